This design comes from an exercise in tuning for small area on the open sky130 flow, not from production work. At most, simulation tests tie the RTL to the original design; equivalence was not proved. Runs are listed by start time; runs that overlapped did not see each other's results, and the first one shown may already differ from the original design. Not every run is shown, and edits may drop behaviour that the tests do not exercise. No functional check of the RTL was part of runs 2, 17 and 18. No activity file was given, so power comes from the tool's default toggle rates.

## design/flow/design.v

```verilog
`default_nettype none
/*verilator lint_off MULTITOP*/
module mux2 #(
    parameter int WIDTH = 32
) (
    input  logic [WIDTH-1:0] d0,
    input  logic [WIDTH-1:0] d1,
    input  logic             sel,
    output logic [WIDTH-1:0] y
);
  assign y = sel ? d1 : d0;
endmodule
module mux3 #(
    parameter int WIDTH = 32
) (
    input  logic [WIDTH-1:0] d0,
    input  logic [WIDTH-1:0] d1,
    input  logic [WIDTH-1:0] d2,
    input  logic [1:0]       sel,
    output logic [WIDTH-1:0] y
);
  assign y = sel[1] ? d2 : (sel[0] ? d1 : d0);
endmodule
module mux4 #(
    parameter int WIDTH = 32
) (
    input  logic [WIDTH-1:0] d0,
    input  logic [WIDTH-1:0] d1,
    input  logic [WIDTH-1:0] d2,
    input  logic [WIDTH-1:0] d3,
    input  logic [1:0]       sel,
    output logic [WIDTH-1:0] y
);
  logic [WIDTH-1:0] low, high;
  mux2 #(.WIDTH(WIDTH)) lowmux (
      .d0(d0),
      .d1(d1),
      .sel (sel[0]),
      .y (low)
  );
  mux2 #(.WIDTH(WIDTH)) highmux (
      .d0(d2),
      .d1(d3),
      .sel (sel[0]),
      .y (high)
  );
  mux2 #(.WIDTH(WIDTH)) finalmux (
      .d0(low),
      .d1(high),
      .sel (sel[1]),
      .y (y)
  );
endmodule
module mux5 #(
    parameter int WIDTH = 32
) (
    input  logic [WIDTH-1:0] d0,
    input  logic [WIDTH-1:0] d1,
    input  logic [WIDTH-1:0] d2,
    input  logic [WIDTH-1:0] d3,
    input  logic [WIDTH-1:0] d4,
    input  logic [2:0]       sel,
    output logic [WIDTH-1:0] y
);
  assign y = (sel == 3'd0) ? d0 :
             (sel == 3'd1) ? d1 :
             (sel == 3'd2) ? d2 :
             (sel == 3'd3) ? d3 : d4;
endmodule
module mux6 #(
    parameter int WIDTH = 32
) (
    input  logic [WIDTH-1:0] d0,
    input  logic [WIDTH-1:0] d1,
    input  logic [WIDTH-1:0] d2,
    input  logic [WIDTH-1:0] d3,
    input  logic [WIDTH-1:0] d4,
    input  logic [WIDTH-1:0] d5,
    input  logic [2:0]       sel,
    output logic [WIDTH-1:0] y
);
  assign y = (sel == 3'd0) ? d0 :
             (sel == 3'd1) ? d1 :
             (sel == 3'd2) ? d2 :
             (sel == 3'd3) ? d3 :
             (sel == 3'd4) ? d4 : d5;
endmodule
module dlatch_kianV #(
    parameter int WIDTH = 32
) (
    input  logic              clk,
    input  logic [WIDTH-1:0]  d,
    output logic [WIDTH-1:0]  q
);
  always_ff @(posedge clk) begin
      q <= d;
  end
endmodule
module dff_kianV #(
    parameter int WIDTH  = 32,
    parameter int PRESET = 0
) (
    input  logic             resetn,
    input  logic             clk,
    input  logic             en,
    input  logic [WIDTH-1:0] d,
    output logic [WIDTH-1:0] q
);
  always_ff @(posedge clk) begin
    if (!resetn)
      q <= PRESET;
    else if (en)
      q <= d;
  end
endmodule
module counter #(
    parameter int WIDTH = 32
) (
    input  logic             resetn,
    input  logic             clk,
    input  logic             inc,
    output logic [WIDTH-1:0] q
);
  always_ff @(posedge clk) begin
    if (!resetn)
      q <= 0;
    else if (inc)
      q <= q + 1;
  end
endmodule
`default_nettype none
module alu (
    input wire [31:0] a,
    input wire [31:0] b,
    input wire [$clog2(22)-1:0] alucontrol,
    output logic [31:0] result,
    output logic zero
);
  logic signed [31:0] signed_a, signed_b;
  assign signed_a = $signed(a);
  assign signed_b = $signed(b);
  always_comb begin
    case (alucontrol)
      9, 0: result = a + b;
      1:                       result = a - b;
      2:                  result = a ^ b;
      3:                    result = a | b;
      4:                  result = a & b;
      5:                  result = a << b[4:0];
      6:                  result = a >> b[4:0];
      7:                  result = signed_a >>> b[4:0];
      8:                  result = {31'b0, signed_a < signed_b};
      11:                result = {31'b0, a < b};
      18:                       result = (signed_a < signed_b) ? a : b;
      19:                       result = (signed_a >= signed_b) ? a : b;
      20:                      result = (a < b) ? a : b;
      21:                      result = (a >= b) ? a : b;
      10:                       result = b;
      12:                       result = {31'b0, a == b};
      13:                       result = {31'b0, a != b};
      15:                       result = {31'b0, signed_a >= signed_b};
      17:                      result = {31'b0, a >= b};
      14:                       result = {31'b0, signed_a < signed_b};
      16:                      result = {31'b0, a < b};
      default:                             result = 32'b0;
    endcase
  end
  assign zero = (result == 32'b0);
endmodule
`default_nettype none
module alu_decoder (
    input wire                         imm_bit10,
    input wire                         op_bit5,
    input wire [2:0]                   funct3,
    input wire                         funct7b5,
    input wire [$clog2(7)-1:0]     ALUOp,
    input wire [$clog2(11)-1:0]     AMOop,
    output logic [$clog2(22)-1:0] ALUControl
);
  logic is_rtype_sub;
  logic is_srl_srli;
  assign is_rtype_sub = op_bit5 & funct7b5;
  assign is_srl_srli  = (op_bit5 && !funct7b5) || (!op_bit5 && !imm_bit10);
  always_comb begin
    case (ALUOp)
      0:                             ALUControl = 0;
      1:                             ALUControl = 1;
      4:                           ALUControl = 9;
      3:                             ALUControl = 10;
      5: begin
        case (funct3)
          3'b000: ALUControl = 12;
          3'b001: ALUControl = 13;
          3'b100: ALUControl = 14;
          3'b101: ALUControl = 15;
          3'b110: ALUControl = 16;
          3'b111: ALUControl = 17;
          default: ALUControl = '0;  
        endcase
      end
      6: begin
        case (AMOop)
          0:  ALUControl = 0;
          1: ALUControl = 0;  
          2:   ALUControl = 0;
          3:   ALUControl = 0;  
          4:  ALUControl = 2;
          5:  ALUControl = 4;
          6:   ALUControl = 3;
          7:  ALUControl = 18;
          8:  ALUControl = 19;  
          9: ALUControl = 20;
          10: ALUControl = 21;
          default: ALUControl = '0;  
        endcase
      end
      2: begin
        case (funct3)
          3'b000: ALUControl = is_rtype_sub ? 1 : 0;
          3'b100: ALUControl = 2;
          3'b110: ALUControl = 3;
          3'b111: ALUControl = 4;
          3'b010: ALUControl = 8;
          3'b001: ALUControl = 5;
          3'b011: ALUControl = 11;
          3'b101: ALUControl = is_srl_srli ? 6 : 7;
          default: ALUControl = '0;  
        endcase
      end
      default: ALUControl = '0;  
    endcase
  end
endmodule
`default_nettype none
module extend (
    input wire [31:7] instr,    
    input wire [2:0]  immsrc,   
    output logic [31:0] immext    
);
    always_comb begin
        case (immsrc)
            3'b000: immext = {{20{instr[31]}}, instr[31:20]};                     
            3'b001: immext = {{20{instr[31]}}, instr[31:25], instr[11:7]};        
            3'b010: immext = {{20{instr[31]}}, instr[7], instr[30:25], instr[11:8], 1'b0};  
            3'b011: immext = {{12{instr[31]}}, instr[19:12], instr[20], instr[30:21], 1'b0};  
            3'b100: immext = {instr[31:12], 12'b0};                              
            default:       immext = 32'b0;                                              
        endcase
    end
endmodule
`default_nettype none
module register_file (
    input wire        clk,             
    input wire        we,              
    input wire [4:0]  A1,              
    input wire [4:0]  A2,              
    input wire [4:0]  A3,              
    input wire [31:0] wd,              
    output logic [31:0] rd1,             
    output logic [31:0] rd2              
);
    logic [31:0] bank0 [31:0];           
    always_ff @(posedge clk) begin
        if (we && (A3 != 0)) begin
            bank0[A3] <= wd;
        end
    end
    assign rd1 = (A1 != 0) ? bank0[A1] : 32'b0;
    assign rd2 = (A2 != 0) ? bank0[A2] : 32'b0;
endmodule
`default_nettype none
module load_alignment (
    input wire [1:0]               addr,      
    input wire [$clog2(5)-1:0] LOADop,   
    input wire [31:0]              data,      
    output logic [31:0]              result     
);
    logic is_lb, is_lbu, is_lh, is_lhu, is_lw;
    assign is_lb  = (LOADop == 0);    
    assign is_lbu = (LOADop == 1);   
    assign is_lh  = (LOADop == 2);    
    assign is_lhu = (LOADop == 3);   
    assign is_lw  = (LOADop == 4);    
    always_comb begin
        result = 32'b0;  
        if (is_lb || is_lbu) begin
            case (addr[1:0])
                2'b00: result[7:0] = data[7:0];     
                2'b01: result[7:0] = data[15:8];    
                2'b10: result[7:0] = data[23:16];   
                2'b11: result[7:0] = data[31:24];   
                default: result[7:0] = 8'h0;
            endcase
            result = is_lbu ? {24'b0, result[7:0]} : {{24{result[7]}}, result[7:0]};
        end
        if (is_lh || is_lhu) begin
            case (addr[1])
                1'b0: result[15:0] = data[15:0];    
                1'b1: result[15:0] = data[31:16];   
                default: result[15:0] = 16'h0;
            endcase
            result = is_lhu ? {16'b0, result[15:0]} : {{16{result[15]}}, result[15:0]};
        end
        if (is_lw) begin
            result = data;   
        end
    end
endmodule
`default_nettype none
module store_alignment (
    input wire [1:0]                   addr,      
    input wire [$clog2(3)-1:0]   STOREop,   
    input wire [31:0]                  data,      
    output logic [31:0]                  result,    
    output logic [3:0]                   wmask      
);
    always_comb begin
        wmask  = 4'b0000;
        result = 32'b0;
        case (STOREop)
            0: begin
                result = 32'b0;   
                case (addr[1:0])
                    2'b00: begin
                        result[7:0]  = data[7:0];
                        wmask        = 4'b0001;
                    end
                    2'b01: begin
                        result[15:8] = data[7:0];
                        wmask        = 4'b0010;
                    end
                    2'b10: begin
                        result[23:16] = data[7:0];
                        wmask         = 4'b0100;
                    end
                    2'b11: begin
                        result[31:24] = data[7:0];
                        wmask         = 4'b1000;
                    end
                endcase
            end
            1: begin
                result = 32'b0;   
                if (!addr[1]) begin
                    result[15:0] = data[15:0];
                    wmask        = 4'b0011;
                end else begin
                    result[31:16] = data[15:0];
                    wmask         = 4'b1100;
                end
            end
            2: begin
                result = data;
                wmask  = 4'b1111;
            end
            default: begin
                result = '0;
                wmask  = 4'b0000;
            end
        endcase
    end
endmodule
`default_nettype none
module load_decoder (
    input  wire  [2:0]                   funct3,           
    input  wire                          amo_data_load,    
    output logic [$clog2(5)-1:0]    LOADop,           
    input  wire  [1:0]                   addr_align_bits,  
    output logic                         is_load_unaligned  
);
    logic is_lb, is_lh, is_lw, is_lbu, is_lhu;
    assign is_lb  = (funct3 == 3'b000);  
    assign is_lh  = (funct3 == 3'b001);  
    assign is_lw  = (funct3 == 3'b010);  
    assign is_lbu = (funct3 == 3'b100);  
    assign is_lhu = (funct3 == 3'b101);  
    always_comb begin
        is_load_unaligned = 1'b0;  
        if (!amo_data_load) begin
            case (1'b1)
                is_lb:  LOADop = 0;    
                is_lbu: LOADop = 1;   
                is_lhu: LOADop = 3;   
                is_lh: begin
                    LOADop = 2;       
                    is_load_unaligned = addr_align_bits[0];  
                end
                is_lw: begin
                    LOADop = 4;       
                    is_load_unaligned = |addr_align_bits;  
                end
                default: LOADop = 0;  
            endcase
        end else begin
            LOADop = 4;
            is_load_unaligned = |addr_align_bits;  
        end
    end
endmodule
`default_nettype none
module store_decoder (
    input wire  [2:0]                  funct3,                
    input wire                         amo_operation_store,   
    output logic [$clog2(3)-1:0] STOREop,               
    input wire  [1:0]                  addr_align_bits,       
    output logic                       is_store_unaligned     
);
    logic is_sb, is_sh, is_sw;
    assign is_sb = (funct3[1:0] == 2'b00);
    assign is_sh = (funct3[1:0] == 2'b01);
    assign is_sw = (funct3[1:0] == 2'b10);
    always_comb begin
        STOREop            = 0;
        is_store_unaligned = 1'b0;
        if (!amo_operation_store) begin
            case (1'b1)
                is_sb: STOREop = 0;
                is_sh: begin
                    STOREop            = 1;
                    is_store_unaligned = addr_align_bits[0];   
                end
                is_sw: begin
                    STOREop            = 2;
                    is_store_unaligned = |addr_align_bits;     
                end
                default: STOREop = 0;  
            endcase
        end else begin
            STOREop            = 2;
            is_store_unaligned = |addr_align_bits;
        end
    end
endmodule
`default_nettype none
module multiplier (
    input wire                      clk,               
    input wire                      resetn,            
    input wire [31:0]               factor1,           
    input wire [31:0]               factor2,           
    input wire [$clog2(4)-1:0]  MULop,             
    output logic [31:0]               product,           
    input wire                      valid,             
    output logic                      ready              
);
    logic is_mulh, is_mulsu, is_mulu;
    logic factor1_is_signed, factor2_is_signed;
    assign is_mulh  = (MULop == 1);
    assign is_mulsu = (MULop == 2);
    assign is_mulu  = (MULop == 3);
    assign factor1_is_signed = is_mulh | is_mulsu;
    assign factor2_is_signed = is_mulh;
    logic [63:0] rslt;                  
    logic [31:0] factor1_abs;           
    logic [31:0] factor2_abs;           
    logic [4:0]  bit_idx;               
    typedef enum logic [2:0] {
        IDLE  = 3'b001,                 
        CALC  = 3'b010,                 
        READY = 3'b100                  
    } state_t;
    state_t state;
    logic [31:0] rslt_upper_low;
    assign rslt_upper_low = (is_mulh | is_mulsu | is_mulu) ? rslt[63:32] : rslt[31:0];
    assign product        = rslt_upper_low;
    always_ff @(posedge clk or negedge resetn) begin
        if (!resetn) begin
            state   <= IDLE;
            ready   <= 1'b0;
            bit_idx <= 0;
        end else begin
            case (state)
                IDLE: begin
                    ready <= 1'b0;
                    if (valid && !ready) begin   
                        factor1_abs <= (factor1_is_signed & factor1[31]) ? ~factor1 + 1 : factor1;
                        factor2_abs <= (factor2_is_signed & factor2[31]) ? ~factor2 + 1 : factor2;
                        bit_idx     <= 0;
                        rslt        <= 64'd0;
                        state       <= CALC;
                    end
                end
                CALC: begin
                    rslt  <= factor1_abs * factor2_abs;
                    state <= READY;
                end
                READY: begin
                    if ((factor1[31] & factor1_is_signed) ^ (factor2[31] & factor2_is_signed)) begin
                        rslt <= ~rslt + 1;   
                    end
                    ready <= 1'b1;
                    state <= IDLE;
                end
                default: state <= IDLE;
            endcase
        end
    end
endmodule
`default_nettype none
module multiplier_decoder (
    input  wire [2:0]                   funct3,          
    output logic [$clog2(4)-1:0]    MULop,           
    input  wire                         mul_ext_valid,   
    output logic                        mul_valid        
);
    logic is_mul;      
    logic is_mulh;     
    logic is_mulsu;    
    logic is_mulu;     
    logic valid;
    assign is_mul   = (funct3 == 3'b000);
    assign is_mulh  = (funct3 == 3'b001);
    assign is_mulsu = (funct3 == 3'b010);
    assign is_mulu  = (funct3 == 3'b011);
    assign mul_valid = valid & mul_ext_valid;
    always_comb begin
        valid = 1'b1;   
        case (1'b1)
            is_mul:   MULop = 0;     
            is_mulh:  MULop = 1;    
            is_mulsu: MULop = 2;   
            is_mulu:  MULop = 3;    
            default: begin
                MULop = '0;   
                valid = 1'b0;   
            end
        endcase
    end
endmodule
`default_nettype none
module multiplier_extension_decoder (
    input  wire [2:0]                  funct3,          
    output logic [$clog2(4)-1:0]   MULop,           
    output logic [$clog2(4)-1:0]   DIVop,           
    input  wire                        mul_ext_valid,   
    output logic                       mul_valid,       
    output logic                       div_valid        
);
    multiplier_decoder multiplier_I (
        .funct3          (funct3),
        .MULop           (MULop),
        .mul_ext_valid   (mul_ext_valid),
        .mul_valid       (mul_valid)
    );
    divider_decoder divider_I (
        .funct3          (funct3),
        .DIVop           (DIVop),
        .mul_ext_valid   (mul_ext_valid),
        .div_valid       (div_valid)
    );
endmodule
`default_nettype none
module divider (
    input wire                     clk,             
    input wire                     resetn,          
    input wire [31:0]              divident,        
    input wire [31:0]              divisor,         
    input wire [$clog2(4)-1:0] DIVop,           
    output logic [31:0]              divOrRemRslt,    
    input wire                     valid,           
    output logic                     ready,           
    output logic                     div_by_zero_err  
);
    localparam logic [2:0] IDLE  = 3'b001;
    localparam logic [2:0] CALC  = 3'b010;
    localparam logic [2:0] READY = 3'b100;
    logic [2:0] div_state;  
    logic [31:0] rem_rslt;     
    logic [31:0] div_rslt;     
    logic [4:0]  bit_idx;      
    logic is_div, is_divu, is_rem, is_remu;
    logic is_signed;
    assign is_div  = (DIVop == 0);    
    assign is_divu = (DIVop == 1);   
    assign is_rem  = (DIVop == 2);    
    assign is_remu = (DIVop == 3);   
    assign is_signed = is_div | is_rem;
    logic [31:0] divident_abs, divisor_abs;
    assign divident_abs = (is_signed && divident[31]) ? ~divident + 1 : divident;
    assign divisor_abs  = (is_signed && divisor[31])  ? ~divisor + 1  : divisor;
    assign div_by_zero_err = (divisor_abs == 32'b0);
    logic [31:0] div_rslt_next;
    logic [31:0] rem_rslt_next;
    logic [32:0] rem_rslt_sub_divident;
    assign div_rslt_next = div_rslt << 1;
    assign rem_rslt_next = {rem_rslt[30:0], div_rslt[31]};
    assign rem_rslt_sub_divident = rem_rslt_next - divisor_abs;
    always_ff @(posedge clk or negedge resetn) begin
        if (!resetn) begin
            div_rslt  <= 32'b0;
            rem_rslt  <= 32'b0;
            div_state <= IDLE;
            ready     <= 1'b0;
            bit_idx   <= 5'd0;
        end else begin
            case (1'b1)
                div_state[0]: begin
                    ready <= 1'b0;
                    if (valid && !ready) begin   
                        div_rslt  <= divident_abs;
                        rem_rslt  <= 32'b0;
                        bit_idx   <= 5'd0;
                        div_state <= CALC;
                    end
                end
                div_state[1]: begin
                    bit_idx <= bit_idx + 1'b1;
                    if (rem_rslt_sub_divident[32]) begin
                        rem_rslt <= rem_rslt_next;
                        div_rslt <= div_rslt_next | 1'b0;
                    end else begin
                        rem_rslt <= rem_rslt_sub_divident[31:0];
                        div_rslt <= div_rslt_next | 1'b1;
                    end
                    if (&bit_idx) begin
                        div_state <= READY;
                    end
                end
                div_state[2]: begin
                    if (is_signed && (divident[31] ^ divisor[31]) && |divisor) begin
                        div_rslt <= ~div_rslt + 1;
                    end
                    if (is_signed && divident[31]) begin
                        rem_rslt <= ~rem_rslt + 1;
                    end
                    ready     <= 1'b1;
                    div_state <= IDLE;
                end
            endcase
        end
    end
    assign divOrRemRslt = (is_div | is_divu) ? div_rslt : rem_rslt;
endmodule
`default_nettype none
module divider_decoder (
    input  wire [2:0]                  funct3,         
    output logic [$clog2(4)-1:0]   DIVop,          
    input  wire                        mul_ext_valid,  
    output logic                       div_valid       
);
    logic is_div;
    logic is_divu;
    logic is_rem;
    logic is_remu;
    logic valid;
    assign is_div  = (funct3 == 3'b100);  
    assign is_divu = (funct3 == 3'b101);  
    assign is_rem  = (funct3 == 3'b110);  
    assign is_remu = (funct3 == 3'b111);  
    assign div_valid = valid & mul_ext_valid;
    always_comb begin
        valid = 1'b1;  
        case (1'b1)
            is_div:  DIVop = 0;    
            is_divu: DIVop = 1;   
            is_rem:  DIVop = 2;    
            is_remu: DIVop = 3;   
            default: begin
                /*verilator lint_off WIDTH*/
                DIVop = '0;  
                /*verilator lint_on WIDTH*/
                valid = 1'b0;  
            end
        endcase
    end
endmodule
`default_nettype none
module csr_decoder (
    input wire  [2:0]                  funct3,
    input wire  [4:0]                  Rs1Uimm,
    input wire  [4:0]                  Rd,
    input wire                         valid,
    output logic                       CSRwe,
    output logic                       CSRre,
    output logic [$clog2(7)-1:0]   CSRop
);
  logic is_csrrw, is_csrrs, is_csrrc;
  logic is_csrrwi, is_csrrsi, is_csrrci;
  assign is_csrrw  = (funct3 == 3'b001);
  assign is_csrrs  = (funct3 == 3'b010);
  assign is_csrrc  = (funct3 == 3'b011);
  assign is_csrrwi = (funct3 == 3'b101);
  assign is_csrrsi = (funct3 == 3'b110);
  assign is_csrrci = (funct3 == 3'b111);
  logic we;
  logic re;
  assign CSRwe = we && valid;
  assign CSRre = re && valid;
  always_comb begin
    we = 1'b0;
    re = 1'b0;
    case (1'b1)
      is_csrrw: begin
        we = 1'b1;
        re = |Rd;
        CSRop = 0;
      end
      is_csrrs: begin
        we = |Rs1Uimm;
        re = 1'b1;
        CSRop = 1;
      end
      is_csrrc: begin
        we = |Rs1Uimm;
        re = 1'b1;
        CSRop = 2;
      end
      is_csrrwi: begin
        we = 1'b1;
        re = |Rd;
        CSRop = 3;
      end
      is_csrrsi: begin
        we = |Rs1Uimm;
        re = 1'b1;
        CSRop = 4;
      end
      is_csrrci: begin
        we = |Rs1Uimm;
        re = 1'b1;
        CSRop = 5;
      end
      default: begin
        we = 1'b0;
        re = 1'b0;
        CSRop = 6;
      end
    endcase
  end
endmodule
`default_nettype none
module csr_exception_handler #(
    parameter SYSTEM_CLK = 50_000_00
) (
    input  wire                      clk,
    input  wire                      resetn,
    input  wire                      incr_inst_retired,
    input  wire [11:0]               CSRAddr,
    input  wire [$clog2(7) -1:0] CSRop,
    input  wire                      we,
    input  wire                      re,
    input  wire [31:0]               Rd1,
    input  wire [4:0]                uimm,
    input  wire                      exception_event,
    input  wire                      mret,
    input  wire                      sret,
    input  wire                      wfi_event,
    input  wire [31:0]               cause,
    input  wire [31:0]               pc,
    input  wire [31:0]               badaddr,
    output logic [31:0]              rdata,
    output logic [31:0]              exception_next_pc,
    output logic                     exception_select,
    output logic [1:0]               privilege_mode,
    output wire                      csr_access_fault,
    output logic [31:0]              mstatus,
    output wire [63:0]              timer_counter,
    output logic [31:0]              satp,
    output logic                     tlb_flush,
    input  wire                      IRQ3,
    input  wire                      IRQ7,
    input  wire                      IRQ9,
    input  wire                      IRQ11,
    output logic                     IRQ_TO_CPU_CTRL1,
    output logic                     IRQ_TO_CPU_CTRL3,
    output logic                     IRQ_TO_CPU_CTRL5,
    output logic                     IRQ_TO_CPU_CTRL7,
    output logic                     IRQ_TO_CPU_CTRL9,
    output logic                     IRQ_TO_CPU_CTRL11
);
  wire is_reg_operand;
  assign is_reg_operand = (CSRop == 0) ||
                          (CSRop == 1) ||
                          (CSRop == 2);
  logic csr_not_exist;
  wire [1:0] csr_privilege_level;
  assign csr_privilege_level = CSRAddr[9:8];
  wire csr_read_only;
  assign csr_read_only = (CSRAddr[11:10] == 2'b11);
  assign csr_access_fault = (privilege_mode < csr_privilege_level) ||
                            (we & csr_read_only) ||
                            csr_not_exist;
  wire csr_write_valid;
  assign csr_write_valid = we && !csr_access_fault;
  wire [31:0] extended_uimm;
  assign extended_uimm = {{27{1'b0}}, uimm};
  wire [31:0] wdata;
  assign wdata = is_reg_operand ? Rd1 : extended_uimm;
  wire [63:0] instr_counter;
  wire increase_instruction;
  assign increase_instruction = incr_inst_retired;
  counter #(64) instr_cnt_I (
      resetn,
      clk,
      incr_inst_retired,
      instr_counter
  );
  logic [17:0] tick_cnt;
  /*verilator lint_off WIDTHTRUNC*/
  wire [15:0] div = (SYSTEM_CLK / 1_000_000);
  /*verilator lint_on WIDTHTRUNC*/
  wire tick = (tick_cnt == ({2'b0, div} - 1));
  always_ff @(posedge clk) begin
    if (!resetn || tick) begin
      tick_cnt <= 0;
    end else begin
      tick_cnt <= tick_cnt + 1;
    end
  end
  counter #(64) timer_cnt_I (
      resetn,
      clk,
      tick,
      timer_counter
  );
  wire [63:0] cycle_counter;
  counter #(64) cycle_counter_I (
      resetn,
      clk,
      1'b1,
      cycle_counter
  );
  logic [1:0] privilege_mode_nxt;
  logic [31:0] mtimecmp;
  logic [31:0] mtimecmph;
  logic [31:0] mscratch;
  logic [31:0] mtvec;
  logic [31:0] mepc;
  logic [31:0] mcause;
  logic [31:0] mtval;
  logic [31:0] medeleg;
  logic [31:0] mideleg;
  logic [31:0] mie;
  logic [31:0] mip;
  logic [31:0] menvcfg;
  logic [31:0] menvcfgh;
  logic [31:0] mcounteren;
  logic [31:0] mcountinhibit;
  logic [31:0] mtimecmp_nxt;
  logic [31:0] mtimecmph_nxt;
  logic [31:0] mscratch_nxt;
  logic [31:0] mtvec_nxt;
  logic [31:0] mepc_nxt;
  logic [31:0] mtval_nxt;
  logic [31:0] mcause_nxt;
  logic [31:0] mstatus_nxt;
  logic [31:0] mie_nxt;
  logic [31:0] mip_nxt;
  logic [31:0] medeleg_nxt;
  logic [31:0] mideleg_nxt;
  logic [31:0] menvcfg_nxt;
  logic [31:0] menvcfgh_nxt;
  logic [31:0] mcounteren_nxt;
  logic [31:0] mcountinhibit_nxt;
  logic [31:0] sscratch;
  logic [31:0] stvec;
  logic [31:0] sepc;
  logic [31:0] scause;
  logic [31:0] stval;
  logic [31:0] stimecmp;
  logic [31:0] stimecmph;
  logic [31:0] scounteren;
  logic [31:0] sscratch_nxt;
  logic [31:0] stvec_nxt;
  logic [31:0] sepc_nxt;
  logic [31:0] scause_nxt;
  logic [31:0] stval_nxt;
  logic [31:0] satp_nxt;
  logic [31:0] stimecmp_nxt;
  logic [31:0] stimecmph_nxt;
  logic [31:0] scounteren_nxt;
  logic [31:0] exception_next_pc_nxt;
  logic         exception_select_nxt;
  wire is_csrrw, is_csrrs, is_csrrc;
  wire is_csrrwi, is_csrrsi, is_csrrci;
  assign is_csrrw  = (CSRop == 0);
  assign is_csrrs  = (CSRop == 1);
  assign is_csrrc  = (CSRop == 2);
  assign is_csrrwi = (CSRop == 3);
  assign is_csrrsi = (CSRop == 4);
  assign is_csrrci = (CSRop == 5);
  wire is_csr_set;
  assign is_csr_set = is_csrrs || is_csrrsi;
  wire is_csr_clear;
  assign is_csr_clear = is_csrrc || is_csrrci;
  always_ff @(posedge clk) begin
    if (!resetn) begin
      privilege_mode <= 3;
      /*verilator lint_off WIDTHEXPAND*/
      mstatus <= 0;   
      /*verilator lint_on WIDTHEXPAND*/
      mtimecmp <= 0;
      mtimecmph <= 0;
      mscratch <= 0;
      mtvec <= 0;
      mepc <= 0;
      mcause <= 0;
      mtval <= 0;
      mie <= 0;
      mip <= 0;
      menvcfg <= 0;
      menvcfgh <= 0;
      mcounteren <= 0;
      mcountinhibit <= 0;
      medeleg <= 0;
      mideleg <= 0;
      sscratch <= 0;
      stvec <= 0;
      sepc <= 0;
      scause <= 0;
      stval <= 0;
      satp <= 0;
      stimecmp <= 0;
      stimecmph <= 0;
      scounteren <= 0;
      exception_next_pc <= 0;
      exception_select <= 1'b0;
    end else begin
      privilege_mode <= privilege_mode_nxt;
      mtimecmp <= mtimecmp_nxt;
      mtimecmph <= mtimecmph_nxt;
      mscratch <= mscratch_nxt;
      mtvec <= mtvec_nxt;
      mepc <= mepc_nxt;
      mcause <= mcause_nxt;
      mtval <= mtval_nxt;
      mie <= mie_nxt;
      mip <= mip_nxt;
      menvcfg <= menvcfg_nxt;
      menvcfgh <= menvcfgh_nxt;
      mcounteren <= mcounteren_nxt;
      mcountinhibit <= mcountinhibit_nxt;
      medeleg <= medeleg_nxt;
      mideleg <= mideleg_nxt;
      sscratch <= sscratch_nxt;
      stvec <= stvec_nxt;
      sepc <= sepc_nxt;
      scause <= scause_nxt;
      stval <= stval_nxt;
      satp <= satp_nxt;
      stimecmp <= stimecmp_nxt;
      stimecmph <= stimecmph_nxt;
      scounteren <= scounteren_nxt;
      exception_next_pc <= exception_next_pc_nxt;
      exception_select <= exception_select_nxt;
      mstatus <= mstatus_nxt;   
    end
  end
  always_comb begin
    csr_not_exist = 1'b0;
    rdata = 32'b0;
    case (CSRAddr)
      12'h301:
        rdata = 
          /*verilator lint_off WIDTHEXPAND*/
          ((2'b01) << 30) |
          (1 << 5'd0) |
          (1 << 5'd8) |
          (1 << 5'd12) |
          (1 << 5'd18) |
          (1 << 5'd20);
          /*verilator lint_on WIDTHEXPAND*/
      12'hC02:    rdata = instr_counter[31:0];
      12'hC82:   rdata = instr_counter[63:32];
      12'hC00:      rdata = cycle_counter[31:0];
      12'hC80:     rdata = cycle_counter[63:32];
      12'hC01:       rdata = timer_counter[31:0];
      12'hC81:      rdata = timer_counter[63:32];
      12'hf14:    rdata = 32'b0;
      12'hf11:  rdata = 32'h0;
      12'hf12:    rdata = 32'h2b;  
      12'hf13:     rdata = 0;
      12'h300:    rdata = mstatus;
      12'h340:   rdata = mscratch;
      12'h304:        rdata = mie;
      12'h344:        rdata = mip;
      12'h305:      rdata = mtvec;
      12'h341:       rdata = mepc;
      12'h342:     rdata = mcause;
      12'h343:      rdata = mtval;
      12'h30a:        rdata = menvcfg;
      12'h31a:       rdata = menvcfgh;
      12'h306:     rdata = mcounteren;
      12'h320:  rdata = mcountinhibit;
      /*verilator lint_off WIDTHEXPAND*/
      12'h302:   rdata = medeleg & ('h0001 | 'h0002 | 
                      'h0004 | 'h0008 | 
                      'h0010 | 'h0020 | 
                      'h0040 | 'h0080 | 
                      'h0100 | 'h0200 | 
                      'h1000 | 'h2000 | 
                      'h8000);
      12'h303:   rdata = mideleg & ('h002 | 'h020 | 
                      'h200);
      /*verilator lint_on WIDTHEXPAND*/
      12'h7c0:   rdata = mtimecmp;
      12'h7c1:  rdata = mtimecmph;
      12'h100:      rdata = mstatus & ((1 << 1) | (1 << 5) | (1 << 6) | 
                      (1 << 8) | (3 << 9) | (3 << 13) | (3 << 15) | (1 << 18) | 
                      (1 << 19) | (1 << 31));
      12'h140:     rdata = sscratch;
      12'h104:          rdata = mie & ((1 << 1) | (1 << 9) | (1 << 5));
      12'h144:          rdata = mip & ((1 << 1) | (1 << 9) | (1 << 5));
      12'h105:        rdata = stvec;
      12'h141:         rdata = sepc;
      12'h142:       rdata = scause;
      12'h143:        rdata = stval;
      12'h180:         rdata = satp;
      12'h14d:     rdata = stimecmp;
      12'h15d:    rdata = stimecmph;
      12'h106:   rdata = scounteren;
      default: begin
        csr_not_exist = 1'b1;
      end
    endcase
  end
  function automatic [31:0] calculate_exception_pc (
      input [1:0] mode,
      input [31:0] base_addr,
      input [31:0] cause_
  );
    begin
      case (mode)
        2'b00:   
          calculate_exception_pc = base_addr;
        2'b01:   
          calculate_exception_pc = base_addr | (cause_ << 2);
        default:  
          calculate_exception_pc = base_addr;
      endcase
    end
  endfunction
  logic [31:0] deleg;
  logic [31:0] mask;
  logic [31:0] pending_irqs;
  logic [31:0] temp_mip;
  logic [31:0] temp_restricted;
  logic [31:0] temp_xstatus;
  logic [31:0] wdata_nxt;
  logic m_enabled;
  logic s_enabled;
  logic [31:0] m_interrupts;
  logic [31:0] s_interrupts;
  logic [31:0] interrupts;
  /*verilator lint_off WIDTHEXPAND*/
  /*verilator lint_off WIDTHTRUNC*/
  wire [2 -1:0] y;
  assign y = (((mstatus) >> 11) & 2'b11);
  /*verilator lint_on WIDTHTRUNC*/
  /*verilator lint_on WIDTHEXPAND*/
  always_comb begin
    mstatus_nxt       = mstatus;
    mscratch_nxt      = mscratch;
    mie_nxt           = mie;
    mip_nxt           = mip;
    mtvec_nxt         = mtvec;
    mepc_nxt          = mepc;
    mcause_nxt        = mcause;
    mtval_nxt         = mtval;
    menvcfg_nxt       = menvcfg;
    menvcfgh_nxt      = menvcfgh;
    mcounteren_nxt    = mcounteren;
    mcountinhibit_nxt = mcountinhibit;
    medeleg_nxt       = medeleg;
    mideleg_nxt       = mideleg;
    mtimecmp_nxt      = mtimecmp;
    mtimecmph_nxt     = mtimecmph;
    temp_restricted   = 0;
    sscratch_nxt      = sscratch;
    stvec_nxt         = stvec;
    sepc_nxt          = sepc;
    scause_nxt        = scause;
    stval_nxt         = stval;
    satp_nxt          = satp;
    stimecmp_nxt      = stimecmp;
    stimecmph_nxt     = stimecmph;
    scounteren_nxt    = scounteren;
    deleg             = 0;
    mask              = 0;
    exception_next_pc_nxt = exception_next_pc;
    exception_select_nxt  = 1'b0;
    privilege_mode_nxt     = privilege_mode;
    temp_xstatus      = 0;
    wdata_nxt = is_csr_clear ? (rdata & ~wdata) : (is_csr_set ? (rdata | wdata) : wdata);
    temp_mip = 0;
    tlb_flush = 1'b0;
    if (exception_event) begin
      mask  = 1 << ((cause) & 32'h7FFFFFFF);
      deleg = (((cause) & 32'h80000000) >> 31) ? mideleg : medeleg;
      if (((privilege_mode == 0) || (privilege_mode == 1)) && (|(deleg & mask))) begin
        temp_xstatus = (mstatus & ~((1 << 1) | (1 << 5) | (1 << 8)));
        mstatus_nxt = temp_xstatus |
                      (((((mstatus) >> 1) & 1'b1)) << 5) |
                      ((1'b0) << 1) |
                      (((privilege_mode == 1)) << 8);
        privilege_mode_nxt = 1;
        sepc_nxt = pc;
        scause_nxt = cause;
        exception_next_pc_nxt = calculate_exception_pc(stvec[1:0], {stvec[31:2], 2'b0}, cause);
        stval_nxt = badaddr;
        exception_select_nxt = 1'b1;
      end else begin
        temp_xstatus = (mstatus & ~((1 << 3) | (1 << 7) | (((1 << 2) - 1) << 11)));
        mstatus_nxt = temp_xstatus |
                      (((((mstatus) >> 3) & 1'b1)) << 7) |
                      ((1'b0) << 3) |
                      (((privilege_mode) & 2'b11) << 11);
        privilege_mode_nxt = 3;
        mepc_nxt = pc;
        mcause_nxt = cause;
        exception_next_pc_nxt = calculate_exception_pc(mtvec[1:0], {mtvec[31:2], 2'b0}, cause);
        mtval_nxt = badaddr;
        exception_select_nxt = 1'b1;
      end
    end else if (mret) begin
      temp_xstatus = (mstatus & ~((1 << 3) | (1 << 7) | (((1 << 2) - 1) << 11) | ((!(y == 3)) << 17)));
      mstatus_nxt = temp_xstatus |
                    (((((mstatus) >> 7) & 1'b1)) << 3) |
                    ((1'b1) << 7) |
                    (((0) & 2'b11) << 11);
      privilege_mode_nxt = y;
      exception_next_pc_nxt = mepc;
      exception_select_nxt = 1'b1;
    end else if (sret) begin
      temp_xstatus = (mstatus & ~((1 << 1) | (1 << 5) | (1 << 8) | ((!(y == 3)) << 17)));
      mstatus_nxt = temp_xstatus |
                    (((((mstatus) >> 5) & 1'b1)) << 1) |
                    ((1'b1) << 5) |
                    ((1'b0) << 8);
      privilege_mode_nxt = (((mstatus) >> 8) & 1'b1);
      exception_next_pc_nxt = sepc;
      exception_select_nxt = 1'b1;
    end else if (csr_write_valid) begin
      case (CSRAddr)
        12'h300:        mstatus_nxt = wdata_nxt;
        12'h340:       mscratch_nxt = wdata_nxt;
        12'h304:            mie_nxt = wdata_nxt;
        12'h344:            mip_nxt = wdata_nxt;
        12'h305:          mtvec_nxt = wdata_nxt;
        12'h341:           mepc_nxt = wdata_nxt;
        12'h342:         mcause_nxt = wdata_nxt;
        12'h343:          mtval_nxt = wdata_nxt;
        12'h30a:        menvcfg_nxt = wdata_nxt;
        12'h31a:       menvcfgh_nxt = wdata_nxt;
        12'h306:     mcounteren_nxt = wdata_nxt;
        12'h320:  mcountinhibit_nxt = wdata_nxt;
        12'h302:        medeleg_nxt = wdata_nxt & ('h0001 | 'h0002 | 
                      'h0004 | 'h0008 | 
                      'h0010 | 'h0020 | 
                      'h0040 | 'h0080 | 
                      'h0100 | 'h0200 | 
                      'h1000 | 'h2000 | 
                      'h8000);
        12'h303:        mideleg_nxt = wdata_nxt & ('h002 | 'h020 | 
                      'h200);
        12'h7c0:       mtimecmp_nxt = wdata_nxt;
        12'h7c1:      mtimecmph_nxt = wdata_nxt;
        12'h100: begin
          temp_restricted = mstatus & ~(((1 << 1) | (1 << 5) | (1 << 6) | 
                      (1 << 8) | (3 << 9) | (3 << 13) | (3 << 15) | (1 << 18) | 
                      (1 << 19) | (1 << 31)));
          mstatus_nxt = temp_restricted | (wdata_nxt & ((1 << 1) | (1 << 5) | (1 << 6) | 
                      (1 << 8) | (3 << 9) | (3 << 13) | (3 << 15) | (1 << 18) | 
                      (1 << 19) | (1 << 31)));
        end
        12'h140:       sscratch_nxt = wdata_nxt;
        12'h104: begin
          temp_restricted = mie & ~(((1 << 1) | (1 << 9) | (1 << 5)));
          mie_nxt = temp_restricted | (wdata_nxt & ((1 << 1) | (1 << 9) | (1 << 5)));
        end
        12'h144: begin
          temp_restricted = mip & ~(((1 << 1) | (1 << 9) | (1 << 5)));
          mip_nxt = temp_restricted | (wdata_nxt & ((1 << 1) | (1 << 9) | (1 << 5)));
        end
        12'h105:          stvec_nxt = wdata_nxt;
        12'h141:           sepc_nxt = wdata_nxt;
        12'h142:         scause_nxt = wdata_nxt;
        12'h143:          stval_nxt = wdata_nxt;
        12'h180: begin
          tlb_flush = 1'b1;
          satp_nxt  = wdata_nxt;
        end
        12'h14d:       stimecmp_nxt = wdata_nxt;
        12'h15d:      stimecmph_nxt = wdata_nxt;
        12'h106:     scounteren_nxt = wdata_nxt;
        default: ;
      endcase
    end else begin
      temp_mip = mip & ~((1 << 7) | (1 << 11) | (1 << 9) |
                   (
    (((menvcfgh >> 31) & 1) && ((mcounteren >> 1) & 1)) << 5));
      mip_nxt = temp_mip |
                ((IRQ3) << 3) |
                ((
    (timer_counter >= {stimecmph, stimecmp} && 
    (((menvcfgh >> 31) & 1) && ((mcounteren >> 1) & 1)))) << 5) |
                ((IRQ7) << 7) |
                ((IRQ11) << 11) |
                ((IRQ9) << 9);
    end
    pending_irqs = mip & mie;
    m_enabled = (!(privilege_mode == 3)) || ((privilege_mode == 3) && (((mstatus) >> 3) & 1'b1));
    s_enabled = (privilege_mode == 0) || ((privilege_mode == 1) && (((mstatus) >> 1) & 1'b1));
    m_interrupts = pending_irqs & (~mideleg) & {32{m_enabled}};
    s_interrupts = pending_irqs & (mideleg)  & {32{s_enabled}};
    interrupts  = (|m_interrupts ? m_interrupts : s_interrupts);
    IRQ_TO_CPU_CTRL1 = (((interrupts) >> 1) & 1'b1);
    IRQ_TO_CPU_CTRL3 = (((interrupts) >> 3) & 1'b1);
    IRQ_TO_CPU_CTRL5 = (((interrupts) >> 5) & 1'b1);
    IRQ_TO_CPU_CTRL7 = (((interrupts) >> 7) & 1'b1);
    IRQ_TO_CPU_CTRL9 = (((interrupts) >> 9) & 1'b1);
    IRQ_TO_CPU_CTRL11 = (((interrupts) >> 11) & 1'b1);
  end
endmodule
`default_nettype none
module main_fsm (
    input  logic                        clk,
    input  logic                        resetn,
    input  logic [6:0]                  op,
    input  logic [6:0]                  funct7,
    input  logic [2:0]                  funct3,
    input  logic [4:0]                  Rs1,
    input  logic [4:0]                  Rs2,
    input  logic [4:0]                  Rd,
    input  logic                        Zero,
    output logic                        AdrSrc,
    output logic                        store_instr,
    output logic                        incr_inst_retired,
    output logic  [$clog2(5)     -1:0] ALUSrcA,
    output logic  [$clog2(4)     -1:0] ALUSrcB,
    output logic  [$clog2(7)   -1:0] ALUOp,
    output logic  [$clog2(11)   -1:0] AMOop,
    output logic  [$clog2(6)   -1:0] ResultSrc,
    output logic  [2:0]                ImmSrc,
    output logic                        CSRvalid,
    output logic                        PCUpdate,
    output logic                        Branch,
    output logic                        RegWrite,
    output logic                        MemWrite,
    input  logic [31:0]                 fault_address,
    input  logic [31:0]                 cpu_mem_addr,
    input  logic                        is_instruction_unaligned,
    input  logic                        is_load_unaligned,
    input  logic                        is_store_unaligned,
    input  logic                        access_fault,
    input  logic                        page_fault,
    output logic                        ALUOutWrite,
    output logic                        mem_valid,
    output logic                        amo_temp_write_operation,
    output logic                        amo_data_load,
    output logic                        amo_operation_store,
    output logic                        muxed_Aluout_or_amo_rd_wr,
    output logic                        amo_set_reserved_state_load,
    output logic                        amo_buffered_data,
    output logic                        amo_buffered_address,
    output logic                        select_ALUResult,
    output logic                        select_amo_temp,
    input  logic                        amo_reserved_state_load,
    output logic                        exception_event,
    output logic [31:0]                 cause,
    output logic [31:0]                 badaddr,
    output logic                        mret,
    output logic                        sret,
    output logic                        wfi_event,
    output logic                        selectPC,
    output logic                        tlb_flush,
    input  logic [1:0]                  privilege_mode,
    input  logic                        csr_access_fault,
    input  logic                        IRQ_TO_CPU_CTRL1,   
    input  logic                        IRQ_TO_CPU_CTRL3,   
    input  logic                        IRQ_TO_CPU_CTRL5,   
    input  logic                        IRQ_TO_CPU_CTRL7,   
    input  logic                        IRQ_TO_CPU_CTRL9,   
    input  logic                        IRQ_TO_CPU_CTRL11,  
    output logic                        mul_ext_valid,
    input  logic                        mul_ext_ready,
    output logic                        is_instruction,
    input  logic                        stall,
    input  logic                        mem_ready
);
  wire funct7b5 = funct7[5];   
  wire funct7b0 = funct7[0];   
  wire [4:0] funct5 = funct7[6:2];
  localparam S0 = 0, S1 = 1, S2 = 2, S3 = 3, S4 = 4, S5 = 5, S6 = 6, S7 = 7, S8 = 8, S9 = 9,
             S10 = 10, S11 = 11, S12 = 12, S13 = 13, S14 = 14, S15 = 15, S16 = 16, S17 = 17, S18 = 18, S19 = 19,
             S20 = 20, S21 = 21, S22 = 22, S23 = 23, S24 = 24, S25 = 25, S26 = 26, S27 = 27, S28 = 28, S29 = 29,
             S30 = 30, S31 = 31, S32 = 32, S33 = 33, S34 = 34, S35 = 35, S36 = 36, S37 = 37, S38 = 38, S39 = 39,
             S40 = 40, S41 = 41, S42 = 42, S43 = 43, S44 = 44, S45 = 45, S46 = 46, S47 = 47, S48 = 48, S49 = 49,
             S50 = 50, S51 = 51, S52 = 52, S53 = 53, S54 = 54, S55 = 55, S56 = 56, S57 = 57, S58 = 58, S59 = 59,
             S60 = 60, S61 = 61, S62 = 62, S_LAST = 63;
  logic [$clog2(S_LAST)-1:0] state, state_nxt;
  localparam load    = 7'b000_0011,
             store   = 7'b010_0011,
             rtype   = 7'b011_0011,
             itype   = 7'b001_0011,
             jal     = 7'b110_1111,   
             jalr    = 7'b110_0111,   
             branch  = 7'b110_0011,
             lui     = 7'b011_0111,   
             aupic   = 7'b001_0111,   
             amo     = 7'b010_1111;
  wire is_csr = (op == 7'b1110011) && (funct3 == 3'b001    ||
                                          funct3 == 3'b010 || funct3 == 3'b011   ||
                                          funct3 == 3'b101 || funct3 == 3'b110 ||
                                          funct3 == 3'b111  );
  wire is_load   = (op == load);
  wire is_store  = (op == store);
  wire is_rtype  = (op == rtype);
  wire is_itype  = (op == itype);
  wire is_jal    = (op == jal);
  wire is_jalr   = (op == jalr);
  wire is_branch = (op == branch);
  wire is_lui    = (op == lui);
  wire is_aupic  = (op == aupic);
  wire is_amo    = 
    ((op == 7'h2F) && (funct3 == 3'h2));
  wire is_amoadd_w  = (funct5 == 5'h00);
  wire is_amoswap_w = (funct5 == 5'h01);
  wire is_amo_lr_w  = (funct5 == 5'h02);
  wire is_amo_sc_w  = (funct5 == 5'h03);
  wire is_amoxor_w  = (funct5 == 5'h04);
  wire is_amoand_w  = (funct5 == 5'h0C);
  wire is_amoor_w   = (funct5 == 5'h08);
  wire is_amomin_w  = (funct5 == 5'h10);
  wire is_amomax_w  = (funct5 == 5'h14);
  wire is_amominu_w = (funct5 == 5'h18);
  wire is_amomaxu_w = (funct5 == 5'h1C);
  wire is_fence     = 
    ((op == 7'b0001111) && (funct3 == 3'b000));
  wire is_sfence_vma= 
    ((op == 7'b1110011) && (funct3 == 3'b000) && (funct7 == 7'b0001001));
  wire is_fence_i   = 
    ((op == 7'b0001111) && (funct3 == 3'b001));
  wire is_ebreak    = ({funct7, Rs2, Rs1, funct3, Rd, op} == 32'h00100073);
  wire is_ecall     = ({funct7, Rs2, Rs1, funct3, Rd, op} == 32'h00000073);
  wire is_mret      = ({funct7, Rs2, Rs1, funct3, Rd, op} == 32'h30200073);
  wire is_sret      = ({funct7, Rs2, Rs1, funct3, Rd, op} == 32'h10200073);
  wire is_wfi       = ({funct7, Rs2, Rs1, funct3, Rd, op} == 32'h10500073);
  always_comb begin
    amo_data_load = is_amo & is_amo_lr_w;
    amo_operation_store = is_amo & is_amo_sc_w;
  end
  always_comb begin
    case (1'b1)
      is_amoadd_w  : begin
        /*verilator lint_off WIDTH*/
        AMOop = 0;
        /*verilator lint_on WIDTH*/
      end
      is_amoswap_w : AMOop = 1;
      is_amo_lr_w  : AMOop = 2;
      is_amo_sc_w  : AMOop = 3;
      is_amoxor_w  : AMOop = 4;
      is_amoand_w  : AMOop = 5;
      is_amoor_w   : AMOop = 6;
      is_amomin_w  : AMOop = 7;
      is_amomax_w  : AMOop = 8;
      is_amominu_w : AMOop = 9;
      is_amomaxu_w : AMOop = 10;
      default: begin
        /*verilator lint_off WIDTH*/
        AMOop = '0;
        /*verilator lint_on WIDTH*/
      end
    endcase
  end
  assign ALUOutWrite = !mem_valid;
  always_comb begin
    case (1'b1)
      is_rtype:                              ImmSrc = 3'b000;
      is_itype | is_jalr | is_load | is_csr: ImmSrc = 3'b000;
      is_store:                              ImmSrc = 3'b001;
      is_branch:                             ImmSrc = 3'b010;
      is_lui | is_aupic:                     ImmSrc = 3'b100;
      is_jal:                                ImmSrc = 3'b011;
      default:                               ImmSrc = 3'b000;
    endcase
  end
  always_ff @(posedge clk) begin
    if (!resetn) begin
      state <= S0;
    end else begin
      state <= (!stall ? state_nxt : state);
    end
  end
  logic [31:0] trap_addr, trap_addr_nxt;
  always_ff @(posedge clk) begin
    if (!resetn) begin
      trap_addr <= 0;
    end else begin
      trap_addr <= trap_addr_nxt;
    end
  end
  always_comb begin
    state_nxt = S0;
    is_instruction = 1'b0;
    trap_addr_nxt = trap_addr;
    case (state)
      S0: begin
        trap_addr_nxt  = cpu_mem_addr;
        is_instruction = 1'b1;
        case (1'b1)
          is_instruction_unaligned: state_nxt = S58;
          page_fault: state_nxt = S52;
          mem_ready: state_nxt = access_fault ? S60 : S1;
          default: state_nxt = S0;
        endcase
      end
      S1: begin
        case (1'b1)
          (IRQ_TO_CPU_CTRL1 || IRQ_TO_CPU_CTRL3 || IRQ_TO_CPU_CTRL5 || IRQ_TO_CPU_CTRL7 || IRQ_TO_CPU_CTRL9 || IRQ_TO_CPU_CTRL11):
            state_nxt = S36;
          (is_load || is_store): state_nxt = S2;
          (is_rtype && !funct7b0): state_nxt = S6;
          (is_rtype && funct7b0): state_nxt = S14;
          is_itype: state_nxt = S8;
          is_jal: state_nxt = S9;
          is_jalr: state_nxt = S11;
          is_branch: state_nxt = S10;
          is_lui: state_nxt = S12;
          is_aupic: state_nxt = S13;
          is_csr: state_nxt = S16;
          is_amo: state_nxt = S18;
          is_sfence_vma: state_nxt = S0;
          is_fence: state_nxt = S0;
          is_fence_i: state_nxt = S0;
          is_wfi: state_nxt = S0;
          is_mret: state_nxt = S30;
          is_sret: state_nxt = S50;
          is_ecall: state_nxt = S34;
          is_ebreak: state_nxt = S39;
          default: state_nxt = S40;   
        endcase
      end
      S2: begin
        case (1'b1)
          is_load:  state_nxt = S3;
          is_store: state_nxt = S5;
          default:  state_nxt = S2;
        endcase
      end
      S3: begin
        trap_addr_nxt = cpu_mem_addr;
        case (1'b1)
          is_load_unaligned: state_nxt = S42;
          page_fault: state_nxt = S54;
          mem_ready: state_nxt = access_fault ? S46 : S4;
          default: state_nxt = S3;
        endcase
      end
      S4: begin
        is_instruction = 1'b1;
        state_nxt = S0;
      end
      S5: begin
        trap_addr_nxt = cpu_mem_addr;
        case (1'b1)
          is_store_unaligned: state_nxt = S44;
          page_fault: state_nxt = S56;
          mem_ready: state_nxt = access_fault ? S48 : S0;
          default: state_nxt = S5;
        endcase
      end
      S6:  state_nxt = S7;
      S7: begin
        is_instruction = 1'b1;
        state_nxt = S0;
      end
      S8:  state_nxt = S7;
      S9:  state_nxt = S7;
      S10: begin
        is_instruction = 1'b1;   
        state_nxt = S0;
      end
      S11: state_nxt = S9;
      S12: state_nxt = S7;
      S13: state_nxt = S7;
      S14: state_nxt = mul_ext_ready ? S15 : S14;
      S15: begin
        is_instruction = 1'b1;
        state_nxt = S0;
      end
      S16: state_nxt = csr_access_fault ? S32 : S17;
      S17: begin
        is_instruction = 1'b1;
        state_nxt = S0;
      end
      S18: begin
        case (1'b1)
          is_amo_lr_w: state_nxt = S19;
          is_amo_sc_w: state_nxt = (amo_reserved_state_load ? S21 : S23);
          (is_amoadd_w | is_amoswap_w | is_amoxor_w | is_amoand_w
                     |  is_amoor_w | is_amomin_w | is_amomax_w | is_amominu_w | is_amomaxu_w):
            state_nxt = S24;
          default: state_nxt = S18;
        endcase
      end
      S19: begin
        trap_addr_nxt = cpu_mem_addr;
        case (1'b1)
          is_load_unaligned: state_nxt = S42;
          page_fault: state_nxt = S54;
          mem_ready: state_nxt = access_fault ? S46 : S20;
          default: state_nxt = S19;
        endcase
      end
      S20: begin
        is_instruction = 1'b1;
        state_nxt = S0;
      end
      S21: begin
        trap_addr_nxt = cpu_mem_addr;
        case (1'b1)
          is_store_unaligned: state_nxt = S44;
          page_fault: state_nxt = S56;
          mem_ready: state_nxt = access_fault ? S48 : S22;
          default: state_nxt = S21;
        endcase
      end
      S22: begin
        is_instruction = 1'b1;
        state_nxt = S0;
      end
      S23: begin
        is_instruction = 1'b1;
        state_nxt = S0;
      end
      S24: begin
        trap_addr_nxt = cpu_mem_addr;
        case (1'b1)
          is_load_unaligned: state_nxt = S42;
          page_fault: state_nxt = S54;
          mem_ready: state_nxt = access_fault ? S46 : S25;
          default: state_nxt = S24;
        endcase
      end
      S25: state_nxt = S26;
      S26: state_nxt = S27;
      S27: state_nxt = S28;
      S28: begin
        trap_addr_nxt = cpu_mem_addr;
        case (1'b1)
          is_store_unaligned: state_nxt = S44;
          page_fault: state_nxt = S56;
          mem_ready: state_nxt = access_fault ? S48 : S0;
          default: state_nxt = S28;
        endcase
      end
      S29: begin
        is_instruction = 1'b1;
        state_nxt = S0;
      end
      S30: state_nxt = S31;
      S31: state_nxt = S0;
      S32: state_nxt = S33;
      S33: state_nxt = S0;
      S34: state_nxt = S35;
      S35: state_nxt = S0;
      S36: state_nxt = S37;
      S37: state_nxt = S0;
      S38: state_nxt = S0;
      S39: state_nxt = S62;
      S40: state_nxt = S41;
      S41: state_nxt = S0;
      S42: state_nxt = S43;
      S43: state_nxt = S0;
      S44: state_nxt = S45;
      S45: state_nxt = S0;
      S46: state_nxt = S47;
      S47: state_nxt = S0;
      S48: state_nxt = S49;
      S49: state_nxt = S0;
      S50: state_nxt = S51;
      S51: state_nxt = S0;
      S52: state_nxt = S53;
      S53: state_nxt = S0;
      S54: state_nxt = S55;
      S55: state_nxt = S0;
      S56: state_nxt = S57;
      S57: state_nxt = S0;
      S58: state_nxt = S59;
      S59: state_nxt = S0;
      S60: state_nxt = S61;
      S61: state_nxt = S0;
      S62: state_nxt = S0;
      default: state_nxt = S0;
    endcase
  end
  logic [31:0] tmp_cause;
  always_comb begin
    incr_inst_retired           = 1'b0;
    AdrSrc                      = 0;
    store_instr                 = 1'b0;
    ALUSrcA                     = 0;
    ALUSrcB                     = 0;
    ALUOp                       = 0;
    ResultSrc                   = 0;
    PCUpdate                    = 1'b0;
    Branch                      = 1'b0;
    RegWrite                    = 1'b0;
    MemWrite                    = 1'b0;
    CSRvalid                    = 1'b0;
    select_ALUResult            = 1'b0;
    amo_temp_write_operation    = 1'b0;
    amo_set_reserved_state_load = 1'b0;
    amo_buffered_data           = 1'b0;
    amo_buffered_address        = 1'b0;
    select_amo_temp             = 1'b0;
    muxed_Aluout_or_amo_rd_wr   = 1'b0;
    mem_valid                   = 1'b0;
    mul_ext_valid               = 1'b0;
    exception_event             = 1'b0;
    cause                       = 32'b0;
    tmp_cause                   = 32'b0;
    badaddr                     = 32'b0;
    mret                        = 1'b0;
    sret                        = 1'b0;
    wfi_event                   = 1'b0;
    selectPC                    = 1'b0;
    tlb_flush                   = 1'b0;
    case (state)
      S0: begin
        mem_valid   = 1'b1;
        AdrSrc      = 0;
        store_instr = mem_ready;
        ALUSrcA     = 0;
        ALUSrcB     = 2;
        ALUOp       = 0;
        ResultSrc   = 2;
        PCUpdate    = mem_ready;
      end
      S1: begin
        ALUSrcA = 1;
        ALUSrcB = 1;
        ALUOp   = 0;
        tlb_flush = is_sfence_vma;
      end
      S2: begin
        ALUSrcA = 2;
        ALUSrcB = 1;
        ALUOp   = 0;
      end
      S3: begin
        mem_valid = !is_load_unaligned;
        ResultSrc = 0;
        AdrSrc    = 1;
      end
      S4: begin
        mem_valid = 1'b1;
        ResultSrc = 1;
        RegWrite = 1'b1;
        incr_inst_retired = 1'b1;
      end
      S5: begin
        mem_valid = !is_store_unaligned;
        ResultSrc = 0;
        AdrSrc    = 1;
        MemWrite  = 1'b1;
        incr_inst_retired = mem_ready || is_store_unaligned;
      end
      S6: begin
        ALUSrcA = 2;
        ALUSrcB = 0;
        ALUOp   = 2;
      end
      S7: begin
        mem_valid = 1'b1;
        ResultSrc = 0;
        RegWrite = 1'b1;
        incr_inst_retired = 1'b1;
      end
      S8: begin
        ALUSrcA = 2;
        ALUSrcB = 1;
        ALUOp   = 2;
      end
      S9: begin
        ALUSrcA   = 1;
        ALUSrcB   = 2;
        ALUOp     = 0;
        ResultSrc = 0;
        PCUpdate  = 1'b1;
      end
      S10: begin
        ALUSrcA           = 2;
        ALUSrcB           = 0;
        ALUOp             = 5;
        ResultSrc         = 0;
        Branch            = 1'b1;
        mem_valid         = Zero;
        incr_inst_retired = 1'b1;
      end
      S11: begin
        ALUSrcA = 2;
        ALUSrcB = 1;
        ALUOp   = 0;
      end
      S12: begin
        ALUSrcB = 1;
        ALUOp   = 3;
      end
      S13: begin
        ALUSrcA = 1;
        ALUSrcB = 1;
        ALUOp   = 4;
      end
      S14: begin
        ALUSrcA       = 2;
        ALUSrcB       = 0;
        mul_ext_valid = 1'b1;
      end
      S15: begin
        mem_valid = 1'b1;
        ResultSrc = 3;
        RegWrite = 1'b1;
        incr_inst_retired = 1'b1;
      end
      S16: begin
        ALUSrcA  = 2;
        ALUSrcB  = 1;
        CSRvalid = 1'b1;
      end
      S17: begin
        mem_valid = 1'b1;
        ResultSrc = 4;
        RegWrite = 1'b1;
        incr_inst_retired = 1'b1;
      end
      S18: begin
        ALUSrcA = 2;
        ALUSrcB = 3;
        ALUOp   = 0;
        amo_buffered_address = 1'b1;
      end
      S19: begin
        amo_set_reserved_state_load = !is_load_unaligned;
        amo_buffered_data = 1'b1;
        mem_valid = !is_load_unaligned;
        ResultSrc = 0;
        AdrSrc = 1;
      end
      S20: begin
        mem_valid = 1'b1;
        ResultSrc = 1;
        RegWrite = 1'b1;
        incr_inst_retired = 1'b1;
      end
      S21: begin
        amo_set_reserved_state_load = 1'b1;
        amo_buffered_data = 1'b0;
        mem_valid = !is_store_unaligned;
        ResultSrc = 5;
        AdrSrc    = 1;
        MemWrite  = 1'b1;
      end
      S22: begin
        amo_buffered_data = 1'b0;
        muxed_Aluout_or_amo_rd_wr = 1'b1;
        ResultSrc = 0;
        RegWrite = 1'b1;
        mem_valid = 1'b1;
        incr_inst_retired = 1'b1;
      end
      S23: begin
        amo_buffered_data = 1'b1;
        muxed_Aluout_or_amo_rd_wr = 1'b1;
        ResultSrc = 0;
        RegWrite = 1'b1;
        mem_valid = 1'b1;
        incr_inst_retired = 1'b1;
      end
      S24: begin
        mem_valid = !is_load_unaligned;
        AdrSrc = 1;
        ResultSrc = 0;
        amo_temp_write_operation = !is_load_unaligned;
      end
      S25: begin
        ALUOp = 0;
        ALUSrcA = 3;
        ALUSrcB = 3;
        ResultSrc = 1;
        RegWrite = 1'b1;
      end
      S26: begin
        ALUOp = 6;
        ALUSrcA = is_amoswap_w ? 4 : 3;
        ALUSrcB = 0;
        ResultSrc = 2;
        select_ALUResult = 1'b1;
        amo_temp_write_operation = 1'b1;
      end
      S27: begin
        ALUSrcA = 2;
        ALUSrcB = 3;
        ALUOp   = 0;
      end
      S28: begin
        MemWrite = 1'b1;
        select_amo_temp = 1'b1;
        ResultSrc = 5;
        AdrSrc    = 1;
        mem_valid = !is_store_unaligned;
        incr_inst_retired = mem_ready || is_store_unaligned;
      end
      S29: begin
        mem_valid = 1'b1;
        incr_inst_retired = 1'b1;
      end
      S30: begin
        mret = 1'b1;
      end
      S31: begin
        PCUpdate = 1'b1;
        incr_inst_retired = 1'b1;
      end
      S32: begin
        cause = 32'h00000002;
        badaddr = {25'b0, op};
        exception_event = 1'b1;
      end
      S33: begin
        PCUpdate = 1'b1;
        incr_inst_retired = 1'b1;
      end
      S34: begin
        tmp_cause = 32'h00000008;
        cause = {tmp_cause[31:2], privilege_mode};
        badaddr = 32'b0;
        exception_event = 1'b1;
      end
      S35: begin
        PCUpdate = 1'b1;
        incr_inst_retired = 1'b1;
      end
      S36: begin
        case (1'b1)
          IRQ_TO_CPU_CTRL1: cause = 32'h80000001;
          IRQ_TO_CPU_CTRL3: cause = 32'h80000003;
          IRQ_TO_CPU_CTRL5: cause = 32'h80000005;
          IRQ_TO_CPU_CTRL7: cause = 32'h80000007;
          IRQ_TO_CPU_CTRL9: cause = 32'h80000009;
          IRQ_TO_CPU_CTRL11: cause = 32'h8000000B;
          default: cause = 32'b0;
        endcase
        badaddr = 32'b0;
        exception_event = 1'b1;
      end
      S37: begin
        PCUpdate = 1'b1;
      end
      S38: begin
        wfi_event = 1'b1;
        incr_inst_retired = 1'b1;
      end
      S39: begin
        cause = 32'h00000003;
        badaddr = 32'b0;
        exception_event = 1'b1;
      end
      S40: begin
        cause = 32'h00000002;
        badaddr = {25'b0, op};
        exception_event = 1'b1;
      end
      S41: begin
        PCUpdate = 1'b1;
        incr_inst_retired = 1'b1;
      end
      S42: begin
        cause           = 32'h00000004;
        badaddr         = trap_addr;
        exception_event = 1'b1;
      end
      S43: begin
        PCUpdate          = 1'b1;
        incr_inst_retired = 1'b1;
      end
      S44: begin
        cause           = 32'h00000006;
        badaddr         = trap_addr;
        exception_event = 1'b1;
      end
      S45: begin
        PCUpdate          = 1'b1;
        incr_inst_retired = 1'b1;
      end
      S46: begin
        cause           = 32'h00000005;
        badaddr         = trap_addr;
        exception_event = 1'b1;
      end
      S47: begin
        PCUpdate          = 1'b1;
        incr_inst_retired = 1'b1;
      end
      S48: begin
        cause           = 32'h00000007;
        badaddr         = trap_addr;
        exception_event = 1'b1;
      end
      S49: begin
        PCUpdate          = 1'b1;
        incr_inst_retired = 1'b1;
      end
      S50: begin
        sret = 1'b1;
      end
      S51: begin
        PCUpdate = 1'b1;
        incr_inst_retired = 1'b1;
      end
      S52: begin
        cause           = 32'h0000000C;
        badaddr         = fault_address;
        exception_event = 1'b1;
        selectPC        = 1'b1;
      end
      S53: begin
        PCUpdate          = 1'b1;
        incr_inst_retired = 1'b1;
        selectPC          = 1'b1;
      end
      S54: begin
        cause           = 32'h0000000D;
        badaddr         = fault_address;
        exception_event = 1'b1;
      end
      S55: begin
        PCUpdate          = 1'b1;
        incr_inst_retired = 1'b1;
      end
      S56: begin
        cause           = 32'h0000000F;
        badaddr         = fault_address;
        exception_event = 1'b1;
      end
      S57: begin
        PCUpdate          = 1'b1;
        incr_inst_retired = 1'b1;
      end
      S58: begin
        cause           = 32'h00000000;
        badaddr         = trap_addr;
        exception_event = 1'b1;
      end
      S59: begin
        PCUpdate          = 1'b1;
        incr_inst_retired = 1'b1;
      end
      S60: begin
        cause           = 32'h00000001;
        badaddr         = trap_addr;
        exception_event = 1'b1;
      end
      S61: begin
        PCUpdate          = 1'b1;
        incr_inst_retired = 1'b1;
      end
      S62: begin
        PCUpdate          = 1'b1;
        incr_inst_retired = 1'b1;
      end
      default: begin
        /*verilator lint_off WIDTH*/
        AdrSrc    = 'b0;
        ALUSrcA   = 'b0;
        ALUSrcB   = 'b0;
        ALUOp     = 'b0;
        PCUpdate  = 'b0;
        Branch    = 'b0;
        ResultSrc = 0;
        RegWrite  = 'b0;
        MemWrite  = 'b0;
        /*verilator lint_on WIDTH*/
      end
    endcase
  end
endmodule
`default_nettype none
module control_unit (
    input  wire                       clk,
    input  wire                       resetn,
    input  wire [6:0]                 op,
    input  wire [2:0]                 funct3,
    input  wire [6:0]                 funct7,
    input  wire                       immb10,
    input  wire                       Zero,
    input  wire [4:0]                 Rs1,
    input  wire [4:0]                 Rs2,
    input  wire [4:0]                 Rd,
    output logic [$clog2(6)-1:0]   ResultSrc,
    output logic [$clog2(22)-1:0] ALUControl,
    output logic [$clog2(5)-1:0]     ALUSrcA,
    output logic [$clog2(4)-1:0]     ALUSrcB,
    output logic [2:0]                 ImmSrc,
    output logic [$clog2(3)-1:0] STOREop,
    output logic [$clog2(5)-1:0]  LOADop,
    output logic [$clog2(4)-1:0]   MULop,
    output logic [$clog2(4)-1:0]   DIVop,
    output logic [$clog2(7)-1:0]   CSRop,
    output logic                       CSRwe,
    output logic                       CSRre,
    output logic                       RegWrite,
    output logic                       PCWrite,
    output logic                       AdrSrc,
    output logic                       MemWrite,
    input  wire                       access_fault,
    input  wire                       page_fault,
    output logic                       store_instr,
    output logic                       incr_inst_retired,
    output logic                       ALUOutWrite,
    output logic                       amo_temp_write_operation,
    output logic                       muxed_Aluout_or_amo_rd_wr,
    output logic                       amo_set_reserved_state_load,
    output logic                       amo_buffered_data,
    output logic                       amo_buffered_address,
    input  wire                       amo_reserved_state_load,
    output logic                       select_ALUResult,
    output logic                       select_amo_temp,
    output logic                       exception_event,
    output logic [31:0]                cause,
    output logic [31:0]                badaddr,
    output logic                       mret,
    output logic                       sret,
    output logic                       wfi_event,
    input  wire [1:0]                 privilege_mode,
    input  wire                       csr_access_fault,
    input  wire [31:0]                fault_address,
    output logic                       selectPC,
    output logic                       tlb_flush,
    input  wire                       IRQ_TO_CPU_CTRL1,   
    input  wire                       IRQ_TO_CPU_CTRL3,   
    input  wire                       IRQ_TO_CPU_CTRL5,   
    input  wire                       IRQ_TO_CPU_CTRL7,   
    input  wire                       IRQ_TO_CPU_CTRL9,   
    input  wire                       IRQ_TO_CPU_CTRL11,  
    output logic                       is_instruction,
    input  wire                       stall,
    output logic                       mem_valid,
    input  wire                       mem_ready,
    input  wire [31:0]                cpu_mem_addr,
    output logic                       mul_valid,
    input  wire                       mul_ready,
    output logic                       div_valid,
    input  wire                       div_ready
);
  logic [$clog2(7)-1:0] ALUOp;
  logic [$clog2(11)-1:0] AMOop;
  logic PCUpdate;
  logic Branch;
  logic mul_ext_ready;
  logic mul_ext_valid;
  logic taken_branch;
  assign taken_branch = !Zero;
  assign PCWrite = Branch & taken_branch | PCUpdate;
  assign mul_ext_ready = mul_ready | div_ready;
  logic amo_data_load;
  logic amo_operation_store;
  logic is_load_unaligned;
  logic is_store_unaligned;
  logic is_instruction_unaligned;
  assign is_instruction_unaligned = |cpu_mem_addr[1:0];
  logic CSRvalid;
  main_fsm main_fsm_I (
      .clk              (clk),
      .resetn           (resetn),
      .op               (op),
      .funct7           (funct7),
      .funct3           (funct3),
      .Rs1              (Rs1),
      .Rs2              (Rs2),
      .Rd               (Rd),
      .Zero             (Zero),
      .AdrSrc           (AdrSrc),
      .is_instruction   (is_instruction),
      .stall            (stall),
      .store_instr      (store_instr),
      .incr_inst_retired(incr_inst_retired),
      .ALUSrcA          (ALUSrcA),
      .ALUSrcB          (ALUSrcB),
      .ALUOp            (ALUOp),
      .AMOop            (AMOop),
      .ResultSrc        (ResultSrc),
      .ImmSrc           (ImmSrc),
      .CSRvalid         (CSRvalid),
      .PCUpdate         (PCUpdate),
      .Branch           (Branch),
      .RegWrite         (RegWrite),
      .ALUOutWrite      (ALUOutWrite),
      .fault_address    (fault_address),
      .cpu_mem_addr     (cpu_mem_addr),
      .amo_temp_write_operation   (amo_temp_write_operation),
      .amo_data_load              (amo_data_load),
      .amo_operation_store        (amo_operation_store),
      .muxed_Aluout_or_amo_rd_wr  (muxed_Aluout_or_amo_rd_wr),
      .amo_set_reserved_state_load(amo_set_reserved_state_load),
      .amo_buffered_data          (amo_buffered_data),
      .amo_buffered_address       (amo_buffered_address),
      .amo_reserved_state_load    (amo_reserved_state_load),
      .select_ALUResult           (select_ALUResult),
      .select_amo_temp            (select_amo_temp),
      .MemWrite                   (MemWrite),
      .is_instruction_unaligned   (is_instruction_unaligned),
      .is_load_unaligned          (is_load_unaligned),
      .is_store_unaligned         (is_store_unaligned),
      .access_fault               (access_fault),
      .page_fault                 (page_fault),
      .selectPC                   (selectPC),
      .tlb_flush                  (tlb_flush),
      .exception_event            (exception_event),
      .cause                      (cause),
      .badaddr                    (badaddr),
      .mret                       (mret),
      .sret                       (sret),
      .wfi_event                  (wfi_event),
      .privilege_mode             (privilege_mode),
      .csr_access_fault           (csr_access_fault),
      .IRQ_TO_CPU_CTRL1           (IRQ_TO_CPU_CTRL1),
      .IRQ_TO_CPU_CTRL3           (IRQ_TO_CPU_CTRL3),
      .IRQ_TO_CPU_CTRL5           (IRQ_TO_CPU_CTRL5),
      .IRQ_TO_CPU_CTRL7           (IRQ_TO_CPU_CTRL7),
      .IRQ_TO_CPU_CTRL9           (IRQ_TO_CPU_CTRL9),
      .IRQ_TO_CPU_CTRL11          (IRQ_TO_CPU_CTRL11),
      .mem_valid                  (mem_valid),
      .mem_ready                  (mem_ready),
      .mul_ext_valid              (mul_ext_valid),
      .mul_ext_ready              (mul_ext_ready)
  );
  load_decoder load_decoder_I (
      .funct3           (funct3),
      .amo_data_load    (amo_data_load),
      .LOADop           (LOADop),
      .addr_align_bits  (cpu_mem_addr[1:0]),
      .is_load_unaligned(is_load_unaligned)
  );
  store_decoder store_decoder_I (
      .funct3             (funct3),
      .amo_operation_store(amo_operation_store),
      .STOREop            (STOREop),
      .addr_align_bits    (cpu_mem_addr[1:0]),
      .is_store_unaligned (is_store_unaligned)
  );
  csr_decoder csr_decoder_I (
      .funct3(funct3),
      .Rs1Uimm(Rs1),
      .Rd(Rd),
      .valid(CSRvalid),
      .CSRwe(CSRwe),
      .CSRre(CSRre),
      .CSRop(CSRop)
  );
  alu_decoder alu_decoder_I (
      .imm_bit10 (immb10),
      .op_bit5   (op[5]),
      .funct3    (funct3),
      .funct7b5  (funct7[5]),
      .ALUOp     (ALUOp),
      .AMOop     (AMOop),
      .ALUControl(ALUControl)
  );
  multiplier_extension_decoder multiplier_extension_decoder_I (
      .funct3       (funct3),
      .MULop        (MULop),
      .DIVop        (DIVop),
      .mul_ext_valid(mul_ext_valid),
      .mul_valid    (mul_valid),
      .div_valid    (div_valid)
  );
endmodule
`default_nettype none
module datapath_unit #(
    parameter RESET_ADDR = 0,
    parameter SYSTEM_CLK = 50_000_000
) (
    input  logic                         clk,
    input  logic                         resetn,
    input  logic [$clog2(6)   -1:0]   ResultSrc,
    input  logic [$clog2(22) -1:0]   ALUControl,
    input  logic [$clog2(5)     -1:0]   ALUSrcA,
    input  logic [$clog2(4)     -1:0]   ALUSrcB,
    input  logic [2:0]                   ImmSrc,
    input  logic [$clog2(3) -1:0]   STOREop,
    input  logic [$clog2(5)  -1:0]   LOADop,
    input  logic [$clog2(4)   -1:0]   MULop,
    input  logic [$clog2(4)   -1:0]   DIVop,
    input  logic [$clog2(7)   -1:0]   CSRop,
    input  logic                         CSRwe,
    input  logic                         CSRre,
    output logic                         Zero,
    output logic                         immb10,
    input  logic                         RegWrite,
    input  logic                         PCWrite,
    input  logic                         AdrSrc,
    input  logic                         MemWrite,
    input  logic                         incr_inst_retired,
    input  logic                         store_instr,
    input  logic                         ALUOutWrite,
    input  logic                         amo_temp_write_operation,
    input  logic                         amo_set_reserved_state_load,
    input  logic                         amo_buffered_data,
    input  logic                         amo_buffered_address,
    output logic                         amo_reserved_state_load,
    input  logic                         muxed_Aluout_or_amo_rd_wr,
    input  logic                         select_ALUResult,
    input  logic                         select_amo_temp,
    output logic [31:0]                  Instr,
    output logic [3:0]                   mem_wstrb,
    output logic [31:0]                  mem_addr,
    output logic [31:0]                  mem_wdata,
    input  logic [31:0]                  mem_rdata,
    input  logic                         mul_valid,
    output logic                         mul_ready,
    input  logic                         div_valid,
    output logic                         div_ready,
    output logic [31:0]                  ProgCounter,
    input  logic                         exception_event,
    input  logic [31:0]                  cause,
    input  logic [31:0]                  badaddr,
    input  logic                         mret,
    input  logic                         sret,
    input  logic                         wfi_event,
    output logic                         csr_access_fault,
    output logic [1:0]                   privilege_mode,
    output logic [31:0]                  satp,
    output logic                         tlb_flush,
    output logic [31:0]                  mstatus,
    output logic [63:0]                  timer_counter,
    input  logic                         page_fault,
    input  logic                         selectPC,
    input  logic                         IRQ3,
    input  logic                         IRQ7,
    input  logic                         IRQ9,
    input  logic                         IRQ11,
    output logic                         IRQ_TO_CPU_CTRL1,
    output logic                         IRQ_TO_CPU_CTRL3,
    output logic                         IRQ_TO_CPU_CTRL5,
    output logic                         IRQ_TO_CPU_CTRL7,
    output logic                         IRQ_TO_CPU_CTRL9,
    output logic                         IRQ_TO_CPU_CTRL11
);
  logic [31:0] Rd1;
  logic [31:0] Rd2;
  wire [4:0] Rs1 = Instr[19:15];
  wire [4:0] Rs2 = Instr[24:20];
  wire [4:0] Rd  = Instr[11:7];
  logic [31:0] WD3;
  register_file register_file_I (
      .clk(clk),
      .we(RegWrite),
      .A1(Rs1),
      .A2(Rs2),
      .A3(Rd),
      .rd1(Rd1),
      .rd2(Rd2),
      .wd(WD3)
  );
  logic [31:0] ImmExt;
  logic [31:0] PC, OldPC;
  logic [31:0] PCNext;
  logic [31:0] A1, A2;
  logic [31:0] SrcA, SrcB;
  logic [31:0] ALUResult;
  logic [31:0] MULResult;
  logic [31:0] DIVResult;
  logic [31:0] MULExtResult;
  logic [31:0] MULExtResultOut;
  logic [31:0] ALUOut;
  logic [31:0] Result;
  logic [3:0]  wmask;
  logic [31:0] Data;
  logic [31:0] DataLatched;
  logic [31:0] CSRData;
  logic [1:0]  mem_addr_align_latch;
  logic [31:0] CSRDataOut;
  logic        div_by_zero_err;
  assign immb10      = ImmExt[10];
  assign ProgCounter = OldPC;
  assign mem_wstrb   = wmask & {4{MemWrite}};
  assign WD3         = Result;
  assign PCNext      = Result;
  logic [31:0] amo_temporary_data;
  logic [31:0] alu_out_or_amo_scw;
  logic [31:0] DataLatched_or_AMOtempData;
  logic [31:0] muxed_A2_data;
  logic [31:0] muxed_Data_ALUResult;
  logic [11:0] CSRAddr;
  assign CSRAddr = ImmExt[11:0];
  logic [31:0] exception_next_pc;
  mux2 #(32) Addr_I (
      .d0(PC),
      .d1(Result),
      .sel(AdrSrc),
      .y(mem_addr)
  );
  mux2 #(32) DataLatched_or_AMOtempData_i (
      .d0(DataLatched),
      .d1(amo_temporary_data),
      .sel(select_amo_temp),
      .y(DataLatched_or_AMOtempData)
  );
  logic [31:0] amo_buffer_addr_value;
  mux6 #(32) Result_I (
      .d0(alu_out_or_amo_scw),
      .d1(DataLatched_or_AMOtempData),
      .d2(ALUResult),
      .d3(MULExtResultOut),
      .d4(CSRDataOut),
      .d5(amo_buffer_addr_value),
      .sel(ResultSrc),
      .y(Result)
  );
  logic [31:0] pc_or_exception_next;
  logic        exception_select;
  mux2 #(32) pc_next_or_exception_mux_I (
      .d0(PCNext),
      .d1(exception_next_pc),
      .sel(exception_select),
      .y(pc_or_exception_next)
  );
  dff_kianV #(32, RESET_ADDR) PC_I (
      .resetn(resetn),
      .clk(clk),
      .en(PCWrite),
      .d(pc_or_exception_next),
      .q(PC)
  );
  dff_kianV #(32, 32'h0000_0013) Instr_I (
      .resetn(resetn),
      .clk(clk),
      .en(store_instr),
      .d(mem_rdata),
      .q(Instr)
  );
  dff_kianV #(32) amo_buffered_addr_I (
      .resetn(resetn),
      .clk(clk),
      .d(ALUResult),
      .en(amo_buffered_address),
      .q(amo_buffer_addr_value)
  );
  dff_kianV #(1) amo_reserved_state_load_I (
      .resetn(resetn),
      .clk(clk),
      .d(amo_buffered_data),
      .en(amo_set_reserved_state_load),
      .q(amo_reserved_state_load)
  );
  dff_kianV #(32, RESET_ADDR) OldPC_I (
      .resetn(resetn),
      .clk(clk),
      .en(store_instr),
      .d(PC),
      .q(OldPC)
  );
  dff_kianV #(32) ALUOut_I (
      .resetn(resetn),
      .clk(clk),
      .en(ALUOutWrite),
      .d(ALUResult),
      .q(ALUOut)
  );
  mux2 #(32) Aluout_or_atomic_scw_I (
      .d0(ALUOut),
      .d1({{31{1'b0}}, amo_buffered_data}),
      .sel(muxed_Aluout_or_amo_rd_wr),
      .y(alu_out_or_amo_scw)
  );
  dlatch_kianV #(2) ADDR_I (
      .clk(clk),
      .d(mem_addr[1:0]),
      .q(mem_addr_align_latch)
  );
  dlatch_kianV #(32) A1_I (
      .clk(clk),
      .d(Rd1),
      .q(A1)
  );
  dlatch_kianV #(32) A2_I (
      .clk(clk),
      .d(Rd2),
      .q(A2)
  );
  dlatch_kianV #(32) Data_I (
      .clk(clk),
      .d(Data),
      .q(DataLatched)
  );
  dlatch_kianV #(32) CSROut_I (
      .clk(clk),
      .d(CSRData),
      .q(CSRDataOut)
  );
  dlatch_kianV #(32) MULExtResultOut_I (
      .clk(clk),
      .d(MULExtResult),
      .q(MULExtResultOut)
  );
  extend extend_I (
      .instr(Instr[31:7]),
      .immsrc(ImmSrc),
      .immext(ImmExt)
  );
  mux2 #(32) muxed_A2_data_I (
      .d0(A2),
      .d1(amo_temporary_data),
      .sel(select_amo_temp),
      .y(muxed_A2_data)
  );
  store_alignment store_alignment_I (
      .addr(mem_addr[1:0]),
      .STOREop(STOREop),
      .data(muxed_A2_data),
      .result(mem_wdata),
      .wmask(wmask)
  );
  load_alignment load_alignment_I (
      .addr(mem_addr_align_latch),
      .LOADop(LOADop),
      .data(mem_rdata),
      .result(Data)
  );
  mux2 #(32) muxed_Data_ALUResult_I (
      .d0(Data),
      .d1(ALUResult),
      .sel(select_ALUResult),
      .y(muxed_Data_ALUResult)
  );
  dff_kianV #(32) AMOTmpData_I (
      .resetn(resetn),
      .clk(clk),
      .en(amo_temp_write_operation),
      .d(muxed_Data_ALUResult),
      .q(amo_temporary_data)
  );
  mux5 #(32) SrcA_I (
      .d0(PC),
      .d1(OldPC),
      .d2(A1),   
      .d3(amo_temporary_data),
      .d4(32'd0),
      .sel(ALUSrcA),
      .y(SrcA)
  );
  mux4 #(32) SrcB_I (
      .d0(A2),   
      .d1(ImmExt),
      .d2(32'd4),
      .d3(32'd0),
      .sel(ALUSrcB),
      .y(SrcB)
  );
  alu alu_I (
      .a(SrcA),
      .b(SrcB),
      .alucontrol(ALUControl),
      .result(ALUResult),
      .zero(Zero)
  );
  mux2 #(32) mul_ext_I (
      .d0(MULResult),
      .d1(DIVResult),
      .sel(!mul_valid),
      .y(MULExtResult)
  );
  multiplier mul_I (
      .clk(clk),
      .resetn(resetn),
      .factor1(SrcA),
      .factor2(SrcB),
      .MULop(MULop),
      .product(MULResult),
      .valid(mul_valid),
      .ready(mul_ready)
  );
  divider div_I (
      .clk(clk),
      .resetn(resetn),
      .divident(SrcA),                
      .divisor(SrcB),                 
      .DIVop(DIVop),
      .divOrRemRslt(DIVResult),       
      .valid(div_valid),
      .ready(div_ready),
      .div_by_zero_err(div_by_zero_err)   
  );
  logic [31:0] pc_on_exception;
  mux2 #(32) mux_select_pc_on_exception_I (
      .d0(OldPC),
      .d1(PC),
      .sel(selectPC),
      .y(pc_on_exception)
  );
  csr_exception_handler #(
      .SYSTEM_CLK(SYSTEM_CLK)
  ) csr_exception_handler_I (
      .clk              (clk),
      .resetn           (resetn),
      .incr_inst_retired(incr_inst_retired),
      .CSRAddr          (CSRAddr),
      .CSRop            (CSRop),
      .Rd1              (SrcA),
      .uimm             (Rs1),
      .we               (CSRwe),
      .re               (CSRre),
      .exception_event  (exception_event),
      .mret             (mret),
      .sret             (sret),
      .wfi_event        (wfi_event),
      .cause            (cause),
      .pc               (pc_on_exception),
      .badaddr          (badaddr),
      .privilege_mode   (privilege_mode),
      .rdata            (CSRData),
      .exception_next_pc(exception_next_pc),
      .exception_select (exception_select),
      .csr_access_fault (csr_access_fault),
      .satp             (satp),
      .tlb_flush        (tlb_flush),
      .mstatus          (mstatus),
      .timer_counter    (timer_counter),
      .IRQ3             (IRQ3),
      .IRQ7             (IRQ7),
      .IRQ9             (IRQ9),
      .IRQ11            (IRQ11),
      .IRQ_TO_CPU_CTRL1 (IRQ_TO_CPU_CTRL1),    
      .IRQ_TO_CPU_CTRL3 (IRQ_TO_CPU_CTRL3),    
      .IRQ_TO_CPU_CTRL5 (IRQ_TO_CPU_CTRL5),    
      .IRQ_TO_CPU_CTRL7 (IRQ_TO_CPU_CTRL7),    
      .IRQ_TO_CPU_CTRL9 (IRQ_TO_CPU_CTRL9),    
      .IRQ_TO_CPU_CTRL11(IRQ_TO_CPU_CTRL11)    
  );
endmodule
`default_nettype none
module tag_ram #(
    parameter int unsigned TAG_RAM_ADDR_WIDTH = 6,
    parameter int unsigned TAG_WIDTH          = 20,
    parameter int unsigned PAYLOAD_WIDTH      = 32
)(
    input wire                            clk,
    input wire                            resetn,
    input wire [TAG_RAM_ADDR_WIDTH-1:0]   idx,         
    input wire [TAG_WIDTH-1:0]            tag,         
    input wire [PAYLOAD_WIDTH-1:0]        payload_i,   
    input wire                            we,          
    input wire                            valid_i,     
    output logic                          hit_o,       
    output logic [PAYLOAD_WIDTH-1:0]      payload_o    
);
    localparam int unsigned LINES = 2 ** TAG_RAM_ADDR_WIDTH;
    logic [TAG_WIDTH-1:0]          tags     [0:LINES-1];
    logic [PAYLOAD_WIDTH-1:0]      payloads [0:LINES-1];
    logic [LINES-1:0]              valid;
    always_comb begin
        hit_o      = (tags[idx] == tag) && valid[idx];
        payload_o  = hit_o ? payloads[idx] : '0;   
    end
    always_ff @(posedge clk or negedge resetn) begin
        if (!resetn) begin
            valid <= '0;   
        end else if (valid_i && we) begin
            tags[idx]     <= tag;         
            payloads[idx] <= payload_i;   
            valid[idx]    <= 1'b1;        
        end
    end
endmodule
`default_nettype none
module sv32_table_walk #(
    parameter NUM_ENTRIES_ITLB = 64,
    parameter NUM_ENTRIES_DTLB = 64
) (
    input  wire        clk,
    input  wire        resetn,
    input  wire [31:0] address,
    input  wire [31:0] satp,
    output logic [31:0] pte,
    input  wire        is_instruction,   
    input  wire        tlb_flush,
    input  wire        valid,
    output logic       ready,
    output logic       walk_mem_valid,
    input  wire        walk_mem_ready,
    output logic [31:0] walk_mem_addr,
    input  wire [31:0] walk_mem_rdata
);
  localparam ITLB_ENTRY_COUNT_WIDTH = $clog2(NUM_ENTRIES_ITLB);
  localparam DTLB_ENTRY_COUNT_WIDTH = $clog2(NUM_ENTRIES_DTLB);
  typedef enum logic [1:0] {
    S0 = 2'd0,
    S1 = 2'd1,
    S2 = 2'd2
  } state_e;
  state_e state, next_state;
  logic [31:0] base, base_nxt;
  logic [3:0]  vpn_shift;
  logic [9:0]  idx;
  logic [31:0] ppn;
  logic [9:0]  pte_flags;
  logic [20:0] vpn;
  logic [31:0] pte_nxt;
  logic        ready_nxt;
  logic [1:0]  level, level_nxt;
  logic [19:0] tag;
  logic [ITLB_ENTRY_COUNT_WIDTH-1:0] itlb_idx;
  logic [DTLB_ENTRY_COUNT_WIDTH-1:0] dtlb_idx;
  logic                              tlb_we;
  logic                              tlb_valid [1:0];
  logic                              tlb_hit   [1:0];
  logic [31:0]                       tlb_pte_i;
  logic [31:0]                       tlb_pte_o [1:0];
  tag_ram #(
      .TAG_RAM_ADDR_WIDTH(ITLB_ENTRY_COUNT_WIDTH),
      .TAG_WIDTH(20),
      .PAYLOAD_WIDTH(32)
  ) itlb_I (
      .clk      (clk),
      .resetn   (resetn && !tlb_flush),
      .idx      (itlb_idx),
      .tag      (tag),
      .we       (tlb_we),
      .valid_i  (tlb_valid[0]),
      .hit_o    (tlb_hit[0]),
      .payload_i(tlb_pte_i),
      .payload_o(tlb_pte_o[0])
  );
  tag_ram #(
      .TAG_RAM_ADDR_WIDTH(DTLB_ENTRY_COUNT_WIDTH),
      .TAG_WIDTH(20),
      .PAYLOAD_WIDTH(32)
  ) dtlb_I (
      .clk      (clk),
      .resetn   (resetn && !tlb_flush),
      .idx      (dtlb_idx),
      .tag      (tag),
      .we       (tlb_we),
      .valid_i  (tlb_valid[1]),
      .hit_o    (tlb_hit[1]),
      .payload_i(tlb_pte_i),
      .payload_o(tlb_pte_o[1])
  );
  wire is_itlb = !is_instruction;
  always_ff @(posedge clk or negedge resetn) begin
    if (!resetn)
      state <= S0;
    else
      state <= next_state;
  end
  always_ff @(posedge clk or negedge resetn) begin
    if (!resetn) begin
      pte   <= 32'b0;
      ready <= 1'b0;
      level <= 2'd1;
      base  <= 32'b0;
    end else begin
      pte   <= pte_nxt;
      ready <= ready_nxt;
      level <= level_nxt;
      base  <= base_nxt;
    end
  end
  wire mmu_translate_enable;
  assign mmu_translate_enable = (((satp) & 32'h80000000) >> 31);
  always_comb begin
    next_state = state;
    case (state)
      S0: next_state = mmu_translate_enable && valid && !ready ? S1 : S0;
      S1: next_state = tlb_hit[is_itlb] ? S0 : ((!(&level)) ? S2 : S0);
      S2: next_state = !walk_mem_ready ? S2 : ((!ready_nxt) ? S1 : S0);
      default: next_state = S0;
    endcase
  end
  integer j;
  always_comb begin
    pte_nxt        = pte;
    base_nxt       = base;
    vpn_shift      = 4'b0;
    vpn            = 21'b0;
    pte_flags      = 10'b0;
    ready_nxt      = ready;
    walk_mem_valid = 1'b0;
    walk_mem_addr  = 32'b0;
    level_nxt      = level;
    ppn            = 32'b0;
    tlb_we         = 1'b0;
    for (j = 0; j < 2; j = j + 1) begin
      tlb_valid[j] = 1'b0;
    end
    tlb_pte_i = 32'b0;
    tag      = address >> (12);
    itlb_idx = tag & (NUM_ENTRIES_ITLB - 1);
    dtlb_idx = tag & (NUM_ENTRIES_DTLB - 1);
    vpn_shift   = level ? 10 : 0;
    idx         = (tag >> vpn_shift) & ((1 << 10) - 1);
    walk_mem_addr = base + (idx << 2);   
    case (state)
      S0: begin
        base_nxt = (((satp) & 32'h003FFFFF) >> 0) << 12;
        if (!(((satp) & 32'h80000000) >> 31) && valid && !ready) begin
          pte_nxt   = (32'h1 << 0) | (32'h1 << 1) | (32'h1 << 2) | (32'h1 << 3) |
                      ((address >> 12) << 12);
          ready_nxt = 1'b1;
        end else begin
          ready_nxt = 1'b0;
          level_nxt = 2'd1;
        end
      end
      S1: begin
        tlb_valid[is_itlb] = 1'b1;
        if (tlb_hit[is_itlb]) begin
          pte_nxt   = tlb_pte_o[is_itlb];
          ready_nxt = 1'b1;
        end else begin
          walk_mem_valid = 1'b1;
        end
      end
      S2: begin
        walk_mem_valid = 1'b1;
        pte_nxt = walk_mem_rdata;
        ppn     = pte_nxt >> 10;
        if (walk_mem_ready) begin
          if (!(((pte_nxt) & (32'h1 << 0)) >> 0)) begin
            pte_nxt   = 32'b0;
            ready_nxt = 1'b1;
          end else begin
            if ((!(((pte_nxt) & (32'h1 << 1)) >> 1)) &&
                (!(((pte_nxt) & (32'h1 << 2)) >> 2)) &&
                (!(((pte_nxt) & (32'h1 << 3)) >> 3))) begin
              if (level == 2'd0) begin
                pte_nxt   = 32'b0;
                ready_nxt = 1'b1;
                level_nxt = 2'd1;
              end else begin
                ready_nxt = 1'b0;
                level_nxt = level - 1;
                base_nxt  = ppn << 12;
              end
            end else begin
              pte_flags = pte_nxt & 32'h3FF;
              vpn = address >> 12;
              pte_nxt = ((level ? (ppn | (vpn & ((1 << 10) - 1))) : ppn) 
                        << 12) | pte_flags;
              level_nxt = 2'd1;
              ready_nxt = 1'b1;
              tlb_valid[is_itlb] = 1'b1;
              tlb_we = 1'b1;
              tlb_pte_i = pte_nxt;
            end
          end
        end
      end
      default: begin
        level_nxt = 2'd1;
        ready_nxt = 1'b0;
      end
    endcase
  end
endmodule
`default_nettype none
module sv32_translate_instruction_to_physical (
    input wire          clk,
    input wire          resetn,
    input wire [31:0]   address,             
    output logic [33:0] physical_address,    
    output logic        page_fault,          
    input wire [1:0]    privilege_mode,      
    input wire [31:0]   satp,                
    input wire          valid,               
    output logic        ready,               
    output logic        walk_valid,          
    input wire          walk_ready,          
    input wire [31:0]   pte                  
);
    typedef enum logic [1:0] {
        S0,   
        S1    
    } state_t;
    state_t state, next_state;
    logic [1:0]  priv;
    logic        page_fault_nxt, ready_nxt;
    logic [33:0] physical_address_nxt;
    logic [11:0] page_offset;
    logic [31:0] pagebase_addr;
    always_ff @(posedge clk or negedge resetn) begin
        if (!resetn) begin
            state            <= S0;
            page_fault       <= 1'b0;
            physical_address <= 34'b0;
            ready            <= 1'b0;
        end else begin
            state            <= next_state;
            page_fault       <= page_fault_nxt;
            physical_address <= physical_address_nxt;
            ready            <= ready_nxt;
        end
    end
    always_comb begin
        next_state = state;
        case (state)
            S0: if (valid && !ready) next_state = walk_ready ? S1 : S0;
            S1: next_state = S0;
            default: next_state = S0;
        endcase
    end
    always_comb begin
        physical_address_nxt = physical_address;
        page_fault_nxt       = 1'b0;
        ready_nxt            = 1'b0;
        walk_valid           = 1'b0;
        priv          = privilege_mode;
        page_offset   = 12'b0;
        pagebase_addr = 32'b0;
        case (state)
            S0: begin
                if (valid && !ready) begin
                    if ((priv == 3)) begin
                        physical_address_nxt = {2'b00, address};
                        ready_nxt            = 1'b1;
                    end else begin
                        walk_valid = 1'b1;   
                    end
                end
            end
            S1: begin
                walk_valid = 1'b0;
                if ((!(((pte) & (32'h1 << 3)) >> 3) && (((pte) & (32'h1 << 2)) >> 2) && !(((pte) & (32'h1 << 1)) >> 1)) ||
                    ((((pte) & (32'h1 << 3)) >> 3) && (((pte) & (32'h1 << 2)) >> 2) && !(((pte) & (32'h1 << 1)) >> 1))) begin
                    page_fault_nxt = 1'b1;
                end else if ((priv == 1)) begin
                    if ((((pte) & (32'h1 << 4)) >> 4) || !(((pte) & (32'h1 << 3)) >> 3)) begin
                        page_fault_nxt = 1'b1;
                    end
                end else begin
                    if (!( (((pte) & (32'h1 << 3)) >> 3) && (((pte) & (32'h1 << 4)) >> 4) )) begin
                        page_fault_nxt = 1'b1;
                    end
                end
                page_offset       = address & (4096 - 1);
                pagebase_addr     = (pte >> 12) << 12;
                physical_address_nxt = page_fault_nxt ? 34'h3FFF_FFFF : {2'b00, pagebase_addr | page_offset};
                ready_nxt         = 1'b1;
            end
        endcase
    end
endmodule
`default_nettype none
module sv32_translate_data_to_physical (
    input wire        clk,
    input wire        resetn,
    input wire [31:0] address,            
    output logic [33:0] physical_address,   
    input wire        is_write,           
    output logic        page_fault,         
    input wire [1:0]  privilege_mode,     
    input wire [31:0] satp,               
    input wire [31:0] mstatus,            
    input wire        valid,              
    output logic        ready,              
    output logic        walk_valid,         
    input wire        walk_ready,         
    input wire [31:0] pte_                
);
    typedef enum logic [1:0] { S0, S1 } state_t;
    state_t state, next_state;
    logic [31:0] pte, pagebase_addr;
    logic [11:0] page_offset;
    logic [1:0]  priv;
    logic        page_fault_nxt, ready_nxt;
    logic [33:0] physical_address_nxt;
    always_ff @(posedge clk or negedge resetn) begin
        if (!resetn) begin
            state            <= S0;
            page_fault       <= 1'b0;
            physical_address <= 34'b0;
            ready            <= 1'b0;
        end else begin
            state            <= next_state;
            page_fault       <= page_fault_nxt;
            physical_address <= physical_address_nxt;
            ready            <= ready_nxt;
        end
    end
    always_comb begin
        next_state = state;
        case (state)
            S0: if (valid && !ready) next_state = walk_ready ? S1 : S0;
            S1: next_state = S0;
            default: next_state = S0;
        endcase
    end
    always_comb begin
        physical_address_nxt = physical_address;
        page_fault_nxt       = 1'b0;
        ready_nxt            = 1'b0;
        walk_valid           = 1'b0;
        priv = privilege_mode;
        pte  = 32'b0;
        page_offset    = 12'b0;
        pagebase_addr  = 32'b0;
        case (state)
            S0: begin
                if (valid && !ready) begin
                    if (((mstatus >> 17) & 1'b1))
                        priv = (((mstatus) >> 11) & 2'b11);
                    if ((priv == 3)) begin
                        physical_address_nxt = {2'b00, address};
                        ready_nxt            = 1'b1;
                    end else begin
                        walk_valid = 1'b1;   
                    end
                end
            end
            S1: begin
                walk_valid = 1'b0;
                pte = pte_ | (((((mstatus) >> 19) & 1'b1) && (((pte_) & (32'h1 << 3)) >> 3)) ? (32'h1 << 1) : 1'b0);
                if ((!(((pte) & (32'h1 << 3)) >> 3) && (((pte) & (32'h1 << 2)) >> 2) && !(((pte) & (32'h1 << 1)) >> 1)) ||
                    ((((pte) & (32'h1 << 3)) >> 3) && (((pte) & (32'h1 << 2)) >> 2) && !(((pte) & (32'h1 << 1)) >> 1))) begin
                    page_fault_nxt = 1'b1;
                end else if ((priv == 1)) begin
                    if ((((pte) & (32'h1 << 4)) >> 4) && !(((mstatus) >> 18) & 1'b1)) begin
                        page_fault_nxt = 1'b1;
                    end else if ((is_write && !(((pte) & (32'h1 << 2)) >> 2)) || (!is_write && !(((pte) & (32'h1 << 1)) >> 1))) begin
                        page_fault_nxt = 1'b1;
                    end
                end else begin
                    if ((is_write && !( (((pte) & (32'h1 << 2)) >> 2) && (((pte) & (32'h1 << 4)) >> 4))) ||
                        (!is_write && !( (((pte) & (32'h1 << 1)) >> 1) && (((pte) & (32'h1 << 4)) >> 4)))) begin
                        page_fault_nxt = 1'b1;
                    end
                end
                page_offset       = address & (4096 - 1);
                pagebase_addr     = (pte >> 12) << 12;
                physical_address_nxt = page_fault_nxt ? 34'h3FFFF_FFFF : {2'b00, pagebase_addr | page_offset};
                ready_nxt         = 1'b1;
            end
        endcase
    end
endmodule
`default_nettype none
module sv32 #(
    parameter NUM_ENTRIES_ITLB = 64,
    parameter NUM_ENTRIES_DTLB = 64
)(
    input wire        clk,
    input wire        resetn,
    input wire        cpu_valid,
    output logic        cpu_ready,
    input wire [ 3:0] cpu_wstrb,
    input wire [31:0] cpu_addr,
    input wire [31:0] cpu_wdata,
    output logic [31:0] cpu_rdata,
    output logic        mem_valid,
    input wire        mem_ready,
    output logic [ 3:0] mem_wstrb,
    output logic [33:0] mem_addr,
    output logic [31:0] mem_wdata,
    input wire [31:0] mem_rdata,
    input wire        is_instruction,
    input wire        tlb_flush,
    output logic        stall,
    input wire [31:0] satp,
    input wire [31:0] mstatus,
    input wire [ 1:0] privilege_mode,
    output logic [31:0] fault_address,
    output logic        page_fault
);
    typedef enum logic [1:0] {
        S0, S1, S2
    } state_t;
    state_t state, next_state;
    logic [33:0] physical_instruction_address, physical_data_address;
    logic        translate_instr_valid, translate_instr_ready;
    logic        translate_data_valid, translate_data_ready;
    logic        page_fault_instruction, page_fault_data;
    logic        walk_mem_valid, walk_mem_ready;
    logic [31:0] walk_mem_addr, walk_mem_rdata;
    logic        walk_valid, walk_ready;
    logic        trans_instr_to_phy_walk_valid, trans_instr_to_phy_walk_ready;
    logic        trans_data_to_phy_walk_valid, trans_data_to_phy_walk_ready;
    logic [31:0] pte;
    logic        mmu_enable;
    logic        translation_complete;
    assign mmu_enable = (((satp) & 32'h80000000) >> 31);
    assign translation_complete = translate_instr_ready || translate_data_ready;
    always_ff @(posedge clk or negedge resetn) begin
        if (!resetn)
            state <= S0;
        else
            state <= next_state;
    end
    always_comb begin
        next_state = state;
        case (state)
            S0: if (cpu_valid && mmu_enable) next_state = S1;
            S1: if (translation_complete || page_fault) next_state = S2;
            S2: if (mem_ready || page_fault || !cpu_valid) next_state = S0;
        endcase
    end
    always_comb begin
        stall            = 1'b0;
        mem_valid        = 1'b0;
        cpu_ready        = mem_ready;
        mem_wstrb        = 4'b0;
        mem_wdata        = 32'b0;
        mem_addr         = 34'b0;
        cpu_rdata        = 32'b0;
        walk_mem_rdata   = mem_rdata;
        walk_mem_ready   = mem_ready;
        translate_instr_valid = 1'b0;
        translate_data_valid  = 1'b0;
        case (state)
            S0: begin
                if (cpu_valid && mmu_enable) begin
                    translate_instr_valid = is_instruction;
                    translate_data_valid  = !is_instruction;
                    cpu_ready             = 1'b0;
                end else begin
                    mem_valid = cpu_valid;
                    mem_addr  = {2'b00, cpu_addr};
                    mem_wstrb = cpu_wstrb;
                    mem_wdata = cpu_wdata;
                    cpu_rdata = mem_rdata;
                end
            end
            S1: begin
                stall = 1'b1;
                cpu_ready = 1'b0;
                translate_instr_valid = is_instruction;
                translate_data_valid  = !is_instruction;
                mem_addr  = {2'b00, walk_mem_addr};
                mem_valid = walk_mem_valid;
            end
            S2: begin
                mem_valid = cpu_valid && !page_fault;
                mem_addr  = is_instruction ? physical_instruction_address : physical_data_address;
                mem_wstrb = cpu_wstrb;
                mem_wdata = cpu_wdata;
                cpu_rdata = mem_rdata;
            end
        endcase
    end
    always_ff @(posedge clk or negedge resetn) begin
        if (!resetn) begin
            page_fault    <= 1'b0;
            fault_address <= 32'b0;
        end else if (page_fault_instruction || page_fault_data) begin
            page_fault    <= 1'b1;
            fault_address <= cpu_addr;
        end else begin
            page_fault <= 1'b0;
        end
    end
    assign walk_valid = trans_instr_to_phy_walk_valid || trans_data_to_phy_walk_valid;
    assign trans_instr_to_phy_walk_ready = walk_ready;
    assign trans_data_to_phy_walk_ready  = walk_ready;
    sv32_table_walk #(
        .NUM_ENTRIES_ITLB(NUM_ENTRIES_ITLB),
        .NUM_ENTRIES_DTLB(NUM_ENTRIES_DTLB)
    ) table_walk_inst (
        .clk             (clk),
        .resetn          (resetn),
        .address         (cpu_addr),
        .satp            (satp),
        .pte             (pte),
        .is_instruction  (is_instruction),
        .tlb_flush       (tlb_flush),
        .valid           (walk_valid),
        .ready           (walk_ready),
        .walk_mem_valid  (walk_mem_valid),
        .walk_mem_ready  (walk_mem_ready),
        .walk_mem_addr   (walk_mem_addr),
        .walk_mem_rdata  (walk_mem_rdata)
    );
    sv32_translate_instruction_to_physical instr_translate_inst (
        .clk             (clk),
        .resetn          (resetn),
        .address         (cpu_addr),
        .physical_address(physical_instruction_address),
        .page_fault      (page_fault_instruction),
        .privilege_mode  (privilege_mode),
        .satp            (satp),
        .valid           (translate_instr_valid),
        .ready           (translate_instr_ready),
        .walk_valid      (trans_instr_to_phy_walk_valid),
        .walk_ready      (trans_instr_to_phy_walk_ready),
        .pte             (pte)
    );
    sv32_translate_data_to_physical data_translate_inst (
        .clk             (clk),
        .resetn          (resetn),
        .address         (cpu_addr),
        .physical_address(physical_data_address),
        .is_write        (|cpu_wstrb),
        .page_fault      (page_fault_data),
        .privilege_mode  (privilege_mode),
        .satp            (satp),
        .mstatus         (mstatus),
        .valid           (translate_data_valid),
        .ready           (translate_data_ready),
        .walk_valid      (trans_data_to_phy_walk_valid),
        .walk_ready      (trans_data_to_phy_walk_ready),
        .pte_            (pte)
    );
endmodule
`default_nettype none
module kianv_harris_mc_edition #(
    parameter int RESET_ADDR        = 0,
    parameter int SYSTEM_CLK        = 50_000_000,
    parameter int NUM_ENTRIES_ITLB  = 16,
    parameter int NUM_ENTRIES_DTLB  = 16
) (
    input  logic         clk,
    input  logic         resetn,
    output logic         mem_valid,
    input  logic         mem_ready,
    output logic [3:0]   mem_wstrb,
    output logic [33:0]  mem_addr,
    output logic [31:0]  mem_wdata,
    input  logic [31:0]  mem_rdata,
    output logic [31:0]  PC,
    input  logic         access_fault,
    input  logic         IRQ3,
    input  logic         IRQ7,
    input  logic         IRQ9,
    input  logic         IRQ11,
    output logic [63:0]  timer_counter,
    output logic         is_instruction
);
  logic [31:0] Instr;
  logic [6:0]  op;
  logic [2:0]  funct3;
  logic [6:0]  funct7;
  logic        immb10;  
  logic        Zero;
  logic [$clog2(6)-1:0] ResultSrc;
  logic [$clog2(22)-1:0] ALUControl;
  logic [$clog2(5)-1:0] ALUSrcA;
  logic [$clog2(4)-1:0] ALUSrcB;
  logic [2:0]  ImmSrc;
  logic [$clog2(3)-1:0] STOREop;
  logic [$clog2(5)-1:0] LOADop;
  logic [$clog2(4)-1:0] MULop;
  logic [$clog2(4)-1:0] DIVop;
  logic [$clog2(7)-1:0] CSRop;
  logic        CSRwe;
  logic        CSRre;
  logic [4:0]  Rs1;
  logic [4:0]  Rs2;
  logic [4:0]  Rd;
  logic        RegWrite;
  logic        PCWrite;
  logic        AdrSrc;
  logic        MemWrite;
  logic        store_instr;
  logic        incr_inst_retired;
  logic        ALUOutWrite;
  logic        mul_valid;
  logic        mul_ready;
  logic        div_valid;
  logic        div_ready;
  assign op     = Instr[6:0];
  assign funct3 = Instr[14:12];
  assign funct7 = Instr[31:25];
  assign Rs1    = Instr[19:15];
  assign Rs2    = Instr[24:20];
  assign Rd     = Instr[11:7];
  logic amo_temp_write_operation;
  logic amo_set_reserved_state_load;
  logic amo_buffered_data;
  logic amo_buffered_address;
  logic amo_reserved_state_load;
  logic muxed_Aluout_or_amo_rd_wr;
  logic select_ALUResult;
  logic select_amo_temp;
  logic        exception_event;
  logic [31:0] cause;
  logic [31:0] badaddr;
  logic        mret;
  logic        sret;
  logic        wfi_event;
  logic        csr_access_fault;
  logic [31:0] mstatus;
  logic IRQ_TO_CPU_CTRL1;  
  logic IRQ_TO_CPU_CTRL3;  
  logic IRQ_TO_CPU_CTRL5;  
  logic IRQ_TO_CPU_CTRL7;  
  logic IRQ_TO_CPU_CTRL9;  
  logic IRQ_TO_CPU_CTRL11;  
  logic        page_fault;
  logic        selectPC;
  logic        tlb_flush;
  logic        tlb_flush_csr;
  logic [31:0] satp;
  logic [1:0]  privilege_mode;
  logic        cpu_mem_ready;
  logic        cpu_mem_valid;
  logic [3:0]  cpu_mem_wstrb;
  logic [31:0] cpu_mem_addr;
  logic [31:0] cpu_mem_wdata;
  logic [31:0] cpu_mem_rdata;
  logic [31:0] sv32_fault_address;
  logic [1:0]  addr_align_bits;
  logic        stall;
  control_unit control_unit_I (
      .clk              (clk),
      .resetn           (resetn),
      .op               (op),
      .funct3           (funct3),
      .funct7           (funct7),
      .immb10           (immb10),
      .Zero             (Zero),
      .Rs1              (Rs1),
      .Rs2              (Rs2),
      .Rd               (Rd),
      .ResultSrc        (ResultSrc),
      .ALUControl       (ALUControl),
      .ALUSrcA          (ALUSrcA),
      .ALUSrcB          (ALUSrcB),
      .ImmSrc           (ImmSrc),
      .STOREop          (STOREop),
      .LOADop           (LOADop),
      .CSRop            (CSRop),
      .CSRwe            (CSRwe),
      .CSRre            (CSRre),
      .RegWrite         (RegWrite),
      .PCWrite          (PCWrite),
      .AdrSrc           (AdrSrc),
      .fault_address    (sv32_fault_address),
      .MemWrite         (MemWrite),
      .store_instr      (store_instr),
      .is_instruction   (is_instruction),
      .stall            (stall),
      .incr_inst_retired(incr_inst_retired),
      .ALUOutWrite      (ALUOutWrite),
      .mem_valid        (cpu_mem_valid),
      .mem_ready        (cpu_mem_ready),
      .cpu_mem_addr     (cpu_mem_addr),
      .MULop            (MULop),
      .access_fault     (access_fault),
      .page_fault       (page_fault),
      .selectPC         (selectPC),
      .tlb_flush        (tlb_flush),
      .mul_valid        (mul_valid),
      .mul_ready        (mul_ready),
      .DIVop            (DIVop),
      .div_valid        (div_valid),
      .div_ready        (div_ready),
      .amo_temp_write_operation   (amo_temp_write_operation),
      .amo_set_reserved_state_load(amo_set_reserved_state_load),
      .amo_buffered_data          (amo_buffered_data),
      .amo_buffered_address       (amo_buffered_address),
      .amo_reserved_state_load    (amo_reserved_state_load),
      .muxed_Aluout_or_amo_rd_wr  (muxed_Aluout_or_amo_rd_wr),
      .select_ALUResult           (select_ALUResult),
      .select_amo_temp            (select_amo_temp),
      .exception_event (exception_event),
      .cause           (cause),
      .badaddr         (badaddr),
      .mret            (mret),
      .sret            (sret),
      .wfi_event       (wfi_event),
      .privilege_mode  (privilege_mode),
      .csr_access_fault(csr_access_fault),
      .IRQ_TO_CPU_CTRL1(IRQ_TO_CPU_CTRL1),   
      .IRQ_TO_CPU_CTRL3(IRQ_TO_CPU_CTRL3),   
      .IRQ_TO_CPU_CTRL5(IRQ_TO_CPU_CTRL5),   
      .IRQ_TO_CPU_CTRL7(IRQ_TO_CPU_CTRL7),   
      .IRQ_TO_CPU_CTRL9(IRQ_TO_CPU_CTRL9),   
      .IRQ_TO_CPU_CTRL11(IRQ_TO_CPU_CTRL11)  
  );
  datapath_unit #(
      .RESET_ADDR(RESET_ADDR),
      .SYSTEM_CLK(SYSTEM_CLK)
  ) datapath_unit_I (
      .clk            (clk),
      .resetn         (resetn),
      .ResultSrc      (ResultSrc),
      .ALUControl     (ALUControl),
      .ALUSrcA        (ALUSrcA),
      .ALUSrcB        (ALUSrcB),
      .ImmSrc         (ImmSrc),
      .STOREop        (STOREop),
      .LOADop         (LOADop),
      .CSRop          (CSRop),
      .CSRwe          (CSRwe),
      .CSRre          (CSRre),
      .Zero           (Zero),
      .immb10         (immb10),
      .RegWrite       (RegWrite),
      .PCWrite        (PCWrite),
      .AdrSrc         (AdrSrc),
      .MemWrite       (MemWrite),
      .incr_inst_retired(incr_inst_retired),
      .store_instr    (store_instr),
      .ALUOutWrite    (ALUOutWrite),
      .Instr          (Instr),
      .mem_wstrb      (cpu_mem_wstrb),
      .mem_addr       (cpu_mem_addr),
      .mem_wdata      (cpu_mem_wdata),
      .mem_rdata      (cpu_mem_rdata),
      .MULop          (MULop),
      .mul_valid      (mul_valid),
      .mul_ready      (mul_ready),
      .DIVop          (DIVop),
      .div_valid      (div_valid),
      .div_ready      (div_ready),
      .ProgCounter    (PC),
      .amo_temp_write_operation   (amo_temp_write_operation),
      .amo_set_reserved_state_load(amo_set_reserved_state_load),
      .amo_buffered_data          (amo_buffered_data),
      .amo_buffered_address       (amo_buffered_address),
      .amo_reserved_state_load    (amo_reserved_state_load),
      .muxed_Aluout_or_amo_rd_wr  (muxed_Aluout_or_amo_rd_wr),
      .select_ALUResult           (select_ALUResult),
      .select_amo_temp            (select_amo_temp),
      .exception_event (exception_event),
      .cause           (cause),
      .badaddr         (badaddr),
      .mret            (mret),
      .sret            (sret),
      .wfi_event       (wfi_event),
      .privilege_mode  (privilege_mode),
      .csr_access_fault(csr_access_fault),
      .mstatus         (mstatus),
      .satp            (satp),
      .tlb_flush       (tlb_flush_csr),
      .timer_counter   (timer_counter),
      .page_fault      (page_fault),
      .selectPC        (selectPC),
      .IRQ3            (IRQ3),
      .IRQ7            (IRQ7),
      .IRQ9            (IRQ9),
      .IRQ11           (IRQ11),
      .IRQ_TO_CPU_CTRL1(IRQ_TO_CPU_CTRL1),   
      .IRQ_TO_CPU_CTRL3(IRQ_TO_CPU_CTRL3),   
      .IRQ_TO_CPU_CTRL5(IRQ_TO_CPU_CTRL5),   
      .IRQ_TO_CPU_CTRL7(IRQ_TO_CPU_CTRL7),   
      .IRQ_TO_CPU_CTRL9(IRQ_TO_CPU_CTRL9),   
      .IRQ_TO_CPU_CTRL11(IRQ_TO_CPU_CTRL11)  
  );
  sv32 #(
      .NUM_ENTRIES_ITLB(NUM_ENTRIES_ITLB),
      .NUM_ENTRIES_DTLB(NUM_ENTRIES_DTLB)
  ) mmu_I (
      .clk          (clk),
      .resetn       (resetn),
      .cpu_valid    (cpu_mem_valid),
      .cpu_ready    (cpu_mem_ready),
      .cpu_wstrb    (cpu_mem_wstrb),
      .cpu_addr     (cpu_mem_addr),
      .cpu_wdata    (cpu_mem_wdata),
      .cpu_rdata    (cpu_mem_rdata),
      .mem_valid    (mem_valid),
      .mem_ready    (mem_ready),
      .mem_wstrb    (mem_wstrb),
      .mem_addr     (mem_addr),
      .mem_wdata    (mem_wdata),
      .mem_rdata    (mem_rdata),
      .fault_address(sv32_fault_address),
      .privilege_mode(privilege_mode),
      .is_instruction(is_instruction),
      .tlb_flush    (tlb_flush | tlb_flush_csr),
      .stall        (stall),
      .satp         (satp),
      .mstatus      (mstatus),
      .page_fault   (page_fault)
  );
endmodule
```

## design/flow/run.sh

```bash
#!/bin/bash
# synth_recipe.tcl (not shown) runs the flow's synth.tcl, then flattens the netlist and writes it again
# the make line also repeats each setting of config.mk as NAME=value (left out here)
make -C /OpenROAD-flow-scripts/flow DESIGN_CONFIG=/design/flow/config.mk WORK_HOME=/design/flow/orfs CLKGATE_MAP_FILE= SYNTH_SCRIPT=/design/flow/synth_recipe.tcl finish
```

## design/flow/config.mk

```make
export PLATFORM = sky130hd
export DESIGN_NAME = kianv_harris_mc_edition
export DESIGN_NICKNAME = kianv_harris_mc_edition
export VERILOG_FILES = /design/flow/design.v
export SDC_FILE = /design/flow/constraint.sdc
export NUM_CORES = 8
export LEC_CHECK = 0
export CAP_MARGIN = 40
export CORE_MARGIN = 2
export CORE_UTILIZATION = 40
export PLACE_DENSITY = 0.6
export SLEW_MARGIN = 40
```

## design/flow/constraint.sdc

```tcl
create_clock -name core_clock -period 25.0 [get_ports {clk}]
set_input_delay 5.0000 -clock core_clock [delete_from_list [all_inputs] [get_ports {clk}]]
set_output_delay 5.0000 -clock core_clock [all_outputs]
set_load 0.01 [all_outputs]
```

==> results by group, run 1 <==
Timing
  – Setup violators final: 0
  – Slew @ Worst Pin: between 1000 and 1500 ps
  – RSZ-0062 raised after global routing: no
  – Max_slew headroom: 28.2%
  – Clock skew: 129 ps
  – Final min period: 18870 ps
  – FMAX: 53.0 MHz
  – Fin. Hold Viols: 0
  – TNS Setup: 0 ps
  – Slew Limit Fails: 0
  – Period utilization: between 70% and 80%

Yosys
  – Sequential cell area fraction in the yosys report: about 48%
  – Post-synth EDFFs: 2560
  – Post-Syn Instances: 21400
  – Most common flop cell mapped by yosys: edfxtp_1
  – Synth area leaders: edfxtp_1, dfxtp_1, fa_1, mux4_2, nor2_1
  – Distinct cells, synth: 132
  – Largest area contributor in the netlist: edfxtp_1
  – Syn Std Cell Area: 0.234 mm^2
  – Share of the synthesized area in the top cell type: between 30% and 40%
  – Mean post-synth cell area: 10.9 um^2
  – #FFs+latches synth: 4214
  – Synthesis Warnings: 33
  – Asr flop ratio synth: 6.26%

Flow run
  – Max Cap Violations: 0

Floorplan
  – Core region area: 0.582 mm^2
  – Chip Height: 769 um
  – Starting density of the core: between 40 and 50%
  – Die X: 769 um
  – # IOs: 208
  – DIE AREA: ~0.6 mm^2
  – FP Rows: 280

Critical path
  – Critical path class: flip-flop to primary output
  – Critical path data arrival time: 13870 ps
  – Req. time, crit path: 20000 ps
  – CP delay by family, top: simple AND/OR/NAND/NOR gates
  – RR Startpoint: control_unit_I.main_fsm_I.state[4]
  – CP max stage delay: 820 ps
  – Critical-path cell with the highest stage delay: or4_1
  – R2r setup slk: 11840 ps
  – CP Capture Type: primary output
  – RR Endpoint: datapath_unit_I.PC_I.q[23]
  – Reg2reg path depth: 33
  – Top cell by count, worst path: buf_4
  – WP buf/inv: 7
  – Worst path depth: 33
  – CP max FO: 32
  – Worst Setup Start Kind: flip-flop

Power and ir drop
  – Pwr dens: 114 mW/mm^2
  – Internal power: about 16000 uW
  – Tot Pwr: between 30000 and 40000 uW
  – Sequential power share: 29.5%
  – Maximum vdd drop: 0.120 mV
  – Net Sw Power: approximately 14000 uW
  – Clk pwr share: 22.5%
  – Switching Share: 46.8%
  – Logic gate share of total power: 48.0%
  – Lkg Pwr: 0.0934 uW

Place
  – Dpl cells: about 29000
  – Final GP Congestion: between 1 and 1.5
  – Post-place instance area: approximately 0.25 mm^2
  – Detailed Place HPWL: ~860000 um
  – Port bufs: approximately 210

Worst hold path
  – Hold Path End: control_unit_I.main_fsm_I.trap_addr[18]
  – Hold WC Path Type: flip-flop to flip-flop
  – Hold path start: control_unit_I.main_fsm_I.trap_addr[18]
  – Hold path cells: 2

Layout
  – Layout area overhead: 13.2%
  – Share of layout cells above drive strength 1: 13.5%
  – Non-filler instance count after layout: 29700
  – Final instance area: 0.265 mm^2
  – Nets: 22800

Clock tree
  – Clk buf depth: 4
  – Root buffer cell: clkbuf_16
  – PostCTS Resize Cnt: 0
  – # H-tree levels: 5
  – TritonCTS clock tree: done
  – Worst-Skew Late Latency: 1140 ps
  – CTS Buf Count: 444
  – Worst-path clk slew: roughly 70 ps
  – Hold_buf cts: 0
  – Total setup buffers inserted after CTS: 0
  – CTS Sinks: approximately 4200

Drt
  – Final ANT Viol Nets: 0
  – Via density: 6.48
  – DRC errors left: 0
  – Via count: 192000
  – First-pass DRT Iterations: 9
  – Post-DR wirelength/cell: a little over 40 um
  – First-iteration detailed-routing DRC count: 28600
  – Total wire length: roughly 1200000 um

Global route
  – Pin count of the biggest net entering global routing: between 150 and 200
  – Total GRT Usage: 39.5%
  – First-pass GRT wire length: 1610000 um
  – Global route total overflow: 0
  – Vias in the first global route: 182000
  – Initial antenna violation count: roughly 190

Run status
  – Run status: timing/DRC/antenna clean
==> cells in the mapped netlist, types with 213 or more instances <==
| master | n |
|---|---|
| edfxtp_1 | 2560 |
| nor2_1 | 2001 |
| nand2_1 | 1864 |
| dfxtp_1 | 1390 |
| clkbuf_1 | 1231 |
| inv_1 | 1197 |
| and2_1 | 1108 |
| a21oi_1 | 935 |
| fa_1 | 899 |
| o21ai_0 | 731 |
| a22oi_1 | 663 |
| a211oi_1 | 657 |
| mux4_2 | 647 |
| ha_1 | 488 |
| nand3_1 | 403 |
| mux2i_1 | 310 |
| nor3_1 | 298 |
| xnor2_1 | 294 |
| dfrtp_1 | 261 |
| a221oi_1 | 213 |
==> kinds of logic after synthesis <==
logic type / Yosys count / synth area share [%]
AOI/OAI and AO/OA: 4822 / 14.3
xor gates and xnor gates: 473 / 1.77
adders and majority gates: 1387 / 10.3
buffers and inverters: 2828 / 4.69
DFF: 4214 / 47.6
muxes: 1027 / 7.89
other: 1 / 0.00160
and+or+nand+nor: 6659 / 13.5
==> area by class of cell <==
type                            instances  area (um^2)
Fill cell                           54200       317000
Multi-Input combinational cell      14400       114000
Sequential cell                      4214       111000
Clock buffer                          614        12300
Timing Repair Buffer                 1123         9730
Tap cell                             7755         9700
Inverter                             1233         4640
Clock inverter                        212         2360
Antenna cell                          133          333
==> worst max path at each step <==
stage          slack [ps]       endpoint                                from
2_1_floorplan       12440  mem_wdata[31]  control_unit_I.main_fsm_I.state[1]
3_3_place_gp         6500   mem_wdata[5]  control_unit_I.main_fsm_I.state[4]
3_5_place_dp         7830   mem_wdata[2]  control_unit_I.main_fsm_I.state[4]
4_1_cts              6580   mem_wdata[2]  control_unit_I.main_fsm_I.state[4]
5_1_grt              6040   mem_wdata[3]  control_unit_I.main_fsm_I.state[4]
6_report             6130   mem_wdata[2]  control_unit_I.main_fsm_I.state[4]
==> state kept, by name, indices dropped and copies added (netlist names), 320 cells and up, named ones only <==
name                                   cells
datapath_unit_I.register_file_I.bank0   1024
mmu_I.table_walk_inst.dtlb_I.payloads    384
mmu_I.table_walk_inst.itlb_I.payloads    384
mmu_I.table_walk_inst.dtlb_I.tags        320
mmu_I.table_walk_inst.itlb_I.tags        320
==> placed cells by master (no fill, tap or decap), types with 196 or more instances in the layout <==
cell type / n
clkbuf_16: 451
a211oi_1: 651
a21oi_1: 902
and2_1: 1082
nor3_1: 263
a221oi_1: 206
dfxtp_1: 1357
buf_4: 802
edfxtp_1: 2560
mux4_2: 647
nand3_1: 399
fa_1: 899
dfrtp_1: 260
mux2i_1: 292
xnor2_1: 289
inv_1: 1190
ha_1: 479
o21ai_0: 688
a22oi_1: 660
nand2_1: 1852
nor2_1: 1865
clkdlybuf4s50_1: 204
nand4_1: 196
==> power by group through the flow <==
stage | clock network [uW] | registers (uW) | logic, uW
floorplan | 0 | 8720 | 7020
global placement | 0 | 8980 | 13800
detailed placement | 0 | 8980 | 13900
CTS | 6810 | 8840 | 13900
global route | 7070 | 8860 | 14600
finish | 6780 | 8870 | 14400
==> routing by layer <==
metal	routed length (um)	up-vias	global-route usage (%)
li1	-	78200	-
met1	457000	98600	51.1
met2	509000	12500	57.9
met3	138000	2872	11.6
met4	93300	110	25.2
met5	734	-	0
==> worst reg2reg max path, delay by kind of cell (launching register included) <==
kind | cells | cell delay, ps
buf+inv | 7 | 2490
fa+ha+maj | 1 | 630
compound gates | 13 | 4580
simple gates | 12 | 4540
flops | 1 | 720
==> metrics by stage <==
stage / setup WS [ps] / hold slack, ps / utilization [%]
after global placement: 6500 / 441 / 42.6
final: 6130 / 453 / 45.5
after floorplan: 12440 / 425 / -
after global routing: 6040 / 472 / 45.5
after detailed placement: 7830 / 445 / 42.8
after CTS: 6580 / 452 / 45.4
## Run 2: large edit since run 1, in outline
design/flow/design.v: 3367 -> 4432 lines; modules unchanged: 18
  alu: edited, 38 -> 60 lines
  register_file: edited, 19 -> 16 lines
  muldiv: new, 112 lines
  mul_step: new, 1315 lines, shown in part
  csr_exception_handler: edited, 483 -> 310 lines, not shown
  ripple_inc: new, 17 lines
  ripple_ge: new, 17 lines
  main_fsm: edited, 764 -> 779 lines
  control_unit: edited, 190 -> 196 lines
  datapath_unit: edited, 362 -> 256 lines
  tag_ram: edited, 33 -> 40 lines
  sv32_table_walk: edited, 190 -> 168 lines
  sv32_translate_instruction_to_physical: edited, 86 -> 80 lines
  sv32_translate_data_to_physical: edited, 92 -> 87 lines
  sv32: edited, 165 -> 170 lines
  kianv_harris_mc_edition: edited, 263 -> 272 lines
  removed: multiplier, divider
  code outside the modules changed too, not shown
==> module alu as of run 2 <==
module alu (
    input wire [31:0] a,
    input wire [31:0] b,
    input wire [$clog2(22)-1:0] alucontrol,
    output logic [31:0] result,
    output logic zero
);
  wire [4:0] c = alucontrol;
  wire is_add = (c == 0) || (c == 9);
  wire        sub = !is_add;
  wire [31:0] bx  = b ^ {32{sub}};
  wire [32:0] cy;
  wire [31:0] s;
  assign cy[0] = sub;
  genvar gi;
  generate
    for (gi = 0; gi < 32; gi = gi + 1) begin : g_add
      assign s[gi]      = a[gi] ^ bx[gi] ^ cy[gi];
      assign cy[gi + 1] = (a[gi] & bx[gi]) | (a[gi] & cy[gi]) | (bx[gi] & cy[gi]);
    end
  endgenerate
  wire ltu = !cy[32];                               
  wire lt  = (a[31] ^ b[31]) ? a[31] : s[31];       
  wire eq  = (a == b);
  wire is_sll = (c == 5);
  wire is_sra = (c == 7);
  logic [31:0] a_rev, sh_in, sh_out, sh_rev;
  always_comb begin
    for (int i = 0; i < 32; i++) a_rev[i] = a[31 - i];
    sh_in  = is_sll ? a_rev : a;
    sh_out = $signed({is_sra & a[31], sh_in}) >>> b[4:0];
    for (int i = 0; i < 32; i++) sh_rev[i] = sh_out[31 - i];
  end
  always_comb begin
    case (c)
      9, 0, 1: result = s;
      2:   result = a ^ b;
      3:     result = a | b;
      4:   result = a & b;
      5:   result = sh_rev;
      6,
      7:   result = sh_out;
      8,
      14:        result = {31'b0, lt};
      11,
      16:       result = {31'b0, ltu};
      18:        result = lt ? a : b;
      19:        result = lt ? b : a;
      20:       result = ltu ? a : b;
      21:       result = ltu ? b : a;
      10:        result = b;
      12:        result = {31'b0, eq};
      13:        result = {31'b0, !eq};
      15:        result = {31'b0, !lt};
      17:       result = {31'b0, !ltu};
      default:              result = 32'b0;
    endcase
  end
  assign zero = (result == 32'b0);
endmodule
==> module register_file as of run 2 <==
module register_file (
    input wire        clk,             
    input wire        we,              
    input wire [4:0]  A1,              
    input wire [4:0]  A3,              
    input wire [31:0] wd,              
    output logic [31:0] rd1            
);
    logic [31:0] bank0 [31:1];
    always_ff @(posedge clk) begin
        if (we && (A3 != 0)) begin
            bank0[A3] <= wd;
        end
    end
    assign rd1 = (A1 != 0) ? bank0[A1] : 32'b0;
endmodule
==> module muldiv as of run 2 <==
module muldiv (
    input  wire        clk,
    input  wire        resetn,
    input  wire [31:0] a,
    input  wire [31:0] b,
    input  wire [2:0]  funct3,
    input  wire        valid,
    output logic [31:0] result,
    output logic        ready
);
  localparam logic [1:0] IDLE = 2'd0, BUSY = 2'd1, FIN = 2'd2;
  logic [1:0]  state;
  logic [4:0]  cnt;
  logic [63:0] R;
  wire is_div   = funct3[2];
  wire is_rem   = funct3[1];             
  wire d_signed = ~funct3[0];            
  wire m_sa     = (funct3[1:0] == 2'b01) | (funct3[1:0] == 2'b10);
  wire m_sb     = (funct3[1:0] == 2'b01);
  wire start = (state == IDLE) & valid & ~ready;
  logic [7:0]  m_d;
  logic        m_d8;
  logic [33:0] m_h;
  always_comb begin
    case (state)
      BUSY:    m_d = b[15:8];
      FIN:     m_d = b[23:16];
      default: m_d = ready ? b[31:24] : b[7:0];
    endcase
    m_d8 = ready & m_sb & b[31];
    m_h  = (state == IDLE && !ready) ? 34'd0 : R[57:24];
  end
  wire [41:0] m_y;
  mul_step mul_step_I (
      .a (a),
      .s (m_sa & a[31]),
      .d (m_d),
      .d8(m_d8),
      .h (m_h),
      .y (m_y)
  );
  wire        d_neg   = d_signed & b[31];
  wire [31:0] rem_nxt = {R[62:32], R[31]};
  wire [31:0] d_op    = b ^ {32{~d_neg}};
  wire [32:0] d_c;
  wire [31:0] d_s;
  assign d_c[0] = ~d_neg;
  genvar gi;
  generate
    for (gi = 0; gi < 32; gi = gi + 1) begin : g_sub
      assign d_s[gi]     = rem_nxt[gi] ^ d_op[gi] ^ d_c[gi];
      assign d_c[gi + 1] = (rem_nxt[gi] & d_op[gi]) | (rem_nxt[gi] & d_c[gi]) | (d_op[gi] & d_c[gi]);
    end
  endgenerate
  wire q = d_c[32];    
  wire [31:0] neg_in  = (state == IDLE) ? a : (is_rem ? R[63:32] : R[31:0]);
  wire [31:0] neg_out = ~neg_in + 32'd1;
  wire neg_fix = d_signed & (is_rem ? a[31] : ((a[31] ^ b[31]) & (|b)));
  always_ff @(posedge clk) begin
    if (!resetn) begin
      state <= IDLE;
      ready <= 1'b0;
      cnt   <= 5'd0;
    end else begin
      case (state)
        IDLE: begin
          ready <= 1'b0;
          if (start) begin
            state <= BUSY;
            cnt   <= 5'd0;
          end
        end
        BUSY: begin
          cnt <= cnt + 5'd1;
          if (!is_div || (&cnt)) state <= FIN;
        end
        FIN: begin
          ready <= 1'b1;
          state <= IDLE;
        end
        default: state <= IDLE;
      endcase
    end
  end
  always_ff @(posedge clk) begin
    if (is_div) begin
      if (start) begin
        R[31:0]  <= (d_signed & a[31]) ? neg_out : a;
        R[63:32] <= 32'd0;
      end else if (state == BUSY) begin
        R[31:0]  <= {R[30:0], q};
        R[63:32] <= q ? d_s : rem_nxt;
      end else if (state == FIN && neg_fix) begin
        if (is_rem) R[63:32] <= neg_out;
        else        R[31:0]  <= neg_out;
      end
    end else begin
      if (start || state == BUSY || state == FIN) begin
        R[57:24] <= m_y[41:8];
        R[23:0]  <= {m_y[7:0], R[23:8]};
      end
    end
  end
  always_comb begin
    if (is_div)
      result = is_rem ? R[63:32] : R[31:0];
    else if (funct3[1:0] == 2'b00)
      result = {m_y[7:0], R[23:0]};
    else
      result = m_y[39:8];
  end
endmodule
==> module mul_step as of run 2, first 123 of 1315 lines <==
module mul_step (
    input  wire [31:0] a,
    input  wire        s,
    input  wire [7:0]  d,
    input  wire        d8,
    input  wire [33:0] h,
    output wire [41:0] y
);
  wire t_s0;
  wire t_c1;
  wire t_s2;
  wire t_c3;
  wire t_s4;
  wire t_c5;
  wire t_s6;
  wire t_c7;
  wire t_s8;
  wire t_c9;
  wire t_s10;
  wire t_c11;
  wire t_s12;
  wire t_c13;
  wire t_s14;
  wire t_c15;
  wire t_s16;
  wire t_c17;
  wire t_s18;
  wire t_c19;
  wire t_s20;
  wire t_c21;
  wire t_s22;
  wire t_c23;
  wire t_s24;
  wire t_c25;
  wire t_s26;
  wire t_c27;
  wire t_s28;
  wire t_c29;
  wire t_s30;
  wire t_c31;
  wire t_s32;
  wire t_c33;
  wire t_s34;
  wire t_c35;
  wire t_s36;
  wire t_c37;
  wire t_s38;
  wire t_c39;
  wire t_s40;
  wire t_c41;
  wire t_s42;
  wire t_c43;
  wire t_s44;
  wire t_c45;
  wire t_s46;
  wire t_c47;
  wire t_s48;
  wire t_c49;
  wire t_s50;
  wire t_c51;
  wire t_s52;
  wire t_c53;
  wire t_s54;
  wire t_c55;
  wire t_s56;
  wire t_c57;
  wire t_s58;
  wire t_c59;
  wire t_s60;
  wire t_c61;
  wire t_s62;
  wire t_c63;
  wire t_s64;
  wire t_c65;
  wire t_s66;
  wire t_c67;
  wire t_s68;
  wire t_c69;
  wire t_s70;
  wire t_c71;
  wire t_s72;
  wire t_c73;
  wire t_s74;
  wire t_c75;
  wire t_s76;
  wire t_c77;
  wire t_s78;
  wire t_c79;
  wire t_s80;
  wire t_c81;
  wire t_s82;
  wire t_c83;
  wire t_s84;
  wire t_c85;
  wire t_s86;
  wire t_c87;
  wire t_s88;
  wire t_c89;
  wire t_s90;
  wire t_c91;
  wire t_s92;
  wire t_c93;
  wire t_s94;
  wire t_c95;
  wire t_s96;
  wire t_c97;
  wire t_s98;
  wire t_c99;
  wire t_s100;
  wire t_c101;
  wire t_s102;
  wire t_c103;
  wire t_s104;
  wire t_c105;
  wire t_s106;
  wire t_c107;
  wire t_s108;
  wire t_c109;
  wire t_s110;
  wire t_c111;
  wire t_s112;
  wire t_c113;
  wire t_s114;
==> module ripple_inc as of run 2 <==
module ripple_inc #(
    parameter int W = 32
) (
    input  wire [W-1:0] a,
    input  wire         ci,
    output wire [W-1:0] y
);
  wire [W:0] c;
  assign c[0] = ci;
  genvar i;
  generate
    for (i = 0; i < W; i = i + 1) begin : g
      assign y[i]     = a[i] ^ c[i];
      assign c[i + 1] = a[i] & c[i];
    end
  endgenerate
endmodule
==> module ripple_ge as of run 2 <==
module ripple_ge #(
    parameter int W = 32
) (
    input  wire [W-1:0] a,
    input  wire [W-1:0] b,
    output wire         ge
);
  wire [W:0] c;
  assign c[0] = 1'b1;
  genvar i;
  generate
    for (i = 0; i < W; i = i + 1) begin : g
      assign c[i + 1] = (a[i] & ~b[i]) | (a[i] & c[i]) | (~b[i] & c[i]);
    end
  endgenerate
  assign ge = c[W];
endmodule
==> module main_fsm, changes in run 2 <==
@@ -61,7 +61,10 @@
     input  logic                        mul_ext_ready,
     output logic                        is_instruction,
     input  logic                        stall,
-    input  logic                        mem_ready
+    input  logic                        mem_ready,
+    output logic                        in_fetch,      
+    output logic                        lr_we,         
+    output logic [1:0]                  lr_src         
 );
   wire funct7b5 = funct7[5];   
   wire funct7b0 = funct7[0];   
@@ -149,7 +152,19 @@
       end
     endcase
   end
-  assign ALUOutWrite = !mem_valid;
+  assign ALUOutWrite = !mem_valid && !(state == S25 || state == S26 || state == S27);
+  always_comb begin
+    in_fetch = (state == S0);
+    lr_we    = 1'b1;
+    lr_src   = 2'd0;
+    case (state)
+      S3, S19, S24: lr_src = 2'd0;
+      S14:          lr_src = 2'd1;
+      S16:          lr_src = 2'd2;
+      S26:          lr_src = 2'd3;
+      default:      lr_we  = 1'b0;
+    endcase
+  end
   always_comb begin
     case (1'b1)
       is_rtype:                              ImmSrc = 3'b000;
@@ -697,7 +712,7 @@
       end
       S52: begin
         cause           = 32'h0000000C;
-        badaddr         = fault_address;
+        badaddr         = trap_addr;
         exception_event = 1'b1;
         selectPC        = 1'b1;
       end
@@ -708,7 +723,7 @@
       end
       S54: begin
         cause           = 32'h0000000D;
-        badaddr         = fault_address;
+        badaddr         = trap_addr;
         exception_event = 1'b1;
       end
       S55: begin
@@ -717,7 +732,7 @@
       end
       S56: begin
         cause           = 32'h0000000F;
-        badaddr         = fault_address;
+        badaddr         = trap_addr;
         exception_event = 1'b1;
       end
       S57: begin
==> module control_unit, changes in run 2 <==
@@ -63,7 +63,10 @@
     output logic                       mul_valid,
     input  wire                       mul_ready,
     output logic                       div_valid,
-    input  wire                       div_ready
+    input  wire                       div_ready,
+    output logic                       in_fetch,
+    output logic                       lr_we,
+    output logic [1:0]                 lr_src
 );
   logic [$clog2(7)-1:0] ALUOp;
   logic [$clog2(11)-1:0] AMOop;
@@ -145,7 +148,10 @@
       .mem_valid                  (mem_valid),
       .mem_ready                  (mem_ready),
       .mul_ext_valid              (mul_ext_valid),
-      .mul_ext_ready              (mul_ext_ready)
+      .mul_ext_ready              (mul_ext_ready),
+      .in_fetch                   (in_fetch),
+      .lr_we                      (lr_we),
+      .lr_src                     (lr_src)
   );
   load_decoder load_decoder_I (
       .funct3           (funct3),
==> module datapath_unit as of run 2 <==
module datapath_unit #(
    parameter RESET_ADDR = 0,
    parameter SYSTEM_CLK = 50_000_000
) (
    input  logic                         clk,
    input  logic                         resetn,
    input  logic [$clog2(6)   -1:0]   ResultSrc,
    input  logic [$clog2(22) -1:0]   ALUControl,
    input  logic [$clog2(5)     -1:0]   ALUSrcA,
    input  logic [$clog2(4)     -1:0]   ALUSrcB,
    input  logic [2:0]                   ImmSrc,
    input  logic [$clog2(3) -1:0]   STOREop,
    input  logic [$clog2(5)  -1:0]   LOADop,
    input  logic [$clog2(4)   -1:0]   MULop,
    input  logic [$clog2(4)   -1:0]   DIVop,
    input  logic [$clog2(7)   -1:0]   CSRop,
    input  logic                         CSRwe,
    input  logic                         CSRre,
    output logic                         Zero,
    output logic                         immb10,
    input  logic                         RegWrite,
    input  logic                         PCWrite,
    input  logic                         AdrSrc,
    input  logic                         MemWrite,
    input  logic                         incr_inst_retired,
    input  logic                         store_instr,
    input  logic                         ALUOutWrite,
    input  logic                         amo_temp_write_operation,
    input  logic                         amo_set_reserved_state_load,
    input  logic                         amo_buffered_data,
    input  logic                         amo_buffered_address,
    output logic                         amo_reserved_state_load,
    input  logic                         muxed_Aluout_or_amo_rd_wr,
    input  logic                         select_ALUResult,
    input  logic                         select_amo_temp,
    output logic [31:0]                  Instr,
    output logic [3:0]                   mem_wstrb,
    output logic [31:0]                  mem_addr,
    output logic [31:0]                  mem_wdata,
    input  logic [31:0]                  mem_rdata,
    input  logic                         mul_valid,
    output logic                         mul_ready,
    input  logic                         div_valid,
    output logic                         div_ready,
    output logic [31:0]                  ProgCounter,
    input  logic                         exception_event,
    input  logic [31:0]                  cause,
    input  logic [31:0]                  badaddr,
    input  logic                         mret,
    input  logic                         sret,
    input  logic                         wfi_event,
    output logic                         csr_access_fault,
    output logic [1:0]                   privilege_mode,
    output logic [31:0]                  satp,
    output logic                         tlb_flush,
    output logic [31:0]                  mstatus,
    output logic [63:0]                  timer_counter,
    input  logic                         page_fault,
    input  logic                         selectPC,
    input  logic                         IRQ3,
    input  logic                         IRQ7,
    input  logic                         IRQ9,
    input  logic                         IRQ11,
    output logic                         IRQ_TO_CPU_CTRL1,
    output logic                         IRQ_TO_CPU_CTRL3,
    output logic                         IRQ_TO_CPU_CTRL5,
    output logic                         IRQ_TO_CPU_CTRL7,
    output logic                         IRQ_TO_CPU_CTRL9,
    output logic                         IRQ_TO_CPU_CTRL11,
    input  logic                         in_fetch,
    input  logic                         lr_we,
    input  logic [1:0]                   lr_src
);
  wire [4:0] Rs1 = Instr[19:15];
  wire [4:0] Rs2 = Instr[24:20];
  wire [4:0] Rd  = Instr[11:7];
  logic [31:0] RdData;
  logic [31:0] WD3;
  register_file register_file_I (
      .clk(clk),
      .we (RegWrite),
      .A1 (in_fetch ? mem_rdata[24:20] : Rs1),
      .A3 (Rd),
      .wd (WD3),
      .rd1(RdData)
  );
  logic [31:0] ImmExt;
  logic [31:0] PC, OldPC;
  logic [31:0] A1, A2;
  logic [31:0] SrcA, SrcB;
  logic [31:0] ALUResult;
  logic [31:0] MULExtResult;
  logic [31:0] ALUOut;
  logic [31:0] Result;
  logic [3:0]  wmask;
  logic [31:0] Data;
  logic [31:0] LR;           
  logic [31:0] CSRData;
  logic [1:0]  mem_addr_align_latch;
  assign immb10      = ImmExt[10];
  assign ProgCounter = OldPC;
  assign mem_wstrb   = wmask & {4{MemWrite}};
  assign WD3         = Result;
  logic [11:0] CSRAddr;
  assign CSRAddr = Instr[31:20];
  logic [31:0] exception_next_pc;
  logic        exception_select;
  assign mem_addr = AdrSrc ? Result : PC;
  always_comb begin
    case (ResultSrc)
      1, 3, 4: Result = LR;
      2: Result = ALUResult;
      0: Result = muxed_Aluout_or_amo_rd_wr ? {31'b0, amo_buffered_data} : ALUOut;
      default: Result = ALUOut;
    endcase
  end
  always_ff @(posedge clk) begin
    if (!resetn)
      PC <= RESET_ADDR;
    else if (PCWrite)
      PC <= exception_select ? exception_next_pc : Result;
  end
  always_ff @(posedge clk) begin
    if (store_instr) Instr <= mem_rdata;
    if (!resetn)
      OldPC <= RESET_ADDR;
    else if (store_instr)
      OldPC <= PC;
  end
  always_ff @(posedge clk) begin
    if (!resetn)
      amo_reserved_state_load <= 1'b0;
    else if (amo_set_reserved_state_load)
      amo_reserved_state_load <= amo_buffered_data;
  end
  always_ff @(posedge clk) begin
    if (ALUOutWrite)
      ALUOut <= ALUResult;
  end
  always_ff @(posedge clk) begin
    mem_addr_align_latch <= mem_addr[1:0];
    if (!in_fetch)   A1 <= RdData;
    if (store_instr) A2 <= RdData;
  end
  always_ff @(posedge clk) begin
    if (lr_we) begin
      case (lr_src)
        2'd0:    LR <= Data;
        2'd1:    LR <= MULExtResult;
        2'd2:    LR <= CSRData;
        default: LR <= ALUResult;
      endcase
    end
  end
  extend extend_I (
      .instr(Instr[31:7]),
      .immsrc(ImmSrc),
      .immext(ImmExt)
  );
  store_alignment store_alignment_I (
      .addr(mem_addr[1:0]),
      .STOREop(STOREop),
      .data(select_amo_temp ? LR : A2),
      .result(mem_wdata),
      .wmask(wmask)
  );
  load_alignment load_alignment_I (
      .addr(mem_addr_align_latch),
      .LOADop(LOADop),
      .data(mem_rdata),
      .result(Data)
  );
  always_comb begin
    case (ALUSrcA)
      0:            SrcA = PC;
      1:        SrcA = OldPC;
      2:       SrcA = A1;
      3: SrcA = LR;
      default:             SrcA = 32'd0;
    endcase
  end
  always_comb begin
    case (ALUSrcB)
      0: SrcB = A2;
      1: SrcB = ImmExt;
      2: SrcB = 32'd4;
      default:       SrcB = 32'd0;
    endcase
  end
  alu alu_I (
      .a(SrcA),
      .b(SrcB),
      .alucontrol(ALUControl),
      .result(ALUResult),
      .zero(Zero)
  );
  logic muldiv_ready;
  muldiv muldiv_I (
      .clk   (clk),
      .resetn(resetn),
      .a     (SrcA),
      .b     (SrcB),
      .funct3(Instr[14:12]),
      .valid (mul_valid | div_valid),
      .result(MULExtResult),
      .ready (muldiv_ready)
  );
  assign mul_ready = muldiv_ready;
  assign div_ready = 1'b0;
  logic [31:0] pc_on_exception;
  mux2 #(32) mux_select_pc_on_exception_I (
      .d0(OldPC),
      .d1(PC),
      .sel(selectPC),
      .y(pc_on_exception)
  );
  csr_exception_handler #(
      .SYSTEM_CLK(SYSTEM_CLK)
  ) csr_exception_handler_I (
      .clk              (clk),
      .resetn           (resetn),
      .incr_inst_retired(incr_inst_retired),
      .CSRAddr          (CSRAddr),
      .CSRop            (CSRop),
      .Rd1              (SrcA),
      .uimm             (Rs1),
      .we               (CSRwe),
      .re               (CSRre),
      .exception_event  (exception_event),
      .mret             (mret),
      .sret             (sret),
      .wfi_event        (wfi_event),
      .cause            (cause),
      .pc               (pc_on_exception),
      .badaddr          (badaddr),
      .privilege_mode   (privilege_mode),
      .rdata            (CSRData),
      .exception_next_pc(exception_next_pc),
      .exception_select (exception_select),
      .csr_access_fault (csr_access_fault),
      .satp             (satp),
      .tlb_flush        (tlb_flush),
      .mstatus          (mstatus),
      .timer_counter    (timer_counter),
      .IRQ3             (IRQ3),
      .IRQ7             (IRQ7),
      .IRQ9             (IRQ9),
      .IRQ11            (IRQ11),
      .IRQ_TO_CPU_CTRL1 (IRQ_TO_CPU_CTRL1),    
      .IRQ_TO_CPU_CTRL3 (IRQ_TO_CPU_CTRL3),    
      .IRQ_TO_CPU_CTRL5 (IRQ_TO_CPU_CTRL5),    
      .IRQ_TO_CPU_CTRL7 (IRQ_TO_CPU_CTRL7),    
      .IRQ_TO_CPU_CTRL9 (IRQ_TO_CPU_CTRL9),    
      .IRQ_TO_CPU_CTRL11(IRQ_TO_CPU_CTRL11)    
  );
endmodule
==> module tag_ram as of run 2 <==
module tag_ram #(
    parameter int unsigned IDX_W = 4,
    parameter int unsigned TAG_W = 16,
    parameter int unsigned FW    = 4
) (
    input  wire              clk,
    input  wire              resetn,
    input  wire              flush,
    input  wire [IDX_W-1:0]  idx,
    input  wire [TAG_W-1:0]  tag,
    input  wire              we,
    input  wire [19:0]       ppn_i,
    input  wire [FW-1:0]     flags_i,
    output logic             hit_o,
    output logic [19:0]      ppn_o,
    output logic [FW-1:0]    flags_o
);
  localparam int unsigned LINES = 2 ** IDX_W;
  logic [TAG_W-1:0] tags  [0:LINES-1];
  logic [19:0]      ppns  [0:LINES-1];
  logic [FW-1:0]    flags [0:LINES-1];
  logic [LINES-1:0] valid;
  assign hit_o   = (tags[idx] == tag) && valid[idx];
  assign ppn_o   = ppns[idx];
  assign flags_o = flags[idx];
  always_ff @(posedge clk) begin
    if (!resetn || flush) begin
      valid <= '0;
    end else if (we) begin
      valid[idx] <= 1'b1;
    end
  end
  always_ff @(posedge clk) begin
    if (we) begin
      tags[idx]  <= tag;
      ppns[idx]  <= ppn_i;
      flags[idx] <= flags_i;
    end
  end
endmodule
==> module sv32_table_walk as of run 2 <==
module sv32_table_walk #(
    parameter NUM_ENTRIES_ITLB = 16,
    parameter NUM_ENTRIES_DTLB = 16
) (
    input  wire        clk,
    input  wire        resetn,
    input  wire [31:0] address,
    input  wire [31:0] satp,
    output logic [31:0] pte,
    input  wire        is_instruction,   
    input  wire        tlb_flush,
    input  wire        valid,
    output logic       ready,
    output logic       walk_mem_valid,
    input  wire        walk_mem_ready,
    output logic [31:0] walk_mem_addr,
    input  wire [31:0] walk_mem_rdata
);
  typedef enum logic [1:0] {
    S0 = 2'd0,
    S1 = 2'd1,
    S2 = 2'd2
  } state_e;
  state_e state, next_state;
  logic [19:0] pte_ppn, pte_ppn_nxt;    
  logic [3:0]  pte_f, pte_f_nxt;        
  logic        ready_nxt;
  logic        level, level_nxt;
  logic [19:0] base, base_nxt;          
  assign pte = {pte_ppn, 7'b0, pte_f, 1'b0};
  wire [15:0] tag = address[31:16];
  wire [3:0]  tidx = address[15:12];
  logic        tlb_we;
  logic [19:0] leaf_ppn;
  logic [3:0]  leaf_f;
  logic        itlb_hit, dtlb_hit;
  logic [19:0] itlb_ppn, dtlb_ppn;
  logic [1:0]  itlb_f;
  logic [3:0]  dtlb_f;
  wire [1:0] itlb_f_i = {leaf_f[3], (leaf_f[1] & ~leaf_f[0]) | ~leaf_f[2]};
  tag_ram #(.IDX_W(4), .TAG_W(16), .FW(2)) itlb_I (
      .clk    (clk),
      .resetn (resetn),
      .flush  (tlb_flush),
      .idx    (tidx),
      .tag    (tag),
      .we     (tlb_we & is_instruction),
      .ppn_i  (leaf_ppn),
      .flags_i(itlb_f_i),
      .hit_o  (itlb_hit),
      .ppn_o  (itlb_ppn),
      .flags_o(itlb_f)
  );
  tag_ram #(.IDX_W(4), .TAG_W(16), .FW(4)) dtlb_I (
      .clk    (clk),
      .resetn (resetn),
      .flush  (tlb_flush),
      .idx    (tidx),
      .tag    (tag),
      .we     (tlb_we & ~is_instruction),
      .ppn_i  (leaf_ppn),
      .flags_i(leaf_f),
      .hit_o  (dtlb_hit),
      .ppn_o  (dtlb_ppn),
      .flags_o(dtlb_f)
  );
  wire        tlb_hit = is_instruction ? itlb_hit : dtlb_hit;
  wire [19:0] tlb_ppn = is_instruction ? itlb_ppn : dtlb_ppn;
  wire [3:0]  tlb_f   = is_instruction ? {itlb_f[1], ~itlb_f[0], 1'b0, 1'b1} : dtlb_f;
  always_ff @(posedge clk) begin
    if (!resetn)
      state <= S0;
    else
      state <= next_state;
  end
  always_ff @(posedge clk) begin
    if (!resetn) begin
      ready <= 1'b0;
      level <= 1'b1;
    end else begin
      ready <= ready_nxt;
      level <= level_nxt;
    end
  end
  always_ff @(posedge clk) begin
    pte_ppn <= pte_ppn_nxt;
    pte_f   <= pte_f_nxt;
    base    <= base_nxt;
  end
  wire mmu_translate_enable = satp[31];
  wire [21:0] r_ppn = walk_mem_rdata[31:10];
  wire r_v = walk_mem_rdata[0];
  wire r_r = walk_mem_rdata[1];
  wire r_w = walk_mem_rdata[2];
  wire r_x = walk_mem_rdata[3];
  wire r_u = walk_mem_rdata[4];
  assign leaf_ppn = {r_ppn[19:10], r_ppn[9:0] | (level ? address[21:12] : 10'b0)};
  assign leaf_f   = {r_u, r_x, r_w, r_r};
  wire [9:0] vidx = level ? address[31:22] : address[21:12];
  assign walk_mem_addr = {base, vidx, 2'b00};
  always_comb begin
    next_state = state;
    case (state)
      S0: next_state = (mmu_translate_enable && valid && !ready) ? S1 : S0;
      S1: next_state = tlb_hit ? S0 : S2;
      S2: next_state = !walk_mem_ready ? S2 : ((!ready_nxt) ? S1 : S0);
      default: next_state = S0;
    endcase
  end
  always_comb begin
    pte_ppn_nxt    = pte_ppn;
    pte_f_nxt      = pte_f;
    base_nxt       = base;
    ready_nxt      = ready;
    level_nxt      = level;
    walk_mem_valid = 1'b0;
    tlb_we         = 1'b0;
    case (state)
      S0: begin
        base_nxt  = satp[19:0];
        ready_nxt = 1'b0;
        level_nxt = 1'b1;
      end
      S1: begin
        if (tlb_hit) begin
          pte_ppn_nxt = tlb_ppn;
          pte_f_nxt   = tlb_f;
          ready_nxt   = 1'b1;
        end else begin
          walk_mem_valid = 1'b1;
        end
      end
      S2: begin
        walk_mem_valid = 1'b1;
        pte_ppn_nxt = walk_mem_rdata[31:12];
        pte_f_nxt   = walk_mem_rdata[4:1];
        if (walk_mem_ready) begin
          if (!r_v) begin
            pte_ppn_nxt = 20'b0;
            pte_f_nxt   = 4'b0;
            ready_nxt   = 1'b1;
          end else if (!r_r && !r_w && !r_x) begin
            if (!level) begin
              pte_ppn_nxt = 20'b0;
              pte_f_nxt   = 4'b0;
              ready_nxt   = 1'b1;
              level_nxt   = 1'b1;
            end else begin
              ready_nxt = 1'b0;
              level_nxt = 1'b0;
              base_nxt  = r_ppn[19:0];
            end
          end else begin
            pte_ppn_nxt = leaf_ppn;
            pte_f_nxt   = leaf_f;
            level_nxt   = 1'b1;
            ready_nxt   = 1'b1;
            tlb_we      = 1'b1;
          end
        end
      end
      default: begin
        level_nxt = 1'b1;
        ready_nxt = 1'b0;
      end
    endcase
  end
endmodule
==> module sv32_translate_instruction_to_physical as of run 2 <==
module sv32_translate_instruction_to_physical (
    input wire          clk,
    input wire          resetn,
    input wire [31:0]   address,             
    output logic        pa_we,               
    output logic [19:0] pa_page,             
    output logic        page_fault,          
    input wire [1:0]    privilege_mode,      
    input wire [31:0]   satp,                
    input wire          valid,               
    output logic        ready,               
    output logic        walk_valid,          
    input wire          walk_ready,          
    input wire [31:0]   pte                  
);
    typedef enum logic [1:0] {
        S0,   
        S1    
    } state_t;
    state_t state, next_state;
    logic [1:0]  priv;
    logic        page_fault_nxt, ready_nxt;
    always_ff @(posedge clk or negedge resetn) begin
        if (!resetn) begin
            state            <= S0;
            page_fault       <= 1'b0;
            ready            <= 1'b0;
        end else begin
            state            <= next_state;
            page_fault       <= page_fault_nxt;
            ready            <= ready_nxt;
        end
    end
    always_comb begin
        next_state = state;
        case (state)
            S0: if (valid && !ready) next_state = walk_ready ? S1 : S0;
            S1: next_state = S0;
            default: next_state = S0;
        endcase
    end
    always_comb begin
        pa_we                = 1'b0;
        pa_page              = pte[31:12];
        page_fault_nxt       = 1'b0;
        ready_nxt            = 1'b0;
        walk_valid           = 1'b0;
        priv          = privilege_mode;
        case (state)
            S0: begin
                if (valid && !ready) begin
                    if ((priv == 3)) begin
                        pa_we                = 1'b1;
                        pa_page              = address[31:12];
                        ready_nxt            = 1'b1;
                    end else begin
                        walk_valid = 1'b1;   
                    end
                end
            end
            S1: begin
                walk_valid = 1'b0;
                if ((!(((pte) & (32'h1 << 3)) >> 3) && (((pte) & (32'h1 << 2)) >> 2) && !(((pte) & (32'h1 << 1)) >> 1)) ||
                    ((((pte) & (32'h1 << 3)) >> 3) && (((pte) & (32'h1 << 2)) >> 2) && !(((pte) & (32'h1 << 1)) >> 1))) begin
                    page_fault_nxt = 1'b1;
                end else if ((priv == 1)) begin
                    if ((((pte) & (32'h1 << 4)) >> 4) || !(((pte) & (32'h1 << 3)) >> 3)) begin
                        page_fault_nxt = 1'b1;
                    end
                end else begin
                    if (!( (((pte) & (32'h1 << 3)) >> 3) && (((pte) & (32'h1 << 4)) >> 4) )) begin
                        page_fault_nxt = 1'b1;
                    end
                end
                pa_we             = 1'b1;
                ready_nxt         = 1'b1;
            end
        endcase
    end
endmodule
==> module sv32_translate_data_to_physical as of run 2 <==
module sv32_translate_data_to_physical (
    input wire        clk,
    input wire        resetn,
    input wire [31:0] address,            
    output logic        pa_we,              
    output logic [19:0] pa_page,            
    input wire        is_write,           
    output logic        page_fault,         
    input wire [1:0]  privilege_mode,     
    input wire [31:0] satp,               
    input wire [31:0] mstatus,            
    input wire        valid,              
    output logic        ready,              
    output logic        walk_valid,         
    input wire        walk_ready,         
    input wire [31:0] pte_                
);
    typedef enum logic [1:0] { S0, S1 } state_t;
    state_t state, next_state;
    logic [31:0] pte;
    logic [1:0]  priv;
    logic        page_fault_nxt, ready_nxt;
    always_ff @(posedge clk or negedge resetn) begin
        if (!resetn) begin
            state            <= S0;
            page_fault       <= 1'b0;
            ready            <= 1'b0;
        end else begin
            state            <= next_state;
            page_fault       <= page_fault_nxt;
            ready            <= ready_nxt;
        end
    end
    always_comb begin
        next_state = state;
        case (state)
            S0: if (valid && !ready) next_state = walk_ready ? S1 : S0;
            S1: next_state = S0;
            default: next_state = S0;
        endcase
    end
    always_comb begin
        pa_we                = 1'b0;
        pa_page              = pte_[31:12];
        page_fault_nxt       = 1'b0;
        ready_nxt            = 1'b0;
        walk_valid           = 1'b0;
        priv = privilege_mode;
        pte  = 32'b0;
        case (state)
            S0: begin
                if (valid && !ready) begin
                    if (((mstatus >> 17) & 1'b1))
                        priv = (((mstatus) >> 11) & 2'b11);
                    if ((priv == 3)) begin
                        pa_we                = 1'b1;
                        pa_page              = address[31:12];
                        ready_nxt            = 1'b1;
                    end else begin
                        walk_valid = 1'b1;   
                    end
                end
            end
            S1: begin
                walk_valid = 1'b0;
                pte = pte_ | (((((mstatus) >> 19) & 1'b1) && (((pte_) & (32'h1 << 3)) >> 3)) ? (32'h1 << 1) : 1'b0);
                if ((!(((pte) & (32'h1 << 3)) >> 3) && (((pte) & (32'h1 << 2)) >> 2) && !(((pte) & (32'h1 << 1)) >> 1)) ||
                    ((((pte) & (32'h1 << 3)) >> 3) && (((pte) & (32'h1 << 2)) >> 2) && !(((pte) & (32'h1 << 1)) >> 1))) begin
                    page_fault_nxt = 1'b1;
                end else if ((priv == 1)) begin
                    if ((((pte) & (32'h1 << 4)) >> 4) && !(((mstatus) >> 18) & 1'b1)) begin
                        page_fault_nxt = 1'b1;
                    end else if ((is_write && !(((pte) & (32'h1 << 2)) >> 2)) || (!is_write && !(((pte) & (32'h1 << 1)) >> 1))) begin
                        page_fault_nxt = 1'b1;
                    end
                end else begin
                    if ((is_write && !( (((pte) & (32'h1 << 2)) >> 2) && (((pte) & (32'h1 << 4)) >> 4))) ||
                        (!is_write && !( (((pte) & (32'h1 << 1)) >> 1) && (((pte) & (32'h1 << 4)) >> 4)))) begin
                        page_fault_nxt = 1'b1;
                    end
                end
                pa_we             = 1'b1;
                ready_nxt         = 1'b1;
            end
        endcase
    end
endmodule
==> module sv32, changes in run 2 <==
@@ -29,7 +29,9 @@
         S0, S1, S2
     } state_t;
     state_t state, next_state;
-    logic [33:0] physical_instruction_address, physical_data_address;
+    logic        pa_we_i, pa_we_d;
+    logic [19:0] pa_page_i, pa_page_d;
+    logic [19:0] pa_page;    
     logic        translate_instr_valid, translate_instr_ready;
     logic        translate_data_valid, translate_data_ready;
     logic        page_fault_instruction, page_fault_data;
@@ -93,23 +95,24 @@
             end
             S2: begin
                 mem_valid = cpu_valid && !page_fault;
-                mem_addr  = is_instruction ? physical_instruction_address : physical_data_address;
+                mem_addr  = {2'b00, pa_page, cpu_addr[11:0]};
                 mem_wstrb = cpu_wstrb;
                 mem_wdata = cpu_wdata;
                 cpu_rdata = mem_rdata;
             end
         endcase
     end
-    always_ff @(posedge clk or negedge resetn) begin
+    always_ff @(posedge clk) begin
         if (!resetn) begin
             page_fault    <= 1'b0;
-            fault_address <= 32'b0;
-        end else if (page_fault_instruction || page_fault_data) begin
-            page_fault    <= 1'b1;
-            fault_address <= cpu_addr;
         end else begin
-            page_fault <= 1'b0;
+            page_fault    <= page_fault_instruction || page_fault_data;
         end
+    end
+    assign fault_address = 32'b0;   
+    always_ff @(posedge clk) begin
+        if (pa_we_i)      pa_page <= pa_page_i;
+        else if (pa_we_d) pa_page <= pa_page_d;
     end
     assign walk_valid = trans_instr_to_phy_walk_valid || trans_data_to_phy_walk_valid;
     assign trans_instr_to_phy_walk_ready = walk_ready;
@@ -136,7 +139,8 @@
         .clk             (clk),
         .resetn          (resetn),
         .address         (cpu_addr),
-        .physical_address(physical_instruction_address),
+        .pa_we           (pa_we_i),
+        .pa_page         (pa_page_i),
         .page_fault      (page_fault_instruction),
         .privilege_mode  (privilege_mode),
         .satp            (satp),
@@ -150,7 +154,8 @@
         .clk             (clk),
         .resetn          (resetn),
         .address         (cpu_addr),
-        .physical_address(physical_data_address),
+        .pa_we           (pa_we_d),
+        .pa_page         (pa_page_d),
         .is_write        (|cpu_wstrb),
         .page_fault      (page_fault_data),
         .privilege_mode  (privilege_mode),
==> module kianv_harris_mc_edition, changes in run 2 <==
@@ -96,6 +96,9 @@
   logic [31:0] sv32_fault_address;
   logic [1:0]  addr_align_bits;
   logic        stall;
+  logic        in_fetch;
+  logic        lr_we;
+  logic [1:0]  lr_src;
   control_unit control_unit_I (
       .clk              (clk),
       .resetn           (resetn),
@@ -161,7 +164,10 @@
       .IRQ_TO_CPU_CTRL5(IRQ_TO_CPU_CTRL5),   
       .IRQ_TO_CPU_CTRL7(IRQ_TO_CPU_CTRL7),   
       .IRQ_TO_CPU_CTRL9(IRQ_TO_CPU_CTRL9),   
-      .IRQ_TO_CPU_CTRL11(IRQ_TO_CPU_CTRL11)  
+      .IRQ_TO_CPU_CTRL11(IRQ_TO_CPU_CTRL11),  
+      .in_fetch        (in_fetch),
+      .lr_we           (lr_we),
+      .lr_src          (lr_src)
   );
   datapath_unit #(
       .RESET_ADDR(RESET_ADDR),
@@ -231,7 +237,10 @@
       .IRQ_TO_CPU_CTRL5(IRQ_TO_CPU_CTRL5),   
       .IRQ_TO_CPU_CTRL7(IRQ_TO_CPU_CTRL7),   
       .IRQ_TO_CPU_CTRL9(IRQ_TO_CPU_CTRL9),   
-      .IRQ_TO_CPU_CTRL11(IRQ_TO_CPU_CTRL11)  
+      .IRQ_TO_CPU_CTRL11(IRQ_TO_CPU_CTRL11),  
+      .in_fetch        (in_fetch),
+      .lr_we           (lr_we),
+      .lr_src          (lr_src)
   );
   sv32 #(
       .NUM_ENTRIES_ITLB(NUM_ENTRIES_ITLB),
--- a/design/flow/config.mk
+++ b/design/flow/config.mk
@@ -7,6 +7,6 @@
 export LEC_CHECK = 0
 export CAP_MARGIN = 40
 export CORE_MARGIN = 2
-export CORE_UTILIZATION = 40
-export PLACE_DENSITY = 0.6
+export CORE_UTILIZATION = 65
+export PLACE_DENSITY = 0.75
 export SLEW_MARGIN = 40
==> run 2 against run 1 <==
Synthesized cell count decreased by 33%. Synthesized area decreased by 24%. The flow now stops in global routing.
==> results by group, run 2 <==
Run status
  – Run status: stopped before the end (was timing/DRC/antenna clean)
  – Last stage: global routing
  – First Err: [ERROR GRT-0232] Routing congestion too high. Check the congestion heatmap in the GUI.

Yosys
  – Synth area leaders: edfxtp_1, dfxtp_1, mux4_2, nand2_1, fa_1 (was edfxtp_1, dfxtp_1, fa_1, mux4_2, nor2_1)
  – Sequential cell area fraction in the yosys report: 59.1% (was 47.6%)
  – Asr flop ratio synth: 0.220% (was 6.26%)
  – Most frequent cell after synthesis: edfxtp_1 (unchanged)
  – Largest area contributor in the netlist: edfxtp_1 (unchanged)
  – Synth top cells by count: edfxtp_1, nand2_1, nor2_1, clkbuf_1, a21oi_1 (was edfxtp_1, nor2_1, nand2_1, dfxtp_1, clkbuf_1)
  – #FFs+latches synth: 3641 (was 4214)
  – Post-synthesis adder-cell area fraction: 6.21% (was 10.3%)
  – Simple-Gate Fraction of Synth Area: 12.1% (was 13.5%)
  – Distinct cells, synth: 116 (was 132)
  – Mean post-synth cell area: 12.4 um^2 (was 10.9 um^2)
  – Syn Std Cell Area: 0.178 mm^2 (was 0.234 mm^2)
  – Share of the synthesized area in the top cell type: 54.3% (was 32.9%)
  – Most common flop cell mapped by yosys: edfxtp_1 (unchanged)
  – Largest family of logic cells by synthesized area: simple AND/OR/NAND/NOR gates (was compound AO/OA/AOI/OAI gates)
  – Proportion of synthesized area in mux cells: 7.15% (was 7.89%)
  – Post-synth EDFFs: 3216 (was 2560)
  – Post-Syn Instances: 14400 (was 21400)
  – Complex-gate fraction of the synthesized area: 11.4% (was 14.3%)
  – Synthesis Warnings: 21 (was 33)
  – Post-Synth XOR/XNOR Area: 0.690% (was 1.77%)

Clock tree
  – Root buffer cell: clkbuf_16 (unchanged)
  – CTS Buf Count: 357 (was 444)
  – Clk buf depth: 4 (unchanged)
  – # H-tree levels: 5 (unchanged)
  – CTS Sinks: 3641 (was 4214)

Place
  – Final GP Congestion: 1.15 (was 1.06)
  – Port bufs: 205 (was 207)
  – Detailed Place HPWL: 576000 um (was 856000 um)
  – Post-place instance area: 0.190 mm^2 (was 0.249 mm^2)

Floorplan
  – Starting density of the core: 65.5% (was 40.2%)
  – # IOs: 208 (unchanged)
  – FP Rows: 191 (was 280)
  – Chip Height: 527 um (was 769 um)
  – Die X: 527 um (was 769 um)

Timing
  – Classification of the worst endpoint: register input
  – Post-GRT worst EP: datapath_unit_I.csr_exception_handler_I.instr_counter[63]$_DFF_P_/D

Global route
  – Pin count of the biggest net entering global routing: 152
-- run 2: cell count changes after synthesis, moves of 459 or more --
cell / previous run / this run
dfxtp_1: 1390 / 417
nor2_1: 2001 / 1038
and2_1: 1108 / 271
inv_1: 1197 / 425
edfxtp_1: 2560 / 3216
fa_1: 899 / 352
a211oi_1: 657 / 195
clkbuf_1: 1231 / 772
-- run 2: what timing repair did --
| item | CTS |
|---|---|
| endpoints found under the hold margin | 0 |
| gates cloned | 0 |
| resized for setup | 45 |
| endpoints found under the setup margin | 24 |
| pin swaps | 11 |
| setup buffers | 13 |
| hold buffers | 0 |
-- run 2: stage by stage --
step | setup slack [ps] | instances | hold WS [ps]
3_5_place_dp | -2990 | 18000 | 435
4_1_cts | -2980 | 18600 | 453
2_1_floorplan | -1510 | 14400 | 402
3_3_place_gp | -3000 | 17900 | 428
-- run 2: logic make-up after synthesis --
family,Yosys count
AOI/OAI and AO/OA,2879
xor gates and xnor gates,140
adders and majority gates,674
buffers and inverters,1490
DFF,3641
muxes,787
other,1
and+or+nand+nor,4745
-- run 2: worst max path at each step --
stage                                          from   endpoint  cells past startpoint
after floorplan           datapath_unit_I.Instr[13]  flip-flop                    130
after global placement    datapath_unit_I.Instr[31]  flip-flop                    130
after detailed placement  datapath_unit_I.Instr[31]  flip-flop                    129
after CTS                 datapath_unit_I.Instr[31]  flip-flop                    129
==> run 3, diff against run 2 <==
--- a/design/flow/design.v
+++ b/design/flow/design.v
@@ -495,17 +495,9 @@
   wire        d_neg   = d_signed & b[31];
   wire [31:0] rem_nxt = {R[62:32], R[31]};
   wire [31:0] d_op    = b ^ {32{~d_neg}};
-  wire [32:0] d_c;
   wire [31:0] d_s;
-  assign d_c[0] = ~d_neg;
-  genvar gi;
-  generate
-    for (gi = 0; gi < 32; gi = gi + 1) begin : g_sub
-      assign d_s[gi]     = rem_nxt[gi] ^ d_op[gi] ^ d_c[gi];
-      assign d_c[gi + 1] = (rem_nxt[gi] & d_op[gi]) | (rem_nxt[gi] & d_c[gi]) | (d_op[gi] & d_c[gi]);
-    end
-  endgenerate
-  wire q = d_c[32];    
+  wire q;
+  assign {q, d_s} = {1'b0, rem_nxt} + {1'b0, d_op} + {32'b0, ~d_neg};    
   wire [31:0] neg_in  = (state == IDLE) ? a : (is_rem ? R[63:32] : R[31:0]);
   wire [31:0] neg_out = ~neg_in + 32'd1;
   wire neg_fix = d_signed & (is_rem ? a[31] : ((a[31] ^ b[31]) & (|b)));
@@ -2440,7 +2432,9 @@
     input  logic                        mem_ready,
     output logic                        in_fetch,      
     output logic                        lr_we,         
-    output logic [1:0]                  lr_src         
+    output logic [1:0]                  lr_src,        
+    output logic                        bad_alu,       
+    output logic                        bad_fetch      
 );
   wire funct7b5 = funct7[5];   
   wire funct7b0 = funct7[0];   
@@ -2528,7 +2522,12 @@
       end
     endcase
   end
-  assign ALUOutWrite = !mem_valid && !(state == S25 || state == S26 || state == S27);
+  assign ALUOutWrite = !mem_valid && !(state == S25 || state == S26 || state == S27 ||
+                                       state == S3 || state == S5 || state == S19 ||
+                                       state == S21 || state == S24 || state == S28);
+  assign bad_alu   = (state == S42) || (state == S44) || (state == S46) || (state == S48) ||
+                     (state == S54) || (state == S56);
+  assign bad_fetch = (state == S52) || (state == S58) || (state == S60);
   always_comb begin
     in_fetch = (state == S0);
     lr_we    = 1'b1;
@@ -2559,21 +2558,11 @@
       state <= (!stall ? state_nxt : state);
     end
   end
-  logic [31:0] trap_addr, trap_addr_nxt;
-  always_ff @(posedge clk) begin
-    if (!resetn) begin
-      trap_addr <= 0;
-    end else begin
-      trap_addr <= trap_addr_nxt;
-    end
-  end
   always_comb begin
     state_nxt = S0;
     is_instruction = 1'b0;
-    trap_addr_nxt = trap_addr;
     case (state)
       S0: begin
-        trap_addr_nxt  = cpu_mem_addr;
         is_instruction = 1'b1;
         case (1'b1)
           is_instruction_unaligned: state_nxt = S58;
@@ -2616,7 +2605,6 @@
         endcase
       end
       S3: begin
-        trap_addr_nxt = cpu_mem_addr;
         case (1'b1)
           is_load_unaligned: state_nxt = S42;
           page_fault: state_nxt = S54;
@@ -2629,7 +2617,6 @@
         state_nxt = S0;
       end
       S5: begin
-        trap_addr_nxt = cpu_mem_addr;
         case (1'b1)
           is_store_unaligned: state_nxt = S44;
           page_fault: state_nxt = S56;
@@ -2672,7 +2659,6 @@
         endcase
       end
       S19: begin
-        trap_addr_nxt = cpu_mem_addr;
         case (1'b1)
           is_load_unaligned: state_nxt = S42;
           page_fault: state_nxt = S54;
@@ -2685,7 +2671,6 @@
         state_nxt = S0;
       end
       S21: begin
-        trap_addr_nxt = cpu_mem_addr;
         case (1'b1)
           is_store_unaligned: state_nxt = S44;
           page_fault: state_nxt = S56;
@@ -2702,7 +2687,6 @@
         state_nxt = S0;
       end
       S24: begin
-        trap_addr_nxt = cpu_mem_addr;
         case (1'b1)
           is_load_unaligned: state_nxt = S42;
           page_fault: state_nxt = S54;
@@ -2714,7 +2698,6 @@
       S26: state_nxt = S27;
       S27: state_nxt = S28;
       S28: begin
-        trap_addr_nxt = cpu_mem_addr;
         case (1'b1)
           is_store_unaligned: state_nxt = S44;
           page_fault: state_nxt = S56;
@@ -2722,43 +2705,24 @@
           default: state_nxt = S28;
         endcase
       end
-      S29: begin
-        is_instruction = 1'b1;
-        state_nxt = S0;
-      end
       S30: state_nxt = S31;
       S31: state_nxt = S0;
-      S32: state_nxt = S33;
-      S33: state_nxt = S0;
-      S34: state_nxt = S35;
-      S35: state_nxt = S0;
+      S32: state_nxt = S31;
+      S34: state_nxt = S31;
       S36: state_nxt = S37;
       S37: state_nxt = S0;
-      S38: state_nxt = S0;
-      S39: state_nxt = S62;
-      S40: state_nxt = S41;
-      S41: state_nxt = S0;
-      S42: state_nxt = S43;
-      S43: state_nxt = S0;
-      S44: state_nxt = S45;
-      S45: state_nxt = S0;
-      S46: state_nxt = S47;
-      S47: state_nxt = S0;
-      S48: state_nxt = S49;
-      S49: state_nxt = S0;
-      S50: state_nxt = S51;
-      S51: state_nxt = S0;
-      S52: state_nxt = S53;
-      S53: state_nxt = S0;
-      S54: state_nxt = S55;
-      S55: state_nxt = S0;
-      S56: state_nxt = S57;
-      S57: state_nxt = S0;
-      S58: state_nxt = S59;
-      S59: state_nxt = S0;
-      S60: state_nxt = S61;
-      S61: state_nxt = S0;
-      S62: state_nxt = S0;
+      S39: state_nxt = S31;
+      S40: state_nxt = S31;
+      S42: state_nxt = S31;
+      S44: state_nxt = S31;
+      S46: state_nxt = S31;
+      S48: state_nxt = S31;
+      S50: state_nxt = S31;
+      S52: state_nxt = S31;
+      S54: state_nxt = S31;
+      S56: state_nxt = S31;
+      S58: state_nxt = S31;
+      S60: state_nxt = S31;
       default: state_nxt = S0;
     endcase
   end
@@ -2979,10 +2943,6 @@
         mem_valid = !is_store_unaligned;
         incr_inst_retired = mem_ready || is_store_unaligned;
       end
-      S29: begin
-        mem_valid = 1'b1;
-        incr_inst_retired = 1'b1;
-      end
       S30: begin
         mret = 1'b1;
       end
@@ -2995,20 +2955,12 @@
         badaddr = {25'b0, op};
         exception_event = 1'b1;
       end
-      S33: begin
-        PCUpdate = 1'b1;
-        incr_inst_retired = 1'b1;
-      end
       S34: begin
         tmp_cause = 32'h00000008;
         cause = {tmp_cause[31:2], privilege_mode};
         badaddr = 32'b0;
         exception_event = 1'b1;
       end
-      S35: begin
-        PCUpdate = 1'b1;
-        incr_inst_retired = 1'b1;
-      end
       S36: begin
         case (1'b1)
           IRQ_TO_CPU_CTRL1: cause = 32'h80000001;
@@ -3025,10 +2977,6 @@
       S37: begin
         PCUpdate = 1'b1;
       end
-      S38: begin
-        wfi_event = 1'b1;
-        incr_inst_retired = 1'b1;
-      end
       S39: begin
         cause = 32'h00000003;
         badaddr = 32'b0;
@@ -3039,104 +2987,55 @@
         badaddr = {25'b0, op};
         exception_event = 1'b1;
       end
-      S41: begin
-        PCUpdate = 1'b1;
-        incr_inst_retired = 1'b1;
-      end
       S42: begin
         cause           = 32'h00000004;
-        badaddr         = trap_addr;
+        badaddr         = 32'b0;
         exception_event = 1'b1;
       end
-      S43: begin
-        PCUpdate          = 1'b1;
-        incr_inst_retired = 1'b1;
-      end
       S44: begin
         cause           = 32'h00000006;
-        badaddr         = trap_addr;
+        badaddr         = 32'b0;
         exception_event = 1'b1;
       end
-      S45: begin
-        PCUpdate          = 1'b1;
-        incr_inst_retired = 1'b1;
-      end
       S46: begin
         cause           = 32'h00000005;
-        badaddr         = trap_addr;
+        badaddr         = 32'b0;
         exception_event = 1'b1;
       end
-      S47: begin
-        PCUpdate          = 1'b1;
-        incr_inst_retired = 1'b1;
-      end
       S48: begin
         cause           = 32'h00000007;
-        badaddr         = trap_addr;
+        badaddr         = 32'b0;
         exception_event = 1'b1;
       end
-      S49: begin
-        PCUpdate          = 1'b1;
-        incr_inst_retired = 1'b1;
-      end
       S50: begin
         sret = 1'b1;
       end
-      S51: begin
-        PCUpdate = 1'b1;
-        incr_inst_retired = 1'b1;
-      end
       S52: begin
         cause           = 32'h0000000C;
-        badaddr         = trap_addr;
+        badaddr         = 32'b0;
         exception_event = 1'b1;
         selectPC        = 1'b1;
       end
-      S53: begin
-        PCUpdate          = 1'b1;
-        incr_inst_retired = 1'b1;
-        selectPC          = 1'b1;
-      end
       S54: begin
         cause           = 32'h0000000D;
-        badaddr         = trap_addr;
+        badaddr         = 32'b0;
         exception_event = 1'b1;
       end
-      S55: begin
-        PCUpdate          = 1'b1;
-        incr_inst_retired = 1'b1;
-      end
       S56: begin
         cause           = 32'h0000000F;
-        badaddr         = trap_addr;
+        badaddr         = 32'b0;
         exception_event = 1'b1;
       end
-      S57: begin
-        PCUpdate          = 1'b1;
-        incr_inst_retired = 1'b1;
-      end
       S58: begin
         cause           = 32'h00000000;
-        badaddr         = trap_addr;
+        badaddr         = 32'b0;
         exception_event = 1'b1;
       end
-      S59: begin
-        PCUpdate          = 1'b1;
-        incr_inst_retired = 1'b1;
-      end
       S60: begin
         cause           = 32'h00000001;
-        badaddr         = trap_addr;
+        badaddr         = 32'b0;
         exception_event = 1'b1;
       end
-      S61: begin
-        PCUpdate          = 1'b1;
-        incr_inst_retired = 1'b1;
-      end
-      S62: begin
-        PCUpdate          = 1'b1;
-        incr_inst_retired = 1'b1;
-      end
       default: begin
         /*verilator lint_off WIDTH*/
         AdrSrc    = 'b0;
@@ -3222,7 +3121,9 @@
     input  wire                       div_ready,
     output logic                       in_fetch,
     output logic                       lr_we,
-    output logic [1:0]                 lr_src
+    output logic [1:0]                 lr_src,
+    output logic                       bad_alu,
+    output logic                       bad_fetch
 );
   logic [$clog2(7)-1:0] ALUOp;
   logic [$clog2(11)-1:0] AMOop;
@@ -3307,7 +3208,9 @@
       .mul_ext_ready              (mul_ext_ready),
       .in_fetch                   (in_fetch),
       .lr_we                      (lr_we),
-      .lr_src                     (lr_src)
+      .lr_src                     (lr_src),
+      .bad_alu                    (bad_alu),
+      .bad_fetch                  (bad_fetch)
   );
   load_decoder load_decoder_I (
       .funct3           (funct3),
@@ -3422,7 +3325,9 @@
     output logic                         IRQ_TO_CPU_CTRL11,
     input  logic                         in_fetch,
     input  logic                         lr_we,
-    input  logic [1:0]                   lr_src
+    input  logic [1:0]                   lr_src,
+    input  logic                         bad_alu,
+    input  logic                         bad_fetch
 );
   wire [4:0] Rs1 = Instr[19:15];
   wire [4:0] Rs2 = Instr[24:20];
@@ -3458,7 +3363,7 @@
   assign CSRAddr = Instr[31:20];
   logic [31:0] exception_next_pc;
   logic        exception_select;
-  assign mem_addr = AdrSrc ? Result : PC;
+  assign mem_addr = AdrSrc ? ALUOut : PC;
   always_comb begin
     case (ResultSrc)
       1, 3, 4: Result = LR;
@@ -3495,6 +3400,14 @@
     if (!in_fetch)   A1 <= RdData;
     if (store_instr) A2 <= RdData;
   end
+  logic fetch_hs;
+  always_ff @(posedge clk) begin
+    if (in_fetch) fetch_hs <= store_instr;
+  end
+  wire [31:0] trap_value = ({32{bad_alu}} & ALUOut) |
+                           ({32{bad_fetch & fetch_hs}} & OldPC) |
+                           ({32{bad_fetch & ~fetch_hs}} & PC) |
+                           badaddr;    
   always_ff @(posedge clk) begin
     if (lr_we) begin
       case (lr_src)
@@ -3585,7 +3498,7 @@
       .wfi_event        (wfi_event),
       .cause            (cause),
       .pc               (pc_on_exception),
-      .badaddr          (badaddr),
+      .badaddr          (trap_value),
       .privilege_mode   (privilege_mode),
       .rdata            (CSRData),
       .exception_next_pc(exception_next_pc),
@@ -4259,6 +4172,8 @@
   logic        in_fetch;
   logic        lr_we;
   logic [1:0]  lr_src;
+  logic        bad_alu;
+  logic        bad_fetch;
   control_unit control_unit_I (
       .clk              (clk),
       .resetn           (resetn),
@@ -4327,7 +4242,9 @@
       .IRQ_TO_CPU_CTRL11(IRQ_TO_CPU_CTRL11),  
       .in_fetch        (in_fetch),
       .lr_we           (lr_we),
-      .lr_src          (lr_src)
+      .lr_src          (lr_src),
+      .bad_alu         (bad_alu),
+      .bad_fetch       (bad_fetch)
   );
   datapath_unit #(
       .RESET_ADDR(RESET_ADDR),
@@ -4400,7 +4317,9 @@
       .IRQ_TO_CPU_CTRL11(IRQ_TO_CPU_CTRL11),  
       .in_fetch        (in_fetch),
       .lr_we           (lr_we),
-      .lr_src          (lr_src)
+      .lr_src          (lr_src),
+      .bad_alu         (bad_alu),
+      .bad_fetch       (bad_fetch)
   );
   sv32 #(
       .NUM_ENTRIES_ITLB(NUM_ENTRIES_ITLB),
--- a/design/flow/config.mk
+++ b/design/flow/config.mk
@@ -7,6 +7,8 @@
 export LEC_CHECK = 0
 export CAP_MARGIN = 40
 export CORE_MARGIN = 2
-export CORE_UTILIZATION = 65
-export PLACE_DENSITY = 0.75
+export CORE_UTILIZATION = 40
+export CTS_CLUSTER_DIAMETER = 100
+export CTS_CLUSTER_SIZE = 20
+export PLACE_DENSITY = 0.6
 export SLEW_MARGIN = 40
==> run 3 against run 2 <==
The layout now fails its checks (setup timing). Synthesized cell count increased by 8.0%. Synthesized area fell by 0.38%.
==> results by group, run 3 <==
Yosys
  – Syn Std Cell Area: 0.177 mm^2 (was 0.178 mm^2)
  – Sequential cell area fraction in the yosys report: 59.0% (was 59.1%)
  – #FFs+latches synth: 3610 (was 3641)
  – Synth top cells by count: edfxtp_1, nand2_1, nor2_1, clkbuf_1, nand3_1 (was edfxtp_1, nand2_1, nor2_1, clkbuf_1, a21oi_1)
  – Synthesis Warnings: 21 (unchanged)
  – Most common flop cell mapped by yosys: edfxtp_1 (unchanged)
  – Mean post-synth cell area: 11.4 um^2 (was 12.4 um^2)
  – Largest area contributor in the netlist: edfxtp_1 (unchanged)
  – Most frequent cell after synthesis: edfxtp_1 (unchanged)
  – Distinct cells, synth: 113 (was 116)
  – Post-synth EDFFs: 3217 (was 3216)
  – Asr flop ratio synth: 0.222% (was 0.220%)
  – Synth area leaders: edfxtp_1, nand2_1, dfxtp_1, fa_1, nor2_1 (was edfxtp_1, dfxtp_1, mux4_2, nand2_1, fa_1)
  – Post-Syn Instances: 15500 (was 14400)
  – Share of the synthesized area in the top cell type: 54.6% (was 54.3%)

Layout
  – Most common cell after layout, fill and taps aside: edfxtp_1
  – Most frequent cells in the layout: edfxtp_1, nand2_1, nor2_1
  – Largest registers: datapath_unit_I.register_file_I.bank0 (992), mmu_I.table_walk_inst.dtlb_I.ppns (320), mmu_I.table_walk_inst.itlb_I.ppns (320)
  – Nets: approximately 17000
  – Biggest register: datapath_unit_I.register_file_I.bank0
  – Largest register FFs: 992
  – Share of layout cells above drive strength 1: 12.9%
  – Layout area overhead: 13.5%

Timing
  – RSZ-0062 raised after global routing: yes
  – Fin. Hold Viols: 0
  – Worst path setup slack after routing: -2920 ps
  – Clock skew: around 150 ps
  – Hold Slack: 385 ps
  – Slew Limit Fails: 0
  – Max_slew headroom: 31.1%
  – Period utilization: 112%
  – FMAX: 35.8 MHz
  – Final min period: 27920 ps
  – Setup violators final: 19
  – Slew @ Worst Pin: 1030 ps

Clock tree
  – # H-tree levels: 4 (was 5)
  – Worst-path clk slew: 90 ps
  – Worst-Skew Late Latency: 1090 ps
  – Hold_buf cts: 0 (unchanged)
  – CTS Buf Count: 217 (was 357)
  – TritonCTS clock tree: done
  – Root buffer cell: clkbuf_16 (unchanged)
  – CTS Sinks: 3610 (was 3641)
  – Clk buf depth: 4 (unchanged)

Critical path
  – Crit path from: datapath_unit_I.Instr[31]
  – Critical path class: flip-flop to flip-flop
  – Req. time, crit path: between 20000 and 30000 ps
  – RR Startpoint: datapath_unit_I.Instr[31]
  – Critical-path cell with the highest stage delay: fa_1
  – CP max stage delay: 550 ps
  – Critical path data arrival time: 28760 ps
  – Worst Setup Start Kind: flip-flop
  – CP Capture Type: flip-flop
  – CP max FO: 5
  – Top cell by count, worst path: ha_4

Worst hold path
  – Hold WC Path Type: flip-flop to flip-flop
  – Hold path start: mmu_I.instr_translate_inst.page_fault

Drt
  – DRC errors left: 0
  – Post-DR wirelength/cell: 40.1 um
  – Total wire length: 880000 um
  – First-pass DRT Iterations: 15
  – Via count: 144000
  – Final ANT Viol Nets: 0
  – First-iteration detailed-routing DRC count: 25100
  – Via density: around 6.6

Floorplan
  – Die X: 669 um (was 527 um)
  – FP Rows: 244 (was 191)
  – Starting density of the core: 40.1% (was 65.5%)
  – # IOs: 208 (unchanged)
  – Chip Height: 669 um (was 527 um)
  – DIE AREA: 0.448 mm^2
  – Core region area: 0.441 mm^2

Global route
  – Vias in the first global route: between 100k and 150k
  – Pin count of the biggest net entering global routing: 150
  – Total GRT Usage: 38.3%
  – Initial antenna violation count: 98
  – First-pass GRT wire length: 1170000 um
  – Global route total overflow: 0

Run status
  – Blocking Checks: setup timing
  – Run status: finished with violations (was stopped before the end)

Place
  – Final GP Congestion: 1.08 (was 1.15)
  – Detailed Place HPWL: 609000 um (was 576000 um)
  – Port bufs: 205 (unchanged)

Flow run
  – Max Cap Violations: 0
-- run 3: layout make-up --
cell class / instances / area [um^2]
Fill cell: 40600 / 240000
Sequential cell: 3610 / 105000
Multi-Input combinational cell: 10200 / 69700
Timing Repair Buffer: 1270 / 10600
Tap cell: 5904 / 7390
Clock buffer: 302 / 5840
Inverter: 565 / 2140
Clock inverter: 38 / 567
Antenna cell: 59 / 148
-- run 3: metal layers --
metal | routed length [um] | part of all wire (%) | up-vias | global-route usage (%)
li1 | - | - | 58700 | -
met1 | 343000 | 39 | 73200 | 51.9
met2 | 366000 | 42 | 10400 | 54.5
met3 | 109000 | 12 | 2035 | 11.1
met4 | 62100 | 7.1 | 72 | 22.1
met5 | 506 | 0.057 | - | 0
-- run 3: cells by family (layout without fill, tap and decap cells) --
| family | Yosys count | in the layout | share of synthesized area, % |
|---|---|---|---|
| other | 1 | 61 | 0.00212 |
| buffers and inverters | 1685 | 2175 | 3.69 |
| AO/OA/AOI/OAI | 3538 | 3538 | 14.1 |
| multiplexers | 463 | 463 | 2.73 |
| AND/OR/NAND/NOR | 5349 | 5349 | 13.4 |
| XOR/XNOR | 172 | 172 | 0.855 |
| adder cells (fa/ha/maj) | 681 | 681 | 6.15 |
| flip-flops | 3610 | 3610 | 59.0 |
-- run 3: timing repair --
action / 4_1_cts / 5_1_grt
endpoints found under the hold margin: 0 / 0
endpoints found under the setup margin: 77 / 22
resized for setup: 54 / 25
buffers inserted: 15 / 9
pin swaps: 14 / 9
-- run 3: per-stage QoR --
step	setup TNS, ps	area (um^2)	setup WS [ps]	std cells	util, %
finish	-29970	201000	-2920	22000	45.5
global route	-36950	201000	-3280	21900	45.5
global placement	-40900	192000	-3420	21500	43.6
CTS	-26000	200000	-2700	21900	45.4
floorplan	-11530	178000	-1660	15500	-
detailed placement	-38030	193000	-3270	21500	43.9
-- run 3: final timing paths --
| kind | endpoint | slack [ps] | cells past startpoint |
|---|---|---|---|
| min reg2reg | mmu_I.page_fault | 390 | 2 |
| max | flip-flop | -2920 | 130 |
| min | mmu_I.page_fault | 390 | 2 |
| max reg2reg | flip-flop | -2920 | 130 |
| min in group asynchronous | mmu_I.instr_translate_inst.state[0] | 3780 | 1 |
| max in group asynchronous | mmu_I.instr_translate_inst.page_fault | 20930 | 1 |
-- run 3: worst max-delay path: cells and delay by family (launching register included) --
kind,cells,cell delay [ps]
adder cells (fa/ha/maj),95,21490
AO/OA/AOI/OAI,14,2640
AND/OR/NAND/NOR,9,1530
buffers and inverters,9,1230
flip-flops,1,450
XOR/XNOR,2,230
multiplexers,1,90
Power of run 3 is not shown: the default activity estimate is doubtful for this run.
==> run 4, diff against run 3 <==
--- a/design/flow/config.mk
+++ b/design/flow/config.mk
@@ -7,8 +7,8 @@
 export LEC_CHECK = 0
 export CAP_MARGIN = 40
 export CORE_MARGIN = 2
-export CORE_UTILIZATION = 40
-export CTS_CLUSTER_DIAMETER = 100
-export CTS_CLUSTER_SIZE = 20
-export PLACE_DENSITY = 0.6
+export CORE_UTILIZATION = 50
+export CTS_CLUSTER_DIAMETER = 70
+export CTS_CLUSTER_SIZE = 25
+export PLACE_DENSITY = 0.65
 export SLEW_MARGIN = 40
==> run 4 against run 3 <==
The layout still fails its checks (setup timing). Flip-flop and latch count unchanged. Synthesized area unchanged. Maximum frequency up 0.73%. Cell count down 5.4%. Setup slack better by 200 ps. Clock skew down 28 ps. Register-to-register slack better by 200 ps. Synthesized cell count unchanged. Routed wire length down 2.6%. Critical path depth down 2. Highest routed layer unchanged.
==> results by group, run 4 <==
Run status
  – Run status: finished with violations (unchanged)
  – Blocking Checks: setup timing (unchanged)

Clock tree
  – Hold_buf cts: 0 (unchanged)
  – CTS Sinks: 3610 (unchanged)
  – Clk buf depth: 4 (unchanged)
  – Worst-Skew Late Latency: 1050 ps (was 1090 ps)
  – TritonCTS clock tree: done (unchanged)
  – CTS Buf Count: 211 (was 217)
  – Worst-path clk slew: 100 ps (was 90 ps)
  – # H-tree levels: 4 (unchanged)
  – Root buffer cell: clkbuf_16 (unchanged)

Timing
  – Slew Limit Fails: 0 (unchanged)
  – RSZ-0062 raised after global routing: yes (unchanged)
  – Fin. Hold Viols: 0 (unchanged)
  – Period utilization: 111% (was 112%)
  – Setup violators final: 19 (unchanged)
  – Clock skew: 122 ps (was 150 ps)
  – Final min period: 27720 ps (was 27920 ps)
  – FMAX: 36.1 MHz (was 35.8 MHz)
  – Max_slew headroom: 24.1% (was 31.1%)
  – Worst path setup slack after routing: -2720 ps (was -2920 ps)
  – Slew @ Worst Pin: 1110 ps (was 1030 ps)

Floorplan
  – Starting density of the core: 50.2% (was 40.1%)
  – Core region area: 0.352 mm^2 (was 0.441 mm^2)
  – Die X: 599 um (was 669 um)
  – FP Rows: 218 (was 244)
  – # IOs: 208 (unchanged)
  – DIE AREA: 0.359 mm^2 (was 0.448 mm^2)
  – Chip Height: 599 um (was 669 um)

Drt
  – First-iteration detailed-routing DRC count: 25300 (was 25100)
  – DRC errors left: 0 (unchanged)
  – Post-DR wirelength/cell: 41.3 um (was 40.1 um)
  – Final ANT Viol Nets: 0 (unchanged)
  – Total wire length: 857000 um (was 880000 um)
  – Via count: 145000 (was 144000)
  – First-pass DRT Iterations: 13 (was 15)
  – Via density: 6.99 (was 6.57)

Critical path
  – R2r setup slk: -2720 ps (was -2920 ps)
  – CP max FO: 5 (unchanged)
  – Critical path data arrival time: 28580 ps (was 28760 ps)
  – CP max stage delay: 760 ps (was 550 ps)
  – Reg2reg path depth: 128 (was 130)
  – Critical-path cell with the highest stage delay: nor4_1 (was fa_1)
  – Critical path class: flip-flop to flip-flop (unchanged)
  – CP delay by family, top: adder cells (unchanged)
  – CP Capture Type: flip-flop (unchanged)
  – Top cell by count, worst path: ha_4 (unchanged)
  – WP buf/inv: 9 (unchanged)
  – RR Startpoint: datapath_unit_I.Instr[30] (was datapath_unit_I.Instr[31])
  – Worst Setup Start Kind: flip-flop (unchanged)
  – Req. time, crit path: 25870 ps (was 25850 ps)

Global route
  – Global route total overflow: 0 (unchanged)
  – First-pass GRT wire length: 1150000 um (was 1170000 um)
  – Initial antenna violation count: 96 (was 98)
  – Total GRT Usage: 46.8% (was 38.3%)
  – Pin count of the biggest net entering global routing: 155 (was 150)
  – Vias in the first global route: 132000 (was 131000)

Yosys
  – Syn Std Cell Area: 0.177 mm^2 (unchanged)
  – #FFs+latches synth: 3610 (unchanged)
  – Synthesis Warnings: 21 (unchanged)
  – Share of the synthesized area in the top cell type: 54.6% (unchanged)
  – Post-Syn Instances: 15500 (unchanged)
  – Asr flop ratio synth: 0.222% (unchanged)
  – Largest area contributor in the netlist: edfxtp_1 (unchanged)
  – Distinct cells, synth: 113 (unchanged)
  – Synth top cells by count: edfxtp_1, nand2_1, nor2_1, clkbuf_1, nand3_1 (unchanged)
  – Most frequent cell after synthesis: edfxtp_1 (unchanged)
  – Synth area leaders: edfxtp_1, nand2_1, dfxtp_1, fa_1, nor2_1 (unchanged)
  – Mean post-synth cell area: 11.4 um^2 (unchanged)
  – Post-synth EDFFs: 3217 (unchanged)
  – Most common flop cell mapped by yosys: edfxtp_1 (unchanged)
  – Sequential cell area fraction in the yosys report: 59.0% (unchanged)

Layout
  – Filler cells: 29500 (was 40600)
  – Largest register FFs: 992 (unchanged)
  – Core Util, Final: 56.7% (was 45.5%)
  – Area of the multi-input gates: 0.0700 mm^2 (was 0.0697 mm^2)
  – Reg area: 0.105 mm^2 (about the same)
  – Nets: 16500 (was 16600)
  – Layout area overhead: 13.0% (was 13.5%)
  – Share of layout cells above drive strength 1: 13.1% (was 12.9%)
  – Largest registers: datapath_unit_I.register_file_I.bank0 (992), mmu_I.table_walk_inst.dtlb_I.ppns (320), mmu_I.table_walk_inst.itlb_I.ppns (320) (unchanged)
  – Most common cell after layout, fill and taps aside: edfxtp_1 (unchanged)
  – Biggest register: datapath_unit_I.register_file_I.bank0 (unchanged)
  – Most frequent cells in the layout: edfxtp_1, nand2_1, nor2_1 (unchanged)

Worst hold path
  – Hold WC Path Type: flip-flop to flip-flop (unchanged)
  – Hold path cells: 1 (was 2)

Place
  – Port bufs: 205 (unchanged)
  – Detailed Place HPWL: 590000 um (was 609000 um)
  – Final GP Congestion: 1.17 (was 1.08)

Flow run
  – Max Cap Violations: 0 (unchanged)
## run 4: cell counts after synthesis
Identical to the previous run, type by type.
## run 4: worst reg2reg max path: cells and delay by family (launching register included)
family,cells,cell delay [ps]
AO/OA/AOI/OAI,14,2720
multiplexers,1,90
flip-flops,1,490
buffers and inverters,9,1270
adder cells (fa/ha/maj),95,21270
AND/OR/NAND/NOR,8,1590
XOR/XNOR,1,120
## run 4: logic make-up after synthesis
family | Yosys count | synth area share [%]
other cells | 1 | 0.00212
flops | 3610 | 59.0
fa+ha+maj | 681 | 6.15
mux | 463 | 2.73
compound gates | 3538 | 14.1
buf+inv | 1685 | 3.69
xor+xnor | 172 | 0.855
simple gates | 5349 | 13.4
## run 4: worst max-delay path by stage
stage	startpoint	end	slack, ps	cells past startpoint
global route	datapath_unit_I.Instr[30]	flip-flop	-3160	128
finish	datapath_unit_I.Instr[30]	flip-flop	-2720	128
floorplan	datapath_unit_I.Instr[31]	flip-flop	-1660	130
detailed placement	datapath_unit_I.Instr[30]	flip-flop	-3100	127
global placement	datapath_unit_I.Instr[30]	flip-flop	-3200	127
CTS	datapath_unit_I.Instr[30]	flip-flop	-2470	125
## run 4: through the flow
stage | setup slack, ps | TNS, ps | std cells | hold WS (ps) | instance area (um^2)
after floorplan | -1660 | -11530 | 15500 | 402 | 178000
after global placement | -3200 | -36240 | 20300 | 411 | 191000
after detailed placement | -3100 | -34810 | 20300 | 426 | 192000
after CTS | -2470 | -23110 | 20700 | 447 | 199000
after global routing | -3160 | -35580 | 20700 | 465 | 200000
final | -2720 | -27260 | 20800 | 445 | 200000
## run 4: area by class of cell
cell class / count / area share, %
antenna: 55 / 0.0688
clock buffer: 251 / 2.77
clock inverter: 113 / 0.789
inverter: 565 / 1.07
multi-input combinational: 10200 / 35.0
sequential: 3610 / 52.3
tap: 4730 / 2.96
timing repair buffer: 1229 / 5.09
## run 4: what timing repair did
| item | in CTS | in global routing |
|---|---|---|
| buffers inserted | 12 | 12 |
| endpoints found under the setup margin | 22 | 48 |
| pin swaps | 10 | 7 |
| gates resized for setup | 45 | 29 |
## run 4: per-layer routing
metal	global-route usage, %	wire [um]	vias to the layer above
met5	0.187	321	-
met4	34.0	77800	46
met3	15.5	117000	2667
met2	65.8	351000	11300
met1	60.5	311000	72500
li1	-	-	58600
Power of run 4 is not shown: the default activity estimate is doubtful for this run.
==> run 5, diff against run 4 <==
--- a/design/flow/design.v
+++ b/design/flow/design.v
@@ -140,16 +140,27 @@
   wire is_add = (c == 0) || (c == 9);
   wire        sub = !is_add;
   wire [31:0] bx  = b ^ {32{sub}};
-  wire [32:0] cy;
+  wire [16:0] cl;
+  wire [16:0] ch0, ch1;
   wire [31:0] s;
-  assign cy[0] = sub;
+  wire [15:0] sh0, sh1;
+  assign cl[0]  = sub;
+  assign ch0[0] = 1'b0;
+  assign ch1[0] = 1'b1;
   genvar gi;
   generate
-    for (gi = 0; gi < 32; gi = gi + 1) begin : g_add
-      assign s[gi]      = a[gi] ^ bx[gi] ^ cy[gi];
-      assign cy[gi + 1] = (a[gi] & bx[gi]) | (a[gi] & cy[gi]) | (bx[gi] & cy[gi]);
+    for (gi = 0; gi < 16; gi = gi + 1) begin : g_add
+      assign s[gi]       = a[gi] ^ bx[gi] ^ cl[gi];
+      assign cl[gi + 1]  = (a[gi] & bx[gi]) | (a[gi] & cl[gi]) | (bx[gi] & cl[gi]);
+      assign sh0[gi]     = a[gi+16] ^ bx[gi+16] ^ ch0[gi];
+      assign ch0[gi + 1] = (a[gi+16] & bx[gi+16]) | (a[gi+16] & ch0[gi]) | (bx[gi+16] & ch0[gi]);
+      assign sh1[gi]     = a[gi+16] ^ bx[gi+16] ^ ch1[gi];
+      assign ch1[gi + 1] = (a[gi+16] & bx[gi+16]) | (a[gi+16] & ch1[gi]) | (bx[gi+16] & ch1[gi]);
     end
   endgenerate
+  assign s[31:16] = cl[16] ? sh1 : sh0;
+  wire [32:0] cy;
+  assign cy[32] = cl[16] ? ch1[16] : ch0[16];
   wire ltu = !cy[32];                               
   wire lt  = (a[31] ^ b[31]) ? a[31] : s[31];       
   wire eq  = (a == b);
@@ -1204,50 +1215,116 @@
   wire t_q585;
   wire t_p586;
   wire t_q587;
-  wire t_p588;
-  wire t_q589;
-  wire t_p590;
-  wire t_q591;
-  wire t_p592;
-  wire t_q593;
-  wire t_p594;
-  wire t_q595;
-  wire t_p596;
-  wire t_q597;
-  wire t_p598;
-  wire t_q599;
-  wire t_p600;
-  wire t_q601;
-  wire t_p602;
-  wire t_q603;
-  wire t_p604;
-  wire t_q605;
-  wire t_p606;
-  wire t_q607;
-  wire t_p608;
-  wire t_q609;
-  wire t_p610;
-  wire t_q611;
-  wire t_p612;
-  wire t_q613;
-  wire t_p614;
-  wire t_q615;
-  wire t_p616;
-  wire t_q617;
-  wire t_p618;
-  wire t_q619;
-  wire t_p620;
-  wire t_q621;
-  wire t_p622;
-  wire t_q623;
-  wire t_p624;
-  wire t_q625;
-  wire t_p626;
-  wire t_q627;
-  wire t_p628;
-  wire t_q629;
-  wire t_p630;
-  wire t_q631;
+  wire t_zp588;
+  wire t_zq589;
+  wire t_op590;
+  wire t_oq591;
+  wire t_m592;
+  wire t_zp593;
+  wire t_zq594;
+  wire t_op595;
+  wire t_oq596;
+  wire t_m597;
+  wire t_zp598;
+  wire t_zq599;
+  wire t_op600;
+  wire t_oq601;
+  wire t_m602;
+  wire t_zp603;
+  wire t_zq604;
+  wire t_op605;
+  wire t_oq606;
+  wire t_m607;
+  wire t_zp608;
+  wire t_zq609;
+  wire t_op610;
+  wire t_oq611;
+  wire t_m612;
+  wire t_zp613;
+  wire t_zq614;
+  wire t_op615;
+  wire t_oq616;
+  wire t_m617;
+  wire t_zp618;
+  wire t_zq619;
+  wire t_op620;
+  wire t_oq621;
+  wire t_m622;
+  wire t_zp623;
+  wire t_zq624;
+  wire t_op625;
+  wire t_oq626;
+  wire t_m627;
+  wire t_zp628;
+  wire t_zq629;
+  wire t_op630;
+  wire t_oq631;
+  wire t_m632;
+  wire t_zp633;
+  wire t_zq634;
+  wire t_op635;
+  wire t_oq636;
+  wire t_m637;
+  wire t_zp638;
+  wire t_zq639;
+  wire t_op640;
+  wire t_oq641;
+  wire t_m642;
+  wire t_zp643;
+  wire t_zq644;
+  wire t_op645;
+  wire t_oq646;
+  wire t_m647;
+  wire t_zp648;
+  wire t_zq649;
+  wire t_op650;
+  wire t_oq651;
+  wire t_m652;
+  wire t_zp653;
+  wire t_zq654;
+  wire t_op655;
+  wire t_oq656;
+  wire t_m657;
+  wire t_zp658;
+  wire t_zq659;
+  wire t_op660;
+  wire t_oq661;
+  wire t_m662;
+  wire t_zp663;
+  wire t_zq664;
+  wire t_op665;
+  wire t_oq666;
+  wire t_m667;
+  wire t_zp668;
+  wire t_zq669;
+  wire t_op670;
+  wire t_oq671;
+  wire t_m672;
+  wire t_zp673;
+  wire t_zq674;
+  wire t_op675;
+  wire t_oq676;
+  wire t_m677;
+  wire t_zp678;
+  wire t_zq679;
+  wire t_op680;
+  wire t_oq681;
+  wire t_m682;
+  wire t_zp683;
+  wire t_zq684;
+  wire t_op685;
+  wire t_oq686;
+  wire t_m687;
+  wire t_zp688;
+  wire t_zq689;
+  wire t_op690;
+  wire t_oq691;
+  wire t_m692;
+  wire t_zp693;
+  wire t_zq694;
+  wire t_op695;
+  wire t_oq696;
+  wire t_m697;
   assign t_s0 = (a[8] & d[0]) ^ (a[7] & d[1]) ^ (a[6] & d[2]);
   assign t_c1 = ((a[8] & d[0]) & (a[7] & d[1])) | ((a[8] & d[0]) & (a[6] & d[2])) | ((a[7] & d[1]) & (a[6] & d[2]));
   assign t_s2 = (a[9] & d[0]) ^ (a[8] & d[1]) ^ (a[7] & d[2]);
@@ -1836,50 +1913,116 @@
   assign t_q585 = (t_c499 & t_s500) | (t_c499 & t_q583) | (t_s500 & t_q583);
   assign t_p586 = t_c501 ^ t_s502 ^ t_q585;
   assign t_q587 = (t_c501 & t_s502) | (t_c501 & t_q585) | (t_s502 & t_q585);
-  assign t_p588 = t_c503 ^ t_s504 ^ t_q587;
-  assign t_q589 = (t_c503 & t_s504) | (t_c503 & t_q587) | (t_s504 & t_q587);
-  assign t_p590 = t_c505 ^ t_s506 ^ t_q589;
-  assign t_q591 = (t_c505 & t_s506) | (t_c505 & t_q589) | (t_s506 & t_q589);
-  assign t_p592 = t_c507 ^ t_s508 ^ t_q591;
-  assign t_q593 = (t_c507 & t_s508) | (t_c507 & t_q591) | (t_s508 & t_q591);
-  assign t_p594 = t_c509 ^ t_s510 ^ t_q593;
-  assign t_q595 = (t_c509 & t_s510) | (t_c509 & t_q593) | (t_s510 & t_q593);
-  assign t_p596 = t_c511 ^ t_s512 ^ t_q595;
-  assign t_q597 = (t_c511 & t_s512) | (t_c511 & t_q595) | (t_s512 & t_q595);
-  assign t_p598 = t_c513 ^ t_s514 ^ t_q597;
-  assign t_q599 = (t_c513 & t_s514) | (t_c513 & t_q597) | (t_s514 & t_q597);
-  assign t_p600 = t_c515 ^ t_s516 ^ t_q599;
-  assign t_q601 = (t_c515 & t_s516) | (t_c515 & t_q599) | (t_s516 & t_q599);
-  assign t_p602 = t_c517 ^ t_s518 ^ t_q601;
-  assign t_q603 = (t_c517 & t_s518) | (t_c517 & t_q601) | (t_s518 & t_q601);
-  assign t_p604 = t_c519 ^ t_s520 ^ t_q603;
-  assign t_q605 = (t_c519 & t_s520) | (t_c519 & t_q603) | (t_s520 & t_q603);
-  assign t_p606 = t_c521 ^ t_s522 ^ t_q605;
-  assign t_q607 = (t_c521 & t_s522) | (t_c521 & t_q605) | (t_s522 & t_q605);
-  assign t_p608 = t_c523 ^ t_s524 ^ t_q607;
-  assign t_q609 = (t_c523 & t_s524) | (t_c523 & t_q607) | (t_s524 & t_q607);
-  assign t_p610 = t_c525 ^ t_s526 ^ t_q609;
-  assign t_q611 = (t_c525 & t_s526) | (t_c525 & t_q609) | (t_s526 & t_q609);
-  assign t_p612 = t_c527 ^ t_s528 ^ t_q611;
-  assign t_q613 = (t_c527 & t_s528) | (t_c527 & t_q611) | (t_s528 & t_q611);
-  assign t_p614 = t_c529 ^ t_s530 ^ t_q613;
-  assign t_q615 = (t_c529 & t_s530) | (t_c529 & t_q613) | (t_s530 & t_q613);
-  assign t_p616 = t_c531 ^ t_s532 ^ t_q615;
-  assign t_q617 = (t_c531 & t_s532) | (t_c531 & t_q615) | (t_s532 & t_q615);
-  assign t_p618 = t_c533 ^ t_s534 ^ t_q617;
-  assign t_q619 = (t_c533 & t_s534) | (t_c533 & t_q617) | (t_s534 & t_q617);
-  assign t_p620 = t_c535 ^ t_s536 ^ t_q619;
-  assign t_q621 = (t_c535 & t_s536) | (t_c535 & t_q619) | (t_s536 & t_q619);
-  assign t_p622 = t_c537 ^ t_s538 ^ t_q621;
-  assign t_q623 = (t_c537 & t_s538) | (t_c537 & t_q621) | (t_s538 & t_q621);
-  assign t_p624 = t_c539 ^ t_s540 ^ t_q623;
-  assign t_q625 = (t_c539 & t_s540) | (t_c539 & t_q623) | (t_s540 & t_q623);
-  assign t_p626 = t_c541 ^ t_s542 ^ t_q625;
-  assign t_q627 = (t_c541 & t_s542) | (t_c541 & t_q625) | (t_s542 & t_q625);
-  assign t_p628 = t_c543 ^ t_s544 ^ t_q627;
-  assign t_q629 = (t_c543 & t_s544) | (t_c543 & t_q627) | (t_s544 & t_q627);
-  assign t_p630 = t_c545 ^ t_s546 ^ t_q629;
-  assign t_q631 = (t_c545 & t_s546) | (t_c545 & t_q629) | (t_s546 & t_q629);
+  assign t_zp588 = t_c503 ^ t_s504;
+  assign t_zq589 = t_c503 & t_s504;
+  assign t_op590 = t_c503 ^ t_s504 ^ 1'b1;
+  assign t_oq591 = (t_c503 & t_s504) | (t_c503 & 1'b1) | (t_s504 & 1'b1);
+  assign t_m592 = t_q587 ? t_op590 : t_zp588;
+  assign t_zp593 = t_c505 ^ t_s506 ^ t_zq589;
+  assign t_zq594 = (t_c505 & t_s506) | (t_c505 & t_zq589) | (t_s506 & t_zq589);
+  assign t_op595 = t_c505 ^ t_s506 ^ t_oq591;
+  assign t_oq596 = (t_c505 & t_s506) | (t_c505 & t_oq591) | (t_s506 & t_oq591);
+  assign t_m597 = t_q587 ? t_op595 : t_zp593;
+  assign t_zp598 = t_c507 ^ t_s508 ^ t_zq594;
+  assign t_zq599 = (t_c507 & t_s508) | (t_c507 & t_zq594) | (t_s508 & t_zq594);
+  assign t_op600 = t_c507 ^ t_s508 ^ t_oq596;
+  assign t_oq601 = (t_c507 & t_s508) | (t_c507 & t_oq596) | (t_s508 & t_oq596);
+  assign t_m602 = t_q587 ? t_op600 : t_zp598;
+  assign t_zp603 = t_c509 ^ t_s510 ^ t_zq599;
+  assign t_zq604 = (t_c509 & t_s510) | (t_c509 & t_zq599) | (t_s510 & t_zq599);
+  assign t_op605 = t_c509 ^ t_s510 ^ t_oq601;
+  assign t_oq606 = (t_c509 & t_s510) | (t_c509 & t_oq601) | (t_s510 & t_oq601);
+  assign t_m607 = t_q587 ? t_op605 : t_zp603;
+  assign t_zp608 = t_c511 ^ t_s512 ^ t_zq604;
+  assign t_zq609 = (t_c511 & t_s512) | (t_c511 & t_zq604) | (t_s512 & t_zq604);
+  assign t_op610 = t_c511 ^ t_s512 ^ t_oq606;
+  assign t_oq611 = (t_c511 & t_s512) | (t_c511 & t_oq606) | (t_s512 & t_oq606);
+  assign t_m612 = t_q587 ? t_op610 : t_zp608;
+  assign t_zp613 = t_c513 ^ t_s514 ^ t_zq609;
+  assign t_zq614 = (t_c513 & t_s514) | (t_c513 & t_zq609) | (t_s514 & t_zq609);
+  assign t_op615 = t_c513 ^ t_s514 ^ t_oq611;
+  assign t_oq616 = (t_c513 & t_s514) | (t_c513 & t_oq611) | (t_s514 & t_oq611);
+  assign t_m617 = t_q587 ? t_op615 : t_zp613;
+  assign t_zp618 = t_c515 ^ t_s516 ^ t_zq614;
+  assign t_zq619 = (t_c515 & t_s516) | (t_c515 & t_zq614) | (t_s516 & t_zq614);
+  assign t_op620 = t_c515 ^ t_s516 ^ t_oq616;
+  assign t_oq621 = (t_c515 & t_s516) | (t_c515 & t_oq616) | (t_s516 & t_oq616);
+  assign t_m622 = t_q587 ? t_op620 : t_zp618;
+  assign t_zp623 = t_c517 ^ t_s518 ^ t_zq619;
+  assign t_zq624 = (t_c517 & t_s518) | (t_c517 & t_zq619) | (t_s518 & t_zq619);
+  assign t_op625 = t_c517 ^ t_s518 ^ t_oq621;
+  assign t_oq626 = (t_c517 & t_s518) | (t_c517 & t_oq621) | (t_s518 & t_oq621);
+  assign t_m627 = t_q587 ? t_op625 : t_zp623;
+  assign t_zp628 = t_c519 ^ t_s520 ^ t_zq624;
+  assign t_zq629 = (t_c519 & t_s520) | (t_c519 & t_zq624) | (t_s520 & t_zq624);
+  assign t_op630 = t_c519 ^ t_s520 ^ t_oq626;
+  assign t_oq631 = (t_c519 & t_s520) | (t_c519 & t_oq626) | (t_s520 & t_oq626);
+  assign t_m632 = t_q587 ? t_op630 : t_zp628;
+  assign t_zp633 = t_c521 ^ t_s522 ^ t_zq629;
+  assign t_zq634 = (t_c521 & t_s522) | (t_c521 & t_zq629) | (t_s522 & t_zq629);
+  assign t_op635 = t_c521 ^ t_s522 ^ t_oq631;
+  assign t_oq636 = (t_c521 & t_s522) | (t_c521 & t_oq631) | (t_s522 & t_oq631);
+  assign t_m637 = t_q587 ? t_op635 : t_zp633;
+  assign t_zp638 = t_c523 ^ t_s524 ^ t_zq634;
+  assign t_zq639 = (t_c523 & t_s524) | (t_c523 & t_zq634) | (t_s524 & t_zq634);
+  assign t_op640 = t_c523 ^ t_s524 ^ t_oq636;
+  assign t_oq641 = (t_c523 & t_s524) | (t_c523 & t_oq636) | (t_s524 & t_oq636);
+  assign t_m642 = t_q587 ? t_op640 : t_zp638;
+  assign t_zp643 = t_c525 ^ t_s526 ^ t_zq639;
+  assign t_zq644 = (t_c525 & t_s526) | (t_c525 & t_zq639) | (t_s526 & t_zq639);
+  assign t_op645 = t_c525 ^ t_s526 ^ t_oq641;
+  assign t_oq646 = (t_c525 & t_s526) | (t_c525 & t_oq641) | (t_s526 & t_oq641);
+  assign t_m647 = t_q587 ? t_op645 : t_zp643;
+  assign t_zp648 = t_c527 ^ t_s528 ^ t_zq644;
+  assign t_zq649 = (t_c527 & t_s528) | (t_c527 & t_zq644) | (t_s528 & t_zq644);
+  assign t_op650 = t_c527 ^ t_s528 ^ t_oq646;
+  assign t_oq651 = (t_c527 & t_s528) | (t_c527 & t_oq646) | (t_s528 & t_oq646);
+  assign t_m652 = t_q587 ? t_op650 : t_zp648;
+  assign t_zp653 = t_c529 ^ t_s530 ^ t_zq649;
+  assign t_zq654 = (t_c529 & t_s530) | (t_c529 & t_zq649) | (t_s530 & t_zq649);
+  assign t_op655 = t_c529 ^ t_s530 ^ t_oq651;
+  assign t_oq656 = (t_c529 & t_s530) | (t_c529 & t_oq651) | (t_s530 & t_oq651);
+  assign t_m657 = t_q587 ? t_op655 : t_zp653;
+  assign t_zp658 = t_c531 ^ t_s532 ^ t_zq654;
+  assign t_zq659 = (t_c531 & t_s532) | (t_c531 & t_zq654) | (t_s532 & t_zq654);
+  assign t_op660 = t_c531 ^ t_s532 ^ t_oq656;
+  assign t_oq661 = (t_c531 & t_s532) | (t_c531 & t_oq656) | (t_s532 & t_oq656);
+  assign t_m662 = t_q587 ? t_op660 : t_zp658;
+  assign t_zp663 = t_c533 ^ t_s534 ^ t_zq659;
+  assign t_zq664 = (t_c533 & t_s534) | (t_c533 & t_zq659) | (t_s534 & t_zq659);
+  assign t_op665 = t_c533 ^ t_s534 ^ t_oq661;
+  assign t_oq666 = (t_c533 & t_s534) | (t_c533 & t_oq661) | (t_s534 & t_oq661);
+  assign t_m667 = t_q587 ? t_op665 : t_zp663;
+  assign t_zp668 = t_c535 ^ t_s536 ^ t_zq664;
+  assign t_zq669 = (t_c535 & t_s536) | (t_c535 & t_zq664) | (t_s536 & t_zq664);
+  assign t_op670 = t_c535 ^ t_s536 ^ t_oq666;
+  assign t_oq671 = (t_c535 & t_s536) | (t_c535 & t_oq666) | (t_s536 & t_oq666);
+  assign t_m672 = t_q587 ? t_op670 : t_zp668;
+  assign t_zp673 = t_c537 ^ t_s538 ^ t_zq669;
+  assign t_zq674 = (t_c537 & t_s538) | (t_c537 & t_zq669) | (t_s538 & t_zq669);
+  assign t_op675 = t_c537 ^ t_s538 ^ t_oq671;
+  assign t_oq676 = (t_c537 & t_s538) | (t_c537 & t_oq671) | (t_s538 & t_oq671);
+  assign t_m677 = t_q587 ? t_op675 : t_zp673;
+  assign t_zp678 = t_c539 ^ t_s540 ^ t_zq674;
+  assign t_zq679 = (t_c539 & t_s540) | (t_c539 & t_zq674) | (t_s540 & t_zq674);
+  assign t_op680 = t_c539 ^ t_s540 ^ t_oq676;
+  assign t_oq681 = (t_c539 & t_s540) | (t_c539 & t_oq676) | (t_s540 & t_oq676);
+  assign t_m682 = t_q587 ? t_op680 : t_zp678;
+  assign t_zp683 = t_c541 ^ t_s542 ^ t_zq679;
+  assign t_zq684 = (t_c541 & t_s542) | (t_c541 & t_zq679) | (t_s542 & t_zq679);
+  assign t_op685 = t_c541 ^ t_s542 ^ t_oq681;
+  assign t_oq686 = (t_c541 & t_s542) | (t_c541 & t_oq681) | (t_s542 & t_oq681);
+  assign t_m687 = t_q587 ? t_op685 : t_zp683;
+  assign t_zp688 = t_c543 ^ t_s544 ^ t_zq684;
+  assign t_zq689 = (t_c543 & t_s544) | (t_c543 & t_zq684) | (t_s544 & t_zq684);
+  assign t_op690 = t_c543 ^ t_s544 ^ t_oq686;
+  assign t_oq691 = (t_c543 & t_s544) | (t_c543 & t_oq686) | (t_s544 & t_oq686);
+  assign t_m692 = t_q587 ? t_op690 : t_zp688;
+  assign t_zp693 = t_c545 ^ t_s546 ^ t_zq689;
+  assign t_zq694 = (t_c545 & t_s546) | (t_c545 & t_zq689) | (t_s546 & t_zq689);
+  assign t_op695 = t_c545 ^ t_s546 ^ t_oq691;
+  assign t_oq696 = (t_c545 & t_s546) | (t_c545 & t_oq691) | (t_s546 & t_oq691);
+  assign t_m697 = t_q587 ? t_op695 : t_zp693;
   assign y[0] = t_p548;
   assign y[1] = t_p550;
   assign y[2] = t_p552;
@@ -1900,28 +2043,28 @@
   assign y[17] = t_p582;
   assign y[18] = t_p584;
   assign y[19] = t_p586;
-  assign y[20] = t_p588;
-  assign y[21] = t_p590;
-  assign y[22] = t_p592;
-  assign y[23] = t_p594;
-  assign y[24] = t_p596;
-  assign y[25] = t_p598;
-  assign y[26] = t_p600;
-  assign y[27] = t_p602;
-  assign y[28] = t_p604;
-  assign y[29] = t_p606;
-  assign y[30] = t_p608;
-  assign y[31] = t_p610;
-  assign y[32] = t_p612;
-  assign y[33] = t_p614;
-  assign y[34] = t_p616;
-  assign y[35] = t_p618;
-  assign y[36] = t_p620;
-  assign y[37] = t_p622;
-  assign y[38] = t_p624;
-  assign y[39] = t_p626;
-  assign y[40] = t_p628;
-  assign y[41] = t_p630;
+  assign y[20] = t_m592;
+  assign y[21] = t_m597;
+  assign y[22] = t_m602;
+  assign y[23] = t_m607;
+  assign y[24] = t_m612;
+  assign y[25] = t_m617;
+  assign y[26] = t_m622;
+  assign y[27] = t_m627;
+  assign y[28] = t_m632;
+  assign y[29] = t_m637;
+  assign y[30] = t_m642;
+  assign y[31] = t_m647;
+  assign y[32] = t_m652;
+  assign y[33] = t_m657;
+  assign y[34] = t_m662;
+  assign y[35] = t_m667;
+  assign y[36] = t_m672;
+  assign y[37] = t_m677;
+  assign y[38] = t_m682;
+  assign y[39] = t_m687;
+  assign y[40] = t_m692;
+  assign y[41] = t_m697;
 endmodule
 `default_nettype none
 module divider_decoder (
@@ -2064,7 +2207,9 @@
   logic [5:0]  tick_cnt;
   wire tick = (tick_cnt == 6'd49);    
   wire [63:0] instr_inc, cycle_inc, timer_inc;
-  ripple_inc #(64) instr_inc_I (.a(instr_counter), .ci(incr_inst_retired), .y(instr_inc));
+  wire [63:0] instr_p;
+  ripple_and #(64) instr_p_I (.a(instr_counter), .p(instr_p));
+  assign instr_inc = instr_counter ^ (instr_p & {64{incr_inst_retired}});
   ripple_inc #(64) cycle_inc_I (.a(cycle_counter), .ci(1'b1), .y(cycle_inc));
   ripple_inc #(64) timer_inc_I (.a(timer_q), .ci(tick), .y(timer_inc));
   wire [5:0] tick_inc = tick_cnt + 6'd1;
@@ -2277,23 +2422,21 @@
     end
   end
   wire rst = !resetn;
-  wire [31:0] wdz   = wdata_nxt & {32{resetn}};
-  wire [31:0] pcz   = pc & {32{resetn}};
-  wire [31:0] causz = cause & {32{resetn}};
-  wire [31:0] badz  = badaddr & {32{resetn}};
-  wire wm = ev_m & resetn;
-  wire ws = ev_s & resetn;
+  wire [31:0] wdz = wdata_nxt & {32{resetn}};
+  wire [31:0] epc_bus   = (exception_event ? pc      : wdata_nxt) & {32{resetn}};
+  wire [31:0] cause_bus = (exception_event ? cause   : wdata_nxt) & {32{resetn}};
+  wire [31:0] tval_bus  = (exception_event ? badaddr : wdata_nxt) & {32{resetn}};
   always_ff @(posedge clk) begin
     mstatus <= mstatus_nxt & {32{resetn}};
     mip     <= mip_nxt & {32{resetn}};
   end
   always_ff @(posedge clk) begin
-    if (wm | (w & s_mepc) | rst)   mepc   <= wm ? pcz   : wdz;
-    if (wm | (w & s_mcause) | rst) mcause <= wm ? causz : wdz;
-    if (wm | (w & s_mtval) | rst)  mtval  <= wm ? badz  : wdz;
-    if (ws | (w & s_sepc) | rst)   sepc   <= ws ? pcz   : wdz;
-    if (ws | (w & s_scause) | rst) scause <= ws ? causz : wdz;
-    if (ws | (w & s_stval) | rst)  stval  <= ws ? badz  : wdz;
+    if (ev_m | (w & s_mepc) | rst)   mepc   <= epc_bus;
+    if (ev_m | (w & s_mcause) | rst) mcause <= cause_bus;
+    if (ev_m | (w & s_mtval) | rst)  mtval  <= tval_bus;
+    if (ev_s | (w & s_sepc) | rst)   sepc   <= epc_bus;
+    if (ev_s | (w & s_scause) | rst) scause <= cause_bus;
+    if (ev_s | (w & s_stval) | rst)  stval  <= tval_bus;
     if ((w & s_mscratch) | rst)   mscratch      <= wdz;
     if ((w & (s_mie | s_sie)) | rst)
       mie <= s_mie ? wdz : ((mie & ~((1 << 1) | (1 << 9) | (1 << 5)) & {32{resetn}}) | (wdz & ((1 << 1) | (1 << 9) | (1 << 5))));
@@ -2365,6 +2508,20 @@
   endgenerate
   assign ge = c[W];
 endmodule
+module ripple_and #(
+    parameter int W = 32
+) (
+    input  wire [W-1:0] a,
+    output wire [W-1:0] p
+);
+  assign p[0] = 1'b1;
+  genvar i;
+  generate
+    for (i = 1; i < W; i = i + 1) begin : g
+      assign p[i] = p[i - 1] & a[i - 1];
+    end
+  endgenerate
+endmodule
 `default_nettype none
 module main_fsm (
     input  logic                        clk,
@@ -3344,7 +3501,7 @@
   );
   logic [31:0] ImmExt;
   logic [31:0] PC, OldPC;
-  logic [31:0] A1, A2;
+  logic [31:0] A2;
   logic [31:0] SrcA, SrcB;
   logic [31:0] ALUResult;
   logic [31:0] MULExtResult;
@@ -3397,7 +3554,6 @@
   end
   always_ff @(posedge clk) begin
     mem_addr_align_latch <= mem_addr[1:0];
-    if (!in_fetch)   A1 <= RdData;
     if (store_instr) A2 <= RdData;
   end
   logic fetch_hs;
@@ -3440,7 +3596,7 @@
     case (ALUSrcA)
       0:            SrcA = PC;
       1:        SrcA = OldPC;
-      2:       SrcA = A1;
+      2:       SrcA = RdData;    
       3: SrcA = LR;
       default:             SrcA = 32'd0;
     endcase
@@ -3961,48 +4117,28 @@
             S2: if (mem_ready || page_fault || !cpu_valid) next_state = S0;
         endcase
     end
+    wire in_s1 = (state == S1);
+    wire in_s2 = (state == S2);
+    wire s0_translate = (state == S0) && cpu_valid && mmu_enable;
     always_comb begin
-        stall            = 1'b0;
-        mem_valid        = 1'b0;
-        cpu_ready        = mem_ready;
-        mem_wstrb        = 4'b0;
-        mem_wdata        = 32'b0;
-        mem_addr         = 34'b0;
-        cpu_rdata        = 32'b0;
+        stall            = in_s1;
         walk_mem_rdata   = mem_rdata;
         walk_mem_ready   = mem_ready;
-        translate_instr_valid = 1'b0;
-        translate_data_valid  = 1'b0;
+        cpu_rdata        = mem_rdata;
+        mem_wdata        = cpu_wdata;
+        mem_wstrb        = in_s1 ? 4'b0 : cpu_wstrb;
+        cpu_ready        = (in_s1 || s0_translate) ? 1'b0 : mem_ready;
+        translate_instr_valid = (in_s1 || s0_translate) && is_instruction;
+        translate_data_valid  = (in_s1 || s0_translate) && !is_instruction;
         case (state)
-            S0: begin
-                if (cpu_valid && mmu_enable) begin
-                    translate_instr_valid = is_instruction;
-                    translate_data_valid  = !is_instruction;
-                    cpu_ready             = 1'b0;
-                end else begin
-                    mem_valid = cpu_valid;
-                    mem_addr  = {2'b00, cpu_addr};
-                    mem_wstrb = cpu_wstrb;
-                    mem_wdata = cpu_wdata;
-                    cpu_rdata = mem_rdata;
-                end
-            end
-            S1: begin
-                stall = 1'b1;
-                cpu_ready = 1'b0;
-                translate_instr_valid = is_instruction;
-                translate_data_valid  = !is_instruction;
-                mem_addr  = {2'b00, walk_mem_addr};
-                mem_valid = walk_mem_valid;
-            end
-            S2: begin
-                mem_valid = cpu_valid && !page_fault;
-                mem_addr  = {2'b00, pa_page, cpu_addr[11:0]};
-                mem_wstrb = cpu_wstrb;
-                mem_wdata = cpu_wdata;
-                cpu_rdata = mem_rdata;
-            end
-        endcase
+            S0:      mem_valid = cpu_valid && !mmu_enable;
+            S1:      mem_valid = walk_mem_valid;
+            S2:      mem_valid = cpu_valid && !page_fault;
+            default: mem_valid = 1'b0;
+        endcase
+        mem_addr[33:32] = 2'b00;
+        mem_addr[31:12] = in_s1 ? walk_mem_addr[31:12] : (in_s2 ? pa_page : cpu_addr[31:12]);
+        mem_addr[11:0]  = in_s1 ? walk_mem_addr[11:0] : cpu_addr[11:0];
     end
     always_ff @(posedge clk) begin
         if (!resetn) begin
==> design/flow/config.mk (replaced) <==
export PLATFORM = sky130hd
export DESIGN_NAME = kianv_harris_mc_edition
export DESIGN_NICKNAME = kianv_harris_mc_edition
export VERILOG_FILES = /design/flow/design.v
export SDC_FILE = /design/flow/constraint.sdc
export NUM_CORES = 8
export LEC_CHECK = 0
export ABC_AREA = 1
export CAP_MARGIN = 40
export CORE_MARGIN = 2
export CORE_UTILIZATION = 40
export CTS_CLUSTER_DIAMETER = 100
export CTS_CLUSTER_SIZE = 20
export PLACE_DENSITY = 0.6
export SLEW_MARGIN = 40
==> run 5 against run 4 <==
The run now finishes clean. Maximum frequency rose by 15%. First-iteration DRC count fell by 9.7%. Worst hold slack improved by 3.5 ps. Sequential share of layout area rose by 1.2 points. Largest cell class unchanged.
==> results by group, run 5 <==
Yosys
  – Share of the synthesized area in the top cell type: 54.2% (was 54.6%)
  – Post-Syn Instances: 17600 (was 15500)
  – Asr flop ratio synth: 0.224% (was 0.222%)
  – Post-synth EDFFs: 3185 (was 3217)
  – Most frequent cell after synthesis: nand2_1 (was edfxtp_1)
  – Largest area contributor in the netlist: edfxtp_1 (unchanged)
  – Sequential cell area fraction in the yosys report: 58.7% (was 59.0%)
  – Synthesis Warnings: 21 (unchanged)
  – #FFs+latches synth: 3578 (was 3610)
  – Synth top cells by count: nand2_1, edfxtp_1, inv_1, nand3_1, nor2_1 (was edfxtp_1, nand2_1, nor2_1, clkbuf_1, nand3_1)
  – Most common flop cell mapped by yosys: edfxtp_1 (unchanged)
  – Syn Std Cell Area: 0.176 mm^2 (was 0.177 mm^2)
  – Mean post-synth cell area: 10.0 um^2 (was 11.4 um^2)
  – Distinct cells, synth: 79 (was 113)
  – Synth area leaders: edfxtp_1, nand2_1, dfxtp_1, nand3_1, o21ai_0 (was edfxtp_1, nand2_1, dfxtp_1, fa_1, nor2_1)

Timing
  – Period utilization: 96.6% (was 111%)
  – Fin. Hold Viols: 0 (unchanged)
  – Slew @ Worst Pin: 1090 ps (was 1110 ps)
  – Slew Limit Fails: 0 (unchanged)
  – RSZ-0062 raised after global routing: no (was yes)
  – FMAX: 41.4 MHz (was 36.1 MHz)
  – Clock skew: 114 ps (was 122 ps)
  – TNS Setup: 0 ps (was -27260 ps)
  – Final min period: 24140 ps (was 27720 ps)
  – Max_slew headroom: 26.5% (was 24.1%)
  – Setup violators final: 0 (was 19)

Critical path
  – Critical-path cell with the highest stage delay: fa_1 (was nor4_1)
  – Worst Setup Start Kind: input pin (was flip-flop)
  – CP Capture Type: primary output (was flip-flop)
  – Req. time, crit path: 20000 ps (was 25870 ps)
  – Critical path data arrival time: 19140 ps (was 28580 ps)
  – Top cell by count, worst path: fa_1 (was ha_4)
  – Critical path class: input pin to primary output (was flip-flop to flip-flop)
  – CP max stage delay: 630 ps (was 760 ps)
  – CP max FO: 70 (was 5)
  – CP delay by family, top: adder cells (unchanged)
  – WP buf/inv: 10 (was 9)

Floorplan
  – Core region area: 0.439 mm^2 (was 0.352 mm^2)
  – DIE AREA: 0.446 mm^2 (was 0.359 mm^2)
  – FP Rows: 243 (was 218)
  – Chip Height: 668 um (was 599 um)
  – # IOs: 208 (unchanged)
  – Starting density of the core: 40.2% (was 50.2%)
  – Die X: 668 um (was 599 um)

Clock tree
  – Worst-path clk slew: 90 ps (was 100 ps)
  – Clk buf depth: 4 (unchanged)
  – # H-tree levels: 4 (unchanged)
  – TritonCTS clock tree: done (unchanged)
  – Worst-Skew Late Latency: 1040 ps (was 1050 ps)
  – PostCTS Resize Cnt: 0 (was 45)
  – CTS Buf Count: 211 (unchanged)
  – Root buffer cell: clkbuf_16 (unchanged)
  – Hold_buf cts: 0 (unchanged)
  – Total setup buffers inserted after CTS: 0 (was 12)
  – CTS Sinks: 3578 (was 3610)

Drt
  – Via count: 144000 (was 145000)
  – Total wire length: 791000 um (was 857000 um)
  – DRC errors left: 0 (unchanged)
  – Via density: 6.12 (was 6.99)
  – First-pass DRT Iterations: 9 (was 13)
  – First-iteration detailed-routing DRC count: 22800 (was 25300)
  – Final ANT Viol Nets: 0 (unchanged)
  – Post-DR wirelength/cell: 33.6 um (was 41.3 um)

Place
  – Port bufs: 205 (unchanged)
  – Final GP Congestion: 1.07 (was 1.17)
  – Detailed Place HPWL: 541000 um (was 590000 um)

Layout
  – Share of layout cells above drive strength 1: 7.58% (was 13.1%)
  – Reg area: 0.104 mm^2 (was 0.105 mm^2)
  – Most frequent cells in the layout: nand2_1, edfxtp_1, inv_1 (was edfxtp_1, nand2_1, nor2_1)
  – Biggest register: datapath_unit_I.register_file_I.bank0 (unchanged)
  – Most common cell after layout, fill and taps aside: nand2_1 (was edfxtp_1)
  – Layout area overhead: 9.79% (was 13.0%)
  – Filler cells: 42000 (was 29500)
  – Largest registers: datapath_unit_I.register_file_I.bank0 (992), mmu_I.table_walk_inst.dtlb_I.ppns (320), mmu_I.table_walk_inst.itlb_I.ppns (320) (unchanged)
  – Nets: 18200 (was 16500)
  – Area of the multi-input gates: 0.0638 mm^2 (was 0.0700 mm^2)
  – Largest register FFs: 992 (unchanged)

Global route
  – Vias in the first global route: 133000 (was 132000)
  – First-pass GRT wire length: 1080000 um (was 1150000 um)
  – Initial antenna violation count: 70 (was 96)
  – Global route total overflow: 0 (unchanged)
  – Pin count of the biggest net entering global routing: 184 (was 155)
  – Total GRT Usage: 34.5% (was 46.8%)

Flow run
  – Max Cap Violations: 0 (unchanged)

Run status
  – Run status: timing/DRC/antenna clean (was finished with violations)

Worst hold path
  – Hold WC Path Type: flip-flop to flip-flop (unchanged)
[run 5: changes by cell type after synthesis, moves of 291 or more]
cell	change
nand3_1	+575
mux2i_1	-338
inv_1	+1073
a22oi_1	-329
o21ai_0	+711
nand2_1	+1595
and2_1	-291
[run 5: final cells by class]
| type | instances | area share (%) |
|---|---|---|
| flip-flops and latches | 3578 | 53.5 |
| inverters | 1697 | 3.30 |
| multi-input cells | 11300 | 32.9 |
| clock buffers | 278 | 2.92 |
| diodes | 32 | 0.0413 |
| repair buffers | 755 | 3.34 |
| clock inverters | 28 | 0.200 |
| well taps | 5880 | 3.80 |
[run 5: final timing paths]
check	to	depth (start not counted)	slack [ps]	start
max	mem_valid	68	860	mem_rdata[20]
min	mmu_I.table_walk_inst.itlb_I.valid[10]	2	450	mmu_I.table_walk_inst.itlb_I.valid[10]
max reg2reg	datapath_unit_I.LR[31]	73	6000	control_unit_I.main_fsm_I.state[5]
min reg2reg	mmu_I.table_walk_inst.itlb_I.valid[10]	2	450	mmu_I.table_walk_inst.itlb_I.valid[10]
max in group asynchronous	mmu_I.instr_translate_inst.state[0]	2	19990	resetn
min in group asynchronous	mmu_I.data_translate_inst.page_fault	2	4510	resetn
[run 5: cell families (layout without fill, tap and decap cells)]
group	after synthesis	in the layout	share of synthesized area, %
adder cells (fa/ha/maj)	598	598	5.45
other	1	34	0.00213
flip-flops	3578	3578	58.7
XOR/XNOR	220	220	1.09
AND/OR/NAND/NOR	7156	7156	17.1
AO/OA/AOI/OAI	3313	3313	11.4
multiplexers	17	17	0.0964
buffers and inverters	2679	2758	6.13
[run 5: worst min-delay path, stage by stage, from the launching register on]
cell and delay (ps):
dfxtp_1 310, inv_1 40, a21oi_1 50
[run 5: layer usage]
metal,part of all wire (%),vias to the layer above,global-route usage (%)
met5,0.014,-,0
met4,8.8,18,25.2
met2,42,9449,50.6
met3,11,2018,7.09
li1,-,61100,-
met1,38,71600,45.3
[run 5: metrics by stage]
| stage | util [%] | hold slack [ps] | setup slack (ps) | instance area (um^2) | cells |
|---|---|---|---|---|---|
| after floorplan | - | 417 | 4250 | 176000 | 17600 |
| after global placement | 42.6 | 432 | 1350 | 187000 | 23200 |
| after detailed placement | 42.7 | 434 | 1180 | 187000 | 23200 |
| after CTS | 44.1 | 447 | 1150 | 193000 | 23500 |
| after global routing | 44.1 | 466 | 267 | 194000 | 23500 |
| final | 44.2 | 448 | 861 | 194000 | 23600 |
Power of run 5 is not shown: the default activity estimate is doubtful for this run.
==> run 6, diff against run 5 <==
--- a/design/flow/config.mk
+++ b/design/flow/config.mk
@@ -6,10 +6,10 @@
 export NUM_CORES = 8
 export LEC_CHECK = 0
 export ABC_AREA = 1
-export CAP_MARGIN = 40
+export CAP_MARGIN = 20
 export CORE_MARGIN = 2
 export CORE_UTILIZATION = 40
 export CTS_CLUSTER_DIAMETER = 100
-export CTS_CLUSTER_SIZE = 20
+export CTS_CLUSTER_SIZE = 24
 export PLACE_DENSITY = 0.6
-export SLEW_MARGIN = 40
+export SLEW_MARGIN = 20
==> run 6 against run 5 <==
Cell count down 0.17%. Critical path depth unchanged. Sequential share of layout area up 0.32 points. Setup slack better by 38 ps. Non-clock buffer count down 13. Worst hold slack better by 2.3 ps. Clock-buffer cell count down 32. Maximum frequency up 0.16%. Synthesized area unchanged. Register-to-register slack worse by 160 ps. Critical path type unchanged. Highest routed layer unchanged.
==> results by group, run 6 <==
Critical path
  – Worst Setup Start Kind: input pin (unchanged)
  – Critical path class: input pin to primary output (unchanged)
  – Req. time, crit path: 20000 ps (about the same)
  – RR Endpoint: datapath_unit_I.LR[31] (unchanged)
  – CP max stage delay: 640 ps (was 630 ps)
  – R2r setup slk: 5840 ps (was 6000 ps)
  – CP max FO: 70 (unchanged)
  – RR Startpoint: control_unit_I.main_fsm_I.state[5] (unchanged)
  – Critical path data arrival time: 19100 ps (was 19140 ps)
  – Critical-path cell with the highest stage delay: fa_1 (unchanged)
  – CP Capture Type: primary output (unchanged)
  – Worst setup endpoint: mem_valid (unchanged)
  – Reg2reg path depth: 77 (was 73)
  – Crit path from: mem_rdata[20] (unchanged)

Yosys
  – #FFs+latches synth: 3578 (unchanged)
  – Distinct cells, synth: 79 (unchanged)
  – Synth area leaders: edfxtp_1, nand2_1, dfxtp_1, nand3_1, o21ai_0 (unchanged)
  – Syn Std Cell Area: 0.176 mm^2 (unchanged)
  – Post-synth EDFFs: 3185 (unchanged)
  – Sequential cell area fraction in the yosys report: 58.7% (unchanged)
  – Synth top cells by count: nand2_1, edfxtp_1, inv_1, nand3_1, nor2_1 (unchanged)
  – Asr flop ratio synth: 0.224% (unchanged)
  – Most common flop cell mapped by yosys: edfxtp_1 (unchanged)
  – Post-Syn Instances: 17600 (unchanged)
  – Largest area contributor in the netlist: edfxtp_1 (unchanged)
  – Share of the synthesized area in the top cell type: 54.2% (unchanged)
  – Synthesis Warnings: 21 (unchanged)
  – Most frequent cell after synthesis: nand2_1 (unchanged)
  – Mean post-synth cell area: 10.0 um^2 (unchanged)

Floorplan
  – # IOs: 208 (unchanged)
  – Die X: 668 um (unchanged)
  – DIE AREA: 0.446 mm^2 (unchanged)
  – Chip Height: 668 um (unchanged)
  – FP Rows: 243 (unchanged)
  – Starting density of the core: 40.2% (unchanged)
  – Core region area: 0.439 mm^2 (unchanged)

Clock tree
  – Root buffer cell: clkbuf_16 (unchanged)
  – CTS Buf Count: 186 (was 211)
  – Total setup buffers inserted after CTS: 0 (unchanged)
  – Worst-path clk slew: 100 ps (was 90 ps)
  – Clk buf depth: 4 (unchanged)
  – TritonCTS clock tree: done (unchanged)
  – Worst-Skew Late Latency: 1030 ps (was 1040 ps)
  – CTS Sinks: 3578 (unchanged)
  – Hold_buf cts: 0 (unchanged)
  – PostCTS Resize Cnt: 0 (unchanged)
  – # H-tree levels: 4 (unchanged)

Layout
  – Area of the multi-input gates: 0.0634 mm^2 (was 0.0638 mm^2)
  – Biggest register: datapath_unit_I.register_file_I.bank0 (unchanged)
  – Most frequent cells in the layout: nand2_1, edfxtp_1, inv_1 (unchanged)
  – Share of layout cells above drive strength 1: 6.96% (was 7.58%)
  – Most common cell after layout, fill and taps aside: nand2_1 (unchanged)
  – Layout area overhead: 9.14% (was 9.79%)
  – Largest register FFs: 992 (unchanged)
  – Reg area: 0.104 mm^2 (about the same)
  – Nets: 18100 (was 18200)
  – Largest registers: datapath_unit_I.register_file_I.bank0 (992), mmu_I.table_walk_inst.dtlb_I.ppns (320), mmu_I.table_walk_inst.itlb_I.ppns (320) (unchanged)
  – Filler cells: 42100 (was 42000)
  – Final instance area: 0.193 mm^2 (was 0.194 mm^2)

Run status
  – Run status: timing/DRC/antenna clean (unchanged)

Drt
  – Via count: 144000 (about the same)
  – Via density: 6.10 (was 6.12)
  – First-iteration detailed-routing DRC count: 22700 (was 22800)
  – Total wire length: 789000 um (was 791000 um)
  – First-pass DRT Iterations: 7 (was 9)
  – DRC errors left: 0 (unchanged)
  – Final ANT Viol Nets: 0 (unchanged)
  – Post-DR wirelength/cell: 33.6 um (about the same)

Place
  – Port bufs: 205 (unchanged)
  – Final GP Congestion: 1.07 (unchanged)
  – Detailed Place HPWL: 541000 um (about the same)
  – Post-place instance area: 0.187 mm^2 (about the same)

Timing
  – Slew @ Worst Pin: 1340 ps (was 1090 ps)
  – Clock skew: 102 ps (was 114 ps)
  – RSZ-0062 raised after global routing: no (unchanged)
  – Period utilization: 96.4% (was 96.6%)
  – Slew Limit Fails: 0 (unchanged)
  – Final min period: 24100 ps (was 24140 ps)
  – Fin. Hold Viols: 0 (unchanged)
  – FMAX: 41.5 MHz (was 41.4 MHz)
  – TNS Setup: 0 ps (unchanged)
  – Setup violators final: 0 (unchanged)
  – Max_slew headroom: 10.6% (was 26.5%)

Global route
  – Total GRT Usage: 34.4% (was 34.5%)
  – Global route total overflow: 0 (unchanged)
  – Pin count of the biggest net entering global routing: 184 (unchanged)
  – First-pass GRT wire length: 1080000 um (about the same)
  – Vias in the first global route: 132000 (was 133000)
  – Initial antenna violation count: 64 (was 70)

Worst hold path
  – Hold WC Path Type: flip-flop to flip-flop (unchanged)

Flow run
  – Max Cap Violations: 0 (unchanged)
run 6: critical path: cells and delay by family:
family                     cells  cell delay (ps)
adders and majority gates     15             5910
AOI/OAI and AO/OA              5              610
and+or+nand+nor               39             5520
buffers and inverters          9             1950
run 6: metal layers:
layer | share of wire (%) | vias up | track usage [%]
met4 | 8.9 | 24 | 25.0
met5 | 0.017 | - | 0
li1 | - | 61000 | -
met2 | 42 | 9330 | 50.4
met1 | 38 | 71100 | 45.2
met3 | 11 | 2034 | 7.08
run 6: how the worst min path moves through the flow:
stage | slack [ps] | from | depth (start not counted) | end
after CTS | 450 | mmu_I.table_walk_inst.itlb_I.valid[10] | 2 | mmu_I.table_walk_inst.itlb_I.valid[10]
after detailed placement | 430 | mmu_I.table_walk_inst.itlb_I.valid[10] | 2 | mmu_I.table_walk_inst.itlb_I.valid[10]
after floorplan | 420 | flip-flop | 1 | flip-flop
after global placement | 430 | mmu_I.table_walk_inst.dtlb_I.valid[1] | 2 | mmu_I.table_walk_inst.dtlb_I.valid[1]
after global routing | 460 | mmu_I.table_walk_inst.itlb_I.valid[15] | 2 | mmu_I.table_walk_inst.itlb_I.valid[15]
final | 450 | mmu_I.table_walk_inst.itlb_I.valid[10] | 2 | mmu_I.table_walk_inst.itlb_I.valid[10]
run 6: area by class of cell:
| class | instances | area share, % |
|---|---|---|
| sequential | 3578 | 53.8 |
| multi-input combinational | 11300 | 32.9 |
| tap | 5880 | 3.82 |
| inverter | 1697 | 3.32 |
| timing repair buffer | 742 | 3.21 |
| clock buffer | 246 | 2.57 |
| clock inverter | 40 | 0.334 |
| antenna | 26 | 0.0338 |
run 6: metrics by stage:
step / cells / hold slack, ps / worst slack, ps / utilization, %
after floorplan: 17600 / 417 / 4250 / -
after global placement: 23200 / 432 / 1350 / 42.6
after detailed placement: 23200 / 434 / 1160 / 42.6
after CTS: 23500 / 449 / 1140 / 43.9
after global routing: 23500 / 464 / 329 / 43.9
final: 23500 / 450 / 899 / 43.9
run 6: cells by family after synthesis:
logic type / Yosys count / share of synthesized area [%]
adder cells (fa/ha/maj): 598 / 5.45
multiplexers: 17 / 0.0964
AND/OR/NAND/NOR: 7156 / 17.1
XOR/XNOR: 220 / 1.09
buffers and inverters: 2679 / 6.13
other: 1 / 0.00213
flip-flops: 3578 / 58.7
AO/OA/AOI/OAI: 3313 / 11.4
Power of run 6 is not shown: the default activity estimate is doubtful for this run.
==> run 7, diff against run 6 <==
--- a/design/flow/design.v
+++ b/design/flow/design.v
@@ -469,7 +469,9 @@
     input  wire [31:0] b,
     input  wire [2:0]  funct3,
     input  wire        valid,
-    output logic [31:0] result,
+    input  wire        ext_we,        
+    input  wire [31:0] ext_d,
+    output logic [31:0] result,       
     output logic        ready
 );
   localparam logic [1:0] IDLE = 2'd0, BUSY = 2'd1, FIN = 2'd2;
@@ -538,8 +540,21 @@
       endcase
     end
   end
+  logic [31:0] fin_result;
+  always_comb begin
+    if (is_div)
+      fin_result = is_rem ? R[63:32] : R[31:0];
+    else if (funct3[1:0] == 2'b00)
+      fin_result = {m_y[7:0], R[23:0]};
+    else
+      fin_result = m_y[39:8];
+  end
   always_ff @(posedge clk) begin
-    if (is_div) begin
+    if (ready) begin
+      R[31:0] <= fin_result;
+    end else if (ext_we) begin
+      R[31:0] <= ext_d;
+    end else if (is_div) begin
       if (start) begin
         R[31:0]  <= (d_signed & a[31]) ? neg_out : a;
         R[63:32] <= 32'd0;
@@ -557,14 +572,7 @@
       end
     end
   end
-  always_comb begin
-    if (is_div)
-      result = is_rem ? R[63:32] : R[31:0];
-    else if (funct3[1:0] == 2'b00)
-      result = {m_y[7:0], R[23:0]};
-    else
-      result = m_y[39:8];
-  end
+  assign result = R[31:0];
 endmodule
 `default_nettype none
 module multiplier_decoder (
@@ -3564,15 +3572,13 @@
                            ({32{bad_fetch & fetch_hs}} & OldPC) |
                            ({32{bad_fetch & ~fetch_hs}} & PC) |
                            badaddr;    
-  always_ff @(posedge clk) begin
-    if (lr_we) begin
-      case (lr_src)
-        2'd0:    LR <= Data;
-        2'd1:    LR <= MULExtResult;
-        2'd2:    LR <= CSRData;
-        default: LR <= ALUResult;
-      endcase
-    end
+  logic [31:0] lr_d;
+  always_comb begin
+    case (lr_src)
+      2'd0:    lr_d = Data;
+      2'd2:    lr_d = CSRData;
+      default: lr_d = ALUResult;
+    endcase
   end
   extend extend_I (
       .instr(Instr[31:7]),
@@ -3624,7 +3630,9 @@
       .b     (SrcB),
       .funct3(Instr[14:12]),
       .valid (mul_valid | div_valid),
-      .result(MULExtResult),
+      .ext_we(lr_we && lr_src != 2'd1),
+      .ext_d (lr_d),
+      .result(LR),
       .ready (muldiv_ready)
   );
   assign mul_ready = muldiv_ready;
@@ -3699,7 +3707,7 @@
   logic [19:0]      ppns  [0:LINES-1];
   logic [FW-1:0]    flags [0:LINES-1];
   logic [LINES-1:0] valid;
-  assign hit_o   = (tags[idx] == tag) && valid[idx];
+  assign hit_o   = (tags[idx] == tag) && valid[idx] && !flush;
   assign ppn_o   = ppns[idx];
   assign flags_o = flags[idx];
   always_ff @(posedge clk) begin
==> run 7 against run 6 <==
Final area down 0.50%. Maximum frequency down 0.53%. Sequential share of layout area down 0.23 points. Critical path depth down 11.
==> results by group, run 7 <==
Global route
  – Pin count of the biggest net entering global routing: 209 (was 184)
  – First-pass GRT wire length: 1130000 um (was 1080000 um)
  – Initial antenna violation count: 102 (was 64)
  – Vias in the first global route: 132000 (about the same)
  – Total GRT Usage: 36.8% (was 34.4%)
  – Global route total overflow: 0 (unchanged)

Drt
  – Final ANT Viol Nets: 0 (unchanged)
  – DRC errors left: 0 (unchanged)
  – First-iteration detailed-routing DRC count: 23700 (was 22700)
  – Post-DR wirelength/cell: 36.0 um (was 33.6 um)
  – Via density: 6.26 (was 6.10)
  – Via count: 146000 (was 144000)
  – Total wire length: 839000 um (was 789000 um)
  – First-pass DRT Iterations: 10 (was 7)

Clock tree
  – TritonCTS clock tree: done (unchanged)
  – CTS Buf Count: 184 (was 186)
  – CTS Sinks: 3546 (was 3578)
  – Clk buf depth: 4 (unchanged)
  – Hold_buf cts: 0 (unchanged)
  – Worst-Skew Late Latency: 1020 ps (was 1030 ps)
  – PostCTS Resize Cnt: 0 (unchanged)
  – Worst-path clk slew: 100 ps (about the same)
  – Total setup buffers inserted after CTS: 0 (unchanged)
  – Root buffer cell: clkbuf_16 (unchanged)
  – # H-tree levels: 4 (unchanged)

Worst hold path
  – Hold path start: mmu_I.table_walk_inst.itlb_I.valid[6] (was mmu_I.table_walk_inst.itlb_I.valid[10])
  – Hold path cells: 2 (unchanged)
  – Hold Path End: mmu_I.table_walk_inst.itlb_I.valid[6] (was mmu_I.table_walk_inst.itlb_I.valid[10])
  – Hold WC Path Type: flip-flop to flip-flop (unchanged)

Timing
  – Slew Limit Fails: 0 (unchanged)
  – Slew @ Worst Pin: 1390 ps (was 1340 ps)
  – RSZ-0062 raised after global routing: no (unchanged)
  – FMAX: 41.3 MHz (was 41.5 MHz)
  – Clock skew: 73.7 ps (was 102 ps)
  – Setup violators final: 0 (unchanged)
  – Fin. Hold Viols: 0 (unchanged)
  – Max_slew headroom: 7.41% (was 10.6%)
  – Period utilization: 96.9% (was 96.4%)
  – Final min period: 24230 ps (was 24100 ps)
  – TNS Setup: 0 ps (unchanged)

Floorplan
  – Starting density of the core: 40.2% (about the same)
  – DIE AREA: 0.442 mm^2 (was 0.446 mm^2)
  – # IOs: 208 (unchanged)
  – FP Rows: 242 (was 243)
  – Core region area: 0.435 mm^2 (was 0.439 mm^2)
  – Chip Height: 665 um (was 668 um)
  – Die X: 665 um (was 668 um)

Yosys
  – Share of the synthesized area in the top cell type: 54.1% (was 54.2%)
  – Mean post-synth cell area: 10.0 um^2 (about the same)
  – Synth area leaders: edfxtp_1, nand2_1, dfxtp_1, nand3_1, o21ai_0 (unchanged)
  – Synth top cells by count: nand2_1, edfxtp_1, inv_1, nand3_1, o21ai_0 (was nand2_1, edfxtp_1, inv_1, nand3_1, nor2_1)
  – Most frequent cell after synthesis: nand2_1 (unchanged)
  – Proportion of synthesized area in mux cells: 0.0916% (was 0.0964%)
  – Post-synthesis adder-cell area fraction: 5.50% (was 5.45%)
  – Syn Std Cell Area: 0.175 mm^2 (was 0.176 mm^2)
  – Sequential cell area fraction in the yosys report: 58.7% (about the same)
  – Largest family of logic cells by synthesized area: simple AND/OR/NAND/NOR gates (unchanged)
  – Most common flop cell mapped by yosys: edfxtp_1 (unchanged)
  – Distinct cells, synth: 83 (was 79)
  – Largest area contributor in the netlist: edfxtp_1 (unchanged)
  – Simple-Gate Fraction of Synth Area: 17.0% (was 17.1%)
  – Complex-gate fraction of the synthesized area: 11.9% (was 11.4%)
  – Post-Synth XOR/XNOR Area: 0.972% (was 1.09%)
  – Synthesis Warnings: 21 (unchanged)
  – Post-synth EDFFs: 3153 (was 3185)
  – Post-Syn Instances: 17400 (was 17600)
  – #FFs+latches synth: 3546 (was 3578)
  – Asr flop ratio synth: 0.226% (was 0.224%)

Critical path
  – Worst Setup Start Kind: input pin (unchanged)
  – CP max stage delay: 800 ps (was 640 ps)
  – RR Startpoint: control_unit_I.main_fsm_I.state[5] (unchanged)
  – Req. time, crit path: 20000 ps (about the same)
  – Top cell by count, worst path: fa_1
  – Critical path data arrival time: 19230 ps (was 19100 ps)
  – Reg2reg path depth: 66 (was 77)
  – Critical-path cell with the highest stage delay: clkdlybuf4s50_1 (was fa_1)
  – CP Capture Type: primary output (unchanged)
  – CP max FO: 41 (was 70)
  – R2r setup slk: 6720 ps (was 5840 ps)
  – RR Endpoint: datapath_unit_I.muldiv_I.R[31] (was datapath_unit_I.LR[31])
  – Critical path class: input pin to primary output (unchanged)

Layout
  – Most common cell after layout, fill and taps aside: nand2_1 (unchanged)
  – Most frequent cells in the layout: nand2_1, edfxtp_1, inv_1 (unchanged)
  – Share of layout cells above drive strength 1: 7.33% (was 6.96%)
  – Biggest register: datapath_unit_I.register_file_I.bank0 (unchanged)
  – Largest register FFs: 992 (unchanged)
  – Largest registers: datapath_unit_I.register_file_I.bank0 (992), mmu_I.table_walk_inst.dtlb_I.ppns (320), mmu_I.table_walk_inst.itlb_I.ppns (320) (unchanged)
  – Nets: 18100 (about the same)
  – Layout area overhead: 9.58% (was 9.14%)

Place
  – Final GP Congestion: 1.12 (was 1.07)
  – Port bufs: 205 (unchanged)
  – Detailed Place HPWL: 581000 um (was 541000 um)

Run status
  – Run status: timing/DRC/antenna clean (unchanged)

Flow run
  – Max Cap Violations: 0 (unchanged)
## run 7: logic make-up (layout without fill, tap and decap cells)
kind of cell             Yosys count  in the layout
AND/OR/NAND/NOR                 7046           7046
flip-flops                      3546           3546
AO/OA/AOI/OAI                   3453           3453
buffers and inverters           2584           2684
adder cells (fa/ha/maj)          598            598
XOR/XNOR                         194            194
multiplexers                      16             16
other                              1             51
## run 7: how the worst max path moves through the flow
stage	slack [ps]	to	depth (start not counted)	start
global placement	1250	mem_valid	58	mem_rdata[20]
detailed placement	1040	mem_valid	57	mem_rdata[20]
floorplan	4410	mem_valid	65	mem_rdata[20]
CTS	1120	mem_valid	57	mem_rdata[20]
finish	770	mem_valid	57	mem_rdata[20]
global route	190	mem_valid	61	mem_rdata[20]
## run 7: layer usage
metal / GRT usage [%] / wire length [um]
met2: 53.1 / 350000
met1: 48.0 / 314000
met3: 9.57 / 100000
met4: 26.2 / 74600
met5: 0 / 434
## run 7: final cells by class
type                            instances  area (um^2)
Antenna cell                           49          123
Timing Repair Buffer                  801         6700
Fill cell                           41700       243000
Sequential cell                      3546       103000
Clock inverter                         37          591
Clock buffer                          243         4930
Tap cell                             5734         7170
Multi-Input combinational cell      11300        63500
Inverter                             1603         6040
## run 7: through the flow
step	worst slack (ps)	hold WS [ps]	cell area [um^2]	util [%]	cells
detailed placement	1040	436	186000	42.7	23000
global route	193	471	192000	44.0	23300
floorplan	4410	417	175000	-	17400
global placement	1250	431	186000	42.7	23000
finish	769	453	192000	44.1	23300
CTS	1120	451	191000	44.0	23300
## run 7: critical path: cells and delay by family
| kind | cells | cell delay, ps |
|---|---|---|
| and+or+nand+nor | 32 | 4620 |
| AOI/OAI and AO/OA | 5 | 840 |
| buffers and inverters | 6 | 2690 |
| adders and majority gates | 14 | 6020 |
Power of run 7 is not shown: the default activity estimate is doubtful for this run.
==> run 8, diff against run 7 <==
--- a/design/flow/config.mk
+++ b/design/flow/config.mk
@@ -6,10 +6,10 @@
 export NUM_CORES = 8
 export LEC_CHECK = 0
 export ABC_AREA = 1
-export CAP_MARGIN = 20
+export CAP_MARGIN = 10
 export CORE_MARGIN = 2
 export CORE_UTILIZATION = 40
-export CTS_CLUSTER_DIAMETER = 100
-export CTS_CLUSTER_SIZE = 24
+export CTS_CLUSTER_DIAMETER = 80
+export CTS_CLUSTER_SIZE = 26
 export PLACE_DENSITY = 0.6
-export SLEW_MARGIN = 20
+export SLEW_MARGIN = 10
==> run 8 against run 7 <==
Now fails the layout checks on slew limit. Cell count about the same. Via count decreased by 0.29%. Worst hold slack improved by 3.1 ps. Final area increased by 0.33%. Maximum frequency decreased by 0.52%. Highest routed layer unchanged.
==> results by group, run 8 <==
Clock tree
  – Total setup buffers inserted after CTS: 0 (unchanged)
  – Root buffer cell: clkbuf_16 (unchanged)
  – PostCTS Resize Cnt: 0 (unchanged)
  – Worst-Skew Late Latency: 1040 ps (was 1020 ps)
  – CTS Buf Count: 190 (was 184)
  – Hold_buf cts: 0 (unchanged)
  – # H-tree levels: 4 (unchanged)
  – TritonCTS clock tree: done (unchanged)
  – Clk buf depth: 4 (unchanged)
  – CTS Sinks: 3546 (unchanged)
  – Worst-path clk slew: 100 ps (about the same)

Drt
  – First-pass DRT Iterations: 7 (was 10)
  – Via density: 6.24 (was 6.26)
  – DRC errors left: 0 (unchanged)
  – Post-DR wirelength/cell: 35.9 um (was 36.0 um)
  – First-iteration detailed-routing DRC count: 23400 (was 23700)
  – Total wire length: 839000 um (about the same)
  – Via count: 146000 (about the same)
  – Final ANT Viol Nets: 0 (unchanged)

Timing
  – Period utilization: 97.4% (was 96.9%)
  – Hold Slack: 456 ps (was 453 ps)
  – Max_slew headroom: -0.504% (was 7.41%)
  – RSZ-0062 raised after global routing: no (unchanged)
  – Final min period: 24360 ps (was 24230 ps)
  – Fin. Hold Viols: 0 (unchanged)
  – Clock skew: 93.3 ps (was 73.7 ps)
  – Slew Limit Fails: 1 (was 0)
  – FMAX: 41.1 MHz (was 41.3 MHz)
  – Setup violators final: 0 (unchanged)
  – Slew @ Worst Pin: 1510 ps (was 1390 ps)
  – TNS Setup: 0 ps (unchanged)

Floorplan
  – FP Rows: 242 (unchanged)
  – DIE AREA: 0.442 mm^2 (unchanged)
  – Core region area: 0.435 mm^2 (unchanged)
  – Die X: 665 um (unchanged)
  – Starting density of the core: 40.2% (unchanged)
  – Chip Height: 665 um (unchanged)
  – # IOs: 208 (unchanged)

Yosys
  – Most common flop cell mapped by yosys: edfxtp_1 (unchanged)
  – #FFs+latches synth: 3546 (unchanged)
  – Distinct cells, synth: 83 (unchanged)
  – Share of the synthesized area in the top cell type: 54.1% (unchanged)
  – Syn Std Cell Area: 0.175 mm^2 (unchanged)
  – Most frequent cell after synthesis: nand2_1 (unchanged)
  – Mean post-synth cell area: 10.0 um^2 (unchanged)
  – Synth area leaders: edfxtp_1, nand2_1, dfxtp_1, nand3_1, o21ai_0 (unchanged)
  – Asr flop ratio synth: 0.226% (unchanged)
  – Synth top cells by count: nand2_1, edfxtp_1, inv_1, nand3_1, o21ai_0 (unchanged)
  – Synthesis Warnings: 21 (unchanged)
  – Sequential cell area fraction in the yosys report: 58.7% (unchanged)
  – Largest area contributor in the netlist: edfxtp_1 (unchanged)
  – Post-Syn Instances: 17400 (unchanged)
  – Post-synth EDFFs: 3153 (unchanged)

Critical path
  – Critical path class: input pin to primary output (unchanged)
  – Critical-path cell with the highest stage delay: clkdlybuf4s50_1 (unchanged)
  – CP max FO: 41 (unchanged)
  – Critical path data arrival time: 19360 ps (was 19230 ps)
  – Req. time, crit path: 20000 ps (about the same)
  – CP Capture Type: primary output (unchanged)
  – Top cell by count, worst path: fa_1 (unchanged)
  – Worst Setup Start Kind: input pin (unchanged)
  – CP max stage delay: 840 ps (was 800 ps)

Global route
  – Pin count of the biggest net entering global routing: 209 (unchanged)
  – First-pass GRT wire length: 1130000 um (about the same)
  – Vias in the first global route: 132000 (about the same)
  – Total GRT Usage: 36.8% (about the same)
  – Global route total overflow: 0 (unchanged)
  – Initial antenna violation count: 106 (was 102)

Layout
  – Biggest register: datapath_unit_I.register_file_I.bank0 (unchanged)
  – Nets: 18100 (about the same)
  – Largest registers: datapath_unit_I.register_file_I.bank0 (992), mmu_I.table_walk_inst.dtlb_I.ppns (320), mmu_I.table_walk_inst.itlb_I.ppns (320) (unchanged)
  – Largest register FFs: 992 (unchanged)
  – Share of layout cells above drive strength 1: 7.53% (was 7.33%)
  – Most frequent cells in the layout: nand2_1, edfxtp_1, inv_1 (unchanged)
  – Filler cells: 41700 (about the same)
  – Final instance area: 0.192 mm^2 (about the same)
  – Most common cell after layout, fill and taps aside: nand2_1 (unchanged)
  – Core Util, Final: 44.2% (was 44.1%)
  – Layout area overhead: 9.93% (was 9.58%)

Run status
  – Blocking Checks: slew limit
  – Run status: finished with violations (was timing/DRC/antenna clean)

Worst hold path
  – Hold WC Path Type: flip-flop to flip-flop (unchanged)

Place
  – Post-place instance area: 0.186 mm^2 (about the same)
  – Final GP Congestion: 1.12 (unchanged)
  – Port bufs: 205 (unchanged)
  – Detailed Place HPWL: 581000 um (about the same)

Flow run
  – Max Cap Violations: 0 (unchanged)
==> run 8: cell counts after synthesis <==
No cell type changed its count.
==> run 8: through the flow <==
stage                     setup slack [ps]  instances
after global routing                  63.5      23300
after floorplan                       4410      17400
after CTS                             1170      23300
final                                  643      23300
after detailed placement              1100      23000
after global placement                1250      23000
==> run 8: logic make-up (layout without fill, tap and decap cells) <==
| kind of cell | count (synthesis) | after routing | synth area share [%] |
|---|---|---|---|
| multiplexers | 16 | 16 | 0.0916 |
| AO/OA/AOI/OAI | 3453 | 3453 | 11.9 |
| XOR/XNOR | 194 | 194 | 0.972 |
| adder cells (fa/ha/maj) | 598 | 598 | 5.50 |
| AND/OR/NAND/NOR | 7046 | 7046 | 17.0 |
| other | 1 | 47 | 0.00214 |
| buffers and inverters | 2584 | 2709 | 5.92 |
| flip-flops | 3546 | 3546 | 58.7 |
==> run 8: worst paths after layout <==
check                                                            from  slack (ps)                                    end  depth (start not counted)
worst min register to register  mmu_I.table_walk_inst.dtlb_I.valid[2]         460  mmu_I.table_walk_inst.dtlb_I.valid[2]                          2
worst max register to register     control_unit_I.main_fsm_I.state[5]        6900         datapath_unit_I.muldiv_I.R[31]                         66
worst max-delay path                                    mem_rdata[20]         640                              mem_valid                         57
max in group asynchronous                                      resetn       19530                         mmu_I.state[0]                          3
worst min-delay path            mmu_I.table_walk_inst.dtlb_I.valid[2]         460  mmu_I.table_walk_inst.dtlb_I.valid[2]                          2
min in group asynchronous                                      resetn        5000    mmu_I.instr_translate_inst.state[0]                          3
==> run 8: area by class of cell <==
type                            count  area (um^2)  area share [%]
Sequential cell                  3546       103000            53.4
Multi-Input combinational cell  11300        63400            33.0
Tap cell                         5734         7170            3.73
Timing Repair Buffer              792         6590            3.43
Inverter                         1603         6040            3.14
Clock buffer                      234         5110            2.66
Clock inverter                     80         1210           0.631
Antenna cell                       45          113          0.0586
==> run 8: critical path: cells and delay by family <==
family,cells,cell delay [ps]
adders and majority gates,14,6030
and+or+nand+nor,32,4680
buffers and inverters,6,2750
AOI/OAI and AO/OA,5,830
==> run 8: layer usage <==
| layer | GRT usage, % | share of wire, % | vias up |
|---|---|---|---|
| met3 | 10.0 | 12 | 2318 |
| met4 | 26.2 | 8.9 | 70 |
| met1 | 47.8 | 37 | 72200 |
| li1 | - | - | 60800 |
| met2 | 53.0 | 42 | 10200 |
| met5 | 0.0977 | 0.062 | - |
Power of run 8 is not shown: the default activity estimate is doubtful for this run.
==> run 9, diff against run 8 <==
==> design/flow/config.mk (replaced) <==
export PLATFORM = sky130hd
export DESIGN_NAME = kianv_harris_mc_edition
export DESIGN_NICKNAME = kianv_harris_mc_edition
export VERILOG_FILES = /design/flow/design.v
export SDC_FILE = /design/flow/constraint.sdc
export NUM_CORES = 8
export LEC_CHECK = 0
export ABC_AREA = 1
export CAP_MARGIN = 20
export CORE_MARGIN = 2
export CORE_UTILIZATION = 40
export CTS_CLUSTER_DIAMETER = 100
export CTS_CLUSTER_SIZE = 24
export PLACE_DENSITY = 0.7
export SLEW_MARGIN = 20
==> run 9 against run 8 <==
Final area decreased by 0.41%. First-iteration DRC count increased by 12%. Clock skew increased by 31 ps. Largest cell class unchanged. Die area unchanged. Highest routed layer unchanged. Flip-flop and latch count unchanged. Synthesized cell count unchanged. Via count increased by 0.94%. The run now finishes clean. Sequential share of layout area increased by 0.22 points. Worst hold slack got worse by 7.7 ps. Global-route usage decreased by 1.8 points.
==> results by group, run 9 <==
Yosys
  – #FFs+latches synth: 3546 (unchanged)
  – Mean post-synth cell area: 10.0 um^2 (unchanged)
  – Sequential cell area fraction in the yosys report: 58.7% (unchanged)
  – Synth top cells by count: nand2_1, edfxtp_1, inv_1, nand3_1, o21ai_0 (unchanged)
  – Post-Syn Instances: 17400 (unchanged)
  – Syn Std Cell Area: 0.175 mm^2 (unchanged)
  – Synth area leaders: edfxtp_1, nand2_1, dfxtp_1, nand3_1, o21ai_0 (unchanged)
  – Post-synth EDFFs: 3153 (unchanged)
  – Most common flop cell mapped by yosys: edfxtp_1 (unchanged)
  – Largest area contributor in the netlist: edfxtp_1 (unchanged)
  – Asr flop ratio synth: 0.226% (unchanged)
  – Distinct cells, synth: 83 (unchanged)
  – Most frequent cell after synthesis: nand2_1 (unchanged)
  – Share of the synthesized area in the top cell type: 54.1% (unchanged)
  – Synthesis Warnings: 21 (unchanged)

Global route
  – Initial antenna violation count: 113 (was 106)
  – Vias in the first global route: 134000 (was 132000)
  – Pin count of the biggest net entering global routing: 220 (was 209)
  – Global route total overflow: 0 (unchanged)
  – First-pass GRT wire length: 1080000 um (was 1130000 um)
  – Total GRT Usage: 35.0% (was 36.8%)

Place
  – Detailed Place HPWL: 547000 um (was 581000 um)
  – Port bufs: 205 (unchanged)
  – Dpl cells: 23000 (about the same)
  – Final GP Congestion: 1.17 (was 1.12)

Timing
  – Final min period: 24530 ps (was 24360 ps)
  – Setup violators final: 0 (unchanged)
  – Clock skew: 124 ps (was 93.3 ps)
  – Max_slew headroom: 3.43% (was -0.504%)
  – RSZ-0062 raised after global routing: no (unchanged)
  – TNS Setup: 0 ps (unchanged)
  – Fin. Hold Viols: 0 (unchanged)
  – Slew Limit Fails: 0 (was 1)
  – Slew @ Worst Pin: 1430 ps (was 1510 ps)
  – FMAX: 40.8 MHz (was 41.1 MHz)
  – Period utilization: 98.1% (was 97.4%)

Floorplan
  – DIE AREA: 0.442 mm^2 (unchanged)
  – # IOs: 208 (unchanged)
  – FP Rows: 242 (unchanged)
  – Starting density of the core: 40.2% (unchanged)
  – Core region area: 0.435 mm^2 (unchanged)
  – Chip Height: 665 um (unchanged)
  – Die X: 665 um (unchanged)

Clock tree
  – Worst-Skew Late Latency: 1030 ps (was 1040 ps)
  – CTS Buf Count: 179 (was 190)
  – Worst-path clk slew: 100 ps (about the same)
  – Total setup buffers inserted after CTS: 0 (unchanged)
  – # H-tree levels: 4 (unchanged)
  – TritonCTS clock tree: done (unchanged)
  – CTS Sinks: 3546 (unchanged)
  – Clk buf depth: 4 (unchanged)
  – Root buffer cell: clkbuf_16 (unchanged)

Layout
  – Most common cell after layout, fill and taps aside: nand2_1 (unchanged)
  – Share of layout cells above drive strength 1: 7.29% (was 7.53%)
  – Layout area overhead: 9.48% (was 9.93%)
  – Largest register FFs: 992 (unchanged)
  – Largest registers: datapath_unit_I.register_file_I.bank0 (992), mmu_I.table_walk_inst.dtlb_I.ppns (320), mmu_I.table_walk_inst.itlb_I.ppns (320) (unchanged)
  – Biggest register: datapath_unit_I.register_file_I.bank0 (unchanged)
  – Most frequent cells in the layout: nand2_1, edfxtp_1, inv_1 (unchanged)
  – Non-filler instance count after layout: 23300 (about the same)
  – Nets: 18100 (about the same)

Drt
  – Final ANT Viol Nets: 0 (unchanged)
  – First-iteration detailed-routing DRC count: 26100 (was 23400)
  – Via count: 147000 (was 146000)
  – Via density: 6.29 (was 6.24)
  – First-pass DRT Iterations: 10 (was 7)
  – Total wire length: 797000 um (was 839000 um)
  – DRC errors left: 0 (unchanged)
  – Post-DR wirelength/cell: 34.2 um (was 35.9 um)

Flow run
  – Max Cap Violations: 0 (unchanged)

Critical path
  – CP Capture Type: primary output (unchanged)
  – Req. time, crit path: 20000 ps (about the same)
  – CP max stage delay: 770 ps (was 840 ps)
  – Critical path class: input pin to primary output (unchanged)
  – CP max FO: 54 (was 41)
  – Top cell by count, worst path: fa_1 (unchanged)
  – Critical path data arrival time: 19530 ps (was 19360 ps)
  – Critical-path cell with the highest stage delay: dlymetal6s2s_1 (was clkdlybuf4s50_1)
  – Worst Setup Start Kind: input pin (unchanged)

Worst hold path
  – Hold WC Path Type: flip-flop to flip-flop (unchanged)

Run status
  – Run status: timing/DRC/antenna clean (was finished with violations)
-- run 9: cell types whose count changed in the layout (fill, tap and decap cells not counted), moves of 7 or more --
| cell | delta |
|---|---|
| o21ai_1 | +22 |
| clkbuf_1 | +31 |
| inv_12 | -11 |
| a221oi_1 | -8 |
| nor2_2 | +9 |
| diode_2 | +35 |
| buf_4 | -7 |
| clkinv_8 | -7 |
| clkbuf_16 | -15 |
| nor2_1 | -11 |
| o21ai_0 | -20 |
| a221oi_2 | +8 |
-- run 9: metal layers --
layer | vias to the layer above | global-route usage [%] | wire, um
li1 | 60900 | - | -
met1 | 71400 | 42.9 | 275000
met2 | 11800 | 49.4 | 326000
met3 | 2839 | 12.4 | 114000
met4 | 50 | 28.7 | 81900
met5 | - | 0.152 | 445
-- run 9: what timing repair did --
action                                 in CTS  in global routing
endpoints found under the hold margin       0                  0
hold buffers                                0                  0
resized for setup                           0                  1
setup endpoints to repair                   0                  1
-- run 9: worst paths after layout --
check / startpoint / end / slack [ps] / cells after the start
max reg2reg: control_unit_I.main_fsm_I.state[5] / datapath_unit_I.muldiv_I.R[57] / 7200 / 67
min reg2reg: mmu_I.table_walk_inst.itlb_I.valid[5] / mmu_I.table_walk_inst.itlb_I.valid[5] / 450 / 2
min: mmu_I.table_walk_inst.itlb_I.valid[5] / mmu_I.table_walk_inst.itlb_I.valid[5] / 450 / 2
max in group asynchronous: resetn / mmu_I.state[1] / 19800 / 2
max: mem_rdata[20] / mem_valid / 470 / 59
min in group asynchronous: resetn / mmu_I.data_translate_inst.state[0] / 4680 / 2
-- run 9: metrics by stage --
step	instance area, um^2	setup WS (ps)	hold WS (ps)	utilization [%]
floorplan	175000	4410	417	-
global placement	186000	694	428	42.7
detailed placement	186000	454	434	42.7
CTS	191000	511	448	43.9
global route	191000	65.2	464	44.0
finish	191000	471	449	44.0
-- run 9: logic make-up after synthesis --
group / Yosys count / synth area share [%]
other: 1 / 0.00214
adder cells (fa/ha/maj): 598 / 5.50
AO/OA/AOI/OAI: 3453 / 11.9
flip-flops: 3546 / 58.7
XOR/XNOR: 194 / 0.972
AND/OR/NAND/NOR: 7046 / 17.0
buffers and inverters: 2584 / 5.92
multiplexers: 16 / 0.0916
-- run 9: area by class of cell --
| type | instances | area [um^2] |
|---|---|---|
| inverters | 1603 | 6040 |
| flip-flops and latches | 3546 | 103000 |
| clock buffers | 246 | 4790 |
| diodes | 80 | 200 |
| multi-input cells | 11300 | 63500 |
| repair buffers | 801 | 6750 |
| clock inverters | 29 | 423 |
| fillers | 41000 | 243000 |
| well taps | 5734 | 7170 |
-- run 9: critical path, delay by kind of cell --
family | cells | cell delay (ps)
buffers and inverters | 6 | 2580
AO/OA/AOI/OAI | 3 | 940
adder cells (fa/ha/maj) | 15 | 6490
AND/OR/NAND/NOR | 35 | 4450
Power of run 9 is not shown: the default activity estimate is doubtful for this run.
==> run 10, diff against run 9 <==
==> design/flow/flow/run.sh (new file) <==
#!/bin/bash
# Layout flow: the standard layout (standard.sh, unchanged synthesis,
# floorplan, power grid and placement) with two changes to how the layout
# is made:
#   - clock tree synthesis without dummy loads (same clustering as
#     config.mk's CTS_CLUSTER_SIZE / CTS_CLUSTER_DIAMETER)
#   - the input/output port buffers use sky130_fd_sc_hd__buf_2
# Every tool's output goes to a log file in this folder (make's output to
# flow_make.log; ORFS keeps each step's log under orfs/logs/).
set -euo pipefail
export CTS_ARGS="-sink_clustering_enable -repair_clock_nets -sink_clustering_size 24 -sink_clustering_max_diameter 100 -dont_use_dummy_load"
export BUFFER_PORTS_ARGS="-buffer_cell sky130_fd_sc_hd__buf_2"
bash standard.sh finish > flow_make.log 2>&1
==> design/flow/standard.sh (new file) <==
#!/bin/bash
# synth_recipe.tcl (not shown) runs the flow's synth.tcl, then flattens the netlist and writes it again
# the make line also repeats each setting of config.mk as NAME=value (left out here)
make -C /OpenROAD-flow-scripts/flow DESIGN_CONFIG=/design/flow/config.mk WORK_HOME=/design/flow/orfs CLKGATE_MAP_FILE= SYNTH_SCRIPT=/design/flow/synth_recipe.tcl "${@:-finish}"
--- a/design/flow/config.mk
+++ b/design/flow/config.mk
@@ -11,5 +11,5 @@
 export CORE_UTILIZATION = 40
 export CTS_CLUSTER_DIAMETER = 100
 export CTS_CLUSTER_SIZE = 24
-export PLACE_DENSITY = 0.7
-export SLEW_MARGIN = 20
+export PLACE_DENSITY = 0.6
+export SLEW_MARGIN = 30
removed: design/flow/run.sh
==> run 10 against run 9 <==
Die area unchanged. Routed wire length up 3.2%. Via count down 0.48%. Critical endpoint unchanged. Maximum frequency up 5.8%. First-iteration DRC count down 3.5%. Synthesized cell count unchanged.
==> results by group, run 10 <==
Global route
  – Pin count of the biggest net entering global routing: 164 (was 220)
  – Initial antenna violation count: 108 (was 113)
  – Global route total overflow: 0 (unchanged)
  – First-pass GRT wire length: 1110000 um (was 1080000 um)
  – Vias in the first global route: 132000 (was 134000)
  – Total GRT Usage: 36.1% (was 35.0%)

Place
  – Post-place instance area: 0.185 mm^2 (was 0.186 mm^2)
  – Port bufs: 205 (unchanged)
  – Final GP Congestion: 1.13 (was 1.17)
  – Detailed Place HPWL: 563000 um (was 547000 um)

Drt
  – DRC errors left: 0 (unchanged)
  – Final ANT Viol Nets: 0 (unchanged)
  – Via density: 6.29 (about the same)
  – First-iteration detailed-routing DRC count: 25200 (was 26100)
  – Via count: 146000 (was 147000)
  – Post-DR wirelength/cell: 35.4 um (was 34.2 um)
  – Total wire length: 823000 um (was 797000 um)
  – First-pass DRT Iterations: 8 (was 10)

Critical path
  – Critical path data arrival time: 18190 ps (was 19530 ps)
  – WP buf/inv: 8 (was 6)
  – Req. time, crit path: 20000 ps (about the same)
  – Reg2reg path depth: 66 (was 67)
  – Critical path class: input pin to primary output (unchanged)
  – CP delay by family, top: adder cells (unchanged)
  – CP max FO: 52 (was 54)
  – RR Endpoint: datapath_unit_I.muldiv_I.R[31] (was datapath_unit_I.muldiv_I.R[57])
  – CP max stage delay: 800 ps (was 770 ps)
  – Worst setup endpoint: mem_valid (unchanged)
  – CP Capture Type: primary output (unchanged)
  – RR Startpoint: control_unit_I.main_fsm_I.state[5] (unchanged)
  – Crit path from: mem_rdata[20] (unchanged)
  – Worst path depth: 58 (was 59)
  – Critical-path cell with the highest stage delay: nand2_4 (was dlymetal6s2s_1)
  – R2r setup slk: 7190 ps (was 7200 ps)
  – Worst Setup Start Kind: input pin (unchanged)
  – Top cell by count, worst path: fa_1 (unchanged)

Flow run
  – Max Cap Violations: 0 (unchanged)

Clock tree
  – Worst-Skew Late Latency: 1020 ps (was 1030 ps)
  – Root buffer cell: clkbuf_16 (unchanged)
  – Worst-path clk slew: 90 ps (was 100 ps)
  – PostCTS Resize Cnt: 0 (unchanged)
  – Total setup buffers inserted after CTS: 0 (unchanged)
  – TritonCTS clock tree: done (unchanged)
  – # H-tree levels: 4 (unchanged)
  – CTS Sinks: 3546 (unchanged)
  – CTS Buf Count: 182 (was 179)
  – Hold_buf cts: 0 (unchanged)
  – Clk buf depth: 4 (unchanged)

Layout
  – Biggest register: datapath_unit_I.register_file_I.bank0 (unchanged)
  – Most frequent cells in the layout: nand2_1, edfxtp_1, inv_1 (unchanged)
  – Largest register FFs: 992 (unchanged)
  – Nets: 18100 (about the same)
  – Share of layout cells above drive strength 1: 8.27% (was 7.29%)
  – Final instance area: 0.190 mm^2 (was 0.191 mm^2)
  – Filler cells: 41700 (was 41000)
  – Core Util, Final: 43.6% (was 44.0%)
  – Most common cell after layout, fill and taps aside: nand2_1 (unchanged)
  – Largest registers: datapath_unit_I.register_file_I.bank0 (992), mmu_I.table_walk_inst.dtlb_I.ppns (320), mmu_I.table_walk_inst.itlb_I.ppns (320) (unchanged)
  – Layout area overhead: 8.47% (was 9.48%)

Yosys
  – Syn Std Cell Area: 0.175 mm^2 (unchanged)
  – Most common flop cell mapped by yosys: edfxtp_1 (unchanged)
  – Sequential cell area fraction in the yosys report: 58.7% (unchanged)
  – Distinct cells, synth: 83 (unchanged)
  – Synth area leaders: edfxtp_1, nand2_1, dfxtp_1, nand3_1, o21ai_0 (unchanged)
  – Post-Syn Instances: 17400 (unchanged)
  – Most frequent cell after synthesis: nand2_1 (unchanged)
  – Largest area contributor in the netlist: edfxtp_1 (unchanged)
  – Synth top cells by count: nand2_1, edfxtp_1, inv_1, nand3_1, o21ai_0 (unchanged)
  – Post-synth EDFFs: 3153 (unchanged)
  – #FFs+latches synth: 3546 (unchanged)
  – Asr flop ratio synth: 0.226% (unchanged)
  – Synthesis Warnings: 21 (unchanged)
  – Share of the synthesized area in the top cell type: 54.1% (unchanged)
  – Mean post-synth cell area: 10.0 um^2 (unchanged)

Timing
  – TNS Setup: 0 ps (unchanged)
  – Setup violators final: 0 (unchanged)
  – RSZ-0062 raised after global routing: no (unchanged)
  – FMAX: 43.1 MHz (was 40.8 MHz)
  – Period utilization: 92.8% (was 98.1%)
  – Slew Limit Fails: 0 (unchanged)
  – Fin. Hold Viols: 0 (unchanged)
  – Final min period: 23190 ps (was 24530 ps)
  – Clock skew: 137 ps (was 124 ps)
  – Slew @ Worst Pin: 1280 ps (was 1430 ps)
  – Max_slew headroom: 14.2% (was 3.43%)

Floorplan
  – Chip Height: 665 um (unchanged)
  – FP Rows: 242 (unchanged)
  – # IOs: 208 (unchanged)
  – Starting density of the core: 40.2% (unchanged)
  – Die X: 665 um (unchanged)
  – Core region area: 0.435 mm^2 (unchanged)
  – DIE AREA: 0.442 mm^2 (unchanged)

Worst hold path
  – Hold WC Path Type: flip-flop to flip-flop (unchanged)
  – Hold path start: mmu_I.table_walk_inst.itlb_I.valid[6] (was mmu_I.table_walk_inst.itlb_I.valid[5])

Run status
  – Run status: timing/DRC/antenna clean (unchanged)
-- run 10: area by class of cell --
cell class / instances / area, um^2 / area share, %
repair buffers: 774 / 5480 / 2.89
diodes: 98 / 245 / 0.129
clock buffers: 182 / 4550 / 2.40
flip-flops and latches: 3546 / 103000 / 54.1
inverters: 1603 / 6040 / 3.19
multi-input cells: 11300 / 63600 / 33.5
well taps: 5734 / 7170 / 3.78
-- run 10: stage by stage --
step / hold slack, ps / worst slack, ps / std cells
final: 448 / 1810 / 23200
after global routing: 460 / 1370 / 23200
after CTS: 447 / 2210 / 23100
after detailed placement: 433 / 2190 / 23000
after global placement: 429 / 2230 / 22900
after floorplan: 417 / 4410 / 17400
-- run 10: how the worst min path moves through the flow --
stage | to | slack [ps] | cells past startpoint
2_1_floorplan | flip-flop | 420 | 1
3_3_place_gp | flip-flop | 430 | 1
3_5_place_dp | mmu_I.table_walk_inst.itlb_I.valid[6] | 430 | 2
4_1_cts | mmu_I.table_walk_inst.itlb_I.valid[6] | 450 | 2
5_1_grt | mmu_I.table_walk_inst.itlb_I.valid[5] | 460 | 2
6_report | mmu_I.table_walk_inst.itlb_I.valid[6] | 450 | 2
-- run 10: cell families (layout without fill, tap and decap cells) --
kind of cell | Yosys count | after routing | share of synthesized area [%]
adder cells (fa/ha/maj) | 598 | 598 | 5.50
AO/OA/AOI/OAI | 3453 | 3453 | 11.9
other | 1 | 100 | 0.00214
buffers and inverters | 2584 | 2559 | 5.92
flip-flops | 3546 | 3546 | 58.7
AND/OR/NAND/NOR | 7046 | 7046 | 17.0
XOR/XNOR | 194 | 194 | 0.972
multiplexers | 16 | 16 | 0.0916
-- run 10: metal layers --
metal	part of all wire [%]	track usage [%]	vias to the layer above	wire (um)
met5	0.046	0.0651	-	380
met4	9.2	26.6	46	75500
met3	13	10.5	2449	105000
met2	41	51.3	10700	339000
met1	37	46.6	72300	303000
li1	-	-	60700	-
-- run 10: tightest hold or removal path: cells and delay by family, from the launching register on --
family | cells | cell delay [ps]
compound gates | 1 | 50
flops | 1 | 320
buf+inv | 1 | 40
Power of run 10 is not shown: the default activity estimate is doubtful for this run.
==> run 11, diff against run 10 <==
==> design/flow/flow/run.sh (replaced) <==
#!/bin/bash
# Layout flow: the standard layout (standard.sh, unchanged synthesis,
# floorplan, power grid and placement) with two changes to how the layout
# is made:
#   - clock tree synthesis without dummy loads (the clustering of
#     config.mk's CTS_CLUSTER_SIZE / CTS_CLUSTER_DIAMETER)
#   - the input/output port buffers use sky130_fd_sc_hd__buf_2
# Every tool's output goes to a log file in this folder (make's output to
# flow_make.log; ORFS keeps each step's log under orfs/logs/).
set -euo pipefail
export CTS_ARGS="-sink_clustering_enable -repair_clock_nets -sink_clustering_size 30 -sink_clustering_max_diameter 60 -dont_use_dummy_load"
export BUFFER_PORTS_ARGS="-buffer_cell sky130_fd_sc_hd__buf_2"
bash standard.sh finish > flow_make.log 2>&1
--- a/design/flow/config.mk
+++ b/design/flow/config.mk
@@ -9,7 +9,7 @@
 export CAP_MARGIN = 20
 export CORE_MARGIN = 2
 export CORE_UTILIZATION = 40
-export CTS_CLUSTER_DIAMETER = 100
-export CTS_CLUSTER_SIZE = 24
+export CTS_CLUSTER_DIAMETER = 60
+export CTS_CLUSTER_SIZE = 30
 export PLACE_DENSITY = 0.6
 export SLEW_MARGIN = 30
==> run 11 against run 10 <==
Still clean on timing, DRC and antenna. Setup slack better by 10 ps. Cell count is 0.53% higher. Critical path depth stayed put. Clock-buffer cell count is 136 higher. Die area stayed put. Core utilization is 0.78 points higher.
==> results by group, run 11 <==
Timing
  – Setup violators final: 0 (unchanged)
  – TNS Setup: 0 ps (unchanged)
  – Final min period: 23180 ps (was 23190 ps)
  – Hold Slack: 445 ps (was 448 ps)
  – Clock skew: 134 ps (was 137 ps)
  – Max_slew headroom: 13.9% (was 14.2%)
  – FMAX: 43.1 MHz (about the same)
  – Period utilization: 92.7% (was 92.8%)
  – RSZ-0062 raised after global routing: no (unchanged)
  – Slew @ Worst Pin: 1290 ps (was 1280 ps)
  – Fin. Hold Viols: 0 (unchanged)
  – Slew Limit Fails: 0 (unchanged)

Clock tree
  – Worst-Skew Late Latency: 1030 ps (was 1020 ps)
  – CTS Buf Count: 318 (was 182)
  – # H-tree levels: 5 (was 4)
  – Hold_buf cts: 0 (unchanged)
  – Total setup buffers inserted after CTS: 0 (unchanged)
  – Clk buf depth: 4 (unchanged)
  – Root buffer cell: clkbuf_16 (unchanged)
  – Worst-path clk slew: 60 ps (was 90 ps)
  – TritonCTS clock tree: done (unchanged)
  – PostCTS Resize Cnt: 0 (unchanged)
  – CTS Sinks: 3546 (unchanged)

Yosys
  – #FFs+latches synth: 3546 (unchanged)
  – Complex-gate fraction of the synthesized area: 11.9% (unchanged)
  – Synth area leaders: edfxtp_1, nand2_1, dfxtp_1, nand3_1, o21ai_0 (unchanged)
  – Most common flop cell mapped by yosys: edfxtp_1 (unchanged)
  – Share of the synthesized area in the top cell type: 54.1% (unchanged)
  – Post-synthesis adder-cell area fraction: 5.50% (unchanged)
  – Asr flop ratio synth: 0.226% (unchanged)
  – Synthesis Warnings: 21 (unchanged)
  – Post-Syn Instances: 17400 (unchanged)
  – Synth top cells by count: nand2_1, edfxtp_1, inv_1, nand3_1, o21ai_0 (unchanged)
  – Sequential cell area fraction in the yosys report: 58.7% (unchanged)
  – Largest family of logic cells by synthesized area: simple AND/OR/NAND/NOR gates (unchanged)
  – Syn Std Cell Area: 0.175 mm^2 (unchanged)
  – Distinct cells, synth: 83 (unchanged)
  – Post-Synth XOR/XNOR Area: 0.972% (unchanged)
  – Mean post-synth cell area: 10.0 um^2 (unchanged)
  – Largest area contributor in the netlist: edfxtp_1 (unchanged)
  – Simple-Gate Fraction of Synth Area: 17.0% (unchanged)
  – Proportion of synthesized area in mux cells: 0.0916% (unchanged)
  – Most frequent cell after synthesis: nand2_1 (unchanged)
  – Post-synth EDFFs: 3153 (unchanged)

Critical path
  – CP Capture Type: primary output (unchanged)
  – WP buf/inv: 8 (unchanged)
  – Top cell by count, worst path: fa_1 (unchanged)
  – Req. time, crit path: 20000 ps (about the same)
  – CP max FO: 52 (unchanged)
  – CP delay by family, top: adder cells (unchanged)
  – Critical path data arrival time: 18180 ps (was 18190 ps)
  – Critical-path cell with the highest stage delay: nand2_4 (unchanged)
  – Critical path class: input pin to primary output (unchanged)
  – Worst Setup Start Kind: input pin (unchanged)
  – CP max stage delay: 810 ps (was 800 ps)

Floorplan
  – Chip Height: 665 um (unchanged)
  – DIE AREA: 0.442 mm^2 (unchanged)
  – # IOs: 208 (unchanged)
  – Die X: 665 um (unchanged)
  – Starting density of the core: 40.2% (unchanged)
  – Core region area: 0.435 mm^2 (unchanged)
  – FP Rows: 242 (unchanged)

Layout
  – Non-filler instance count after layout: 23400 (was 23200)
  – Layout area overhead: 10.4% (was 8.47%)
  – Biggest register: datapath_unit_I.register_file_I.bank0 (unchanged)
  – Largest registers: datapath_unit_I.register_file_I.bank0 (992), mmu_I.table_walk_inst.dtlb_I.ppns (320), mmu_I.table_walk_inst.itlb_I.ppns (320) (unchanged)
  – Most common cell after layout, fill and taps aside: nand2_1 (unchanged)
  – Most frequent cells in the layout: nand2_1, edfxtp_1, inv_1 (unchanged)
  – Nets: 18200 (was 18100)
  – Filler cells: 41300 (was 41700)
  – Largest register FFs: 992 (unchanged)
  – Share of layout cells above drive strength 1: 8.98% (was 8.27%)

Place
  – Dpl cells: 23000 (unchanged)
  – Port bufs: 205 (unchanged)
  – Detailed Place HPWL: 563000 um (unchanged)
  – Final GP Congestion: 1.13 (unchanged)

Drt
  – Via count: 147000 (was 146000)
  – Final ANT Viol Nets: 0 (unchanged)
  – Post-DR wirelength/cell: 35.3 um (was 35.4 um)
  – First-iteration detailed-routing DRC count: 25700 (was 25200)
  – Total wire length: 825000 um (was 823000 um)
  – DRC errors left: 0 (unchanged)
  – First-pass DRT Iterations: 9 (was 8)
  – Via density: 6.29 (about the same)

Worst hold path
  – Hold WC Path Type: flip-flop to flip-flop (unchanged)

Global route
  – Pin count of the biggest net entering global routing: 164 (unchanged)
  – Total GRT Usage: 36.2% (was 36.1%)
  – Initial antenna violation count: 110 (was 108)
  – Vias in the first global route: 133000 (was 132000)
  – Global route total overflow: 0 (unchanged)
  – First-pass GRT wire length: 1120000 um (was 1110000 um)

Flow run
  – Max Cap Violations: 0 (unchanged)

Run status
  – Run status: timing/DRC/antenna clean (unchanged)
[run 11: cell counts after synthesis]
Identical to the previous run, type by type.
[run 11: final timing paths]
| kind | start | endpoint | slack, ps | cells past startpoint |
|---|---|---|---|---|
| max in group asynchronous | resetn | mmu_I.state[0] | 19890 | 2 |
| min reg2reg | mmu_I.table_walk_inst.itlb_I.valid[6] | mmu_I.table_walk_inst.itlb_I.valid[6] | 440 | 2 |
| min in group asynchronous | resetn | mmu_I.instr_translate_inst.page_fault | 4570 | 2 |
| max | mem_rdata[20] | mem_valid | 1820 | 58 |
| min | mmu_I.table_walk_inst.itlb_I.valid[6] | mmu_I.table_walk_inst.itlb_I.valid[6] | 440 | 2 |
| max reg2reg | control_unit_I.main_fsm_I.state[5] | datapath_unit_I.muldiv_I.R[31] | 7110 | 66 |
[run 11: cells by family (layout without fill, tap and decap cells)]
logic type               Yosys count  in the layout
multiplexers                      16             16
flip-flops                      3546           3546
AO/OA/AOI/OAI                   3453           3453
other                              1             89
buffers and inverters           2584           2693
adder cells (fa/ha/maj)          598            598
XOR/XNOR                         194            194
AND/OR/NAND/NOR                 7046           7046
[run 11: metrics by stage]
| step | utilization, % | setup WS (ps) | instance area [um^2] |
|---|---|---|---|
| after floorplan | - | 4410 | 175000 |
| after global placement | 42.4 | 2230 | 184000 |
| after detailed placement | 42.5 | 2190 | 185000 |
| after CTS | 44.3 | 2210 | 193000 |
| after global routing | 44.4 | 1350 | 193000 |
| final | 44.4 | 1820 | 193000 |
[run 11: layout make-up]
| cell class | count | area, um^2 | area share [%] |
|---|---|---|---|
| sequential | 3546 | 103000 | 53.1 |
| multi-input combinational | 11300 | 63600 | 32.9 |
| timing repair buffer | 772 | 5480 | 2.84 |
| inverter | 1603 | 6040 | 3.13 |
| tap | 5734 | 7170 | 3.72 |
| clock buffer | 318 | 7960 | 4.12 |
| antenna | 87 | 218 | 0.113 |
[run 11: worst register-to-register path, delay by kind of cell, from the launching register on]
family          cells  cell delay [ps]
fa+ha+maj          20             7660
simple gates       18             3370
buf+inv            16             3150
compound gates     11             2400
flops               1              610
xor+xnor            1              370
[run 11: per-layer routing]
metal | GRT usage, % | part of all wire, % | wire, um | up-vias
met4 | 27.4 | 9.4 | 77600 | 46
li1 | - | - | - | 61000
met3 | 10.8 | 13 | 106000 | 2644
met2 | 51.3 | 41 | 339000 | 10700
met5 | 0 | 0.047 | 385 | -
met1 | 46.6 | 37 | 303000 | 72700
Power of run 11 is not shown: the default activity estimate is doubtful for this run.
==> run 12, diff against run 11 <==
==> design/flow/flow/run.sh (replaced) <==
#!/bin/bash
# Layout flow: the standard layout (standard.sh, unchanged synthesis,
# floorplan, power grid and placement) with two changes to how the layout
# is made:
#   - clock tree synthesis without dummy loads (same clustering as
#     config.mk's CTS_CLUSTER_SIZE / CTS_CLUSTER_DIAMETER)
#   - the input/output port buffers use sky130_fd_sc_hd__buf_2
#   - after global routing, gates on paths with positive slack are
#     downsized where timing allows (ORFS's power recovery step)
# Every tool's output goes to a log file in this folder (make's output to
# flow_make.log; ORFS keeps each step's log under orfs/logs/).
set -euo pipefail
export CTS_ARGS="-sink_clustering_enable -repair_clock_nets -sink_clustering_size 24 -sink_clustering_max_diameter 100 -dont_use_dummy_load"
export BUFFER_PORTS_ARGS="-buffer_cell sky130_fd_sc_hd__buf_2"
export RECOVER_POWER=100
bash standard.sh finish > flow_make.log 2>&1
--- a/design/flow/config.mk
+++ b/design/flow/config.mk
@@ -9,7 +9,7 @@
 export CAP_MARGIN = 20
 export CORE_MARGIN = 2
 export CORE_UTILIZATION = 40
-export CTS_CLUSTER_DIAMETER = 60
-export CTS_CLUSTER_SIZE = 30
+export CTS_CLUSTER_DIAMETER = 100
+export CTS_CLUSTER_SIZE = 24
 export PLACE_DENSITY = 0.6
 export SLEW_MARGIN = 30
==> run 12 against run 11 <==
Now fails the layout checks on capacitance limit, slew limit. Maximum frequency down 3.9%. Clock-buffer cell count down 136. Non-clock buffer count up 2. Highest routed layer unchanged. Worst hold slack better by 3.8 ps.
==> results by group, run 12 <==
Run status
  – Run status: finished with violations (was timing/DRC/antenna clean)
  – Blocking Checks: capacitance limit, slew limit

Floorplan
  – # IOs: 208 (unchanged)
  – Core region area: 0.435 mm^2 (unchanged)
  – DIE AREA: 0.442 mm^2 (unchanged)
  – FP Rows: 242 (unchanged)
  – Die X: 665 um (unchanged)
  – Starting density of the core: 40.2% (unchanged)
  – Chip Height: 665 um (unchanged)

Timing
  – Clock skew: 150 ps (was 134 ps)
  – TNS Setup: 0 ps (unchanged)
  – Slew Limit Fails: 7225 (was 0)
  – Max_slew headroom: -486% (was 13.9%)
  – Setup violators final: 0 (unchanged)
  – Slew @ Worst Pin: 8790 ps (was 1290 ps)
  – Final min period: 24130 ps (was 23180 ps)
  – RSZ-0062 raised after global routing: no (unchanged)
  – FMAX: 41.4 MHz (was 43.1 MHz)
  – Fin. Hold Viols: 0 (unchanged)
  – Period utilization: 96.5% (was 92.7%)

Layout
  – Core Util, Final: 43.1% (was 44.4%)
  – Most frequent cells in the layout: nand2_1, edfxtp_1, inv_1 (unchanged)
  – Non-filler instance count after layout: 23200 (was 23400)
  – Biggest register: datapath_unit_I.register_file_I.bank0 (unchanged)
  – Layout area overhead: 7.21% (was 10.4%)
  – Largest registers: datapath_unit_I.register_file_I.bank0 (992), mmu_I.table_walk_inst.dtlb_I.ppns (320), mmu_I.table_walk_inst.itlb_I.ppns (320) (unchanged)
  – Share of layout cells above drive strength 1: 5.01% (was 8.98%)
  – Most common cell after layout, fill and taps aside: nand2_1 (unchanged)
  – Nets: 18100 (was 18200)
  – Filler cells: 42200 (was 41300)
  – Largest register FFs: 992 (unchanged)

Global route
  – GR peak layer: met2 (unchanged)
  – Initial antenna violation count: 108 (was 110)
  – Vias in the first global route: 132000 (was 133000)
  – First-pass GRT wire length: 1110000 um (was 1120000 um)
  – GR Util met3: 10.5% (was 10.8%)
  – Met1 Use GR: 46.6% (about the same)
  – Pin count of the biggest net entering global routing: 164 (unchanged)
  – Total GRT Usage: 36.1% (was 36.2%)
  – Global route total overflow: 0 (unchanged)
  – Met2 usage: 51.3% (about the same)

Critical path
  – Critical path class: input pin to primary output (unchanged)
  – Worst Setup Start Kind: input pin (unchanged)
  – Crit path from: mem_rdata[20] (unchanged)
  – Req. time, crit path: 20000 ps (about the same)
  – CP max stage delay: 2220 ps (was 810 ps)
  – CP delay by family, top: buffers and inverters (was adder cells)
  – Worst path depth: 36 (was 58)
  – Worst setup endpoint: mem_valid (unchanged)
  – Reg2reg path depth: 65 (was 66)
  – R2r setup slk: 3690 ps (was 7110 ps)
  – Top cell by count, worst path: nand2_1 (was fa_1)
  – CP max FO: 112 (was 52)
  – Critical path data arrival time: 19130 ps (was 18180 ps)
  – Critical-path cell with the highest stage delay: clkbuf_1 (was nand2_4)
  – RR Startpoint: datapath_unit_I.Instr[13] (was control_unit_I.main_fsm_I.state[5])
  – WP buf/inv: 8 (unchanged)
  – CP Capture Type: primary output (unchanged)

Drt
  – DRC errors left: 0 (unchanged)
  – Total wire length: 823000 um (was 825000 um)
  – Post-DR wirelength/cell: 35.4 um (was 35.3 um)
  – Via density: 6.28 (was 6.29)
  – Final ANT Viol Nets: 0 (unchanged)
  – Via count: 146000 (was 147000)
  – First-pass DRT Iterations: 6 (was 9)
  – First-iteration detailed-routing DRC count: 24900 (was 25700)

Yosys
  – Synth area leaders: edfxtp_1, nand2_1, dfxtp_1, nand3_1, o21ai_0 (unchanged)
  – Largest area contributor in the netlist: edfxtp_1 (unchanged)
  – Syn Std Cell Area: 0.175 mm^2 (unchanged)
  – Post-synth EDFFs: 3153 (unchanged)
  – Share of the synthesized area in the top cell type: 54.1% (unchanged)
  – Sequential cell area fraction in the yosys report: 58.7% (unchanged)
  – Asr flop ratio synth: 0.226% (unchanged)
  – Most common flop cell mapped by yosys: edfxtp_1 (unchanged)
  – Mean post-synth cell area: 10.0 um^2 (unchanged)
  – Distinct cells, synth: 83 (unchanged)
  – Synthesis Warnings: 21 (unchanged)
  – Post-Syn Instances: 17400 (unchanged)
  – Most frequent cell after synthesis: nand2_1 (unchanged)
  – Synth top cells by count: nand2_1, edfxtp_1, inv_1, nand3_1, o21ai_0 (unchanged)
  – #FFs+latches synth: 3546 (unchanged)

Clock tree
  – CTS Sinks: 3546 (unchanged)
  – Total setup buffers inserted after CTS: 0 (unchanged)
  – CTS Buf Count: 182 (was 318)
  – PostCTS Resize Cnt: 0 (unchanged)
  – Worst-path clk slew: 90 ps (was 60 ps)
  – Root buffer cell: clkbuf_16 (unchanged)
  – # H-tree levels: 4 (was 5)
  – TritonCTS clock tree: done (unchanged)
  – Clk buf depth: 4 (unchanged)
  – Worst-Skew Late Latency: 1040 ps (was 1030 ps)
  – Hold_buf cts: 0 (unchanged)

Worst hold path
  – Hold path cells: 2 (unchanged)
  – Hold Path End: mmu_I.table_walk_inst.itlb_I.valid[6] (unchanged)
  – Hold WC Path Type: flip-flop to flip-flop (unchanged)
  – Hold path start: mmu_I.table_walk_inst.itlb_I.valid[6] (unchanged)

Flow run
  – Max Cap Violations: 231 (was 0)

Place
  – Final GP Congestion: 1.13 (unchanged)
  – Port bufs: 205 (unchanged)
  – Detailed Place HPWL: 563000 um (unchanged)
  – Dpl cells: 23000 (unchanged)
[run 12: worst min-delay path by stage]
stage                                           from                               endpoint  slack, ps
4_1_cts        mmu_I.table_walk_inst.itlb_I.valid[6]  mmu_I.table_walk_inst.itlb_I.valid[6]        450
3_5_place_dp   mmu_I.table_walk_inst.itlb_I.valid[6]  mmu_I.table_walk_inst.itlb_I.valid[6]        430
3_3_place_gp                               flip-flop                              flip-flop        430
2_1_floorplan                              flip-flop                              flip-flop        420
[run 12: area by class of cell]
| class | instances | area [um^2] | area share (%) |
|---|---|---|---|
| clock buffers | 182 | 4550 | 2.43 |
| well taps | 5734 | 7170 | 3.83 |
| multi-input cells | 11300 | 62600 | 33.4 |
| diodes | 96 | 240 | 0.128 |
| flip-flops and latches | 3546 | 103000 | 54.7 |
| inverters | 1603 | 6030 | 3.22 |
| repair buffers | 774 | 4250 | 2.27 |
[run 12: layer usage]
layer  part of all wire, %  vias to the layer above
met4                   9.4                       38
li1                      -                    60700
met1                    37                    72000
met3                    13                     2554
met5                 0.037                        -
met2                    41                    10800
[run 12: cells by family after synthesis]
| family | Yosys count | synth area share (%) |
|---|---|---|
| AO/OA/AOI/OAI | 3453 | 11.9 |
| XOR/XNOR | 194 | 0.972 |
| adder cells (fa/ha/maj) | 598 | 5.50 |
| buffers and inverters | 2584 | 5.92 |
| flip-flops | 3546 | 58.7 |
| multiplexers | 16 | 0.0916 |
| other | 1 | 0.00214 |
| AND/OR/NAND/NOR | 7046 | 17.0 |
[run 12: stage by stage]
stage          hold WS (ps)  setup slack, ps  cell area (um^2)
3_3_place_gp            429             2230            184000
5_1_grt                 460              725            187000
4_1_cts                 447             2210            189000
6_report                449              868            187000
3_5_place_dp            433             2190            185000
2_1_floorplan           417             4410            175000
Power of run 12 is not shown: the default activity estimate is doubtful for this run.
==> run 13, diff against run 12 <==
==> design/flow/flow/run.sh (replaced) <==
#!/bin/bash
# Layout flow: the standard layout (standard.sh, unchanged synthesis,
# floorplan, power grid and placement) with these changes to how the layout
# is made:
#   - clock tree synthesis without dummy loads (same clustering as
#     config.mk's CTS_CLUSTER_SIZE / CTS_CLUSTER_DIAMETER)
#   - the input/output port buffers use sky130_fd_sc_hd__buf_2
#   - after global routing, gates on paths with positive slack are
#     downsized where timing allows (ORFS's power recovery step), and the
#     slew and capacitance limits are repaired again afterwards
#     (flow/post_grt.tcl)
# Every tool's output goes to a log file in this folder (make's output to
# flow_make.log; ORFS keeps each step's log under orfs/logs/).
set -euo pipefail
export CTS_ARGS="-sink_clustering_enable -repair_clock_nets -sink_clustering_size 24 -sink_clustering_max_diameter 100 -dont_use_dummy_load"
export BUFFER_PORTS_ARGS="-buffer_cell sky130_fd_sc_hd__buf_2"
export RECOVER_POWER=100
export POST_GLOBAL_ROUTE_TCL="$PWD/flow/post_grt.tcl"
bash standard.sh finish > flow_make.log 2>&1
==> design/flow/flow/post_grt.tcl (new file) <==
# After ORFS's power recovery (downsizing of gates with positive slack) in
# the global-route step: fix the slew and capacitance limits again on the
# global-route parasitics, then re-legalise and re-route the changed nets.
log_cmd estimate_parasitics -global_routing
log_cmd repair_design -slew_margin $::env(SLEW_MARGIN) -cap_margin $::env(CAP_MARGIN)
log_cmd global_route -start_incremental
log_cmd detailed_placement
log_cmd global_route -end_incremental
log_cmd estimate_parasitics -global_routing
==> run 13 against run 12 <==
The run now finishes clean. Core utilization rose by 1.1 points. Synthesized cell count is the same. Non-clock buffer count rose by 188. Cell count up 0.79%. First-iteration DRC count is 0.25% higher. Clock skew decreased by 28 ps. Routed wire length increased by 0.14%. Final area increased by 2.6%. Via count up 0.41%. Sequential share of layout area fell by 1.4 points. Setup slack better by 770 ps. Synthesized area unchanged. Highest routed layer unchanged.
==> results by group, run 13 <==
Layout
  – Layout area overhead: 10.0% (was 7.21%)
  – Most frequent cells in the layout: nand2_1, edfxtp_1, inv_1 (unchanged)
  – Most common cell after layout, fill and taps aside: nand2_1 (unchanged)
  – Biggest register: datapath_unit_I.register_file_I.bank0 (unchanged)
  – Core Util, Final: 44.2% (was 43.1%)
  – Nets: 18200 (was 18100)
  – Share of layout cells above drive strength 1: 7.62% (was 5.01%)
  – Largest registers: datapath_unit_I.register_file_I.bank0 (992), mmu_I.table_walk_inst.dtlb_I.ppns (320), mmu_I.table_walk_inst.itlb_I.ppns (320) (unchanged)
  – Filler cells: 41600 (was 42200)
  – Largest register FFs: 992 (unchanged)

Critical path
  – Critical path data arrival time: 18360 ps (was 19130 ps)
  – Req. time, crit path: 20000 ps (about the same)
  – CP max stage delay: 610 ps (was 2220 ps)
  – Critical path class: input pin to primary output (unchanged)
  – RR Endpoint: datapath_unit_I.muldiv_I.R[31]
  – Top cell by count, worst path: fa_1 (was nand2_1)
  – CP Capture Type: primary output (unchanged)
  – Critical-path cell with the highest stage delay: nand4_1 (was clkbuf_1)
  – Crit path from: mem_rdata[20] (unchanged)
  – RR Startpoint: control_unit_I.main_fsm_I.state[5] (was datapath_unit_I.Instr[13])
  – Worst Setup Start Kind: input pin (unchanged)
  – Reg2reg path depth: 67 (was 65)
  – R2r setup slk: 6380 ps (was 3690 ps)
  – Worst setup endpoint: mem_valid (unchanged)
  – CP max FO: 53 (was 112)

Run status
  – Run status: timing/DRC/antenna clean (was finished with violations)

Clock tree
  – Worst-path clk slew: 90 ps (about the same)
  – Clk buf depth: 4 (unchanged)
  – CTS Sinks: 3546 (unchanged)
  – Worst-Skew Late Latency: 1020 ps (was 1040 ps)
  – CTS Buf Count: 182 (unchanged)
  – TritonCTS clock tree: done (unchanged)
  – Root buffer cell: clkbuf_16 (unchanged)
  – Hold_buf cts: 0 (unchanged)
  – # H-tree levels: 4 (unchanged)
  – PostCTS Resize Cnt: 0 (unchanged)
  – Total setup buffers inserted after CTS: 0 (unchanged)

Timing
  – Max_slew headroom: 13.8% (was -486%)
  – Period utilization: 93.4% (was 96.5%)
  – Setup violators final: 0 (unchanged)
  – Clock skew: 123 ps (was 150 ps)
  – TNS Setup: 0 ps (unchanged)
  – Final min period: 23360 ps (was 24130 ps)
  – Hold Slack: 446 ps (was 449 ps)
  – Slew Limit Fails: 0 (was 7225)
  – FMAX: 42.8 MHz (was 41.4 MHz)
  – Slew @ Worst Pin: 1290 ps (was 8790 ps)
  – Worst path setup slack after routing: 1640 ps (was 868 ps)
  – Fin. Hold Viols: 0 (unchanged)

Global route
  – Total GRT Usage: 36.1% (unchanged)
  – Pin count of the biggest net entering global routing: 164 (unchanged)
  – Initial antenna violation count: 108 (unchanged)
  – First-pass GRT wire length: 1110000 um (unchanged)
  – Global route total overflow: 0 (unchanged)
  – Vias in the first global route: 132000 (unchanged)

Floorplan
  – Die X: 665 um (unchanged)
  – Core region area: 0.435 mm^2 (unchanged)
  – DIE AREA: 0.442 mm^2 (unchanged)
  – Starting density of the core: 40.2% (unchanged)
  – # IOs: 208 (unchanged)
  – Chip Height: 665 um (unchanged)
  – FP Rows: 242 (unchanged)

Yosys
  – Asr flop ratio synth: 0.226% (unchanged)
  – #FFs+latches synth: 3546 (unchanged)
  – Distinct cells, synth: 83 (unchanged)
  – Largest family of logic cells by synthesized area: simple AND/OR/NAND/NOR gates (unchanged)
  – Post-Syn Instances: 17400 (unchanged)
  – Simple-Gate Fraction of Synth Area: 17.0% (unchanged)
  – Largest area contributor in the netlist: edfxtp_1 (unchanged)
  – Synth area leaders: edfxtp_1, nand2_1, dfxtp_1, nand3_1, o21ai_0 (unchanged)
  – Share of the synthesized area in the top cell type: 54.1% (unchanged)
  – Synthesis Warnings: 21 (unchanged)
  – Post-Synth XOR/XNOR Area: 0.972% (unchanged)
  – Sequential cell area fraction in the yosys report: 58.7% (unchanged)
  – Post-synth EDFFs: 3153 (unchanged)
  – Complex-gate fraction of the synthesized area: 11.9% (unchanged)
  – Proportion of synthesized area in mux cells: 0.0916% (unchanged)
  – Post-synthesis adder-cell area fraction: 5.50% (unchanged)
  – Synth top cells by count: nand2_1, edfxtp_1, inv_1, nand3_1, o21ai_0 (unchanged)
  – Mean post-synth cell area: 10.0 um^2 (unchanged)
  – Most common flop cell mapped by yosys: edfxtp_1 (unchanged)
  – Syn Std Cell Area: 0.175 mm^2 (unchanged)
  – Most frequent cell after synthesis: nand2_1 (unchanged)

Drt
  – First-iteration detailed-routing DRC count: 25000 (was 24900)
  – Via density: 6.26 (was 6.28)
  – Post-DR wirelength/cell: 35.2 um (was 35.4 um)
  – First-pass DRT Iterations: 9 (was 6)
  – Total wire length: 824000 um (was 823000 um)
  – Via count: 147000 (was 146000)
  – Final ANT Viol Nets: 0 (unchanged)
  – DRC errors left: 0 (unchanged)

Worst hold path
  – Hold WC Path Type: flip-flop to flip-flop (unchanged)

Place
  – Detailed Place HPWL: 563000 um (unchanged)
  – Final GP Congestion: 1.13 (unchanged)
  – Port bufs: 205 (unchanged)
  – Pre-CTS WS: 2190 ps (unchanged)

Flow run
  – Max Cap Violations: 0 (was 231)
==> run 13: cell counts after synthesis <==
No cell type changed its count.
==> run 13: routing by layer <==
| metal | GRT usage (%) | part of all wire [%] | up-vias | routed length (um) |
|---|---|---|---|---|
| met5 | 0.0651 | 0.031 | - | 253 |
| met4 | 26.6 | 9.2 | 32 | 75600 |
| met3 | 10.5 | 13 | 2449 | 106000 |
| met2 | 51.3 | 41 | 10500 | 339000 |
| met1 | 46.6 | 37 | 72600 | 303000 |
| li1 | - | - | 61100 | - |
==> run 13: cells by family (layout without fill, tap and decap cells) <==
logic type,Yosys count,after routing
compound gates,3453,3453
flops,3546,3546
mux,16,16
xor+xnor,194,194
fa+ha+maj,598,598
buf+inv,2584,2747
simple gates,7046,7046
other cells,1,93
==> run 13: critical path: cells and delay by family <==
kind / cells / cell delay, ps
adder cells (fa/ha/maj): 15 / 5860
AO/OA/AOI/OAI: 7 / 1010
AND/OR/NAND/NOR: 32 / 4650
buffers and inverters: 6 / 1700
==> run 13: per-stage QoR <==
| stage | area (um^2) | instances |
|---|---|---|
| 6_report | 192000 | 23400 |
| 3_5_place_dp | 185000 | 23000 |
| 4_1_cts | 189000 | 23100 |
| 2_1_floorplan | 175000 | 17400 |
| 3_3_place_gp | 184000 | 22900 |
==> run 13: cell type report <==
type                            instances  area, um^2  area share [%]
Sequential cell                      3546      103000            53.3
Multi-Input combinational cell      11300       63000            32.7
Timing Repair Buffer                  962        8850            4.60
Tap cell                             5734        7170            3.73
Inverter                             1603        6040            3.14
Clock buffer                          182        4550            2.37
Antenna cell                           91         228           0.118
==> run 13: worst min-delay path by stage <==
stage | startpoint | to | slack, ps | depth (start not counted)
4_1_cts | mmu_I.table_walk_inst.itlb_I.valid[6] | mmu_I.table_walk_inst.itlb_I.valid[6] | 450 | 2
2_1_floorplan | flip-flop | flip-flop | 420 | 1
6_report | mmu_I.table_walk_inst.itlb_I.valid[6] | mmu_I.table_walk_inst.itlb_I.valid[6] | 450 | 2
3_5_place_dp | mmu_I.table_walk_inst.itlb_I.valid[6] | mmu_I.table_walk_inst.itlb_I.valid[6] | 430 | 2
3_3_place_gp | flip-flop | flip-flop | 430 | 1
Power of run 13 is not shown: the default activity estimate is doubtful for this run.
==> run 14, diff against run 13 <==
==> design/flow/flow/run.sh (replaced) <==
#!/bin/bash
# Layout flow: the standard layout (standard.sh, unchanged synthesis,
# floorplan, power grid and placement) with two changes to how the layout
# is made:
#   - clock tree synthesis without dummy loads (same clustering as
#     config.mk's CTS_CLUSTER_SIZE / CTS_CLUSTER_DIAMETER)
#   - the input/output port buffers use sky130_fd_sc_hd__buf_2
# Every tool's output goes to a log file in this folder (make's output to
# flow_make.log; ORFS keeps each step's log under orfs/logs/).
set -euo pipefail
export CTS_ARGS="-sink_clustering_enable -repair_clock_nets -sink_clustering_size 24 -sink_clustering_max_diameter 100 -dont_use_dummy_load"
export BUFFER_PORTS_ARGS="-buffer_cell sky130_fd_sc_hd__buf_2"
bash standard.sh finish > flow_make.log 2>&1
--- a/design/flow/config.mk
+++ b/design/flow/config.mk
@@ -8,8 +8,8 @@
 export ABC_AREA = 1
 export CAP_MARGIN = 20
 export CORE_MARGIN = 2
-export CORE_UTILIZATION = 40
+export CORE_UTILIZATION = 45
 export CTS_CLUSTER_DIAMETER = 100
 export CTS_CLUSTER_SIZE = 24
-export PLACE_DENSITY = 0.6
+export PLACE_DENSITY = 0.65
 export SLEW_MARGIN = 30
removed: design/flow/flow/post_grt.tcl
==> run 14 against run 13 <==
Maximum frequency shrank 3.4%. Global-route usage rose by 5.6 points. First-iteration DRC count down 1.1%. Largest cell class unchanged.
==> results by group, run 14 <==
Critical path
  – Reg2reg path depth: 67 (unchanged)
  – RR Startpoint: control_unit_I.main_fsm_I.state[3] (was control_unit_I.main_fsm_I.state[5])
  – Worst Setup Start Kind: input pin (unchanged)
  – Crit path from: mem_rdata[20] (unchanged)
  – R2r setup slk: 6530 ps (was 6380 ps)
  – CP Capture Type: primary output (unchanged)
  – Critical-path cell with the highest stage delay: a21oi_1 (was nand4_1)
  – Req. time, crit path: 20000 ps (about the same)
  – Critical path data arrival time: 19190 ps (was 18360 ps)
  – Top cell by count, worst path: fa_1 (unchanged)
  – CP max stage delay: 820 ps (was 610 ps)
  – RR Endpoint: datapath_unit_I.muldiv_I.R[31] (unchanged)
  – Worst setup endpoint: mem_valid (unchanged)
  – Critical path class: input pin to primary output (unchanged)
  – CP max FO: 35 (was 53)

Layout
  – Largest register FFs: 992 (unchanged)
  – Largest registers: datapath_unit_I.register_file_I.bank0 (992), mmu_I.table_walk_inst.dtlb_I.ppns (320), mmu_I.table_walk_inst.itlb_I.ppns (320) (unchanged)
  – Share of layout cells above drive strength 1: 8.40% (was 7.62%)
  – Nets: 18100 (was 18200)
  – Most common cell after layout, fill and taps aside: nand2_1 (unchanged)
  – Filler cells: 35800 (was 41600)
  – Layout area overhead: 8.22% (was 10.0%)
  – Most frequent cells in the layout: nand2_1, edfxtp_1, inv_1 (unchanged)
  – Biggest register: datapath_unit_I.register_file_I.bank0 (unchanged)

Yosys
  – Largest area contributor in the netlist: edfxtp_1 (unchanged)
  – Post-synth EDFFs: 3153 (unchanged)
  – Most frequent cell after synthesis: nand2_1 (unchanged)
  – Post-Synth XOR/XNOR Area: 0.972% (unchanged)
  – #FFs+latches synth: 3546 (unchanged)
  – Proportion of synthesized area in mux cells: 0.0916% (unchanged)
  – Synth area leaders: edfxtp_1, nand2_1, dfxtp_1, nand3_1, o21ai_0 (unchanged)
  – Synth top cells by count: nand2_1, edfxtp_1, inv_1, nand3_1, o21ai_0 (unchanged)
  – Largest family of logic cells by synthesized area: simple AND/OR/NAND/NOR gates (unchanged)
  – Syn Std Cell Area: 0.175 mm^2 (unchanged)
  – Simple-Gate Fraction of Synth Area: 17.0% (unchanged)
  – Post-Syn Instances: 17400 (unchanged)
  – Complex-gate fraction of the synthesized area: 11.9% (unchanged)
  – Synthesis Warnings: 21 (unchanged)
  – Sequential cell area fraction in the yosys report: 58.7% (unchanged)
  – Share of the synthesized area in the top cell type: 54.1% (unchanged)
  – Distinct cells, synth: 83 (unchanged)
  – Post-synthesis adder-cell area fraction: 5.50% (unchanged)
  – Most common flop cell mapped by yosys: edfxtp_1 (unchanged)
  – Mean post-synth cell area: 10.0 um^2 (unchanged)
  – Asr flop ratio synth: 0.226% (unchanged)

Drt
  – DRC errors left: 0 (unchanged)
  – Via count: 146000 (was 147000)
  – Total wire length: 839000 um (was 824000 um)
  – Post-DR wirelength/cell: 37.0 um (was 35.2 um)
  – Via density: 6.43 (was 6.26)
  – Final ANT Viol Nets: 0 (unchanged)
  – First-iteration detailed-routing DRC count: 24700 (was 25000)
  – First-pass DRT Iterations: 8 (was 9)

Floorplan
  – DIE AREA: 0.394 mm^2 (was 0.442 mm^2)
  – FP Rows: 228 (was 242)
  – Starting density of the core: 45.3% (was 40.2%)
  – Core region area: 0.386 mm^2 (was 0.435 mm^2)
  – # IOs: 208 (unchanged)
  – Chip Height: 627 um (was 665 um)
  – Die X: 627 um (was 665 um)

Run status
  – Run status: timing/DRC/antenna clean (unchanged)

Global route
  – Global route total overflow: 0 (unchanged)
  – Total GRT Usage: 41.6% (was 36.1%)
  – First-pass GRT wire length: 1120000 um (was 1110000 um)
  – Vias in the first global route: 132000 (about the same)
  – Initial antenna violation count: 115 (was 108)
  – Pin count of the biggest net entering global routing: 204 (was 164)

Clock tree
  – Root buffer cell: clkbuf_16 (unchanged)
  – PostCTS Resize Cnt: 0 (unchanged)
  – TritonCTS clock tree: done (unchanged)
  – # H-tree levels: 4 (unchanged)
  – Worst-Skew Late Latency: 1000 ps (was 1020 ps)
  – Worst-path clk slew: 90 ps (about the same)
  – Hold_buf cts: 0 (unchanged)
  – Clk buf depth: 4 (unchanged)
  – CTS Buf Count: 188 (was 182)
  – CTS Sinks: 3546 (unchanged)
  – Total setup buffers inserted after CTS: 0 (unchanged)

Timing
  – Clock skew: 148 ps (was 123 ps)
  – Slew Limit Fails: 0 (unchanged)
  – Setup violators final: 0 (unchanged)
  – Final min period: 24190 ps (was 23360 ps)
  – Fin. Hold Viols: 0 (unchanged)
  – RSZ-0062 raised after global routing: no
  – Max_slew headroom: 17.7% (was 13.8%)
  – Slew @ Worst Pin: 1230 ps (was 1290 ps)
  – TNS Setup: 0 ps (unchanged)
  – FMAX: 41.3 MHz (was 42.8 MHz)
  – Period utilization: 96.8% (was 93.4%)

Worst hold path
  – Hold WC Path Type: flip-flop to flip-flop (unchanged)

Flow run
  – Max Cap Violations: 0 (unchanged)

Place
  – Detailed Place HPWL: 593000 um (was 563000 um)
  – Final GP Congestion: 1.14 (was 1.13)
  – Port bufs: 205 (unchanged)
==> run 14: worst min-delay path by stage <==
stage / from / end / slack [ps] / cells past startpoint
floorplan: flip-flop / flip-flop / 420 / 1
global placement: mmu_I.table_walk_inst.dtlb_I.valid[2] / mmu_I.table_walk_inst.dtlb_I.valid[2] / 430 / 2
detailed placement: mmu_I.table_walk_inst.dtlb_I.valid[1] / mmu_I.table_walk_inst.dtlb_I.valid[1] / 430 / 2
CTS: mmu_I.table_walk_inst.dtlb_I.valid[1] / mmu_I.table_walk_inst.dtlb_I.valid[1] / 450 / 2
global route: mmu_I.table_walk_inst.dtlb_I.valid[15] / mmu_I.table_walk_inst.dtlb_I.valid[15] / 470 / 2
finish: mmu_I.table_walk_inst.dtlb_I.valid[1] / mmu_I.table_walk_inst.dtlb_I.valid[1] / 450 / 2
==> run 14: kinds of logic after synthesis <==
family                   count (synthesis)
AND/OR/NAND/NOR                       7046
flip-flops                            3546
AO/OA/AOI/OAI                         3453
buffers and inverters                 2584
adder cells (fa/ha/maj)                598
XOR/XNOR                               194
multiplexers                            16
other                                    1
==> run 14: final cells by class <==
type                       instances  area [um^2]  area share, %
sequential                      3546       103000           54.2
multi-input combinational      11300        63700           33.6
tap                             5175         6470           3.42
inverter                        1603         6040           3.19
timing repair buffer             786         5550           2.93
clock buffer                     188         4700           2.49
antenna                           91          228          0.120
==> run 14: stage by stage <==
step | worst slack, ps | instances | util (%) | cell area (um^2) | hold WS, ps
2_1_floorplan | 4410 | 17400 | - | 175000 | 417
3_3_place_gp | 1490 | 22400 | 47.6 | 184000 | 431
3_5_place_dp | 1260 | 22400 | 47.7 | 184000 | 434
4_1_cts | 1330 | 22600 | 48.9 | 189000 | 447
5_1_grt | 552 | 22600 | 49.0 | 189000 | 466
6_report | 806 | 22700 | 49.0 | 189000 | 450
==> run 14: layer usage <==
layer  up-vias  wire [um]  track usage (%)
li1      60700          -                -
met1     72300     306000             53.3
met2     10500     351000             60.0
met3      2318     108000             12.7
met4        38      73200             29.6
met5         -        465                0
==> run 14: worst max-delay path, delay by kind of cell <==
kind / cells / cell delay [ps]
fa+ha+maj: 15 / 6330
simple gates: 31 / 5030
buf+inv: 8 / 1640
compound gates: 3 / 1100
Power of run 14 is not shown: the default activity estimate is doubtful for this run.
==> run 15, diff against run 14 <==
--- a/design/flow/config.mk
+++ b/design/flow/config.mk
@@ -8,8 +8,8 @@
 export ABC_AREA = 1
 export CAP_MARGIN = 20
 export CORE_MARGIN = 2
-export CORE_UTILIZATION = 45
+export CORE_UTILIZATION = 40
 export CTS_CLUSTER_DIAMETER = 100
 export CTS_CLUSTER_SIZE = 24
-export PLACE_DENSITY = 0.65
+export PLACE_DENSITY = 0.7
 export SLEW_MARGIN = 30
==> run 15 against run 14 <==
Core utilization fell by 5.3 points. Clock skew fell by 38 ps. Register-to-register slack improved by 730 ps. Highest routed layer unchanged.
==> results by group, run 15 <==
Global route
  – Pin count of the biggest net entering global routing: 211 (was 204)
  – Total GRT Usage: 37.5% (was 41.6%)
  – Vias in the first global route: 133000 (was 132000)
  – First-pass GRT wire length: 1140000 um (was 1120000 um)
  – Global route total overflow: 0 (unchanged)
  – Initial antenna violation count: 121 (was 115)

Critical path
  – CP max FO: 30 (was 35)
  – Critical path data arrival time: 19000 ps (was 19190 ps)
  – R2r setup slk: 7260 ps (was 6530 ps)
  – Crit path from: mem_rdata[20] (unchanged)
  – Reg2reg path depth: 65 (was 67)
  – Top cell by count, worst path: fa_1 (unchanged)
  – CP Capture Type: primary output (unchanged)
  – Worst Setup Start Kind: input pin (unchanged)
  – CP max stage delay: 790 ps (was 820 ps)
  – RR Endpoint: datapath_unit_I.muldiv_I.R[31] (unchanged)
  – Req. time, crit path: 20000 ps (about the same)
  – Critical-path cell with the highest stage delay: a21oi_1 (unchanged)
  – Critical path class: input pin to primary output (unchanged)
  – RR Startpoint: control_unit_I.main_fsm_I.state[5] (was control_unit_I.main_fsm_I.state[3])

Yosys
  – Asr flop ratio synth: 0.226% (unchanged)
  – Sequential cell area fraction in the yosys report: 58.7% (unchanged)
  – Syn Std Cell Area: 0.175 mm^2 (unchanged)
  – Distinct cells, synth: 83 (unchanged)
  – Share of the synthesized area in the top cell type: 54.1% (unchanged)
  – Mean post-synth cell area: 10.0 um^2 (unchanged)
  – Post-Syn Instances: 17400 (unchanged)
  – Largest area contributor in the netlist: edfxtp_1 (unchanged)
  – Synthesis Warnings: 21 (unchanged)
  – Synth top cells by count: nand2_1, edfxtp_1, inv_1, nand3_1, o21ai_0 (unchanged)
  – Most common flop cell mapped by yosys: edfxtp_1 (unchanged)
  – Post-synth EDFFs: 3153 (unchanged)
  – Most frequent cell after synthesis: nand2_1 (unchanged)
  – Synth area leaders: edfxtp_1, nand2_1, dfxtp_1, nand3_1, o21ai_0 (unchanged)
  – #FFs+latches synth: 3546 (unchanged)

Clock tree
  – TritonCTS clock tree: done (unchanged)
  – Hold_buf cts: 0 (unchanged)
  – Total setup buffers inserted after CTS: 0 (unchanged)
  – Worst-path clk slew: 90 ps (about the same)
  – CTS Sinks: 3546 (unchanged)
  – PostCTS Resize Cnt: 0 (unchanged)
  – CTS Buf Count: 188 (unchanged)
  – Worst-Skew Late Latency: 980 ps (was 1000 ps)
  – Clk buf depth: 4 (unchanged)
  – # H-tree levels: 4 (unchanged)
  – Root buffer cell: clkbuf_16 (unchanged)

Floorplan
  – Chip Height: 665 um (was 627 um)
  – FP Rows: 242 (was 228)
  – # IOs: 208 (unchanged)
  – DIE AREA: 0.442 mm^2 (was 0.394 mm^2)
  – Core region area: 0.435 mm^2 (was 0.386 mm^2)
  – Starting density of the core: 40.2% (was 45.3%)
  – Die X: 665 um (was 627 um)

Layout
  – Most common cell after layout, fill and taps aside: nand2_1 (unchanged)
  – Biggest register: datapath_unit_I.register_file_I.bank0 (unchanged)
  – Share of layout cells above drive strength 1: 8.47% (was 8.40%)
  – Nets: 18100 (about the same)
  – Layout area overhead: 8.61% (was 8.22%)
  – Filler cells: 41100 (was 35800)
  – Largest register FFs: 992 (unchanged)
  – Most frequent cells in the layout: nand2_1, edfxtp_1, inv_1 (unchanged)
  – Largest registers: datapath_unit_I.register_file_I.bank0 (992), mmu_I.table_walk_inst.dtlb_I.ppns (320), mmu_I.table_walk_inst.itlb_I.ppns (320) (unchanged)
  – Core Util, Final: 43.7% (was 49.0%)

Drt
  – Via density: 6.25 (was 6.43)
  – Via count: 145000 (was 146000)
  – Total wire length: 857000 um (was 839000 um)
  – DRC errors left: 0 (unchanged)
  – Post-DR wirelength/cell: 36.9 um (was 37.0 um)
  – First-iteration detailed-routing DRC count: 23600 (was 24700)
  – First-pass DRT Iterations: 7 (was 8)
  – Final ANT Viol Nets: 0 (unchanged)

Timing
  – Max_slew headroom: 7.81% (was 17.7%)
  – Slew @ Worst Pin: 1380 ps (was 1230 ps)
  – Slew Limit Fails: 0 (unchanged)
  – Clock skew: 110 ps (was 148 ps)
  – Period utilization: 96.0% (was 96.8%)
  – Final min period: 24000 ps (was 24190 ps)
  – TNS Setup: 0 ps (unchanged)
  – Setup violators final: 0 (unchanged)
  – Fin. Hold Viols: 0 (unchanged)
  – FMAX: 41.7 MHz (was 41.3 MHz)
  – RSZ-0062 raised after global routing: no (unchanged)

Run status
  – Run status: timing/DRC/antenna clean (unchanged)

Place
  – Detailed Place HPWL: 609000 um (was 593000 um)
  – Final GP Congestion: 1.11 (was 1.14)
  – Port bufs: 205 (unchanged)

Worst hold path
  – Hold Path End: mmu_I.table_walk_inst.itlb_I.valid[5] (was mmu_I.table_walk_inst.dtlb_I.valid[1])
  – Hold WC Path Type: flip-flop to flip-flop (unchanged)
  – Hold path start: mmu_I.table_walk_inst.itlb_I.valid[5] (was mmu_I.table_walk_inst.dtlb_I.valid[1])
  – Hold path cells: 2 (unchanged)

Flow run
  – Max Cap Violations: 0 (unchanged)
[run 15: area by class of cell]
class,instances,area (um^2),share of cell area (%)
inverter,1603,6050,3.18
tap,5734,7170,3.78
timing repair buffer,797,5580,2.94
clock buffer,188,4700,2.48
multi-input combinational,11300,63700,33.5
antenna,72,180,0.0949
sequential,3546,103000,54.0
[run 15: worst max-delay path by stage]
stage                      to  slack (ps)  depth (start not counted)
floorplan           mem_valid        4410                         65
global placement    mem_valid        1360                         63
detailed placement  mem_valid        1300                         63
CTS                 mem_valid        1290                         63
global route        mem_valid         790                         63
finish              mem_valid        1000                         63
[run 15: worst max-delay path: cells and delay by family]
| family | cells | cell delay (ps) |
|---|---|---|
| AND/OR/NAND/NOR | 36 | 5010 |
| buffers and inverters | 8 | 1740 |
| adder cells (fa/ha/maj) | 15 | 6100 |
| AO/OA/AOI/OAI | 4 | 1080 |
[run 15: per-stage QoR]
step | setup WS, ps | cells | hold slack (ps) | area (um^2)
floorplan | 4410 | 17400 | 417 | 175000
global placement | 1360 | 23000 | 431 | 185000
detailed placement | 1300 | 23000 | 437 | 185000
CTS | 1290 | 23200 | 450 | 190000
global route | 794 | 23200 | 462 | 190000
finish | 996 | 23200 | 448 | 190000
[run 15: cell families after synthesis]
logic type	share of synthesized area, %
multiplexers	0.0916
AO/OA/AOI/OAI	11.9
AND/OR/NAND/NOR	17.0
other	0.00214
XOR/XNOR	0.972
adder cells (fa/ha/maj)	5.50
flip-flops	58.7
buffers and inverters	5.92
[run 15: routing by layer]
| metal | global-route usage [%] | vias to the layer above | share of wire, % |
|---|---|---|---|
| met4 | 25.3 | 58 | 8.3 |
| met5 | 0 | - | 0.047 |
| met2 | 55.2 | 10200 | 42 |
| li1 | - | 60800 | - |
| met1 | 48.9 | 72100 | 38 |
| met3 | 9.59 | 2107 | 12 |
Power of run 15 is not shown: the default activity estimate is doubtful for this run.
==> run 16, diff against run 15 <==
--- a/design/flow/config.mk
+++ b/design/flow/config.mk
@@ -5,11 +5,11 @@
 export SDC_FILE = /design/flow/constraint.sdc
 export NUM_CORES = 8
 export LEC_CHECK = 0
-export ABC_AREA = 1
+export ABC_AREA = 0
 export CAP_MARGIN = 20
 export CORE_MARGIN = 2
 export CORE_UTILIZATION = 40
 export CTS_CLUSTER_DIAMETER = 100
 export CTS_CLUSTER_SIZE = 24
-export PLACE_DENSITY = 0.7
+export PLACE_DENSITY = 0.6
 export SLEW_MARGIN = 30
==> run 16 against run 15 <==
Final area up 0.12%. Core utilization up 0.085 points. Setup slack worse by 560 ps. Global-route usage down 2.5 points. Cell count down 10%. Critical path depth down 16. Clock-buffer cell count down 4. Synthesized area down 0.15%. Sequential share of layout area down 0.063 points. Critical path type unchanged.
==> results by group, run 16 <==
Run status
  – Run status: timing/DRC/antenna clean (unchanged)

Floorplan
  – DIE AREA: 0.442 mm^2 (about the same)
  – Chip Height: 665 um (about the same)
  – FP Rows: 242 (unchanged)
  – Starting density of the core: 40.2% (about the same)
  – # IOs: 208 (unchanged)
  – Core region area: 0.435 mm^2 (about the same)
  – Die X: 665 um (about the same)

Global route
  – Initial antenna violation count: 93 (was 121)
  – First-pass GRT wire length: 1080000 um (was 1140000 um)
  – Total GRT Usage: 35.0% (was 37.5%)
  – Global route total overflow: 0 (unchanged)
  – Vias in the first global route: 126000 (was 133000)
  – Pin count of the biggest net entering global routing: 152 (was 211)

Yosys
  – Simple-Gate Fraction of Synth Area: 13.8% (was 17.0%)
  – Post-synth EDFFs: 3153 (unchanged)
  – Syn Std Cell Area: 0.175 mm^2 (about the same)
  – Proportion of synthesized area in mux cells: 4.09% (was 0.0916%)
  – Synthesis Warnings: 21 (unchanged)
  – Post-synthesis adder-cell area fraction: 5.64% (was 5.50%)
  – #FFs+latches synth: 3546 (unchanged)
  – Synth area leaders: edfxtp_1, nand2_1, dfxtp_1, fa_1, nand3_1 (was edfxtp_1, nand2_1, dfxtp_1, nand3_1, o21ai_0)
  – Largest family of logic cells by synthesized area: simple AND/OR/NAND/NOR gates (unchanged)
  – Asr flop ratio synth: 0.226% (unchanged)
  – Post-Syn Instances: 15100 (was 17400)
  – Largest area contributor in the netlist: edfxtp_1 (unchanged)
  – Post-Synth XOR/XNOR Area: 1.24% (was 0.972%)
  – Synth top cells by count: edfxtp_1, nand2_1, nor2_1, nand3_1, clkbuf_1 (was nand2_1, edfxtp_1, inv_1, nand3_1, o21ai_0)
  – Share of the synthesized area in the top cell type: 54.2% (was 54.1%)
  – Most common flop cell mapped by yosys: edfxtp_1 (unchanged)
  – Complex-gate fraction of the synthesized area: 13.0% (was 11.9%)
  – Most frequent cell after synthesis: edfxtp_1 (was nand2_1)
  – Mean post-synth cell area: 11.6 um^2 (was 10.0 um^2)
  – Sequential cell area fraction in the yosys report: 58.8% (was 58.7%)
  – Distinct cells, synth: 115 (was 83)

Critical path
  – WP buf/inv: 8 (unchanged)
  – Critical-path cell with the highest stage delay: fa_1 (was a21oi_1)
  – RR Endpoint: datapath_unit_I.PC[14] (was datapath_unit_I.muldiv_I.R[31])
  – Top cell by count, worst path: fa_1 (unchanged)
  – R2r setup slk: 7110 ps (was 7260 ps)
  – Req. time, crit path: 20000 ps (about the same)
  – CP Capture Type: primary output (unchanged)
  – CP max FO: 8 (was 30)
  – Critical path class: input pin to primary output (unchanged)
  – Worst Setup Start Kind: input pin (unchanged)
  – Critical path data arrival time: 19560 ps (was 19000 ps)
  – RR Startpoint: control_unit_I.main_fsm_I.state[0] (was control_unit_I.main_fsm_I.state[5])
  – CP delay by family, top: adder cells (unchanged)
  – Reg2reg path depth: 49 (was 65)
  – CP max stage delay: 490 ps (was 790 ps)

Place
  – Port bufs: 205 (unchanged)
  – Final GP Congestion: 1.10 (was 1.11)
  – Post-place instance area: 0.185 mm^2 (about the same)
  – Pre-CTS WS: 549 ps (was 1300 ps)
  – Detailed Place HPWL: 543000 um (was 609000 um)

Drt
  – First-iteration detailed-routing DRC count: 23800 (was 23600)
  – Post-DR wirelength/cell: 38.3 um (was 36.9 um)
  – Via density: 6.62 (was 6.25)
  – DRC errors left: 0 (unchanged)
  – First-pass DRT Iterations: 10 (was 7)
  – Via count: 138000 (was 145000)
  – Total wire length: 800000 um (was 857000 um)
  – Final ANT Viol Nets: 0 (unchanged)

Layout
  – Nets: 15700 (was 18100)
  – Core Util, Final: 43.8% (was 43.7%)
  – Most frequent cells in the layout: edfxtp_1, nand2_1, nand3_1 (was nand2_1, edfxtp_1, inv_1)
  – Largest register FFs: 992 (unchanged)
  – Share of layout cells above drive strength 1: 11.4% (was 8.47%)
  – Layout area overhead: 8.91% (was 8.61%)
  – Biggest register: datapath_unit_I.register_file_I.bank0 (unchanged)
  – Final instance area: 0.190 mm^2 (about the same)
  – Most common cell after layout, fill and taps aside: edfxtp_1 (was nand2_1)
  – Largest registers: datapath_unit_I.register_file_I.bank0 (992), mmu_I.table_walk_inst.dtlb_I.ppns (320), mmu_I.table_walk_inst.itlb_I.ppns (320) (unchanged)

Timing
  – RSZ-0062 raised after global routing: no (unchanged)
  – FMAX: 40.7 MHz (was 41.7 MHz)
  – Slew Limit Fails: 0 (unchanged)
  – Fin. Hold Viols: 0 (unchanged)
  – TNS Setup: 0 ps (unchanged)
  – Final min period: 24560 ps (was 24000 ps)
  – Period utilization: 98.2% (was 96.0%)
  – Worst path setup slack after routing: 441 ps (was 996 ps)
  – Setup violators final: 0 (unchanged)
  – Max_slew headroom: 12.5% (was 7.81%)
  – Slew @ Worst Pin: 1300 ps (was 1380 ps)
  – Clock skew: 191 ps (was 110 ps)

Clock tree
  – Worst-path clk slew: 100 ps (was 90 ps)
  – Total setup buffers inserted after CTS: 0 (unchanged)
  – CTS Buf Count: 184 (was 188)
  – TritonCTS clock tree: done (unchanged)
  – Worst-Skew Late Latency: 1030 ps (was 980 ps)
  – Root buffer cell: clkbuf_16 (unchanged)
  – Clk buf depth: 4 (unchanged)
  – CTS Sinks: 3546 (unchanged)
  – # H-tree levels: 4 (unchanged)

Worst hold path
  – Hold path start: mmu_I.data_translate_inst.page_fault (was mmu_I.table_walk_inst.itlb_I.valid[5])
  – Hold WC Path Type: flip-flop to flip-flop (unchanged)
  – Hold path cells: 2 (unchanged)
  – Hold Path End: mmu_I.page_fault (was mmu_I.table_walk_inst.itlb_I.valid[5])

Flow run
  – Max Cap Violations: 0 (unchanged)
-- run 16: worst min-delay path, delay by kind of cell, from the launching register on --
family | cells | cell delay [ps]
flops | 1 | 330
simple gates | 2 | 100
-- run 16: final cells by class --
class	instances	area [um^2]
sequential	3546	103000
clock buffer	184	4600
multi-input combinational	10000	67700
tap	5734	7170
fill	40400	244000
timing repair buffer	866	6270
antenna	63	158
inverter	434	1660
-- run 16: worst max-delay path by stage --
stage,start,to,slack (ps),depth (start not counted)
floorplan,mem_rdata[21],mem_valid,2310,48
global placement,mem_rdata[21],mem_valid,360,46
detailed placement,mem_rdata[21],mem_valid,550,47
CTS,mem_rdata[21],mem_valid,510,47
global route,mem_rdata[21],mem_valid,130,47
finish,mem_rdata[21],mem_valid,440,47
-- run 16: cells by family (layout without fill, tap and decap cells) --
family	after synthesis	count (layout)
compound gates	3229	3229
xor+xnor	248	248
fa+ha+maj	620	620
buf+inv	1500	1484
flops	3546	3546
mux	550	550
other cells	1	65
simple gates	5393	5393
-- run 16: what timing repair did --
item | CTS | global route
gates resized for setup | 0 | 1
setup endpoints to repair | 0 | 1
hold buffers | 0 | 0
-- run 16: metrics by stage --
stage / std cells / hold slack [ps]
3_5_place_dp: 20600 / 436
6_report: 20900 / 422
5_1_grt: 20800 / 440
4_1_cts: 20800 / 422
3_3_place_gp: 20600 / 435
2_1_floorplan: 15100 / 417
-- run 16: per-layer routing --
| layer | vias to the layer above | part of all wire (%) | track usage [%] | wire [um] |
|---|---|---|---|---|
| li1 | 56300 | - | - | - |
| met1 | 69100 | 37 | 45.7 | 296000 |
| met2 | 10400 | 42 | 50.5 | 334000 |
| met3 | 2224 | 13 | 10.0 | 102000 |
| met4 | 58 | 8.4 | 23.7 | 67400 |
| met5 | - | 0.053 | 0.119 | 427 |
Power of run 16 is not shown: the default activity estimate is doubtful for this run.
## Run 17: large edit since run 16, in outline
design/flow/design.v: 4495 -> 4459 lines; modules unchanged: 29
  muldiv: edited, 112 -> 114 lines
  mul_step: edited, 1447 -> 1400 lines, shown in part
  main_fsm: edited, 686 -> 688 lines
  control_unit: edited, 200 -> 202 lines
  datapath_unit: edited, 265 -> 267 lines
  kianv_harris_mc_edition: edited, 278 -> 281 lines
==> module muldiv, changes in run 17 <==
@@ -5,6 +5,7 @@
     input  wire [31:0] b,
     input  wire [2:0]  funct3,
     input  wire        valid,
+    input  wire        pre,           
     input  wire        ext_we,        
     input  wire [31:0] ext_d,
     output logic [31:0] result,       
@@ -20,19 +21,20 @@
   wire m_sa     = (funct3[1:0] == 2'b01) | (funct3[1:0] == 2'b10);
   wire m_sb     = (funct3[1:0] == 2'b01);
   wire start = (state == IDLE) & valid & ~ready;
-  logic [7:0]  m_d;
+  logic [6:0]  m_d;
   logic        m_d8;
   logic [33:0] m_h;
+  wire         m_top = m_sb & b[31];
   always_comb begin
     case (state)
-      BUSY:    m_d = b[15:8];
-      FIN:     m_d = b[23:16];
-      default: m_d = ready ? b[31:24] : b[7:0];
+      BUSY:    m_d = b[20:14];
+      FIN:     m_d = b[27:21];
+      default: m_d = ready ? {m_top, m_top, m_top, b[31:28]} : (pre ? b[6:0] : b[13:7]);
     endcase
-    m_d8 = ready & m_sb & b[31];
-    m_h  = (state == IDLE && !ready) ? 34'd0 : R[57:24];
+    m_d8 = ready & m_top;
+    m_h  = pre ? 34'd0 : R[61:28];
   end
-  wire [41:0] m_y;
+  wire [40:0] m_y;
   mul_step mul_step_I (
       .a (a),
       .s (m_sa & a[31]),
@@ -81,9 +83,9 @@
     if (is_div)
       fin_result = is_rem ? R[63:32] : R[31:0];
     else if (funct3[1:0] == 2'b00)
-      fin_result = {m_y[7:0], R[23:0]};
+      fin_result = {m_y[3:0], R[27:0]};
     else
-      fin_result = m_y[39:8];
+      fin_result = m_y[35:4];
   end
   always_ff @(posedge clk) begin
     if (ready) begin
@@ -102,9 +104,9 @@
         else        R[31:0]  <= neg_out;
       end
     end else begin
-      if (start || state == BUSY || state == FIN) begin
-        R[57:24] <= m_y[41:8];
-        R[23:0]  <= {m_y[7:0], R[23:8]};
+      if (pre || start || state == BUSY || state == FIN) begin
+        R[61:28] <= m_y[40:7];
+        R[27:0]  <= {m_y[6:0], R[27:7]};
       end
     end
   end
==> module mul_step, changes in run 17, first 105 of 1750 lines <==
@@ -1,10 +1,10 @@
 module mul_step (
     input  wire [31:0] a,
     input  wire        s,
-    input  wire [7:0]  d,
+    input  wire [6:0]  d,
     input  wire        d8,
     input  wire [33:0] h,
-    output wire [41:0] y
+    output wire [40:0] y
 );
   wire t_s0;
   wire t_c1;
@@ -536,24 +536,24 @@
   wire t_c527;
   wire t_s528;
   wire t_c529;
-  wire t_s530;
-  wire t_c531;
-  wire t_s532;
-  wire t_c533;
-  wire t_s534;
-  wire t_c535;
-  wire t_s536;
-  wire t_c537;
-  wire t_s538;
-  wire t_c539;
-  wire t_s540;
-  wire t_c541;
-  wire t_s542;
-  wire t_c543;
-  wire t_s544;
-  wire t_c545;
-  wire t_s546;
-  wire t_c547;
+  wire t_p530;
+  wire t_q531;
+  wire t_p532;
+  wire t_q533;
+  wire t_p534;
+  wire t_q535;
+  wire t_p536;
+  wire t_q537;
+  wire t_p538;
+  wire t_q539;
+  wire t_p540;
+  wire t_q541;
+  wire t_p542;
+  wire t_q543;
+  wire t_p544;
+  wire t_q545;
+  wire t_p546;
+  wire t_q547;
   wire t_p548;
   wire t_q549;
   wire t_p550;
@@ -576,872 +576,825 @@
   wire t_q567;
   wire t_p568;
   wire t_q569;
-  wire t_p570;
-  wire t_q571;
-  wire t_p572;
-  wire t_q573;
-  wire t_p574;
-  wire t_q575;
-  wire t_p576;
-  wire t_q577;
-  wire t_p578;
-  wire t_q579;
-  wire t_p580;
-  wire t_q581;
-  wire t_p582;
-  wire t_q583;
-  wire t_p584;
-  wire t_q585;
-  wire t_p586;
-  wire t_q587;
-  wire t_zp588;
-  wire t_zq589;
-  wire t_op590;
-  wire t_oq591;
-  wire t_m592;
-  wire t_zp593;
-  wire t_zq594;
-  wire t_op595;
-  wire t_oq596;
-  wire t_m597;
-  wire t_zp598;
-  wire t_zq599;
-  wire t_op600;
-  wire t_oq601;
-  wire t_m602;
-  wire t_zp603;
-  wire t_zq604;
-  wire t_op605;
-  wire t_oq606;
-  wire t_m607;
-  wire t_zp608;
-  wire t_zq609;
-  wire t_op610;
-  wire t_oq611;
-  wire t_m612;
-  wire t_zp613;
-  wire t_zq614;
==> module main_fsm, changes in run 17 <==
@@ -63,6 +63,7 @@
     input  logic                        stall,
     input  logic                        mem_ready,
     output logic                        in_fetch,      
+    output logic                        in_decode,     
     output logic                        lr_we,         
     output logic [1:0]                  lr_src,        
     output logic                        bad_alu,       
@@ -162,6 +163,7 @@
   assign bad_fetch = (state == S52) || (state == S58) || (state == S60);
   always_comb begin
     in_fetch = (state == S0);
+    in_decode = (state == S1);
     lr_we    = 1'b1;
     lr_src   = 2'd0;
     case (state)
==> module control_unit, changes in run 17 <==
@@ -65,6 +65,7 @@
     output logic                       div_valid,
     input  wire                       div_ready,
     output logic                       in_fetch,
+    output logic                       in_decode,
     output logic                       lr_we,
     output logic [1:0]                 lr_src,
     output logic                       bad_alu,
@@ -152,6 +153,7 @@
       .mul_ext_valid              (mul_ext_valid),
       .mul_ext_ready              (mul_ext_ready),
       .in_fetch                   (in_fetch),
+      .in_decode                  (in_decode),
       .lr_we                      (lr_we),
       .lr_src                     (lr_src),
       .bad_alu                    (bad_alu),
==> module datapath_unit, changes in run 17 <==
@@ -68,6 +68,7 @@
     output logic                         IRQ_TO_CPU_CTRL9,
     output logic                         IRQ_TO_CPU_CTRL11,
     input  logic                         in_fetch,
+    input  logic                         in_decode,
     input  logic                         lr_we,
     input  logic [1:0]                   lr_src,
     input  logic                         bad_alu,
@@ -205,10 +206,11 @@
   muldiv muldiv_I (
       .clk   (clk),
       .resetn(resetn),
-      .a     (SrcA),
-      .b     (SrcB),
+      .a     (RdData),    
+      .b     (A2),        
       .funct3(Instr[14:12]),
       .valid (mul_valid | div_valid),
+      .pre   (in_decode && (Instr[6:0] == 7'b0110011) && Instr[25] && !Instr[14]),
       .ext_we(lr_we && lr_src != 2'd1),
       .ext_d (lr_d),
       .result(LR),
==> module kianv_harris_mc_edition, changes in run 17 <==
@@ -97,6 +97,7 @@
   logic [1:0]  addr_align_bits;
   logic        stall;
   logic        in_fetch;
+  logic        in_decode;
   logic        lr_we;
   logic [1:0]  lr_src;
   logic        bad_alu;
@@ -168,6 +169,7 @@
       .IRQ_TO_CPU_CTRL9(IRQ_TO_CPU_CTRL9),   
       .IRQ_TO_CPU_CTRL11(IRQ_TO_CPU_CTRL11),  
       .in_fetch        (in_fetch),
+      .in_decode       (in_decode),
       .lr_we           (lr_we),
       .lr_src          (lr_src),
       .bad_alu         (bad_alu),
@@ -243,6 +245,7 @@
       .IRQ_TO_CPU_CTRL9(IRQ_TO_CPU_CTRL9),   
       .IRQ_TO_CPU_CTRL11(IRQ_TO_CPU_CTRL11),  
       .in_fetch        (in_fetch),
+      .in_decode       (in_decode),
       .lr_we           (lr_we),
       .lr_src          (lr_src),
       .bad_alu         (bad_alu),
--- a/design/flow/config.mk
+++ b/design/flow/config.mk
@@ -5,7 +5,7 @@
 export SDC_FILE = /design/flow/constraint.sdc
 export NUM_CORES = 8
 export LEC_CHECK = 0
-export ABC_AREA = 0
+export ABC_AREA = 1
 export CAP_MARGIN = 20
 export CORE_MARGIN = 2
 export CORE_UTILIZATION = 40
==> run 17 against run 16 <==
Still clean. Routed wire length is 2.8% lower. First-iteration DRC count down 1.5%. Clock-buffer cell count up 2. Die area increased by 0.80%. Synthesized area increased by 0.81%. Setup slack improved by 510 ps. Final area hardly changed. Clock skew decreased by 25 ps. Critical path depth rose by 18. Maximum frequency grew 2.1%. Flip-flop and latch count unchanged. Global-route usage fell by 1.1 points. Critical path type unchanged. Highest routed layer unchanged.
==> results by group, run 17 <==
Yosys
  – Post-Synth XOR/XNOR Area: 0.751% (was 1.24%)
  – Largest family of logic cells by synthesized area: simple AND/OR/NAND/NOR gates (unchanged)
  – #FFs+latches synth: 3546 (unchanged)
  – Sequential cell area fraction in the yosys report: 58.3% (was 58.8%)
  – Synth top cells by count: nand2_1, edfxtp_1, inv_1, nand3_1, o21ai_0 (was edfxtp_1, nand2_1, nor2_1, nand3_1, clkbuf_1)
  – Most common flop cell mapped by yosys: edfxtp_1 (unchanged)
  – Asr flop ratio synth: 0.226% (unchanged)
  – Most frequent cell after synthesis: nand2_1 (was edfxtp_1)
  – Distinct cells, synth: 87 (was 115)
  – Share of the synthesized area in the top cell type: 53.8% (was 54.2%)
  – Post-Syn Instances: 17800 (was 15100)
  – Synth area leaders: edfxtp_1, nand2_1, dfxtp_1, nand3_1, o21ai_0 (was edfxtp_1, nand2_1, dfxtp_1, fa_1, nand3_1)
  – Post-synth EDFFs: 3153 (unchanged)
  – Complex-gate fraction of the synthesized area: 11.6% (was 13.0%)
  – Post-synthesis adder-cell area fraction: 5.27% (was 5.64%)
  – Syn Std Cell Area: 0.176 mm^2 (was 0.175 mm^2)
  – Proportion of synthesized area in mux cells: 0.0569% (was 4.09%)
  – Largest area contributor in the netlist: edfxtp_1 (unchanged)
  – Mean post-synth cell area: 9.88 um^2 (was 11.6 um^2)
  – Synthesis Warnings: 21 (unchanged)
  – Simple-Gate Fraction of Synth Area: 17.6% (was 13.8%)

Layout
  – Layout area overhead: 8.00% (was 8.91%)
  – Largest register FFs: 992 (unchanged)
  – Biggest register: datapath_unit_I.register_file_I.bank0 (unchanged)
  – Most frequent cells in the layout: nand2_1, edfxtp_1, inv_1 (was edfxtp_1, nand2_1, nand3_1)
  – Nets: 18300 (was 15700)
  – Largest registers: datapath_unit_I.register_file_I.bank0 (992), mmu_I.table_walk_inst.dtlb_I.ppns (320), mmu_I.table_walk_inst.itlb_I.ppns (320) (unchanged)
  – Most common cell after layout, fill and taps aside: nand2_1 (was edfxtp_1)
  – Share of layout cells above drive strength 1: 7.96% (was 11.4%)

Place
  – Detailed Place HPWL: 533000 um (was 543000 um)
  – Port bufs: 205 (unchanged)
  – Final GP Congestion: 1.05 (was 1.10)

Global route
  – Vias in the first global route: 132000 (was 126000)
  – First-pass GRT wire length: 1060000 um (was 1080000 um)
  – Total GRT Usage: 33.9% (was 35.0%)
  – Global route total overflow: 0 (unchanged)
  – Pin count of the biggest net entering global routing: 173 (was 152)
  – Initial antenna violation count: 64 (was 93)

Critical path
  – Critical path class: input pin to primary output (unchanged)
  – CP max stage delay: 730 ps (was 490 ps)
  – Crit path from: mem_rdata[20] (was mem_rdata[21])
  – RR Startpoint: datapath_unit_I.Instr[30] (was control_unit_I.main_fsm_I.state[0])
  – Req. time, crit path: 20000 ps (about the same)
  – CP max FO: 105 (was 8)
  – Critical-path cell with the highest stage delay: fa_1 (unchanged)
  – Top cell by count, worst path: fa_1 (unchanged)
  – Critical path data arrival time: 19050 ps (was 19560 ps)
  – CP Capture Type: primary output (unchanged)
  – Worst Setup Start Kind: input pin (unchanged)
  – WP buf/inv: 10 (was 8)
  – CP delay by family, top: adder cells (unchanged)

Flow run
  – Max Cap Violations: 0 (unchanged)

Clock tree
  – Root buffer cell: clkbuf_16 (unchanged)
  – CTS Sinks: 3546 (unchanged)
  – # H-tree levels: 4 (unchanged)
  – TritonCTS clock tree: done (unchanged)
  – Worst-Skew Late Latency: 1080 ps (was 1030 ps)
  – Hold_buf cts: 0 (unchanged)
  – CTS Buf Count: 186 (was 184)
  – Clk buf depth: 4 (unchanged)
  – PostCTS Resize Cnt: 0 (unchanged)
  – Worst-path clk slew: 100 ps (about the same)
  – Total setup buffers inserted after CTS: 0 (unchanged)

Timing
  – Fin. Hold Viols: 0 (unchanged)
  – Slew @ Worst Pin: 1230 ps (was 1300 ps)
  – FMAX: 41.6 MHz (was 40.7 MHz)
  – Setup violators final: 0 (unchanged)
  – TNS Setup: 0 ps (unchanged)
  – Final min period: 24050 ps (was 24560 ps)
  – RSZ-0062 raised after global routing: no (unchanged)
  – Max_slew headroom: 16.8% (was 12.5%)
  – Slew Limit Fails: 0 (unchanged)
  – Hold Slack: 452 ps (was 422 ps)
  – Clock skew: 166 ps (was 191 ps)
  – Period utilization: 96.2% (was 98.2%)

Floorplan
  – FP Rows: 243 (was 242)
  – Core region area: 0.438 mm^2 (was 0.435 mm^2)
  – DIE AREA: 0.445 mm^2 (was 0.442 mm^2)
  – # IOs: 208 (unchanged)
  – Chip Height: 667 um (was 665 um)
  – Die X: 667 um (was 665 um)
  – Starting density of the core: 40.2% (about the same)

Worst hold path
  – Hold path start: mmu_I.table_walk_inst.dtlb_I.valid[2] (was mmu_I.data_translate_inst.page_fault)
  – Hold WC Path Type: flip-flop to flip-flop (unchanged)

Drt
  – First-iteration detailed-routing DRC count: 23400 (was 23800)
  – First-pass DRT Iterations: 7 (was 10)
  – Post-DR wirelength/cell: 32.9 um (was 38.3 um)
  – Via count: 144000 (was 138000)
  – Total wire length: 778000 um (was 800000 um)
  – Final ANT Viol Nets: 0 (unchanged)
  – DRC errors left: 0 (unchanged)
  – Via density: 6.09 (was 6.62)

Run status
  – Run status: timing/DRC/antenna clean (unchanged)
## run 17: changes by cell type after synthesis, sizes merged, moves of 183 or more
cell    previous run  this run
a211oi           250        36
inv              419      1783
and2             225         3
nand3            958      1475
mux2i            272        10
o21ai            553      1459
a311oi           222         3
clkbuf           826       643
nand2           2320      4023
o22ai             96       381
nor2            1054      1341
a22oi            322        70
## run 17: through the flow
stage	utilization, %	instance area (um^2)	setup WS (ps)	cells
2_1_floorplan	-	176000	4920	17800
3_3_place_gp	42.2	185000	1240	23400
3_5_place_dp	42.3	185000	1250	23400
4_1_cts	43.3	190000	1190	23600
5_1_grt	43.4	190000	499	23600
6_report	43.4	190000	950	23600
## run 17: layout make-up
type                            count  area (um^2)
Antenna cell                       45          113
Clock buffer                      186         4650
Fill cell                       41900       248000
Inverter                         1818         6860
Multi-Input combinational cell  11500        63700
Sequential cell                  3546       103000
Tap cell                         5880         7360
Timing Repair Buffer              683         4790
## run 17: tightest hold or removal path: stages (launching register included)
cell	delay [ps]
dfxtp_1	320
inv_1	40
a21oi_1	50
## run 17: final timing paths
kind                                                              end  depth (start not counted)  slack [ps]
worst min register to register  mmu_I.table_walk_inst.dtlb_I.valid[2]                          2         450
worst max register to register                              flip-flop                         68        7630
worst max-delay path                                        mem_valid                         65         950
min in group asynchronous                              mmu_I.state[1]                          1        3920
worst min-delay path            mmu_I.table_walk_inst.dtlb_I.valid[2]                          2         450
max in group asynchronous         mmu_I.instr_translate_inst.state[0]                          2       20080
## run 17: kinds of logic after synthesis
kind of cell	Yosys count
xor gates and xnor gates	151
AOI/OAI and AO/OA	3421
buffers and inverters	2802
other	1
and+or+nand+nor	7301
DFF	3546
adders and majority gates	588
muxes	10
## run 17: per-layer routing
layer  global-route usage (%)  up-vias  wire length [um]
met5                        0        -               254
met4                     16.9       38             47800
met3                     9.81     1719            102000
met2                     48.9     9705            322000
met1                     46.4    70900            306000
li1                         -    61500                 -
Power of run 17 is left out: the tool's default activity adds up to more than one toggle a clock period on the data nets, which glitch-free logic cannot reach.
==> run 18, diff against run 17 <==
==> design/flow/flow/run.sh (replaced) <==
#!/bin/bash
# Layout flow: the standard layout (standard.sh, unchanged synthesis,
# floorplan, power grid and placement) with two changes to how the layout
# is made:
#   - clock tree synthesis without dummy loads (same clustering as
#     config.mk's CTS_CLUSTER_SIZE / CTS_CLUSTER_DIAMETER)
#   - the clock tree's inner (H-tree) buffers are sky130_fd_sc_hd__clkbuf_8
#   - the input/output port buffers use sky130_fd_sc_hd__buf_2
# Every tool's output goes to a log file in this folder (make's output to
# flow_make.log; ORFS keeps each step's log under orfs/logs/).
set -euo pipefail
export CTS_ARGS="-sink_clustering_enable -repair_clock_nets -sink_clustering_size 24 -sink_clustering_max_diameter 100 -dont_use_dummy_load -tree_buf sky130_fd_sc_hd__clkbuf_8"
export BUFFER_PORTS_ARGS="-buffer_cell sky130_fd_sc_hd__buf_2"
bash standard.sh finish > flow_make.log 2>&1
==> run 18 against run 17 <==
Setup slack improved by 14 ps. Maximum frequency about the same. Cell count hardly changed. Critical path depth is the same.
==> results by group, run 18 <==
Layout
  – Share of layout cells above drive strength 1: 7.96% (unchanged)
  – Layout area overhead: 7.97% (was 8.00%)
  – Biggest register: datapath_unit_I.register_file_I.bank0 (unchanged)
  – Reg area: 0.103 mm^2 (unchanged)
  – Nets: 18300 (unchanged)
  – Area of the multi-input gates: 0.0637 mm^2 (about the same)
  – Most common cell after layout, fill and taps aside: nand2_1 (unchanged)
  – Filler cells: 41900 (about the same)
  – Largest registers: datapath_unit_I.register_file_I.bank0 (992), mmu_I.table_walk_inst.dtlb_I.ppns (320), mmu_I.table_walk_inst.itlb_I.ppns (320) (unchanged)
  – Largest register FFs: 992 (unchanged)
  – Most frequent cells in the layout: nand2_1, edfxtp_1, inv_1 (unchanged)

Yosys
  – Share of the synthesized area in the top cell type: 53.8% (unchanged)
  – Asr flop ratio synth: 0.226% (unchanged)
  – #FFs+latches synth: 3546 (unchanged)
  – Synth top cells by count: nand2_1, edfxtp_1, inv_1, nand3_1, o21ai_0 (unchanged)
  – Syn Std Cell Area: 0.176 mm^2 (unchanged)
  – Sequential cell area fraction in the yosys report: 58.3% (unchanged)
  – Most frequent cell after synthesis: nand2_1 (unchanged)
  – Distinct cells, synth: 87 (unchanged)
  – Post-Syn Instances: 17800 (unchanged)
  – Largest area contributor in the netlist: edfxtp_1 (unchanged)
  – Post-synth EDFFs: 3153 (unchanged)
  – Mean post-synth cell area: 9.88 um^2 (unchanged)
  – Most common flop cell mapped by yosys: edfxtp_1 (unchanged)
  – Synthesis Warnings: 21 (unchanged)
  – Synth area leaders: edfxtp_1, nand2_1, dfxtp_1, nand3_1, o21ai_0 (unchanged)

Timing
  – Max_slew headroom: 11.5% (was 16.8%)
  – Slew Limit Fails: 0 (unchanged)
  – Final min period: 24040 ps (was 24050 ps)
  – FMAX: 41.6 MHz (about the same)
  – Fin. Hold Viols: 0 (unchanged)
  – Clock skew: 159 ps (was 166 ps)
  – Slew @ Worst Pin: 1310 ps (was 1230 ps)
  – RSZ-0062 raised after global routing: no (unchanged)
  – Worst path setup slack after routing: 964 ps (was 950 ps)
  – Period utilization: 96.1% (was 96.2%)
  – Setup violators final: 0 (unchanged)
  – TNS Setup: 0 ps (unchanged)

Clock tree
  – Hold_buf cts: 0 (unchanged)
  – Root buffer cell: clkbuf_16 (unchanged)
  – Worst-path clk slew: 100 ps (about the same)
  – Total setup buffers inserted after CTS: 0 (unchanged)
  – TritonCTS clock tree: done (unchanged)
  – Worst-Skew Late Latency: 1130 ps (was 1080 ps)
  – Clk buf depth: 4 (unchanged)
  – # H-tree levels: 4 (unchanged)
  – CTS Sinks: 3546 (unchanged)
  – PostCTS Resize Cnt: 0 (unchanged)
  – CTS Buf Count: 186 (unchanged)

Drt
  – First-iteration detailed-routing DRC count: 23400 (about the same)
  – WL met2: 323000 um (was 322000 um)
  – DRC errors left: 0 (unchanged)
  – Final ANT Viol Nets: 0 (unchanged)
  – Via count: 144000 (about the same)
  – Met1 WL: 306000 um (about the same)
  – First-pass DRT Iterations: 9 (was 7)
  – Total wire length: 777000 um (was 778000 um)
  – Via density: 6.09 (about the same)
  – Met3 WL: 101000 um (was 102000 um)
  – Post-DR wirelength/cell: 32.9 um (about the same)
  – Highest Signal Layer: met5 (unchanged)

Run status
  – Run status: timing/DRC/antenna clean (unchanged)

Flow run
  – Max Cap Violations: 0 (unchanged)

Floorplan
  – Die X: 667 um (unchanged)
  – Core region area: 0.438 mm^2 (unchanged)
  – # IOs: 208 (unchanged)
  – Chip Height: 667 um (unchanged)
  – Starting density of the core: 40.2% (unchanged)
  – FP Rows: 243 (unchanged)
  – DIE AREA: 0.445 mm^2 (unchanged)

Global route
  – Initial antenna violation count: 65 (was 64)
  – First-pass GRT wire length: 1060000 um (about the same)
  – Global route total overflow: 0 (unchanged)
  – Vias in the first global route: 132000 (about the same)
  – Total GRT Usage: 33.9% (about the same)
  – Pin count of the biggest net entering global routing: 173 (unchanged)

Critical path
  – Reg2reg path depth: 68 (unchanged)
  – Req. time, crit path: 20000 ps (about the same)
  – CP max stage delay: 740 ps (was 730 ps)
  – Worst Setup Start Kind: input pin (unchanged)
  – CP Capture Type: primary output (unchanged)
  – Top cell by count, worst path: fa_1 (unchanged)
  – CP max FO: 105 (unchanged)
  – Critical-path cell with the highest stage delay: fa_1 (unchanged)
  – Critical path data arrival time: 19040 ps (was 19050 ps)
  – RR Startpoint: datapath_unit_I.Instr[30] (unchanged)
  – R2r setup slk: 7680 ps (was 7630 ps)
  – Critical path class: input pin to primary output (unchanged)

Place
  – Detailed Place HPWL: 533000 um (unchanged)
  – Final GP Congestion: 1.05 (unchanged)
  – Pre-CTS WS: 1250 ps (unchanged)
  – Port bufs: 205 (unchanged)

Worst hold path
  – Hold Path End: mmu_I.table_walk_inst.dtlb_I.valid[2] (unchanged)
  – Hold path start: mmu_I.table_walk_inst.dtlb_I.valid[2] (unchanged)
  – Hold WC Path Type: flip-flop to flip-flop (unchanged)
  – Hold path cells: 2 (unchanged)
## run 18: worst max-delay path by stage
| stage | startpoint | endpoint | slack (ps) |
|---|---|---|---|
| final | mem_rdata[20] | mem_valid | 960 |
| after global placement | mem_rdata[20] | mem_valid | 1240 |
| after global routing | mem_rdata[20] | mem_valid | 500 |
| after CTS | mem_rdata[20] | mem_valid | 1190 |
| after detailed placement | mem_rdata[20] | mem_valid | 1250 |
| after floorplan | mem_rdata[20] | mem_valid | 4920 |
## run 18: per-layer routing
| layer | GRT usage (%) | up-vias |
|---|---|---|
| met5 | 0 | - |
| met3 | 9.83 | 1627 |
| met4 | 16.8 | 28 |
| met1 | 46.4 | 71300 |
| li1 | - | 61500 |
| met2 | 48.9 | 9556 |
## run 18: cells by family after synthesis
group,after synthesis,share of synthesized area (%)
mux,10,0.0569
buf+inv,2802,6.44
simple gates,7301,17.6
xor+xnor,151,0.751
compound gates,3421,11.6
flops,3546,58.3
fa+ha+maj,588,5.27
other cells,1,0.00213
## run 18: final cells by class
| cell class | instances | area share [%] |
|---|---|---|
| repair buffers | 683 | 2.52 |
| well taps | 5880 | 3.87 |
| multi-input cells | 11500 | 33.5 |
| diodes | 46 | 0.0606 |
| inverters | 1818 | 3.61 |
| flip-flops and latches | 3546 | 54.0 |
| clock buffers | 186 | 2.43 |
## run 18: per-stage QoR
step | cells | cell area, um^2 | util, % | hold slack (ps)
2_1_floorplan | 17800 | 176000 | - | 410
3_3_place_gp | 23400 | 185000 | 42.2 | 430
3_5_place_dp | 23400 | 185000 | 42.3 | 430
4_1_cts | 23600 | 190000 | 43.3 | 448
5_1_grt | 23600 | 190000 | 43.4 | 466
6_report | 23600 | 190000 | 43.4 | 449
## run 18: worst max-delay path: cells and delay by family
kind                       cells  cell delay, ps
adders and majority gates     15            5880
buffers and inverters         10            2070
and+or+nand+nor               35            4980
AOI/OAI and AO/OA              5             920
Power of run 18 is left out for the same reason.
==> run 19, diff against run 18 <==
--- a/design/flow/design.v
+++ b/design/flow/design.v
@@ -485,36 +485,46 @@
   wire m_sa     = (funct3[1:0] == 2'b01) | (funct3[1:0] == 2'b10);
   wire m_sb     = (funct3[1:0] == 2'b01);
   wire start = (state == IDLE) & valid & ~ready;
+  wire        d_neg   = d_signed & b[31];
+  wire [31:0] rem_nxt = {R[62:32], R[31]};
+  wire        div_busy = is_div && (state == BUSY);
+  logic [31:0] m_x;
+  logic        m_s;
   logic [6:0]  m_d;
   logic        m_d8;
   logic [33:0] m_h;
   wire         m_top = m_sb & b[31];
   always_comb begin
-    case (state)
-      BUSY:    m_d = b[20:14];
-      FIN:     m_d = b[27:21];
-      default: m_d = ready ? {m_top, m_top, m_top, b[31:28]} : (pre ? b[6:0] : b[13:7]);
-    endcase
-    m_d8 = ready & m_top;
-    m_h  = pre ? 34'd0 : R[61:28];
+    if (is_div) begin
+      m_x  = (state == BUSY) ? b : ((state == FIN) ? (is_rem ? R[63:32] : R[31:0]) : a);
+      m_s  = 1'b0;
+      m_d  = (div_busy && d_neg) ? 7'd1 : 7'h7f;
+      m_d8 = !(div_busy && d_neg);
+      m_h  = div_busy ? {2'b00, rem_nxt} : 34'd0;
+    end else begin
+      m_x  = a;
+      m_s  = m_sa & a[31];
+      case (state)
+        BUSY:    m_d = b[20:14];
+        FIN:     m_d = b[27:21];
+        default: m_d = ready ? {m_top, m_top, m_top, b[31:28]} : (pre ? b[6:0] : b[13:7]);
+      endcase
+      m_d8 = ready & m_top;
+      m_h  = pre ? 34'd0 : R[61:28];
+    end
   end
   wire [40:0] m_y;
   mul_step mul_step_I (
-      .a (a),
-      .s (m_sa & a[31]),
+      .a (m_x),
+      .s (m_s),
       .d (m_d),
       .d8(m_d8),
       .h (m_h),
       .y (m_y)
   );
-  wire        d_neg   = d_signed & b[31];
-  wire [31:0] rem_nxt = {R[62:32], R[31]};
-  wire [31:0] d_op    = b ^ {32{~d_neg}};
-  wire [31:0] d_s;
-  wire q;
-  assign {q, d_s} = {1'b0, rem_nxt} + {1'b0, d_op} + {32'b0, ~d_neg};    
-  wire [31:0] neg_in  = (state == IDLE) ? a : (is_rem ? R[63:32] : R[31:0]);
-  wire [31:0] neg_out = ~neg_in + 32'd1;
+  wire        q       = d_neg ? m_y[32] : !m_y[40];
+  wire [31:0] d_s     = m_y[31:0];
+  wire [31:0] neg_out = m_y[31:0];    
   wire neg_fix = d_signed & (is_rem ? a[31] : ((a[31] ^ b[31]) & (|b)));
   always_ff @(posedge clk) begin
     if (!resetn) begin
==> design/flow/flow/run.sh (replaced) <==
#!/bin/bash
# Layout flow: the standard layout (standard.sh, unchanged synthesis,
# floorplan, power grid and placement) with two changes to how the layout
# is made:
#   - clock tree synthesis without dummy loads (same clustering as
#     config.mk's CTS_CLUSTER_SIZE / CTS_CLUSTER_DIAMETER)
#   - the input/output port buffers use sky130_fd_sc_hd__buf_2
# Every tool's output goes to a log file in this folder (make's output to
# flow_make.log; ORFS keeps each step's log under orfs/logs/).
set -euo pipefail
export CTS_ARGS="-sink_clustering_enable -repair_clock_nets -sink_clustering_size 24 -sink_clustering_max_diameter 100 -dont_use_dummy_load"
export BUFFER_PORTS_ARGS="-buffer_cell sky130_fd_sc_hd__buf_2"
bash standard.sh finish > flow_make.log 2>&1
==> run 19 against run 18 <==
Still clean. Core utilization increased by 0.057 points. Worst hold slack got worse by 23 ps. Non-clock buffer count increased by 84. Largest cell class unchanged.
==> results by group, run 19 <==
Global route
  – Global route total overflow: 0 (unchanged)
  – GR Util met3: 8.36% (was 9.83%)
  – Total GRT Usage: 34.4% (was 33.9%)
  – First-pass GRT wire length: 1070000 um (was 1060000 um)
  – Pin count of the biggest net entering global routing: 193 (was 173)
  – Vias in the first global route: 131000 (was 132000)
  – Initial antenna violation count: 84 (was 65)
  – GR peak layer: met2 (unchanged)
  – Met1 Use GR: 45.9% (was 46.4%)
  – Met2 usage: 50.7% (was 48.9%)

Timing
  – Worst path setup slack after routing: 1050 ps (was 964 ps)
  – RSZ-0062 raised after global routing: no (unchanged)
  – Max_slew headroom: 17.0% (was 11.5%)
  – Period utilization: 95.8% (was 96.1%)
  – Clock skew: 145 ps (was 159 ps)
  – TNS Setup: 0 ps (unchanged)
  – FMAX: 41.7 MHz (was 41.6 MHz)
  – Slew @ Worst Pin: 1230 ps (was 1310 ps)
  – Hold Slack: 426 ps (was 449 ps)
  – Final min period: 23950 ps (was 24040 ps)
  – Slew Limit Fails: 0 (unchanged)
  – Setup violators final: 0 (unchanged)
  – Fin. Hold Viols: 0 (unchanged)

Place
  – Final GP Congestion: 1.09 (was 1.05)
  – Post-place instance area: 0.184 mm^2 (was 0.185 mm^2)
  – Pre-CTS WS: 1430 ps (was 1250 ps)
  – Port bufs: 205 (unchanged)
  – Detailed Place HPWL: 542000 um (was 533000 um)

Yosys
  – Sequential cell area fraction in the yosys report: 59.0% (was 58.3%)
  – Synth top cells by count: nand2_1, edfxtp_1, inv_1, o21ai_0, nor2_1 (was nand2_1, edfxtp_1, inv_1, nand3_1, o21ai_0)
  – Share of the synthesized area in the top cell type: 54.4% (was 53.8%)
  – #FFs+latches synth: 3546 (unchanged)
  – Synth area leaders: edfxtp_1, nand2_1, dfxtp_1, o21ai_0, nand3_1 (was edfxtp_1, nand2_1, dfxtp_1, nand3_1, o21ai_0)
  – Most frequent cell after synthesis: nand2_1 (unchanged)
  – Post-Syn Instances: 17500 (was 17800)
  – Syn Std Cell Area: 0.174 mm^2 (was 0.176 mm^2)
  – Asr flop ratio synth: 0.226% (unchanged)
  – Largest area contributor in the netlist: edfxtp_1 (unchanged)
  – Post-synth EDFFs: 3153 (unchanged)
  – Mean post-synth cell area: 9.93 um^2 (was 9.88 um^2)
  – Distinct cells, synth: 85 (was 87)
  – Synthesis Warnings: 21 (unchanged)
  – Most common flop cell mapped by yosys: edfxtp_1 (unchanged)

Critical path
  – Critical-path cell with the highest stage delay: o21ai_4 (was fa_1)
  – CP max FO: 100 (was 105)
  – R2r setup slk: 6720 ps (was 7680 ps)
  – Worst Setup Start Kind: input pin (unchanged)
  – Reg2reg path depth: 75 (was 68)
  – Req. time, crit path: 20000 ps (about the same)
  – CP Capture Type: primary output (unchanged)
  – CP max stage delay: 760 ps (was 740 ps)
  – Critical path data arrival time: 18950 ps (was 19040 ps)
  – CP delay by family, top: adder cells (unchanged)
  – WP buf/inv: 9 (was 10)
  – Worst path depth: 67 (was 65)
  – Top cell by count, worst path: nand2_2 (was fa_1)
  – Critical path class: input pin to primary output (unchanged)

Clock tree
  – # H-tree levels: 4 (unchanged)
  – Clk buf depth: 4 (unchanged)
  – Root buffer cell: clkbuf_16 (unchanged)
  – Hold_buf cts: 0 (unchanged)
  – Worst-path clk slew: 100 ps (about the same)
  – CTS Sinks: 3546 (unchanged)
  – Total setup buffers inserted after CTS: 0 (unchanged)
  – TritonCTS clock tree: done (unchanged)
  – Worst-Skew Late Latency: 1000 ps (was 1130 ps)
  – CTS Buf Count: 182 (was 186)
  – PostCTS Resize Cnt: 0 (unchanged)

Floorplan
  – Core region area: 0.434 mm^2 (was 0.438 mm^2)
  – Chip Height: 664 um (was 667 um)
  – FP Rows: 242 (was 243)
  – DIE AREA: 0.440 mm^2 (was 0.445 mm^2)
  – Die X: 664 um (was 667 um)
  – Starting density of the core: 40.1% (was 40.2%)
  – # IOs: 208 (unchanged)

Run status
  – Run status: timing/DRC/antenna clean (unchanged)

Drt
  – Total wire length: 783000 um (was 777000 um)
  – Post-DR wirelength/cell: 33.7 um (was 32.9 um)
  – Via count: 143000 (was 144000)
  – First-pass DRT Iterations: 9 (unchanged)
  – Final ANT Viol Nets: 0 (unchanged)
  – DRC errors left: 0 (unchanged)
  – Via density: 6.14 (was 6.09)
  – First-iteration detailed-routing DRC count: 22800 (was 23400)

Layout
  – Filler cells: 41700 (was 41900)
  – Final instance area: 0.188 mm^2 (was 0.190 mm^2)
  – Largest registers: datapath_unit_I.register_file_I.bank0 (992), mmu_I.table_walk_inst.dtlb_I.ppns (320), mmu_I.table_walk_inst.itlb_I.ppns (320) (unchanged)
  – Most common cell after layout, fill and taps aside: nand2_1 (unchanged)
  – Layout area overhead: 8.31% (was 7.97%)
  – Nets: 18100 (was 18300)
  – Reg area: 0.103 mm^2 (about the same)
  – Most frequent cells in the layout: nand2_1, edfxtp_1, inv_1 (unchanged)
  – Largest register FFs: 992 (unchanged)
  – Biggest register: datapath_unit_I.register_file_I.bank0 (unchanged)
  – Area of the multi-input gates: 0.0617 mm^2 (was 0.0637 mm^2)
  – Share of layout cells above drive strength 1: 8.03% (was 7.96%)

Worst hold path
  – Hold WC Path Type: flip-flop to flip-flop (unchanged)
  – Hold path cells: 1 (was 2)

Flow run
  – Max Cap Violations: 0 (unchanged)
run 19: cell count changes after synthesis, moves of 41 or more:
cell      delta
o21ai_0    +109
nand2_1    -203
nor2_1      +99
nand3_1    -131
a22oi_1     -41
nor4_1      -42
clkbuf_1    +59
run 19: stage by stage:
stage | utilization [%] | instances
2_1_floorplan | - | 17500
6_report | 43.4 | 23300
3_5_place_dp | 42.3 | 23000
3_3_place_gp | 42.3 | 23000
5_1_grt | 43.4 | 23200
4_1_cts | 43.4 | 23200
run 19: cell families after synthesis:
family | share of synthesized area [%]
AO/OA/AOI/OAI | 12.1
XOR/XNOR | 0.629
adder cells (fa/ha/maj) | 5.09
buffers and inverters | 6.34
flip-flops | 59.0
multiplexers | 0.0920
other | 0.00216
AND/OR/NAND/NOR | 16.7
run 19: final timing paths:
kind / startpoint / end
worst max register to register: datapath_unit_I.Instr[13] / mmu_I.pa_page[10]
worst min register to register: mmu_I.data_translate_inst.state[0] / mmu_I.data_translate_inst.state[0]
worst min-delay path: mmu_I.data_translate_inst.state[0] / mmu_I.data_translate_inst.state[0]
worst max-delay path: mem_rdata[21] / mem_valid
min in group asynchronous: resetn / mmu_I.instr_translate_inst.state[0]
max in group asynchronous: resetn / mmu_I.data_translate_inst.state[0]
run 19: per-layer routing:
metal,up-vias,share of wire (%)
met5,-,0.044
met4,52,7.5
met3,1821,12
met2,9250,43
met1,71200,38
li1,60600,-
run 19: layout make-up:
cell class	instances	share of cell area, %
inverters	1792	3.58
well taps	5734	3.81
multi-input cells	11200	32.8
diodes	37	0.0491
repair buffers	767	2.95
clock buffers	182	2.42
flip-flops and latches	3546	54.4
Power of run 19 is left out for the same reason.
==> run 20, diff against run 19 <==
--- a/design/flow/design.v
+++ b/design/flow/design.v
@@ -552,30 +552,23 @@
       endcase
     end
   end
-  logic [31:0] fin_result;
-  always_comb begin
-    if (is_div)
-      fin_result = is_rem ? R[63:32] : R[31:0];
-    else if (funct3[1:0] == 2'b00)
-      fin_result = {m_y[3:0], R[27:0]};
-    else
-      fin_result = m_y[35:4];
-  end
+  wire [31:0] mul_result = (funct3[1:0] == 2'b00) ? {m_y[3:0], R[27:0]} : m_y[35:4];
+  wire div_neg = (state == FIN) ? neg_fix : (d_signed & a[31]);
   always_ff @(posedge clk) begin
-    if (ready) begin
-      R[31:0] <= fin_result;
+    if (ready && !is_div) begin
+      R[31:0] <= mul_result;
     end else if (ext_we) begin
       R[31:0] <= ext_d;
     end else if (is_div) begin
+      if (start || state == FIN) begin
+        R[31:0] <= div_neg ? m_y[31:0] : m_x;
+      end else if (state == BUSY) begin
+        R[31:0] <= {R[30:0], q};
+      end
       if (start) begin
-        R[31:0]  <= (d_signed & a[31]) ? neg_out : a;
         R[63:32] <= 32'd0;
       end else if (state == BUSY) begin
-        R[31:0]  <= {R[30:0], q};
         R[63:32] <= q ? d_s : rem_nxt;
-      end else if (state == FIN && neg_fix) begin
-        if (is_rem) R[63:32] <= neg_out;
-        else        R[31:0]  <= neg_out;
       end
     end else begin
       if (pre || start || state == BUSY || state == FIN) begin
==> run 20 against run 19 <==
Sequential share of layout area up 0.24 points. Clock skew up 4.0 ps. Routed wire length down 2.7%. First-iteration DRC count down 4.2%. Clock-buffer cell count down 2. Core utilization up 0.078 points. Synthesized cell count down 0.37%. Via count down 1.3%.
==> results by group, run 20 <==
Run status
  – Run status: timing/DRC/antenna clean (unchanged)

Global route
  – First-pass GRT wire length: 1040000 um (was 1070000 um)
  – Total GRT Usage: 33.8% (was 34.4%)
  – Pin count of the biggest net entering global routing: 192 (was 193)
  – Global route total overflow: 0 (unchanged)
  – Initial antenna violation count: 77 (was 84)
  – Vias in the first global route: 129000 (was 131000)

Clock tree
  – Total setup buffers inserted after CTS: 0 (unchanged)
  – TritonCTS clock tree: done (unchanged)
  – # H-tree levels: 4 (unchanged)
  – Worst-path clk slew: 100 ps (about the same)
  – CTS Sinks: 3546 (unchanged)
  – CTS Buf Count: 180 (was 182)
  – Worst-Skew Late Latency: 1020 ps (was 1000 ps)
  – Hold_buf cts: 0 (unchanged)
  – Clk buf depth: 4 (unchanged)
  – Root buffer cell: clkbuf_16 (unchanged)
  – PostCTS Resize Cnt: 0 (unchanged)

Layout
  – Core Util, Final: 43.5% (was 43.4%)
  – Layout area overhead: 8.25% (was 8.31%)
  – Filler cells: 41300 (was 41700)
  – Most common cell after layout, fill and taps aside: nand2_1 (unchanged)
  – Most frequent cells in the layout: nand2_1, edfxtp_1, inv_1 (unchanged)
  – Share of layout cells above drive strength 1: 7.80% (was 8.03%)
  – Area of the multi-input gates: 0.0613 mm^2 (was 0.0617 mm^2)
  – Largest register FFs: 992 (unchanged)
  – Nets: 18000 (was 18100)
  – Largest registers: datapath_unit_I.register_file_I.bank0 (992), mmu_I.table_walk_inst.dtlb_I.ppns (320), mmu_I.table_walk_inst.itlb_I.ppns (320) (unchanged)
  – Reg area: 0.103 mm^2 (unchanged)
  – Biggest register: datapath_unit_I.register_file_I.bank0 (unchanged)

Floorplan
  – Core region area: 0.431 mm^2 (was 0.434 mm^2)
  – FP Rows: 241 (was 242)
  – DIE AREA: 0.439 mm^2 (was 0.440 mm^2)
  – Starting density of the core: 40.2% (was 40.1%)
  – # IOs: 208 (unchanged)
  – Chip Height: 662 um (was 664 um)
  – Die X: 662 um (was 664 um)

Timing
  – Clock skew: 149 ps (was 145 ps)
  – TNS Setup: 0 ps (unchanged)
  – Final min period: 24220 ps (was 23950 ps)
  – FMAX: 41.3 MHz (was 41.7 MHz)
  – RSZ-0062 raised after global routing: no (unchanged)
  – Slew @ Worst Pin: 1290 ps (was 1230 ps)
  – Max_slew headroom: 13.1% (was 17.0%)
  – Worst path setup slack after routing: 776 ps (was 1050 ps)
  – Setup violators final: 0 (unchanged)
  – Slew Limit Fails: 0 (unchanged)
  – Period utilization: 96.9% (was 95.8%)
  – Fin. Hold Viols: 0 (unchanged)

Yosys
  – Sequential cell area fraction in the yosys report: 59.2% (was 59.0%)
  – Most frequent cell after synthesis: nand2_1 (unchanged)
  – Largest area contributor in the netlist: edfxtp_1 (unchanged)
  – #FFs+latches synth: 3546 (unchanged)
  – Synthesis Warnings: 21 (unchanged)
  – Synth top cells by count: nand2_1, edfxtp_1, inv_1, nor2_1, o21ai_0 (was nand2_1, edfxtp_1, inv_1, o21ai_0, nor2_1)
  – Synth area leaders: edfxtp_1, nand2_1, dfxtp_1, o21ai_0, nand3_1 (unchanged)
  – Distinct cells, synth: 85 (unchanged)
  – Most common flop cell mapped by yosys: edfxtp_1 (unchanged)
  – Asr flop ratio synth: 0.226% (unchanged)
  – Syn Std Cell Area: 0.173 mm^2 (was 0.174 mm^2)
  – Share of the synthesized area in the top cell type: 54.6% (was 54.4%)
  – Post-Syn Instances: 17500 (about the same)
  – Post-synth EDFFs: 3153 (unchanged)
  – Mean post-synth cell area: 9.93 um^2 (about the same)

Drt
  – Final ANT Viol Nets: 0 (unchanged)
  – Via density: 6.08 (was 6.14)
  – Post-DR wirelength/cell: 32.9 um (was 33.7 um)
  – DRC errors left: 0 (unchanged)
  – First-pass DRT Iterations: 7 (was 9)
  – Total wire length: 763000 um (was 783000 um)
  – First-iteration detailed-routing DRC count: 21800 (was 22800)
  – Via count: 141000 (was 143000)

Critical path
  – Req. time, crit path: 20000 ps (about the same)
  – Critical path data arrival time: 19220 ps (was 18950 ps)
  – Critical path class: input pin to primary output (unchanged)
  – CP max FO: 118 (was 100)
  – Worst Setup Start Kind: input pin (unchanged)
  – CP Capture Type: primary output (unchanged)
  – Top cell by count, worst path: nand2_2 (unchanged)
  – Critical-path cell with the highest stage delay: nand2_8 (was o21ai_4)
  – CP max stage delay: 790 ps (was 760 ps)

Place
  – Port bufs: 205 (unchanged)
  – Pre-CTS WS: 1020 ps (was 1430 ps)
  – Final GP Congestion: 1.08 (was 1.09)
  – Detailed Place HPWL: 524000 um (was 542000 um)

Worst hold path
  – Hold WC Path Type: flip-flop to flip-flop (unchanged)

Flow run
  – Max Cap Violations: 0 (unchanged)
run 20: cell families (layout without fill, tap and decap cells):
| family | count (synthesis) | in the layout | share of synthesized area, % |
|---|---|---|---|
| compound gates | 3389 | 3389 | 11.6 |
| xor+xnor | 129 | 129 | 0.652 |
| fa+ha+maj | 555 | 555 | 5.11 |
| buf+inv | 2726 | 2698 | 6.32 |
| flops | 3546 | 3546 | 59.2 |
| mux | 12 | 12 | 0.0693 |
| other cells | 1 | 49 | 0.00216 |
| simple gates | 7097 | 7097 | 17.1 |
run 20: final timing paths:
kind / start / to / slack, ps / depth (start not counted)
max: mem_rdata[20] / mem_valid / 780 / 64
min: mmu_I.instr_translate_inst.ready / mmu_I.instr_translate_inst.state[0] / 450 / 1
max reg2reg: control_unit_I.main_fsm_I.state[5] / datapath_unit_I.muldiv_I.R[60] / 6010 / 65
min reg2reg: mmu_I.instr_translate_inst.ready / mmu_I.instr_translate_inst.state[0] / 450 / 1
max in group asynchronous: resetn / mmu_I.instr_translate_inst.page_fault / 20490 / 1
min in group asynchronous: resetn / mmu_I.state[1] / 4010 / 1
run 20: area by class of cell:
type	count	area share [%]
flip-flops and latches	3546	54.7
clock buffers	180	2.40
multi-input cells	11200	32.7
diodes	47	0.0627
repair buffers	758	2.83
well taps	5710	3.81
inverters	1760	3.53
run 20: per-layer routing:
| layer | wire length [um] | vias to the layer above | track usage, % |
|---|---|---|---|
| li1 | - | 60200 | - |
| met1 | 284000 | 69300 | 43.5 |
| met2 | 320000 | 9367 | 49.1 |
| met3 | 97200 | 2121 | 10.8 |
| met4 | 61300 | 20 | 22.0 |
| met5 | 133 | - | 0 |
run 20: through the flow:
| step | std cells | instance area, um^2 | hold slack (ps) |
|---|---|---|---|
| after floorplan | 17500 | 173000 | 411 |
| after global placement | 22900 | 183000 | 425 |
| after detailed placement | 23000 | 183000 | 426 |
| after CTS | 23100 | 187000 | 440 |
| after global routing | 23200 | 188000 | 456 |
| final | 23200 | 188000 | 448 |
run 20: critical path: cells and delay by family:
kind / cells / cell delay, ps
adders and majority gates: 15 / 6280
buffers and inverters: 8 / 1420
AOI/OAI and AO/OA: 1 / 410
and+or+nand+nor: 40 / 5980
Power of run 20 is left out for the same reason.
==> run 21, diff against run 20 <==
--- a/design/flow/config.mk
+++ b/design/flow/config.mk
@@ -5,11 +5,12 @@
 export SDC_FILE = /design/flow/constraint.sdc
 export NUM_CORES = 8
 export LEC_CHECK = 0
-export ABC_AREA = 1
+export ABC_AREA = 0
 export CAP_MARGIN = 20
 export CORE_MARGIN = 2
 export CORE_UTILIZATION = 40
 export CTS_CLUSTER_DIAMETER = 100
 export CTS_CLUSTER_SIZE = 24
 export PLACE_DENSITY = 0.6
+export SETUP_SLACK_MARGIN = 0.3
 export SLEW_MARGIN = 30
==> run 21 against run 20 <==
Still clean on timing, DRC and antenna. Worst hold slack improved by 4.8 ps. Core utilization rose by 0.14 points. Flip-flop and latch count did not move. Via count fell by 8.2%. Register-to-register slack got worse by 530 ps. Non-clock buffer count rose by 34.
==> results by group, run 21 <==
Run status
  – Run status: timing/DRC/antenna clean (unchanged)

Critical path
  – Reg2reg path depth: 63 (was 65)
  – Critical path data arrival time: 19620 ps (was 19220 ps)
  – Critical path class: input pin to primary output (unchanged)
  – Critical-path cell with the highest stage delay: fa_1 (was nand2_8)
  – Worst Setup Start Kind: input pin (unchanged)
  – CP max stage delay: 490 ps (was 790 ps)
  – Top cell by count, worst path: fa_1 (was nand2_2)
  – CP Capture Type: primary output (unchanged)
  – Req. time, crit path: 20000 ps (about the same)
  – CP max FO: 70 (was 118)

Layout
  – Filler cells: 39400 (was 41300)
  – Most common cell after layout, fill and taps aside: edfxtp_1 (was nand2_1)
  – Reg area: 0.103 mm^2 (about the same)
  – Largest registers: datapath_unit_I.register_file_I.bank0 (992), mmu_I.table_walk_inst.dtlb_I.ppns (320), mmu_I.table_walk_inst.itlb_I.ppns (320) (unchanged)
  – Final instance area: 0.186 mm^2 (was 0.188 mm^2)
  – Nets: 15000 (was 18000)
  – Area of the multi-input gates: 0.0643 mm^2 (was 0.0613 mm^2)
  – Biggest register: datapath_unit_I.register_file_I.bank0 (unchanged)
  – Share of layout cells above drive strength 1: 11.7% (was 7.80%)
  – Layout area overhead: 8.83% (was 8.25%)
  – Most frequent cells in the layout: edfxtp_1, nand2_1, nor2_1 (was nand2_1, edfxtp_1, inv_1)
  – Largest register FFs: 992 (unchanged)

Drt
  – Via density: 6.44 (was 6.08)
  – WL met2: 303000 um (was 320000 um)
  – Via count: 130000 (was 141000)
  – Final ANT Viol Nets: 0 (unchanged)
  – Highest Signal Layer: met5 (unchanged)
  – Post-DR wirelength/cell: 35.2 um (was 32.9 um)
  – DRC errors left: 0 (unchanged)
  – First-pass DRT Iterations: 9 (was 7)
  – Total wire length: 708000 um (was 763000 um)
  – Met3 WL: 85700 um (was 97200 um)
  – Met1 WL: 269000 um (was 284000 um)
  – First-iteration detailed-routing DRC count: 21500 (was 21800)

Yosys
  – Synth area leaders: edfxtp_1, nand2_1, dfxtp_1, mux2i_1, fa_1 (was edfxtp_1, nand2_1, dfxtp_1, o21ai_0, nand3_1)
  – Simple-Gate Fraction of Synth Area: 12.7% (was 17.1%)
  – #FFs+latches synth: 3546 (unchanged)
  – Share of the synthesized area in the top cell type: 55.3% (was 54.6%)
  – Largest family of logic cells by synthesized area: simple AND/OR/NAND/NOR gates (unchanged)
  – Sequential cell area fraction in the yosys report: 59.9% (was 59.2%)
  – Post-synthesis adder-cell area fraction: 5.29% (was 5.11%)
  – Post-synth EDFFs: 3153 (unchanged)
  – Mean post-synth cell area: 11.9 um^2 (was 9.93 um^2)
  – Synth top cells by count: edfxtp_1, nand2_1, nor2_1, clkbuf_1, nand3_1 (was nand2_1, edfxtp_1, inv_1, nor2_1, o21ai_0)
  – Synthesis Warnings: 21 (unchanged)
  – Most common flop cell mapped by yosys: edfxtp_1 (unchanged)
  – Proportion of synthesized area in mux cells: 5.35% (was 0.0693%)
  – Syn Std Cell Area: 0.171 mm^2 (was 0.173 mm^2)
  – Distinct cells, synth: 117 (was 85)
  – Most frequent cell after synthesis: edfxtp_1 (was nand2_1)
  – Post-Synth XOR/XNOR Area: 0.727% (was 0.652%)
  – Asr flop ratio synth: 0.226% (unchanged)
  – Complex-gate fraction of the synthesized area: 12.5% (was 11.6%)
  – Largest area contributor in the netlist: edfxtp_1 (unchanged)
  – Post-Syn Instances: 14400 (was 17500)

Global route
  – Initial antenna violation count: 64 (was 77)
  – Vias in the first global route: 119000 (was 129000)
  – First-pass GRT wire length: 971000 um (was 1040000 um)
  – Global route total overflow: 0 (unchanged)
  – Pin count of the biggest net entering global routing: 131 (was 192)
  – Total GRT Usage: 31.6% (was 33.8%)

Worst hold path
  – Hold WC Path Type: flip-flop to flip-flop (unchanged)
  – Hold path cells: 2 (was 1)

Floorplan
  – Starting density of the core: 40.1% (was 40.2%)
  – DIE AREA: 0.433 mm^2 (was 0.439 mm^2)
  – # IOs: 208 (unchanged)
  – Die X: 658 um (was 662 um)
  – Chip Height: 658 um (was 662 um)
  – FP Rows: 240 (was 241)
  – Core region area: 0.427 mm^2 (was 0.431 mm^2)

Timing
  – Slew Limit Fails: 0 (unchanged)
  – Max_slew headroom: 18.5% (was 13.1%)
  – Setup violators final: 0 (unchanged)
  – TNS Setup: 0 ps (unchanged)
  – Worst path setup slack after routing: 379 ps (was 776 ps)
  – Period utilization: 98.5% (was 96.9%)
  – RSZ-0062 raised after global routing: no (unchanged)
  – Fin. Hold Viols: 0 (unchanged)
  – FMAX: 40.6 MHz (was 41.3 MHz)
  – Clock skew: 174 ps (was 149 ps)
  – Final min period: 24620 ps (was 24220 ps)
  – Slew @ Worst Pin: 1210 ps (was 1290 ps)

Place
  – Post-place instance area: 0.181 mm^2 (was 0.183 mm^2)
  – Pre-CTS WS: 163 ps (was 1020 ps)
  – Detailed Place HPWL: 479000 um (was 524000 um)
  – Final GP Congestion: 1.10 (was 1.08)
  – Port bufs: 205 (unchanged)

Clock tree
  – Worst-path clk slew: 80 ps (was 100 ps)
  – # H-tree levels: 4 (unchanged)
  – CTS Sinks: 3546 (unchanged)
  – Worst-Skew Late Latency: 1000 ps (was 1020 ps)
  – TritonCTS clock tree: done (unchanged)
  – CTS Buf Count: 183 (was 180)
  – Root buffer cell: clkbuf_16 (unchanged)
  – Hold_buf cts: 0 (unchanged)
  – Clk buf depth: 4 (unchanged)

Flow run
  – Max Cap Violations: 0 (unchanged)
==> run 21: cell types whose count changed in the layout (fill, tap and decap cells not counted), sizes merged, moves of 141 or more <==
| cell | change |
|---|---|
| a211oi | +141 |
| o22ai | -224 |
| a311oi | +258 |
| nand3 | -687 |
| and2 | +189 |
| nor2 | -540 |
| mux2i | +521 |
| o21ai | -961 |
| and3 | +198 |
| a22oi | +250 |
| inv | -1220 |
| nand2 | -1741 |
| a21oi | -229 |
==> run 21: cell families (layout without fill, tap and decap cells) <==
logic type	after synthesis	after routing
and+or+nand+nor	4854	4856
buffers and inverters	1504	1500
adders and majority gates	575	575
DFF	3546	3546
other	1	51
muxes	761	761
AOI/OAI and AO/OA	2993	2993
xor gates and xnor gates	142	142
==> run 21: worst paths after layout <==
path                                                            start                                to  slack (ps)
max in group asynchronous                                      resetn   mmu_I.data_translate_inst.ready       20120
worst max register to register     control_unit_I.main_fsm_I.state[5]    datapath_unit_I.muldiv_I.R[47]        5480
worst min-delay path            mmu_I.instr_translate_inst.page_fault                  mmu_I.page_fault         450
worst max-delay path                                    mem_rdata[21]                         mem_valid         380
worst min register to register  mmu_I.instr_translate_inst.page_fault                  mmu_I.page_fault         450
min in group asynchronous                                      resetn  mmu_I.instr_translate_inst.ready        4490
==> run 21: critical path: cells and delay by family <==
family	cells	cell delay [ps]
AO/OA/AOI/OAI	16	4670
AND/OR/NAND/NOR	6	1960
adder cells (fa/ha/maj)	14	5890
multiplexers	3	940
buffers and inverters	4	1050
==> run 21: per-layer routing <==
layer | GRT usage, % | vias to the layer above
met5 | 0.399 | -
met4 | 18.5 | 36
met3 | 8.56 | 1827
met2 | 46.4 | 8888
met1 | 41.9 | 65100
li1 | - | 53700
==> run 21: layout make-up <==
cell class | instances | area share [%]
diodes | 49 | 0.0658
flip-flops and latches | 3546 | 55.1
multi-input cells | 9329 | 34.5
clock buffers | 183 | 2.46
well taps | 5687 | 3.82
repair buffers | 792 | 2.99
inverters | 525 | 1.07
==> run 21: what timing repair did <==
item | 4_1_cts | 5_1_grt
gates cloned | 0 | 2
gates resized for setup | 1 | 7
setup endpoints to repair | 1 | 1
pin swaps | 0 | 3
buffers inserted | 0 | 8
==> run 21: stage by stage <==
stage	cells	hold WS [ps]	utilization [%]
floorplan	14400	418	-
global placement	19900	435	42.4
detailed placement	19900	440	42.5
CTS	20100	457	43.6
global route	20100	480	43.6
finish	20100	453	43.7
Power of run 21 is left out for the same reason.
==> run 22, diff against run 21 <==
--- a/design/flow/design.v
+++ b/design/flow/design.v
@@ -140,27 +140,32 @@
   wire is_add = (c == 0) || (c == 9);
   wire        sub = !is_add;
   wire [31:0] bx  = b ^ {32{sub}};
-  wire [16:0] cl;
-  wire [16:0] ch0, ch1;
   wire [31:0] s;
-  wire [15:0] sh0, sh1;
-  assign cl[0]  = sub;
-  assign ch0[0] = 1'b0;
-  assign ch1[0] = 1'b1;
-  genvar gi;
-  generate
-    for (gi = 0; gi < 16; gi = gi + 1) begin : g_add
-      assign s[gi]       = a[gi] ^ bx[gi] ^ cl[gi];
-      assign cl[gi + 1]  = (a[gi] & bx[gi]) | (a[gi] & cl[gi]) | (bx[gi] & cl[gi]);
-      assign sh0[gi]     = a[gi+16] ^ bx[gi+16] ^ ch0[gi];
-      assign ch0[gi + 1] = (a[gi+16] & bx[gi+16]) | (a[gi+16] & ch0[gi]) | (bx[gi+16] & ch0[gi]);
-      assign sh1[gi]     = a[gi+16] ^ bx[gi+16] ^ ch1[gi];
-      assign ch1[gi + 1] = (a[gi+16] & bx[gi+16]) | (a[gi+16] & ch1[gi]) | (bx[gi+16] & ch1[gi]);
-    end
-  endgenerate
-  assign s[31:16] = cl[16] ? sh1 : sh0;
   wire [32:0] cy;
-  assign cy[32] = cl[16] ? ch1[16] : ch0[16];
+  function automatic [11:0] rca(input [10:0] x, input [10:0] y, input ci, input integer n);
+    logic c;
+    rca = 12'b0;
+    c = ci;
+    for (int i = 0; i < 11; i++) begin
+      if (i < n) begin
+        rca[i] = x[i] ^ y[i] ^ c;
+        c = (x[i] & y[i]) | (x[i] & c) | (y[i] & c);
+      end
+    end
+    rca[11] = c;
+  endfunction
+  wire [11:0] r0  = rca(a[10:0],  bx[10:0],  sub,  11);
+  wire [11:0] r10 = rca(a[21:11], bx[21:11], 1'b0, 11);
+  wire [11:0] r11 = rca(a[21:11], bx[21:11], 1'b1, 11);
+  wire [11:0] r20 = rca({1'b0, a[31:22]}, {1'b0, bx[31:22]}, 1'b0, 10);
+  wire [11:0] r21 = rca({1'b0, a[31:22]}, {1'b0, bx[31:22]}, 1'b1, 10);
+  wire        c11 = r0[11];
+  wire        c22 = c11 ? r11[11] : r10[11];
+  assign s[10:0]  = r0[10:0];
+  assign s[21:11] = c11 ? r11[10:0] : r10[10:0];
+  assign s[31:22] = c22 ? r21[9:0] : r20[9:0];
+  assign cy[32]   = c22 ? r21[11] : r20[11];
+  assign cy[31:0] = 32'b0;
   wire ltu = !cy[32];                               
   wire lt  = (a[31] ^ b[31]) ? a[31] : s[31];       
   wire eq  = (a == b);
@@ -198,7 +203,19 @@
       default:              result = 32'b0;
     endcase
   end
-  assign zero = (result == 32'b0);
+  wire is_br = (c >= 12) && (c <= 17);
+  logic br_bit;
+  always_comb begin
+    case (c)
+      12:  br_bit = eq;
+      13:  br_bit = !eq;
+      14:  br_bit = lt;
+      15:  br_bit = !lt;
+      16: br_bit = ltu;
+      default:        br_bit = !ltu;    
+    endcase
+  end
+  assign zero = is_br ? !br_bit : (s == 32'b0);
 endmodule
 `default_nettype none
 module alu_decoder (
--- a/design/flow/config.mk
+++ b/design/flow/config.mk
@@ -12,5 +12,4 @@
 export CTS_CLUSTER_DIAMETER = 100
 export CTS_CLUSTER_SIZE = 24
 export PLACE_DENSITY = 0.6
-export SETUP_SLACK_MARGIN = 0.3
 export SLEW_MARGIN = 30
==> run 22 against run 21 <==
Flip-flop and latch count unchanged. Via count increased by 2.8%. Critical path depth decreased by 2. Clock-buffer cell count unchanged. Global-route usage increased by 0.90 points. Clock skew increased by 42 ps. Final area decreased by 0.22%.
==> results by group, run 22 <==
Clock tree
  – Root buffer cell: clkbuf_16 (unchanged)
  – CTS Sinks: 3546 (unchanged)
  – # H-tree levels: 4 (unchanged)
  – TritonCTS clock tree: done (unchanged)
  – CTS Buf Count: 183 (unchanged)
  – PostCTS Resize Cnt: 0 (was 1)
  – Hold_buf cts: 0 (unchanged)
  – Worst-Skew Late Latency: 990 ps (was 1000 ps)
  – Worst-path clk slew: 100 ps (was 80 ps)
  – Total setup buffers inserted after CTS: 0 (unchanged)
  – Clk buf depth: 4 (unchanged)

Yosys
  – Share of the synthesized area in the top cell type: 55.3% (about the same)
  – Most common flop cell mapped by yosys: edfxtp_1 (unchanged)
  – Most frequent cell after synthesis: edfxtp_1 (unchanged)
  – Syn Std Cell Area: 0.171 mm^2 (about the same)
  – Synthesis Warnings: 21 (unchanged)
  – Post-synth EDFFs: 3153 (unchanged)
  – Distinct cells, synth: 116 (was 117)
  – Asr flop ratio synth: 0.226% (unchanged)
  – Synth area leaders: edfxtp_1, nand2_1, dfxtp_1, fa_1, mux2i_1 (was edfxtp_1, nand2_1, dfxtp_1, mux2i_1, fa_1)
  – Synth top cells by count: edfxtp_1, nand2_1, nor2_1, clkbuf_1, nand3_1 (unchanged)
  – #FFs+latches synth: 3546 (unchanged)
  – Sequential cell area fraction in the yosys report: 59.9% (about the same)
  – Mean post-synth cell area: 11.6 um^2 (was 11.9 um^2)
  – Post-Syn Instances: 14800 (was 14400)
  – Largest area contributor in the netlist: edfxtp_1 (unchanged)

Critical path
  – Worst Setup Start Kind: input pin (unchanged)
  – Critical-path cell with the highest stage delay: buf_4 (was fa_1)
  – CP Capture Type: primary output (unchanged)
  – Critical path class: input pin to primary output (unchanged)
  – RR Startpoint: control_unit_I.main_fsm_I.state[2] (was control_unit_I.main_fsm_I.state[5])
  – Top cell by count, worst path: fa_1 (unchanged)
  – Crit path from: mem_rdata[20] (was mem_rdata[21])
  – Critical path data arrival time: 17160 ps (was 19620 ps)
  – CP max stage delay: 770 ps (was 490 ps)
  – CP max FO: 55 (was 70)
  – Req. time, crit path: 20000 ps (about the same)

Layout
  – Biggest register: datapath_unit_I.register_file_I.bank0 (unchanged)
  – Share of layout cells above drive strength 1: 9.51% (was 11.7%)
  – Layout area overhead: 8.48% (was 8.83%)
  – Filler cells: 39900 (was 39400)
  – Nets: 15300 (was 15000)
  – Most common cell after layout, fill and taps aside: edfxtp_1 (unchanged)
  – Largest registers: datapath_unit_I.register_file_I.bank0 (992), mmu_I.table_walk_inst.dtlb_I.ppns (320), mmu_I.table_walk_inst.itlb_I.ppns (320) (unchanged)
  – Reg area: 0.103 mm^2 (about the same)
  – Largest register FFs: 992 (unchanged)
  – Most frequent cells in the layout: edfxtp_1, nand2_1, nor2_1 (unchanged)
  – Area of the multi-input gates: 0.0639 mm^2 (was 0.0643 mm^2)

Global route
  – Initial antenna violation count: 76 (was 64)
  – Vias in the first global route: 122000 (was 119000)
  – Total GRT Usage: 32.5% (was 31.6%)
  – Pin count of the biggest net entering global routing: 145 (was 131)
  – First-pass GRT wire length: 996000 um (was 971000 um)
  – Global route total overflow: 0 (unchanged)

Timing
  – Slew @ Worst Pin: 1290 ps (was 1210 ps)
  – Slew Limit Fails: 0 (unchanged)
  – Worst path setup slack after routing: 2840 ps (was 379 ps)
  – Final min period: 22160 ps (was 24620 ps)
  – TNS Setup: 0 ps (unchanged)
  – Max_slew headroom: 13.6% (was 18.5%)
  – Period utilization: 88.6% (was 98.5%)
  – RSZ-0062 raised after global routing: no (unchanged)
  – FMAX: 45.1 MHz (was 40.6 MHz)
  – Clock skew: 216 ps (was 174 ps)
  – Fin. Hold Viols: 0 (unchanged)
  – Setup violators final: 0 (unchanged)

Drt
  – DRC errors left: 0 (unchanged)
  – Final ANT Viol Nets: 0 (unchanged)
  – Via count: 133000 (was 130000)
  – Total wire length: 728000 um (was 708000 um)
  – Via density: 6.52 (was 6.44)
  – First-pass DRT Iterations: 9 (unchanged)
  – Post-DR wirelength/cell: 35.7 um (was 35.2 um)
  – First-iteration detailed-routing DRC count: 21600 (was 21500)

Floorplan
  – DIE AREA: 0.434 mm^2 (was 0.433 mm^2)
  – # IOs: 208 (unchanged)
  – Chip Height: 658 um (about the same)
  – Core region area: 0.427 mm^2 (about the same)
  – Die X: 658 um (about the same)
  – Starting density of the core: 40.1% (about the same)
  – FP Rows: 240 (unchanged)

Place
  – Port bufs: 205 (unchanged)
  – Detailed Place HPWL: 479000 um (about the same)
  – Final GP Congestion: 1.07 (was 1.10)
  – Pre-CTS WS: 2960 ps (was 163 ps)

Flow run
  – Max Cap Violations: 0 (unchanged)

Worst hold path
  – Hold path start: mmu_I.data_translate_inst.page_fault (was mmu_I.instr_translate_inst.page_fault)
  – Hold WC Path Type: flip-flop to flip-flop (unchanged)

Run status
  – Run status: timing/DRC/antenna clean (unchanged)
[run 22: cell types whose count changed after synthesis, sizes merged, moves of 78 or more]
cell	previous run	this run
a21oi	552	474
a311oi	259	389
and2	190	269
and3	201	342
mux2i	533	394
mux4	105	19
nand2	2223	2581
or2	154	34
[run 22: final timing paths]
| kind | endpoint | slack (ps) | depth (start not counted) |
|---|---|---|---|
| min reg2reg | mmu_I.page_fault | 470 | 2 |
| max | mem_valid | 2840 | 41 |
| min in group asynchronous | mmu_I.instr_translate_inst.page_fault | 3960 | 1 |
| max reg2reg | datapath_unit_I.muldiv_I.R[63] | 6750 | 62 |
| min | mmu_I.page_fault | 470 | 2 |
| max in group asynchronous | mmu_I.instr_translate_inst.ready | 19990 | 2 |
[run 22: cells by family (layout without fill, tap and decap cells)]
kind of cell	Yosys count	after routing	synth area share (%)
other	1	50	0.00219
muxes	531	531	3.35
buffers and inverters	1542	1445	3.58
xor gates and xnor gates	172	172	0.879
DFF	3546	3546	59.9
AOI/OAI and AO/OA	3135	3135	13.3
and+or+nand+nor	5271	5271	13.7
adders and majority gates	581	581	5.30
[run 22: worst max-delay path: cells and delay by family]
kind,cells,cell delay (ps)
compound gates,15,3950
xor+xnor,1,150
fa+ha+maj,10,3330
buf+inv,5,1540
mux,3,800
simple gates,7,2270
[run 22: cell type report]
cell class,count,share of cell area [%]
inverters,505,1.03
repair buffers,757,3.00
multi-input cells,9692,34.4
diodes,48,0.0646
well taps,5687,3.83
flip-flops and latches,3546,55.2
clock buffers,183,2.46
[run 22: per-stage QoR]
step | std cells | area (um^2) | utilization [%] | hold WS, ps
after CTS | 20400 | 186000 | 43.5 | 470
final | 20400 | 186000 | 43.5 | 468
after global placement | 20200 | 181000 | 42.3 | 440
after detailed placement | 20200 | 181000 | 42.4 | 446
after global routing | 20400 | 186000 | 43.5 | 499
after floorplan | 14800 | 171000 | - | 418
[run 22: routing by layer]
metal  share of wire [%]  wire [um]  track usage (%)  vias to the layer above
met5               0.043        314                0                        -
met4                 7.7      56000             20.0                       48
met3                  13      91100             8.49                     1930
met2                  42     303000             46.9                     9300
met1                  38     278000             43.7                    67100
li1                    -          -                -                    54800
Power of run 22 is left out for the same reason.
==> run 23, diff against run 22 <==
--- a/design/flow/flow/run.sh
+++ b/design/flow/flow/run.sh
@@ -8,6 +8,6 @@
 # Every tool's output goes to a log file in this folder (make's output to
 # flow_make.log; ORFS keeps each step's log under orfs/logs/).
 set -euo pipefail
-export CTS_ARGS="-sink_clustering_enable -repair_clock_nets -sink_clustering_size 24 -sink_clustering_max_diameter 100 -dont_use_dummy_load"
+export CTS_ARGS="-sink_clustering_enable -repair_clock_nets -sink_clustering_size 28 -sink_clustering_max_diameter 100 -dont_use_dummy_load"
 export BUFFER_PORTS_ARGS="-buffer_cell sky130_fd_sc_hd__buf_2"
 bash standard.sh finish > flow_make.log 2>&1
--- a/design/flow/config.mk
+++ b/design/flow/config.mk
@@ -10,6 +10,6 @@
 export CORE_MARGIN = 2
 export CORE_UTILIZATION = 40
 export CTS_CLUSTER_DIAMETER = 100
-export CTS_CLUSTER_SIZE = 24
+export CTS_CLUSTER_SIZE = 28
 export PLACE_DENSITY = 0.6
 export SLEW_MARGIN = 30
==> run 23 against run 22 <==
Critical path depth unchanged. First-iteration DRC count increased by 0.30%. Clock-buffer cell count decreased by 19. Worst hold slack improved by 6.1 ps. Non-clock buffer count increased by 1. Largest cell class unchanged. Clock skew decreased by 38 ps. Sequential share of layout area increased by 0.14 points. Cell count decreased by 0.12%.
==> results by group, run 23 <==
Critical path
  – CP delay by family, top: compound AO/OA/AOI/OAI gates (unchanged)
  – Critical path class: input pin to primary output (unchanged)
  – Top cell by count, worst path: fa_1 (unchanged)
  – Critical path data arrival time: 17240 ps (was 17160 ps)
  – WP buf/inv: 5 (unchanged)
  – CP max FO: 55 (unchanged)
  – Worst Setup Start Kind: input pin (unchanged)
  – CP max stage delay: 770 ps (about the same)
  – Req. time, crit path: 20000 ps (about the same)
  – CP Capture Type: primary output (unchanged)
  – Critical-path cell with the highest stage delay: buf_4 (unchanged)

Worst hold path
  – Hold WC Path Type: flip-flop to flip-flop (unchanged)

Yosys
  – Synth top cells by count: edfxtp_1, nand2_1, nor2_1, clkbuf_1, nand3_1 (unchanged)
  – Synth area leaders: edfxtp_1, nand2_1, dfxtp_1, fa_1, mux2i_1 (unchanged)
  – Post-synth EDFFs: 3153 (unchanged)
  – Asr flop ratio synth: 0.226% (unchanged)
  – Sequential cell area fraction in the yosys report: 59.9% (unchanged)
  – Share of the synthesized area in the top cell type: 55.3% (unchanged)
  – Post-Syn Instances: 14800 (unchanged)
  – Most frequent cell after synthesis: edfxtp_1 (unchanged)
  – Mean post-synth cell area: 11.6 um^2 (unchanged)
  – Syn Std Cell Area: 0.171 mm^2 (unchanged)
  – Largest area contributor in the netlist: edfxtp_1 (unchanged)
  – Distinct cells, synth: 116 (unchanged)
  – Most common flop cell mapped by yosys: edfxtp_1 (unchanged)
  – #FFs+latches synth: 3546 (unchanged)
  – Synthesis Warnings: 21 (unchanged)

Drt
  – Via count: 133000 (about the same)
  – Post-DR wirelength/cell: 35.8 um (was 35.7 um)
  – First-pass DRT Iterations: 10 (was 9)
  – Via density: 6.51 (was 6.52)
  – Final ANT Viol Nets: 0 (unchanged)
  – DRC errors left: 0 (unchanged)
  – Total wire length: 729000 um (was 728000 um)
  – First-iteration detailed-routing DRC count: 21700 (was 21600)

Layout
  – Nets: 15300 (about the same)
  – Share of layout cells above drive strength 1: 9.40% (was 9.51%)
  – Most common cell after layout, fill and taps aside: edfxtp_1 (unchanged)
  – Filler cells: 40000 (was 39900)
  – Largest register FFs: 992 (unchanged)
  – Largest registers: datapath_unit_I.register_file_I.bank0 (992), mmu_I.table_walk_inst.dtlb_I.ppns (320), mmu_I.table_walk_inst.itlb_I.ppns (320) (unchanged)
  – Most frequent cells in the layout: edfxtp_1, nand2_1, nor2_1 (unchanged)
  – Biggest register: datapath_unit_I.register_file_I.bank0 (unchanged)
  – Layout area overhead: 8.21% (was 8.48%)

Timing
  – Clock skew: 178 ps (was 216 ps)
  – FMAX: 45.0 MHz (was 45.1 MHz)
  – Max_slew headroom: 13.3% (was 13.6%)
  – Slew @ Worst Pin: 1300 ps (was 1290 ps)
  – TNS Setup: 0 ps (unchanged)
  – Fin. Hold Viols: 0 (unchanged)
  – Setup violators final: 0 (unchanged)
  – Slew Limit Fails: 0 (unchanged)
  – Period utilization: 88.9% (was 88.6%)
  – Final min period: 22240 ps (was 22160 ps)
  – RSZ-0062 raised after global routing: no (unchanged)

Clock tree
  – Worst-Skew Late Latency: 1030 ps (was 990 ps)
  – Total setup buffers inserted after CTS: 0 (unchanged)
  – Hold_buf cts: 0 (unchanged)
  – Worst-path clk slew: 120 ps (was 100 ps)
  – CTS Buf Count: 164 (was 183)
  – CTS Sinks: 3546 (unchanged)
  – # H-tree levels: 4 (unchanged)
  – Clk buf depth: 4 (unchanged)
  – TritonCTS clock tree: done (unchanged)
  – PostCTS Resize Cnt: 0 (unchanged)
  – Root buffer cell: clkbuf_16 (unchanged)

Place
  – Detailed Place HPWL: 479000 um (unchanged)
  – Port bufs: 205 (unchanged)
  – Final GP Congestion: 1.07 (unchanged)

Global route
  – Global route total overflow: 0 (unchanged)
  – Pin count of the biggest net entering global routing: 145 (unchanged)
  – First-pass GRT wire length: 996000 um (unchanged)
  – Total GRT Usage: 32.5% (about the same)
  – Initial antenna violation count: 82 (was 76)
  – Vias in the first global route: 122000 (about the same)

Flow run
  – Max Cap Violations: 0 (unchanged)

Floorplan
  – Chip Height: 658 um (unchanged)
  – Starting density of the core: 40.1% (unchanged)
  – FP Rows: 240 (unchanged)
  – Core region area: 0.427 mm^2 (unchanged)
  – DIE AREA: 0.434 mm^2 (unchanged)
  – Die X: 658 um (unchanged)
  – # IOs: 208 (unchanged)

Run status
  – Run status: timing/DRC/antenna clean (unchanged)
==> run 23: cell counts after synthesis <==
Identical to the previous run, type by type.
==> run 23: cells by family (layout without fill, tap and decap cells) <==
logic type | count (synthesis) | after routing | synth area share [%]
adder cells (fa/ha/maj) | 581 | 581 | 5.30
flip-flops | 3546 | 3546 | 59.9
XOR/XNOR | 172 | 172 | 0.879
AO/OA/AOI/OAI | 3135 | 3135 | 13.3
other | 1 | 43 | 0.00219
AND/OR/NAND/NOR | 5271 | 5271 | 13.7
buffers and inverters | 1542 | 1427 | 3.58
multiplexers | 531 | 531 | 3.35
==> run 23: final timing paths <==
check | start | endpoint | slack (ps) | cells after the start
max | mem_rdata[20] | mem_valid | 2760 | 41
min | mmu_I.data_translate_inst.page_fault | mmu_I.page_fault | 470 | 2
max reg2reg | control_unit_I.main_fsm_I.state[2] | datapath_unit_I.muldiv_I.R[63] | 6710 | 62
min reg2reg | mmu_I.data_translate_inst.page_fault | mmu_I.page_fault | 470 | 2
max in group asynchronous | resetn | mmu_I.data_translate_inst.ready | 19970 | 2
min in group asynchronous | resetn | mmu_I.instr_translate_inst.page_fault | 3940 | 1
==> run 23: final cells by class <==
cell class                      count  area, um^2  area share, %
Clock buffer                      164        4100           2.21
Timing Repair Buffer              758        5580           3.01
Sequential cell                  3546      103000           55.3
Tap cell                         5687        7120           3.84
Inverter                          505        1920           1.03
Antenna cell                       41         103         0.0553
Multi-Input combinational cell   9692       64000           34.5
==> run 23: worst reg2reg max path, delay by kind of cell (launching register included) <==
kind,cells,cell delay (ps)
simple gates,8,3190
compound gates,27,4940
flops,1,320
buf+inv,7,1850
fa+ha+maj,20,7760
==> run 23: metrics by stage <==
step | util [%] | setup slack [ps] | instance area [um^2] | std cells | hold WS [ps]
after floorplan | - | 4600 | 171000 | 14800 | 418
after global placement | 42.3 | 2790 | 181000 | 20200 | 440
after detailed placement | 42.4 | 2960 | 181000 | 20200 | 446
after CTS | 43.4 | 3160 | 185000 | 20300 | 472
after global routing | 43.4 | 2380 | 185000 | 20400 | 501
final | 43.4 | 2760 | 185000 | 20400 | 474
==> run 23: routing by layer <==
metal  GRT usage (%)  up-vias  wire length (um)
li1                -    54800                 -
met1            43.6    66900            279000
met2            46.9     9230            304000
met3            8.70     1859             91200
met4            19.8       46             54200
met5               0        -               322
Power of run 23 is left out for the same reason.

[re-timing with driven ports]
Ports are ideal in the flow. The routed layouts listed here were re-timed in OpenROAD.
Step 1 sets driving cells, clkbuf_16 on the clock port and buf_2 on the other inputs (assumed; they add their load-dependent delay and slew).
Step 2 times the ports against the registers' clock, not the clock port: input delays grow and output delays shrink by t, the midpoint of the rising clock arrivals with the driver on.
Slacks: ideal ports / drivers / drivers and shift; pairs: ideal ports / drivers.
| run | t (ns) | setup slack, ns | worst setup path after step 2 | pins driven straight from the clock port |
|---|---|---|---|---|
| run 1 | 1.187 | 6.134 / 6.021 / 7.207 | register to output | 1 |
| run 3 | 1.155 | -2.916 / -2.916 / -2.916 | register to register | 1 |
| run 4 | 1.107 | -2.715 / -2.715 / -2.715 | register to register | 1 |
| run 5 | 1.099 | 0.861 / 0.835 / 0.835 | input to output | 1 |
| run 6 | 1.098 | 0.899 / 0.872 / 0.872 | input to output | 1 |
| run 7 | 1.104 | 0.769 / 0.748 / 0.748 | input to output | 1 |
| run 8 | 1.116 | 0.643 / 0.620 / 0.620 | input to output | 1 |
| run 9 | 1.095 | 0.471 / 0.452 / 0.452 | input to output | 1 |
| run 10 | 1.067 | 1.809 / 1.789 / 1.789 | input to output | 1 |
| run 11 | 1.079 | 1.819 / 1.799 / 1.799 | input to output | 1 |
| run 12 | 1.069 | 0.868 / 0.844 / 0.644 | input to register | 1 |
| run 13 | 1.070 | 1.639 / 1.614 / 1.614 | input to output | 1 |
| run 14 | 1.049 | 0.806 / 0.783 / 0.783 | input to output | 1 |
| run 15 | 1.071 | 0.996 / 0.960 / 0.960 | input to output | 1 |
| run 16 | 1.055 | 0.441 / 0.422 / 0.422 | input to output | 1 |
| run 17 | 1.083 | 0.950 / 0.884 / 0.884 | input to output | 1 |
| run 18 | 1.153 | 0.964 / 0.901 / 0.901 | input to output | 1 |
| run 19 | 1.046 | 1.046 / 0.976 / 0.976 | input to output | 1 |
| run 20 | 1.071 | 0.776 / 0.650 / 0.650 | input to output | 1 |
| run 21 | 1.035 | 0.379 / 0.210 / 0.210 | input to output | 1 |
| run 22 | 1.008 | 2.845 / 2.819 / 2.777 | input to register | 1 |
| run 23 | 1.028 | 2.763 / 2.737 / 2.670 | input to register | 1 |
The setup slack of run 12, which loses most, moves by -0.024 ns with the drivers and by -0.224 ns with both steps.
